From an optimization exercise on the open Yosys and OpenROAD flow, aimed at small area, a short achievable clock period and few clock cycles per item; shortcuts taken in it are not production practice.
RTL that was checked went through simulation tests only; none was proved equivalent to the original.
Order is by start time. A run may have started before the one above it ended, and the first run may already hold edits.
Not every run is shown, and edits may drop behaviour that the tests do not exercise.
No functional check of the RTL was part of runs 9, 11 to 14 and 23.

==> flow/weights_pe_0.hex <==
ff58
0015
0084
ffd6
fedd
fff4
004c
ffe0
ff70
003a
008d
ffe7
ff32
012e
ff9f
ffcc
fe5c
ffc0
007a
ffe1
fef7
ffae
00a1
fff8
fe8b
ff44
0073
ffdb
ff6a
000f
0058
ffe7
ffcc
003d
0063
ffce
fe97
ff77
0087
ffc3
0168
ffbe
ff94
ffe1
fedf
ffdd
00af
ffde
00b1
002b
ffe1
ffd1
ff17
fff5
00d4
ffd7
00fb
00aa
fff2
ffd1
ff09
fff8
0111
ffee
0400
==> flow/constraint.sdc <==
create_clock -name core_clock -period 10.0 [get_ports {clk}]
set_input_delay 2.0000 -clock core_clock [delete_from_list [all_inputs] [get_ports {clk}]]
set_output_delay 2.0000 -clock core_clock [all_outputs]
set_load 0.01 [all_outputs]
==> flow/design.v <==
`timescale 1ns / 1ps
module pe_quad #(
    parameter integer WIDTH = 16,
    parameter integer FRAC_BITS = 10,
    parameter integer DEGREE = 3          
)(
    input  logic             clk,
    input  logic             rst_n,
    input  logic             start, 
    input  logic signed [WIDTH-1:0] x_A, x_B, x_C, x_D,
    input  logic signed [WIDTH-1:0] coeff_in, 
    output logic [1:0]       curr_thread,
    output logic [7:0]       curr_k,
    output logic             done, 
    output logic signed [WIDTH-1:0] y_A, y_B, y_C, y_D
);
    logic [1:0] thread_idx;
    logic [7:0] k; 
    logic active;
    assign curr_thread = thread_idx;
    assign curr_k = k;
    logic [1:0] thread_idx_d1, thread_idx_d2, thread_idx_d3;
    logic [7:0] k_d1, k_d2, k_d3;
    logic active_d1, active_d2, active_d3;
    logic signed [WIDTH-1:0] b_next [0:3];
    logic signed [WIDTH-1:0] b_prev [0:3];
    logic signed [WIDTH-1:0] current_x, current_b;
    logic signed [WIDTH-1:0] reg_x, reg_b;
    always_comb begin
        case (thread_idx)
            0: begin current_x = x_A; current_b = b_next[0]; end
            1: begin current_x = x_B; current_b = b_next[1]; end
            2: begin current_x = x_C; current_b = b_next[2]; end
            3: begin current_x = x_D; current_b = b_next[3]; end
        endcase
    end
    always_ff @(posedge clk or negedge rst_n) begin
        if (!rst_n) begin
            reg_x <= 0; reg_b <= 0;
            thread_idx_d1 <= 0; k_d1 <= 0; active_d1 <= 0;
        end else begin
            reg_x <= current_x; reg_b <= current_b;
            thread_idx_d1 <= thread_idx;
            k_d1 <= k;
            active_d1 <= active;
        end
    end
    logic signed [2*WIDTH-1:0] mult_reg;
    always_ff @(posedge clk or negedge rst_n) begin
        if (!rst_n) begin
            mult_reg <= 0;
            thread_idx_d2 <= 0; k_d2 <= 0; active_d2 <= 0;
        end else begin
            mult_reg <= reg_x * reg_b;
            thread_idx_d2 <= thread_idx_d1;
            k_d2 <= k_d1;
            active_d2 <= active_d1;
        end
    end
    logic signed [2*WIDTH-1:0] scaled_product;
    logic signed [WIDTH-1:0] term;
    logic signed [WIDTH-1:0] add_reg;
    always_comb begin
        scaled_product = (k_d2 == 0) ? mult_reg : (mult_reg <<< 1);
        term = WIDTH'((scaled_product + (1 <<< (FRAC_BITS - 1))) >>> FRAC_BITS);
    end
    always_ff @(posedge clk or negedge rst_n) begin
        if (!rst_n) begin
            add_reg <= 0;
            thread_idx_d3 <= 0; k_d3 <= 0; active_d3 <= 0;
        end else begin
            add_reg <= coeff_in + term;
            thread_idx_d3 <= thread_idx_d2;
            k_d3 <= k_d2;
            active_d3 <= active_d2;
        end
    end
    always_ff @(posedge clk or negedge rst_n) begin
        if (!rst_n) begin
            active <= 0; thread_idx <= 0; k <= DEGREE; done <= 0;
            for(int i=0; i<4; i++) begin b_next[i]<=0; b_prev[i]<=0; end
            y_A <= 0; y_B <= 0; y_C <= 0; y_D <= 0;
        end else begin
            done <= 0;
            if (start) begin
                active <= 1; thread_idx <= 0; k <= DEGREE;
                for(int i=0; i<4; i++) begin b_next[i]<=0; b_prev[i]<=0; end
            end else if (active) begin
                if (thread_idx == 3) begin
                    if (k == 0) begin active <= 0; end
                    else begin k <= k - 1; thread_idx <= 0; end
                end else begin
                    thread_idx <= thread_idx + 1;
                end
            end
            if (active_d3) begin
                b_prev[thread_idx_d3] <= b_next[thread_idx_d3];
                b_next[thread_idx_d3] <= add_reg - b_prev[thread_idx_d3];
                if (k_d3 == 0) begin 
                    case (thread_idx_d3)
                        0: y_A <= add_reg - b_prev[0];
                        1: y_B <= add_reg - b_prev[1];
                        2: y_C <= add_reg - b_prev[2];
                        3: y_D <= add_reg - b_prev[3];
                    endcase
                    if (thread_idx_d3 == 3) done <= 1;
                end
            end
        end
    end
endmodule
`timescale 1ns / 1ps
module layer #(
    parameter integer NUM_INPUTS  = 16,
    parameter integer NUM_OUTPUTS = 1,
    parameter integer WIDTH       = 16,
    parameter integer DEGREE      = 3,
    parameter integer ACC_WIDTH   = 22,
    parameter integer REQUANT_SHIFT = 5,    
    parameter MIF_PREFIX = "mem_init/weights_pe_"
)(
    input  logic              clk,
    input  logic              rst_n,
    input  logic              start,
    input  logic signed [WIDTH-1:0] x_in,
    output logic              ready,
    output logic              debug_bit,
    output logic signed [WIDTH-1:0]     y_out,
    output logic signed [ACC_WIDTH-1:0] acc_out
);
    localparam integer NUM_GROUPS     = (NUM_INPUTS + 3) / 4;
    localparam integer MEM_SIZE       = NUM_GROUPS * 4;
    localparam integer COEFFS_PER_IN  = DEGREE + 1;
    localparam integer NUM_COEFF_ROWS = MEM_SIZE * COEFFS_PER_IN;
    localparam integer MEM_DEPTH      = NUM_COEFF_ROWS + 1;
    localparam integer ADDR_BITS      = $clog2(MEM_DEPTH);
    localparam integer GRP_BITS       = $clog2(NUM_GROUPS + 1);
    localparam [ADDR_BITS-1:0] SCALE_ROW_ADDR = NUM_COEFF_ROWS;
    localparam integer PROD_WIDTH = ACC_WIDTH + WIDTH;
    localparam signed [PROD_WIDTH-1:0] SAT_MAX =  32767;
    localparam signed [PROD_WIDTH-1:0] SAT_MIN = -32767;
    typedef enum logic [2:0] {
        IDLE,
        WAIT_FIRST_QUAD,
        FETCH,
        COMPUTE,
        ACCUM_1,
        ACCUM_2,
        REQUANT,
        FINISH
    } state_t;
    state_t state;
    logic signed [WIDTH-1:0] input_buffer [0:MEM_SIZE-1];
    logic [15:0] load_idx;
    logic loading;
    logic [GRP_BITS-1:0] group_idx;
    logic pe_start;
    logic [NUM_OUTPUTS-1:0] pe_dones;
    logic signed [WIDTH-1:0] curr_x_A, curr_x_B, curr_x_C, curr_x_D;
    wire [GRP_BITS+1:0] base_addr = {group_idx, 2'b00};
    assign curr_x_A = input_buffer[base_addr];
    assign curr_x_B = input_buffer[base_addr + 1];
    assign curr_x_C = input_buffer[base_addr + 2];
    assign curr_x_D = input_buffer[base_addr + 3];
    logic signed [WIDTH-1:0] pe_coeff_in [0:NUM_OUTPUTS-1];
    logic [1:0] curr_thread [0:NUM_OUTPUTS-1];
    logic [7:0] curr_k      [0:NUM_OUTPUTS-1];
    logic [ADDR_BITS-1:0] mem_addr;
    logic                  requant_reading;
    always_comb begin
        if (requant_reading)
            mem_addr = SCALE_ROW_ADDR;
        else
            mem_addr = (group_idx * 4 * COEFFS_PER_IN
                        + curr_thread[0] * COEFFS_PER_IN
                        + (DEGREE - curr_k[0]));
    end
    logic signed [ACC_WIDTH-1:0] accumulator [0:NUM_OUTPUTS-1];
    logic signed [WIDTH-1:0] res_A [0:NUM_OUTPUTS-1], res_B [0:NUM_OUTPUTS-1],
                             res_C [0:NUM_OUTPUTS-1], res_D [0:NUM_OUTPUTS-1];
    logic signed [ACC_WIDTH-1:0] sum_AB [0:NUM_OUTPUTS-1];
    logic signed [ACC_WIDTH-1:0] sum_CD [0:NUM_OUTPUTS-1];
    localparam integer LAST_GROUP_VALID = (NUM_INPUTS % 4 == 0) ? 4 : (NUM_INPUTS % 4);
    logic [3:0] thread_mask;
    assign thread_mask = (group_idx == NUM_GROUPS - 1)
                         ? ((1 << LAST_GROUP_VALID) - 1)
                         : 4'b1111;
    logic signed [WIDTH-1:0]       requant_scale [0:NUM_OUTPUTS-1];
    (* keep *) logic signed [WIDTH-1:0] requant_out [0:NUM_OUTPUTS-1];
    localparam integer PE_IDX_BITS = $clog2(NUM_OUTPUTS + 1);
    logic [PE_IDX_BITS-1:0] rq_idx;
    logic [1:0]             rq_phase;
    logic signed [ACC_WIDTH-1:0]   rq_acc_reg;
    logic signed [WIDTH-1:0]       rq_scale_reg;
    logic [PE_IDX_BITS-1:0]        rq_wr_idx;
    logic                          rq_pipe_valid;
    logic signed [PROD_WIDTH-1:0]  rq_product;
    logic [PE_IDX_BITS-1:0]        rq_wr_idx_d1;
    logic                          rq_pipe_valid_d1;
    function automatic logic signed [WIDTH-1:0] saturate_s16(
        input logic signed [PROD_WIDTH-1:0] val
    );
        if (val > SAT_MAX)
            saturate_s16 = 16'sd32767;
        else if (val < SAT_MIN)
            saturate_s16 = -16'sd32767;
        else
            saturate_s16 = val[WIDTH-1:0];
    endfunction
    genvar gi;
    generate
        for (gi = 0; gi < NUM_OUTPUTS; gi++) begin : pes
            localparam [7:0] D0 = 8'd48 + (gi % 10);
            localparam [7:0] D1 = 8'd48 + ((gi / 10) % 10);
            localparam [7:0] D2 = 8'd48 + ((gi / 100) % 10);
            weight_rom #(
                .WIDTH(16),
                .ADDR_BITS(ADDR_BITS),
                .DEPTH(MEM_DEPTH)
            ) weight_ram (
                .clk(clk),
                .address(mem_addr),
                .q(pe_coeff_in[gi])
            );
            pe_quad #(.WIDTH(WIDTH), .DEGREE(DEGREE)) core (
                .clk(clk), .rst_n(rst_n), .start(pe_start),
                .x_A(curr_x_A), .x_B(curr_x_B), .x_C(curr_x_C), .x_D(curr_x_D),
                .coeff_in(pe_coeff_in[gi]),
                .curr_thread(curr_thread[gi]),
                .curr_k(curr_k[gi]),
                .done(pe_dones[gi]),
                .y_A(res_A[gi]), .y_B(res_B[gi]), .y_C(res_C[gi]), .y_D(res_D[gi])
            );
        end
    endgenerate
    always_ff @(posedge clk or negedge rst_n) begin
        if (!rst_n) begin
            loading  <= 0;
            load_idx <= 0;
        end else begin
            if (start) begin
                loading  <= 1;
                load_idx <= 1;
                input_buffer[0] <= x_in;
                for (int p = NUM_INPUTS; p < MEM_SIZE; p++)
                    input_buffer[p] <= '0;
            end else if (loading) begin
                input_buffer[load_idx] <= x_in;
                if (load_idx == NUM_INPUTS - 1) loading <= 0;
                else load_idx <= load_idx + 1;
            end
        end
    end
    always_ff @(posedge clk or negedge rst_n) begin
        if (!rst_n) begin
            rq_product       <= '0;
            rq_wr_idx_d1     <= '0;
            rq_pipe_valid_d1 <= 1'b0;
        end else begin
            rq_product       <= rq_acc_reg * rq_scale_reg;
            rq_wr_idx_d1     <= rq_wr_idx;
            rq_pipe_valid_d1 <= rq_pipe_valid;
        end
    end
    always_ff @(posedge clk or negedge rst_n) begin
        if (!rst_n) begin
            for (int p = 0; p < NUM_OUTPUTS; p++)
                requant_out[p] <= '0;
        end else if (rq_pipe_valid_d1) begin
            requant_out[rq_wr_idx_d1] <= saturate_s16(rq_product >>> REQUANT_SHIFT);
        end
    end
    always_ff @(posedge clk or negedge rst_n) begin
        if (!rst_n) begin
            state     <= IDLE;
            group_idx <= 0;
            ready     <= 0;
            pe_start  <= 0;
            requant_reading <= 0;
            rq_phase  <= 0;
            rq_idx    <= 0;
            rq_acc_reg    <= '0;
            rq_scale_reg  <= '0;
            rq_wr_idx     <= '0;
            rq_pipe_valid <= 1'b0;
            for (int p = 0; p < NUM_OUTPUTS; p++) begin
                accumulator[p]   <= 0;
                sum_AB[p]        <= 0;
                sum_CD[p]        <= 0;
                requant_scale[p] <= 0;
            end
        end else begin
            rq_pipe_valid <= 1'b0;
            case (state)
                IDLE: begin
                    ready <= 0;
                    if (start) begin
                        state     <= WAIT_FIRST_QUAD;
                        group_idx <= 0;
                        for (int p = 0; p < NUM_OUTPUTS; p++) begin
                            accumulator[p] <= 0;
                            sum_AB[p]      <= 0;
                            sum_CD[p]      <= 0;
                        end
                    end
                end
                WAIT_FIRST_QUAD: begin
                    if (load_idx >= 4 || !loading) begin
                        state <= FETCH;
                    end
                end
                FETCH: begin
                    pe_start <= 1;
                    state    <= COMPUTE;
                end
                COMPUTE: begin
                    pe_start <= 0;
                    if (pe_dones[0]) begin
                        state <= ACCUM_1;
                    end
                end
                ACCUM_1: begin
                    for (int p = 0; p < NUM_OUTPUTS; p++) begin
                        sum_AB[p] <= (thread_mask[0] ? res_A[p] : 16'sd0)
                                   + (thread_mask[1] ? res_B[p] : 16'sd0);
                        sum_CD[p] <= (thread_mask[2] ? res_C[p] : 16'sd0)
                                   + (thread_mask[3] ? res_D[p] : 16'sd0);
                    end
                    state <= ACCUM_2;
                end
                ACCUM_2: begin
                    for (int p = 0; p < NUM_OUTPUTS; p++) begin
                        accumulator[p] <= accumulator[p] + sum_AB[p] + sum_CD[p];
                    end
                    if (group_idx >= NUM_GROUPS - 1) begin
                        state           <= REQUANT;
                        requant_reading <= 1;
                        rq_phase        <= 2'd0;
                        rq_idx          <= 0;
                    end else begin
                        group_idx <= group_idx + 1;
                        state     <= FETCH;
                    end
                end
                REQUANT: begin
                    case (rq_phase)
                        2'd0: begin
                            rq_phase <= 2'd1;
                        end
                        2'd1: begin
                            rq_phase <= 2'd2;
                            rq_idx   <= 0;
                        end
                        2'd2: begin
                            rq_acc_reg    <= accumulator[rq_idx];
                            rq_scale_reg  <= pe_coeff_in[rq_idx]; 
                            rq_wr_idx     <= rq_idx;
                            rq_pipe_valid <= 1'b1;
                            if (rq_idx == NUM_OUTPUTS - 1) begin
                                rq_phase <= 2'd3;
                            end else begin
                                rq_idx <= rq_idx + 1;
                            end
                        end
                        2'd3: begin
                            requant_reading <= 0;
                            state           <= FINISH;
                        end
                    endcase
                end
                FINISH: begin
                    ready <= 1;
                    state <= IDLE;
                end
            endcase
        end
    end
    (* keep *) logic [NUM_OUTPUTS*ACC_WIDTH-1:0] pe_accum_results;
    (* keep *) logic [NUM_OUTPUTS*WIDTH-1:0]     pe_requant_results;
    genvar j;
    generate
        for (j = 0; j < NUM_OUTPUTS; j++) begin : pack_results
            assign pe_accum_results[j*ACC_WIDTH +: ACC_WIDTH]  = accumulator[j];
            assign pe_requant_results[j*WIDTH +: WIDTH]        = requant_out[j];
        end
    endgenerate
    assign debug_bit = ^pe_accum_results ^ ^pe_requant_results;
    assign y_out   = requant_out[0];
    assign acc_out = accumulator[0];
endmodule
module weight_rom #(
    parameter integer WIDTH     = 16,
    parameter integer ADDR_BITS = 7,
    parameter integer DEPTH     = 65
)(
    input  logic                 clk,
    input  logic [ADDR_BITS-1:0] address,
    output logic [WIDTH-1:0]     q
);
    logic [WIDTH-1:0] mem [0:DEPTH-1];
    logic [ADDR_BITS-1:0] addr_reg;
    initial $readmemh("weights_pe_0.hex", mem);
    always_ff @(posedge clk) begin
        addr_reg <= address;
        q        <= mem[addr_reg];
    end
endmodule
==> flow/config.mk <==
export PLATFORM = sky130hd
export DESIGN_NAME = layer
export DESIGN_NICKNAME = layer
export VERILOG_FILES = /design/flow/design.v
export SDC_FILE = /design/flow/constraint.sdc
export NUM_CORES = 4
export LEC_CHECK = 0
export CAP_MARGIN = 20
export CORE_MARGIN = 2
export CORE_UTILIZATION = 40
export SLEW_MARGIN = 20
==> flow/run.sh <==
#!/bin/bash
# synth_recipe.tcl (not shown) runs the flow's synth.tcl, then flattens the netlist and writes it again
# the make line also repeats each setting of config.mk as NAME=value (left out here)
make -C /OpenROAD-flow-scripts/flow DESIGN_CONFIG=/design/flow/config.mk WORK_HOME=/design/flow/orfs CLKGATE_MAP_FILE= SYNTH_SCRIPT=/design/flow/synth_recipe.tcl finish
==> flow_summary.json, run 1 <==
{
  "clk_pin_slew_worst_paths_ns": 0.06,
  "core_area_um2": 140000,
  "cts_tree": "yes",
  "area_growth_pct": 9.34,
  "htree_levels": 3,
  "place_ws_ns": 3.03,
  "multiInputGateArea_um2": 32400,
  "met3_usage_pct": 2.18,
  "relSlewSlack_pct": 28.6,
  "viasPerCell": 5.22,
  "grt_max_degree": 157,
  "finalHoldViolCount": 0,
  "reg_top3": "input_buffer x256, pes.core.b_next x64, pes.core.b_prev x64",
  "cts-resized-gates": 0,
  "busiest_layer": "met2",
  "placed_cells": 7211,
  "avgSynthCellArea_um2": 10.3,
  "fmax_mhz": 145,
  "syn-cell-area_um2": 56400,
  "cts-root-buf": "clkbuf_16",
  "grt.met1_usage_pct": 27.9,
  "port_buffers": 58,
  "clock_sinks": 745,
  "finalCritPeriodShare_pct": 69.2,
  "firstDrtPassIters": 6,
  "critical_path_required_ns": 10.59,
  "met2_usage_pct": 32.7,
  "die_y_um": 380,
  "numCtsBuffers": 87,
  "fin_skew_ns": 0.0575,
  "io_pins": 59,
  "regMostFlops": "input_buffer",
  "crit_type": "register to register",
  "slew_viol_final": 0,
  "layout_common_cells": "inv_1 (810), nand2_1 (654), fa_1 (576), dfrtp_1 (468), ha_1 (340)",
  "worst_setup_path_start_kind": "register",
  "cts_buffer_depth": 3,
  "status": "complete, no violations",
  "end_kind": "register",
  "drt-total-wl_um": 143000,
  "chipWidth_um": 380,
  "largest_reg_flops": 256,
  "die_area_um2": 144000,
  "drt_iter0_drc": 2719,
  "via_count": 38500,
  "grt_use_total_pct": 19.9,
  "arrival_ns": 7.51,
  "fin_cells": 7373,
  "critPathMaxFanout": 23,
  "overflow": 0,
  "n_fill_cell": 13200,
  "rows": 137,
  "final_nets": 6364,
  "setup_tns_ns": 0,
  "finalWeightedCongestion": 0.869,
  "syn-num-nets": 6430,
  "grt_pass1_wl_um": 227000,
  "grt_pass1_vias": 39500,
  "synthCells": 5490,
  "antenna_found_initial": 3,
  "final_common_cell": "inv_1",
  "rsz0062_at_grt": "no",
  "cap_viol_max_count": 0,
  "start_util_pct": 40.4,
  "avgRoutedWirePerCell_um": 19.3,
  "seq_area_um2": 19800,
  "dpl.hpwl_um": 104000,
  "drc": 0,
  "cts_setup_buffers": 0,
  "worst_pin_slew_ns": 1.07,
  "synth_warnings": 24,
  "hold_buffers": 0,
  "drive_gt1_share_pct": 5.35,
  "setup_viol": 0,
  "fin_ws_ns": 3.08,
  "detail-route-antenna-nets": 0,
  "fin_crit_ns": 6.92,
  "clk_latency_ns": 0.70,
  "hold_class": "register to register"
}
==> metal layers <==
metal | vias to the layer above | share of wire, %
met5 | - | 0
met4 | 0 | 2.7
met3 | 201 | 4.3
met2 | 844 | 47
met1 | 19500 | 46
li1 | 18000 | -
==> path summary, 6_finish.rpt <==
check	startpoint	slack [ns]	endpoint	cells after the start
worst max register to register	rq_scale_reg[4]	3.08	rq_product[31]	21
max in group asynchronous	rst_n	6.83	pe_start	3
worst min register to register	pes[0].core.k_d1[5]	0.35	pes[0].core.k_d2[5]	0
min in group asynchronous	rst_n	1.22	rq_product[5]	1
worst max-delay path	rq_scale_reg[4]	3.08	rq_product[31]	21
worst min-delay path	pes[0].core.k_d1[5]	0.35	pes[0].core.k_d2[5]	0
==> layout make-up <==
class / count / area share (%)
multi-input combinational: 3657 / 52.6
sequential: 745 / 32.2
inverter: 812 / 4.94
clock buffer: 114 / 3.84
tap: 1876 / 3.80
timing repair buffer: 121 / 1.74
clock inverter: 47 / 0.959
antenna: 1 / 0.00406
==> per-stage QoR <==
| stage | hold slack [ns] | util [%] | area (um2) |
|---|---|---|---|
| 2_1_floorplan | 0.331 | - | 56400 |
| 3_3_place_gp | 0.331 | 42.0 | 58700 |
| 3_5_place_dp | 0.335 | 42.0 | 58700 |
| 4_1_cts | 0.348 | 44.2 | 61700 |
| 5_1_grt | 0.353 | 44.2 | 61700 |
| 6_report | 0.348 | 44.2 | 61700 |
==> critical path, stage by stage, from the launching register on <==
cell      delay [ns]
dfrtp_1         0.86
nand2_1         0.18
fa_1            0.58
inv_1           0.05
fa_1            0.47
fa_1            0.50
fa_1            0.50
fa_1            0.49
inv_1           0.05
fa_1            0.48
inv_1           0.04
ha_1            0.31
a211oi_1        0.25
nor2_1          0.07
a211oi_1        0.41
o21a_1          0.25
nand3_1         0.12
a221o_1         0.40
a21oi_2         0.21
o21bai_2        0.12
nor4b_1         0.34
a211o_1         0.14
Testbench counts, summed over its fixed seeds: cycles 40,712, items 384.
Power of run 1 is not shown: default switching activity piles up to over one toggle a cycle in this logic, so the estimate is an artifact.
==> inputs of run 2 (changes only) <==
==> flow/design.v (replaced) <==
`timescale 1ns / 1ps
module cheb_mac2 (
  input  logic [3:0]  idx,
  input  logic [15:0] x,
  output logic [15:0] b
);
  logic [4:0] m2_one;
  always_comb begin
    case (idx)
      4'd0: m2_one = 5'h18;
      4'd1: m2_one = 5'h1b;
      4'd2: m2_one = 5'h14;
      4'd3: m2_one = 5'h1e;
      4'd4: m2_one = 5'ha;
      4'd5: m2_one = 5'h15;
      4'd6: m2_one = 5'h17;
      4'd7: m2_one = 5'h16;
      4'd8: m2_one = 5'he;
      4'd9: m2_one = 5'h15;
      4'd10: m2_one = 5'h14;
      4'd11: m2_one = 5'h19;
      4'd12: m2_one = 5'h1d;
      4'd13: m2_one = 5'h15;
      4'd14: m2_one = 5'h13;
      4'd15: m2_one = 5'h15;
      default: m2_one = '0;
    endcase
  end
  logic [4:0] m2_two;
  always_comb begin
    case (idx)
      4'd0: m2_two = 5'h6;
      4'd1: m2_two = 5'h4;
      4'd2: m2_two = 5'h8;
      4'd3: m2_two = 5'h1;
      4'd4: m2_two = 5'h14;
      4'd5: m2_two = 5'h2;
      4'd6: m2_two = 5'h8;
      4'd7: m2_two = 5'h9;
      4'd8: m2_two = 5'h0;
      4'd9: m2_two = 5'ha;
      4'd10: m2_two = 5'ha;
      4'd11: m2_two = 5'h4;
      4'd12: m2_two = 5'h0;
      4'd13: m2_two = 5'h2;
      4'd14: m2_two = 5'h0;
      4'd15: m2_two = 5'h2;
      default: m2_two = '0;
    endcase
  end
  logic [4:0] m2_neg;
  always_comb begin
    case (idx)
      4'd0: m2_neg = 5'h12;
      4'd1: m2_neg = 5'h1a;
      4'd2: m2_neg = 5'h14;
      4'd3: m2_neg = 5'h15;
      4'd4: m2_neg = 5'h12;
      4'd5: m2_neg = 5'h15;
      4'd6: m2_neg = 5'h1b;
      4'd7: m2_neg = 5'h17;
      4'd8: m2_neg = 5'ha;
      4'd9: m2_neg = 5'h19;
      4'd10: m2_neg = 5'h6;
      4'd11: m2_neg = 5'h19;
      4'd12: m2_neg = 5'hc;
      4'd13: m2_neg = 5'h11;
      4'd14: m2_neg = 5'h3;
      4'd15: m2_neg = 5'h12;
      default: m2_neg = '0;
    endcase
  end
  logic [24:0] m2_k;
  always_comb begin
    case (idx)
      4'd0: m2_k = 25'hab2c04;
      4'd1: m2_k = 25'haaea44;
      4'd2: m2_k = 25'hab7610;
      4'd3: m2_k = 25'had5e11;
      4'd4: m2_k = 25'haa8204;
      4'd5: m2_k = 25'haa5e11;
      4'd6: m2_k = 25'ha98a45;
      4'd7: m2_k = 25'hab2015;
      4'd8: m2_k = 25'hab7b44;
      4'd9: m2_k = 25'ha9f041;
      4'd10: m2_k = 25'haa7d14;
      4'd11: m2_k = 25'haabc41;
      4'd12: m2_k = 25'hab5750;
      4'd13: m2_k = 25'haaec01;
      4'd14: m2_k = 25'hac5505;
      4'd15: m2_k = 25'haaf204;
      default: m2_k = '0;
    endcase
  end
  wire [16:0] m2_m0 = ({17{m2_one[0]}} & {x[15], x}) | ({17{m2_two[0]}} & {x, 1'b0});
  wire [16:0] m2_p0 = m2_m0 ^ {17{m2_neg[0]}};
  wire [16:0] m2_m1 = ({17{m2_one[1]}} & {x[15], x}) | ({17{m2_two[1]}} & {x, 1'b0});
  wire [16:0] m2_p1 = m2_m1 ^ {17{m2_neg[1]}};
  wire [16:0] m2_m2 = ({17{m2_one[2]}} & {x[15], x}) | ({17{m2_two[2]}} & {x, 1'b0});
  wire [16:0] m2_p2 = m2_m2 ^ {17{m2_neg[2]}};
  wire [16:0] m2_m3 = ({17{m2_one[3]}} & {x[15], x}) | ({17{m2_two[3]}} & {x, 1'b0});
  wire [16:0] m2_p3 = m2_m3 ^ {17{m2_neg[3]}};
  wire [16:0] m2_m4 = ({17{m2_one[4]}} & {x[15], x}) | ({17{m2_two[4]}} & {x, 1'b0});
  wire [16:0] m2_p4 = m2_m4 ^ {17{m2_neg[4]}};
  wire m2_w1, m2_w2;
  assign m2_w1 = m2_k[6] ^ m2_p0[6];
  assign m2_w2 = m2_k[6] & m2_p0[6];
  wire m2_w3, m2_w4;
  assign m2_w3 = m2_k[7] ^ m2_p0[7] ^ m2_p1[5];
  assign m2_w4 = (m2_k[7] & m2_p0[7]) | (m2_k[7] & m2_p1[5]) | (m2_p0[7] & m2_p1[5]);
  wire m2_w5, m2_w6;
  assign m2_w5 = m2_k[8] ^ m2_p0[8] ^ m2_p1[6];
  assign m2_w6 = (m2_k[8] & m2_p0[8]) | (m2_k[8] & m2_p1[6]) | (m2_p0[8] & m2_p1[6]);
  wire m2_w7, m2_w8;
  assign m2_w7 = m2_p2[4] ^ m2_p3[2];
  assign m2_w8 = m2_p2[4] & m2_p3[2];
  wire m2_w9, m2_w10;
  assign m2_w9 = m2_k[9] ^ m2_p0[9] ^ m2_p1[7];
  assign m2_w10 = (m2_k[9] & m2_p0[9]) | (m2_k[9] & m2_p1[7]) | (m2_p0[9] & m2_p1[7]);
  wire m2_w11, m2_w12;
  assign m2_w11 = m2_p2[5] ^ m2_p3[3] ^ m2_p4[1];
  assign m2_w12 = (m2_p2[5] & m2_p3[3]) | (m2_p2[5] & m2_p4[1]) | (m2_p3[3] & m2_p4[1]);
  wire m2_w13, m2_w14;
  assign m2_w13 = m2_k[10] ^ m2_p0[10] ^ m2_p1[8];
  assign m2_w14 = (m2_k[10] & m2_p0[10]) | (m2_k[10] & m2_p1[8]) | (m2_p0[10] & m2_p1[8]);
  wire m2_w15, m2_w16;
  assign m2_w15 = m2_p2[6] ^ m2_p3[4] ^ m2_p4[2];
  assign m2_w16 = (m2_p2[6] & m2_p3[4]) | (m2_p2[6] & m2_p4[2]) | (m2_p3[4] & m2_p4[2]);
  wire m2_w17, m2_w18;
  assign m2_w17 = m2_k[11] ^ m2_p0[11] ^ m2_p1[9];
  assign m2_w18 = (m2_k[11] & m2_p0[11]) | (m2_k[11] & m2_p1[9]) | (m2_p0[11] & m2_p1[9]);
  wire m2_w19, m2_w20;
  assign m2_w19 = m2_p2[7] ^ m2_p3[5] ^ m2_p4[3];
  assign m2_w20 = (m2_p2[7] & m2_p3[5]) | (m2_p2[7] & m2_p4[3]) | (m2_p3[5] & m2_p4[3]);
  wire m2_w21, m2_w22;
  assign m2_w21 = m2_k[12] ^ m2_p0[12] ^ m2_p1[10];
  assign m2_w22 = (m2_k[12] & m2_p0[12]) | (m2_k[12] & m2_p1[10]) | (m2_p0[12] & m2_p1[10]);
  wire m2_w23, m2_w24;
  assign m2_w23 = m2_p2[8] ^ m2_p3[6] ^ m2_p4[4];
  assign m2_w24 = (m2_p2[8] & m2_p3[6]) | (m2_p2[8] & m2_p4[4]) | (m2_p3[6] & m2_p4[4]);
  wire m2_w25, m2_w26;
  assign m2_w25 = m2_k[13] ^ m2_p0[13] ^ m2_p1[11];
  assign m2_w26 = (m2_k[13] & m2_p0[13]) | (m2_k[13] & m2_p1[11]) | (m2_p0[13] & m2_p1[11]);
  wire m2_w27, m2_w28;
  assign m2_w27 = m2_p2[9] ^ m2_p3[7] ^ m2_p4[5];
  assign m2_w28 = (m2_p2[9] & m2_p3[7]) | (m2_p2[9] & m2_p4[5]) | (m2_p3[7] & m2_p4[5]);
  wire m2_w29, m2_w30;
  assign m2_w29 = m2_k[14] ^ m2_p0[14] ^ m2_p1[12];
  assign m2_w30 = (m2_k[14] & m2_p0[14]) | (m2_k[14] & m2_p1[12]) | (m2_p0[14] & m2_p1[12]);
  wire m2_w31, m2_w32;
  assign m2_w31 = m2_p2[10] ^ m2_p3[8] ^ m2_p4[6];
  assign m2_w32 = (m2_p2[10] & m2_p3[8]) | (m2_p2[10] & m2_p4[6]) | (m2_p3[8] & m2_p4[6]);
  wire m2_w33, m2_w34;
  assign m2_w33 = m2_k[15] ^ m2_p0[15] ^ m2_p1[13];
  assign m2_w34 = (m2_k[15] & m2_p0[15]) | (m2_k[15] & m2_p1[13]) | (m2_p0[15] & m2_p1[13]);
  wire m2_w35, m2_w36;
  assign m2_w35 = m2_p2[11] ^ m2_p3[9] ^ m2_p4[7];
  assign m2_w36 = (m2_p2[11] & m2_p3[9]) | (m2_p2[11] & m2_p4[7]) | (m2_p3[9] & m2_p4[7]);
  wire m2_w37, m2_w38;
  assign m2_w37 = m2_k[16] ^ ~m2_p0[16] ^ m2_p1[14];
  assign m2_w38 = (m2_k[16] & ~m2_p0[16]) | (m2_k[16] & m2_p1[14]) | (~m2_p0[16] & m2_p1[14]);
  wire m2_w39, m2_w40;
  assign m2_w39 = m2_p2[12] ^ m2_p3[10] ^ m2_p4[8];
  assign m2_w40 = (m2_p2[12] & m2_p3[10]) | (m2_p2[12] & m2_p4[8]) | (m2_p3[10] & m2_p4[8]);
  wire m2_w41, m2_w42;
  assign m2_w41 = m2_k[17] ^ m2_p1[15] ^ m2_p2[13];
  assign m2_w42 = (m2_k[17] & m2_p1[15]) | (m2_k[17] & m2_p2[13]) | (m2_p1[15] & m2_p2[13]);
  wire m2_w43, m2_w44;
  assign m2_w43 = m2_p3[11] ^ m2_p4[9];
  assign m2_w44 = m2_p3[11] & m2_p4[9];
  wire m2_w45, m2_w46;
  assign m2_w45 = m2_k[18] ^ ~m2_p1[16] ^ m2_p2[14];
  assign m2_w46 = (m2_k[18] & ~m2_p1[16]) | (m2_k[18] & m2_p2[14]) | (~m2_p1[16] & m2_p2[14]);
  wire m2_w47, m2_w48;
  assign m2_w47 = m2_p3[12] ^ m2_p4[10];
  assign m2_w48 = m2_p3[12] & m2_p4[10];
  wire m2_w49, m2_w50;
  assign m2_w49 = m2_k[19] ^ m2_p2[15] ^ m2_p3[13];
  assign m2_w50 = (m2_k[19] & m2_p2[15]) | (m2_k[19] & m2_p3[13]) | (m2_p2[15] & m2_p3[13]);
  wire m2_w51, m2_w52;
  assign m2_w51 = m2_k[20] ^ ~m2_p2[16];
  assign m2_w52 = m2_k[20] & ~m2_p2[16];
  wire m2_w53, m2_w54;
  assign m2_w53 = m2_k[4] ^ m2_p0[4];
  assign m2_w54 = m2_k[4] & m2_p0[4];
  wire m2_w55, m2_w56;
  assign m2_w55 = m2_k[5] ^ m2_p0[5] ^ m2_p1[3];
  assign m2_w56 = (m2_k[5] & m2_p0[5]) | (m2_k[5] & m2_p1[3]) | (m2_p0[5] & m2_p1[3]);
  wire m2_w57, m2_w58;
  assign m2_w57 = m2_p1[4] ^ m2_p2[2] ^ m2_p3[0];
  assign m2_w58 = (m2_p1[4] & m2_p2[2]) | (m2_p1[4] & m2_p3[0]) | (m2_p2[2] & m2_p3[0]);
  wire m2_w59, m2_w60;
  assign m2_w59 = m2_p2[3] ^ m2_p3[1] ^ m2_w2;
  assign m2_w60 = (m2_p2[3] & m2_p3[1]) | (m2_p2[3] & m2_w2) | (m2_p3[1] & m2_w2);
  wire m2_w61, m2_w62;
  assign m2_w61 = m2_p4[0] ^ m2_w7 ^ m2_w4;
  assign m2_w62 = (m2_p4[0] & m2_w7) | (m2_p4[0] & m2_w4) | (m2_w7 & m2_w4);
  wire m2_w63, m2_w64;
  assign m2_w63 = m2_w8 ^ m2_w6 ^ m2_w9;
  assign m2_w64 = (m2_w8 & m2_w6) | (m2_w8 & m2_w9) | (m2_w6 & m2_w9);
  wire m2_w65, m2_w66;
  assign m2_w65 = m2_w10 ^ m2_w12 ^ m2_w13;
  assign m2_w66 = (m2_w10 & m2_w12) | (m2_w10 & m2_w13) | (m2_w12 & m2_w13);
  wire m2_w67, m2_w68;
  assign m2_w67 = m2_w14 ^ m2_w16 ^ m2_w17;
  assign m2_w68 = (m2_w14 & m2_w16) | (m2_w14 & m2_w17) | (m2_w16 & m2_w17);
  wire m2_w69, m2_w70;
  assign m2_w69 = m2_w18 ^ m2_w20 ^ m2_w21;
  assign m2_w70 = (m2_w18 & m2_w20) | (m2_w18 & m2_w21) | (m2_w20 & m2_w21);
  wire m2_w71, m2_w72;
  assign m2_w71 = m2_w22 ^ m2_w24 ^ m2_w25;
  assign m2_w72 = (m2_w22 & m2_w24) | (m2_w22 & m2_w25) | (m2_w24 & m2_w25);
  wire m2_w73, m2_w74;
  assign m2_w73 = m2_w26 ^ m2_w28 ^ m2_w29;
  assign m2_w74 = (m2_w26 & m2_w28) | (m2_w26 & m2_w29) | (m2_w28 & m2_w29);
  wire m2_w75, m2_w76;
  assign m2_w75 = m2_w30 ^ m2_w32 ^ m2_w33;
  assign m2_w76 = (m2_w30 & m2_w32) | (m2_w30 & m2_w33) | (m2_w32 & m2_w33);
  wire m2_w77, m2_w78;
  assign m2_w77 = m2_w34 ^ m2_w36 ^ m2_w37;
  assign m2_w78 = (m2_w34 & m2_w36) | (m2_w34 & m2_w37) | (m2_w36 & m2_w37);
  wire m2_w79, m2_w80;
  assign m2_w79 = m2_w43 ^ m2_w38 ^ m2_w40;
  assign m2_w80 = (m2_w43 & m2_w38) | (m2_w43 & m2_w40) | (m2_w38 & m2_w40);
  wire m2_w81, m2_w82;
  assign m2_w81 = m2_w44 ^ m2_w47 ^ m2_w42;
  assign m2_w82 = (m2_w44 & m2_w47) | (m2_w44 & m2_w42) | (m2_w47 & m2_w42);
  wire m2_w83, m2_w84;
  assign m2_w83 = m2_p4[11] ^ m2_w48 ^ m2_w46;
  assign m2_w84 = (m2_p4[11] & m2_w48) | (m2_p4[11] & m2_w46) | (m2_w48 & m2_w46);
  wire m2_w85, m2_w86;
  assign m2_w85 = m2_p3[14] ^ m2_p4[12] ^ m2_w51;
  assign m2_w86 = (m2_p3[14] & m2_p4[12]) | (m2_p3[14] & m2_w51) | (m2_p4[12] & m2_w51);
  wire m2_w87, m2_w88;
  assign m2_w87 = m2_k[21] ^ m2_p3[15] ^ m2_p4[13];
  assign m2_w88 = (m2_k[21] & m2_p3[15]) | (m2_k[21] & m2_p4[13]) | (m2_p3[15] & m2_p4[13]);
  wire m2_w89, m2_w90;
  assign m2_w89 = m2_k[22] ^ ~m2_p3[16];
  assign m2_w90 = m2_k[22] & ~m2_p3[16];
  wire m2_w91, m2_w92;
  assign m2_w91 = m2_k[2] ^ m2_p0[2];
  assign m2_w92 = m2_k[2] & m2_p0[2];
  wire m2_w93, m2_w94;
  assign m2_w93 = m2_k[3] ^ m2_p0[3] ^ m2_p1[1];
  assign m2_w94 = (m2_k[3] & m2_p0[3]) | (m2_k[3] & m2_p1[1]) | (m2_p0[3] & m2_p1[1]);
  wire m2_w95, m2_w96;
  assign m2_w95 = m2_p1[2] ^ m2_p2[0] ^ m2_w53;
  assign m2_w96 = (m2_p1[2] & m2_p2[0]) | (m2_p1[2] & m2_w53) | (m2_p2[0] & m2_w53);
  wire m2_w97, m2_w98;
  assign m2_w97 = m2_p2[1] ^ m2_w54 ^ m2_w55;
  assign m2_w98 = (m2_p2[1] & m2_w54) | (m2_p2[1] & m2_w55) | (m2_w54 & m2_w55);
  wire m2_w99, m2_w100;
  assign m2_w99 = m2_w1 ^ m2_w56 ^ m2_w57;
  assign m2_w100 = (m2_w1 & m2_w56) | (m2_w1 & m2_w57) | (m2_w56 & m2_w57);
  wire m2_w101, m2_w102;
  assign m2_w101 = m2_w58 ^ m2_w3 ^ m2_w59;
  assign m2_w102 = (m2_w58 & m2_w3) | (m2_w58 & m2_w59) | (m2_w3 & m2_w59);
  wire m2_w103, m2_w104;
  assign m2_w103 = m2_w5 ^ m2_w60 ^ m2_w61;
  assign m2_w104 = (m2_w5 & m2_w60) | (m2_w5 & m2_w61) | (m2_w60 & m2_w61);
  wire m2_w105, m2_w106;
  assign m2_w105 = m2_w11 ^ m2_w62 ^ m2_w63;
  assign m2_w106 = (m2_w11 & m2_w62) | (m2_w11 & m2_w63) | (m2_w62 & m2_w63);
  wire m2_w107, m2_w108;
  assign m2_w107 = m2_w15 ^ m2_w64 ^ m2_w65;
  assign m2_w108 = (m2_w15 & m2_w64) | (m2_w15 & m2_w65) | (m2_w64 & m2_w65);
  wire m2_w109, m2_w110;
  assign m2_w109 = m2_w19 ^ m2_w66 ^ m2_w67;
  assign m2_w110 = (m2_w19 & m2_w66) | (m2_w19 & m2_w67) | (m2_w66 & m2_w67);
  wire m2_w111, m2_w112;
  assign m2_w111 = m2_w23 ^ m2_w68 ^ m2_w69;
  assign m2_w112 = (m2_w23 & m2_w68) | (m2_w23 & m2_w69) | (m2_w68 & m2_w69);
  wire m2_w113, m2_w114;
  assign m2_w113 = m2_w27 ^ m2_w70 ^ m2_w71;
  assign m2_w114 = (m2_w27 & m2_w70) | (m2_w27 & m2_w71) | (m2_w70 & m2_w71);
  wire m2_w115, m2_w116;
  assign m2_w115 = m2_w31 ^ m2_w72 ^ m2_w73;
  assign m2_w116 = (m2_w31 & m2_w72) | (m2_w31 & m2_w73) | (m2_w72 & m2_w73);
  wire m2_w117, m2_w118;
  assign m2_w117 = m2_w35 ^ m2_w74 ^ m2_w75;
  assign m2_w118 = (m2_w35 & m2_w74) | (m2_w35 & m2_w75) | (m2_w74 & m2_w75);
  wire m2_w119, m2_w120;
  assign m2_w119 = m2_w39 ^ m2_w76 ^ m2_w77;
  assign m2_w120 = (m2_w39 & m2_w76) | (m2_w39 & m2_w77) | (m2_w76 & m2_w77);
  wire m2_w121, m2_w122;
  assign m2_w121 = m2_w41 ^ m2_w78 ^ m2_w79;
  assign m2_w122 = (m2_w41 & m2_w78) | (m2_w41 & m2_w79) | (m2_w78 & m2_w79);
  wire m2_w123, m2_w124;
  assign m2_w123 = m2_w45 ^ m2_w80 ^ m2_w81;
  assign m2_w124 = (m2_w45 & m2_w80) | (m2_w45 & m2_w81) | (m2_w80 & m2_w81);
  wire m2_w125, m2_w126;
  assign m2_w125 = m2_w49 ^ m2_w82 ^ m2_w83;
  assign m2_w126 = (m2_w49 & m2_w82) | (m2_w49 & m2_w83) | (m2_w82 & m2_w83);
  wire m2_w127, m2_w128;
  assign m2_w127 = m2_w50 ^ m2_w85 ^ m2_w84;
  assign m2_w128 = (m2_w50 & m2_w85) | (m2_w50 & m2_w84) | (m2_w85 & m2_w84);
  wire m2_w129, m2_w130;
  assign m2_w129 = m2_w52 ^ m2_w87 ^ m2_w86;
  assign m2_w130 = (m2_w52 & m2_w87) | (m2_w52 & m2_w86) | (m2_w87 & m2_w86);
  wire m2_w131, m2_w132;
  assign m2_w131 = m2_p4[14] ^ m2_w89 ^ m2_w88;
  assign m2_w132 = (m2_p4[14] & m2_w89) | (m2_p4[14] & m2_w88) | (m2_w89 & m2_w88);
  wire m2_w133, m2_w134;
  assign m2_w133 = m2_k[23] ^ m2_p4[15] ^ m2_w90;
  assign m2_w134 = (m2_k[23] & m2_p4[15]) | (m2_k[23] & m2_w90) | (m2_p4[15] & m2_w90);
  wire m2_w135, m2_w136;
  assign m2_w135 = m2_k[24] ^ ~m2_p4[16];
  assign m2_w136 = m2_k[24] & ~m2_p4[16];
  wire [24:0] m2_ra = {m2_w134, m2_w132, m2_w130, m2_w128, m2_w126, m2_w124, m2_w122, m2_w120, m2_w118, m2_w116, m2_w114, m2_w112, m2_w110, m2_w108, m2_w106, m2_w104, m2_w102, m2_w100, m2_w98, m2_w96, m2_w94, m2_w92, m2_w91, m2_k[1], m2_k[0]};
  wire [24:0] m2_rb = {m2_w135, m2_w133, m2_w131, m2_w129, m2_w127, m2_w125, m2_w123, m2_w121, m2_w119, m2_w117, m2_w115, m2_w113, m2_w111, m2_w109, m2_w107, m2_w105, m2_w103, m2_w101, m2_w99, m2_w97, m2_w95, m2_w93, m2_p1[0], m2_p0[1], m2_p0[0]};
  wire [24:0] m2_sum = m2_ra + m2_rb;
  assign b = m2_sum[24:9];
endmodule
module cheb_mac1 (
  input  logic [3:0]  idx,
  input  logic [15:0] x,
  input  logic [15:0] bin,
  output logic [15:0] b
);
  wire m1_one0 = x[0] ^ 1'b0;
  wire m1_two0 = (x[1] & ~x[0] & ~1'b0) | (~x[1] & x[0] & 1'b0);
  wire m1_neg0 = x[1];
  wire [16:0] m1_m0 = ({17{m1_one0}} & {bin[15], bin}) | ({17{m1_two0}} & {bin, 1'b0});
  wire [16:0] m1_p0 = m1_m0 ^ {17{m1_neg0}};
  wire m1_one1 = x[2] ^ x[1];
  wire m1_two1 = (x[3] & ~x[2] & ~x[1]) | (~x[3] & x[2] & x[1]);
  wire m1_neg1 = x[3];
  wire [16:0] m1_m1 = ({17{m1_one1}} & {bin[15], bin}) | ({17{m1_two1}} & {bin, 1'b0});
  wire [16:0] m1_p1 = m1_m1 ^ {17{m1_neg1}};
  wire m1_one2 = x[4] ^ x[3];
  wire m1_two2 = (x[5] & ~x[4] & ~x[3]) | (~x[5] & x[4] & x[3]);
  wire m1_neg2 = x[5];
  wire [16:0] m1_m2 = ({17{m1_one2}} & {bin[15], bin}) | ({17{m1_two2}} & {bin, 1'b0});
  wire [16:0] m1_p2 = m1_m2 ^ {17{m1_neg2}};
  wire m1_one3 = x[6] ^ x[5];
  wire m1_two3 = (x[7] & ~x[6] & ~x[5]) | (~x[7] & x[6] & x[5]);
  wire m1_neg3 = x[7];
  wire [16:0] m1_m3 = ({17{m1_one3}} & {bin[15], bin}) | ({17{m1_two3}} & {bin, 1'b0});
  wire [16:0] m1_p3 = m1_m3 ^ {17{m1_neg3}};
  wire m1_one4 = x[8] ^ x[7];
  wire m1_two4 = (x[9] & ~x[8] & ~x[7]) | (~x[9] & x[8] & x[7]);
  wire m1_neg4 = x[9];
  wire [16:0] m1_m4 = ({17{m1_one4}} & {bin[15], bin}) | ({17{m1_two4}} & {bin, 1'b0});
  wire [16:0] m1_p4 = m1_m4 ^ {17{m1_neg4}};
  wire m1_one5 = x[10] ^ x[9];
  wire m1_two5 = (x[11] & ~x[10] & ~x[9]) | (~x[11] & x[10] & x[9]);
  wire m1_neg5 = x[11];
  wire [16:0] m1_m5 = ({17{m1_one5}} & {bin[15], bin}) | ({17{m1_two5}} & {bin, 1'b0});
  wire [16:0] m1_p5 = m1_m5 ^ {17{m1_neg5}};
  wire m1_one6 = x[12] ^ x[11];
  wire m1_two6 = (x[13] & ~x[12] & ~x[11]) | (~x[13] & x[12] & x[11]);
  wire m1_neg6 = x[13];
  wire [16:0] m1_m6 = ({17{m1_one6}} & {bin[15], bin}) | ({17{m1_two6}} & {bin, 1'b0});
  wire [16:0] m1_p6 = m1_m6 ^ {17{m1_neg6}};
  wire m1_one7 = x[14] ^ x[13];
  wire m1_two7 = (x[15] & ~x[14] & ~x[13]) | (~x[15] & x[14] & x[13]);
  wire m1_neg7 = x[15];
  wire [16:0] m1_m7 = ({17{m1_one7}} & {bin[15], bin}) | ({17{m1_two7}} & {bin, 1'b0});
  wire [16:0] m1_p7 = m1_m7 ^ {17{m1_neg7}};
  logic [24:0] m1_k;
  always_comb begin
    case (idx)
      4'd0: m1_k = 25'had5900;
      4'd1: m1_k = 25'haddf00;
      4'd2: m1_k = 25'had3b00;
      4'd3: m1_k = 25'habdb00;
      4'd4: m1_k = 25'haf3d00;
      4'd5: m1_k = 25'hae5500;
      4'd6: m1_k = 25'haed100;
      4'd7: m1_k = 25'hacdd00;
      4'd8: m1_k = 25'hac2f00;
      4'd9: m1_k = 25'haee100;
      4'd10: m1_k = 25'ha75900;
      4'd11: m1_k = 25'haea100;
      4'd12: m1_k = 25'ha96100;
      4'd13: m1_k = 25'hae7b00;
      4'd14: m1_k = 25'ha8ef00;
      4'd15: m1_k = 25'haf1100;
      default: m1_k = '0;
    endcase
  end
  wire m1_w1, m1_w2;
  assign m1_w1 = m1_neg7 ^ m1_k[14];
  assign m1_w2 = m1_neg7 & m1_k[14];
  wire m1_w3, m1_w4;
  assign m1_w3 = m1_k[15] ^ m1_p0[15];
  assign m1_w4 = m1_k[15] & m1_p0[15];
  wire m1_w5, m1_w6;
  assign m1_w5 = m1_k[16] ^ ~m1_p0[16];
  assign m1_w6 = m1_k[16] & ~m1_p0[16];
  wire m1_w7, m1_w8;
  assign m1_w7 = m1_neg4 ^ m1_k[8];
  assign m1_w8 = m1_neg4 & m1_k[8];
  wire m1_w9, m1_w10;
  assign m1_w9 = m1_k[9] ^ m1_p0[9];
  assign m1_w10 = m1_k[9] & m1_p0[9];
  wire m1_w11, m1_w12;
  assign m1_w11 = m1_neg5 ^ m1_k[10] ^ m1_p0[10];
  assign m1_w12 = (m1_neg5 & m1_k[10]) | (m1_neg5 & m1_p0[10]) | (m1_k[10] & m1_p0[10]);
  wire m1_w13, m1_w14;
  assign m1_w13 = m1_p1[8] ^ m1_p2[6];
  assign m1_w14 = m1_p1[8] & m1_p2[6];
  wire m1_w15, m1_w16;
  assign m1_w15 = m1_k[11] ^ m1_p0[11] ^ m1_p1[9];
  assign m1_w16 = (m1_k[11] & m1_p0[11]) | (m1_k[11] & m1_p1[9]) | (m1_p0[11] & m1_p1[9]);
  wire m1_w17, m1_w18;
  assign m1_w17 = m1_p2[7] ^ m1_p3[5];
  assign m1_w18 = m1_p2[7] & m1_p3[5];
  wire m1_w19, m1_w20;
  assign m1_w19 = m1_neg6 ^ m1_k[12] ^ m1_p0[12];
  assign m1_w20 = (m1_neg6 & m1_k[12]) | (m1_neg6 & m1_p0[12]) | (m1_k[12] & m1_p0[12]);
  wire m1_w21, m1_w22;
  assign m1_w21 = m1_p1[10] ^ m1_p2[8] ^ m1_p3[6];
  assign m1_w22 = (m1_p1[10] & m1_p2[8]) | (m1_p1[10] & m1_p3[6]) | (m1_p2[8] & m1_p3[6]);
  wire m1_w23, m1_w24;
  assign m1_w23 = m1_p4[4] ^ m1_p5[2];
  assign m1_w24 = m1_p4[4] & m1_p5[2];
  wire m1_w25, m1_w26;
  assign m1_w25 = m1_k[13] ^ m1_p0[13] ^ m1_p1[11];
  assign m1_w26 = (m1_k[13] & m1_p0[13]) | (m1_k[13] & m1_p1[11]) | (m1_p0[13] & m1_p1[11]);
  wire m1_w27, m1_w28;
  assign m1_w27 = m1_p2[9] ^ m1_p3[7] ^ m1_p4[5];
  assign m1_w28 = (m1_p2[9] & m1_p3[7]) | (m1_p2[9] & m1_p4[5]) | (m1_p3[7] & m1_p4[5]);
  wire m1_w29, m1_w30;
  assign m1_w29 = m1_p5[3] ^ m1_p6[1];
  assign m1_w30 = m1_p5[3] & m1_p6[1];
  wire m1_w31, m1_w32;
  assign m1_w31 = m1_p0[14] ^ m1_p1[12] ^ m1_p2[10];
  assign m1_w32 = (m1_p0[14] & m1_p1[12]) | (m1_p0[14] & m1_p2[10]) | (m1_p1[12] & m1_p2[10]);
  wire m1_w33, m1_w34;
  assign m1_w33 = m1_p3[8] ^ m1_p4[6] ^ m1_p5[4];
  assign m1_w34 = (m1_p3[8] & m1_p4[6]) | (m1_p3[8] & m1_p5[4]) | (m1_p4[6] & m1_p5[4]);
  wire m1_w35, m1_w36;
  assign m1_w35 = m1_p6[2] ^ m1_p7[0] ^ m1_w1;
  assign m1_w36 = (m1_p6[2] & m1_p7[0]) | (m1_p6[2] & m1_w1) | (m1_p7[0] & m1_w1);
  wire m1_w37, m1_w38;
  assign m1_w37 = m1_p1[13] ^ m1_p2[11] ^ m1_p3[9];
  assign m1_w38 = (m1_p1[13] & m1_p2[11]) | (m1_p1[13] & m1_p3[9]) | (m1_p2[11] & m1_p3[9]);
  wire m1_w39, m1_w40;
  assign m1_w39 = m1_p4[7] ^ m1_p5[5] ^ m1_p6[3];
  assign m1_w40 = (m1_p4[7] & m1_p5[5]) | (m1_p4[7] & m1_p6[3]) | (m1_p5[5] & m1_p6[3]);
  wire m1_w41, m1_w42;
  assign m1_w41 = m1_p7[1] ^ m1_w2 ^ m1_w3;
  assign m1_w42 = (m1_p7[1] & m1_w2) | (m1_p7[1] & m1_w3) | (m1_w2 & m1_w3);
  wire m1_w43, m1_w44;
  assign m1_w43 = m1_p1[14] ^ m1_p2[12] ^ m1_p3[10];
  assign m1_w44 = (m1_p1[14] & m1_p2[12]) | (m1_p1[14] & m1_p3[10]) | (m1_p2[12] & m1_p3[10]);
  wire m1_w45, m1_w46;
  assign m1_w45 = m1_p4[8] ^ m1_p5[6] ^ m1_p6[4];
  assign m1_w46 = (m1_p4[8] & m1_p5[6]) | (m1_p4[8] & m1_p6[4]) | (m1_p5[6] & m1_p6[4]);
  wire m1_w47, m1_w48;
  assign m1_w47 = m1_p7[2] ^ m1_w4 ^ m1_w5;
  assign m1_w48 = (m1_p7[2] & m1_w4) | (m1_p7[2] & m1_w5) | (m1_w4 & m1_w5);
  wire m1_w49, m1_w50;
  assign m1_w49 = m1_k[17] ^ m1_p1[15] ^ m1_p2[13];
  assign m1_w50 = (m1_k[17] & m1_p1[15]) | (m1_k[17] & m1_p2[13]) | (m1_p1[15] & m1_p2[13]);
  wire m1_w51, m1_w52;
  assign m1_w51 = m1_p3[11] ^ m1_p4[9] ^ m1_p5[7];
  assign m1_w52 = (m1_p3[11] & m1_p4[9]) | (m1_p3[11] & m1_p5[7]) | (m1_p4[9] & m1_p5[7]);
  wire m1_w53, m1_w54;
  assign m1_w53 = m1_p6[5] ^ m1_p7[3] ^ m1_w6;
  assign m1_w54 = (m1_p6[5] & m1_p7[3]) | (m1_p6[5] & m1_w6) | (m1_p7[3] & m1_w6);
  wire m1_w55, m1_w56;
  assign m1_w55 = m1_k[18] ^ ~m1_p1[16] ^ m1_p2[14];
  assign m1_w56 = (m1_k[18] & ~m1_p1[16]) | (m1_k[18] & m1_p2[14]) | (~m1_p1[16] & m1_p2[14]);
  wire m1_w57, m1_w58;
  assign m1_w57 = m1_p3[12] ^ m1_p4[10] ^ m1_p5[8];
  assign m1_w58 = (m1_p3[12] & m1_p4[10]) | (m1_p3[12] & m1_p5[8]) | (m1_p4[10] & m1_p5[8]);
  wire m1_w59, m1_w60;
  assign m1_w59 = m1_p6[6] ^ m1_p7[4];
  assign m1_w60 = m1_p6[6] & m1_p7[4];
  wire m1_w61, m1_w62;
  assign m1_w61 = m1_k[19] ^ m1_p2[15] ^ m1_p3[13];
  assign m1_w62 = (m1_k[19] & m1_p2[15]) | (m1_k[19] & m1_p3[13]) | (m1_p2[15] & m1_p3[13]);
  wire m1_w63, m1_w64;
  assign m1_w63 = m1_p4[11] ^ m1_p5[9] ^ m1_p6[7];
  assign m1_w64 = (m1_p4[11] & m1_p5[9]) | (m1_p4[11] & m1_p6[7]) | (m1_p5[9] & m1_p6[7]);
  wire m1_w65, m1_w66;
  assign m1_w65 = m1_k[20] ^ ~m1_p2[16] ^ m1_p3[14];
  assign m1_w66 = (m1_k[20] & ~m1_p2[16]) | (m1_k[20] & m1_p3[14]) | (~m1_p2[16] & m1_p3[14]);
  wire m1_w67, m1_w68;
  assign m1_w67 = m1_p4[12] ^ m1_p5[10];
  assign m1_w68 = m1_p4[12] & m1_p5[10];
  wire m1_w69, m1_w70;
  assign m1_w69 = m1_k[21] ^ m1_p3[15] ^ m1_p4[13];
  assign m1_w70 = (m1_k[21] & m1_p3[15]) | (m1_k[21] & m1_p4[13]) | (m1_p3[15] & m1_p4[13]);
  wire m1_w71, m1_w72;
  assign m1_w71 = m1_k[22] ^ ~m1_p3[16];
  assign m1_w72 = m1_k[22] & ~m1_p3[16];
  wire m1_w73, m1_w74;
  assign m1_w73 = m1_neg2 ^ m1_k[4];
  assign m1_w74 = m1_neg2 & m1_k[4];
  wire m1_w75, m1_w76;
  assign m1_w75 = m1_k[5] ^ m1_p0[5];
  assign m1_w76 = m1_k[5] & m1_p0[5];
  wire m1_w77, m1_w78;
  assign m1_w77 = m1_neg3 ^ m1_k[6] ^ m1_p0[6];
  assign m1_w78 = (m1_neg3 & m1_k[6]) | (m1_neg3 & m1_p0[6]) | (m1_k[6] & m1_p0[6]);
  wire m1_w79, m1_w80;
  assign m1_w79 = m1_p1[4] ^ m1_p2[2];
  assign m1_w80 = m1_p1[4] & m1_p2[2];
  wire m1_w81, m1_w82;
  assign m1_w81 = m1_k[7] ^ m1_p0[7] ^ m1_p1[5];
  assign m1_w82 = (m1_k[7] & m1_p0[7]) | (m1_k[7] & m1_p1[5]) | (m1_p0[7] & m1_p1[5]);
  wire m1_w83, m1_w84;
  assign m1_w83 = m1_p2[3] ^ m1_p3[1];
  assign m1_w84 = m1_p2[3] & m1_p3[1];
  wire m1_w85, m1_w86;
  assign m1_w85 = m1_p0[8] ^ m1_p1[6] ^ m1_p2[4];
  assign m1_w86 = (m1_p0[8] & m1_p1[6]) | (m1_p0[8] & m1_p2[4]) | (m1_p1[6] & m1_p2[4]);
  wire m1_w87, m1_w88;
  assign m1_w87 = m1_p3[2] ^ m1_p4[0] ^ m1_w7;
  assign m1_w88 = (m1_p3[2] & m1_p4[0]) | (m1_p3[2] & m1_w7) | (m1_p4[0] & m1_w7);
  wire m1_w89, m1_w90;
  assign m1_w89 = m1_p1[7] ^ m1_p2[5] ^ m1_p3[3];
  assign m1_w90 = (m1_p1[7] & m1_p2[5]) | (m1_p1[7] & m1_p3[3]) | (m1_p2[5] & m1_p3[3]);
  wire m1_w91, m1_w92;
  assign m1_w91 = m1_p4[1] ^ m1_w8 ^ m1_w9;
  assign m1_w92 = (m1_p4[1] & m1_w8) | (m1_p4[1] & m1_w9) | (m1_w8 & m1_w9);
  wire m1_w93, m1_w94;
  assign m1_w93 = m1_p3[4] ^ m1_p4[2] ^ m1_p5[0];
  assign m1_w94 = (m1_p3[4] & m1_p4[2]) | (m1_p3[4] & m1_p5[0]) | (m1_p4[2] & m1_p5[0]);
  wire m1_w95, m1_w96;
  assign m1_w95 = m1_w10 ^ m1_w13 ^ m1_w11;
  assign m1_w96 = (m1_w10 & m1_w13) | (m1_w10 & m1_w11) | (m1_w13 & m1_w11);
  wire m1_w97, m1_w98;
  assign m1_w97 = m1_p4[3] ^ m1_p5[1] ^ m1_w14;
  assign m1_w98 = (m1_p4[3] & m1_p5[1]) | (m1_p4[3] & m1_w14) | (m1_p5[1] & m1_w14);
  wire m1_w99, m1_w100;
  assign m1_w99 = m1_w17 ^ m1_w12 ^ m1_w15;
  assign m1_w100 = (m1_w17 & m1_w12) | (m1_w17 & m1_w15) | (m1_w12 & m1_w15);
  wire m1_w101, m1_w102;
  assign m1_w101 = m1_p6[0] ^ m1_w18 ^ m1_w23;
  assign m1_w102 = (m1_p6[0] & m1_w18) | (m1_p6[0] & m1_w23) | (m1_w18 & m1_w23);
  wire m1_w103, m1_w104;
  assign m1_w103 = m1_w16 ^ m1_w19 ^ m1_w21;
  assign m1_w104 = (m1_w16 & m1_w19) | (m1_w16 & m1_w21) | (m1_w19 & m1_w21);
  wire m1_w105, m1_w106;
  assign m1_w105 = m1_w24 ^ m1_w29 ^ m1_w20;
  assign m1_w106 = (m1_w24 & m1_w29) | (m1_w24 & m1_w20) | (m1_w29 & m1_w20);
  wire m1_w107, m1_w108;
  assign m1_w107 = m1_w22 ^ m1_w25 ^ m1_w27;
  assign m1_w108 = (m1_w22 & m1_w25) | (m1_w22 & m1_w27) | (m1_w25 & m1_w27);
  wire m1_w109, m1_w110;
  assign m1_w109 = m1_w30 ^ m1_w26 ^ m1_w28;
  assign m1_w110 = (m1_w30 & m1_w26) | (m1_w30 & m1_w28) | (m1_w26 & m1_w28);
  wire m1_w111, m1_w112;
  assign m1_w111 = m1_w31 ^ m1_w33 ^ m1_w35;
  assign m1_w112 = (m1_w31 & m1_w33) | (m1_w31 & m1_w35) | (m1_w33 & m1_w35);
  wire m1_w113, m1_w114;
  assign m1_w113 = m1_w32 ^ m1_w34 ^ m1_w37;
  assign m1_w114 = (m1_w32 & m1_w34) | (m1_w32 & m1_w37) | (m1_w34 & m1_w37);
  wire m1_w115, m1_w116;
  assign m1_w115 = m1_w39 ^ m1_w36 ^ m1_w41;
  assign m1_w116 = (m1_w39 & m1_w36) | (m1_w39 & m1_w41) | (m1_w36 & m1_w41);
  wire m1_w117, m1_w118;
  assign m1_w117 = m1_w38 ^ m1_w40 ^ m1_w43;
  assign m1_w118 = (m1_w38 & m1_w40) | (m1_w38 & m1_w43) | (m1_w40 & m1_w43);
  wire m1_w119, m1_w120;
  assign m1_w119 = m1_w45 ^ m1_w42 ^ m1_w47;
  assign m1_w120 = (m1_w45 & m1_w42) | (m1_w45 & m1_w47) | (m1_w42 & m1_w47);
  wire m1_w121, m1_w122;
  assign m1_w121 = m1_w44 ^ m1_w46 ^ m1_w49;
  assign m1_w122 = (m1_w44 & m1_w46) | (m1_w44 & m1_w49) | (m1_w46 & m1_w49);
  wire m1_w123, m1_w124;
  assign m1_w123 = m1_w51 ^ m1_w48 ^ m1_w53;
  assign m1_w124 = (m1_w51 & m1_w48) | (m1_w51 & m1_w53) | (m1_w48 & m1_w53);
  wire m1_w125, m1_w126;
  assign m1_w125 = m1_w59 ^ m1_w50 ^ m1_w52;
  assign m1_w126 = (m1_w59 & m1_w50) | (m1_w59 & m1_w52) | (m1_w50 & m1_w52);
  wire m1_w127, m1_w128;
  assign m1_w127 = m1_w55 ^ m1_w57 ^ m1_w54;
  assign m1_w128 = (m1_w55 & m1_w57) | (m1_w55 & m1_w54) | (m1_w57 & m1_w54);
  wire m1_w129, m1_w130;
  assign m1_w129 = m1_p7[5] ^ m1_w60 ^ m1_w56;
  assign m1_w130 = (m1_p7[5] & m1_w60) | (m1_p7[5] & m1_w56) | (m1_w60 & m1_w56);
  wire m1_w131, m1_w132;
  assign m1_w131 = m1_w58 ^ m1_w61 ^ m1_w63;
  assign m1_w132 = (m1_w58 & m1_w61) | (m1_w58 & m1_w63) | (m1_w61 & m1_w63);
  wire m1_w133, m1_w134;
  assign m1_w133 = m1_p6[8] ^ m1_p7[6] ^ m1_w67;
  assign m1_w134 = (m1_p6[8] & m1_p7[6]) | (m1_p6[8] & m1_w67) | (m1_p7[6] & m1_w67);
  wire m1_w135, m1_w136;
  assign m1_w135 = m1_w62 ^ m1_w64 ^ m1_w65;
  assign m1_w136 = (m1_w62 & m1_w64) | (m1_w62 & m1_w65) | (m1_w64 & m1_w65);
  wire m1_w137, m1_w138;
  assign m1_w137 = m1_p5[11] ^ m1_p6[9] ^ m1_p7[7];
  assign m1_w138 = (m1_p5[11] & m1_p6[9]) | (m1_p5[11] & m1_p7[7]) | (m1_p6[9] & m1_p7[7]);
  wire m1_w139, m1_w140;
  assign m1_w139 = m1_w68 ^ m1_w66 ^ m1_w69;
  assign m1_w140 = (m1_w68 & m1_w66) | (m1_w68 & m1_w69) | (m1_w66 & m1_w69);
  wire m1_w141, m1_w142;
  assign m1_w141 = m1_p4[14] ^ m1_p5[12] ^ m1_p6[10];
  assign m1_w142 = (m1_p4[14] & m1_p5[12]) | (m1_p4[14] & m1_p6[10]) | (m1_p5[12] & m1_p6[10]);
  wire m1_w143, m1_w144;
  assign m1_w143 = m1_p7[8] ^ m1_w71 ^ m1_w70;
  assign m1_w144 = (m1_p7[8] & m1_w71) | (m1_p7[8] & m1_w70) | (m1_w71 & m1_w70);
  wire m1_w145, m1_w146;
  assign m1_w145 = m1_k[23] ^ m1_p4[15] ^ m1_p5[13];
  assign m1_w146 = (m1_k[23] & m1_p4[15]) | (m1_k[23] & m1_p5[13]) | (m1_p4[15] & m1_p5[13]);
  wire m1_w147, m1_w148;
  assign m1_w147 = m1_p6[11] ^ m1_p7[9] ^ m1_w72;
  assign m1_w148 = (m1_p6[11] & m1_p7[9]) | (m1_p6[11] & m1_w72) | (m1_p7[9] & m1_w72);
  wire m1_w149, m1_w150;
  assign m1_w149 = m1_k[24] ^ ~m1_p4[16] ^ m1_p5[14];
  assign m1_w150 = (m1_k[24] & ~m1_p4[16]) | (m1_k[24] & m1_p5[14]) | (~m1_p4[16] & m1_p5[14]);
  wire m1_w151, m1_w152;
  assign m1_w151 = m1_p6[12] ^ m1_p7[10];
  assign m1_w152 = m1_p6[12] & m1_p7[10];
  wire m1_w153, m1_w154;
  assign m1_w153 = m1_neg1 ^ m1_k[2];
  assign m1_w154 = m1_neg1 & m1_k[2];
  wire m1_w155, m1_w156;
  assign m1_w155 = m1_k[3] ^ m1_p0[3];
  assign m1_w156 = m1_k[3] & m1_p0[3];
  wire m1_w157, m1_w158;
  assign m1_w157 = m1_p0[4] ^ m1_p1[2] ^ m1_p2[0];
  assign m1_w158 = (m1_p0[4] & m1_p1[2]) | (m1_p0[4] & m1_p2[0]) | (m1_p1[2] & m1_p2[0]);
  wire m1_w159, m1_w160;
  assign m1_w159 = m1_p1[3] ^ m1_p2[1] ^ m1_w74;
  assign m1_w160 = (m1_p1[3] & m1_p2[1]) | (m1_p1[3] & m1_w74) | (m1_p2[1] & m1_w74);
  wire m1_w161, m1_w162;
  assign m1_w161 = m1_p3[0] ^ m1_w76 ^ m1_w79;
  assign m1_w162 = (m1_p3[0] & m1_w76) | (m1_p3[0] & m1_w79) | (m1_w76 & m1_w79);
  wire m1_w163, m1_w164;
  assign m1_w163 = m1_w80 ^ m1_w83 ^ m1_w78;
  assign m1_w164 = (m1_w80 & m1_w83) | (m1_w80 & m1_w78) | (m1_w83 & m1_w78);
  wire m1_w165, m1_w166;
  assign m1_w165 = m1_w84 ^ m1_w82 ^ m1_w85;
  assign m1_w166 = (m1_w84 & m1_w82) | (m1_w84 & m1_w85) | (m1_w82 & m1_w85);
  wire m1_w167, m1_w168;
  assign m1_w167 = m1_w86 ^ m1_w89 ^ m1_w88;
  assign m1_w168 = (m1_w86 & m1_w89) | (m1_w86 & m1_w88) | (m1_w89 & m1_w88);
  wire m1_w169, m1_w170;
  assign m1_w169 = m1_w90 ^ m1_w93 ^ m1_w92;
  assign m1_w170 = (m1_w90 & m1_w93) | (m1_w90 & m1_w92) | (m1_w93 & m1_w92);
  wire m1_w171, m1_w172;
  assign m1_w171 = m1_w94 ^ m1_w97 ^ m1_w96;
  assign m1_w172 = (m1_w94 & m1_w97) | (m1_w94 & m1_w96) | (m1_w97 & m1_w96);
  wire m1_w173, m1_w174;
  assign m1_w173 = m1_w98 ^ m1_w101 ^ m1_w100;
  assign m1_w174 = (m1_w98 & m1_w101) | (m1_w98 & m1_w100) | (m1_w101 & m1_w100);
  wire m1_w175, m1_w176;
  assign m1_w175 = m1_w102 ^ m1_w104 ^ m1_w105;
  assign m1_w176 = (m1_w102 & m1_w104) | (m1_w102 & m1_w105) | (m1_w104 & m1_w105);
  wire m1_w177, m1_w178;
  assign m1_w177 = m1_w106 ^ m1_w108 ^ m1_w109;
  assign m1_w178 = (m1_w106 & m1_w108) | (m1_w106 & m1_w109) | (m1_w108 & m1_w109);
  wire m1_w179, m1_w180;
  assign m1_w179 = m1_w110 ^ m1_w113 ^ m1_w112;
  assign m1_w180 = (m1_w110 & m1_w113) | (m1_w110 & m1_w112) | (m1_w113 & m1_w112);
  wire m1_w181, m1_w182;
  assign m1_w181 = m1_w114 ^ m1_w117 ^ m1_w116;
  assign m1_w182 = (m1_w114 & m1_w117) | (m1_w114 & m1_w116) | (m1_w117 & m1_w116);
  wire m1_w183, m1_w184;
  assign m1_w183 = m1_w118 ^ m1_w121 ^ m1_w120;
  assign m1_w184 = (m1_w118 & m1_w121) | (m1_w118 & m1_w120) | (m1_w121 & m1_w120);
  wire m1_w185, m1_w186;
  assign m1_w185 = m1_w122 ^ m1_w125 ^ m1_w124;
  assign m1_w186 = (m1_w122 & m1_w125) | (m1_w122 & m1_w124) | (m1_w125 & m1_w124);
  wire m1_w187, m1_w188;
  assign m1_w187 = m1_w126 ^ m1_w129 ^ m1_w131;
  assign m1_w188 = (m1_w126 & m1_w129) | (m1_w126 & m1_w131) | (m1_w129 & m1_w131);
  wire m1_w189, m1_w190;
  assign m1_w189 = m1_w133 ^ m1_w130 ^ m1_w132;
  assign m1_w190 = (m1_w133 & m1_w130) | (m1_w133 & m1_w132) | (m1_w130 & m1_w132);
  wire m1_w191, m1_w192;
  assign m1_w191 = m1_w137 ^ m1_w134 ^ m1_w136;
  assign m1_w192 = (m1_w137 & m1_w134) | (m1_w137 & m1_w136) | (m1_w134 & m1_w136);
  wire m1_w193, m1_w194;
  assign m1_w193 = m1_w138 ^ m1_w141 ^ m1_w140;
  assign m1_w194 = (m1_w138 & m1_w141) | (m1_w138 & m1_w140) | (m1_w141 & m1_w140);
  wire m1_w195, m1_w196;
  assign m1_w195 = m1_w142 ^ m1_w145 ^ m1_w147;
  assign m1_w196 = (m1_w142 & m1_w145) | (m1_w142 & m1_w147) | (m1_w145 & m1_w147);
  wire m1_w197, m1_w198;
  assign m1_w197 = m1_w151 ^ m1_w146 ^ m1_w149;
  assign m1_w198 = (m1_w151 & m1_w146) | (m1_w151 & m1_w149) | (m1_w146 & m1_w149);
  wire m1_w199, m1_w200;
  assign m1_w199 = m1_neg0 ^ m1_k[0];
  assign m1_w200 = m1_neg0 & m1_k[0];
  wire m1_w201, m1_w202;
  assign m1_w201 = m1_k[1] ^ m1_p0[1];
  assign m1_w202 = m1_k[1] & m1_p0[1];
  wire m1_w203, m1_w204;
  assign m1_w203 = m1_p0[2] ^ m1_p1[0] ^ m1_w153;
  assign m1_w204 = (m1_p0[2] & m1_p1[0]) | (m1_p0[2] & m1_w153) | (m1_p1[0] & m1_w153);
  wire m1_w205, m1_w206;
  assign m1_w205 = m1_p1[1] ^ m1_w154 ^ m1_w155;
  assign m1_w206 = (m1_p1[1] & m1_w154) | (m1_p1[1] & m1_w155) | (m1_w154 & m1_w155);
  wire m1_w207, m1_w208;
  assign m1_w207 = m1_w73 ^ m1_w156 ^ m1_w157;
  assign m1_w208 = (m1_w73 & m1_w156) | (m1_w73 & m1_w157) | (m1_w156 & m1_w157);
  wire m1_w209, m1_w210;
  assign m1_w209 = m1_w75 ^ m1_w158 ^ m1_w159;
  assign m1_w210 = (m1_w75 & m1_w158) | (m1_w75 & m1_w159) | (m1_w158 & m1_w159);
  wire m1_w211, m1_w212;
  assign m1_w211 = m1_w77 ^ m1_w160 ^ m1_w161;
  assign m1_w212 = (m1_w77 & m1_w160) | (m1_w77 & m1_w161) | (m1_w160 & m1_w161);
  wire m1_w213, m1_w214;
  assign m1_w213 = m1_w81 ^ m1_w162 ^ m1_w163;
  assign m1_w214 = (m1_w81 & m1_w162) | (m1_w81 & m1_w163) | (m1_w162 & m1_w163);
  wire m1_w215, m1_w216;
  assign m1_w215 = m1_w87 ^ m1_w164 ^ m1_w165;
  assign m1_w216 = (m1_w87 & m1_w164) | (m1_w87 & m1_w165) | (m1_w164 & m1_w165);
  wire m1_w217, m1_w218;
  assign m1_w217 = m1_w91 ^ m1_w166 ^ m1_w167;
  assign m1_w218 = (m1_w91 & m1_w166) | (m1_w91 & m1_w167) | (m1_w166 & m1_w167);
  wire m1_w219, m1_w220;
  assign m1_w219 = m1_w168 ^ m1_w95 ^ m1_w169;
  assign m1_w220 = (m1_w168 & m1_w95) | (m1_w168 & m1_w169) | (m1_w95 & m1_w169);
  wire m1_w221, m1_w222;
  assign m1_w221 = m1_w99 ^ m1_w170 ^ m1_w171;
  assign m1_w222 = (m1_w99 & m1_w170) | (m1_w99 & m1_w171) | (m1_w170 & m1_w171);
  wire m1_w223, m1_w224;
  assign m1_w223 = m1_w103 ^ m1_w172 ^ m1_w173;
  assign m1_w224 = (m1_w103 & m1_w172) | (m1_w103 & m1_w173) | (m1_w172 & m1_w173);
  wire m1_w225, m1_w226;
  assign m1_w225 = m1_w107 ^ m1_w174 ^ m1_w175;
  assign m1_w226 = (m1_w107 & m1_w174) | (m1_w107 & m1_w175) | (m1_w174 & m1_w175);
  wire m1_w227, m1_w228;
  assign m1_w227 = m1_w111 ^ m1_w176 ^ m1_w177;
  assign m1_w228 = (m1_w111 & m1_w176) | (m1_w111 & m1_w177) | (m1_w176 & m1_w177);
  wire m1_w229, m1_w230;
  assign m1_w229 = m1_w115 ^ m1_w178 ^ m1_w179;
  assign m1_w230 = (m1_w115 & m1_w178) | (m1_w115 & m1_w179) | (m1_w178 & m1_w179);
  wire m1_w231, m1_w232;
  assign m1_w231 = m1_w119 ^ m1_w180 ^ m1_w181;
  assign m1_w232 = (m1_w119 & m1_w180) | (m1_w119 & m1_w181) | (m1_w180 & m1_w181);
  wire m1_w233, m1_w234;
  assign m1_w233 = m1_w123 ^ m1_w182 ^ m1_w183;
  assign m1_w234 = (m1_w123 & m1_w182) | (m1_w123 & m1_w183) | (m1_w182 & m1_w183);
  wire m1_w235, m1_w236;
  assign m1_w235 = m1_w127 ^ m1_w184 ^ m1_w185;
  assign m1_w236 = (m1_w127 & m1_w184) | (m1_w127 & m1_w185) | (m1_w184 & m1_w185);
  wire m1_w237, m1_w238;
  assign m1_w237 = m1_w128 ^ m1_w187 ^ m1_w186;
  assign m1_w238 = (m1_w128 & m1_w187) | (m1_w128 & m1_w186) | (m1_w187 & m1_w186);
  wire m1_w239, m1_w240;
  assign m1_w239 = m1_w135 ^ m1_w188 ^ m1_w189;
  assign m1_w240 = (m1_w135 & m1_w188) | (m1_w135 & m1_w189) | (m1_w188 & m1_w189);
  wire m1_w241, m1_w242;
  assign m1_w241 = m1_w139 ^ m1_w190 ^ m1_w191;
  assign m1_w242 = (m1_w139 & m1_w190) | (m1_w139 & m1_w191) | (m1_w190 & m1_w191);
  wire m1_w243, m1_w244;
  assign m1_w243 = m1_w143 ^ m1_w192 ^ m1_w193;
  assign m1_w244 = (m1_w143 & m1_w192) | (m1_w143 & m1_w193) | (m1_w192 & m1_w193);
  wire m1_w245, m1_w246;
  assign m1_w245 = m1_w144 ^ m1_w195 ^ m1_w194;
  assign m1_w246 = (m1_w144 & m1_w195) | (m1_w144 & m1_w194) | (m1_w195 & m1_w194);
  wire m1_w247, m1_w248;
  assign m1_w247 = m1_w148 ^ m1_w197 ^ m1_w196;
  assign m1_w248 = (m1_w148 & m1_w197) | (m1_w148 & m1_w196) | (m1_w197 & m1_w196);
  wire [24:0] m1_ra = {m1_w246, m1_w244, m1_w242, m1_w240, m1_w238, m1_w236, m1_w234, m1_w232, m1_w230, m1_w228, m1_w226, m1_w224, m1_w222, m1_w220, m1_w218, m1_w216, m1_w214, m1_w212, m1_w210, m1_w208, m1_w206, m1_w204, m1_w202, m1_w200, m1_w199};
  wire [24:0] m1_rb = {m1_w247, m1_w245, m1_w243, m1_w241, m1_w239, m1_w237, m1_w235, m1_w233, m1_w231, m1_w229, m1_w227, m1_w225, m1_w223, m1_w221, m1_w219, m1_w217, m1_w215, m1_w213, m1_w211, m1_w209, m1_w207, m1_w205, m1_w203, m1_w201, m1_p0[0]};
  wire [24:0] m1_sum = m1_ra + m1_rb;
  assign b = m1_sum[24:9];
endmodule
module cheb_mac0 (
  input  logic [3:0]  idx,
  input  logic [15:0] x,
  input  logic [15:0] bin,
  input  logic [15:0] b2,
  output logic [15:0] y
);
  wire m0_one0 = x[0] ^ 1'b0;
  wire m0_two0 = (x[1] & ~x[0] & ~1'b0) | (~x[1] & x[0] & 1'b0);
  wire m0_neg0 = x[1];
  wire [16:0] m0_m0 = ({17{m0_one0}} & {bin[15], bin}) | ({17{m0_two0}} & {bin, 1'b0});
  wire [16:0] m0_p0 = m0_m0 ^ {17{m0_neg0}};
  wire m0_one1 = x[2] ^ x[1];
  wire m0_two1 = (x[3] & ~x[2] & ~x[1]) | (~x[3] & x[2] & x[1]);
  wire m0_neg1 = x[3];
  wire [16:0] m0_m1 = ({17{m0_one1}} & {bin[15], bin}) | ({17{m0_two1}} & {bin, 1'b0});
  wire [16:0] m0_p1 = m0_m1 ^ {17{m0_neg1}};
  wire m0_one2 = x[4] ^ x[3];
  wire m0_two2 = (x[5] & ~x[4] & ~x[3]) | (~x[5] & x[4] & x[3]);
  wire m0_neg2 = x[5];
  wire [16:0] m0_m2 = ({17{m0_one2}} & {bin[15], bin}) | ({17{m0_two2}} & {bin, 1'b0});
  wire [16:0] m0_p2 = m0_m2 ^ {17{m0_neg2}};
  wire m0_one3 = x[6] ^ x[5];
  wire m0_two3 = (x[7] & ~x[6] & ~x[5]) | (~x[7] & x[6] & x[5]);
  wire m0_neg3 = x[7];
  wire [16:0] m0_m3 = ({17{m0_one3}} & {bin[15], bin}) | ({17{m0_two3}} & {bin, 1'b0});
  wire [16:0] m0_p3 = m0_m3 ^ {17{m0_neg3}};
  wire m0_one4 = x[8] ^ x[7];
  wire m0_two4 = (x[9] & ~x[8] & ~x[7]) | (~x[9] & x[8] & x[7]);
  wire m0_neg4 = x[9];
  wire [16:0] m0_m4 = ({17{m0_one4}} & {bin[15], bin}) | ({17{m0_two4}} & {bin, 1'b0});
  wire [16:0] m0_p4 = m0_m4 ^ {17{m0_neg4}};
  wire m0_one5 = x[10] ^ x[9];
  wire m0_two5 = (x[11] & ~x[10] & ~x[9]) | (~x[11] & x[10] & x[9]);
  wire m0_neg5 = x[11];
  wire [16:0] m0_m5 = ({17{m0_one5}} & {bin[15], bin}) | ({17{m0_two5}} & {bin, 1'b0});
  wire [16:0] m0_p5 = m0_m5 ^ {17{m0_neg5}};
  wire m0_one6 = x[12] ^ x[11];
  wire m0_two6 = (x[13] & ~x[12] & ~x[11]) | (~x[13] & x[12] & x[11]);
  wire m0_neg6 = x[13];
  wire [16:0] m0_m6 = ({17{m0_one6}} & {bin[15], bin}) | ({17{m0_two6}} & {bin, 1'b0});
  wire [16:0] m0_p6 = m0_m6 ^ {17{m0_neg6}};
  wire m0_one7 = x[14] ^ x[13];
  wire m0_two7 = (x[15] & ~x[14] & ~x[13]) | (~x[15] & x[14] & x[13]);
  wire m0_neg7 = x[15];
  wire [16:0] m0_m7 = ({17{m0_one7}} & {bin[15], bin}) | ({17{m0_two7}} & {bin, 1'b0});
  wire [16:0] m0_p7 = m0_m7 ^ {17{m0_neg7}};
  logic [25:0] m0_k;
  always_comb begin
    case (idx)
      4'd0: m0_k = 26'h2aa5e00;
      4'd1: m0_k = 26'h2aa8600;
      4'd2: m0_k = 26'h2aaa200;
      4'd3: m0_k = 26'h2aa3600;
      4'd4: m0_k = 26'h2aa8a00;
      4'd5: m0_k = 26'h2aae600;
      4'd6: m0_k = 26'h2aa7200;
      4'd7: m0_k = 26'h2aaa200;
      4'd8: m0_k = 26'h2aa3e00;
      4'd9: m0_k = 26'h2aa1200;
      4'd10: m0_k = 26'h2aa8a00;
      4'd11: m0_k = 26'h2aa7e00;
      4'd12: m0_k = 26'h2aa4a00;
      4'd13: m0_k = 26'h2aa6200;
      4'd14: m0_k = 26'h2aa4a00;
      4'd15: m0_k = 26'h2aabe00;
      default: m0_k = '0;
    endcase
  end
  wire [15:0] m0_nb2 = ~b2;
  wire m0_w1, m0_w2;
  assign m0_w1 = m0_nb2[2] ^ m0_neg6;
  assign m0_w2 = m0_nb2[2] & m0_neg6;
  wire m0_w3, m0_w4;
  assign m0_w3 = m0_nb2[3] ^ m0_k[13];
  assign m0_w4 = m0_nb2[3] & m0_k[13];
  wire m0_w5, m0_w6;
  assign m0_w5 = m0_nb2[4] ^ m0_neg7 ^ m0_k[14];
  assign m0_w6 = (m0_nb2[4] & m0_neg7) | (m0_nb2[4] & m0_k[14]) | (m0_neg7 & m0_k[14]);
  wire m0_w7, m0_w8;
  assign m0_w7 = m0_p0[14] ^ m0_p1[12];
  assign m0_w8 = m0_p0[14] & m0_p1[12];
  wire m0_w9, m0_w10;
  assign m0_w9 = m0_nb2[5] ^ m0_k[15] ^ m0_p0[15];
  assign m0_w10 = (m0_nb2[5] & m0_k[15]) | (m0_nb2[5] & m0_p0[15]) | (m0_k[15] & m0_p0[15]);
  wire m0_w11, m0_w12;
  assign m0_w11 = m0_p1[13] ^ m0_p2[11];
  assign m0_w12 = m0_p1[13] & m0_p2[11];
  wire m0_w13, m0_w14;
  assign m0_w13 = m0_nb2[6] ^ m0_k[16] ^ ~m0_p0[16];
  assign m0_w14 = (m0_nb2[6] & m0_k[16]) | (m0_nb2[6] & ~m0_p0[16]) | (m0_k[16] & ~m0_p0[16]);
  wire m0_w15, m0_w16;
  assign m0_w15 = m0_p1[14] ^ m0_p2[12];
  assign m0_w16 = m0_p1[14] & m0_p2[12];
  wire m0_w17, m0_w18;
  assign m0_w17 = m0_nb2[7] ^ m0_k[17] ^ m0_p1[15];
  assign m0_w18 = (m0_nb2[7] & m0_k[17]) | (m0_nb2[7] & m0_p1[15]) | (m0_k[17] & m0_p1[15]);
  wire m0_w19, m0_w20;
  assign m0_w19 = m0_nb2[8] ^ m0_k[18];
  assign m0_w20 = m0_nb2[8] & m0_k[18];
  wire m0_w21, m0_w22;
  assign m0_w21 = m0_neg4 ^ m0_k[8];
  assign m0_w22 = m0_neg4 & m0_k[8];
  wire m0_w23, m0_w24;
  assign m0_w23 = m0_k[9] ^ m0_p0[9];
  assign m0_w24 = m0_k[9] & m0_p0[9];
  wire m0_w25, m0_w26;
  assign m0_w25 = m0_nb2[0] ^ m0_neg5 ^ m0_k[10];
  assign m0_w26 = (m0_nb2[0] & m0_neg5) | (m0_nb2[0] & m0_k[10]) | (m0_neg5 & m0_k[10]);
  wire m0_w27, m0_w28;
  assign m0_w27 = m0_p0[10] ^ m0_p1[8] ^ m0_p2[6];
  assign m0_w28 = (m0_p0[10] & m0_p1[8]) | (m0_p0[10] & m0_p2[6]) | (m0_p1[8] & m0_p2[6]);
  wire m0_w29, m0_w30;
  assign m0_w29 = m0_nb2[1] ^ m0_k[11] ^ m0_p0[11];
  assign m0_w30 = (m0_nb2[1] & m0_k[11]) | (m0_nb2[1] & m0_p0[11]) | (m0_k[11] & m0_p0[11]);
  wire m0_w31, m0_w32;
  assign m0_w31 = m0_p1[9] ^ m0_p2[7] ^ m0_p3[5];
  assign m0_w32 = (m0_p1[9] & m0_p2[7]) | (m0_p1[9] & m0_p3[5]) | (m0_p2[7] & m0_p3[5]);
  wire m0_w33, m0_w34;
  assign m0_w33 = m0_k[12] ^ m0_p0[12] ^ m0_p1[10];
  assign m0_w34 = (m0_k[12] & m0_p0[12]) | (m0_k[12] & m0_p1[10]) | (m0_p0[12] & m0_p1[10]);
  wire m0_w35, m0_w36;
  assign m0_w35 = m0_p2[8] ^ m0_p3[6] ^ m0_p4[4];
  assign m0_w36 = (m0_p2[8] & m0_p3[6]) | (m0_p2[8] & m0_p4[4]) | (m0_p3[6] & m0_p4[4]);
  wire m0_w37, m0_w38;
  assign m0_w37 = m0_p5[2] ^ m0_p6[0];
  assign m0_w38 = m0_p5[2] & m0_p6[0];
  wire m0_w39, m0_w40;
  assign m0_w39 = m0_w2 ^ m0_p0[13] ^ m0_p1[11];
  assign m0_w40 = (m0_w2 & m0_p0[13]) | (m0_w2 & m0_p1[11]) | (m0_p0[13] & m0_p1[11]);
  wire m0_w41, m0_w42;
  assign m0_w41 = m0_p2[9] ^ m0_p3[7] ^ m0_p4[5];
  assign m0_w42 = (m0_p2[9] & m0_p3[7]) | (m0_p2[9] & m0_p4[5]) | (m0_p3[7] & m0_p4[5]);
  wire m0_w43, m0_w44;
  assign m0_w43 = m0_p5[3] ^ m0_p6[1] ^ m0_w3;
  assign m0_w44 = (m0_p5[3] & m0_p6[1]) | (m0_p5[3] & m0_w3) | (m0_p6[1] & m0_w3);
  wire m0_w45, m0_w46;
  assign m0_w45 = m0_p2[10] ^ m0_p3[8] ^ m0_p4[6];
  assign m0_w46 = (m0_p2[10] & m0_p3[8]) | (m0_p2[10] & m0_p4[6]) | (m0_p3[8] & m0_p4[6]);
  wire m0_w47, m0_w48;
  assign m0_w47 = m0_p5[4] ^ m0_p6[2] ^ m0_p7[0];
  assign m0_w48 = (m0_p5[4] & m0_p6[2]) | (m0_p5[4] & m0_p7[0]) | (m0_p6[2] & m0_p7[0]);
  wire m0_w49, m0_w50;
  assign m0_w49 = m0_w4 ^ m0_w7 ^ m0_w5;
  assign m0_w50 = (m0_w4 & m0_w7) | (m0_w4 & m0_w5) | (m0_w7 & m0_w5);
  wire m0_w51, m0_w52;
  assign m0_w51 = m0_p3[9] ^ m0_p4[7] ^ m0_p5[5];
  assign m0_w52 = (m0_p3[9] & m0_p4[7]) | (m0_p3[9] & m0_p5[5]) | (m0_p4[7] & m0_p5[5]);
  wire m0_w53, m0_w54;
  assign m0_w53 = m0_p6[3] ^ m0_p7[1] ^ m0_w8;
  assign m0_w54 = (m0_p6[3] & m0_p7[1]) | (m0_p6[3] & m0_w8) | (m0_p7[1] & m0_w8);
  wire m0_w55, m0_w56;
  assign m0_w55 = m0_w6 ^ m0_w11 ^ m0_w9;
  assign m0_w56 = (m0_w6 & m0_w11) | (m0_w6 & m0_w9) | (m0_w11 & m0_w9);
  wire m0_w57, m0_w58;
  assign m0_w57 = m0_p3[10] ^ m0_p4[8] ^ m0_p5[6];
  assign m0_w58 = (m0_p3[10] & m0_p4[8]) | (m0_p3[10] & m0_p5[6]) | (m0_p4[8] & m0_p5[6]);
  wire m0_w59, m0_w60;
  assign m0_w59 = m0_p6[4] ^ m0_p7[2] ^ m0_w12;
  assign m0_w60 = (m0_p6[4] & m0_p7[2]) | (m0_p6[4] & m0_w12) | (m0_p7[2] & m0_w12);
  wire m0_w61, m0_w62;
  assign m0_w61 = m0_w15 ^ m0_w10 ^ m0_w13;
  assign m0_w62 = (m0_w15 & m0_w10) | (m0_w15 & m0_w13) | (m0_w10 & m0_w13);
  wire m0_w63, m0_w64;
  assign m0_w63 = m0_p2[13] ^ m0_p3[11] ^ m0_p4[9];
  assign m0_w64 = (m0_p2[13] & m0_p3[11]) | (m0_p2[13] & m0_p4[9]) | (m0_p3[11] & m0_p4[9]);
  wire m0_w65, m0_w66;
  assign m0_w65 = m0_p5[7] ^ m0_p6[5] ^ m0_p7[3];
  assign m0_w66 = (m0_p5[7] & m0_p6[5]) | (m0_p5[7] & m0_p7[3]) | (m0_p6[5] & m0_p7[3]);
  wire m0_w67, m0_w68;
  assign m0_w67 = m0_w16 ^ m0_w14 ^ m0_w17;
  assign m0_w68 = (m0_w16 & m0_w14) | (m0_w16 & m0_w17) | (m0_w14 & m0_w17);
  wire m0_w69, m0_w70;
  assign m0_w69 = ~m0_p1[16] ^ m0_p2[14] ^ m0_p3[12];
  assign m0_w70 = (~m0_p1[16] & m0_p2[14]) | (~m0_p1[16] & m0_p3[12]) | (m0_p2[14] & m0_p3[12]);
  wire m0_w71, m0_w72;
  assign m0_w71 = m0_p4[10] ^ m0_p5[8] ^ m0_p6[6];
  assign m0_w72 = (m0_p4[10] & m0_p5[8]) | (m0_p4[10] & m0_p6[6]) | (m0_p5[8] & m0_p6[6]);
  wire m0_w73, m0_w74;
  assign m0_w73 = m0_p7[4] ^ m0_w19 ^ m0_w18;
  assign m0_w74 = (m0_p7[4] & m0_w19) | (m0_p7[4] & m0_w18) | (m0_w19 & m0_w18);
  wire m0_w75, m0_w76;
  assign m0_w75 = m0_nb2[9] ^ m0_k[19] ^ m0_p2[15];
  assign m0_w76 = (m0_nb2[9] & m0_k[19]) | (m0_nb2[9] & m0_p2[15]) | (m0_k[19] & m0_p2[15]);
  wire m0_w77, m0_w78;
  assign m0_w77 = m0_p3[13] ^ m0_p4[11] ^ m0_p5[9];
  assign m0_w78 = (m0_p3[13] & m0_p4[11]) | (m0_p3[13] & m0_p5[9]) | (m0_p4[11] & m0_p5[9]);
  wire m0_w79, m0_w80;
  assign m0_w79 = m0_p6[7] ^ m0_p7[5] ^ m0_w20;
  assign m0_w80 = (m0_p6[7] & m0_p7[5]) | (m0_p6[7] & m0_w20) | (m0_p7[5] & m0_w20);
  wire m0_w81, m0_w82;
  assign m0_w81 = m0_nb2[10] ^ m0_k[20] ^ ~m0_p2[16];
  assign m0_w82 = (m0_nb2[10] & m0_k[20]) | (m0_nb2[10] & ~m0_p2[16]) | (m0_k[20] & ~m0_p2[16]);
  wire m0_w83, m0_w84;
  assign m0_w83 = m0_p3[14] ^ m0_p4[12] ^ m0_p5[10];
  assign m0_w84 = (m0_p3[14] & m0_p4[12]) | (m0_p3[14] & m0_p5[10]) | (m0_p4[12] & m0_p5[10]);
  wire m0_w85, m0_w86;
  assign m0_w85 = m0_p6[8] ^ m0_p7[6];
  assign m0_w86 = m0_p6[8] & m0_p7[6];
  wire m0_w87, m0_w88;
  assign m0_w87 = m0_nb2[11] ^ m0_k[21] ^ m0_p3[15];
  assign m0_w88 = (m0_nb2[11] & m0_k[21]) | (m0_nb2[11] & m0_p3[15]) | (m0_k[21] & m0_p3[15]);
  wire m0_w89, m0_w90;
  assign m0_w89 = m0_p4[13] ^ m0_p5[11] ^ m0_p6[9];
  assign m0_w90 = (m0_p4[13] & m0_p5[11]) | (m0_p4[13] & m0_p6[9]) | (m0_p5[11] & m0_p6[9]);
  wire m0_w91, m0_w92;
  assign m0_w91 = m0_nb2[12] ^ m0_k[22] ^ ~m0_p3[16];
  assign m0_w92 = (m0_nb2[12] & m0_k[22]) | (m0_nb2[12] & ~m0_p3[16]) | (m0_k[22] & ~m0_p3[16]);
  wire m0_w93, m0_w94;
  assign m0_w93 = m0_p4[14] ^ m0_p5[12];
  assign m0_w94 = m0_p4[14] & m0_p5[12];
  wire m0_w95, m0_w96;
  assign m0_w95 = m0_nb2[13] ^ m0_k[23] ^ m0_p4[15];
  assign m0_w96 = (m0_nb2[13] & m0_k[23]) | (m0_nb2[13] & m0_p4[15]) | (m0_k[23] & m0_p4[15]);
  wire m0_w97, m0_w98;
  assign m0_w97 = m0_nb2[14] ^ m0_k[24];
  assign m0_w98 = m0_nb2[14] & m0_k[24];
  wire m0_w99, m0_w100;
  assign m0_w99 = m0_neg2 ^ m0_k[4];
  assign m0_w100 = m0_neg2 & m0_k[4];
  wire m0_w101, m0_w102;
  assign m0_w101 = m0_k[5] ^ m0_p0[5];
  assign m0_w102 = m0_k[5] & m0_p0[5];
  wire m0_w103, m0_w104;
  assign m0_w103 = m0_neg3 ^ m0_k[6] ^ m0_p0[6];
  assign m0_w104 = (m0_neg3 & m0_k[6]) | (m0_neg3 & m0_p0[6]) | (m0_k[6] & m0_p0[6]);
  wire m0_w105, m0_w106;
  assign m0_w105 = m0_p1[4] ^ m0_p2[2];
  assign m0_w106 = m0_p1[4] & m0_p2[2];
  wire m0_w107, m0_w108;
  assign m0_w107 = m0_k[7] ^ m0_p0[7] ^ m0_p1[5];
  assign m0_w108 = (m0_k[7] & m0_p0[7]) | (m0_k[7] & m0_p1[5]) | (m0_p0[7] & m0_p1[5]);
  wire m0_w109, m0_w110;
  assign m0_w109 = m0_p2[3] ^ m0_p3[1];
  assign m0_w110 = m0_p2[3] & m0_p3[1];
  wire m0_w111, m0_w112;
  assign m0_w111 = m0_p0[8] ^ m0_p1[6] ^ m0_p2[4];
  assign m0_w112 = (m0_p0[8] & m0_p1[6]) | (m0_p0[8] & m0_p2[4]) | (m0_p1[6] & m0_p2[4]);
  wire m0_w113, m0_w114;
  assign m0_w113 = m0_p3[2] ^ m0_p4[0] ^ m0_w21;
  assign m0_w114 = (m0_p3[2] & m0_p4[0]) | (m0_p3[2] & m0_w21) | (m0_p4[0] & m0_w21);
  wire m0_w115, m0_w116;
  assign m0_w115 = m0_p1[7] ^ m0_p2[5] ^ m0_p3[3];
  assign m0_w116 = (m0_p1[7] & m0_p2[5]) | (m0_p1[7] & m0_p3[3]) | (m0_p2[5] & m0_p3[3]);
  wire m0_w117, m0_w118;
  assign m0_w117 = m0_p4[1] ^ m0_w22 ^ m0_w23;
  assign m0_w118 = (m0_p4[1] & m0_w22) | (m0_p4[1] & m0_w23) | (m0_w22 & m0_w23);
  wire m0_w119, m0_w120;
  assign m0_w119 = m0_p3[4] ^ m0_p4[2] ^ m0_p5[0];
  assign m0_w120 = (m0_p3[4] & m0_p4[2]) | (m0_p3[4] & m0_p5[0]) | (m0_p4[2] & m0_p5[0]);
  wire m0_w121, m0_w122;
  assign m0_w121 = m0_w24 ^ m0_w25 ^ m0_w27;
  assign m0_w122 = (m0_w24 & m0_w25) | (m0_w24 & m0_w27) | (m0_w25 & m0_w27);
  wire m0_w123, m0_w124;
  assign m0_w123 = m0_p4[3] ^ m0_p5[1] ^ m0_w26;
  assign m0_w124 = (m0_p4[3] & m0_p5[1]) | (m0_p4[3] & m0_w26) | (m0_p5[1] & m0_w26);
  wire m0_w125, m0_w126;
  assign m0_w125 = m0_w28 ^ m0_w29 ^ m0_w31;
  assign m0_w126 = (m0_w28 & m0_w29) | (m0_w28 & m0_w31) | (m0_w29 & m0_w31);
  wire m0_w127, m0_w128;
  assign m0_w127 = m0_w1 ^ m0_w37 ^ m0_w30;
  assign m0_w128 = (m0_w1 & m0_w37) | (m0_w1 & m0_w30) | (m0_w37 & m0_w30);
  wire m0_w129, m0_w130;
  assign m0_w129 = m0_w32 ^ m0_w33 ^ m0_w35;
  assign m0_w130 = (m0_w32 & m0_w33) | (m0_w32 & m0_w35) | (m0_w33 & m0_w35);
  wire m0_w131, m0_w132;
  assign m0_w131 = m0_w38 ^ m0_w34 ^ m0_w36;
  assign m0_w132 = (m0_w38 & m0_w34) | (m0_w38 & m0_w36) | (m0_w34 & m0_w36);
  wire m0_w133, m0_w134;
  assign m0_w133 = m0_w39 ^ m0_w41 ^ m0_w43;
  assign m0_w134 = (m0_w39 & m0_w41) | (m0_w39 & m0_w43) | (m0_w41 & m0_w43);
  wire m0_w135, m0_w136;
  assign m0_w135 = m0_w40 ^ m0_w42 ^ m0_w45;
  assign m0_w136 = (m0_w40 & m0_w42) | (m0_w40 & m0_w45) | (m0_w42 & m0_w45);
  wire m0_w137, m0_w138;
  assign m0_w137 = m0_w47 ^ m0_w44 ^ m0_w49;
  assign m0_w138 = (m0_w47 & m0_w44) | (m0_w47 & m0_w49) | (m0_w44 & m0_w49);
  wire m0_w139, m0_w140;
  assign m0_w139 = m0_w46 ^ m0_w48 ^ m0_w51;
  assign m0_w140 = (m0_w46 & m0_w48) | (m0_w46 & m0_w51) | (m0_w48 & m0_w51);
  wire m0_w141, m0_w142;
  assign m0_w141 = m0_w53 ^ m0_w50 ^ m0_w55;
  assign m0_w142 = (m0_w53 & m0_w50) | (m0_w53 & m0_w55) | (m0_w50 & m0_w55);
  wire m0_w143, m0_w144;
  assign m0_w143 = m0_w52 ^ m0_w57 ^ m0_w54;
  assign m0_w144 = (m0_w52 & m0_w57) | (m0_w52 & m0_w54) | (m0_w57 & m0_w54);
  wire m0_w145, m0_w146;
  assign m0_w145 = m0_w59 ^ m0_w56 ^ m0_w61;
  assign m0_w146 = (m0_w59 & m0_w56) | (m0_w59 & m0_w61) | (m0_w56 & m0_w61);
  wire m0_w147, m0_w148;
  assign m0_w147 = m0_w58 ^ m0_w63 ^ m0_w65;
  assign m0_w148 = (m0_w58 & m0_w63) | (m0_w58 & m0_w65) | (m0_w63 & m0_w65);
  wire m0_w149, m0_w150;
  assign m0_w149 = m0_w60 ^ m0_w62 ^ m0_w67;
  assign m0_w150 = (m0_w60 & m0_w62) | (m0_w60 & m0_w67) | (m0_w62 & m0_w67);
  wire m0_w151, m0_w152;
  assign m0_w151 = m0_w64 ^ m0_w66 ^ m0_w69;
  assign m0_w152 = (m0_w64 & m0_w66) | (m0_w64 & m0_w69) | (m0_w66 & m0_w69);
  wire m0_w153, m0_w154;
  assign m0_w153 = m0_w71 ^ m0_w68 ^ m0_w73;
  assign m0_w154 = (m0_w71 & m0_w68) | (m0_w71 & m0_w73) | (m0_w68 & m0_w73);
  wire m0_w155, m0_w156;
  assign m0_w155 = m0_w70 ^ m0_w72 ^ m0_w75;
  assign m0_w156 = (m0_w70 & m0_w72) | (m0_w70 & m0_w75) | (m0_w72 & m0_w75);
  wire m0_w157, m0_w158;
  assign m0_w157 = m0_w77 ^ m0_w79 ^ m0_w74;
  assign m0_w158 = (m0_w77 & m0_w79) | (m0_w77 & m0_w74) | (m0_w79 & m0_w74);
  wire m0_w159, m0_w160;
  assign m0_w159 = m0_w85 ^ m0_w76 ^ m0_w78;
  assign m0_w160 = (m0_w85 & m0_w76) | (m0_w85 & m0_w78) | (m0_w76 & m0_w78);
  wire m0_w161, m0_w162;
  assign m0_w161 = m0_w81 ^ m0_w83 ^ m0_w80;
  assign m0_w162 = (m0_w81 & m0_w83) | (m0_w81 & m0_w80) | (m0_w83 & m0_w80);
  wire m0_w163, m0_w164;
  assign m0_w163 = m0_p7[7] ^ m0_w86 ^ m0_w82;
  assign m0_w164 = (m0_p7[7] & m0_w86) | (m0_p7[7] & m0_w82) | (m0_w86 & m0_w82);
  wire m0_w165, m0_w166;
  assign m0_w165 = m0_w84 ^ m0_w87 ^ m0_w89;
  assign m0_w166 = (m0_w84 & m0_w87) | (m0_w84 & m0_w89) | (m0_w87 & m0_w89);
  wire m0_w167, m0_w168;
  assign m0_w167 = m0_p6[10] ^ m0_p7[8] ^ m0_w93;
  assign m0_w168 = (m0_p6[10] & m0_p7[8]) | (m0_p6[10] & m0_w93) | (m0_p7[8] & m0_w93);
  wire m0_w169, m0_w170;
  assign m0_w169 = m0_w88 ^ m0_w90 ^ m0_w91;
  assign m0_w170 = (m0_w88 & m0_w90) | (m0_w88 & m0_w91) | (m0_w90 & m0_w91);
  wire m0_w171, m0_w172;
  assign m0_w171 = m0_p5[13] ^ m0_p6[11] ^ m0_p7[9];
  assign m0_w172 = (m0_p5[13] & m0_p6[11]) | (m0_p5[13] & m0_p7[9]) | (m0_p6[11] & m0_p7[9]);
  wire m0_w173, m0_w174;
  assign m0_w173 = m0_w94 ^ m0_w92 ^ m0_w95;
  assign m0_w174 = (m0_w94 & m0_w92) | (m0_w94 & m0_w95) | (m0_w92 & m0_w95);
  wire m0_w175, m0_w176;
  assign m0_w175 = ~m0_p4[16] ^ m0_p5[14] ^ m0_p6[12];
  assign m0_w176 = (~m0_p4[16] & m0_p5[14]) | (~m0_p4[16] & m0_p6[12]) | (m0_p5[14] & m0_p6[12]);
  wire m0_w177, m0_w178;
  assign m0_w177 = m0_p7[10] ^ m0_w97 ^ m0_w96;
  assign m0_w178 = (m0_p7[10] & m0_w97) | (m0_p7[10] & m0_w96) | (m0_w97 & m0_w96);
  wire m0_w179, m0_w180;
  assign m0_w179 = m0_nb2[15] ^ m0_k[25] ^ m0_p5[15];
  assign m0_w180 = (m0_nb2[15] & m0_k[25]) | (m0_nb2[15] & m0_p5[15]) | (m0_k[25] & m0_p5[15]);
  wire m0_w181, m0_w182;
  assign m0_w181 = m0_p6[13] ^ m0_p7[11] ^ m0_w98;
  assign m0_w182 = (m0_p6[13] & m0_p7[11]) | (m0_p6[13] & m0_w98) | (m0_p7[11] & m0_w98);
  wire m0_w183, m0_w184;
  assign m0_w183 = m0_neg1 ^ m0_k[2];
  assign m0_w184 = m0_neg1 & m0_k[2];
  wire m0_w185, m0_w186;
  assign m0_w185 = m0_k[3] ^ m0_p0[3];
  assign m0_w186 = m0_k[3] & m0_p0[3];
  wire m0_w187, m0_w188;
  assign m0_w187 = m0_p0[4] ^ m0_p1[2] ^ m0_p2[0];
  assign m0_w188 = (m0_p0[4] & m0_p1[2]) | (m0_p0[4] & m0_p2[0]) | (m0_p1[2] & m0_p2[0]);
  wire m0_w189, m0_w190;
  assign m0_w189 = m0_p1[3] ^ m0_p2[1] ^ m0_w100;
  assign m0_w190 = (m0_p1[3] & m0_p2[1]) | (m0_p1[3] & m0_w100) | (m0_p2[1] & m0_w100);
  wire m0_w191, m0_w192;
  assign m0_w191 = m0_p3[0] ^ m0_w102 ^ m0_w105;
  assign m0_w192 = (m0_p3[0] & m0_w102) | (m0_p3[0] & m0_w105) | (m0_w102 & m0_w105);
  wire m0_w193, m0_w194;
  assign m0_w193 = m0_w106 ^ m0_w109 ^ m0_w104;
  assign m0_w194 = (m0_w106 & m0_w109) | (m0_w106 & m0_w104) | (m0_w109 & m0_w104);
  wire m0_w195, m0_w196;
  assign m0_w195 = m0_w110 ^ m0_w108 ^ m0_w111;
  assign m0_w196 = (m0_w110 & m0_w108) | (m0_w110 & m0_w111) | (m0_w108 & m0_w111);
  wire m0_w197, m0_w198;
  assign m0_w197 = m0_w112 ^ m0_w115 ^ m0_w114;
  assign m0_w198 = (m0_w112 & m0_w115) | (m0_w112 & m0_w114) | (m0_w115 & m0_w114);
  wire m0_w199, m0_w200;
  assign m0_w199 = m0_w116 ^ m0_w119 ^ m0_w118;
  assign m0_w200 = (m0_w116 & m0_w119) | (m0_w116 & m0_w118) | (m0_w119 & m0_w118);
  wire m0_w201, m0_w202;
  assign m0_w201 = m0_w120 ^ m0_w123 ^ m0_w122;
  assign m0_w202 = (m0_w120 & m0_w123) | (m0_w120 & m0_w122) | (m0_w123 & m0_w122);
  wire m0_w203, m0_w204;
  assign m0_w203 = m0_w124 ^ m0_w126 ^ m0_w127;
  assign m0_w204 = (m0_w124 & m0_w126) | (m0_w124 & m0_w127) | (m0_w126 & m0_w127);
  wire m0_w205, m0_w206;
  assign m0_w205 = m0_w128 ^ m0_w130 ^ m0_w131;
  assign m0_w206 = (m0_w128 & m0_w130) | (m0_w128 & m0_w131) | (m0_w130 & m0_w131);
  wire m0_w207, m0_w208;
  assign m0_w207 = m0_w132 ^ m0_w135 ^ m0_w134;
  assign m0_w208 = (m0_w132 & m0_w135) | (m0_w132 & m0_w134) | (m0_w135 & m0_w134);
  wire m0_w209, m0_w210;
  assign m0_w209 = m0_w136 ^ m0_w139 ^ m0_w138;
  assign m0_w210 = (m0_w136 & m0_w139) | (m0_w136 & m0_w138) | (m0_w139 & m0_w138);
  wire m0_w211, m0_w212;
  assign m0_w211 = m0_w140 ^ m0_w143 ^ m0_w142;
  assign m0_w212 = (m0_w140 & m0_w143) | (m0_w140 & m0_w142) | (m0_w143 & m0_w142);
  wire m0_w213, m0_w214;
  assign m0_w213 = m0_w147 ^ m0_w144 ^ m0_w146;
  assign m0_w214 = (m0_w147 & m0_w144) | (m0_w147 & m0_w146) | (m0_w144 & m0_w146);
  wire m0_w215, m0_w216;
  assign m0_w215 = m0_w148 ^ m0_w151 ^ m0_w150;
  assign m0_w216 = (m0_w148 & m0_w151) | (m0_w148 & m0_w150) | (m0_w151 & m0_w150);
  wire m0_w217, m0_w218;
  assign m0_w217 = m0_w152 ^ m0_w155 ^ m0_w154;
  assign m0_w218 = (m0_w152 & m0_w155) | (m0_w152 & m0_w154) | (m0_w155 & m0_w154);
  wire m0_w219, m0_w220;
  assign m0_w219 = m0_w156 ^ m0_w159 ^ m0_w161;
  assign m0_w220 = (m0_w156 & m0_w159) | (m0_w156 & m0_w161) | (m0_w159 & m0_w161);
  wire m0_w221, m0_w222;
  assign m0_w221 = m0_w160 ^ m0_w163 ^ m0_w162;
  assign m0_w222 = (m0_w160 & m0_w163) | (m0_w160 & m0_w162) | (m0_w163 & m0_w162);
  wire m0_w223, m0_w224;
  assign m0_w223 = m0_w167 ^ m0_w164 ^ m0_w166;
  assign m0_w224 = (m0_w167 & m0_w164) | (m0_w167 & m0_w166) | (m0_w164 & m0_w166);
  wire m0_w225, m0_w226;
  assign m0_w225 = m0_w171 ^ m0_w168 ^ m0_w170;
  assign m0_w226 = (m0_w171 & m0_w168) | (m0_w171 & m0_w170) | (m0_w168 & m0_w170);
  wire m0_w227, m0_w228;
  assign m0_w227 = m0_w172 ^ m0_w175 ^ m0_w174;
  assign m0_w228 = (m0_w172 & m0_w175) | (m0_w172 & m0_w174) | (m0_w175 & m0_w174);
  wire m0_w229, m0_w230;
  assign m0_w229 = m0_w176 ^ m0_w179 ^ m0_w181;
  assign m0_w230 = (m0_w176 & m0_w179) | (m0_w176 & m0_w181) | (m0_w179 & m0_w181);
  wire m0_w231, m0_w232;
  assign m0_w231 = m0_neg0 ^ m0_k[0];
  assign m0_w232 = m0_neg0 & m0_k[0];
  wire m0_w233, m0_w234;
  assign m0_w233 = m0_k[1] ^ m0_p0[1];
  assign m0_w234 = m0_k[1] & m0_p0[1];
  wire m0_w235, m0_w236;
  assign m0_w235 = m0_p0[2] ^ m0_p1[0] ^ m0_w183;
  assign m0_w236 = (m0_p0[2] & m0_p1[0]) | (m0_p0[2] & m0_w183) | (m0_p1[0] & m0_w183);
  wire m0_w237, m0_w238;
  assign m0_w237 = m0_p1[1] ^ m0_w184 ^ m0_w185;
  assign m0_w238 = (m0_p1[1] & m0_w184) | (m0_p1[1] & m0_w185) | (m0_w184 & m0_w185);
  wire m0_w239, m0_w240;
  assign m0_w239 = m0_w99 ^ m0_w186 ^ m0_w187;
  assign m0_w240 = (m0_w99 & m0_w186) | (m0_w99 & m0_w187) | (m0_w186 & m0_w187);
  wire m0_w241, m0_w242;
  assign m0_w241 = m0_w101 ^ m0_w188 ^ m0_w189;
  assign m0_w242 = (m0_w101 & m0_w188) | (m0_w101 & m0_w189) | (m0_w188 & m0_w189);
  wire m0_w243, m0_w244;
  assign m0_w243 = m0_w103 ^ m0_w190 ^ m0_w191;
  assign m0_w244 = (m0_w103 & m0_w190) | (m0_w103 & m0_w191) | (m0_w190 & m0_w191);
  wire m0_w245, m0_w246;
  assign m0_w245 = m0_w107 ^ m0_w192 ^ m0_w193;
  assign m0_w246 = (m0_w107 & m0_w192) | (m0_w107 & m0_w193) | (m0_w192 & m0_w193);
  wire m0_w247, m0_w248;
  assign m0_w247 = m0_w113 ^ m0_w194 ^ m0_w195;
  assign m0_w248 = (m0_w113 & m0_w194) | (m0_w113 & m0_w195) | (m0_w194 & m0_w195);
  wire m0_w249, m0_w250;
  assign m0_w249 = m0_w117 ^ m0_w196 ^ m0_w197;
  assign m0_w250 = (m0_w117 & m0_w196) | (m0_w117 & m0_w197) | (m0_w196 & m0_w197);
  wire m0_w251, m0_w252;
  assign m0_w251 = m0_w198 ^ m0_w121 ^ m0_w199;
  assign m0_w252 = (m0_w198 & m0_w121) | (m0_w198 & m0_w199) | (m0_w121 & m0_w199);
  wire m0_w253, m0_w254;
  assign m0_w253 = m0_w125 ^ m0_w200 ^ m0_w201;
  assign m0_w254 = (m0_w125 & m0_w200) | (m0_w125 & m0_w201) | (m0_w200 & m0_w201);
  wire m0_w255, m0_w256;
  assign m0_w255 = m0_w129 ^ m0_w202 ^ m0_w203;
  assign m0_w256 = (m0_w129 & m0_w202) | (m0_w129 & m0_w203) | (m0_w202 & m0_w203);
  wire m0_w257, m0_w258;
  assign m0_w257 = m0_w133 ^ m0_w204 ^ m0_w205;
  assign m0_w258 = (m0_w133 & m0_w204) | (m0_w133 & m0_w205) | (m0_w204 & m0_w205);
  wire m0_w259, m0_w260;
  assign m0_w259 = m0_w206 ^ m0_w137 ^ m0_w207;
  assign m0_w260 = (m0_w206 & m0_w137) | (m0_w206 & m0_w207) | (m0_w137 & m0_w207);
  wire m0_w261, m0_w262;
  assign m0_w261 = m0_w208 ^ m0_w141 ^ m0_w209;
  assign m0_w262 = (m0_w208 & m0_w141) | (m0_w208 & m0_w209) | (m0_w141 & m0_w209);
  wire m0_w263, m0_w264;
  assign m0_w263 = m0_w145 ^ m0_w210 ^ m0_w211;
  assign m0_w264 = (m0_w145 & m0_w210) | (m0_w145 & m0_w211) | (m0_w210 & m0_w211);
  wire m0_w265, m0_w266;
  assign m0_w265 = m0_w149 ^ m0_w212 ^ m0_w213;
  assign m0_w266 = (m0_w149 & m0_w212) | (m0_w149 & m0_w213) | (m0_w212 & m0_w213);
  wire m0_w267, m0_w268;
  assign m0_w267 = m0_w153 ^ m0_w214 ^ m0_w215;
  assign m0_w268 = (m0_w153 & m0_w214) | (m0_w153 & m0_w215) | (m0_w214 & m0_w215);
  wire m0_w269, m0_w270;
  assign m0_w269 = m0_w157 ^ m0_w216 ^ m0_w217;
  assign m0_w270 = (m0_w157 & m0_w216) | (m0_w157 & m0_w217) | (m0_w216 & m0_w217);
  wire m0_w271, m0_w272;
  assign m0_w271 = m0_w158 ^ m0_w219 ^ m0_w218;
  assign m0_w272 = (m0_w158 & m0_w219) | (m0_w158 & m0_w218) | (m0_w219 & m0_w218);
  wire m0_w273, m0_w274;
  assign m0_w273 = m0_w165 ^ m0_w220 ^ m0_w221;
  assign m0_w274 = (m0_w165 & m0_w220) | (m0_w165 & m0_w221) | (m0_w220 & m0_w221);
  wire m0_w275, m0_w276;
  assign m0_w275 = m0_w169 ^ m0_w222 ^ m0_w223;
  assign m0_w276 = (m0_w169 & m0_w222) | (m0_w169 & m0_w223) | (m0_w222 & m0_w223);
  wire m0_w277, m0_w278;
  assign m0_w277 = m0_w173 ^ m0_w224 ^ m0_w225;
  assign m0_w278 = (m0_w173 & m0_w224) | (m0_w173 & m0_w225) | (m0_w224 & m0_w225);
  wire m0_w279, m0_w280;
  assign m0_w279 = m0_w177 ^ m0_w226 ^ m0_w227;
  assign m0_w280 = (m0_w177 & m0_w226) | (m0_w177 & m0_w227) | (m0_w226 & m0_w227);
  wire m0_w281, m0_w282;
  assign m0_w281 = m0_w178 ^ m0_w229 ^ m0_w228;
  assign m0_w282 = (m0_w178 & m0_w229) | (m0_w178 & m0_w228) | (m0_w229 & m0_w228);
  wire [25:0] m0_ra = {m0_w280, m0_w278, m0_w276, m0_w274, m0_w272, m0_w270, m0_w268, m0_w266, m0_w264, m0_w262, m0_w260, m0_w258, m0_w256, m0_w254, m0_w252, m0_w250, m0_w248, m0_w246, m0_w244, m0_w242, m0_w240, m0_w238, m0_w236, m0_w234, m0_w232, m0_w231};
  wire [25:0] m0_rb = {m0_w281, m0_w279, m0_w277, m0_w275, m0_w273, m0_w271, m0_w269, m0_w267, m0_w265, m0_w263, m0_w261, m0_w259, m0_w257, m0_w255, m0_w253, m0_w251, m0_w249, m0_w247, m0_w245, m0_w243, m0_w241, m0_w239, m0_w237, m0_w235, m0_w233, m0_p0[0]};
  wire [25:0] m0_sum = m0_ra + m0_rb;
  assign y = m0_sum[25:10];
endmodule
`timescale 1ns / 1ps
module layer #(
    parameter integer WIDTH     = 16,
    parameter integer ACC_WIDTH = 22
)(
    input  logic              clk,
    input  logic              rst_n,
    input  logic              start,
    input  logic signed [WIDTH-1:0] x_in,
    output logic              ready,
    output logic              debug_bit,
    output logic signed [WIDTH-1:0]     y_out,
    output logic signed [ACC_WIDTH-1:0] acc_out
);
    logic        active;
    logic [3:0]  cnt;
    always_ff @(posedge clk or negedge rst_n) begin
        if (!rst_n) begin
            active <= 1'b0;
            cnt    <= 4'd0;
        end else if (start) begin
            active <= 1'b1;
            cnt    <= 4'd1;
        end else if (active) begin
            cnt <= cnt + 4'd1;
            if (cnt == 4'd15) active <= 1'b0;
        end
    end
    logic        v0, va, vb, vc;
    logic [3:0]  i0, ia, ib;
    logic        first_c, last_c;
    logic [15:0] x0, xa, xb;
    logic [15:0] b2a, b2b, b1b, yc;
    logic [15:0] b2_n, b1_n, y_n;
    always_ff @(posedge clk or negedge rst_n) begin
        if (!rst_n) begin
            v0 <= 1'b0; va <= 1'b0; vb <= 1'b0; vc <= 1'b0;
        end else begin
            v0 <= start | active;
            va <= v0;
            vb <= va;
            vc <= vb;
        end
    end
    always_ff @(posedge clk) begin
        x0  <= x_in;
        i0  <= start ? 4'd0 : cnt;
        xa  <= x0;
        ia  <= i0;
        b2a <= b2_n;
        xb  <= xa;
        ib  <= ia;
        b2b <= b2a;
        b1b <= b1_n;
        yc      <= y_n;
        first_c <= (ib == 4'd0);
        last_c  <= (ib == 4'd15);
    end
    cheb_mac2 u_m2 (.idx(i0), .x(x0), .b(b2_n));
    cheb_mac1 u_m1 (.idx(ia), .x(xa), .bin(b2a), .b(b1_n));
    cheb_mac0 u_m0 (.idx(ib), .x(xb), .bin(b1b), .b2(b2b), .y(y_n));
    logic signed [ACC_WIDTH-1:0] acc, acc_n;
    logic signed [WIDTH-1:0]     yq_n, yq;
    logic                        dbg;
    assign acc_n = (first_c ? '0 : acc) + {{(ACC_WIDTH-WIDTH){yc[15]}}, yc};
    always_comb begin
        if (!acc_n[21] && acc_n[20:10] != '0)
            yq_n = 16'sd32767;
        else if (acc_n[21] && (acc_n[20:10] != '1 || acc_n[9:0] == '0))
            yq_n = -16'sd32767;
        else
            yq_n = {acc_n[10:0], 5'b0};
    end
    always_ff @(posedge clk) begin
        if (vc) begin
            acc <= acc_n;
            yq  <= yq_n;
            dbg <= ^acc_n ^ ^yq_n;
        end
    end
    always_ff @(posedge clk or negedge rst_n) begin
        if (!rst_n) ready <= 1'b0;
        else        ready <= vc & last_c;
    end
    assign acc_out   = acc;
    assign y_out     = yq;
    assign debug_bit = dbg;
endmodule
removed: flow/weights_pe_0.hex
==> run 2 against run 1 <==
  * Clock skew shrank 0.041 ns
  * Sequential share of layout area shrank 16 points
  * Critical path type unchanged
  * Global-route usage grew 1.3 points
  * Count of clock-buffer cells in the layout shrank 78
  * Still clean
  * First-iteration DRC count shrank 14%
  * Via count shrank 41%
  * Non-clock buffer count shrank 5
  * Core utilization shrank 1.4 points
  * Critical path depth shrank 1
==> flow_summary.json, run 2 <==
{
  "status": "complete, no violations",
  "fin_skew_ns": 0.0162,
  "htree_levels": 1,
  "fin_ws_ns": 3.56,
  "synth_mux_area_share_pct": 1.55,
  "arrival_ns": 6.92,
  "synth_area_leaders": "fa_1 (18%), dfxtp_1 (13%), ha_1 (8.5%), inv_1 (5.2%), nand2_1 (4.9%)",
  "critical_path_required_ns": 10.48,
  "slew_viol_final": 0,
  "end_kind": "register",
  "rsz0062_at_grt": "no",
  "die_y_um": 263,
  "synth-async-reset-ratio_pct": 4.65,
  "min_from": "vb",
  "synth_simple_gate_area_share_pct": 12.5,
  "overflow": 0,
  "worst_pin_slew_ns": 1.09,
  "avgRoutedWirePerCell_um": 18.2,
  "final_common_cell": "inv_1",
  "synth_top_family_by_area": "adder cells",
  "cts_setup_buffers": 0,
  "area_growth_pct": 6.33,
  "min_path_cells": 0,
  "synth.largest_area_cell": "fa_1",
  "detail-route-antenna-nets": 0,
  "setup_tns_ns": 0,
  "cts-root-buf": "clkbuf_16",
  "synth-main-ff-cell": "dfxtp_1",
  "synth_adder_area_share_pct": 28.7,
  "layout_common_cells": "inv_1 (374), nand2_1 (348), a21oi_1 (255), fa_1 (240), nor2_1 (229)",
  "cts-resized-gates": 0,
  "clock_sinks": 215,
  "antenna_found_initial": 2,
  "n_fill_cell": 6763,
  "setup_viol": 0,
  "fin_crit_ns": 6.44,
  "r2r_cells": 20,
  "cts_tree": "yes",
  "clk_pin_slew_worst_paths_ns": 0.06,
  "finalCritPeriodShare_pct": 64.4,
  "drt-total-wl_um": 74600,
  "largest_reg_flops": 22,
  "finalHoldViolCount": 0,
  "synthCells": 3394,
  "core_area_um2": 66900,
  "critPathMaxFanout": 22,
  "syn-cell-area_um2": 26900,
  "relSlewSlack_pct": 26.9,
  "rows": 95,
  "holdPathEnd": "vc",
  "final_nets": 3654,
  "synth_most_common_cell": "inv_1",
  "start_util_pct": 40.2,
  "worst_setup_path_start_kind": "register",
  "multiInputGateArea_um2": 19600,
  "netlist-cell-type-count": 79,
  "syn-num-nets": 3835,
  "synth_xor_area_share_pct": 7.47,
  "viasPerCell": 5.55,
  "yosysSeqAreaShare_pct": 17.5,
  "avgSynthCellArea_um2": 7.93,
  "seq_area_um2": 4720,
  "place_ws_ns": 3.62,
  "synth_commonest_cells": "inv_1 (374), nand2_1 (348), clkbuf_1 (279), a21oi_1 (255), fa_1 (240)",
  "grt_use_total_pct": 21.2,
  "drc": 0,
  "die_area_um2": 69400,
  "numCtsBuffers": 25,
  "dpl.hpwl_um": 53300,
  "cts_buffer_depth": 3,
  "port_buffers": 58,
  "ys_ff_latch": 215,
  "synth_top_area_share_pct": 17.8,
  "via_count": 22800,
  "hold_class": "register to register",
  "chipWidth_um": 263,
  "drt_iter0_drc": 2343,
  "reg2reg_from": "b1b[6]",
  "cap_viol_max_count": 0,
  "grt_pass1_wl_um": 120000,
  "grt_max_degree": 89,
  "timing.rr.end": "yc[12]",
  "synth_compound_area_share_pct": 22.4,
  "synth_warnings": 4,
  "crit_type": "register to register",
  "fmax_mhz": 155,
  "drive_gt1_share_pct": 4.12,
  "regMostFlops": "acc",
  "synth_edf_count": 36,
  "hold_buffers": 0,
  "finalWeightedCongestion": 0.876,
  "clk_latency_ns": 0.56,
  "io_pins": 59,
  "rrSetupSlack_ns": 3.56,
  "grt_pass1_vias": 21300,
  "firstDrtPassIters": 6
}
-- run 2: cell types whose count changed in the layout (fill, tap and decap cells not counted), sizes merged, moves of 82 or more --
cell	delta
dfrtp	-459
edfxtp	-220
and2	-201
ha	-163
dfxtp	+151
o31ai	-82
fa	-336
a21oi	+85
nand2	-307
inv	-439
-- run 2: worst max path at each step --
stage | start | slack, ns | endpoint
2_1_floorplan | xb[1] | 4.29 | yc[12]
3_3_place_gp | b1b[6] | 3.68 | yc[12]
3_5_place_dp | b1b[6] | 3.62 | yc[12]
4_1_cts | b1b[6] | 3.54 | yc[12]
5_1_grt | xb[7] | 3.19 | yc[12]
6_report | b1b[6] | 3.56 | yc[12]
-- run 2: metal layers --
| layer | up-vias | global-route usage [%] | routed length (um) | share of wire [%] |
|---|---|---|---|---|
| met2 | 718 | 34.0 | 34400 | 46 |
| met4 | 0 | 5.85 | 1990 | 2.7 |
| met5 | - | 0 | 0 | 0 |
| li1 | 11100 | - | - | - |
| met1 | 10900 | 30.4 | 34100 | 46 |
| met3 | 108 | 2.21 | 4120 | 5.5 |
-- run 2: critical path, stage by stage (launching register included) --
cell and delay (ns):
dfxtp_1 0.89, inv_1 0.48, nor2_1 0.26, nand2_1 0.09, o311a_1 0.16, o22ai_1 0.21
fa_1 0.48, fa_1 0.55, inv_1 0.06, fa_1 0.47, ha_1 0.21, or3_1 0.38
a211oi_2 0.17, o21bai_2 0.16, a2111oi_4 0.41, nor3_2 0.10, o31a_2 0.38, o21a_4 0.22
a311o_2 0.41, a21oi_2 0.15, xnor2_1 0.13
-- run 2: logic make-up after synthesis --
logic type | Yosys count
flip-flops | 215
AO/OA/AOI/OAI | 950
multiplexers | 35
AND/OR/NAND/NOR | 777
XOR/XNOR | 228
buffers and inverters | 702
adder cells (fa/ha/maj) | 487
-- run 2: area by class of cell --
| class | count | area share [%] |
|---|---|---|
| inverters | 378 | 4.95 |
| repair buffers | 116 | 3.55 |
| flip-flops and latches | 215 | 16.5 |
| multi-input cells | 2477 | 68.3 |
| clock buffers | 36 | 2.55 |
| clock inverters | 9 | 0.323 |
| diodes | 1 | 0.00874 |
| well taps | 873 | 3.81 |
-- run 2: stage by stage --
step	hold WS [ns]	utilization, %	area (um2)	cells
after global routing	0.362	42.8	28600	4104
after floorplan	0.329	-	26900	3394
after CTS	0.349	42.8	28600	4104
after detailed placement	0.335	41.6	27800	4059
after global placement	0.334	41.6	27800	4059
final	0.347	42.8	28600	4105
Testbench counts for the RTL of run 2, summed over its fixed seeds: cycles 7,688, items 384.
Power of run 2 is left out for the same reason.
==> inputs of run 3 (changes only) <==
--- a/flow/config.mk
+++ b/flow/config.mk
@@ -8,4 +8,5 @@
 export CAP_MARGIN = 20
 export CORE_MARGIN = 2
 export CORE_UTILIZATION = 40
+export SETUP_SLACK_MARGIN = 5
 export SLEW_MARGIN = 20
==> run 3 against run 2 <==
  * Still clean
  * Worst setup slack improved by 1.2 ns
  * Synthesized cell count unchanged
  * Critical path depth increased by 1
  * Via count rose by 6.0%
  * Highest routed layer unchanged
==> flow_summary.json, run 3 <==
{
  "status": "complete, no violations",
  "wl_met3_um": 5220,
  "netlist-cell-type-count": 79,
  "path_cells": "clkbuf_4, nand2_2, nand2_1, a21oi_1, nor2_1, a221oi_4, ha_1, inv_1, fa_1, inv_1, fa_1, fa_1, fa_1, ha_4, nand4_1, nor3_2, o31a_2, o21a_4, a311o_2, a21oi_2, xnor2_1",
  "syn-num-nets": 3835,
  "place_ws_ns": 3.77,
  "drive_gt1_share_pct": 14.3,
  "rows": 95,
  "setup_tns_ns": 0,
  "area_growth_pct": 17.8,
  "die_area_um2": 69400,
  "grt_max_degree": 77,
  "fmax_mhz": 190,
  "grt_use_total_pct": 22.4,
  "placed_area_um2": 27900,
  "min_from": "vb",
  "via_count": 24200,
  "slew_viol_final": 0,
  "synth.largest_area_cell": "fa_1",
  "crit_type": "register to register",
  "largest_reg_flops": 22,
  "relSlewSlack_pct": 33.0,
  "critical_path_required_ns": 10.49,
  "routed.top_layer": "met4",
  "antenna_found_initial": 3,
  "regMostFlops": "acc",
  "synth-async-reset-ratio_pct": 4.65,
  "core_area_um2": 66900,
  "finalCritPeriodShare_pct": 52.5,
  "clk_latency_ns": 0.58,
  "utilization_pct": 47.4,
  "overflow": 0,
  "grt_pass1_wl_um": 126000,
  "min_path_cells": 0,
  "final_common_cell": "inv_1",
  "synth_area_leaders": "fa_1 (18%), dfxtp_1 (13%), ha_1 (8.5%), inv_1 (5.2%), nand2_1 (4.9%)",
  "clock_sinks": 215,
  "cap_viol_max_count": 0,
  "crit_cells": 21,
  "dpl.hpwl_um": 55000,
  "critPathBufInv": 3,
  "syn-cell-area_um2": 26900,
  "yosysSeqAreaShare_pct": 17.5,
  "drt-total-wl_um": 83700,
  "numCtsBuffers": 27,
  "synth_warnings": 4,
  "drt_iter0_drc": 2068,
  "rrSetupSlack_ns": 4.75,
  "synth_commonest_cells": "inv_1 (374), nand2_1 (348), clkbuf_1 (279), a21oi_1 (255), fa_1 (240)",
  "crit_top_cell": "fa_1",
  "cts-root-buf": "clkbuf_16",
  "clk_pin_slew_worst_paths_ns": 0.06,
  "final_area_um2": 31700,
  "viasPerCell": 5.69,
  "fin_crit_ns": 5.25,
  "synthCells": 3394,
  "avgSynthCellArea_um2": 7.93,
  "synth_top_area_share_pct": 17.8,
  "met2_length_um": 39800,
  "finalWeightedCongestion": 0.919,
  "ys_ff_latch": 215,
  "drc": 0,
  "port_buffers": 58,
  "layout_common_cells": "inv_1 (358), nand2_1 (336), a21oi_1 (246), fa_1 (228), nor2_1 (214)",
  "holdPathEnd": "vc",
  "worst_pin_slew_ns": 1.00,
  "synth_most_common_cell": "inv_1",
  "timing.rr.end": "yc[12]",
  "reg2reg_from": "xb[2]",
  "slowest_delay_ns": 0.56,
  "fin_skew_ns": 0.0180,
  "avgRoutedWirePerCell_um": 19.7,
  "arrival_ns": 5.74,
  "synth-main-ff-cell": "dfxtp_1",
  "critPathMaxFanout": 6,
  "end_kind": "register",
  "chipWidth_um": 263,
  "n_fill_cell": 6427,
  "firstDrtPassIters": 6,
  "worst_setup_path_start_kind": "register",
  "hold_class": "register to register",
  "finalHoldViolCount": 0,
  "r2r_cells": 21,
  "detail-route-antenna-nets": 0,
  "htree_levels": 1,
  "wl_met1_um": 34400,
  "worst_path_dominant_cell_family": "adder cells",
  "die_y_um": 263,
  "synth_edf_count": 36,
  "final_nets": 3796,
  "grt_pass1_vias": 22400,
  "cts_tree": "yes",
  "hold_buffers": 0,
  "rsz0062_at_grt": "yes",
  "setup_viol": 0,
  "cts_buffer_depth": 3,
  "fin_ws_ns": 4.75,
  "io_pins": 59,
  "start_util_pct": 40.2,
  "crit_slowest_cell": "fa_1"
}
-- run 3: cell types whose count changed in the layout (fill, tap and decap cells not counted), moves of 16 or more --
cell / previous run / this run
and2_1: 25 / 9
dfxtp_1: 161 / 119
buf_4: 58 / 129
dfxtp_4: 0 / 28
o21ai_1: 0 / 23
o21ai_0: 225 / 194
inv_1: 374 / 358
ha_1: 182 / 163
buf_12: 0 / 21
and2_4: 0 / 16
-- run 3: cell families (layout without fill, tap and decap cells) --
kind of cell	count (synthesis)	after routing	share of synthesized area, %
flip-flops	215	215	17.5
other	0	1	0
AND/OR/NAND/NOR	777	777	12.5
buffers and inverters	702	683	9.87
adder cells (fa/ha/maj)	487	487	28.7
multiplexers	35	35	1.55
XOR/XNOR	228	228	7.47
AO/OA/AOI/OAI	950	950	22.4
-- run 3: per-layer routing --
metal,vias to the layer above,GRT usage (%)
met2,1011,38.2
met1,11500,28.9
met4,0,9.31
met5,-,0
met3,247,2.45
li1,11400,-
-- run 3: final cells by class --
type / instances / area, um2 / area share [%]
sequential: 215 / 4850 / 15.3
clock inverter: 12 / 153 / 0.481
inverter: 378 / 1470 / 4.62
antenna: 1 / 2.50 / 0.00789
timing repair buffer: 256 / 2960 / 9.33
multi-input combinational: 2477 / 20400 / 64.4
tap: 873 / 1090 / 3.44
clock buffer: 37 / 757 / 2.39
-- run 3: repair_timing --
item,in CTS,in global routing
pin swaps,31,63
endpoints found under the setup margin,26,21
buffers inserted,61,56
gates resized for setup,200,194
cloned,12,13
-- run 3: worst max path at each step --
stage | startpoint | endpoint | slack [ns]
final | xb[2] | yc[12] | 4.75
after global routing | b1b[2] | yc[12] | 4.57
after CTS | xb[3] | yc[12] | 4.73
after detailed placement | xb[2] | yc[12] | 3.77
after global placement | xb[2] | yc[12] | 3.86
after floorplan | xb[7] | yc[12] | 4.99
-- run 3: per-stage QoR --
step           hold slack, ns  cells
6_report                0.347   4249
5_1_grt                 0.350   4248
4_1_cts                 0.348   4179
3_5_place_dp            0.335   4057
3_3_place_gp            0.332   4057
2_1_floorplan           0.329   3394
Power of run 3 is left out for the same reason.
## Run 4: large edit since run 3, in outline
flow/design.v: 1344 -> 1935 lines; modules unchanged: 0
  cheb_fa: new, 4 lines
  cheb_ha: new, 4 lines
  cheb_bpp: new, 3 lines
  cheb_bppn: new, 3 lines
  cheb_mac2: edited, 312 -> 519 lines, not shown
  cheb_mac1: edited, 445 -> 647 lines, not shown
  cheb_mac0: edited, 498 -> 673 lines, shown in part
  layer: edited, 87 -> 80 lines, not shown
==> module cheb_fa as of run 4 <==
module cheb_fa (input logic a, b, c, output logic s, co);
  assign s  = a ^ b ^ c;
  assign co = (a & b) | (a & c) | (b & c);
endmodule
==> module cheb_ha as of run 4 <==
module cheb_ha (input logic a, b, output logic s, co);
  assign s  = a ^ b;
  assign co = a & b;
endmodule
==> module cheb_bpp as of run 4 <==
module cheb_bpp (input logic one, two, neg, bi, bim1, output logic p);
  assign p = ((one & bi) | (two & bim1)) ^ neg;
endmodule
==> module cheb_bppn as of run 4 <==
module cheb_bppn (input logic one, two, neg, bi, bim1, output logic p);
  assign p = ~(((one & bi) | (two & bim1)) ^ neg);
endmodule
==> module cheb_mac0, changes in run 4, first 30 of 1007 lines <==
@@ -8,491 +8,666 @@
   wire m0_one0 = x[0] ^ 1'b0;
   wire m0_two0 = (x[1] & ~x[0] & ~1'b0) | (~x[1] & x[0] & 1'b0);
   wire m0_neg0 = x[1];
-  wire [16:0] m0_m0 = ({17{m0_one0}} & {bin[15], bin}) | ({17{m0_two0}} & {bin, 1'b0});
-  wire [16:0] m0_p0 = m0_m0 ^ {17{m0_neg0}};
+  wire m0_pp0_0 = (m0_one0 & bin[0]) ^ m0_neg0;
+  wire m0_pp0_1;
+  cheb_bpp u_m0_pp0_1 (.one(m0_one0), .two(m0_two0), .neg(m0_neg0), .bi(bin[1]), .bim1(bin[0]), .p(m0_pp0_1));
+  wire m0_pp0_2;
+  cheb_bpp u_m0_pp0_2 (.one(m0_one0), .two(m0_two0), .neg(m0_neg0), .bi(bin[2]), .bim1(bin[1]), .p(m0_pp0_2));
+  wire m0_pp0_3;
+  cheb_bpp u_m0_pp0_3 (.one(m0_one0), .two(m0_two0), .neg(m0_neg0), .bi(bin[3]), .bim1(bin[2]), .p(m0_pp0_3));
+  wire m0_pp0_4;
+  cheb_bpp u_m0_pp0_4 (.one(m0_one0), .two(m0_two0), .neg(m0_neg0), .bi(bin[4]), .bim1(bin[3]), .p(m0_pp0_4));
+  wire m0_pp0_5;
+  cheb_bpp u_m0_pp0_5 (.one(m0_one0), .two(m0_two0), .neg(m0_neg0), .bi(bin[5]), .bim1(bin[4]), .p(m0_pp0_5));
+  wire m0_pp0_6;
+  cheb_bpp u_m0_pp0_6 (.one(m0_one0), .two(m0_two0), .neg(m0_neg0), .bi(bin[6]), .bim1(bin[5]), .p(m0_pp0_6));
+  wire m0_pp0_7;
+  cheb_bpp u_m0_pp0_7 (.one(m0_one0), .two(m0_two0), .neg(m0_neg0), .bi(bin[7]), .bim1(bin[6]), .p(m0_pp0_7));
+  wire m0_pp0_8;
+  cheb_bpp u_m0_pp0_8 (.one(m0_one0), .two(m0_two0), .neg(m0_neg0), .bi(bin[8]), .bim1(bin[7]), .p(m0_pp0_8));
+  wire m0_pp0_9;
+  cheb_bpp u_m0_pp0_9 (.one(m0_one0), .two(m0_two0), .neg(m0_neg0), .bi(bin[9]), .bim1(bin[8]), .p(m0_pp0_9));
+  wire m0_pp0_10;
+  cheb_bpp u_m0_pp0_10 (.one(m0_one0), .two(m0_two0), .neg(m0_neg0), .bi(bin[10]), .bim1(bin[9]), .p(m0_pp0_10));
+  wire m0_pp0_11;
+  cheb_bpp u_m0_pp0_11 (.one(m0_one0), .two(m0_two0), .neg(m0_neg0), .bi(bin[11]), .bim1(bin[10]), .p(m0_pp0_11));
+  wire m0_pp0_12;
--- a/flow/config.mk
+++ b/flow/config.mk
@@ -8,5 +8,6 @@
 export CAP_MARGIN = 20
 export CORE_MARGIN = 2
 export CORE_UTILIZATION = 40
-export SETUP_SLACK_MARGIN = 5
 export SLEW_MARGIN = 20
+export SYNTH_HIERARCHICAL = 1
+export SYNTH_MINIMUM_KEEP_SIZE = 0
==> run 4 against run 3 <==
  * Still clean
  * First-iteration DRC count is 60% lower
  * Maximum frequency is 17% lower
  * Register-to-register slack worse by 1.1 ns
  * Largest cell class unchanged
==> flow_summary.json, run 4 <==
{
  "reg2reg_from": "xb[1]",
  "synth-main-ff-cell": "dfxtp_1",
  "clk_latency_ns": 0.49,
  "largest_reg_flops": 22,
  "setup_tns_ns": 0,
  "status": "complete, no violations",
  "worst_pin_slew_ns": 1.13,
  "fin_crit_ns": 6.33,
  "synth_area_leaders": "fa_1 (24%), a22oi_2 (18%), xnor2_1 (15%), dfxtp_1 (13%), ha_1 (9.7%)",
  "synth_warnings": 10,
  "grt_use_total_pct": 21.0,
  "finalWeightedCongestion": 0.880,
  "fmax_mhz": 158,
  "port_buffers": 58,
  "grt_pass1_wl_um": 93500,
  "start_util_pct": 40.3,
  "netlist-cell-type-count": 82,
  "via_count": 16000,
  "htree_levels": 4,
  "final_nets": 2573,
  "area_growth_pct": 11.6,
  "yosysSeqAreaShare_pct": 14.5,
  "syn-num-nets": 2460,
  "drive_gt1_share_pct": 21.9,
  "drt-total-wl_um": 57800,
  "overflow": 0,
  "finalCritPeriodShare_pct": 63.3,
  "end_kind": "register",
  "arrival_ns": 6.75,
  "synth_commonest_cells": "xnor2_1 (375), a22oi_2 (316), fa_1 (266), ha_1 (172), dfxtp_1 (148)",
  "clock_sinks": 158,
  "rrSetupSlack_ns": 3.67,
  "worst_setup_path_start_kind": "register",
  "min_from": "v0",
  "rows": 86,
  "chipWidth_um": 239,
  "critPathMaxFanout": 21,
  "drc": 0,
  "grt_max_degree": 38,
  "slew_viol_final": 0,
  "drt_iter0_drc": 830,
  "timing.rr.end": "yc[11]",
  "synth-async-reset-ratio_pct": 6.33,
  "relSlewSlack_pct": 24.7,
  "setup_viol": 0,
  "crit_type": "register to register",
  "hold_class": "register to register",
  "io_pins": 59,
  "hold_buffers": 0,
  "synth_most_common_cell": "xnor2_1",
  "holdPathEnd": "va",
  "die_y_um": 239,
  "synth_top_area_share_pct": 24.1,
  "regMostFlops": "acc",
  "cts_tree": "yes",
  "min_path_cells": 0,
  "die_area_um2": 57200,
  "grt_pass1_vias": 17100,
  "layout_common_cells": "xnor2_1 (375), a22oi_2 (316), fa_1 (266), ha_1 (172), dfxtp_1 (147)",
  "ys_ff_latch": 158,
  "synthCells": 2003,
  "diodes": 0,
  "final_common_cell": "xnor2_1",
  "viasPerCell": 5.64,
  "cts-resized-gates": 0,
  "avgRoutedWirePerCell_um": 20.4,
  "finalHoldViolCount": 0,
  "cts-root-buf": "clkbuf_16",
  "cts_buffer_depth": 2,
  "avgSynthCellArea_um2": 11.0,
  "syn-cell-area_um2": 22100,
  "critical_path_required_ns": 10.42,
  "numCtsBuffers": 17,
  "core_area_um2": 54900,
  "dpl.hpwl_um": 43600,
  "synth_edf_count": 0,
  "antenna_found_initial": 0,
  "cap_viol_max_count": 0,
  "clk_pin_slew_worst_paths_ns": 0.08,
  "detail-route-antenna-nets": 0,
  "cts_setup_buffers": 0,
  "r2r_cells": 15,
  "rsz0062_at_grt": "no",
  "firstDrtPassIters": 5,
  "synth.largest_area_cell": "fa_1",
  "fin_skew_ns": 0.0153
}
[run 4: how the worst max path moves through the flow]
| stage | to | from | slack [ns] |
|---|---|---|---|
| final | yc[11] | xb[1] | 3.67 |
| after global routing | yc[14] | xb[1] | 3.36 |
| after CTS | b2a[15] | i0[0] | 3.61 |
| after detailed placement | b2a[15] | i0[0] | 3.64 |
| after global placement | b2a[7] | i0[0] | 3.89 |
| after floorplan | b1b[15] | xa[3] | 3.26 |
[run 4: logic make-up (layout without fill, tap and decap cells)]
group | count (synthesis) | after routing | share of synthesized area, %
compound gates | 559 | 559 | 25.3
xor+xnor | 433 | 433 | 17.2
fa+ha+maj | 438 | 438 | 33.8
buf+inv | 134 | 260 | 2.36
flops | 158 | 158 | 14.5
mux | 16 | 16 | 1.13
simple gates | 265 | 265 | 5.68
[run 4: metal layers]
| metal | global-route usage [%] | routed length, um | vias up |
|---|---|---|---|
| met5 | 0 | 0 | - |
| met4 | 8.05 | 1780 | 0 |
| met3 | 3.05 | 2430 | 98 |
| met2 | 36.6 | 28900 | 412 |
| met1 | 26.3 | 24700 | 8113 |
| li1 | - | - | 7358 |
[run 4: per-module statistics from Yosys (local to each module, per instance)]
| module | copies in the design | cells | flip-flops and latches | area (um2) |
|---|---|---|---|---|
| cheb_bpp | 300 | 2 | 0 | 21.3 |
| cheb_bppn | 15 | 2 | 0 | 21.3 |
| cheb_fa | 262 | 1 | 0 | 20.0 |
| cheb_ha | 40 | 1 | 0 | 12.5 |
| cheb_mac0 | 1 | 223 | 0 | 1520 |
| cheb_mac1 | 1 | 221 | 0 | 1570 |
| cheb_mac2 | 1 | 209 | 0 | 1510 |
| layer | 1 | 418 | 158 | 5080 |
[run 4: critical path: stages, from the launching register on]
cell      delay (ns)
dfxtp_1         1.07
xor2_2          0.90
a22oi_2         0.19
xnor2_1         0.24
fa_1            0.47
fa_1            0.43
fa_1            0.53
fa_1            0.41
ha_1            0.37
a21o_1          0.21
a21oi_1         0.18
o221a_2         0.24
a21boi_2        0.20
o221ai_1        0.22
or4_1           0.46
nand4_1         0.10
[run 4: layout make-up]
cell class	count	area (um2)
clock buffer	18	439
clock inverter	14	148
fill	5096	30200
inverter	109	409
multi-input combinational	1711	18600
sequential	158	3210
tap	704	881
timing repair buffer	119	1040
[run 4: metrics by stage]
step	cell area (um2)	setup slack, ns	hold slack [ns]	std cells	util [%]
floorplan	22100	3.26	0.329	2003	-
global placement	24000	3.89	0.334	2801	43.8
detailed placement	24100	3.64	0.340	2801	43.9
CTS	24700	3.61	0.356	2833	44.9
global route	24700	3.36	0.369	2833	45.0
finish	24700	3.67	0.352	2833	45.0
Testbench counts for the RTL of run 4, summed over its fixed seeds: cycles 7,688, items 384.
Power of run 4 is left out for the same reason.
==> run 5: too many edits to list; what changed since run 4 <==
flow/design.v: 1935 -> 2087 lines; modules unchanged: 5
  cheb_mac1: edited, 647 -> 660 lines, shown in part
  cheb_mac0: edited, 673 -> 617 lines, not shown
  cheb_dsub: new, 103 lines, not shown
  cheb_accadd: new, 85 lines, not shown
  layer: edited, 80 -> 87 lines
==> module cheb_mac1, changes in run 5, first 56 of 436 lines <==
@@ -268,270 +268,283 @@
   cheb_bpp u_m1_pp7_9 (.one(m1_one7), .two(m1_two7), .neg(m1_neg7), .bi(bin[9]), .bim1(bin[8]), .p(m1_pp7_9));
   wire m1_pp7_10;
   cheb_bpp u_m1_pp7_10 (.one(m1_one7), .two(m1_two7), .neg(m1_neg7), .bi(bin[10]), .bim1(bin[9]), .p(m1_pp7_10));
+  wire [4:0] m1_sel = {x[15], idx};
   logic [15:0] m1_k;
   always_comb begin
-    case (idx)
-      4'd0: m1_k = 16'h12c;
-      4'd1: m1_k = 16'h16f;
-      4'd2: m1_k = 16'h11d;
-      4'd3: m1_k = 16'h6d;
-      4'd4: m1_k = 16'h21e;
-      4'd5: m1_k = 16'h1aa;
-      4'd6: m1_k = 16'h1e8;
-      4'd7: m1_k = 16'hee;
-      4'd8: m1_k = 16'h97;
-      4'd9: m1_k = 16'h1f0;
-      4'd10: m1_k = 16'hfe2c;
-      4'd11: m1_k = 16'h1d0;
-      4'd12: m1_k = 16'hff30;
-      4'd13: m1_k = 16'h1bd;
-      4'd14: m1_k = 16'hfef7;
-      4'd15: m1_k = 16'h208;
+    case (m1_sel)
+      5'd0: m1_k = 16'h12c;
+      5'd1: m1_k = 16'h16f;
+      5'd2: m1_k = 16'h11d;
+      5'd3: m1_k = 16'h6d;
+      5'd4: m1_k = 16'h21e;
+      5'd5: m1_k = 16'h1aa;
+      5'd6: m1_k = 16'h1e8;
+      5'd7: m1_k = 16'hee;
+      5'd8: m1_k = 16'h97;
+      5'd9: m1_k = 16'h1f0;
+      5'd10: m1_k = 16'hfe2c;
+      5'd11: m1_k = 16'h1d0;
+      5'd12: m1_k = 16'hff30;
+      5'd13: m1_k = 16'h1bd;
+      5'd14: m1_k = 16'hfef7;
+      5'd15: m1_k = 16'h208;
+      5'd16: m1_k = 16'h14c;
+      5'd17: m1_k = 16'h18f;
+      5'd18: m1_k = 16'h13d;
+      5'd19: m1_k = 16'h8d;
+      5'd20: m1_k = 16'h23e;
+      5'd21: m1_k = 16'h1ca;
+      5'd22: m1_k = 16'h208;
+      5'd23: m1_k = 16'h10e;
+      5'd24: m1_k = 16'hb7;
+      5'd25: m1_k = 16'h210;
+      5'd26: m1_k = 16'hfe4c;
+      5'd27: m1_k = 16'h1f0;
+      5'd28: m1_k = 16'hff50;
+      5'd29: m1_k = 16'h1dd;
+      5'd30: m1_k = 16'hff17;
==> module layer as of run 5 <==
module layer #(
    parameter integer WIDTH     = 16,
    parameter integer ACC_WIDTH = 22
)(
    input  logic              clk,
    input  logic              rst_n,
    input  logic              start,
    input  logic signed [WIDTH-1:0] x_in,
    output logic              ready,
    output logic              debug_bit,
    output logic signed [WIDTH-1:0]     y_out,
    output logic signed [ACC_WIDTH-1:0] acc_out
);
    logic        active;
    logic [3:0]  cnt;
    always_ff @(posedge clk or negedge rst_n) begin
        if (!rst_n) begin
            active <= 1'b0;
            cnt    <= 4'd0;
        end else if (start) begin
            active <= 1'b1;
            cnt    <= 4'd1;
        end else if (active) begin
            cnt <= cnt + 4'd1;
            if (cnt == 4'd15) active <= 1'b0;
        end
    end
    logic v0, va, vb, vc;
    always_ff @(posedge clk or negedge rst_n) begin
        if (!rst_n) begin
            v0 <= 1'b0; va <= 1'b0; vb <= 1'b0; vc <= 1'b0;
        end else begin
            v0 <= start | active;
            va <= v0;
            vb <= va;
            vc <= vb;
        end
    end
    logic [3:0]  i0, ia, ib;
    logic        first_c, last_c;
    logic [15:0] x0, xa, xb;
    logic [15:0] b2a, db, b1b, yc;
    logic [15:0] b2_n, b1_n, d_n, y_n;
    always_ff @(posedge clk) begin
        x0  <= x_in;
        i0  <= start ? 4'd0 : cnt;
        xa  <= x0;
        ia  <= i0;
        b2a <= b2_n;
        xb  <= xa;
        ib  <= ia;
        db  <= d_n;
        b1b <= b1_n;
        yc      <= y_n;
        first_c <= (ib == 4'd0);
        last_c  <= (ib == 4'd15);
    end
    cheb_mac2 u_m2 (.idx(i0), .x(x0), .b(b2_n));
    cheb_mac1 u_m1 (.idx(ia), .x(xa), .bin(b2a), .b(b1_n));
    cheb_dsub u_ds (.idx(ia), .x15(xa[15]), .b2(b2a), .d(d_n));
    cheb_mac0 u_m0 (.x(xb), .bin(b1b), .d(db), .y(y_n));
    logic signed [ACC_WIDTH-1:0] acc, acc_n;
    logic                        dbg;
    cheb_accadd u_acc (.first(first_c), .acc(acc), .y(yc), .s(acc_n));
    always_ff @(posedge clk) begin
        acc <= acc_n;
        dbg <= sat_parity(acc_n);
    end
    always_ff @(posedge clk or negedge rst_n) begin
        if (!rst_n) ready <= 1'b0;
        else        ready <= vc & last_c;
    end
    function automatic logic [WIDTH-1:0] requant(input logic [ACC_WIDTH-1:0] a);
        if (!a[21] && a[20:10] != '0)
            requant = 16'h7fff;
        else if (a[21] && (a[20:10] != '1 || a[9:0] == '0))
            requant = 16'h8001;
        else
            requant = {a[10:0], 5'b0};
    endfunction
    function automatic logic sat_parity(input logic [ACC_WIDTH-1:0] a);
        sat_parity = ^a ^ ^requant(a);
    endfunction
    assign acc_out   = acc;
    assign y_out     = requant(acc);
    assign debug_bit = dbg;
endmodule
--- a/flow/config.mk
+++ b/flow/config.mk
@@ -8,6 +8,7 @@
 export CAP_MARGIN = 20
 export CORE_MARGIN = 2
 export CORE_UTILIZATION = 40
+export SETUP_SLACK_MARGIN = 5
 export SLEW_MARGIN = 20
 export SYNTH_HIERARCHICAL = 1
 export SYNTH_MINIMUM_KEEP_SIZE = 0
==> run 5 against run 4 <==
  * Synthesized cell count is 2.5% higher
  * Via count is 8.9% higher
  * Routed wire length is 13% higher
  * Critical path depth is 1 lower
  * Design area is 14% higher
  * Count of clock-buffer cells in the layout stayed put
  * Still clean on timing, DRC and antenna
  * Die area is 1.9% higher
  * Highest routed layer unchanged
  * Final cell count is 11% higher
==> flow_summary.json, run 5 <==
{
  "grt_use_total_pct": 22.9,
  "die_y_um": 241,
  "cap_viol_max_count": 0,
  "core_area_um2": 56100,
  "syn-num-nets": 2516,
  "crit_slowest_cell": "mux4_2",
  "io_pins": 59,
  "antenna_found_initial": 0,
  "min_from": "v0",
  "final_nets": 2831,
  "detail-route-antenna-nets": 0,
  "cts-root-buf": "clkbuf_16",
  "firstDrtPassIters": 5,
  "yosysSeqAreaShare_pct": 14.3,
  "critical_path_required_ns": 10.37,
  "worst_setup_path_start_kind": "register",
  "synth_most_common_cell": "xnor2_1",
  "arrival_ns": 5.39,
  "largest_reg_flops": 22,
  "grt_pass1_vias": 18800,
  "synth-main-ff-cell": "dfxtp_1",
  "synth_edf_count": 0,
  "timing.rr.end": "b2a[7]",
  "grt_pass1_wl_um": 103000,
  "r2r_cells": 14,
  "slowest_delay_ns": 0.66,
  "crit_top_cell": "fa_1",
  "rsz0062_at_grt": "yes",
  "area_growth_pct": 25.4,
  "dpl.hpwl_um": 44700,
  "die_area_um2": 58300,
  "rows": 87,
  "synth_commonest_cells": "xnor2_1 (374), a22oi_2 (315), fa_1 (272), ha_1 (171), dfxtp_1 (149)",
  "critPathMaxFanout": 8,
  "fin_skew_ns": 0.0212,
  "drive_gt1_share_pct": 36.0,
  "hold_buffers": 0,
  "rrSetupSlack_ns": 4.98,
  "diodes": 0,
  "clk_pin_slew_worst_paths_ns": 0.08,
  "viasPerCell": 5.55,
  "slew_viol_final": 0,
  "reg2reg_from": "i0[0]",
  "synth.largest_area_cell": "fa_1",
  "netlist-cell-type-count": 88,
  "relSlewSlack_pct": 26.9,
  "synth_top_area_share_pct": 24.2,
  "clk_latency_ns": 0.49,
  "final_common_cell": "xnor2_1",
  "cts_tree": "yes",
  "finalCritPeriodShare_pct": 50.2,
  "synthCells": 2054,
  "regMostFlops": "acc",
  "end_kind": "register",
  "port_buffers": 58,
  "via_count": 17400,
  "setup_tns_ns": 0,
  "avgSynthCellArea_um2": 11.0,
  "worst_pin_slew_ns": 1.09,
  "drt-total-wl_um": 65300,
  "holdPathEnd": "va",
  "htree_levels": 4,
  "min_path_cells": 0,
  "cts_buffer_depth": 2,
  "crit_type": "register to register",
  "hold_class": "register to register",
  "utilization_pct": 50.4,
  "finalHoldViolCount": 0,
  "start_util_pct": 40.2,
  "ys_ff_latch": 159,
  "chipWidth_um": 241,
  "path_cells": "inv_6, ha_4, mux4_2, xnor2_2, fa_1, fa_1, fa_1, ha_4, nand2_4, o21ai_4, a311oi_4, o41a_4, fa_2, inv_2",
  "drc": 0,
  "synth_area_leaders": "fa_1 (24%), a22oi_2 (17%), xnor2_1 (15%), dfxtp_1 (13%), ha_1 (9.5%)",
  "synth_warnings": 10,
  "drt_iter0_drc": 847,
  "finalWeightedCongestion": 0.868,
  "status": "complete, no violations",
  "avgRoutedWirePerCell_um": 20.8,
  "fin_crit_ns": 5.02,
  "syn-cell-area_um2": 22500,
  "fmax_mhz": 199,
  "layout_common_cells": "xnor2_1 (360), a22oi_2 (315), fa_1 (252), buf_4 (227), ha_1 (151)",
  "synth-async-reset-ratio_pct": 6.29,
  "overflow": 0,
  "numCtsBuffers": 17,
  "setup_viol": 0,
  "grt_max_degree": 49,
  "clock_sinks": 159
}
==> run 5: cell types whose count changed in the layout (fill, tap and decap cells not counted), moves of 13 or more <==
cell | previous run | this run
ha_4 | 0 | 15
buf_4 | 61 | 227
ha_1 | 172 | 151
xnor2_1 | 375 | 360
dfxtp_2 | 1 | 24
fa_1 | 266 | 252
xnor2_2 | 1 | 14
dfxtp_1 | 147 | 102
buf_12 | 0 | 20
dfxtp_4 | 0 | 23
inv_1 | 109 | 94
nor2b_1 | 14 | 33
fa_2 | 0 | 20
o21ai_4 | 4 | 19
==> run 5: layout make-up <==
cell class                      instances  area, um2
Fill cell                            4968      27800
Multi-Input combinational cell       1760      20000
Sequential cell                       159       3350
Timing Repair Buffer                  327       2990
Tap cell                              756        946
Clock buffer                           18        429
Inverter                              104        410
Clock inverter                         14        191
==> run 5: per-module statistics from Yosys (local to each module, per instance), a selection <==
module	cell area, um2	flops+latches	copies in the design
cheb_accadd	1000	0	1
cheb_bpp	21.3	0	300
cheb_bppn	21.3	0	15
cheb_dsub	830	0	1
cheb_fa	20.0	0	254
cheb_ha	12.5	0	35
cheb_mac1	1670	0	1
==> run 5: how the worst max path moves through the flow <==
stage | start | end | slack [ns] | cells past startpoint
2_1_floorplan | xa[9] | b1b[15] | 5.00 | 16
3_3_place_gp | i0[2] | b2a[7] | 4.42 | 14
3_5_place_dp | i0[2] | b2a[7] | 4.29 | 14
4_1_cts | i0[3] | b2a[7] | 4.99 | 17
5_1_grt | xb[6] | yc[15] | 4.86 | 15
6_report | i0[0] | b2a[7] | 4.98 | 14
==> run 5: metal layers <==
layer	part of all wire (%)	vias up	GRT usage, %
li1	-	7946	-
met1	41	8804	27.5
met2	51	525	40.8
met3	4.5	132	3.00
met4	3.7	0	10.2
met5	0	-	0
==> run 5: worst max-delay path: cells and delay by family, from the launching register on <==
kind / cells / cell delay [ns]
DFF: 1 / 0.45
adders and majority gates: 6 / 2.64
buffers and inverters: 2 / 0.10
AOI/OAI and AO/OA: 3 / 0.76
xor gates and xnor gates: 1 / 0.22
muxes: 1 / 0.66
and+or+nand+nor: 1 / 0.06
==> run 5: cell families (layout without fill, tap and decap cells) <==
logic type | Yosys count | count (layout) | synth area share (%)
xor+xnor | 437 | 437 | 17.0
mux | 13 | 14 | 0.777
buf+inv | 136 | 463 | 2.52
flops | 159 | 159 | 14.3
fa+ha+maj | 443 | 443 | 33.6
simple gates | 313 | 313 | 6.80
compound gates | 553 | 553 | 24.9
==> run 5: timing repair <==
item	CTS	global route
setup buffers	172	70
gates resized for setup	77	98
setup endpoints to repair	33	24
cloned	1	2
pin swaps	44	44
==> run 5: through the flow <==
step,instance area (um2),cells,setup slack (ns),hold WS (ns)
floorplan,23200,2054,5.00,0.331
CTS,27200,3066,4.99,0.361
global placement,24700,2861,4.42,0.335
finish,28300,3138,4.98,0.356
detailed placement,24700,2861,4.29,0.342
global route,28300,3138,4.86,0.369
Testbench counts for the RTL of run 5, summed over its fixed seeds: cycles 7,688, items 384.
Power of run 5 is left out for the same reason.
==> inputs of run 6 (changes only) <==
--- a/flow/config.mk
+++ b/flow/config.mk
@@ -5,6 +5,7 @@
 export SDC_FILE = /design/flow/constraint.sdc
 export NUM_CORES = 4
 export LEC_CHECK = 0
+export ABC_CLOCK_PERIOD_IN_PS = 4000
 export CAP_MARGIN = 20
 export CORE_MARGIN = 2
 export CORE_UTILIZATION = 40
==> run 6 against run 5 <==
  * Global-route usage is the same
  * Routed wire length is the same
  * First-iteration DRC count is the same
  * Sequential cell count unchanged
  * Worst setup slack is the same
  * Synthesized cell count did not move
  * Die area unchanged
  * Area after synthesis unchanged
  * Critical path type unchanged
==> flow_summary.json, run 6 <==
{
  "synth_simple_gate_area_share_pct": 6.80,
  "final_nets": 2831,
  "drive_gt1_share_pct": 36.0,
  "die_y_um": 241,
  "overflow": 0,
  "chipWidth_um": 241,
  "min_path_cells": 0,
  "grt_max_degree": 49,
  "avgSynthCellArea_um2": 11.0,
  "htree_levels": 4,
  "cts_tree": "yes",
  "cts-root-buf": "clkbuf_16",
  "critical_path_required_ns": 10.37,
  "reg2reg_from": "i0[0]",
  "synth.largest_area_cell": "fa_1",
  "port_buffers": 58,
  "setup_viol": 0,
  "drt_iter0_drc": 847,
  "worst_setup_path_start_kind": "register",
  "syn-cell-area_um2": 22500,
  "detail-route-antenna-nets": 0,
  "synth_most_common_cell": "xnor2_1",
  "area_growth_pct": 25.4,
  "largest_reg_flops": 22,
  "io_pins": 59,
  "yosysSeqAreaShare_pct": 14.3,
  "synth_adder_area_share_pct": 33.6,
  "critPathMaxFanout": 8,
  "core_area_um2": 56100,
  "final_common_cell": "xnor2_1",
  "timing.rr.end": "b2a[7]",
  "grt_pass1_wl_um": 103000,
  "min_from": "v0",
  "syn-num-nets": 2516,
  "synth_commonest_cells": "xnor2_1 (374), a22oi_2 (315), fa_1 (272), ha_1 (171), dfxtp_1 (149)",
  "fin_crit_ns": 5.02,
  "status": "complete, no violations",
  "end_kind": "register",
  "fmax_mhz": 199,
  "worst_path_dominant_cell_family": "adder cells",
  "rows": 87,
  "synth-main-ff-cell": "dfxtp_1",
  "synth_xor_area_share_pct": 17.0,
  "layout_common_cells": "xnor2_1 (360), a22oi_2 (315), fa_1 (252), buf_4 (227), ha_1 (151)",
  "synth_edf_count": 0,
  "grt_use_total_pct": 22.9,
  "rsz0062_at_grt": "yes",
  "grt_pass1_vias": 18800,
  "numCtsBuffers": 17,
  "clock_sinks": 159,
  "setup_tns_ns": 0,
  "holdPathEnd": "va",
  "synth_mux_area_share_pct": 0.777,
  "relSlewSlack_pct": 26.9,
  "netlist-cell-type-count": 88,
  "via_count": 17400,
  "die_area_um2": 58300,
  "finalHoldViolCount": 0,
  "slowest_delay_ns": 0.66,
  "synth-async-reset-ratio_pct": 6.29,
  "r2r_cells": 14,
  "crit_slowest_cell": "mux4_2",
  "drt-total-wl_um": 65300,
  "cap_viol_max_count": 0,
  "crit_type": "register to register",
  "cts_buffer_depth": 2,
  "finalCritPeriodShare_pct": 50.2,
  "worst_pin_slew_ns": 1.09,
  "synth_compound_area_share_pct": 24.9,
  "synth_top_family_by_area": "adder cells",
  "finalWeightedCongestion": 0.868,
  "dpl.hpwl_um": 44700,
  "synth_area_leaders": "fa_1 (24%), a22oi_2 (17%), xnor2_1 (15%), dfxtp_1 (13%), ha_1 (9.5%)",
  "start_util_pct": 40.2,
  "arrival_ns": 5.39,
  "regMostFlops": "acc",
  "ys_ff_latch": 159,
  "synth_warnings": 10,
  "clk_latency_ns": 0.49,
  "slew_viol_final": 0,
  "crit_top_cell": "fa_1",
  "clk_pin_slew_worst_paths_ns": 0.08,
  "viasPerCell": 5.55,
  "antenna_found_initial": 0,
  "path_cells": "inv_6, ha_4, mux4_2, xnor2_2, fa_1, fa_1, fa_1, ha_4, nand2_4, o21ai_4, a311oi_4, o41a_4, fa_2, inv_2",
  "synth_top_area_share_pct": 24.2,
  "avgRoutedWirePerCell_um": 20.8,
  "firstDrtPassIters": 5,
  "rrSetupSlack_ns": 4.98,
  "drc": 0,
  "diodes": 0,
  "hold_class": "register to register",
  "fin_skew_ns": 0.0212,
  "synthCells": 2054,
  "critPathBufInv": 2
}
## run 6: cell counts in the layout (fill, tap and decap cells not counted)
No cell type changed its count.
## run 6: final cells by class
type                       count  area, um2
clock buffer                  18        429
clock inverter                14        191
fill                        4968      27800
inverter                     104        410
multi-input combinational   1760      20000
sequential                   159       3350
tap                          756        946
timing repair buffer         327       2990
## run 6: through the flow
| step | hold slack [ns] | std cells | setup slack, ns | utilization (%) | area, um2 |
|---|---|---|---|---|---|
| final | 0.356 | 3138 | 4.98 | 50.4 | 28300 |
| after global routing | 0.369 | 3138 | 4.86 | 50.4 | 28300 |
| after CTS | 0.361 | 3066 | 4.99 | 48.6 | 27200 |
| after detailed placement | 0.342 | 2861 | 4.29 | 44.1 | 24700 |
| after global placement | 0.335 | 2861 | 4.42 | 44.1 | 24700 |
| after floorplan | 0.331 | 2054 | 5.00 | - | 23200 |
## run 6: how the worst max path moves through the flow
stage	start	endpoint	slack (ns)	cells past startpoint
6_report	i0[0]	b2a[7]	4.98	14
3_5_place_dp	i0[2]	b2a[7]	4.29	14
3_3_place_gp	i0[2]	b2a[7]	4.42	14
4_1_cts	i0[3]	b2a[7]	4.99	17
5_1_grt	xb[6]	yc[15]	4.86	15
2_1_floorplan	xa[9]	b1b[15]	5.00	16
## run 6: routing by layer
layer	wire, um	track usage (%)	vias to the layer above
met5	0	0	-
met4	2440	10.2	0
met3	2940	3.00	132
met2	33100	40.8	525
met1	26800	27.5	8804
li1	-	-	7946
## run 6: cell families (layout without fill, tap and decap cells)
group                    after synthesis  count (layout)
flip-flops                           159             159
adder cells (fa/ha/maj)              443             443
XOR/XNOR                             437             437
buffers and inverters                136             463
multiplexers                          13              14
AND/OR/NAND/NOR                      313             313
AO/OA/AOI/OAI                        553             553
## run 6: repair_timing
item | in CTS | in global routing
setup endpoints to repair | 33 | 24
hold buffers | 0 | 0
setup buffers | 172 | 70
gates resized for setup | 77 | 98
pin swaps | 44 | 44
cloned | 1 | 2
## run 6: per-module statistics from Yosys, one instance, submodules excluded, excerpt
module / cells inside / area [um2] / times used
layer: 286 / 4080 / 1
cheb_dsub: 111 / 830 / 1
cheb_bppn: 2 / 21.3 / 15
cheb_mac2: 218 / 1580 / 1
cheb_accadd: 119 / 1000 / 1
cheb_mac1: 244 / 1670 / 1
cheb_bpp: 2 / 21.3 / 300
Power of run 6 is left out for the same reason.
--- run 7: outline of the changes from run 6 ---
flow/design.v: 2087 -> 1866 lines; modules unchanged: 5
  cheb_mac2: edited, 519 -> 368 lines, shown in part
  cheb_mac1: edited, 660 -> 571 lines, not shown
  cheb_mac0: edited, 617 -> 524 lines, not shown
  cheb_accadd: edited, 85 -> 86 lines
  cheb_cpa16: new, 75 lines, not shown
  layer: edited, 87 -> 123 lines, not shown
==> module cheb_mac2, changes in run 7, first 69 of 218 lines <==
@@ -1,74 +1,14 @@
 module cheb_mac2 (
   input  logic [3:0]  idx,
+  input  logic [14:0] dig,
   input  logic [15:0] x,
-  output logic [15:0] b
+  output logic [15:0] ca,
+  output logic [15:0] cb,
+  output logic cc
 );
-  logic [4:0] m2_one;
-  always_comb begin
-    case (idx)
-      4'd0: m2_one = 5'h18;
-      4'd1: m2_one = 5'h1b;
-      4'd2: m2_one = 5'h14;
-      4'd3: m2_one = 5'h1e;
-      4'd4: m2_one = 5'ha;
-      4'd5: m2_one = 5'h15;
-      4'd6: m2_one = 5'h17;
-      4'd7: m2_one = 5'h16;
-      4'd8: m2_one = 5'he;
-      4'd9: m2_one = 5'h15;
-      4'd10: m2_one = 5'h14;
-      4'd11: m2_one = 5'h19;
-      4'd12: m2_one = 5'h1d;
-      4'd13: m2_one = 5'h15;
-      4'd14: m2_one = 5'h13;
-      4'd15: m2_one = 5'h15;
-      default: m2_one = '0;
-    endcase
-  end
-  logic [4:0] m2_two;
-  always_comb begin
-    case (idx)
-      4'd0: m2_two = 5'h6;
-      4'd1: m2_two = 5'h4;
-      4'd2: m2_two = 5'h8;
-      4'd3: m2_two = 5'h1;
-      4'd4: m2_two = 5'h14;
-      4'd5: m2_two = 5'h2;
-      4'd6: m2_two = 5'h8;
-      4'd7: m2_two = 5'h9;
-      4'd8: m2_two = 5'h0;
-      4'd9: m2_two = 5'ha;
-      4'd10: m2_two = 5'ha;
-      4'd11: m2_two = 5'h4;
-      4'd12: m2_two = 5'h0;
-      4'd13: m2_two = 5'h2;
-      4'd14: m2_two = 5'h0;
-      4'd15: m2_two = 5'h2;
-      default: m2_two = '0;
-    endcase
-  end
-  logic [4:0] m2_neg;
-  always_comb begin
-    case (idx)
-      4'd0: m2_neg = 5'h12;
-      4'd1: m2_neg = 5'h1a;
-      4'd2: m2_neg = 5'h14;
-      4'd3: m2_neg = 5'h15;
-      4'd4: m2_neg = 5'h12;
-      4'd5: m2_neg = 5'h15;
-      4'd6: m2_neg = 5'h1b;
-      4'd7: m2_neg = 5'h17;
-      4'd8: m2_neg = 5'ha;
-      4'd9: m2_neg = 5'h19;
-      4'd10: m2_neg = 5'h6;
-      4'd11: m2_neg = 5'h19;
==> module cheb_accadd, changes in run 7 <==
@@ -1,11 +1,12 @@
 module cheb_accadd (
   input  logic        first,
+  input  logic        valid,
   input  logic [21:0] acc,
   input  logic [15:0] y,
   output logic [21:0] s
 );
   wire [21:0] a = first ? 22'd0 : acc;
-  wire [21:0] b = {{6{y[15]}}, y};
+  wire [21:0] b = valid ? {{6{y[15]}}, y} : 22'd0;
   wire [21:0] aa_g0 = a & b;
   wire [21:0] aa_p0 = a ^ b;
   wire aa_G1 = aa_g0[1] | (aa_p0[1] & aa_g0[0]);
--- a/flow/config.mk
+++ b/flow/config.mk
@@ -5,7 +5,6 @@
 export SDC_FILE = /design/flow/constraint.sdc
 export NUM_CORES = 4
 export LEC_CHECK = 0
-export ABC_CLOCK_PERIOD_IN_PS = 4000
 export CAP_MARGIN = 20
 export CORE_MARGIN = 2
 export CORE_UTILIZATION = 40
==> run 7 against run 6 <==
  * Clock skew up 0.0015 ns
  * Die area up 19%
  * Still clean
  * Design area up 4.8%
  * Critical path depth up 4
  * Final cell count up 4.3%
  * Synthesized cell count up 14%
  * Hold slack worse by 0.035 ns
  * Routed wire length down 0.17%
  * Worst setup slack better by 0.36 ns
==> flow_summary.json, run 7 <==
{
  "io_pins": 59,
  "crit_type": "register to register",
  "syn-num-nets": 2821,
  "synth.largest_area_cell": "dfxtp_1",
  "status": "complete, no violations",
  "cts_buffer_depth": 3,
  "min_from": "x3[13]",
  "final_nets": 2846,
  "ys_ff_latch": 329,
  "worst_setup_path_start_kind": "register",
  "final_area_um2": 29600,
  "n_fill_cell": 6165,
  "critPathBufInv": 3,
  "synth-async-reset-ratio_pct": 4.56,
  "slew_viol_final": 0,
  "cts_tree": "yes",
  "numCtsBuffers": 40,
  "worstSetupStartpoint": "a0[0]",
  "syn-cell-area_um2": 26900,
  "netlist-cell-type-count": 79,
  "hold_class": "register to register",
  "drt-total-wl_um": 65200,
  "grt_pass1_wl_um": 105000,
  "area_growth_pct": 10.0,
  "rows": 95,
  "relSlewSlack_pct": 20.7,
  "path_cells": "inv_1, fa_1, fa_1, nor2b_1, o2111ai_1, a21oi_2, o21ai_0, a2111oi_1, a211oi_1, nand2_1, inv_1, ha_1, nand4_1, inv_1, a221oi_2, a31oi_1, fa_1, xor2_1",
  "core_area_um2": 66900,
  "grt_max_degree": 31,
  "firstDrtPassIters": 5,
  "slowest_delay_ns": 0.46,
  "final_common_cell": "xnor2_1",
  "start_util_pct": 40.2,
  "synth_area_leaders": "dfxtp_1 (23%), fa_1 (21%), a22oi_2 (15%), xnor2_1 (12%), ha_1 (8.0%)",
  "dpl.hpwl_um": 47500,
  "die_area_um2": 69400,
  "drt_iter0_drc": 1092,
  "synth_commonest_cells": "xnor2_1 (372), a22oi_2 (315), dfxtp_1 (314), fa_1 (284), ha_1 (173)",
  "worst_path_dominant_cell_family": "adder cells",
  "avgSynthCellArea_um2": 11.5,
  "yosysSeqAreaShare_pct": 24.7,
  "grt_pass1_vias": 18500,
  "finalHoldViolCount": 0,
  "die_y_um": 263,
  "clk_pin_slew_worst_paths_ns": 0.06,
  "critical_path_required_ns": 10.45,
  "largest_reg_flops": 22,
  "rsz0062_at_grt": "no",
  "finalWeightedCongestion": 0.875,
  "detail-route-antenna-nets": 0,
  "setup_viol": 0,
  "finalCritPeriodShare_pct": 46.6,
  "critPathMaxFanout": 7,
  "synth-main-ff-cell": "dfxtp_1",
  "worst_pin_slew_ns": 1.19,
  "synth_most_common_cell": "xnor2_1",
  "viasPerCell": 5.33,
  "cts-root-buf": "clkbuf_16",
  "fin_cells": 3272,
  "cap_viol_max_count": 0,
  "synth_edf_count": 0,
  "regMostFlops": "acc",
  "layout_common_cells": "xnor2_1 (372), a22oi_2 (315), dfxtp_1 (304), fa_1 (284), ha_1 (173)",
  "avgRoutedWirePerCell_um": 19.9,
  "drive_gt1_share_pct": 20.8,
  "synthCells": 2345,
  "placed_area_um2": 28200,
  "grt_use_total_pct": 19.0,
  "placed_cells": 3200,
  "setup_tns_ns": 0,
  "htree_levels": 2,
  "end_kind": "register",
  "cts_setup_buffers": 0,
  "synth_warnings": 10,
  "port_buffers": 58,
  "drc": 0,
  "diodes": 0,
  "clk_latency_ns": 0.57,
  "hold_buffers": 0,
  "fin_crit_ns": 4.66,
  "clock_sinks": 329,
  "reg2reg_from": "a0[0]",
  "fin_skew_ns": 0.0227,
  "crit_slowest_cell": "fa_1",
  "place_ws_ns": 5.27,
  "arrival_ns": 5.11,
  "rrSetupSlack_ns": 5.34,
  "via_count": 17400,
  "antenna_found_initial": 0,
  "fin_ws_ns": 5.34,
  "chipWidth_um": 263,
  "fmax_mhz": 214,
  "synth_top_area_share_pct": 23.3,
  "overflow": 0
}
run 7: cell count changes after synthesis, sizes merged, moves of 8 or more:
cell	change
buf	+99
nand2	+8
nor2	-18
and2	+17
inv	+31
dfxtp	+165
a211oi	+10
xor2	-14
o21bai	-8
o21ai	-13
fa	+12
run 7: layout make-up:
class	instances	area (um2)	area share, %
Clock buffer	52	1160	3.90
Clock inverter	19	253	0.853
Inverter	135	507	1.71
Multi-Input combinational cell	1753	19000	64.0
Sequential cell	329	6670	22.5
Tap cell	873	1090	3.69
Timing Repair Buffer	111	986	3.33
run 7: Yosys stat by module, one instance, submodules excluded, a selection:
| module | copies in the design | cells inside | cell area (um2) |
|---|---|---|---|
| cheb_accadd | 1 | 137 | 1130 |
| cheb_bpp | 300 | 2 | 21.3 |
| cheb_bppn | 15 | 2 | 21.3 |
| cheb_cpa16 | 3 | 87 | 672 |
| cheb_fa | 254 | 1 | 20.0 |
| cheb_ha | 35 | 1 | 12.5 |
| cheb_mac0 | 1 | 100 | 708 |
| cheb_mac1 | 1 | 182 | 1200 |
| cheb_mac2 | 1 | 132 | 948 |
| layer | 1 | 502 | 7880 |
run 7: through the flow:
step,hold slack (ns),utilization [%]
detailed placement,0.312,42.1
global route,0.330,44.3
floorplan,0.310,-
finish,0.320,44.3
global placement,0.310,42.1
CTS,0.324,44.2
run 7: kinds of logic after synthesis:
logic type | Yosys count | synth area share (%)
xor gates and xnor gates | 421 | 13.7
and+or+nand+nor | 299 | 5.47
AOI/OAI and AO/OA | 558 | 20.8
buffers and inverters | 263 | 5.25
adders and majority gates | 457 | 29.1
muxes | 18 | 0.841
DFF | 329 | 24.7
run 7: what timing repair did:
item	in CTS	in global routing
resized for setup	0	1
endpoints found under the hold margin	0	0
endpoints found under the setup margin	0	2
run 7: path summary, 6_finish.rpt:
path	end	depth (start not counted)
max	acc[19]	18
max reg2reg	acc[19]	18
min in group asynchronous	cnt[3]	1
min	x4[13]	0
min reg2reg	x4[13]	0
max in group asynchronous	ready	1
run 7: worst reg2reg max path: cells and delay by family (launching register included):
family,cells,cell delay (ns)
AOI/OAI and AO/OA,7,1.59
xor gates and xnor gates,1,0.15
adders and majority gates,4,1.69
buffers and inverters,3,0.32
DFF,1,0.30
and+or+nand+nor,3,0.52
run 7: per-layer routing:
layer,share of wire [%],track usage (%)
met1,45,24.8
met2,48,31.4
met4,3.6,7.40
met5,0,0
met3,4.3,3.04
Testbench counts for the RTL of run 7, summed over its fixed seeds: cycles 8,840, items 384.
Power of run 7 is not shown: the default activity estimate is doubtful for this run.
==> inputs of run 8 (changes only) <==
==> flow/flow/run.sh (new file) <==
#!/bin/bash
# The standard layout (standard.sh: ORFS synthesis to final layout),
# with timing repair aimed at a setup slack margin of 6.6 ns, i.e. paths of
# at most 3.4 ns; the SDC, clock period and I/O constraints are unchanged.
set -euo pipefail
bash standard.sh SETUP_SLACK_MARGIN=6.6 finish > standard.log 2>&1
==> flow/standard.sh (new file) <==
#!/bin/bash
# synth_recipe.tcl (not shown) runs the flow's synth.tcl, then flattens the netlist and writes it again
# the make line also repeats each setting of config.mk as NAME=value (left out here)
make -C /OpenROAD-flow-scripts/flow DESIGN_CONFIG=/design/flow/config.mk WORK_HOME=/design/flow/orfs CLKGATE_MAP_FILE= SYNTH_SCRIPT=/design/flow/synth_recipe.tcl "${@:-finish}"
--- a/flow/config.mk
+++ b/flow/config.mk
@@ -8,7 +8,6 @@
 export CAP_MARGIN = 20
 export CORE_MARGIN = 2
 export CORE_UTILIZATION = 40
-export SETUP_SLACK_MARGIN = 5
 export SLEW_MARGIN = 20
 export SYNTH_HIERARCHICAL = 1
 export SYNTH_MINIMUM_KEEP_SIZE = 0
removed: flow/run.sh
==> run 8 against run 7 <==
  * Design area increased by 11%
  * Count of clock-buffer cells in the layout is 3 higher
  * Sequential share of layout area decreased by 1.6 points
  * Via count is 5.9% higher
  * Sequential cell count stayed put
  * First-iteration DRC count down 13%
  * Core utilization is 4.7 points higher
  * Hold slack got worse by 0.00090 ns
  * Die area unchanged
==> flow_summary.json, run 8 <==
{
  "htree_levels": 2,
  "drc": 0,
  "critPathBufInv": 4,
  "antenna_found_initial": 1,
  "finalCritPeriodShare_pct": 39.4,
  "netlist-cell-type-count": 79,
  "synth_warnings": 10,
  "grt_use_total_pct": 20.5,
  "viasPerCell": 5.37,
  "synth_area_leaders": "dfxtp_1 (23%), fa_1 (21%), a22oi_2 (15%), xnor2_1 (12%), ha_1 (8.0%)",
  "relSlewSlack_pct": 25.1,
  "ys_ff_latch": 329,
  "clock_sinks": 329,
  "dpl.hpwl_um": 48300,
  "critical_path_required_ns": 10.44,
  "reg2reg_from": "c0",
  "rsz0062_at_grt": "yes",
  "synth_compound_area_share_pct": 20.8,
  "synth_top_family_by_area": "adder cells",
  "synth_most_common_cell": "xnor2_1",
  "via_count": 18500,
  "worst_path_dominant_cell_family": "adder cells",
  "final_nets": 3012,
  "rows": 95,
  "cts_buffer_depth": 3,
  "final_common_cell": "xnor2_1",
  "worst_pin_slew_ns": 1.12,
  "drt_iter0_drc": 955,
  "end_kind": "register",
  "io_pins": 59,
  "firstDrtPassIters": 5,
  "clk_latency_ns": 0.57,
  "synth-main-ff-cell": "dfxtp_1",
  "synth-async-reset-ratio_pct": 4.56,
  "clk_pin_slew_worst_paths_ns": 0.06,
  "synth.largest_area_cell": "dfxtp_1",
  "crit_top_cell": "fa_2",
  "hold_class": "register to register",
  "cts-root-buf": "clkbuf_16",
  "n_fill_cell": 5832,
  "die_y_um": 263,
  "synth_commonest_cells": "xnor2_1 (372), a22oi_2 (315), dfxtp_1 (314), fa_1 (284), ha_1 (173)",
  "seq_area_um2": 6840,
  "fmax_mhz": 253,
  "area_growth_pct": 21.6,
  "core_area_um2": 66900,
  "crit_slowest_cell": "fa_2",
  "finalWeightedCongestion": 0.863,
  "drt-total-wl_um": 71400,
  "hold_buffers": 0,
  "die_area_um2": 69400,
  "synth_xor_area_share_pct": 13.7,
  "overflow": 0,
  "detail-route-antenna-nets": 0,
  "setup_tns_ns": 0,
  "synth_adder_area_share_pct": 29.1,
  "avgRoutedWirePerCell_um": 20.8,
  "finalHoldViolCount": 0,
  "regMostFlops": "acc",
  "layout_common_cells": "xnor2_1 (355), a22oi_2 (316), dfxtp_1 (230), fa_1 (206), buf_4 (167)",
  "synth_top_area_share_pct": 23.3,
  "cap_viol_max_count": 0,
  "worst_setup_path_start_kind": "register",
  "synthCells": 2345,
  "yosysSeqAreaShare_pct": 24.7,
  "chipWidth_um": 263,
  "grt_pass1_vias": 19700,
  "setup_viol": 0,
  "syn-cell-area_um2": 26900,
  "grt_pass1_wl_um": 113000,
  "crit_type": "register to register",
  "avgSynthCellArea_um2": 11.5,
  "path_cells": "inv_2, fa_2, fa_2, nor2b_4, buf_4, o21a_1, nor2_1, fa_2, inv_2, and2_4, ha_4, o211ai_4, o211ai_4, buf_4, a41oi_4, o21ai_2, fa_2",
  "min_from": "x1[11]",
  "numCtsBuffers": 39,
  "arrival_ns": 4.39,
  "fin_crit_ns": 3.94,
  "cts_tree": "yes",
  "fin_skew_ns": 0.0397,
  "largest_reg_flops": 22,
  "start_util_pct": 40.2,
  "diodes": 0,
  "drive_gt1_share_pct": 36.4,
  "grt_max_degree": 31,
  "synth_mux_area_share_pct": 0.841,
  "multiInputGateArea_um2": 20200,
  "syn-num-nets": 2821,
  "worstSetupStartpoint": "c0",
  "status": "complete, no violations",
  "critPathMaxFanout": 3,
  "synth_simple_gate_area_share_pct": 5.47,
  "synth_edf_count": 0,
  "slowest_delay_ns": 0.60,
  "port_buffers": 58,
  "slew_viol_final": 0
}
## run 8: cell counts after synthesis
No cell type changed its count.
## run 8: area by class of cell
cell class                 instances  share of cell area [%]
clock buffer                      55                    3.44
clock inverter                    16                   0.649
multi-input combinational       1753                    61.7
tap                              873                    3.33
sequential                       329                    20.9
inverter                         135                    1.57
timing repair buffer             278                    8.43
## run 8: per-module statistics from Yosys, one instance, submodules excluded
module | cells inside | times used | cell area (um2)
layer | 502 | 1 | 7880
cheb_mac1 | 182 | 1 | 1200
cheb_accadd | 137 | 1 | 1130
cheb_mac2 | 132 | 1 | 948
cheb_dsub | 112 | 1 | 832
cheb_mac0 | 100 | 1 | 708
cheb_cpa16 | 87 | 3 | 672
cheb_bpp | 2 | 300 | 21.3
cheb_bppn | 2 | 15 | 21.3
cheb_fa | 1 | 254 | 20.0
cheb_ha | 1 | 35 | 12.5
## run 8: stage by stage
step | area, um2 | std cells | hold WS [ns] | util [%] | worst slack [ns]
detailed placement | 28700 | 3167 | 0.312 | 42.8 | 5.73
global placement | 28700 | 3167 | 0.310 | 42.8 | 5.88
CTS | 31800 | 3381 | 0.322 | 47.6 | 6.03
floorplan | 27800 | 2345 | 0.309 | - | 6.26
finish | 32800 | 3439 | 0.320 | 48.9 | 6.06
global route | 32800 | 3439 | 0.325 | 48.9 | 5.91
## run 8: metal layers
layer / part of all wire, % / vias to the layer above / GRT usage [%] / routed length (um)
met1: 44 / 9470 / 26.5 / 31100
met4: 2.7 / 0 / 5.87 / 1930
met2: 50 / 419 / 35.9 / 35500
li1: - / 8446 / - / -
met5: 0 / - / 0 / 0
met3: 4.0 / 121 / 2.78 / 2820
## run 8: cell families (layout without fill, tap and decap cells)
family / count (synthesis) / in the layout
buffers and inverters: 263 / 484
AND/OR/NAND/NOR: 299 / 299
AO/OA/AOI/OAI: 558 / 558
adder cells (fa/ha/maj): 457 / 457
multiplexers: 18 / 18
flip-flops: 329 / 329
XOR/XNOR: 421 / 421
## run 8: repair_timing
| action | 4_1_cts | 5_1_grt |
|---|---|---|
| pin swaps | 52 | 54 |
| cloned | 0 | 1 |
| buffers inserted | 143 | 57 |
| endpoints found under the setup margin | 135 | 65 |
| resized for setup | 144 | 95 |
## run 8: worst paths after layout
check / cells past startpoint / slack, ns / to
min in group asynchronous: 1 / 1.85 / lst6
setup reg to reg: 17 / 6.06 / acc[14]
setup / recovery: 17 / 6.06 / acc[14]
hold / removal: 0 / 0.32 / x2[11]
hold reg to reg: 0 / 0.32 / x2[11]
max in group asynchronous: 1 / 7.71 / v1
Power of run 8 is not shown: the default activity estimate is doubtful for this run.
==> inputs of run 9 (changes only) <==
--- a/flow/design.v
+++ b/flow/design.v
@@ -15,15 +15,77 @@
 endmodule
 module cheb_mac2 (
   input  logic [3:0]  idx,
-  input  logic [14:0] dig,
   input  logic [15:0] x,
   output logic [15:0] ca,
   output logic [15:0] cb,
   output logic cc
 );
-  wire [4:0] m2_one = dig[4:0];
-  wire [4:0] m2_two = dig[9:5];
-  wire [4:0] m2_neg = dig[14:10];
+  logic [4:0] m2_one;
+  always_comb begin
+    case (idx)
+      4'd0: m2_one = 5'h18;
+      4'd1: m2_one = 5'h1b;
+      4'd2: m2_one = 5'h14;
+      4'd3: m2_one = 5'h1e;
+      4'd4: m2_one = 5'ha;
+      4'd5: m2_one = 5'h15;
+      4'd6: m2_one = 5'h17;
+      4'd7: m2_one = 5'h16;
+      4'd8: m2_one = 5'he;
+      4'd9: m2_one = 5'h15;
+      4'd10: m2_one = 5'h14;
+      4'd11: m2_one = 5'h19;
+      4'd12: m2_one = 5'h1d;
+      4'd13: m2_one = 5'h15;
+      4'd14: m2_one = 5'h13;
+      4'd15: m2_one = 5'h15;
+      default: m2_one = '0;
+    endcase
+  end
+  logic [4:0] m2_two;
+  always_comb begin
+    case (idx)
+      4'd0: m2_two = 5'h6;
+      4'd1: m2_two = 5'h4;
+      4'd2: m2_two = 5'h8;
+      4'd3: m2_two = 5'h1;
+      4'd4: m2_two = 5'h14;
+      4'd5: m2_two = 5'h2;
+      4'd6: m2_two = 5'h8;
+      4'd7: m2_two = 5'h9;
+      4'd8: m2_two = 5'h0;
+      4'd9: m2_two = 5'ha;
+      4'd10: m2_two = 5'ha;
+      4'd11: m2_two = 5'h4;
+      4'd12: m2_two = 5'h0;
+      4'd13: m2_two = 5'h2;
+      4'd14: m2_two = 5'h0;
+      4'd15: m2_two = 5'h2;
+      default: m2_two = '0;
+    endcase
+  end
+  logic [4:0] m2_neg;
+  always_comb begin
+    case (idx)
+      4'd0: m2_neg = 5'h12;
+      4'd1: m2_neg = 5'h1a;
+      4'd2: m2_neg = 5'h14;
+      4'd3: m2_neg = 5'h15;
+      4'd4: m2_neg = 5'h12;
+      4'd5: m2_neg = 5'h15;
+      4'd6: m2_neg = 5'h1b;
+      4'd7: m2_neg = 5'h17;
+      4'd8: m2_neg = 5'ha;
+      4'd9: m2_neg = 5'h19;
+      4'd10: m2_neg = 5'h6;
+      4'd11: m2_neg = 5'h19;
+      4'd12: m2_neg = 5'hc;
+      4'd13: m2_neg = 5'h11;
+      4'd14: m2_neg = 5'h3;
+      4'd15: m2_neg = 5'h12;
+      default: m2_neg = '0;
+    endcase
+  end
   wire m2_pp0_0 = (m2_one[0] & x[0]) ^ m2_neg[0];
   wire m2_pp0_1;
   cheb_bpp u_m2_pp0_1 (.one(m2_one[0]), .two(m2_two[0]), .neg(m2_neg[0]), .bi(x[1]), .bim1(x[0]), .p(m2_pp0_1));
@@ -1581,89 +1643,141 @@
 endmodule
 module cheb_accadd (
   input  logic        first,
-  input  logic        valid,
   input  logic [21:0] acc,
-  input  logic [15:0] y,
+  input  logic [15:0] a,
+  input  logic [15:0] b,
+  input  logic        c,
   output logic [21:0] s
 );
-  wire [21:0] a = first ? 22'd0 : acc;
-  wire [21:0] b = valid ? {{6{y[15]}}, y} : 22'd0;
-  wire [21:0] aa_g0 = a & b;
-  wire [21:0] aa_p0 = a ^ b;
-  wire aa_G1 = aa_g0[1] | (aa_p0[1] & aa_g0[0]);
-  wire aa_P1 = aa_p0[1] & aa_p0[0];
-  wire aa_G2 = aa_g0[3] | (aa_p0[3] & aa_g0[2]);
-  wire aa_P2 = aa_p0[3] & aa_p0[2];
-  wire aa_G3 = aa_g0[5] | (aa_p0[5] & aa_g0[4]);
-  wire aa_P3 = aa_p0[5] & aa_p0[4];
-  wire aa_G4 = aa_g0[7] | (aa_p0[7] & aa_g0[6]);
-  wire aa_P4 = aa_p0[7] & aa_p0[6];
-  wire aa_G5 = aa_g0[9] | (aa_p0[9] & aa_g0[8]);
-  wire aa_P5 = aa_p0[9] & aa_p0[8];
-  wire aa_G6 = aa_g0[11] | (aa_p0[11] & aa_g0[10]);
-  wire aa_P6 = aa_p0[11] & aa_p0[10];
-  wire aa_G7 = aa_g0[13] | (aa_p0[13] & aa_g0[12]);
-  wire aa_P7 = aa_p0[13] & aa_p0[12];
-  wire aa_G8 = aa_g0[15] | (aa_p0[15] & aa_g0[14]);
-  wire aa_P8 = aa_p0[15] & aa_p0[14];
-  wire aa_G9 = aa_g0[17] | (aa_p0[17] & aa_g0[16]);
-  wire aa_P9 = aa_p0[17] & aa_p0[16];
-  wire aa_G10 = aa_g0[19] | (aa_p0[19] & aa_g0[18]);
-  wire aa_P10 = aa_p0[19] & aa_p0[18];
-  wire aa_G11 = aa_g0[21] | (aa_p0[21] & aa_g0[20]);
-  wire aa_P11 = aa_p0[21] & aa_p0[20];
-  wire aa_G12 = aa_G2 | (aa_P2 & aa_G1);
-  wire aa_P12 = aa_P2 & aa_P1;
-  wire aa_G13 = aa_G4 | (aa_P4 & aa_G3);
-  wire aa_P13 = aa_P4 & aa_P3;
-  wire aa_G14 = aa_G6 | (aa_P6 & aa_G5);
-  wire aa_P14 = aa_P6 & aa_P5;
-  wire aa_G15 = aa_G8 | (aa_P8 & aa_G7);
-  wire aa_P15 = aa_P8 & aa_P7;
-  wire aa_G16 = aa_G10 | (aa_P10 & aa_G9);
-  wire aa_P16 = aa_P10 & aa_P9;
-  wire aa_G17 = aa_G13 | (aa_P13 & aa_G12);
-  wire aa_P17 = aa_P13 & aa_P12;
-  wire aa_G18 = aa_G15 | (aa_P15 & aa_G14);
-  wire aa_P18 = aa_P15 & aa_P14;
-  wire aa_G19 = aa_G18 | (aa_P18 & aa_G17);
-  wire aa_P19 = aa_P18 & aa_P17;
-  wire aa_G20 = aa_G14 | (aa_P14 & aa_G17);
-  wire aa_P20 = aa_P14 & aa_P17;
-  wire aa_G21 = aa_G16 | (aa_P16 & aa_G19);
-  wire aa_P21 = aa_P16 & aa_P19;
-  wire aa_G22 = aa_G3 | (aa_P3 & aa_G12);
-  wire aa_P22 = aa_P3 & aa_P12;
-  wire aa_G23 = aa_G5 | (aa_P5 & aa_G17);
-  wire aa_P23 = aa_P5 & aa_P17;
-  wire aa_G24 = aa_G7 | (aa_P7 & aa_G20);
-  wire aa_P24 = aa_P7 & aa_P20;
-  wire aa_G25 = aa_G9 | (aa_P9 & aa_G19);
-  wire aa_P25 = aa_P9 & aa_P19;
-  wire aa_G26 = aa_G11 | (aa_P11 & aa_G21);
-  wire aa_P26 = aa_P11 & aa_P21;
-  wire aa_G27 = aa_g0[2] | (aa_p0[2] & aa_G1);
-  wire aa_P27 = aa_p0[2] & aa_P1;
-  wire aa_G28 = aa_g0[4] | (aa_p0[4] & aa_G12);
-  wire aa_P28 = aa_p0[4] & aa_P12;
-  wire aa_G29 = aa_g0[6] | (aa_p0[6] & aa_G22);
-  wire aa_P29 = aa_p0[6] & aa_P22;
-  wire aa_G30 = aa_g0[8] | (aa_p0[8] & aa_G17);
-  wire aa_P30 = aa_p0[8] & aa_P17;
-  wire aa_G31 = aa_g0[10] | (aa_p0[10] & aa_G23);
-  wire aa_P31 = aa_p0[10] & aa_P23;
-  wire aa_G32 = aa_g0[12] | (aa_p0[12] & aa_G20);
-  wire aa_P32 = aa_p0[12] & aa_P20;
-  wire aa_G33 = aa_g0[14] | (aa_p0[14] & aa_G24);
-  wire aa_P33 = aa_p0[14] & aa_P24;
-  wire aa_G34 = aa_g0[16] | (aa_p0[16] & aa_G19);
-  wire aa_P34 = aa_p0[16] & aa_P19;
-  wire aa_G35 = aa_g0[18] | (aa_p0[18] & aa_G25);
-  wire aa_P35 = aa_p0[18] & aa_P25;
-  wire aa_G36 = aa_g0[20] | (aa_p0[20] & aa_G21);
-  wire aa_P36 = aa_p0[20] & aa_P21;
-  wire [21:0] aa_s = {aa_p0[21] ^ aa_G36, aa_p0[20] ^ aa_G21, aa_p0[19] ^ aa_G35, aa_p0[18] ^ aa_G25, aa_p0[17] ^ aa_G34, aa_p0[16] ^ aa_G19, aa_p0[15] ^ aa_G33, aa_p0[14] ^ aa_G24, aa_p0[13] ^ aa_G32, aa_p0[12] ^ aa_G20, aa_p0[11] ^ aa_G31, aa_p0[10] ^ aa_G23, aa_p0[9] ^ aa_G30, aa_p0[8] ^ aa_G17, aa_p0[7] ^ aa_G29, aa_p0[6] ^ aa_G22, aa_p0[5] ^ aa_G28, aa_p0[4] ^ aa_G12, aa_p0[3] ^ aa_G27, aa_p0[2] ^ aa_G1, aa_p0[1] ^ aa_g0[0], aa_p0[0] ^ 1'b0};
-  assign s = aa_s;
+  wire [21:0] ax = first ? 22'd0 : acc;
+  wire [15:0] ap = a ^ 16'h8000;
+  wire [16:0] cr;
+  wire [15:0] sm;
+  assign cr[0] = c;
+  cheb_fa u_f0 (.a(ax[0]), .b(ap[0]), .c(b[0]), .s(sm[0]), .co(cr[1]));
+  cheb_fa u_f1 (.a(ax[1]), .b(ap[1]), .c(b[1]), .s(sm[1]), .co(cr[2]));
+  cheb_fa u_f2 (.a(ax[2]), .b(ap[2]), .c(b[2]), .s(sm[2]), .co(cr[3]));
+  cheb_fa u_f3 (.a(ax[3]), .b(ap[3]), .c(b[3]), .s(sm[3]), .co(cr[4]));
+  cheb_fa u_f4 (.a(ax[4]), .b(ap[4]), .c(b[4]), .s(sm[4]), .co(cr[5]));
+  cheb_fa u_f5 (.a(ax[5]), .b(ap[5]), .c(b[5]), .s(sm[5]), .co(cr[6]));
+  cheb_fa u_f6 (.a(ax[6]), .b(ap[6]), .c(b[6]), .s(sm[6]), .co(cr[7]));
+  cheb_fa u_f7 (.a(ax[7]), .b(ap[7]), .c(b[7]), .s(sm[7]), .co(cr[8]));
+  cheb_fa u_f8 (.a(ax[8]), .b(ap[8]), .c(b[8]), .s(sm[8]), .co(cr[9]));
+  cheb_fa u_f9 (.a(ax[9]), .b(ap[9]), .c(b[9]), .s(sm[9]), .co(cr[10]));
+  cheb_fa u_f10 (.a(ax[10]), .b(ap[10]), .c(b[10]), .s(sm[10]), .co(cr[11]));
+  cheb_fa u_f11 (.a(ax[11]), .b(ap[11]), .c(b[11]), .s(sm[11]), .co(cr[12]));
+  cheb_fa u_f12 (.a(ax[12]), .b(ap[12]), .c(b[12]), .s(sm[12]), .co(cr[13]));
+  cheb_fa u_f13 (.a(ax[13]), .b(ap[13]), .c(b[13]), .s(sm[13]), .co(cr[14]));
+  cheb_fa u_f14 (.a(ax[14]), .b(ap[14]), .c(b[14]), .s(sm[14]), .co(cr[15]));
+  cheb_fa u_f15 (.a(ax[15]), .b(ap[15]), .c(b[15]), .s(sm[15]), .co(cr[16]));
+  wire [16:0] ra = {1'b0, sm};
+  wire [16:0] rb = cr;
+  wire [16:0] g = ra & rb;
+  wire [16:0] p = ra ^ rb;
+  wire G0_1 = g[1] | (p[1] & g[0]);
+  wire P0_1 = p[1] & p[0];
+  wire G0_3 = g[3] | (p[3] & g[2]);
+  wire P0_3 = p[3] & p[2];
+  wire G0_5 = g[5] | (p[5] & g[4]);
+  wire P0_5 = p[5] & p[4];
+  wire G0_7 = g[7] | (p[7] & g[6]);
+  wire P0_7 = p[7] & p[6];
+  wire G0_9 = g[9] | (p[9] & g[8]);
+  wire P0_9 = p[9] & p[8];
+  wire G0_11 = g[11] | (p[11] & g[10]);
+  wire P0_11 = p[11] & p[10];
+  wire G0_13 = g[13] | (p[13] & g[12]);
+  wire P0_13 = p[13] & p[12];
+  wire G0_15 = g[15] | (p[15] & g[14]);
+  wire P0_15 = p[15] & p[14];
+  wire G1_2 = g[2] | (p[2] & G0_1);
+  wire P1_2 = p[2] & P0_1;
+  wire G1_3 = G0_3 | (P0_3 & G0_1);
+  wire P1_3 = P0_3 & P0_1;
+  wire G1_6 = g[6] | (p[6] & G0_5);
+  wire P1_6 = p[6] & P0_5;
+  wire G1_7 = G0_7 | (P0_7 & G0_5);
+  wire P1_7 = P0_7 & P0_5;
+  wire G1_10 = g[10] | (p[10] & G0_9);
+  wire P1_10 = p[10] & P0_9;
+  wire G1_11 = G0_11 | (P0_11 & G0_9);
+  wire P1_11 = P0_11 & P0_9;
+  wire G1_14 = g[14] | (p[14] & G0_13);
+  wire P1_14 = p[14] & P0_13;
+  wire G1_15 = G0_15 | (P0_15 & G0_13);
+  wire P1_15 = P0_15 & P0_13;
+  wire G2_4 = g[4] | (p[4] & G1_3);
+  wire P2_4 = p[4] & P1_3;
+  wire G2_5 = G0_5 | (P0_5 & G1_3);
+  wire P2_5 = P0_5 & P1_3;
+  wire G2_6 = G1_6 | (P1_6 & G1_3);
+  wire P2_6 = P1_6 & P1_3;
+  wire G2_7 = G1_7 | (P1_7 & G1_3);
+  wire P2_7 = P1_7 & P1_3;
+  wire G2_12 = g[12] | (p[12] & G1_11);
+  wire P2_12 = p[12] & P1_11;
+  wire G2_13 = G0_13 | (P0_13 & G1_11);
+  wire P2_13 = P0_13 & P1_11;
+  wire G2_14 = G1_14 | (P1_14 & G1_11);
+  wire P2_14 = P1_14 & P1_11;
+  wire G2_15 = G1_15 | (P1_15 & G1_11);
+  wire P2_15 = P1_15 & P1_11;
+  wire G3_8 = g[8] | (p[8] & G2_7);
+  wire P3_8 = p[8] & P2_7;
+  wire G3_9 = G0_9 | (P0_9 & G2_7);
+  wire P3_9 = P0_9 & P2_7;
+  wire G3_10 = G1_10 | (P1_10 & G2_7);
+  wire P3_10 = P1_10 & P2_7;
+  wire G3_11 = G1_11 | (P1_11 & G2_7);
+  wire P3_11 = P1_11 & P2_7;
+  wire G3_12 = G2_12 | (P2_12 & G2_7);
+  wire P3_12 = P2_12 & P2_7;
+  wire G3_13 = G2_13 | (P2_13 & G2_7);
+  wire P3_13 = P2_13 & P2_7;
+  wire G3_14 = G2_14 | (P2_14 & G2_7);
+  wire P3_14 = P2_14 & P2_7;
+  wire G3_15 = G2_15 | (P2_15 & G2_7);
+  wire P3_15 = P2_15 & P2_7;
+  wire G4_16 = g[16] | (p[16] & G3_15);
+  wire P4_16 = p[16] & P3_15;
+  wire [16:0] lo = {p[16] ^ G3_15, p[15] ^ G3_14, p[14] ^ G3_13, p[13] ^ G3_12, p[12] ^ G3_11, p[11] ^ G3_10, p[10] ^ G3_9, p[9] ^ G3_8, p[8] ^ G2_7, p[7] ^ G2_6, p[6] ^ G2_5, p[5] ^ G2_4, p[4] ^ G1_3, p[3] ^ G1_2, p[2] ^ G0_1, p[1] ^ g[0], p[0]};
+  wire lo17 = G4_16;
+  wire [15:0] tg = ap & b;
+  wire [15:0] tp = ap ^ b;
+  wire tg0c = tg[0] | (tp[0] & c);
+  wire TG0_1 = tg[1] | (tp[1] & tg0c);
+  wire TP0_1 = tp[1] & tp[0];
+  wire TG2_3 = tg[3] | (tp[3] & tg[2]);
+  wire TP2_3 = tp[3] & tp[2];
+  wire TG0_3 = TG2_3 | (TP2_3 & TG0_1);
+  wire TP0_3 = TP2_3 & TP0_1;
+  wire TG4_5 = tg[5] | (tp[5] & tg[4]);
+  wire TP4_5 = tp[5] & tp[4];
+  wire TG6_7 = tg[7] | (tp[7] & tg[6]);
+  wire TP6_7 = tp[7] & tp[6];
+  wire TG4_7 = TG6_7 | (TP6_7 & TG4_5);
+  wire TP4_7 = TP6_7 & TP4_5;
+  wire TG0_7 = TG4_7 | (TP4_7 & TG0_3);
+  wire TP0_7 = TP4_7 & TP0_3;
+  wire TG8_9 = tg[9] | (tp[9] & tg[8]);
+  wire TP8_9 = tp[9] & tp[8];
+  wire TG10_11 = tg[11] | (tp[11] & tg[10]);
+  wire TP10_11 = tp[11] & tp[10];
+  wire TG8_11 = TG10_11 | (TP10_11 & TG8_9);
+  wire TP8_11 = TP10_11 & TP8_9;
+  wire TG12_13 = tg[13] | (tp[13] & tg[12]);
+  wire TP12_13 = tp[13] & tp[12];
+  wire TG14_15 = tg[15] | (tp[15] & tg[14]);
+  wire TP14_15 = tp[15] & tp[14];
+  wire TG12_15 = TG14_15 | (TP14_15 & TG12_13);
+  wire TP12_15 = TP14_15 & TP12_13;
+  wire TG8_15 = TG12_15 | (TP12_15 & TG8_11);
+  wire TP8_15 = TP12_15 & TP8_11;
+  wire TG0_15 = TG8_15 | (TP8_15 & TG0_7);
+  wire TP0_15 = TP8_15 & TP0_7;
+  wire t16 = TG0_15;
+  wire [5:0] hi = ax[21:16] + {4'b0, lo17, lo[16]} + {5'b0, lo[15]} - 6'd1 - {5'b0, t16};
+  assign s = {hi, lo[15:0] ^ 16'h8000};
 endmodule
 module cheb_cpa16 (
   input  logic [15:0] a,
@@ -1787,42 +1901,17 @@
             ready <= lst7;
         end
     end
-    wire [3:0] idx_n = start ? 4'd0 : cnt;
-  logic [14:0] dig_n;
-  always_comb begin
-    case (idx_n)
-      4'd0: dig_n = 15'h48d8;
-      4'd1: dig_n = 15'h689b;
-      4'd2: dig_n = 15'h5114;
-      4'd3: dig_n = 15'h543e;
-      4'd4: dig_n = 15'h4a8a;
-      4'd5: dig_n = 15'h5455;
-      4'd6: dig_n = 15'h6d17;
-      4'd7: dig_n = 15'h5d36;
-      4'd8: dig_n = 15'h280e;
-      4'd9: dig_n = 15'h6555;
-      4'd10: dig_n = 15'h1954;
-      4'd11: dig_n = 15'h6499;
-      4'd12: dig_n = 15'h301d;
-      4'd13: dig_n = 15'h4455;
-      4'd14: dig_n = 15'hc13;
-      4'd15: dig_n = 15'h4855;
-      default: dig_n = '0;
-    endcase
-  end
     logic [3:0]  i0, i1, i2, i3, i4;
-    logic [14:0] dig0;
     logic [15:0] x0, x1, x2, x3, x4;
     logic [15:0] a2, b2s, a1, b1s, a0, b0s;      
     logic        c2, c1, c0;
     logic [15:0] b2, b2d, b1, d;
     logic [15:0] a2_n, b2s_n, a1_n, b1s_n, a0_n, b0s_n;
     logic        c2_n, c1_n, c0_n;
-    logic [15:0] b2_n, b1_n, d_n, y_n;
+    logic [15:0] b2_n, b1_n, d_n;
     always_ff @(posedge clk) begin
         x0   <= x_in;
-        i0   <= idx_n;
-        dig0 <= dig_n;
+        i0   <= start ? 4'd0 : cnt;
         x1 <= x0;  i1 <= i0;
         a2 <= a2_n; b2s <= b2s_n; c2 <= c2_n;
         x2 <= x1;  i2 <= i1;
@@ -1835,17 +1924,16 @@
         d  <= d_n;
         a0 <= a0_n; b0s <= b0s_n; c0 <= c0_n;
     end
-    cheb_mac2  u_m2  (.idx(i0), .dig(dig0), .x(x0), .ca(a2_n), .cb(b2s_n), .cc(c2_n));
+    cheb_mac2  u_m2  (.idx(i0), .x(x0), .ca(a2_n), .cb(b2s_n), .cc(c2_n));
     cheb_cpa16 u_p2  (.a(a2), .b(b2s), .c(c2), .s(b2_n));
     cheb_mac1  u_m1  (.idx(i2), .x(x2), .bin(b2), .ca(a1_n), .cb(b1s_n), .cc(c1_n));
     cheb_cpa16 u_p1  (.a(a1), .b(b1s), .c(c1), .s(b1_n));
     cheb_dsub  u_ds  (.idx(i3), .x15(x3[15]), .b2(b2d), .d(d_n));
     cheb_mac0  u_m0  (.x(x4), .bin(b1), .d(d), .ca(a0_n), .cb(b0s_n), .cc(c0_n));
-    cheb_cpa16 u_p0  (.a(a0), .b(b0s), .c(c0), .s(y_n));
     logic signed [ACC_WIDTH-1:0] acc, acc_n;
-    cheb_accadd u_acc (.first(fst6), .valid(v5), .acc(acc), .y(y_n), .s(acc_n));
+    cheb_accadd u_acc (.first(fst6), .acc(acc), .a(a0), .b(b0s), .c(c0), .s(acc_n));
     always_ff @(posedge clk)
-        acc <= acc_n;
+        if (v5) acc <= acc_n;
     function automatic logic [WIDTH-1:0] requant(input logic [ACC_WIDTH-1:0] a);
         if (!a[21] && a[20:10] != '0)
             requant = 16'h7fff;
==> flow/flow/run.sh (replaced) <==
#!/bin/bash
# The standard layout (standard.sh), in two parts:
#  1. the standard synthesis;
#  3. the rest of the standard flow, with timing repair aimed at a setup
#     slack margin of 6.6 ns. The SDC, clock period and I/O constraints are
#     unchanged.
set -euo pipefail
bash standard.sh synth > synth.log 2>&1
R=orfs/results/sky130hd/layer/base
openroad -no_init -exit flow/downsize.tcl > downsize.log 2>&1
bash standard.sh SETUP_SLACK_MARGIN=6.6 finish > standard.log 2>&1
==> flow/flow/downsize.tcl (new file) <==
set odb orfs/results/sky130hd/layer/base/1_synth.odb
read_db $odb
set db [ord::get_db]
set block [ord::get_db_block]
set to [$db findMaster sky130_fd_sc_hd__a22oi_1]
set n 0
foreach inst [$block getInsts] {
  if {[[$inst getMaster] getName] eq "sky130_fd_sc_hd__a22oi_2"} {
    $inst swapMaster $to
    incr n
  }
}
puts "downsized $n a22oi_2 to a22oi_1"
write_db $odb
--- a/flow/config.mk
+++ b/flow/config.mk
@@ -8,6 +8,7 @@
 export CAP_MARGIN = 20
 export CORE_MARGIN = 2
 export CORE_UTILIZATION = 40
+export CTS_BUF_LIST = sky130_fd_sc_hd__clkbuf_4 sky130_fd_sc_hd__clkbuf_8
 export SLEW_MARGIN = 20
 export SYNTH_HIERARCHICAL = 1
 export SYNTH_MINIMUM_KEEP_SIZE = 0
==> run 9 against run 8 <==
  * Still clean on timing, DRC and antenna
  * Count of clock-buffer cells in the layout grew 28
  * Area after synthesis shrank 7.1%
  * Register-to-register slack got worse by 0.72 ns
  * First-iteration DRC count rose by 19%
  * Sequential share of layout area grew 0.56 points
  * Non-clock buffer count rose by 49
  * Critical path depth up 2
  * Sequential cell count fell by 15
  * Critical path type unchanged
  * Largest cell class unchanged
  * Highest routed layer unchanged
==> flow_summary.json, run 9 <==
{
  "end_kind": "register",
  "fmax_mhz": 214,
  "syn-cell-area_um2": 25000,
  "reg2reg_from": "fst6",
  "rrSetupSlack_ns": 5.34,
  "chipWidth_um": 254,
  "synth_warnings": 10,
  "hold_buffers": 0,
  "setup_viol": 0,
  "htree_levels": 2,
  "n_fill_cell": 5470,
  "arrival_ns": 5.05,
  "grt_use_total_pct": 20.8,
  "worst_pin_slew_ns": 0.979,
  "cts_tree": "yes",
  "largest_reg_flops": 22,
  "hold_class": "register to register",
  "layout_common_cells": "xnor2_1 (345), a22oi_1 (259), dfxtp_1 (231), fa_1 (224), buf_4 (199)",
  "antenna_found_initial": 2,
  "firstDrtPassIters": 6,
  "syn-num-nets": 2714,
  "timing.rr.end": "acc[20]",
  "crit_type": "register to register",
  "cts-root-buf": "clkbuf_8",
  "core_area_um2": 61800,
  "finalWeightedCongestion": 0.859,
  "setup_tns_ns": 0,
  "cap_viol_max_count": 0,
  "numCtsBuffers": 59,
  "grt_max_degree": 35,
  "port_buffers": 58,
  "avgSynthCellArea_um2": 11.2,
  "clk_latency_ns": 0.68,
  "avgRoutedWirePerCell_um": 19.6,
  "drt-total-wl_um": 66400,
  "clk_pin_slew_worst_paths_ns": 0.06,
  "area_growth_pct": 24.9,
  "holdPathEnd": "x4[1]",
  "rsz0062_at_grt": "yes",
  "fin_crit_ns": 4.66,
  "worst_setup_path_start_kind": "register",
  "io_pins": 59,
  "min_path_cells": 0,
  "dpl.hpwl_um": 44100,
  "status": "complete, no violations",
  "start_util_pct": 40.5,
  "critPathMaxFanout": 7,
  "overflow": 0,
  "drt_iter0_drc": 1137,
  "r2r_cells": 19,
  "relSlewSlack_pct": 34.7,
  "synthCells": 2234,
  "min_from": "x3[1]",
  "final_common_cell": "xnor2_1",
  "viasPerCell": 5.35,
  "via_count": 18100,
  "die_area_um2": 64600,
  "finalCritPeriodShare_pct": 46.6,
  "slew_viol_final": 0,
  "critical_path_required_ns": 10.38,
  "die_y_um": 254,
  "clock_sinks": 314,
  "rows": 91,
  "regMostFlops": "acc",
  "drc": 0,
  "final_nets": 2978,
  "multiInputGateArea_um2": 18500,
  "finalHoldViolCount": 0,
  "detail-route-antenna-nets": 0,
  "cts_buffer_depth": 3,
  "grt_pass1_vias": 19700,
  "fin_skew_ns": 0.0422,
  "drive_gt1_share_pct": 28.2,
  "seq_area_um2": 6700,
  "grt_pass1_wl_um": 106000
}
-- run 9: area by class of cell --
| cell class | instances | area share, % |
|---|---|---|
| flip-flops and latches | 314 | 21.4 |
| repair buffers | 327 | 9.93 |
| clock buffers | 83 | 3.40 |
| multi-input cells | 1677 | 59.3 |
| diodes | 1 | 0.00801 |
| inverters | 119 | 1.53 |
| clock inverters | 28 | 1.09 |
| well taps | 837 | 3.35 |
-- run 9: how the worst max path moves through the flow --
stage	startpoint	to	slack [ns]	cells after the start
global route	fst6	acc[20]	5.11	19
CTS	fst6	acc[20]	5.32	19
finish	fst6	acc[20]	5.34	19
detailed placement	fst6	acc[20]	4.83	19
floorplan	acc[0]	acc[20]	5.44	19
global placement	fst6	acc[20]	4.93	19
-- run 9: layer usage --
layer / track usage, % / vias up / routed length, um
met1: 23.9 / 9103 / 25900
li1: - / 8273 / -
met3: 3.10 / 136 / 3430
met2: 38.3 / 615 / 34900
met5: 0 / - / 0
met4: 8.61 / 0 / 2170
-- run 9: per-stage QoR --
stage	hold WS (ns)	std cells	instance area (um2)	util (%)	setup slack, ns
after floorplan	0.309	2234	26000	-	5.44
final	0.308	3386	31200	50.5	5.34
after global placement	0.310	3012	26800	43.3	4.93
after detailed placement	0.312	3012	26800	43.3	4.83
after global routing	0.314	3386	31200	50.5	5.11
after CTS	0.290	3326	30400	49.2	5.32
-- run 9: what timing repair did --
item	in CTS	in global routing
setup buffers	203	58
pin swaps	51	78
cloned	0	1
setup endpoints to repair	136	94
resized for setup	212	89
-- run 9: worst max-delay path, cell delays in order (launching register included) --
cell and delay [ns]:
dfrtp_4 0.52, nor2b_4 0.13, fa_1 0.40, ha_2 0.19
fa_2 0.35, a211oi_2 0.22, o21ai_2 0.12, a41oi_4 0.20
o21ai_4 0.09, a221oi_4 0.24, o21bai_1 0.09, ha_1 0.27
inv_1 0.05, fa_1 0.49, inv_2 0.04, ha_4 0.15
fa_2 0.34, a21o_1 0.16, a21oi_1 0.19, xnor2_1 0.09
Power of run 9 is not shown: the default activity estimate is doubtful for this run.
==> inputs of run 10 (changes only) <==
==> flow/design.v: back to that of run 5 <==
==> flow/flow/run.sh (replaced) <==
#!/bin/bash
# The standard layout (standard.sh), in two parts:
#  1. the standard synthesis;
#  3. the rest of the standard flow, with timing repair aimed at a setup
#     slack margin of 5.7 ns. The SDC, clock period and I/O constraints are
#     unchanged.
set -euo pipefail
bash standard.sh synth > synth.log 2>&1
R=orfs/results/sky130hd/layer/base
openroad -no_init -exit flow/downsize.tcl > downsize.log 2>&1
bash standard.sh SETUP_SLACK_MARGIN=5.7 finish > standard.log 2>&1
==> run 10 against run 9 <==
  * Area after synthesis decreased by 16%
  * Highest routed layer unchanged
  * Critical endpoint is now b1b[15]
  * Maximum frequency decreased by 6.3%
  * Still clean on timing, DRC and antenna
  * Critical path type unchanged
  * Core utilization increased by 2.5 points
==> flow_summary.json, run 10 <==
{
  "status": "complete, no violations",
  "numCtsBuffers": 17,
  "largest_reg_flops": 22,
  "cts_tree": "yes",
  "via_count": 17400,
  "finalWeightedCongestion": 0.898,
  "synthCells": 2054,
  "clk_latency_ns": 0.52,
  "htree_levels": 4,
  "cap_viol_max_count": 0,
  "fin_ws_ns": 5.02,
  "worstSetupStartpoint": "ia[1]",
  "timing.rr.end": "b1b[15]",
  "grt_pass1_wl_um": 98100,
  "overflow": 0,
  "critical_path_required_ns": 10.41,
  "synth_warnings": 10,
  "critPathBufInv": 1,
  "place_ws_ns": 4.55,
  "slowest_delay_ns": 0.57,
  "port_buffers": 58,
  "drc": 0,
  "rsz0062_at_grt": "yes",
  "multiInputGateArea_um2": 19300,
  "end_kind": "register",
  "clock_sinks": 159,
  "rows": 83,
  "hold_buffers": 0,
  "drt-total-wl_um": 63700,
  "path_cells": "buf_4, ha_2, mux4_2, xnor2_2, fa_2, fa_1, fa_1, fa_1, ha_4, and4_4, a221oi_4, a2bb2oi_2, nand2_4, o21a_4, o211a_1",
  "hold_class": "register to register",
  "die_area_um2": 54300,
  "syn-cell-area_um2": 21000,
  "finalHoldViolCount": 0,
  "endpoint": "b1b[15]",
  "crit_top_cell": "fa_1",
  "final_common_cell": "xnor2_1",
  "detail-route-antenna-nets": 0,
  "layout_common_cells": "xnor2_1 (349), a22oi_1 (283), fa_1 (237), buf_4 (177), ha_1 (131)",
  "dpl.hpwl_um": 42800,
  "r2r_cells": 15,
  "worst_setup_path_start_kind": "register",
  "die_y_um": 233,
  "antenna_found_initial": 2,
  "worst_pin_slew_ns": 0.918,
  "rrSetupSlack_ns": 5.02,
  "drive_gt1_share_pct": 28.5,
  "slew_viol_final": 0,
  "syn-num-nets": 2516,
  "crit_slowest_cell": "fa_1",
  "cts-root-buf": "clkbuf_8",
  "crit_cells": 15,
  "fin_crit_ns": 4.98,
  "reg2reg_from": "ia[1]",
  "area_growth_pct": 30.6,
  "finalCritPeriodShare_pct": 49.8,
  "clk_pin_slew_worst_paths_ns": 0.11,
  "avgRoutedWirePerCell_um": 20.9,
  "regMostFlops": "acc",
  "grt_pass1_vias": 17700,
  "grt_use_total_pct": 23.3,
  "whs_ns": 0.359,
  "final_nets": 2812,
  "seq_area_um2": 3380,
  "firstDrtPassIters": 6,
  "start_util_pct": 40.6,
  "viasPerCell": 5.73,
  "setup_viol": 0,
  "relSlewSlack_pct": 38.7,
  "utilization_pct": 53.1,
  "chipWidth_um": 233,
  "io_pins": 59,
  "drt_iter0_drc": 1536,
  "cts_buffer_depth": 2,
  "fin_skew_ns": 0.0249,
  "critPathMaxFanout": 5,
  "setup_tns_ns": 0,
  "grt_max_degree": 49,
  "core_area_um2": 51600,
  "avgSynthCellArea_um2": 10.2,
  "crit_type": "register to register",
  "n_fill_cell": 4429,
  "worst_path_dominant_cell_family": "adder cells",
  "arrival_ns": 5.39,
  "fmax_mhz": 201
}
-- run 10: worst register-to-register path, delay by kind of cell, from the launching register on --
family          cells  cell delay [ns]
fa+ha+maj           6             2.39
compound gates      4             0.99
mux                 1             0.51
flops               1             0.38
simple gates        2             0.30
xor+xnor            1             0.17
buf+inv             1             0.16
-- run 10: cell type report --
type / count / area share (%)
multi-input combinational: 1761 / 70.3
sequential: 159 / 12.4
timing repair buffer: 307 / 11.2
tap: 680 / 3.11
inverter: 104 / 1.50
clock buffer: 18 / 0.882
clock inverter: 14 / 0.626
antenna: 1 / 0.00914
-- run 10: worst min path at each step --
stage          endpoint  slack (ns)  cells past startpoint  startpoint
2_1_floorplan        va        0.33                      0          v0
5_1_grt              va        0.37                      0          v0
3_5_place_dp         va        0.33                      0          v0
4_1_cts              va        0.36                      0          v0
3_3_place_gp         va        0.34                      0          v0
6_report             va        0.36                      0          v0
-- run 10: layer usage --
layer / wire length, um / GRT usage [%] / vias up
li1: - / - / 7922
met1: 27000 / 30.4 / 8772
met2: 31300 / 38.8 / 614
met3: 3520 / 3.63 / 131
met4: 1910 / 8.46 / 0
met5: 0 / 0 / -
-- run 10: what timing repair did --
action | 4_1_cts | 5_1_grt
buffers inserted | 187 | 49
setup endpoints to repair | 60 | 56
pin swaps | 103 | 138
resized for setup | 172 | 175
gates cloned | 6 | 0
-- run 10: metrics by stage --
| stage | cells | area [um2] |
|---|---|---|
| after floorplan | 2054 | 21800 |
| after global placement | 2769 | 23100 |
| after detailed placement | 2769 | 23100 |
| after CTS | 2994 | 26200 |
| after global routing | 3044 | 27400 |
| final | 3044 | 27400 |
Testbench counts for the RTL of run 10, summed over its fixed seeds: cycles 7,688, items 384.
Power of run 10 is left out: the tool's default activity adds up to more than one toggle a clock period on the data nets, which glitch-free logic cannot reach.
==> run 11: too many edits to list; what changed since run 10 <==
flow/design.v: 2087 -> 1964 lines; modules unchanged: 5
  cheb_mac2: edited, 519 -> 430 lines, not shown
  cheb_mac1: edited, 660 -> 571 lines, not shown
  cheb_mac0: edited, 617 -> 524 lines, shown in part
  cheb_accadd: edited, 85 -> 148 lines, not shown
  cheb_cpa16: new, 75 lines, not shown
  layer: edited, 87 -> 97 lines, not shown
==> module cheb_mac0, changes in run 11, first 35 of 155 lines <==
@@ -2,7 +2,9 @@
   input  logic [15:0] x,
   input  logic [15:0] bin,
   input  logic [15:0] d,
-  output logic [15:0] y
+  output logic [15:0] ca,
+  output logic [15:0] cb,
+  output logic cc
 );
   wire m0_one0 = x[0] ^ 1'b0;
   wire m0_two0 = (x[1] & ~x[0] & ~1'b0) | (~x[1] & x[0] & 1'b0);
@@ -496,122 +498,27 @@
   cheb_fa u_m0_w219 (.a(m0_w127), .b(m0_w170), .c(m0_w171), .s(m0_w219), .co(m0_w220));
   wire [25:0] m0_a = {m0_w218, m0_w216, m0_w214, m0_w212, m0_w210, m0_w208, m0_w206, m0_w204, m0_w202, m0_w200, m0_w198, m0_w196, m0_w194, m0_w192, m0_w190, m0_w188, m0_w186, m0_w184, m0_w182, m0_w180, m0_w178, m0_w176, m0_w174, m0_w173, m0_pp0_1, m0_neg0};
   wire [25:0] m0_b = {m0_w219, m0_w217, m0_w215, m0_w213, m0_w211, m0_w209, m0_w207, m0_w205, m0_w203, m0_w201, m0_w199, m0_w197, m0_w195, m0_w193, m0_w191, m0_w189, m0_w187, m0_w185, m0_w183, m0_w181, m0_w179, m0_w177, m0_w175, m0_pp1_0, 1'b0, m0_pp0_0};
-  wire [25:0] m0_g = m0_a & m0_b;
-  wire [25:0] m0_p = m0_a ^ m0_b;
+  wire [9:0] m0_g = m0_a[9:0] & m0_b[9:0];
+  wire [9:0] m0_p = m0_a[9:0] ^ m0_b[9:0];
   wire m0_G0_1 = m0_g[1] | (m0_p[1] & m0_g[0]);
   wire m0_P0_1 = m0_p[1] & m0_p[0];
-  wire m0_G0_3 = m0_g[3] | (m0_p[3] & m0_g[2]);
-  wire m0_P0_3 = m0_p[3] & m0_p[2];
-  wire m0_G0_5 = m0_g[5] | (m0_p[5] & m0_g[4]);
-  wire m0_P0_5 = m0_p[5] & m0_p[4];
-  wire m0_G0_7 = m0_g[7] | (m0_p[7] & m0_g[6]);
-  wire m0_P0_7 = m0_p[7] & m0_p[6];
-  wire m0_G0_9 = m0_g[9] | (m0_p[9] & m0_g[8]);
-  wire m0_P0_9 = m0_p[9] & m0_p[8];
-  wire m0_G0_11 = m0_g[11] | (m0_p[11] & m0_g[10]);
-  wire m0_P0_11 = m0_p[11] & m0_p[10];
-  wire m0_G0_13 = m0_g[13] | (m0_p[13] & m0_g[12]);
-  wire m0_P0_13 = m0_p[13] & m0_p[12];
-  wire m0_G0_15 = m0_g[15] | (m0_p[15] & m0_g[14]);
-  wire m0_P0_15 = m0_p[15] & m0_p[14];
==> flow/flow/run.sh (replaced) <==
#!/bin/bash
# The standard layout (standard.sh: ORFS synthesis to final layout),
# with timing repair aimed at a setup slack margin of 6.6 ns, i.e. paths of
# at most 3.4 ns; the SDC, clock period and I/O constraints are unchanged.
set -euo pipefail
bash standard.sh SETUP_SLACK_MARGIN=6.6 finish > standard.log 2>&1
==> run 11 against run 10 <==
  * Register-to-register slack better by 0.37 ns
  * Sequential cell count is 155 higher
  * First-iteration DRC count is 40% lower
  * Design area is 21% higher
  * Global-route usage is 1.8 points lower
  * Sequential share of layout area is 7.3 points higher
  * Core utilization is 2.8 points lower
  * Critical path type unchanged
  * Still clean
  * Final cell count is 14% higher
  * Area after synthesis is 28% higher
==> flow_summary.json, run 11 <==
{
  "end_kind": "register",
  "synth_warnings": 10,
  "cts-root-buf": "clkbuf_8",
  "chipWidth_um": 263,
  "cts_buffer_depth": 3,
  "ys_ff_latch": 314,
  "clock_sinks": 314,
  "clk_pin_slew_worst_paths_ns": 0.08,
  "slowest_delay_ns": 0.58,
  "final_common_cell": "xnor2_1",
  "placed_area_um2": 28500,
  "drive_gt1_share_pct": 39.9,
  "grt_pass1_vias": 20500,
  "htree_levels": 2,
  "fin_skew_ns": 0.0571,
  "start_util_pct": 40.6,
  "fmax_mhz": 217,
  "fin_crit_ns": 4.60,
  "setup_viol": 0,
  "status": "complete, no violations",
  "overflow": 0,
  "grt_pass1_wl_um": 116000,
  "regMostFlops": "acc",
  "finalCritPeriodShare_pct": 46.0,
  "critPathBufInv": 1,
  "die_area_um2": 69000,
  "viasPerCell": 5.38,
  "finalHoldViolCount": 0,
  "finalWeightedCongestion": 0.815,
  "slew_viol_final": 0,
  "hold_buffers": 0,
  "path_cells": "and2_4, fa_1, ha_2, fa_2, a211oi_2, o211a_1, o22a_2, a21oi_2, a21o_1, ha_4, inv_2, fa_2, and4bb_2, o21a_1, or2_4, a22oi_2, o21ai_1",
  "cts_tree": "yes",
  "worst_path_dominant_cell_family": "adder cells",
  "hold_class": "register to register",
  "synth_edf_count": 0,
  "largest_reg_flops": 22,
  "via_count": 18700,
  "utilization_pct": 50.3,
  "die_y_um": 263,
  "drc": 0,
  "synth-async-reset-ratio_pct": 4.78,
  "crit_type": "register to register",
  "netlist-cell-type-count": 89,
  "syn-num-nets": 2796,
  "area_growth_pct": 23.9,
  "final_nets": 3051,
  "synth_most_common_cell": "xnor2_1",
  "setup_tns_ns": 0,
  "cap_viol_max_count": 0,
  "whs_ns": 0.312,
  "numCtsBuffers": 57,
  "firstDrtPassIters": 5,
  "crit_slowest_cell": "fa_2",
  "relSlewSlack_pct": 39.4,
  "critical_path_required_ns": 10.55,
  "dpl.hpwl_um": 47900,
  "rows": 94,
  "avgRoutedWirePerCell_um": 21.3,
  "worst_pin_slew_ns": 0.907,
  "synth.largest_area_cell": "dfxtp_1",
  "yosysSeqAreaShare_pct": 23.8,
  "worst_setup_path_start_kind": "register",
  "core_area_um2": 66000,
  "synth_area_leaders": "dfxtp_1 (22%), fa_1 (22%), a22oi_2 (15%), xnor2_1 (12%), ha_1 (8.0%)",
  "port_buffers": 58,
  "rsz0062_at_grt": "yes",
  "synth-main-ff-cell": "dfxtp_1",
  "synth_commonest_cells": "xnor2_1 (362), a22oi_2 (315), dfxtp_1 (299), fa_1 (289), ha_1 (171)",
  "crit_top_cell": "fa_2",
  "avgSynthCellArea_um2": 11.6,
  "arrival_ns": 5.16,
  "synth_top_area_share_pct": 22.4,
  "clk_latency_ns": 0.67,
  "drt-total-wl_um": 74400,
  "grt_use_total_pct": 21.4,
  "syn-cell-area_um2": 26800,
  "final_area_um2": 33200,
  "io_pins": 59,
  "antenna_found_initial": 3,
  "drt_iter0_drc": 921,
  "detail-route-antenna-nets": 0,
  "critPathMaxFanout": 7,
  "layout_common_cells": "xnor2_1 (332), a22oi_2 (316), dfxtp_1 (229), fa_1 (202), buf_4 (193)",
  "synthCells": 2317,
  "grt_max_degree": 35
}
## run 11: logic make-up (layout without fill, tap and decap cells)
| family | Yosys count | count (layout) | synth area share [%] |
|---|---|---|---|
| AOI/OAI and AO/OA | 540 | 540 | 20.4 |
| adders and majority gates | 460 | 460 | 29.6 |
| xor gates and xnor gates | 412 | 412 | 13.6 |
| and+or+nand+nor | 316 | 316 | 6.16 |
| DFF | 314 | 314 | 23.8 |
| buffers and inverters | 253 | 555 | 5.19 |
| muxes | 22 | 22 | 1.32 |
| other | 0 | 1 | 0 |
## run 11: final cells by class
cell class	instances	area, um2
Timing Repair Buffer	330	3280
Multi-Input combinational cell	1750	20500
Fill cell	5700	32800
Clock inverter	22	313
Clock buffer	84	1040
Antenna cell	1	2.50
Sequential cell	314	6520
Inverter	119	483
Tap cell	864	1080
## run 11: repair_timing
action / in CTS / in global routing
endpoints found under the setup margin: 136 / 71
buffers inserted: 219 / 33
gates resized for setup: 185 / 94
pin swaps: 87 / 73
cloned: 0 / 2
## run 11: path summary, 6_finish.rpt
kind | startpoint | endpoint | slack, ns | cells past startpoint
setup / recovery | v5 | acc[21] | 5.40 | 17
hold / removal | x3[0] | x4[0] | 0.31 | 0
setup reg to reg | v5 | acc[21] | 5.40 | 17
hold reg to reg | x3[0] | x4[0] | 0.31 | 0
max in group asynchronous | rst_n | fst6 | 7.70 | 1
min in group asynchronous | rst_n | lst6 | 1.76 | 1
## run 11: routing by layer
metal | track usage (%) | up-vias | wire length (um)
li1 | - | 8521 | -
met2 | 37.4 | 510 | 37300
met4 | 9.93 | 2 | 2990
met3 | 3.15 | 172 | 3460
met1 | 26.0 | 9532 | 30600
met5 | 0 | - | 13
## run 11: through the flow
step / setup WS, ns / std cells
finish: 5.40 / 3484
global route: 5.23 / 3484
CTS: 5.41 / 3448
detailed placement: 4.88 / 3123
global placement: 4.99 / 3123
floorplan: 5.65 / 2317
## run 11: per-module statistics from Yosys (local to each module, per instance)
| module | flops+latches | copies in the design | area [um2] |
|---|---|---|---|
| cheb_ha | 0 | 35 | 12.5 |
| cheb_fa | 0 | 270 | 20.0 |
| cheb_mac0 | 0 | 1 | 714 |
| layer | 314 | 1 | 7130 |
| cheb_bppn | 0 | 15 | 21.3 |
| cheb_mac2 | 0 | 1 | 1180 |
| cheb_bpp | 0 | 300 | 21.3 |
| cheb_accadd | 0 | 1 | 1780 |
| cheb_dsub | 0 | 1 | 832 |
| cheb_cpa16 | 0 | 2 | 672 |
| cheb_mac1 | 0 | 1 | 1260 |
Power of run 11 is not shown: the default activity estimate is doubtful for this run.
==> inputs of run 12 (changes only) <==
==> flow/flow/run.sh (replaced) <==
#!/bin/bash
# The standard layout (standard.sh), in three parts:
#  1. the standard synthesis;
#  3. the rest of the standard flow, with timing repair aimed at a setup
#     slack margin of 6.6 ns and free to resize cells across footprints, so
#     that it sizes up again the cells on critical paths. The SDC, clock
#     period and I/O constraints are unchanged.
set -euo pipefail
bash standard.sh synth > synth.log 2>&1
openroad -no_init -exit flow/downsize.tcl > downsize.log 2>&1
bash standard.sh SETUP_SLACK_MARGIN=6.6 MATCH_CELL_FOOTPRINT=0 finish > standard.log 2>&1
==> run 12 against run 11 <==
  * Via count up 0.96%
  * Sequential share of layout area up 0.65 points
  * Area after synthesis down 5.9%
  * Count of clock-buffer cells in the layout down 9
  * Register-to-register slack better by 0.05 ns
  * Maximum frequency up 1.2%
  * Critical path depth up 2
  * Die area down 5.8%
  * Sequential cell count unchanged
  * Critical path type unchanged
  * Critical endpoint unchanged
==> flow_summary.json, run 12 <==
{
  "fin_cells": 3466,
  "drt_iter0_drc": 1355,
  "cts_tree": "yes",
  "end_kind": "register",
  "min_path_cells": 0,
  "critPathMaxFanout": 7,
  "grt_max_degree": 33,
  "status": "complete, no violations",
  "die_y_um": 255,
  "layout_common_cells": "xnor2_1 (338), a22oi_1 (244), dfxtp_1 (237), fa_1 (211), buf_4 (175)",
  "cts_buffer_depth": 3,
  "via_count": 18900,
  "rrSetupSlack_ns": 5.45,
  "critical_path_required_ns": 10.53,
  "whs_ns": 0.319,
  "fmax_mhz": 220,
  "finalWeightedCongestion": 0.890,
  "cts-root-buf": "clkbuf_8",
  "io_pins": 59,
  "chipWidth_um": 255,
  "htree_levels": 2,
  "crit_slowest_cell": "fa_1",
  "final_common_cell": "xnor2_1",
  "rows": 92,
  "dpl.hpwl_um": 45900,
  "holdPathEnd": "x4[4]",
  "grt_pass1_wl_um": 112000,
  "finalCritPeriodShare_pct": 45.5,
  "antenna_found_initial": 3,
  "fin_crit_ns": 4.55,
  "overflow": 0,
  "worst_setup_path_start_kind": "register",
  "arrival_ns": 5.08,
  "grt_use_total_pct": 22.1,
  "drive_gt1_share_pct": 30.1,
  "area_growth_pct": 27.3,
  "multiInputGateArea_um2": 19300,
  "slew_viol_final": 0,
  "placed_cells": 3095,
  "fin_skew_ns": 0.0473,
  "die_area_um2": 65000,
  "reg2reg_from": "v5",
  "firstDrtPassIters": 6,
  "drc": 0,
  "worst_pin_slew_ns": 0.873,
  "r2r_cells": 19,
  "clk_latency_ns": 0.66,
  "syn-num-nets": 2796,
  "hold_class": "register to register",
  "crit_type": "register to register",
  "relSlewSlack_pct": 41.7,
  "numCtsBuffers": 54,
  "grt_pass1_vias": 20000,
  "final_nets": 3051,
  "avgRoutedWirePerCell_um": 20.6,
  "seq_area_um2": 6510,
  "timing.rr.end": "acc[21]",
  "clk_pin_slew_worst_paths_ns": 0.08,
  "drt-total-wl_um": 71500,
  "n_fill_cell": 5448,
  "path_cells": "buf_6, and2_4, fa_1, ha_4, and3_4, a221oi_4, o22a_2, a21oi_2, a21o_1, ha_1, inv_2, fa_2, inv_2, ha_4, and4bb_2, o21a_1, or2_4, o211ai_1, o21ai_1",
  "core_area_um2": 62600,
  "slowest_delay_ns": 0.57,
  "cap_viol_max_count": 0,
  "synth_warnings": 10,
  "setup_tns_ns": 0,
  "min_from": "x3[4]",
  "port_buffers": 58,
  "finalHoldViolCount": 0,
  "largest_reg_flops": 22,
  "rsz0062_at_grt": "yes",
  "viasPerCell": 5.46,
  "worst_path_dominant_cell_family": "adder cells",
  "synthCells": 2317,
  "clock_sinks": 314,
  "setup_viol": 0,
  "start_util_pct": 40.2,
  "detail-route-antenna-nets": 0,
  "critPathBufInv": 3,
  "avgSynthCellArea_um2": 10.9,
  "regMostFlops": "acc",
  "syn-cell-area_um2": 25200
}
==> run 12: layout make-up <==
class                           instances  area share, %
Tap cell                              846           3.30
Timing Repair inverter                  1         0.0156
Clock buffer                           75           3.02
Multi-Input combinational cell       1750           60.1
Clock inverter                         27           1.04
Timing Repair Buffer                  332           10.8
Antenna cell                            2         0.0156
Sequential cell                       314           20.3
Inverter                              119           1.46
==> run 12: metrics by stage <==
step | worst slack, ns | area, um2 | utilization [%]
4_1_cts | 5.46 | 31000 | 49.5
3_3_place_gp | 4.96 | 26900 | 43.0
5_1_grt | 5.27 | 32100 | 51.2
2_1_floorplan | 5.66 | 26200 | -
3_5_place_dp | 4.85 | 26900 | 43.0
6_report | 5.45 | 32100 | 51.2
==> run 12: worst max path at each step <==
stage,slack [ns],endpoint,startpoint,cells past startpoint
floorplan,5.66,acc[21],v5,20
global placement,4.96,acc[21],fst6,17
detailed placement,4.85,acc[21],v5,17
CTS,5.46,acc[21],v5,19
global route,5.27,acc[21],v5,20
finish,5.45,acc[21],v5,19
==> run 12: worst register-to-register path: stages, from the launching register on <==
cell,delay (ns)
dfrtp_4,0.54
buf_6,0.16
and2_4,0.16
fa_1,0.57
ha_4,0.24
and3_4,0.20
a221oi_4,0.28
o22a_2,0.20
a21oi_2,0.06
a21o_1,0.17
ha_1,0.28
inv_2,0.04
fa_2,0.37
inv_2,0.08
ha_4,0.21
and4bb_2,0.23
o21a_1,0.18
or2_4,0.26
o211ai_1,0.11
o21ai_1,0.09
==> run 12: metal layers <==
metal | vias up | global-route usage [%] | part of all wire (%)
li1 | 8509 | - | -
met1 | 9531 | 27.3 | 40
met2 | 678 | 38.5 | 50
met3 | 194 | 3.34 | 5.7
met4 | 4 | 9.11 | 4.0
met5 | - | 0 | 0.038
==> run 12: repair_timing <==
| action | CTS | global route |
|---|---|---|
| buffers inserted | 210 | 53 |
| gates resized for setup | 227 | 131 |
| pin swaps | 112 | 119 |
| endpoints found under the setup margin | 135 | 78 |
| gates cloned | 2 | 2 |
| hold buffers | 0 | 0 |
Power of run 12 is not shown: the default activity estimate is doubtful for this run.
==> inputs of run 13 (changes only) <==
--- a/flow/design.v
+++ b/flow/design.v
@@ -1654,30 +1654,28 @@
   wire [15:0] ag = valid ? a : 16'd0;
   wire [15:0] bg = valid ? b : 16'd0;
   wire cg = valid & c;
-  wire [15:0] ap = ag ^ 16'h8000;
   wire [16:0] cr;
   wire [15:0] sm;
   assign cr[0] = cg;
-  cheb_fa u_f0 (.a(ax[0]), .b(ap[0]), .c(bg[0]), .s(sm[0]), .co(cr[1]));
-  cheb_fa u_f1 (.a(ax[1]), .b(ap[1]), .c(bg[1]), .s(sm[1]), .co(cr[2]));
-  cheb_fa u_f2 (.a(ax[2]), .b(ap[2]), .c(bg[2]), .s(sm[2]), .co(cr[3]));
-  cheb_fa u_f3 (.a(ax[3]), .b(ap[3]), .c(bg[3]), .s(sm[3]), .co(cr[4]));
-  cheb_fa u_f4 (.a(ax[4]), .b(ap[4]), .c(bg[4]), .s(sm[4]), .co(cr[5]));
-  cheb_fa u_f5 (.a(ax[5]), .b(ap[5]), .c(bg[5]), .s(sm[5]), .co(cr[6]));
-  cheb_fa u_f6 (.a(ax[6]), .b(ap[6]), .c(bg[6]), .s(sm[6]), .co(cr[7]));
-  cheb_fa u_f7 (.a(ax[7]), .b(ap[7]), .c(bg[7]), .s(sm[7]), .co(cr[8]));
-  cheb_fa u_f8 (.a(ax[8]), .b(ap[8]), .c(bg[8]), .s(sm[8]), .co(cr[9]));
-  cheb_fa u_f9 (.a(ax[9]), .b(ap[9]), .c(bg[9]), .s(sm[9]), .co(cr[10]));
-  cheb_fa u_f10 (.a(ax[10]), .b(ap[10]), .c(bg[10]), .s(sm[10]), .co(cr[11]));
-  cheb_fa u_f11 (.a(ax[11]), .b(ap[11]), .c(bg[11]), .s(sm[11]), .co(cr[12]));
-  cheb_fa u_f12 (.a(ax[12]), .b(ap[12]), .c(bg[12]), .s(sm[12]), .co(cr[13]));
-  cheb_fa u_f13 (.a(ax[13]), .b(ap[13]), .c(bg[13]), .s(sm[13]), .co(cr[14]));
-  cheb_fa u_f14 (.a(ax[14]), .b(ap[14]), .c(bg[14]), .s(sm[14]), .co(cr[15]));
-  cheb_fa u_f15 (.a(ax[15]), .b(ap[15]), .c(bg[15]), .s(sm[15]), .co(cr[16]));
+  cheb_fa u_f0 (.a(ax[0]), .b(ag[0]), .c(bg[0]), .s(sm[0]), .co(cr[1]));
+  cheb_fa u_f1 (.a(ax[1]), .b(ag[1]), .c(bg[1]), .s(sm[1]), .co(cr[2]));
+  cheb_fa u_f2 (.a(ax[2]), .b(ag[2]), .c(bg[2]), .s(sm[2]), .co(cr[3]));
+  cheb_fa u_f3 (.a(ax[3]), .b(ag[3]), .c(bg[3]), .s(sm[3]), .co(cr[4]));
+  cheb_fa u_f4 (.a(ax[4]), .b(ag[4]), .c(bg[4]), .s(sm[4]), .co(cr[5]));
+  cheb_fa u_f5 (.a(ax[5]), .b(ag[5]), .c(bg[5]), .s(sm[5]), .co(cr[6]));
+  cheb_fa u_f6 (.a(ax[6]), .b(ag[6]), .c(bg[6]), .s(sm[6]), .co(cr[7]));
+  cheb_fa u_f7 (.a(ax[7]), .b(ag[7]), .c(bg[7]), .s(sm[7]), .co(cr[8]));
+  cheb_fa u_f8 (.a(ax[8]), .b(ag[8]), .c(bg[8]), .s(sm[8]), .co(cr[9]));
+  cheb_fa u_f9 (.a(ax[9]), .b(ag[9]), .c(bg[9]), .s(sm[9]), .co(cr[10]));
+  cheb_fa u_f10 (.a(ax[10]), .b(ag[10]), .c(bg[10]), .s(sm[10]), .co(cr[11]));
+  cheb_fa u_f11 (.a(ax[11]), .b(ag[11]), .c(bg[11]), .s(sm[11]), .co(cr[12]));
+  cheb_fa u_f12 (.a(ax[12]), .b(ag[12]), .c(bg[12]), .s(sm[12]), .co(cr[13]));
+  cheb_fa u_f13 (.a(ax[13]), .b(ag[13]), .c(bg[13]), .s(sm[13]), .co(cr[14]));
+  cheb_fa u_f14 (.a(ax[14]), .b(ag[14]), .c(bg[14]), .s(sm[14]), .co(cr[15]));
+  cheb_fa u_f15 (.a(ax[15]), .b(ag[15]), .c(bg[15]), .s(sm[15]), .co(cr[16]));
   wire [16:0] ra = {1'b0, sm};
-  wire [16:0] rb = cr;
-  wire [16:0] g = ra & rb;
-  wire [16:0] p = ra ^ rb;
+  wire [16:0] g = ra & cr;
+  wire [16:0] p = ra ^ cr;
   wire G0_1 = g[1] | (p[1] & g[0]);
   wire P0_1 = p[1] & p[0];
   wire G0_3 = g[3] | (p[3] & g[2]);
@@ -1745,49 +1743,44 @@
   wire G4_16 = g[16] | (p[16] & G3_15);
   wire P4_16 = p[16] & P3_15;
   wire [16:0] lo = {p[16] ^ G3_15, p[15] ^ G3_14, p[14] ^ G3_13, p[13] ^ G3_12, p[12] ^ G3_11, p[11] ^ G3_10, p[10] ^ G3_9, p[9] ^ G3_8, p[8] ^ G2_7, p[7] ^ G2_6, p[6] ^ G2_5, p[5] ^ G2_4, p[4] ^ G1_3, p[3] ^ G1_2, p[2] ^ G0_1, p[1] ^ g[0], p[0]};
-  wire lo17 = G4_16;
-  wire [15:0] tg = ap & bg;
-  wire [15:0] tp = ap ^ bg;
+  wire [15:0] tg = ag & bg;
+  wire [15:0] tp = ag ^ bg;
   wire tg0c = tg[0] | (tp[0] & cg);
-  wire TG0_1 = tg[1] | (tp[1] & tg0c);
-  wire TP0_1 = tp[1] & tp[0];
-  wire TG2_3 = tg[3] | (tp[3] & tg[2]);
-  wire TP2_3 = tp[3] & tp[2];
-  wire TG0_3 = TG2_3 | (TP2_3 & TG0_1);
-  wire TP0_3 = TP2_3 & TP0_1;
-  wire TG4_5 = tg[5] | (tp[5] & tg[4]);
-  wire TP4_5 = tp[5] & tp[4];
-  wire TG6_7 = tg[7] | (tp[7] & tg[6]);
-  wire TP6_7 = tp[7] & tp[6];
-  wire TG4_7 = TG6_7 | (TP6_7 & TG4_5);
-  wire TP4_7 = TP6_7 & TP4_5;
-  wire TG0_7 = TG4_7 | (TP4_7 & TG0_3);
-  wire TP0_7 = TP4_7 & TP0_3;
-  wire TG8_9 = tg[9] | (tp[9] & tg[8]);
-  wire TP8_9 = tp[9] & tp[8];
-  wire TG10_11 = tg[11] | (tp[11] & tg[10]);
-  wire TP10_11 = tp[11] & tp[10];
-  wire TG8_11 = TG10_11 | (TP10_11 & TG8_9);
-  wire TP8_11 = TP10_11 & TP8_9;
-  wire TG12_13 = tg[13] | (tp[13] & tg[12]);
-  wire TP12_13 = tp[13] & tp[12];
-  wire TG14_15 = tg[15] | (tp[15] & tg[14]);
-  wire TP14_15 = tp[15] & tp[14];
-  wire TG12_15 = TG14_15 | (TP14_15 & TG12_13);
-  wire TP12_15 = TP14_15 & TP12_13;
-  wire TG8_15 = TG12_15 | (TP12_15 & TG8_11);
-  wire TP8_15 = TP12_15 & TP8_11;
-  wire TG0_15 = TG8_15 | (TP8_15 & TG0_7);
-  wire TP0_15 = TP8_15 & TP0_7;
-  wire t16 = TG0_15;
-  wire [5:0] h0 = ax[21:16] - 6'd2;
-  wire [5:0] h1 = ax[21:16] - 6'd1;
-  wire [5:0] h2 = ax[21:16];
-  wire [5:0] h3 = ax[21:16] + 6'd1;
-  wire [5:0] h4 = ax[21:16] + 6'd2;
-  wire [2:0] e = {1'b0, lo17, lo[16]} + {2'b0, lo[15]} + {2'b0, ~t16};
-  wire [5:0] hi = e == 3'd0 ? h0 : e == 3'd1 ? h1 : e == 3'd2 ? h2 : e == 3'd3 ? h3 : h4;
-  assign s = {hi, lo[15:0] ^ 16'h8000};
+  wire TG1_2 = tg[2] | (tp[2] & tg[1]);
+  wire TP1_2 = tp[2] & tp[1];
+  wire TG0_2 = TG1_2 | (TP1_2 & tg0c);
+  wire TP0_2 = TP1_2 & tp[0];
+  wire TG3_4 = tg[4] | (tp[4] & tg[3]);
+  wire TP3_4 = tp[4] & tp[3];
+  wire TG5_6 = tg[6] | (tp[6] & tg[5]);
+  wire TP5_6 = tp[6] & tp[5];
+  wire TG3_6 = TG5_6 | (TP5_6 & TG3_4);
+  wire TP3_6 = TP5_6 & TP3_4;
+  wire TG0_6 = TG3_6 | (TP3_6 & TG0_2);
+  wire TP0_6 = TP3_6 & TP0_2;
+  wire TG7_8 = tg[8] | (tp[8] & tg[7]);
+  wire TP7_8 = tp[8] & tp[7];
+  wire TG9_10 = tg[10] | (tp[10] & tg[9]);
+  wire TP9_10 = tp[10] & tp[9];
+  wire TG7_10 = TG9_10 | (TP9_10 & TG7_8);
+  wire TP7_10 = TP9_10 & TP7_8;
+  wire TG11_12 = tg[12] | (tp[12] & tg[11]);
+  wire TP11_12 = tp[12] & tp[11];
+  wire TG13_14 = tg[14] | (tp[14] & tg[13]);
+  wire TP13_14 = tp[14] & tp[13];
+  wire TG11_14 = TG13_14 | (TP13_14 & TG11_12);
+  wire TP11_14 = TP13_14 & TP11_12;
+  wire TG7_14 = TG11_14 | (TP11_14 & TG7_10);
+  wire TP7_14 = TP11_14 & TP7_10;
+  wire TG0_14 = TG7_14 | (TP7_14 & TG0_6);
+  wire TP0_14 = TP7_14 & TP0_6;
+  wire t16 = tg[15] | (tp[15] & TG0_14);
+  wire y15 = tp[15] ^ TG0_14;
+  wire co = lo[16] ^ t16;
+  wire [5:0] hp = ax[21:16] + 6'd1;
+  wire [5:0] hm = ax[21:16] - 6'd1;
+  wire [5:0] hi = (co & ~y15) ? hp : (~co & y15) ? hm : ax[21:16];
+  assign s = {hi, lo[15:0]};
 endmodule
 module cheb_cpa16 (
   input  logic [15:0] a,
==> run 13 against run 12 <==
  * Design area shrank 2.1%
  * Hold slack worse by 0.014 ns
  * Synthesized cell count stayed put
  * Clock skew up 0.011 ns
  * Non-clock buffer count decreased by 37
  * Global-route usage down 0.48 points
  * Maximum frequency up 22%
  * First-iteration DRC count decreased by 11%
  * Via count down 1.1%
  * Critical path type unchanged
  * Core utilization fell by 0.32 points
  * Final cell count shrank 1.0%
==> flow_summary.json, run 13 <==
{
  "syn-num-nets": 2790,
  "critPathMaxFanout": 34,
  "cts_buffer_depth": 3,
  "core_area_um2": 61700,
  "clk_latency_ns": 0.69,
  "clock_sinks": 314,
  "dpl.hpwl_um": 45300,
  "crit_slowest_cell": "fa_1",
  "grt_pass1_wl_um": 109000,
  "path_cells": "buf_12, mux2_2, o22a_4, a22oi_2, xnor2_1, ha_1, fa_1, fa_1, ha_1, a211o_1, o31a_1, a31o_1",
  "crit_type": "register to register",
  "wl_met1_um": 27500,
  "synth_warnings": 10,
  "synthCells": 2317,
  "slowest_delay_ns": 0.53,
  "fin_crit_ns": 3.73,
  "die_y_um": 254,
  "detail-route-antenna-nets": 0,
  "die_area_um2": 64500,
  "finalHoldViolCount": 0,
  "clk_pin_slew_worst_paths_ns": 0.07,
  "antenna_found_initial": 2,
  "area_growth_pct": 25.7,
  "status": "complete, no violations",
  "cap_viol_max_count": 0,
  "numCtsBuffers": 59,
  "final_nets": 3015,
  "routed.top_layer": "met4",
  "wl_met3_um": 4410,
  "critical_path_required_ns": 10.55,
  "fmax_mhz": 268,
  "fin_skew_ns": 0.0585,
  "syn-cell-area_um2": 25000,
  "rows": 91,
  "hold_buffers": 0,
  "arrival_ns": 4.28,
  "viasPerCell": 5.45,
  "place_ws_ns": 5.55,
  "met2_length_um": 35000,
  "worst_setup_path_start_kind": "register",
  "critPathBufInv": 1,
  "largest_reg_flops": 22,
  "final_common_cell": "xnor2_1",
  "slew_viol_final": 0,
  "hold_class": "register to register",
  "overflow": 0,
  "drc": 0,
  "avgSynthCellArea_um2": 10.8,
  "relSlewSlack_pct": 42.2,
  "avgRoutedWirePerCell_um": 20.4,
  "setup_viol": 0,
  "cts-root-buf": "clkbuf_8",
  "port_buffers": 58,
  "finalWeightedCongestion": 0.865,
  "grt_use_total_pct": 21.6,
  "end_kind": "register",
  "finalCritPeriodShare_pct": 37.3,
  "cts_tree": "yes",
  "drive_gt1_share_pct": 28.3,
  "chipWidth_um": 254,
  "firstDrtPassIters": 5,
  "grt_pass1_vias": 19700,
  "regMostFlops": "acc",
  "setup_tns_ns": 0,
  "layout_common_cells": "xnor2_1 (330), a22oi_1 (258), dfxtp_1 (224), fa_1 (214), buf_4 (155)",
  "drt-total-wl_um": 69900,
  "start_util_pct": 40.5,
  "htree_levels": 2,
  "fin_ws_ns": 6.27,
  "via_count": 18700,
  "worst_pin_slew_ns": 0.866,
  "io_pins": 59,
  "drt_iter0_drc": 1209,
  "rsz0062_at_grt": "yes",
  "worst_path_dominant_cell_family": "adder cells",
  "grt_max_degree": 35,
  "n_fill_cell": 5392
}
run 13: final timing paths:
kind	from	end	slack, ns	cells past startpoint
worst max-delay path	i0[3]	c2	6.27	12
worst min-delay path	x3[2]	x4[2]	0.31	0
worst max register to register	i0[3]	c2	6.27	12
worst min register to register	x3[2]	x4[2]	0.31	0
max in group asynchronous	rst_n	fst6	7.60	1
min in group asynchronous	rst_n	v5	1.81	1
run 13: timing repair:
action	4_1_cts	5_1_grt
endpoints found under the setup margin	134	79
cloned	2	1
gates resized for setup	184	141
pin swaps	84	129
buffers inserted	181	46
run 13: final cells by class:
cell class / instances / area (um2) / area share (%)
antenna: 1 / 2.50 / 0.00796
clock buffer: 82 / 1050 / 3.35
clock inverter: 30 / 309 / 0.984
inverter: 117 / 458 / 1.46
multi-input combinational: 1754 / 18900 / 60.1
sequential: 314 / 6530 / 20.8
tap: 837 / 1050 / 3.33
timing repair buffer: 295 / 3130 / 9.96
timing repair inverter: 1 / 5.00 / 0.0159
run 13: per-layer routing:
| layer | up-vias | global-route usage [%] |
|---|---|---|
| met1 | 9347 | 25.7 |
| li1 | 8454 | - |
| met2 | 715 | 38.1 |
| met4 | 0 | 9.46 |
| met3 | 196 | 3.77 |
| met5 | - | 0 |
run 13: worst register-to-register path, stage by stage, from the launching register on:
cell and delay [ns]:
dfxtp_1 0.35, buf_12 0.20, mux2_2 0.39, o22a_4 0.25, a22oi_2 0.19, xnor2_1 0.09
ha_1 0.21, fa_1 0.53, fa_1 0.42, ha_1 0.30, a211o_1 0.29, o31a_1 0.23
a31o_1 0.19
run 13: per-stage QoR:
stage,hold slack [ns],std cells,cell area (um2),utilization (%)
3_5_place_dp,0.312,3088,26600,43.0
6_report,0.305,3431,31400,50.9
5_1_grt,0.323,3431,31400,50.9
3_3_place_gp,0.309,3088,26600,43.0
4_1_cts,0.292,3383,30400,49.3
2_1_floorplan,0.309,2317,25900,-
Power of run 13 is not shown: the default activity estimate is doubtful for this run.
==> inputs of run 14 (changes only) <==
--- a/flow/config.mk
+++ b/flow/config.mk
@@ -7,7 +7,7 @@
 export LEC_CHECK = 0
 export CAP_MARGIN = 20
 export CORE_MARGIN = 2
-export CORE_UTILIZATION = 40
+export CORE_UTILIZATION = 60
 export CTS_BUF_LIST = sky130_fd_sc_hd__clkbuf_4 sky130_fd_sc_hd__clkbuf_8
 export SLEW_MARGIN = 20
 export SYNTH_HIERARCHICAL = 1
==> run 14 against run 13 <==
  * Largest cell class unchanged
  * Routed wire length up 1.6%
  * Synthesized cell count stayed put
  * Count of clock-buffer cells in the layout down 9
  * Critical path type unchanged
  * Worst setup slack got worse by 0.040 ns
  * Clock skew is 0.025 ns lower
  * Area after synthesis did not move
  * Via count increased by 2.6%
  * Core utilization up 24 points
  * Non-clock buffer count rose by 1
==> flow_summary.json, run 14 <==
{
  "status": "complete, no violations",
  "io_pins": 59,
  "port_buffers": 58,
  "arrival_ns": 4.30,
  "critPathMaxFanout": 5,
  "rows": 74,
  "rsz0062_at_grt": "yes",
  "worstSetupStartpoint": "i0[1]",
  "syn-num-nets": 2790,
  "hold_class": "register to register",
  "finalCritPeriodShare_pct": 37.7,
  "min_from": "x3[10]",
  "cts_buffer_depth": 3,
  "drc": 0,
  "area_growth_pct": 23.3,
  "clock_sinks": 314,
  "fin_ws_ns": 6.23,
  "final_nets": 3009,
  "clk_latency_ns": 0.65,
  "finalWeightedCongestion": 0.891,
  "cts_tree": "yes",
  "antenna_found_initial": 4,
  "synth_warnings": 10,
  "grt_pass1_vias": 19800,
  "numCtsBuffers": 52,
  "final_common_cell": "xnor2_1",
  "crit_slowest_cell": "fa_1",
  "hold_buffers": 0,
  "drive_gt1_share_pct": 27.6,
  "drt-total-wl_um": 71000,
  "final_area_um2": 30800,
  "start_util_pct": 60.9,
  "slowest_delay_ns": 0.44,
  "avgSynthCellArea_um2": 10.8,
  "synthCells": 2317,
  "htree_levels": 2,
  "fin_skew_ns": 0.0337,
  "critical_path_required_ns": 10.53,
  "fmax_mhz": 265,
  "path_cells": "inv_6, ha_4, mux2_2, o22a_4, a22oi_2, xnor2_1, ha_2, fa_1, fa_1, ha_1, a211o_1, o31a_1, a31o_1",
  "detail-route-antenna-nets": 0,
  "finalHoldViolCount": 0,
  "die_area_um2": 43300,
  "setup_tns_ns": 0,
  "slew_viol_final": 0,
  "clk_pin_slew_worst_paths_ns": 0.07,
  "grt_use_total_pct": 32.2,
  "place_ws_ns": 5.65,
  "worst_pin_slew_ns": 0.906,
  "core_area_um2": 41000,
  "syn-cell-area_um2": 25000,
  "cts-root-buf": "clkbuf_8",
  "via_count": 19200,
  "regMostFlops": "acc",
  "dpl.hpwl_um": 45400,
  "die_y_um": 208,
  "viasPerCell": 6.16,
  "n_fill_cell": 2725,
  "reg2reg_from": "i0[1]",
  "drt_iter0_drc": 1796,
  "chipWidth_um": 208,
  "setup_viol": 0,
  "layout_common_cells": "xnor2_1 (329), a22oi_1 (261), dfxtp_1 (226), fa_1 (210), buf_4 (159)",
  "firstDrtPassIters": 8,
  "worst_path_dominant_cell_family": "adder cells",
  "largest_reg_flops": 22,
  "end_kind": "register",
  "grt_pass1_wl_um": 109000,
  "cap_viol_max_count": 0,
  "placed_area_um2": 26200,
  "grt_max_degree": 27,
  "overflow": 0,
  "avgRoutedWirePerCell_um": 22.8,
  "crit_top_cell": "fa_1",
  "critPathBufInv": 1,
  "worst_setup_path_start_kind": "register",
  "fin_crit_ns": 3.77,
  "crit_type": "register to register",
  "relSlewSlack_pct": 39.5
}
[run 14: cell count changes in the layout (fill, tap and decap cells not counted), moves of 5 or more]
cell and change:
clkbuf_8 -11, ha_4 -7, clkinv_2 -6, dfxtp_2 -6, ha_2 +6, buf_12 -5, clkinvlp_4 -5
[run 14: through the flow]
step                      hold WS, ns  instances  utilization [%]
final                           0.317       3113             75.1
after global routing            0.322       3112             75.1
after CTS                       0.324       3038             71.7
after detailed placement        0.312       2780             63.8
after global placement          0.310       2780             63.8
after floorplan                 0.309       2317                -
[run 14: repair_timing]
action,in CTS,in global routing
endpoints found under the setup margin,136,87
buffers inserted,159,72
resized for setup,153,168
pin swaps,67,123
gates cloned,2,1
[run 14: layout make-up]
| class | instances | area, um2 | share of cell area [%] |
|---|---|---|---|
| multi-input combinational | 1754 | 18800 | 61.1 |
| sequential | 314 | 6540 | 21.2 |
| timing repair buffer | 296 | 3100 | 10.1 |
| clock buffer | 73 | 923 | 3.00 |
| tap | 532 | 666 | 2.16 |
| inverter | 117 | 454 | 1.47 |
| clock inverter | 24 | 290 | 0.942 |
| timing repair inverter | 1 | 5.00 | 0.0162 |
| antenna | 2 | 5.00 | 0.0162 |
[run 14: layer usage]
metal  vias to the layer above  share of wire [%]  GRT usage, %
met2                       917                 49          53.6
met4                         0                4.1          14.5
li1                       8435                  -             -
met5                         -                  0             0
met1                      9622                 40          41.3
met3                       216                7.3          5.42
[run 14: final timing paths]
kind	slack, ns	endpoint	cells past startpoint
setup reg to reg	6.23	c2	13
hold / removal	0.32	x4[10]	0
setup / recovery	6.23	c2	13
hold reg to reg	0.32	x4[10]	0
min in group asynchronous	1.75	v1	1
max in group asynchronous	7.77	v5	1
Power of run 14 is not shown: the default activity estimate is doubtful for this run.
==> inputs of run 15 (changes only) <==
==> flow/design.v: back to that of run 5 <==
==> flow/flow/run.sh (replaced) <==
#!/bin/bash
# The standard layout (standard.sh), in three parts:
#  1. the standard synthesis;
#  3. the rest of the standard flow, with timing repair aimed at a setup
#     slack margin of 5.8 ns and free to resize cells across footprints, so
#     that it sizes up again the cells on critical paths. The SDC, clock
#     period and I/O constraints are unchanged.
set -euo pipefail
bash standard.sh synth > synth.log 2>&1
openroad -no_init -exit flow/downsize.tcl > downsize.log 2>&1
bash standard.sh SETUP_SLACK_MARGIN=5.8 MATCH_CELL_FOOTPRINT=0 finish > standard.log 2>&1
--- a/flow/config.mk
+++ b/flow/config.mk
@@ -7,7 +7,7 @@
 export LEC_CHECK = 0
 export CAP_MARGIN = 20
 export CORE_MARGIN = 2
-export CORE_UTILIZATION = 60
+export CORE_UTILIZATION = 40
 export CTS_BUF_LIST = sky130_fd_sc_hd__clkbuf_4 sky130_fd_sc_hd__clkbuf_8
 export SLEW_MARGIN = 20
 export SYNTH_HIERARCHICAL = 1
==> run 15 against run 14 <==
  * Still clean on timing, DRC and antenna
  * First-iteration DRC count down 23%
  * Count of clock-buffer cells in the layout down 55
  * Core utilization down 23 points
  * Area after synthesis down 16%
  * Critical path type unchanged
==> flow_summary.json, run 15 <==
{
  "slowest_delay_ns": 0.57,
  "path_cells": "inv_2, ha_4, inv_2, mux4_2, xnor2_4, fa_2, fa_1, fa_1, fa_1, ha_4, and4_4, a221oi_4, a2bb2oi_2, nand2_2, o21a_4, o211a_1",
  "chipWidth_um": 233,
  "crit_top_cell": "fa_1",
  "grt_pass1_vias": 17800,
  "worst_path_dominant_cell_family": "adder cells",
  "via_count": 17400,
  "avgRoutedWirePerCell_um": 20.8,
  "hold_class": "register to register",
  "finalWeightedCongestion": 0.881,
  "synthCells": 2054,
  "die_area_um2": 54300,
  "numCtsBuffers": 17,
  "slew_viol_final": 0,
  "arrival_ns": 5.43,
  "grt_use_total_pct": 23.3,
  "setup_viol": 0,
  "grt_pass1_wl_um": 98100,
  "end_kind": "register",
  "n_fill_cell": 4551,
  "area_growth_pct": 28.3,
  "dpl.hpwl_um": 42400,
  "overflow": 0,
  "final_common_cell": "xnor2_1",
  "crit_slowest_cell": "fa_1",
  "firstDrtPassIters": 6,
  "drc": 0,
  "worst_pin_slew_ns": 1.04,
  "finalCritPeriodShare_pct": 50.0,
  "cap_viol_max_count": 0,
  "drt_iter0_drc": 1382,
  "final_nets": 2804,
  "drive_gt1_share_pct": 26.2,
  "timing.rr.end": "b1b[15]",
  "utilization_pct": 52.1,
  "crit_cells": 16,
  "critPathBufInv": 2,
  "whs_ns": 0.359,
  "grt_max_degree": 49,
  "clk_latency_ns": 0.55,
  "critPathMaxFanout": 4,
  "antenna_found_initial": 2,
  "core_area_um2": 51600,
  "rows": 83,
  "start_util_pct": 40.6,
  "finalHoldViolCount": 0,
  "die_y_um": 233,
  "fin_crit_ns": 5.00,
  "fin_skew_ns": 0.0265,
  "relSlewSlack_pct": 30.8,
  "hold_buffers": 0,
  "syn-num-nets": 2516,
  "htree_levels": 4,
  "clock_sinks": 159,
  "rsz0062_at_grt": "yes",
  "min_from": "va",
  "rrSetupSlack_ns": 5.00,
  "syn-cell-area_um2": 21000,
  "status": "complete, no violations",
  "cts_buffer_depth": 2,
  "critical_path_required_ns": 10.43,
  "cts-root-buf": "clkbuf_8",
  "viasPerCell": 5.74,
  "worst_setup_path_start_kind": "register",
  "avgSynthCellArea_um2": 10.2,
  "port_buffers": 58,
  "regMostFlops": "acc",
  "detail-route-antenna-nets": 0,
  "crit_type": "register to register",
  "fin_cells": 3037,
  "r2r_cells": 16,
  "drt-total-wl_um": 63300,
  "min_path_cells": 0,
  "setup_tns_ns": 0,
  "clk_pin_slew_worst_paths_ns": 0.10,
  "io_pins": 59,
  "cts_tree": "yes",
  "layout_common_cells": "xnor2_1 (357), a22oi_1 (287), fa_1 (244), buf_4 (178), ha_1 (137)",
  "largest_reg_flops": 22,
  "placed_cells": 2770,
  "holdPathEnd": "vb",
  "reg2reg_from": "ia[0]",
  "synth_warnings": 10,
  "fmax_mhz": 200
}
[run 15: cell types whose count changed in the layout (fill, tap and decap cells not counted), sizes merged, moves of 7 or more]
| cell | previous run | this run |
|---|---|---|
| dfxtp | 299 | 149 |
| clkbuf | 76 | 22 |
| and2 | 39 | 6 |
| clkdlybuf4s50 | 18 | 47 |
| dlymetal6s2s | 40 | 11 |
| nor2 | 62 | 81 |
| fa | 289 | 272 |
| xor2 | 47 | 62 |
| xnor2 | 365 | 374 |
| clkinv | 14 | 6 |
| inv | 119 | 111 |
| o21bai | 1 | 9 |
| o21ai | 56 | 63 |
[run 15: metrics by stage]
step,setup slack (ns),instance area (um2)
floorplan,5.10,21800
global placement,4.43,23100
detailed placement,4.25,23100
CTS,5.04,26000
global route,4.90,26900
finish,5.00,26900
[run 15: how the worst max path moves through the flow]
stage | start | endpoint | slack [ns]
after floorplan | i0[0] | b2a[8] | 5.10
after global placement | i0[2] | b2a[7] | 4.43
after detailed placement | i0[2] | b2a[8] | 4.25
after CTS | ia[1] | b1b[15] | 5.04
after global routing | ia[1] | b1b[15] | 4.90
final | ia[0] | b1b[15] | 5.00
[run 15: layer usage]
layer	wire length (um)	track usage, %
met5	0	0
met3	3920	4.39
met2	30800	39.2
met1	26400	29.5
met4	2190	9.26
[run 15: cell type report]
class	count	area (um2)	share of cell area, %
antenna	2	5.00	0.0186
clock buffer	18	248	0.921
inverter	104	410	1.53
multi-input combinational	1759	19000	70.5
sequential	159	3380	12.6
clock inverter	14	145	0.539
tap	680	851	3.16
timing repair buffer	301	2900	10.8
[run 15: what timing repair did]
item | 4_1_cts | 5_1_grt
setup endpoints to repair | 63 | 48
gates resized for setup | 191 | 99
pin swaps | 123 | 73
buffers inserted | 191 | 41
gates cloned | 1 | 0
Testbench counts for the RTL of run 15, summed over its fixed seeds: cycles 7,688, items 384.
Power of run 15 is left out: the tool's default activity adds up to more than one toggle a clock period on the data nets, which glitch-free logic cannot reach.
## Run 16: large edit since run 15, in outline
flow/design.v: 2087 -> 1921 lines; modules unchanged: 5
  cheb_mac2: edited, 519 -> 368 lines, shown in part
  cheb_mac1: edited, 660 -> 571 lines, not shown
  cheb_mac0: edited, 617 -> 524 lines, not shown
  cheb_accadd: edited, 85 -> 140 lines, not shown
  cheb_cpa16: new, 75 lines, not shown
  layer: edited, 87 -> 124 lines, not shown
==> module cheb_mac2, changes in run 16, first 69 of 218 lines <==
@@ -1,74 +1,14 @@
 module cheb_mac2 (
   input  logic [3:0]  idx,
+  input  logic [14:0] dig,
   input  logic [15:0] x,
-  output logic [15:0] b
+  output logic [15:0] ca,
+  output logic [15:0] cb,
+  output logic cc
 );
-  logic [4:0] m2_one;
-  always_comb begin
-    case (idx)
-      4'd0: m2_one = 5'h18;
-      4'd1: m2_one = 5'h1b;
-      4'd2: m2_one = 5'h14;
-      4'd3: m2_one = 5'h1e;
-      4'd4: m2_one = 5'ha;
-      4'd5: m2_one = 5'h15;
-      4'd6: m2_one = 5'h17;
-      4'd7: m2_one = 5'h16;
-      4'd8: m2_one = 5'he;
-      4'd9: m2_one = 5'h15;
-      4'd10: m2_one = 5'h14;
-      4'd11: m2_one = 5'h19;
-      4'd12: m2_one = 5'h1d;
-      4'd13: m2_one = 5'h15;
-      4'd14: m2_one = 5'h13;
-      4'd15: m2_one = 5'h15;
-      default: m2_one = '0;
-    endcase
-  end
-  logic [4:0] m2_two;
-  always_comb begin
-    case (idx)
-      4'd0: m2_two = 5'h6;
-      4'd1: m2_two = 5'h4;
-      4'd2: m2_two = 5'h8;
-      4'd3: m2_two = 5'h1;
-      4'd4: m2_two = 5'h14;
-      4'd5: m2_two = 5'h2;
-      4'd6: m2_two = 5'h8;
-      4'd7: m2_two = 5'h9;
-      4'd8: m2_two = 5'h0;
-      4'd9: m2_two = 5'ha;
-      4'd10: m2_two = 5'ha;
-      4'd11: m2_two = 5'h4;
-      4'd12: m2_two = 5'h0;
-      4'd13: m2_two = 5'h2;
-      4'd14: m2_two = 5'h0;
-      4'd15: m2_two = 5'h2;
-      default: m2_two = '0;
-    endcase
-  end
-  logic [4:0] m2_neg;
-  always_comb begin
-    case (idx)
-      4'd0: m2_neg = 5'h12;
-      4'd1: m2_neg = 5'h1a;
-      4'd2: m2_neg = 5'h14;
-      4'd3: m2_neg = 5'h15;
-      4'd4: m2_neg = 5'h12;
-      4'd5: m2_neg = 5'h15;
-      4'd6: m2_neg = 5'h1b;
-      4'd7: m2_neg = 5'h17;
-      4'd8: m2_neg = 5'ha;
-      4'd9: m2_neg = 5'h19;
-      4'd10: m2_neg = 5'h6;
-      4'd11: m2_neg = 5'h19;
==> flow/flow/run.sh (replaced) <==
#!/bin/bash
# The standard layout (standard.sh), in three parts:
#  1. the standard synthesis;
#  3. the rest of the standard flow, with timing repair aimed at a setup
#     slack margin of 6.6 ns and free to resize cells across footprints, so
#     that it sizes up again the cells on critical paths. The SDC, clock
#     period and I/O constraints are unchanged.
set -euo pipefail
bash standard.sh synth > synth.log 2>&1
openroad -no_init -exit flow/downsize.tcl > downsize.log 2>&1
bash standard.sh SETUP_SLACK_MARGIN=6.6 MATCH_CELL_FOOTPRINT=0 finish > standard.log 2>&1
==> run 16 against run 15 <==
  * Critical path depth decreased by 6
  * Global-route usage decreased by 4.0 points
  * Routed wire length increased by 3.5%
  * Non-clock buffer count decreased by 56
  * Highest routed layer unchanged
  * Sequential cell count increased by 191
  * Largest cell class unchanged
  * Area after synthesis increased by 23%
  * Synthesized cell count increased by 14%
  * Clock skew increased by 0.017 ns
  * Sequential share of layout area increased by 11 points
  * Design area increased by 16%
  * Final cell count increased by 13%
==> flow_summary.json, run 16 <==
{
  "port_buffers": 58,
  "grt_pass1_wl_um": 104000,
  "drt_iter0_drc": 1161,
  "drc": 0,
  "clock_sinks": 350,
  "cts_tree": "yes",
  "clk_pin_slew_worst_paths_ns": 0.06,
  "worst_setup_path_start_kind": "register",
  "cts-root-buf": "clkbuf_8",
  "fin_skew_ns": 0.0431,
  "die_area_um2": 66400,
  "final_nets": 3003,
  "viasPerCell": 5.40,
  "worst_pin_slew_ns": 0.798,
  "synthCells": 2341,
  "avgRoutedWirePerCell_um": 19.1,
  "critical_path_required_ns": 10.53,
  "grt_use_total_pct": 19.4,
  "critPathMaxFanout": 5,
  "min_path_cells": 0,
  "syn-num-nets": 2822,
  "crit_slowest_cell": "fa_1",
  "grt_pass1_vias": 19600,
  "via_count": 18500,
  "end_kind": "register",
  "rows": 93,
  "relSlewSlack_pct": 46.7,
  "drt-total-wl_um": 65600,
  "numCtsBuffers": 61,
  "setup_tns_ns": 0,
  "crit_cells": 10,
  "layout_common_cells": "xnor2_1 (363), a22oi_1 (298), dfxtp_1 (265), fa_1 (247), ha_1 (162)",
  "clk_latency_ns": 0.68,
  "fin_crit_ns": 3.41,
  "core_area_um2": 64000,
  "worst_path_dominant_cell_family": "adder cells",
  "arrival_ns": 3.94,
  "n_fill_cell": 5764,
  "io_pins": 59,
  "overflow": 0,
  "slowest_delay_ns": 0.54,
  "status": "complete, no violations",
  "critPathBufInv": 2,
  "cap_viol_max_count": 0,
  "placed_area_um2": 26900,
  "fmax_mhz": 293,
  "r2r_cells": 10,
  "area_growth_pct": 21.0,
  "path_cells": "or2b_1, o22ai_4, buf_12, clkbuf_16, a22oi_1, xnor2_1, fa_1, fa_2, fa_1, fa_1",
  "start_util_pct": 40.2,
  "drive_gt1_share_pct": 22.1,
  "antenna_found_initial": 1,
  "synth_warnings": 10,
  "crit_type": "register to register",
  "finalHoldViolCount": 0,
  "firstDrtPassIters": 5,
  "hold_class": "register to register",
  "final_area_um2": 31200,
  "syn-cell-area_um2": 25800,
  "htree_levels": 2,
  "reg_top3": "acc x22, acc_q x22",
  "dpl.hpwl_um": 44000,
  "final_common_cell": "xnor2_1",
  "chipWidth_um": 258,
  "avgSynthCellArea_um2": 11.0,
  "finalCritPeriodShare_pct": 34.1,
  "detail-route-antenna-nets": 0,
  "setup_viol": 0,
  "hold_buffers": 0,
  "rsz0062_at_grt": "yes",
  "grt_max_degree": 31,
  "crit_top_cell": "fa_1",
  "die_y_um": 258,
  "finalWeightedCongestion": 0.839,
  "cts_buffer_depth": 3,
  "slew_viol_final": 0
}
## run 16: final timing paths
kind                       slack [ns]      to  startpoint
min in group asynchronous        1.73  cnt[3]       rst_n
max                              6.59  b0s[3]       x4[3]
min                              0.32  x2[11]      x1[11]
max in group asynchronous        7.79    fst6       rst_n
min reg2reg                      0.32  x2[11]      x1[11]
max reg2reg                      6.59  b0s[3]       x4[3]
## run 16: through the flow
step                      setup slack [ns]  hold slack, ns  instances  util [%]
after floorplan                       6.52           0.309       2341         -
after global placement                5.80           0.311       3128      42.0
after detailed placement              5.74           0.312       3128      42.0
after CTS                             6.51           0.318       3352      46.9
after global routing                  6.50           0.326       3430      48.7
final                                 6.59           0.321       3430      48.7
## run 16: worst reg2reg max path: stages, from the launching register on
cell and delay (ns):
dfxtp_4 0.38, or2b_1 0.27, o22ai_4 0.13, buf_12 0.15, clkbuf_16 0.14, a22oi_1 0.09, xnor2_1 0.33, fa_1 0.46
fa_2 0.38, fa_1 0.54, fa_1 0.40
## run 16: layout make-up
type	count	area, um2	share of cell area, %
clock buffers	95	1180	3.79
inverters	114	440	1.41
well taps	855	1070	3.43
clock inverters	20	244	0.783
diodes	1	2.50	0.00803
multi-input cells	1750	18400	59.0
repair buffers	245	2600	8.34
flip-flops and latches	350	7220	23.2
## run 16: what timing repair did
action | 4_1_cts | 5_1_grt
cloned | 1 | 2
resized for setup | 116 | 134
setup endpoints to repair | 124 | 62
buffers inserted | 108 | 75
pin swaps | 39 | 97
## run 16: routing by layer
layer | part of all wire [%] | vias up | wire (um) | track usage, %
met2 | 51 | 645 | 33300 | 34.5
met5 | 0 | - | 0 | 0
met3 | 5.7 | 162 | 3710 | 3.13
met1 | 40 | 9255 | 26200 | 22.9
li1 | - | 8472 | - | -
met4 | 3.5 | 0 | 2300 | 8.65
Testbench counts for the RTL of run 16, summed over its fixed seeds: cycles 8,840, items 384.
Power of run 16 is not shown: the default activity estimate is doubtful for this run.
==> inputs of run 17 (changes only) <==
==> flow/flow/run.sh (replaced) <==
#!/bin/bash
# The standard layout (standard.sh), in three parts:
#  1. the standard synthesis;
#  3. the rest of the standard flow, with timing repair aimed at a setup
#     slack margin of 6.9 ns and free to resize cells across footprints, so
#     that it sizes up again the cells on critical paths. The SDC, clock
#     period and I/O constraints are unchanged.
set -euo pipefail
bash standard.sh synth > synth.log 2>&1
openroad -no_init -exit flow/downsize.tcl > downsize.log 2>&1
bash standard.sh SETUP_SLACK_MARGIN=6.9 MATCH_CELL_FOOTPRINT=0 finish > standard.log 2>&1
==> run 17 against run 16 <==
  * Still clean
  * Critical path depth unchanged
  * Design area increased by 2.9%
  * Register-to-register slack about the same
  * Via count increased by 1.2%
  * Sequential share of layout area decreased by 0.40 points
  * First-iteration DRC count increased by 20%
  * Maximum frequency decreased by 0.16%
  * Global-route usage increased by 0.83 points
  * Hold slack got worse by 0.0058 ns
  * Worst setup slack got worse by 0.0056 ns
  * Core utilization increased by 1.4 points
  * Final cell count increased by 0.55%
  * Largest cell class unchanged
==> flow_summary.json, run 17 <==
{
  "status": "complete, no violations",
  "reg_top3": "acc x22, acc_q x22",
  "port_buffers": 58,
  "overflow": 0,
  "fin_crit_ns": 3.41,
  "grt_pass1_wl_um": 108000,
  "clock_sinks": 350,
  "io_pins": 59,
  "seq_area_um2": 7310,
  "cts-root-buf": "clkbuf_8",
  "synthCells": 2341,
  "detail-route-antenna-nets": 0,
  "syn-num-nets": 2822,
  "grt_max_degree": 31,
  "firstDrtPassIters": 5,
  "htree_levels": 2,
  "finalCritPeriodShare_pct": 34.1,
  "rsz0062_at_grt": "yes",
  "setup_tns_ns": 0,
  "clk_pin_slew_worst_paths_ns": 0.08,
  "core_area_um2": 64000,
  "worst_pin_slew_ns": 0.842,
  "dpl.hpwl_um": 43700,
  "avgSynthCellArea_um2": 11.0,
  "critical_path_required_ns": 10.62,
  "synth_warnings": 10,
  "finalHoldViolCount": 0,
  "slew_viol_final": 0,
  "slowest_delay_ns": 0.56,
  "path_cells": "or2b_1, o22ai_4, buf_6, buf_12, a22oi_2, xor2_2, fa_2, fa_2, fa_2, fa_2",
  "drive_gt1_share_pct": 32.0,
  "setup_viol": 0,
  "critPathBufInv": 2,
  "rows": 93,
  "final_area_um2": 32100,
  "finalWeightedCongestion": 0.860,
  "worst_setup_path_start_kind": "register",
  "multiInputGateArea_um2": 19200,
  "final_nets": 3023,
  "avgRoutedWirePerCell_um": 19.7,
  "via_count": 18800,
  "worstSetupStartpoint": "x4[3]",
  "crit_type": "register to register",
  "drt-total-wl_um": 67900,
  "die_y_um": 258,
  "reg2reg_from": "x4[3]",
  "grt_pass1_vias": 20000,
  "die_area_um2": 66400,
  "numCtsBuffers": 61,
  "viasPerCell": 5.44,
  "chipWidth_um": 258,
  "n_fill_cell": 5634,
  "crit_top_cell": "fa_2",
  "drt_iter0_drc": 1390,
  "min_from": "x3[3]",
  "cap_viol_max_count": 0,
  "cts_tree": "yes",
  "clk_latency_ns": 0.69,
  "start_util_pct": 40.2,
  "fin_skew_ns": 0.0418,
  "grt_use_total_pct": 20.2,
  "placed_area_um2": 27000,
  "relSlewSlack_pct": 43.8,
  "cts_buffer_depth": 3,
  "whs_ns": 0.315,
  "area_growth_pct": 24.5,
  "critPathMaxFanout": 5,
  "worst_path_dominant_cell_family": "adder cells",
  "fmax_mhz": 293,
  "drc": 0,
  "antenna_found_initial": 1,
  "crit_slowest_cell": "fa_2",
  "hold_class": "register to register",
  "layout_common_cells": "xnor2_1 (338), a22oi_1 (259), dfxtp_1 (240), fa_1 (182), ha_1 (146)",
  "final_common_cell": "xnor2_1",
  "arrival_ns": 4.03,
  "syn-cell-area_um2": 25800,
  "end_kind": "register"
}
==> run 17: routing by layer <==
layer  GRT usage, %  vias up  wire [um]  part of all wire (%)
li1               -     8515          -                     -
met1           23.7     9318      26900                    40
met2           36.2      758      34700                    51
met3           3.35      173       4090                   6.0
met4           8.88        0       2160                   3.2
met5              0        -          0                     0
==> run 17: path summary, 6_finish.rpt <==
| check | depth (start not counted) | slack [ns] | to |
|---|---|---|---|
| min in group asynchronous | 1 | 1.71 | active |
| worst min-delay path | 0 | 0.31 | x4[3] |
| worst max-delay path | 10 | 6.59 | b0s[9] |
| worst max register to register | 10 | 6.59 | b0s[9] |
| worst min register to register | 0 | 0.31 | x4[3] |
| max in group asynchronous | 1 | 7.81 | fst6 |
==> run 17: final cells by class <==
type | count | share of cell area (%)
multi-input cells | 1750 | 60.0
flip-flops and latches | 350 | 22.8
inverters | 114 | 1.38
repair buffers | 265 | 8.22
clock inverters | 20 | 0.605
clock buffers | 94 | 3.70
diodes | 1 | 0.00780
well taps | 855 | 3.34
==> run 17: what timing repair did <==
| item | 4_1_cts | 5_1_grt |
|---|---|---|
| pin swaps | 174 | 155 |
| gates resized for setup | 425 | 177 |
| cloned | 4 | 1 |
| endpoints found under the setup margin | 163 | 123 |
| setup buffers | 169 | 31 |
| hold buffers | 0 | 0 |
==> run 17: worst reg2reg max path: cells and delay by family (launching register included) <==
family,cells,cell delay (ns)
flip-flops,1,0.36
buffers and inverters,2,0.28
XOR/XNOR,1,0.21
AND/OR/NAND/NOR,1,0.25
adder cells (fa/ha/maj),4,1.97
AO/OA/AOI/OAI,2,0.26
==> run 17: metrics by stage <==
step | cells | worst slack [ns] | util (%)
floorplan | 2341 | 6.52 | -
global placement | 3129 | 5.97 | 42.2
detailed placement | 3129 | 5.94 | 42.2
CTS | 3416 | 6.57 | 48.4
global route | 3449 | 6.46 | 50.1
finish | 3449 | 6.59 | 50.1
Power of run 17 is not shown: the default activity estimate is doubtful for this run.
==> inputs of run 18 (changes only) <==
==> flow/flow/run.sh (replaced) <==
#!/bin/bash
# The standard layout (standard.sh), in three parts:
#  1. the standard synthesis;
#  3. the rest of the standard flow, with timing repair aimed at a setup
#     slack margin of 6.6 ns and free to resize cells across footprints, so
#     that it buffers and sizes up what the critical paths need. The SDC,
#     clock period and I/O constraints are unchanged.
set -euo pipefail
bash standard.sh synth > synth.log 2>&1
openroad -no_init -exit flow/downsize.tcl > downsize.log 2>&1
bash standard.sh SETUP_SLACK_MARGIN=6.6 MATCH_CELL_FOOTPRINT=0 finish > standard.log 2>&1
--- a/flow/flow/downsize.tcl
+++ b/flow/flow/downsize.tcl
@@ -1,5 +1,7 @@
 set odb orfs/results/sky130hd/layer/base/1_synth.odb
 read_db $odb
+read_liberty $::env(FLOW_HOME)/platforms/sky130hd/lib/sky130_fd_sc_hd__tt_025C_1v80.lib
+remove_buffers
 set db [ord::get_db]
 set block [ord::get_db_block]
 set to [$db findMaster sky130_fd_sc_hd__a22oi_1]
==> run 18 against run 17 <==
  * Still clean
  * Design area decreased by 4.8%
  * Register-to-register slack got worse by 0.07 ns
  * Final cell count decreased by 2.0%
  * Synthesized cell count fell by 5.4%
  * Die area decreased by 3.5%
  * Area after synthesis decreased by 3.5%
  * Critical path depth increased by 2
  * Global-route usage about the same
  * Non-clock buffer count down 46
==> flow_summary.json, run 18 <==
{
  "syn-cell-area_um2": 24900,
  "drive_gt1_share_pct": 19.3,
  "area_growth_pct": 22.8,
  "crit_top_cell": "fa_1",
  "arrival_ns": 4.03,
  "crit_cells": 12,
  "critPathMaxFanout": 5,
  "synthCells": 2214,
  "end_kind": "register",
  "timing.rr.end": "c0",
  "cap_viol_max_count": 0,
  "finalCritPeriodShare_pct": 34.8,
  "critPathBufInv": 1,
  "grt_use_total_pct": 20.1,
  "grt_pass1_wl_um": 103000,
  "cts-root-buf": "clkbuf_8",
  "path_cells": "or2b_1, o22ai_4, buf_6, a22oi_2, xnor2_2, fa_2, fa_1, fa_1, ha_1, nand3_1, a21oi_1, a211o_1",
  "placed_area_um2": 26800,
  "numCtsBuffers": 61,
  "rsz0062_at_grt": "yes",
  "fin_skew_ns": 0.0446,
  "avgSynthCellArea_um2": 11.2,
  "reg2reg_from": "x4[3]",
  "setup_viol": 0,
  "hold_class": "register to register",
  "htree_levels": 2,
  "finalHoldViolCount": 0,
  "syn-num-nets": 2695,
  "core_area_um2": 61600,
  "firstDrtPassIters": 7,
  "drt-total-wl_um": 64100,
  "rows": 91,
  "fin_crit_ns": 3.48,
  "synth_warnings": 10,
  "port_buffers": 58,
  "slowest_delay_ns": 0.51,
  "drc": 0,
  "r2r_cells": 12,
  "io_pins": 59,
  "worstSetupStartpoint": "x4[3]",
  "n_fill_cell": 5476,
  "clock_sinks": 350,
  "start_util_pct": 40.3,
  "final_area_um2": 30500,
  "relSlewSlack_pct": 47.4,
  "viasPerCell": 5.42,
  "final_nets": 2977,
  "crit_type": "register to register",
  "rrSetupSlack_ns": 6.52,
  "die_area_um2": 64100,
  "slew_viol_final": 0,
  "cts_buffer_depth": 3,
  "grt_max_degree": 31,
  "layout_common_cells": "xnor2_1 (367), a22oi_1 (304), dfxtp_1 (275), fa_1 (250), ha_1 (166)",
  "seq_area_um2": 7210,
  "avgRoutedWirePerCell_um": 19.0,
  "critical_path_required_ns": 10.55,
  "chipWidth_um": 253,
  "worst_setup_path_start_kind": "register",
  "drt_iter0_drc": 1088,
  "clk_latency_ns": 0.67,
  "overflow": 0,
  "worst_pin_slew_ns": 0.789,
  "die_y_um": 253,
  "clk_pin_slew_worst_paths_ns": 0.06,
  "multiInputGateArea_um2": 18200,
  "grt_pass1_vias": 19400,
  "finalWeightedCongestion": 0.835,
  "detail-route-antenna-nets": 0,
  "worst_path_dominant_cell_family": "adder cells",
  "via_count": 18300,
  "final_common_cell": "xnor2_1",
  "antenna_found_initial": 1,
  "status": "complete, no violations",
  "reg_top3": "acc x22, acc_q x22",
  "setup_tns_ns": 0,
  "cts_tree": "yes",
  "crit_slowest_cell": "fa_1",
  "fmax_mhz": 287,
  "endpoint": "c0",
  "dpl.hpwl_um": 43500
}
==> run 18: final cells by class <==
cell class | instances | share of cell area, %
flip-flops and latches | 350 | 23.6
multi-input cells | 1750 | 59.6
clock buffers | 85 | 3.52
well taps | 837 | 3.43
diodes | 1 | 0.00820
inverters | 114 | 1.41
clock inverters | 24 | 0.820
repair buffers | 219 | 7.56
==> run 18: through the flow <==
stage	setup slack (ns)	utilization, %	hold slack [ns]	instances
after floorplan	6.59	-	0.309	2214
after global placement	5.82	43.5	0.311	3113
after detailed placement	5.79	43.5	0.312	3113
after CTS	6.52	48.5	0.284	3335
after global routing	6.40	49.6	0.310	3380
final	6.52	49.6	0.291	3380
==> run 18: layer usage <==
metal / vias up / global-route usage [%] / part of all wire [%]
li1: 8407 / - / -
met4: 0 / 7.95 / 2.9
met2: 630 / 35.8 / 51
met3: 130 / 2.95 / 5.6
met5: - / 0 / 0
met1: 9141 / 24.5 / 41
==> run 18: repair_timing <==
| action | CTS | global route |
|---|---|---|
| cloned | 2 | 0 |
| endpoints found under the setup margin | 122 | 66 |
| hold buffers | 0 | 0 |
| setup buffers | 111 | 44 |
| pin swaps | 64 | 66 |
| resized for setup | 134 | 100 |
==> run 18: worst min-delay path by stage <==
stage | from | to | cells past startpoint
floorplan | x1[1] | x2[1] | 0
global placement | x3[13] | x4[13] | 0
detailed placement | x3[11] | x4[11] | 0
CTS | x3[10] | x4[10] | 0
global route | x3[10] | x4[10] | 0
finish | x3[10] | x4[10] | 0
Power of run 18 is not shown: the default activity estimate is doubtful for this run.
==> inputs of run 19 (changes only) <==
--- a/flow/config.mk
+++ b/flow/config.mk
@@ -8,7 +8,9 @@
 export CAP_MARGIN = 20
 export CORE_MARGIN = 2
 export CORE_UTILIZATION = 40
-export CTS_BUF_LIST = sky130_fd_sc_hd__clkbuf_4 sky130_fd_sc_hd__clkbuf_8
+export CTS_BUF_LIST = sky130_fd_sc_hd__clkbuf_8 sky130_fd_sc_hd__clkbuf_16
+export CTS_CLUSTER_DIAMETER = 60
+export CTS_CLUSTER_SIZE = 24
 export SLEW_MARGIN = 20
 export SYNTH_HIERARCHICAL = 1
 export SYNTH_MINIMUM_KEEP_SIZE = 0
==> run 19 against run 18 <==
  * Hold slack gained 0.027 ns
  * Worst setup slack got worse by 0.0080 ns
  * Final cell count shrank 0.95%
  * Global-route usage is 0.093 points lower
  * Via count fell by 0.76%
  * Design area increased by 0.76%
  * Critical path type unchanged
==> flow_summary.json, run 19 <==
{
  "core_area_um2": 61600,
  "clock_sinks": 350,
  "arrival_ns": 3.93,
  "worst_setup_path_start_kind": "register",
  "start_util_pct": 40.3,
  "area_growth_pct": 23.8,
  "avgRoutedWirePerCell_um": 19.2,
  "final_nets": 2963,
  "syn-cell-area_um2": 24900,
  "grt.met1_usage_pct": 24.1,
  "busiest_layer": "met2",
  "finalCritPeriodShare_pct": 34.9,
  "drive_gt1_share_pct": 19.0,
  "end_kind": "register",
  "fin_ws_ns": 6.51,
  "viasPerCell": 5.43,
  "met2_usage_pct": 35.9,
  "hold_class": "register to register",
  "hold_buffers": 0,
  "via_count": 18200,
  "overflow": 0,
  "n_fill_cell": 5440,
  "clk_pin_slew_worst_paths_ns": 0.09,
  "worst_pin_slew_ns": 0.812,
  "fmax_mhz": 286,
  "antenna_found_initial": 0,
  "r2r_cells": 14,
  "drc": 0,
  "grt_max_degree": 31,
  "min_path_cells": 0,
  "placed_area_um2": 26800,
  "slew_viol_final": 0,
  "diodes": 0,
  "htree_levels": 2,
  "fin_skew_ns": 0.0370,
  "critical_path_required_ns": 10.44,
  "crit_type": "register to register",
  "clk_latency_ns": 0.59,
  "drt-total-wl_um": 64200,
  "dpl.hpwl_um": 43500,
  "avgSynthCellArea_um2": 11.2,
  "reg_top3": "acc x22, acc_q x22",
  "die_area_um2": 64100,
  "synth_warnings": 10,
  "io_pins": 59,
  "utilization_pct": 49.9,
  "met3_usage_pct": 3.55,
  "finalWeightedCongestion": 0.835,
  "synthCells": 2214,
  "status": "complete, no violations",
  "firstDrtPassIters": 5,
  "grt_use_total_pct": 20.1,
  "layout_common_cells": "xnor2_1 (363), a22oi_1 (300), dfxtp_1 (267), fa_1 (250), ha_1 (168)",
  "rows": 91,
  "cts_tree": "yes",
  "cap_viol_max_count": 0,
  "drt_iter0_drc": 1177,
  "critPathMaxFanout": 5,
  "chipWidth_um": 253,
  "port_buffers": 58,
  "finalHoldViolCount": 0,
  "numCtsBuffers": 37,
  "grt_pass1_vias": 19100,
  "detail-route-antenna-nets": 0,
  "syn-num-nets": 2695,
  "setup_tns_ns": 0,
  "cts_buffer_depth": 3,
  "relSlewSlack_pct": 45.8,
  "rsz0062_at_grt": "yes",
  "final_common_cell": "xnor2_1",
  "final_area_um2": 30800,
  "cts-root-buf": "clkbuf_16",
  "die_y_um": 253,
  "grt_pass1_wl_um": 102000,
  "fin_crit_ns": 3.49,
  "setup_viol": 0,
  "place_ws_ns": 5.79
}
run 19: worst paths after layout:
| kind | from | to | slack, ns |
|---|---|---|---|
| hold / removal | i1[1] | i2[1] | 0.32 |
| min in group asynchronous | rst_n | cnt[2] | 1.80 |
| hold reg to reg | i1[1] | i2[1] | 0.32 |
| setup reg to reg | x4[3] | c0 | 6.51 |
| max in group asynchronous | rst_n | fst6 | 7.71 |
| setup / recovery | x4[3] | c0 | 6.51 |
run 19: critical path, cell delays in order (launching register included):
cell and delay, ns:
dfxtp_4 0.39, or2b_1 0.27, o22ai_4 0.13, buf_4 0.19, a22oi_2 0.08, xnor2_1 0.18, inv_1 0.07, ha_1 0.27
inv_1 0.05, fa_1 0.48, fa_1 0.52, ha_1 0.30, nand3_1 0.09, a21oi_1 0.04, a211o_1 0.29
run 19: cell type report:
class | count | area [um2] | share of cell area, %
multi-input cells | 1750 | 18200 | 59.3
clock buffers | 38 | 940 | 3.05
repair buffers | 229 | 2460 | 8.01
flip-flops and latches | 350 | 7230 | 23.5
well taps | 837 | 1050 | 3.40
inverters | 114 | 434 | 1.41
clock inverters | 30 | 402 | 1.31
run 19: repair_timing:
| item | 4_1_cts | 5_1_grt |
|---|---|---|
| setup buffers | 100 | 64 |
| hold endpoints to repair | 0 | 0 |
| gates cloned | 2 | 1 |
| setup endpoints to repair | 123 | 65 |
| pin swaps | 48 | 91 |
| resized for setup | 125 | 132 |
run 19: routing by layer:
layer / up-vias / share of wire (%)
li1: 8376 / -
met1: 9040 / 41
met2: 622 / 51
met3: 130 / 5.7
met4: 0 / 2.9
met5: - / 0
run 19: stage by stage:
step / cells / hold WS [ns]
after global routing: 3348 / 0.324
after CTS: 3283 / 0.320
after floorplan: 2214 / 0.309
final: 3348 / 0.318
after detailed placement: 3113 / 0.312
after global placement: 3113 / 0.311
Power of run 19 is not shown: the default activity estimate is doubtful for this run.
==> inputs of run 20 (changes only) <==
--- a/flow/flow/run.sh
+++ b/flow/flow/run.sh
@@ -7,5 +7,5 @@
 #     clock period and I/O constraints are unchanged.
 set -euo pipefail
 bash standard.sh synth > synth.log 2>&1
-openroad -no_init -exit flow/downsize.tcl > downsize.log 2>&1
+openroad -no_init -exit flow/presize.tcl > presize.log 2>&1
 bash standard.sh SETUP_SLACK_MARGIN=6.6 MATCH_CELL_FOOTPRINT=0 finish > standard.log 2>&1
==> flow/flow/presize.tcl (new file) <==
# After the standard synthesis, before the standard floorplan:
#  - take out the buffers ABC put in (the layout's repair buffers what it needs);
#  - give flip-flops that drive many loads a stronger drive (same cell type,
#    dfxtp_1 -> dfxtp_2 or dfxtp_4).
set odb orfs/results/sky130hd/layer/base/1_synth.odb
read_db $odb
read_liberty $::env(FLOW_HOME)/platforms/sky130hd/lib/sky130_fd_sc_hd__tt_025C_1v80.lib
remove_buffers
set db [ord::get_db]
set block [ord::get_db_block]
set aoi1 [$db findMaster sky130_fd_sc_hd__a22oi_1]
set ff2 [$db findMaster sky130_fd_sc_hd__dfxtp_2]
set ff4 [$db findMaster sky130_fd_sc_hd__dfxtp_4]
set n 0
set f2 0
set f4 0
foreach inst [$block getInsts] {
  set m [[$inst getMaster] getName]
  if {$m eq "sky130_fd_sc_hd__a22oi_2"} {
    $inst swapMaster $aoi1
    incr n
  } elseif {$m eq "sky130_fd_sc_hd__dfxtp_1"} {
    set q [$inst findITerm Q]
    set net [$q getNet]
    if {$net eq "NULL"} { continue }
    set loads [expr {[llength [$net getITerms]] - 1 + [llength [$net getBTerms]]}]
    if {$loads >= 12} {
      $inst swapMaster $ff4
      incr f4
    } elseif {$loads >= 6} {
      $inst swapMaster $ff2
      incr f2
    }
  }
}
puts "a22oi_2 -> a22oi_1: $n; dfxtp_1 -> dfxtp_2: $f2, -> dfxtp_4: $f4"
write_db $odb
--- a/flow/config.mk
+++ b/flow/config.mk
@@ -8,9 +8,7 @@
 export CAP_MARGIN = 20
 export CORE_MARGIN = 2
 export CORE_UTILIZATION = 40
-export CTS_BUF_LIST = sky130_fd_sc_hd__clkbuf_8 sky130_fd_sc_hd__clkbuf_16
-export CTS_CLUSTER_DIAMETER = 60
-export CTS_CLUSTER_SIZE = 24
+export CTS_BUF_LIST = sky130_fd_sc_hd__clkbuf_4 sky130_fd_sc_hd__clkbuf_8
 export SLEW_MARGIN = 20
 export SYNTH_HIERARCHICAL = 1
 export SYNTH_MINIMUM_KEEP_SIZE = 0
removed: flow/flow/downsize.tcl
==> run 20 against run 19 <==
  * Maximum frequency is 1.4% higher
  * Global-route usage is 0.078 points lower
  * Non-clock buffer count is 12 lower
  * Clock skew is 0.0066 ns lower
  * Critical endpoint is now b0s[3]
==> flow_summary.json, run 20 <==
{
  "viasPerCell": 5.46,
  "min_from": "x1[11]",
  "clk_pin_slew_worst_paths_ns": 0.07,
  "slew_viol_final": 0,
  "syn-cell-area_um2": 25200,
  "hold_buffers": 0,
  "firstDrtPassIters": 6,
  "port_buffers": 58,
  "grt_pass1_wl_um": 103000,
  "core_area_um2": 61900,
  "critPathMaxFanout": 7,
  "finalWeightedCongestion": 0.843,
  "clk_latency_ns": 0.69,
  "io_pins": 59,
  "finalCritPeriodShare_pct": 34.4,
  "end_kind": "register",
  "fin_crit_ns": 3.44,
  "rrSetupSlack_ns": 6.56,
  "layout_common_cells": "xnor2_1 (364), a22oi_1 (304), fa_1 (250), dfxtp_1 (226), ha_1 (162)",
  "n_fill_cell": 5546,
  "fin_skew_ns": 0.0304,
  "avgRoutedWirePerCell_um": 19.3,
  "reg2reg_from": "x4[3]",
  "r2r_cells": 10,
  "syn-num-nets": 2695,
  "crit_type": "register to register",
  "arrival_ns": 4.00,
  "drt-total-wl_um": 65300,
  "timing.rr.end": "b0s[3]",
  "antenna_found_initial": 2,
  "start_util_pct": 40.6,
  "cts_tree": "yes",
  "synth_warnings": 10,
  "rsz0062_at_grt": "yes",
  "drc": 0,
  "drt_iter0_drc": 1326,
  "holdPathEnd": "x2[11]",
  "avgSynthCellArea_um2": 11.4,
  "min_path_cells": 0,
  "detail-route-antenna-nets": 0,
  "dpl.hpwl_um": 43600,
  "reg_top3": "acc x22, acc_q x22",
  "clock_sinks": 350,
  "synthCells": 2214,
  "grt_max_degree": 31,
  "setup_viol": 0,
  "final_area_um2": 30900,
  "grt_pass1_vias": 19300,
  "final_common_cell": "xnor2_1",
  "worst_setup_path_start_kind": "register",
  "rows": 91,
  "die_y_um": 255,
  "via_count": 18500,
  "cts-root-buf": "clkbuf_8",
  "cts_buffer_depth": 3,
  "finalHoldViolCount": 0,
  "final_nets": 2975,
  "critical_path_required_ns": 10.56,
  "fmax_mhz": 290,
  "worst_pin_slew_ns": 0.799,
  "cap_viol_max_count": 0,
  "placed_area_um2": 27000,
  "relSlewSlack_pct": 46.6,
  "chipWidth_um": 255,
  "status": "complete, no violations",
  "hold_class": "register to register",
  "drive_gt1_share_pct": 22.1,
  "setup_tns_ns": 0,
  "die_area_um2": 64900,
  "grt_use_total_pct": 20.0,
  "overflow": 0,
  "numCtsBuffers": 61,
  "htree_levels": 2,
  "area_growth_pct": 22.8
}
## run 20: critical path: stages (launching register included)
cell	delay, ns
dfxtp_4	0.38
or2b_1	0.26
o22ai_4	0.22
buf_6	0.18
buf_4	0.10
a22oi_1	0.07
xnor2_1	0.27
fa_2	0.49
fa_2	0.38
fa_2	0.55
fa_1	0.39
## run 20: repair_timing
action / 4_1_cts / 5_1_grt
cloned: 0 / 2
gates resized for setup: 102 / 108
pin swaps: 31 / 72
setup buffers: 93 / 61
setup endpoints to repair: 121 / 55
## run 20: stage by stage
step | cells | worst slack, ns | hold slack (ns) | utilization (%)
detailed placement | 3112 | 5.74 | 0.312 | 43.6
finish | 3386 | 6.56 | 0.315 | 49.9
floorplan | 2214 | 6.54 | 0.309 | -
global route | 3386 | 6.46 | 0.317 | 49.9
global placement | 3112 | 5.79 | 0.310 | 43.6
CTS | 3321 | 6.45 | 0.314 | 48.3
## run 20: layout make-up
cell class / instances / area, um2 / share of cell area, %
Multi-Input combinational cell: 1750 / 18300 / 59.1
Sequential cell: 350 / 7410 / 24.0
Timing Repair Buffer: 217 / 2320 / 7.52
Clock buffer: 93 / 1190 / 3.86
Tap cell: 837 / 1050 / 3.39
Inverter: 114 / 434 / 1.40
Clock inverter: 23 / 230 / 0.745
Antenna cell: 2 / 5.00 / 0.0162
## run 20: worst max path at each step
stage / from / end / cells after the start
floorplan: x4[3] / c0 / 11
global placement: start / dig0[6] / 7
detailed placement: start / dig0[6] / 7
CTS: i0[0] / b2s[9] / 8
global route: x4[3] / b0s[3] / 10
finish: x4[3] / b0s[3] / 10
## run 20: metal layers
layer,share of wire [%],track usage (%),vias to the layer above
met1,40,24.4,9307
met4,2.9,6.97,0
met3,5.6,2.86,147
met5,0,0,-
met2,51,35.9,626
li1,-,-,8411
Power of run 20 is not shown: the default activity estimate is doubtful for this run.
==> inputs of run 21 (changes only) <==
--- a/flow/design.v
+++ b/flow/design.v
@@ -17,9 +17,8 @@
   input  logic [3:0]  idx,
   input  logic [14:0] dig,
   input  logic [15:0] x,
-  output logic [15:0] ca,
-  output logic [15:0] cb,
-  output logic cc
+  output logic [24:0] ca,
+  output logic [24:0] cb
 );
   wire [4:0] m2_one = dig[4:0];
   wire [4:0] m2_two = dig[9:5];
@@ -357,41 +356,20 @@
   cheb_fa u_m2_w143 (.a(m2_pp4_15), .b(m2_w99), .c(m2_w98), .s(m2_w143), .co(m2_w144));
   wire m2_w145, m2_w146;
   cheb_fa u_m2_w145 (.a(m2_k[20]), .b(m2_w100), .c(m2_pp4_16), .s(m2_w145), .co(m2_w146));
-  wire [24:0] m2_a = {m2_w144, m2_w142, m2_w140, m2_w138, m2_w136, m2_w134, m2_w132, m2_w130, m2_w128, m2_w126, m2_w124, m2_w122, m2_w120, m2_w118, m2_w116, m2_w114, m2_w112, m2_w110, m2_w108, m2_w106, m2_w104, m2_w102, m2_w101, m2_pp0_1, m2_k[0]};
-  wire [24:0] m2_b = {m2_w145, m2_w143, m2_w141, m2_w139, m2_w137, m2_w135, m2_w133, m2_w131, m2_w129, m2_w127, m2_w125, m2_w123, m2_w121, m2_w119, m2_w117, m2_w115, m2_w113, m2_w111, m2_w109, m2_w107, m2_w105, m2_w103, m2_pp1_0, 1'b0, m2_pp0_0};
-  wire [8:0] m2_g = m2_a[8:0] & m2_b[8:0];
-  wire [8:0] m2_p = m2_a[8:0] ^ m2_b[8:0];
-  wire m2_G0_1 = m2_g[1] | (m2_p[1] & m2_g[0]);
-  wire m2_P0_1 = m2_p[1] & m2_p[0];
-  wire m2_G2_3 = m2_g[3] | (m2_p[3] & m2_g[2]);
-  wire m2_P2_3 = m2_p[3] & m2_p[2];
-  wire m2_G0_3 = m2_G2_3 | (m2_P2_3 & m2_G0_1);
-  wire m2_P0_3 = m2_P2_3 & m2_P0_1;
-  wire m2_G4_5 = m2_g[5] | (m2_p[5] & m2_g[4]);
-  wire m2_P4_5 = m2_p[5] & m2_p[4];
-  wire m2_G7_8 = m2_g[8] | (m2_p[8] & m2_g[7]);
-  wire m2_P7_8 = m2_p[8] & m2_p[7];
-  wire m2_G6_8 = m2_G7_8 | (m2_P7_8 & m2_g[6]);
-  wire m2_P6_8 = m2_P7_8 & m2_p[6];
-  wire m2_G4_8 = m2_G6_8 | (m2_P6_8 & m2_G4_5);
-  wire m2_P4_8 = m2_P6_8 & m2_P4_5;
-  wire m2_G0_8 = m2_G4_8 | (m2_P4_8 & m2_G0_3);
-  wire m2_P0_8 = m2_P4_8 & m2_P0_3;
-  assign ca = m2_a[24:9];
-  assign cb = m2_b[24:9];
-  assign cc = m2_G0_8;
+  assign ca = {m2_w144, m2_w142, m2_w140, m2_w138, m2_w136, m2_w134, m2_w132, m2_w130, m2_w128, m2_w126, m2_w124, m2_w122, m2_w120, m2_w118, m2_w116, m2_w114, m2_w112, m2_w110, m2_w108, m2_w106, m2_w104, m2_w102, m2_w101, m2_pp0_1, m2_k[0]};
+  assign cb = {m2_w145, m2_w143, m2_w141, m2_w139, m2_w137, m2_w135, m2_w133, m2_w131, m2_w129, m2_w127, m2_w125, m2_w123, m2_w121, m2_w119, m2_w117, m2_w115, m2_w113, m2_w111, m2_w109, m2_w107, m2_w105, m2_w103, m2_pp1_0, 1'b0, m2_pp0_0};
 endmodule
 module cheb_mac1 (
   input  logic [3:0]  idx,
-  input  logic [15:0] x,
+  input  logic [23:0] xe,
   input  logic [15:0] bin,
   output logic [15:0] ca,
   output logic [15:0] cb,
   output logic cc
 );
-  wire m1_one0 = x[0] ^ 1'b0;
-  wire m1_two0 = (x[1] & ~x[0] & ~1'b0) | (~x[1] & x[0] & 1'b0);
-  wire m1_neg0 = x[1];
+  wire m1_one0 = xe[0];
+  wire m1_two0 = xe[8];
+  wire m1_neg0 = xe[16];
   wire m1_pp0_0 = (m1_one0 & bin[0]) ^ m1_neg0;
   wire m1_pp0_1;
   cheb_bpp u_m1_pp0_1 (.one(m1_one0), .two(m1_two0), .neg(m1_neg0), .bi(bin[1]), .bim1(bin[0]), .p(m1_pp0_1));
@@ -425,9 +403,9 @@
   cheb_bpp u_m1_pp0_15 (.one(m1_one0), .two(m1_two0), .neg(m1_neg0), .bi(bin[15]), .bim1(bin[14]), .p(m1_pp0_15));
   wire m1_pp0_16;
   cheb_bppn u_m1_pp0_16 (.one(m1_one0), .two(m1_two0), .neg(m1_neg0), .bi(bin[15]), .bim1(bin[15]), .p(m1_pp0_16));
-  wire m1_one1 = x[2] ^ x[1];
-  wire m1_two1 = (x[3] & ~x[2] & ~x[1]) | (~x[3] & x[2] & x[1]);
-  wire m1_neg1 = x[3];
+  wire m1_one1 = xe[1];
+  wire m1_two1 = xe[9];
+  wire m1_neg1 = xe[17];
   wire m1_pp1_0 = (m1_one1 & bin[0]) ^ m1_neg1;
   wire m1_pp1_1;
   cheb_bpp u_m1_pp1_1 (.one(m1_one1), .two(m1_two1), .neg(m1_neg1), .bi(bin[1]), .bim1(bin[0]), .p(m1_pp1_1));
@@ -461,9 +439,9 @@
   cheb_bpp u_m1_pp1_15 (.one(m1_one1), .two(m1_two1), .neg(m1_neg1), .bi(bin[15]), .bim1(bin[14]), .p(m1_pp1_15));
   wire m1_pp1_16;
   cheb_bppn u_m1_pp1_16 (.one(m1_one1), .two(m1_two1), .neg(m1_neg1), .bi(bin[15]), .bim1(bin[15]), .p(m1_pp1_16));
-  wire m1_one2 = x[4] ^ x[3];
-  wire m1_two2 = (x[5] & ~x[4] & ~x[3]) | (~x[5] & x[4] & x[3]);
-  wire m1_neg2 = x[5];
+  wire m1_one2 = xe[2];
+  wire m1_two2 = xe[10];
+  wire m1_neg2 = xe[18];
   wire m1_pp2_0 = (m1_one2 & bin[0]) ^ m1_neg2;
   wire m1_pp2_1;
   cheb_bpp u_m1_pp2_1 (.one(m1_one2), .two(m1_two2), .neg(m1_neg2), .bi(bin[1]), .bim1(bin[0]), .p(m1_pp2_1));
@@ -497,9 +475,9 @@
   cheb_bpp u_m1_pp2_15 (.one(m1_one2), .two(m1_two2), .neg(m1_neg2), .bi(bin[15]), .bim1(bin[14]), .p(m1_pp2_15));
   wire m1_pp2_16;
   cheb_bppn u_m1_pp2_16 (.one(m1_one2), .two(m1_two2), .neg(m1_neg2), .bi(bin[15]), .bim1(bin[15]), .p(m1_pp2_16));
-  wire m1_one3 = x[6] ^ x[5];
-  wire m1_two3 = (x[7] & ~x[6] & ~x[5]) | (~x[7] & x[6] & x[5]);
-  wire m1_neg3 = x[7];
+  wire m1_one3 = xe[3];
+  wire m1_two3 = xe[11];
+  wire m1_neg3 = xe[19];
   wire m1_pp3_0 = (m1_one3 & bin[0]) ^ m1_neg3;
   wire m1_pp3_1;
   cheb_bpp u_m1_pp3_1 (.one(m1_one3), .two(m1_two3), .neg(m1_neg3), .bi(bin[1]), .bim1(bin[0]), .p(m1_pp3_1));
@@ -533,9 +511,9 @@
   cheb_bpp u_m1_pp3_15 (.one(m1_one3), .two(m1_two3), .neg(m1_neg3), .bi(bin[15]), .bim1(bin[14]), .p(m1_pp3_15));
   wire m1_pp3_16;
   cheb_bppn u_m1_pp3_16 (.one(m1_one3), .two(m1_two3), .neg(m1_neg3), .bi(bin[15]), .bim1(bin[15]), .p(m1_pp3_16));
-  wire m1_one4 = x[8] ^ x[7];
-  wire m1_two4 = (x[9] & ~x[8] & ~x[7]) | (~x[9] & x[8] & x[7]);
-  wire m1_neg4 = x[9];
+  wire m1_one4 = xe[4];
+  wire m1_two4 = xe[12];
+  wire m1_neg4 = xe[20];
   wire m1_pp4_0 = (m1_one4 & bin[0]) ^ m1_neg4;
   wire m1_pp4_1;
   cheb_bpp u_m1_pp4_1 (.one(m1_one4), .two(m1_two4), .neg(m1_neg4), .bi(bin[1]), .bim1(bin[0]), .p(m1_pp4_1));
@@ -569,9 +547,9 @@
   cheb_bpp u_m1_pp4_15 (.one(m1_one4), .two(m1_two4), .neg(m1_neg4), .bi(bin[15]), .bim1(bin[14]), .p(m1_pp4_15));
   wire m1_pp4_16;
   cheb_bppn u_m1_pp4_16 (.one(m1_one4), .two(m1_two4), .neg(m1_neg4), .bi(bin[15]), .bim1(bin[15]), .p(m1_pp4_16));
-  wire m1_one5 = x[10] ^ x[9];
-  wire m1_two5 = (x[11] & ~x[10] & ~x[9]) | (~x[11] & x[10] & x[9]);
-  wire m1_neg5 = x[11];
+  wire m1_one5 = xe[5];
+  wire m1_two5 = xe[13];
+  wire m1_neg5 = xe[21];
   wire m1_pp5_0 = (m1_one5 & bin[0]) ^ m1_neg5;
   wire m1_pp5_1;
   cheb_bpp u_m1_pp5_1 (.one(m1_one5), .two(m1_two5), .neg(m1_neg5), .bi(bin[1]), .bim1(bin[0]), .p(m1_pp5_1));
@@ -601,9 +579,9 @@
   cheb_bpp u_m1_pp5_13 (.one(m1_one5), .two(m1_two5), .neg(m1_neg5), .bi(bin[13]), .bim1(bin[12]), .p(m1_pp5_13));
   wire m1_pp5_14;
   cheb_bpp u_m1_pp5_14 (.one(m1_one5), .two(m1_two5), .neg(m1_neg5), .bi(bin[14]), .bim1(bin[13]), .p(m1_pp5_14));
-  wire m1_one6 = x[12] ^ x[11];
-  wire m1_two6 = (x[13] & ~x[12] & ~x[11]) | (~x[13] & x[12] & x[11]);
-  wire m1_neg6 = x[13];
+  wire m1_one6 = xe[6];
+  wire m1_two6 = xe[14];
+  wire m1_neg6 = xe[22];
   wire m1_pp6_0 = (m1_one6 & bin[0]) ^ m1_neg6;
   wire m1_pp6_1;
   cheb_bpp u_m1_pp6_1 (.one(m1_one6), .two(m1_two6), .neg(m1_neg6), .bi(bin[1]), .bim1(bin[0]), .p(m1_pp6_1));
@@ -629,9 +607,9 @@
   cheb_bpp u_m1_pp6_11 (.one(m1_one6), .two(m1_two6), .neg(m1_neg6), .bi(bin[11]), .bim1(bin[10]), .p(m1_pp6_11));
   wire m1_pp6_12;
   cheb_bpp u_m1_pp6_12 (.one(m1_one6), .two(m1_two6), .neg(m1_neg6), .bi(bin[12]), .bim1(bin[11]), .p(m1_pp6_12));
-  wire m1_one7 = x[14] ^ x[13];
-  wire m1_two7 = (x[15] & ~x[14] & ~x[13]) | (~x[15] & x[14] & x[13]);
-  wire m1_neg7 = x[15];
+  wire m1_one7 = xe[7];
+  wire m1_two7 = xe[15];
+  wire m1_neg7 = xe[23];
   wire m1_pp7_0 = (m1_one7 & bin[0]) ^ m1_neg7;
   wire m1_pp7_1;
   cheb_bpp u_m1_pp7_1 (.one(m1_one7), .two(m1_two7), .neg(m1_neg7), .bi(bin[1]), .bim1(bin[0]), .p(m1_pp7_1));
@@ -653,7 +631,7 @@
   cheb_bpp u_m1_pp7_9 (.one(m1_one7), .two(m1_two7), .neg(m1_neg7), .bi(bin[9]), .bim1(bin[8]), .p(m1_pp7_9));
   wire m1_pp7_10;
   cheb_bpp u_m1_pp7_10 (.one(m1_one7), .two(m1_two7), .neg(m1_neg7), .bi(bin[10]), .bim1(bin[9]), .p(m1_pp7_10));
-  wire [4:0] m1_sel = {x[15], idx};
+  wire [4:0] m1_sel = {xe[23], idx};
   logic [15:0] m1_k;
   always_comb begin
     case (m1_sel)
@@ -953,16 +931,16 @@
   assign cc = m1_G0_8;
 endmodule
 module cheb_mac0 (
-  input  logic [15:0] x,
+  input  logic [23:0] xe,
   input  logic [15:0] bin,
   input  logic [15:0] d,
   output logic [15:0] ca,
   output logic [15:0] cb,
   output logic cc
 );
-  wire m0_one0 = x[0] ^ 1'b0;
-  wire m0_two0 = (x[1] & ~x[0] & ~1'b0) | (~x[1] & x[0] & 1'b0);
-  wire m0_neg0 = x[1];
+  wire m0_one0 = xe[0];
+  wire m0_two0 = xe[8];
+  wire m0_neg0 = xe[16];
   wire m0_pp0_0 = (m0_one0 & bin[0]) ^ m0_neg0;
   wire m0_pp0_1;
   cheb_bpp u_m0_pp0_1 (.one(m0_one0), .two(m0_two0), .neg(m0_neg0), .bi(bin[1]), .bim1(bin[0]), .p(m0_pp0_1));
@@ -996,9 +974,9 @@
   cheb_bpp u_m0_pp0_15 (.one(m0_one0), .two(m0_two0), .neg(m0_neg0), .bi(bin[15]), .bim1(bin[14]), .p(m0_pp0_15));
   wire m0_pp0_16;
   cheb_bppn u_m0_pp0_16 (.one(m0_one0), .two(m0_two0), .neg(m0_neg0), .bi(bin[15]), .bim1(bin[15]), .p(m0_pp0_16));
-  wire m0_one1 = x[2] ^ x[1];
-  wire m0_two1 = (x[3] & ~x[2] & ~x[1]) | (~x[3] & x[2] & x[1]);
-  wire m0_neg1 = x[3];
+  wire m0_one1 = xe[1];
+  wire m0_two1 = xe[9];
+  wire m0_neg1 = xe[17];
   wire m0_pp1_0 = (m0_one1 & bin[0]) ^ m0_neg1;
   wire m0_pp1_1;
   cheb_bpp u_m0_pp1_1 (.one(m0_one1), .two(m0_two1), .neg(m0_neg1), .bi(bin[1]), .bim1(bin[0]), .p(m0_pp1_1));
@@ -1032,9 +1010,9 @@
   cheb_bpp u_m0_pp1_15 (.one(m0_one1), .two(m0_two1), .neg(m0_neg1), .bi(bin[15]), .bim1(bin[14]), .p(m0_pp1_15));
   wire m0_pp1_16;
   cheb_bppn u_m0_pp1_16 (.one(m0_one1), .two(m0_two1), .neg(m0_neg1), .bi(bin[15]), .bim1(bin[15]), .p(m0_pp1_16));
-  wire m0_one2 = x[4] ^ x[3];
-  wire m0_two2 = (x[5] & ~x[4] & ~x[3]) | (~x[5] & x[4] & x[3]);
-  wire m0_neg2 = x[5];
+  wire m0_one2 = xe[2];
+  wire m0_two2 = xe[10];
+  wire m0_neg2 = xe[18];
   wire m0_pp2_0 = (m0_one2 & bin[0]) ^ m0_neg2;
   wire m0_pp2_1;
   cheb_bpp u_m0_pp2_1 (.one(m0_one2), .two(m0_two2), .neg(m0_neg2), .bi(bin[1]), .bim1(bin[0]), .p(m0_pp2_1));
@@ -1068,9 +1046,9 @@
   cheb_bpp u_m0_pp2_15 (.one(m0_one2), .two(m0_two2), .neg(m0_neg2), .bi(bin[15]), .bim1(bin[14]), .p(m0_pp2_15));
   wire m0_pp2_16;
   cheb_bppn u_m0_pp2_16 (.one(m0_one2), .two(m0_two2), .neg(m0_neg2), .bi(bin[15]), .bim1(bin[15]), .p(m0_pp2_16));
-  wire m0_one3 = x[6] ^ x[5];
-  wire m0_two3 = (x[7] & ~x[6] & ~x[5]) | (~x[7] & x[6] & x[5]);
-  wire m0_neg3 = x[7];
+  wire m0_one3 = xe[3];
+  wire m0_two3 = xe[11];
+  wire m0_neg3 = xe[19];
   wire m0_pp3_0 = (m0_one3 & bin[0]) ^ m0_neg3;
   wire m0_pp3_1;
   cheb_bpp u_m0_pp3_1 (.one(m0_one3), .two(m0_two3), .neg(m0_neg3), .bi(bin[1]), .bim1(bin[0]), .p(m0_pp3_1));
@@ -1104,9 +1082,9 @@
   cheb_bpp u_m0_pp3_15 (.one(m0_one3), .two(m0_two3), .neg(m0_neg3), .bi(bin[15]), .bim1(bin[14]), .p(m0_pp3_15));
   wire m0_pp3_16;
   cheb_bppn u_m0_pp3_16 (.one(m0_one3), .two(m0_two3), .neg(m0_neg3), .bi(bin[15]), .bim1(bin[15]), .p(m0_pp3_16));
-  wire m0_one4 = x[8] ^ x[7];
-  wire m0_two4 = (x[9] & ~x[8] & ~x[7]) | (~x[9] & x[8] & x[7]);
-  wire m0_neg4 = x[9];
+  wire m0_one4 = xe[4];
+  wire m0_two4 = xe[12];
+  wire m0_neg4 = xe[20];
   wire m0_pp4_0 = (m0_one4 & bin[0]) ^ m0_neg4;
   wire m0_pp4_1;
   cheb_bpp u_m0_pp4_1 (.one(m0_one4), .two(m0_two4), .neg(m0_neg4), .bi(bin[1]), .bim1(bin[0]), .p(m0_pp4_1));
@@ -1140,9 +1118,9 @@
   cheb_bpp u_m0_pp4_15 (.one(m0_one4), .two(m0_two4), .neg(m0_neg4), .bi(bin[15]), .bim1(bin[14]), .p(m0_pp4_15));
   wire m0_pp4_16;
   cheb_bppn u_m0_pp4_16 (.one(m0_one4), .two(m0_two4), .neg(m0_neg4), .bi(bin[15]), .bim1(bin[15]), .p(m0_pp4_16));
-  wire m0_one5 = x[10] ^ x[9];
-  wire m0_two5 = (x[11] & ~x[10] & ~x[9]) | (~x[11] & x[10] & x[9]);
-  wire m0_neg5 = x[11];
+  wire m0_one5 = xe[5];
+  wire m0_two5 = xe[13];
+  wire m0_neg5 = xe[21];
   wire m0_pp5_0 = (m0_one5 & bin[0]) ^ m0_neg5;
   wire m0_pp5_1;
   cheb_bpp u_m0_pp5_1 (.one(m0_one5), .two(m0_two5), .neg(m0_neg5), .bi(bin[1]), .bim1(bin[0]), .p(m0_pp5_1));
@@ -1174,9 +1152,9 @@
   cheb_bpp u_m0_pp5_14 (.one(m0_one5), .two(m0_two5), .neg(m0_neg5), .bi(bin[14]), .bim1(bin[13]), .p(m0_pp5_14));
   wire m0_pp5_15;
   cheb_bpp u_m0_pp5_15 (.one(m0_one5), .two(m0_two5), .neg(m0_neg5), .bi(bin[15]), .bim1(bin[14]), .p(m0_pp5_15));
-  wire m0_one6 = x[12] ^ x[11];
-  wire m0_two6 = (x[13] & ~x[12] & ~x[11]) | (~x[13] & x[12] & x[11]);
-  wire m0_neg6 = x[13];
+  wire m0_one6 = xe[6];
+  wire m0_two6 = xe[14];
+  wire m0_neg6 = xe[22];
   wire m0_pp6_0 = (m0_one6 & bin[0]) ^ m0_neg6;
   wire m0_pp6_1;
   cheb_bpp u_m0_pp6_1 (.one(m0_one6), .two(m0_two6), .neg(m0_neg6), .bi(bin[1]), .bim1(bin[0]), .p(m0_pp6_1));
@@ -1204,9 +1182,9 @@
   cheb_bpp u_m0_pp6_12 (.one(m0_one6), .two(m0_two6), .neg(m0_neg6), .bi(bin[12]), .bim1(bin[11]), .p(m0_pp6_12));
   wire m0_pp6_13;
   cheb_bpp u_m0_pp6_13 (.one(m0_one6), .two(m0_two6), .neg(m0_neg6), .bi(bin[13]), .bim1(bin[12]), .p(m0_pp6_13));
-  wire m0_one7 = x[14] ^ x[13];
-  wire m0_two7 = (x[15] & ~x[14] & ~x[13]) | (~x[15] & x[14] & x[13]);
-  wire m0_neg7 = x[15];
+  wire m0_one7 = xe[7];
+  wire m0_two7 = xe[15];
+  wire m0_neg7 = xe[23];
   wire m0_pp7_0 = (m0_one7 & bin[0]) ^ m0_neg7;
   wire m0_pp7_1;
   cheb_bpp u_m0_pp7_1 (.one(m0_one7), .two(m0_two7), .neg(m0_neg7), .bi(bin[1]), .bim1(bin[0]), .p(m0_pp7_1));
@@ -1580,14 +1558,13 @@
   assign d = ad_s;
 endmodule
 module cheb_accadd (
-  input  logic        first,
   input  logic [21:0] acc,
   input  logic [15:0] a,
   input  logic [15:0] b,
   input  logic        c,
   output logic [21:0] s
 );
-  wire [21:0] ax = first ? 22'd0 : acc;
+  wire [21:0] ax = acc;
   wire [15:0] ag = a;
   wire [15:0] bg = b;
   wire cg = c;
@@ -1794,6 +1771,123 @@
   wire P3_15 = P2_15 & P2_7;
   assign s = {p[15] ^ G3_14, p[14] ^ G3_13, p[13] ^ G3_12, p[12] ^ G3_11, p[11] ^ G3_10, p[10] ^ G3_9, p[9] ^ G3_8, p[8] ^ G2_7, p[7] ^ G2_6, p[6] ^ G2_5, p[5] ^ G2_4, p[4] ^ G1_3, p[3] ^ G1_2, p[2] ^ G0_1, p[1] ^ g0c, p[0] ^ c};
 endmodule
+module cheb_cpa25 (
+  input  logic [24:0] a,
+  input  logic [24:0] b,
+  output logic [15:0] s
+);
+  wire [24:0] g = a & b;
+  wire [24:0] p = a ^ b;
+  wire G0_1 = g[1] | (p[1] & g[0]);
+  wire P0_1 = p[1] & p[0];
+  wire G0_3 = g[3] | (p[3] & g[2]);
+  wire P0_3 = p[3] & p[2];
+  wire G0_5 = g[5] | (p[5] & g[4]);
+  wire P0_5 = p[5] & p[4];
+  wire G0_7 = g[7] | (p[7] & g[6]);
+  wire P0_7 = p[7] & p[6];
+  wire G0_9 = g[9] | (p[9] & g[8]);
+  wire P0_9 = p[9] & p[8];
+  wire G0_11 = g[11] | (p[11] & g[10]);
+  wire P0_11 = p[11] & p[10];
+  wire G0_13 = g[13] | (p[13] & g[12]);
+  wire P0_13 = p[13] & p[12];
+  wire G0_15 = g[15] | (p[15] & g[14]);
+  wire P0_15 = p[15] & p[14];
+  wire G0_17 = g[17] | (p[17] & g[16]);
+  wire P0_17 = p[17] & p[16];
+  wire G0_19 = g[19] | (p[19] & g[18]);
+  wire P0_19 = p[19] & p[18];
+  wire G0_21 = g[21] | (p[21] & g[20]);
+  wire P0_21 = p[21] & p[20];
+  wire G0_23 = g[23] | (p[23] & g[22]);
+  wire P0_23 = p[23] & p[22];
+  wire G1_2 = g[2] | (p[2] & G0_1);
+  wire P1_2 = p[2] & P0_1;
+  wire G1_3 = G0_3 | (P0_3 & G0_1);
+  wire P1_3 = P0_3 & P0_1;
+  wire G1_6 = g[6] | (p[6] & G0_5);
+  wire P1_6 = p[6] & P0_5;
+  wire G1_7 = G0_7 | (P0_7 & G0_5);
+  wire P1_7 = P0_7 & P0_5;
+  wire G1_10 = g[10] | (p[10] & G0_9);
+  wire P1_10 = p[10] & P0_9;
+  wire G1_11 = G0_11 | (P0_11 & G0_9);
+  wire P1_11 = P0_11 & P0_9;
+  wire G1_14 = g[14] | (p[14] & G0_13);
+  wire P1_14 = p[14] & P0_13;
+  wire G1_15 = G0_15 | (P0_15 & G0_13);
+  wire P1_15 = P0_15 & P0_13;
+  wire G1_18 = g[18] | (p[18] & G0_17);
+  wire P1_18 = p[18] & P0_17;
+  wire G1_19 = G0_19 | (P0_19 & G0_17);
+  wire P1_19 = P0_19 & P0_17;
+  wire G1_22 = g[22] | (p[22] & G0_21);
+  wire P1_22 = p[22] & P0_21;
+  wire G1_23 = G0_23 | (P0_23 & G0_21);
+  wire P1_23 = P0_23 & P0_21;
+  wire G2_4 = g[4] | (p[4] & G1_3);
+  wire P2_4 = p[4] & P1_3;
+  wire G2_5 = G0_5 | (P0_5 & G1_3);
+  wire P2_5 = P0_5 & P1_3;
+  wire G2_6 = G1_6 | (P1_6 & G1_3);
+  wire P2_6 = P1_6 & P1_3;
+  wire G2_7 = G1_7 | (P1_7 & G1_3);
+  wire P2_7 = P1_7 & P1_3;
+  wire G2_12 = g[12] | (p[12] & G1_11);
+  wire P2_12 = p[12] & P1_11;
+  wire G2_13 = G0_13 | (P0_13 & G1_11);
+  wire P2_13 = P0_13 & P1_11;
+  wire G2_14 = G1_14 | (P1_14 & G1_11);
+  wire P2_14 = P1_14 & P1_11;
+  wire G2_15 = G1_15 | (P1_15 & G1_11);
+  wire P2_15 = P1_15 & P1_11;
+  wire G2_20 = g[20] | (p[20] & G1_19);
+  wire P2_20 = p[20] & P1_19;
+  wire G2_21 = G0_21 | (P0_21 & G1_19);
+  wire P2_21 = P0_21 & P1_19;
+  wire G2_22 = G1_22 | (P1_22 & G1_19);
+  wire P2_22 = P1_22 & P1_19;
+  wire G2_23 = G1_23 | (P1_23 & G1_19);
+  wire P2_23 = P1_23 & P1_19;
+  wire G3_8 = g[8] | (p[8] & G2_7);
+  wire P3_8 = p[8] & P2_7;
+  wire G3_9 = G0_9 | (P0_9 & G2_7);
+  wire P3_9 = P0_9 & P2_7;
+  wire G3_10 = G1_10 | (P1_10 & G2_7);
+  wire P3_10 = P1_10 & P2_7;
+  wire G3_11 = G1_11 | (P1_11 & G2_7);
+  wire P3_11 = P1_11 & P2_7;
+  wire G3_12 = G2_12 | (P2_12 & G2_7);
+  wire P3_12 = P2_12 & P2_7;
+  wire G3_13 = G2_13 | (P2_13 & G2_7);
+  wire P3_13 = P2_13 & P2_7;
+  wire G3_14 = G2_14 | (P2_14 & G2_7);
+  wire P3_14 = P2_14 & P2_7;
+  wire G3_15 = G2_15 | (P2_15 & G2_7);
+  wire P3_15 = P2_15 & P2_7;
+  wire G3_24 = g[24] | (p[24] & G2_23);
+  wire P3_24 = p[24] & P2_23;
+  wire G4_16 = g[16] | (p[16] & G3_15);
+  wire P4_16 = p[16] & P3_15;
+  wire G4_17 = G0_17 | (P0_17 & G3_15);
+  wire P4_17 = P0_17 & P3_15;
+  wire G4_18 = G1_18 | (P1_18 & G3_15);
+  wire P4_18 = P1_18 & P3_15;
+  wire G4_19 = G1_19 | (P1_19 & G3_15);
+  wire P4_19 = P1_19 & P3_15;
+  wire G4_20 = G2_20 | (P2_20 & G3_15);
+  wire P4_20 = P2_20 & P3_15;
+  wire G4_21 = G2_21 | (P2_21 & G3_15);
+  wire P4_21 = P2_21 & P3_15;
+  wire G4_22 = G2_22 | (P2_22 & G3_15);
+  wire P4_22 = P2_22 & P3_15;
+  wire G4_23 = G2_23 | (P2_23 & G3_15);
+  wire P4_23 = P2_23 & P3_15;
+  wire G4_24 = G3_24 | (P3_24 & G3_15);
+  wire P4_24 = P3_24 & P3_15;
+  assign s = {p[24] ^ G4_23, p[23] ^ G4_22, p[22] ^ G4_21, p[21] ^ G4_20, p[20] ^ G4_19, p[19] ^ G4_18, p[18] ^ G4_17, p[17] ^ G4_16, p[16] ^ G3_15, p[15] ^ G3_14, p[14] ^ G3_13, p[13] ^ G3_12, p[12] ^ G3_11, p[11] ^ G3_10, p[10] ^ G3_9, p[9] ^ G3_8};
+endmodule
 `timescale 1ns / 1ps
 module layer #(
     parameter integer WIDTH     = 16,
@@ -1822,12 +1916,13 @@
             if (cnt == 4'd15) active <= 1'b0;
         end
     end
-    logic v0, v1, v2, v3, v4, v5, fst6, lst6, lst7;
+    logic v0, v1, v2, v3, v4, v5, lst6, lst7;
+    logic [3:0] i0, i1, i2, i3, i4;
     always_ff @(posedge clk or negedge rst_n) begin
         if (!rst_n) begin
             v0 <= 1'b0; v1 <= 1'b0; v2 <= 1'b0; v3 <= 1'b0;
             v4 <= 1'b0; v5 <= 1'b0;
-            fst6 <= 1'b0; lst6 <= 1'b0; lst7 <= 1'b0; ready <= 1'b0;
+            lst6 <= 1'b0; lst7 <= 1'b0; ready <= 1'b0;
         end else begin
             v0 <= start | active;
             v1 <= v0;
@@ -1835,70 +1930,81 @@
             v3 <= v2;
             v4 <= v3;
             v5 <= v4;
-            fst6 <= v4 && i4 == 4'd0;
-            lst6 <= v4 && i4 == 4'd15;
+            lst6  <= v4 && i4 == 4'd15;
             lst7  <= lst6;
             ready <= lst7;
         end
     end
-    wire [3:0] idx_n = start ? 4'd0 : cnt;
-  logic [14:0] dig_n;
+  logic [14:0] dig_c;
   always_comb begin
-    case (idx_n)
-      4'd0: dig_n = 15'h48d8;
-      4'd1: dig_n = 15'h689b;
-      4'd2: dig_n = 15'h5114;
-      4'd3: dig_n = 15'h543e;
-      4'd4: dig_n = 15'h4a8a;
-      4'd5: dig_n = 15'h5455;
-      4'd6: dig_n = 15'h6d17;
-      4'd7: dig_n = 15'h5d36;
-      4'd8: dig_n = 15'h280e;
-      4'd9: dig_n = 15'h6555;
-      4'd10: dig_n = 15'h1954;
-      4'd11: dig_n = 15'h6499;
-      4'd12: dig_n = 15'h301d;
-      4'd13: dig_n = 15'h4455;
-      4'd14: dig_n = 15'hc13;
-      4'd15: dig_n = 15'h4855;
-      default: dig_n = '0;
+    case (cnt)
+      4'd0: dig_c = 15'h48d8;
+      4'd1: dig_c = 15'h689b;
+      4'd2: dig_c = 15'h5114;
+      4'd3: dig_c = 15'h543e;
+      4'd4: dig_c = 15'h4a8a;
+      4'd5: dig_c = 15'h5455;
+      4'd6: dig_c = 15'h6d17;
+      4'd7: dig_c = 15'h5d36;
+      4'd8: dig_c = 15'h280e;
+      4'd9: dig_c = 15'h6555;
+      4'd10: dig_c = 15'h1954;
+      4'd11: dig_c = 15'h6499;
+      4'd12: dig_c = 15'h301d;
+      4'd13: dig_c = 15'h4455;
+      4'd14: dig_c = 15'hc13;
+      4'd15: dig_c = 15'h4855;
+      default: dig_c = '0;
     endcase
   end
+    wire [14:0] dig_n = start ? 15'h48d8 : dig_c;
+    function automatic logic [23:0] booth_enc(input logic [15:0] x);
+        logic [16:0] xx;
+        xx = {x, 1'b0};
+        for (int j = 0; j < 8; j++) begin
+            booth_enc[j]      = xx[2*j+1] ^ xx[2*j];
+            booth_enc[8 + j]  = (xx[2*j+2] & ~xx[2*j+1] & ~xx[2*j]) |
+                                (~xx[2*j+2] & xx[2*j+1] & xx[2*j]);
+            booth_enc[16 + j] = xx[2*j+2];
+        end
+    endfunction
     logic [14:0] dig0;
-    logic [3:0]  i0, i1, i2, i3, i4;
-    logic [15:0] x0, x1, x2, x3, x4;
-    logic [15:0] a2, b2s, a1, b1s, a0, b0s;      
-    logic        c2, c1, c0;
+    logic [15:0] x0, x1;
+    logic [23:0] e2, e3, e4;                      
+    logic [24:0] a2, b2s;                         
+    logic [15:0] a1, b1s, a0, b0s;
+    logic        c1, c0;
     logic [15:0] b2, b2d, b1, d;
-    logic [15:0] a2_n, b2s_n, a1_n, b1s_n, a0_n, b0s_n;
-    logic        c2_n, c1_n, c0_n;
+    logic [24:0] a2_n, b2s_n;
+    logic [15:0] a1_n, b1s_n, a0_n, b0s_n;
+    logic        c1_n, c0_n;
     logic [15:0] b2_n, b1_n, d_n;
     always_ff @(posedge clk) begin
         x0   <= x_in;
-        i0   <= idx_n;
+        i0   <= start ? 4'd0 : cnt;
         dig0 <= dig_n;
         x1 <= x0;  i1 <= i0;
-        a2 <= a2_n; b2s <= b2s_n; c2 <= c2_n;
-        x2 <= x1;  i2 <= i1;
+        a2 <= a2_n; b2s <= b2s_n;
+        e2 <= booth_enc(x1);  i2 <= i1;
         b2 <= b2_n;
-        x3 <= x2;  i3 <= i2;
+        e3 <= e2;  i3 <= i2;
         a1 <= a1_n; b1s <= b1s_n; c1 <= c1_n;
         b2d <= b2;
-        x4 <= x3;  i4 <= i3;
+        e4 <= e3;  i4 <= i3;
         b1 <= b1_n;
         d  <= d_n;
         a0 <= a0_n; b0s <= b0s_n; c0 <= c0_n;
     end
-    cheb_mac2  u_m2  (.idx(i0), .dig(dig0), .x(x0), .ca(a2_n), .cb(b2s_n), .cc(c2_n));
-    cheb_cpa16 u_p2  (.a(a2), .b(b2s), .c(c2), .s(b2_n));
-    cheb_mac1  u_m1  (.idx(i2), .x(x2), .bin(b2), .ca(a1_n), .cb(b1s_n), .cc(c1_n));
+    cheb_mac2  u_m2  (.idx(i0), .dig(dig0), .x(x0), .ca(a2_n), .cb(b2s_n));
+    cheb_cpa25 u_p2  (.a(a2), .b(b2s), .s(b2_n));
+    cheb_mac1  u_m1  (.idx(i2), .xe(e2), .bin(b2), .ca(a1_n), .cb(b1s_n), .cc(c1_n));
     cheb_cpa16 u_p1  (.a(a1), .b(b1s), .c(c1), .s(b1_n));
-    cheb_dsub  u_ds  (.idx(i3), .x15(x3[15]), .b2(b2d), .d(d_n));
-    cheb_mac0  u_m0  (.x(x4), .bin(b1), .d(d), .ca(a0_n), .cb(b0s_n), .cc(c0_n));
+    cheb_dsub  u_ds  (.idx(i3), .x15(e3[23]), .b2(b2d), .d(d_n));
+    cheb_mac0  u_m0  (.xe(e4), .bin(b1), .d(d), .ca(a0_n), .cb(b0s_n), .cc(c0_n));
     logic signed [ACC_WIDTH-1:0] acc, acc_n;
-    cheb_accadd u_acc (.first(fst6), .acc(acc), .a(a0), .b(b0s), .c(c0), .s(acc_n));
+    cheb_accadd u_acc (.acc(acc), .a(a0), .b(b0s), .c(c0), .s(acc_n));
     always_ff @(posedge clk)
-        acc <= acc_n;
+        acc <= v5 ? acc_n : '0;
     function automatic logic [WIDTH-1:0] requant(input logic [ACC_WIDTH-1:0] a);
         if (!a[21] && a[20:10] != '0)
             requant = 16'h7fff;
==> flow/flow/run.sh (replaced) <==
#!/bin/bash
# The standard layout (standard.sh), in three parts:
#  1. the standard synthesis;
#  3. the rest of the standard flow, with timing repair aimed at a setup
#     slack margin of 6.85 ns and free to resize cells across footprints, so
#     that it buffers and sizes up what the critical paths need. The SDC,
#     clock period and I/O constraints are unchanged.
set -euo pipefail
bash standard.sh synth > synth.log 2>&1
openroad -no_init -exit flow/presize.tcl > presize.log 2>&1
bash standard.sh SETUP_SLACK_MARGIN=6.85 MATCH_CELL_FOOTPRINT=0 finish > standard.log 2>&1
==> run 21 against run 20 <==
  * Highest routed layer unchanged
  * Routed wire length is 2.8% lower
  * Hold slack better by 0.0022 ns
  * First-iteration DRC count is 13% lower
  * Final cell count is 3.0% lower
  * Area after synthesis is 2.7% higher
==> flow_summary.json, run 21 <==
{
  "grt_pass1_wl_um": 102000,
  "n_fill_cell": 5898,
  "layout_common_cells": "xnor2_1 (365), a22oi_1 (313), fa_1 (252), dfxtp_1 (238), ha_1 (166)",
  "fin_skew_ns": 0.0339,
  "grt_pass1_vias": 19200,
  "finalWeightedCongestion": 0.855,
  "firstDrtPassIters": 8,
  "cts_tree": "yes",
  "setup_tns_ns": 0,
  "detail-route-antenna-nets": 0,
  "worst_setup_path_start_kind": "register",
  "cap_viol_max_count": 0,
  "slew_viol_final": 0,
  "syn-num-nets": 2678,
  "grt_use_total_pct": 19.1,
  "worst_path_dominant_cell_family": "adder cells",
  "rsz0062_at_grt": "yes",
  "core_area_um2": 64100,
  "area_growth_pct": 14.7,
  "critical_path_required_ns": 10.50,
  "cts_buffer_depth": 3,
  "status": "complete, no violations",
  "critPathBufInv": 2,
  "fmax_mhz": 294,
  "viasPerCell": 5.44,
  "avgRoutedWirePerCell_um": 19.3,
  "clk_latency_ns": 0.65,
  "end_kind": "register",
  "synthCells": 2199,
  "via_count": 17900,
  "path_cells": "inv_6, ha_4, inv_4, mux4_2, mux2i_4, fa_1, fa_2, fa_2, fa_2",
  "reg_top3": "a2 x25, b2s x25",
  "rows": 93,
  "numCtsBuffers": 68,
  "avgSynthCellArea_um2": 11.8,
  "syn-cell-area_um2": 25800,
  "chipWidth_um": 258,
  "start_util_pct": 40.3,
  "grt_max_degree": 30,
  "cts-root-buf": "clkbuf_8",
  "drive_gt1_share_pct": 18.4,
  "final_common_cell": "xnor2_1",
  "relSlewSlack_pct": 50.3,
  "clk_pin_slew_worst_paths_ns": 0.06,
  "crit_type": "register to register",
  "dpl.hpwl_um": 45200,
  "finalCritPeriodShare_pct": 34.0,
  "crit_top_cell": "fa_2",
  "drc": 0,
  "antenna_found_initial": 1,
  "critPathMaxFanout": 7,
  "crit_slowest_cell": "fa_2",
  "drt-total-wl_um": 63400,
  "finalHoldViolCount": 0,
  "clock_sinks": 391,
  "drt_iter0_drc": 1151,
  "synth_warnings": 10,
  "overflow": 0,
  "slowest_delay_ns": 0.53,
  "fin_crit_ns": 3.40,
  "die_area_um2": 66700,
  "arrival_ns": 3.90,
  "htree_levels": 3,
  "die_y_um": 258,
  "port_buffers": 58,
  "final_nets": 2853,
  "setup_viol": 0,
  "hold_class": "register to register",
  "io_pins": 59,
  "worst_pin_slew_ns": 0.746
}
-- run 21: what timing repair did --
action	in CTS	in global routing
setup buffers	22	25
pin swaps	36	35
gates cloned	0	0
gates resized for setup	115	57
setup endpoints to repair	78	67
hold buffers	0	0
-- run 21: path summary, 6_finish.rpt --
| kind | endpoint | from | slack [ns] | cells past startpoint |
|---|---|---|---|---|
| worst max-delay path | b1s[6] | i2[0] | 6.60 | 9 |
| worst min-delay path | e4[2] | e3[2] | 0.32 | 0 |
| worst max register to register | b1s[6] | i2[0] | 6.60 | 9 |
| worst min register to register | e4[2] | e3[2] | 0.32 | 0 |
| max in group asynchronous | lst6 | rst_n | 7.83 | 1 |
| min in group asynchronous | cnt[0] | rst_n | 1.75 | 1 |
-- run 21: layout make-up --
class	count	area, um2	share of cell area, %
multi-input cells	1713	17500	59.1
flip-flops and latches	391	8340	28.1
clock buffers	98	1220	4.11
well taps	855	1070	3.61
repair buffers	105	883	2.98
inverters	95	367	1.24
clock inverters	25	250	0.844
diodes	1	2.50	0.00844
-- run 21: metal layers --
layer | routed length [um] | vias up | GRT usage [%]
li1 | - | 8156 | -
met1 | 25100 | 8892 | 22.6
met2 | 32700 | 654 | 34.3
met3 | 3470 | 155 | 3.51
met4 | 2170 | 0 | 7.43
met5 | 0 | - | 0
-- run 21: stage by stage --
stage | setup slack (ns) | util, % | hold slack (ns) | instances | instance area, um2
6_report | 6.60 | 46.2 | 0.317 | 3283 | 29600
5_1_grt | 6.51 | 46.2 | 0.324 | 3283 | 29600
4_1_cts | 6.60 | 45.8 | 0.319 | 3257 | 29400
3_5_place_dp | 6.31 | 43.0 | 0.312 | 3112 | 27500
3_3_place_gp | 6.32 | 43.0 | 0.312 | 3112 | 27500
2_1_floorplan | 6.82 | - | 0.309 | 2199 | 25900
Testbench counts for the RTL of run 21, summed over its fixed seeds: cycles 8,840, items 384.
Power of run 21 is not shown: the default activity estimate is doubtful for this run.
==> inputs of run 22 (changes only) <==
==> flow/flow/run.sh (replaced) <==
#!/bin/bash
# The standard layout (standard.sh), in three parts:
#  1. the standard synthesis;
#  3. the rest of the standard flow, with timing repair aimed at a setup
#     slack margin of 6.6 ns and free to resize cells across footprints, so
#     that it buffers and sizes up what the critical paths need. The SDC,
#     clock period and I/O constraints are unchanged.
set -euo pipefail
bash standard.sh synth > synth.log 2>&1
openroad -no_init -exit flow/presize.tcl > presize.log 2>&1
bash standard.sh SETUP_SLACK_MARGIN=6.6 MATCH_CELL_FOOTPRINT=0 finish > standard.log 2>&1
==> run 22 against run 21 <==
  * Design area is 0.41% lower
  * Critical path type unchanged
  * Area after synthesis stayed put
  * Sequential share of layout area is 0.083 points higher
  * Core utilization is 0.19 points lower
==> flow_summary.json, run 22 <==
{
  "detail-route-antenna-nets": 0,
  "final_nets": 2816,
  "worstSetupStartpoint": "i2[1]",
  "utilization_pct": 46.0,
  "numCtsBuffers": 72,
  "via_count": 17600,
  "fmax_mhz": 297,
  "final_common_cell": "xnor2_1",
  "cap_viol_max_count": 0,
  "dpl.hpwl_um": 44600,
  "arrival_ns": 3.87,
  "finalHoldViolCount": 0,
  "reg2reg_from": "i2[1]",
  "slowest_delay_ns": 0.59,
  "start_util_pct": 40.3,
  "drt_iter0_drc": 1096,
  "drive_gt1_share_pct": 14.2,
  "antenna_found_initial": 1,
  "overflow": 0,
  "rsz0062_at_grt": "yes",
  "critical_path_required_ns": 10.51,
  "cts-root-buf": "clkbuf_8",
  "grt_max_degree": 34,
  "clk_pin_slew_worst_paths_ns": 0.06,
  "core_area_um2": 64100,
  "syn-num-nets": 2678,
  "finalCritPeriodShare_pct": 33.6,
  "worst_setup_path_start_kind": "register",
  "firstDrtPassIters": 5,
  "port_buffers": 58,
  "cts_tree": "yes",
  "rows": 93,
  "hold_buffers": 0,
  "setup_viol": 0,
  "drt-total-wl_um": 61500,
  "crit_type": "register to register",
  "syn-cell-area_um2": 25800,
  "min_from": "e3[9]",
  "finalWeightedCongestion": 0.868,
  "slew_viol_final": 0,
  "die_area_um2": 66700,
  "die_y_um": 258,
  "clk_latency_ns": 0.66,
  "worst_path_dominant_cell_family": "adder cells",
  "chipWidth_um": 258,
  "crit_top_cell": "fa_1",
  "layout_common_cells": "xnor2_1 (366), a22oi_1 (315), fa_1 (274), dfxtp_1 (240), ha_1 (170)",
  "avgRoutedWirePerCell_um": 18.9,
  "path_cells": "inv_4, ha_1, nor2_1, a21oi_1, mux4_2, fa_1, fa_2, fa_1, fa_1",
  "synthCells": 2199,
  "setup_tns_ns": 0,
  "cts_buffer_depth": 3,
  "critPathBufInv": 1,
  "grt_pass1_vias": 18600,
  "critPathMaxFanout": 5,
  "hold_class": "register to register",
  "io_pins": 59,
  "grt_pass1_wl_um": 100000,
  "grt_use_total_pct": 18.7,
  "viasPerCell": 5.41,
  "drc": 0,
  "status": "complete, no violations",
  "avgSynthCellArea_um2": 11.8,
  "htree_levels": 3,
  "end_kind": "register",
  "area_growth_pct": 14.2,
  "worst_pin_slew_ns": 0.804,
  "fin_skew_ns": 0.0388,
  "clock_sinks": 391,
  "relSlewSlack_pct": 46.4,
  "fin_crit_ns": 3.36,
  "synth_warnings": 10,
  "reg_top3": "a2 x25, b2s x25",
  "crit_slowest_cell": "fa_2",
  "n_fill_cell": 5760
}
==> run 22: cell types whose count changed in the layout (fill, tap and decap cells not counted), sizes merged <==
| cell | previous run | this run |
|---|---|---|
| buf | 54 | 6 |
| dlymetal6s2s | 10 | 40 |
| clkbuf | 121 | 94 |
| clkinv | 16 | 25 |
| bufinv | 4 | 11 |
| clkinvlp | 4 | 2 |
| diode | 1 | 3 |
| inv | 96 | 95 |
==> run 22: final timing paths <==
kind / endpoint / slack [ns] / depth (start not counted)
min in group asynchronous: cnt[3] / 1.80 / 1
max in group asynchronous: ready / 7.72 / 1
worst min register to register: e4[9] / 0.32 / 0
worst min-delay path: e4[9] / 0.32 / 0
worst max-delay path: b1s[7] / 6.64 / 9
worst max register to register: b1s[7] / 6.64 / 9
==> run 22: routing by layer <==
metal / share of wire [%] / vias to the layer above / GRT usage, %
met5: 0 / - / 0
met4: 2.6 / 0 / 6.90
met3: 4.9 / 113 / 3.53
met2: 51 / 552 / 32.9
met1: 42 / 8831 / 22.8
li1: - / 8094 / -
==> run 22: area by class of cell <==
| cell class | instances | area (um2) | area share [%] |
|---|---|---|---|
| timing repair buffer | 64 | 729 | 2.47 |
| clock inverter | 38 | 489 | 1.66 |
| sequential | 391 | 8330 | 28.2 |
| clock buffer | 94 | 1220 | 4.13 |
| inverter | 95 | 367 | 1.24 |
| antenna | 3 | 7.51 | 0.0254 |
| multi-input combinational | 1713 | 17300 | 58.6 |
| tap | 855 | 1070 | 3.62 |
==> run 22: repair_timing <==
item | in CTS | in global routing
gates resized for setup | 54 | 31
pin swaps | 10 | 15
setup buffers | 4 | 2
cloned | 0 | 0
endpoints found under the setup margin | 56 | 14
==> run 22: metrics by stage <==
stage / cell area [um2] / setup slack [ns] / cells / hold WS [ns]
2_1_floorplan: 25900 / 6.61 / 2199 / 0.309
3_3_place_gp: 27500 / 6.38 / 3112 / 0.310
6_report: 29500 / 6.64 / 3253 / 0.319
5_1_grt: 29500 / 6.56 / 3253 / 0.313
3_5_place_dp: 27500 / 6.36 / 3112 / 0.312
4_1_cts: 29400 / 6.52 / 3248 / 0.319
Power of run 22 is not shown: the default activity estimate is doubtful for this run.
--- run 23: outline of the changes from run 22 ---
flow/design.v: 2027 -> 2077 lines; modules unchanged: 7
  cheb_mac2: edited, 346 -> 346 lines, not shown
  cheb_mac1: edited, 571 -> 571 lines, shown in part
  cheb_dsub: edited, 103 -> 115 lines, not shown
  cheb_accadd: edited, 139 -> 173 lines, not shown
  layer: edited, 136 -> 140 lines
==> module cheb_mac1, changes in run 23, first 37 of 286 lines <==
@@ -309,82 +309,82 @@
       default: m1_k = '0;
     endcase
   end
-  wire m1_w1 = ~m1_k[7];
-  wire m1_w2 = m1_k[7];
-  wire m1_w3 = ~m1_k[8];
-  wire m1_w4 = m1_k[8];
+  wire m1_w1 = ~m1_pp0_16;
+  wire m1_w2 = m1_pp0_16;
+  wire m1_w3 = ~m1_pp1_15;
+  wire m1_w4 = m1_pp1_15;
   wire m1_w5 = ~m1_neg4;
   wire m1_w6 = m1_neg4;
   wire m1_w7, m1_w8;
-  cheb_ha u_m1_w7 (.a(m1_k[0]), .b(m1_pp0_9), .s(m1_w7), .co(m1_w8));
+  cheb_ha u_m1_w7 (.a(m1_pp0_9), .b(m1_pp1_7), .s(m1_w7), .co(m1_w8));
   wire m1_w9, m1_w10;
-  cheb_fa u_m1_w9 (.a(m1_k[1]), .b(m1_neg5), .c(m1_pp0_10), .s(m1_w9), .co(m1_w10));
+  cheb_fa u_m1_w9 (.a(m1_neg5), .b(m1_pp0_10), .c(m1_pp1_8), .s(m1_w9), .co(m1_w10));
   wire m1_w11, m1_w12;
-  cheb_ha u_m1_w11 (.a(m1_pp1_8), .b(m1_pp2_6), .s(m1_w11), .co(m1_w12));
+  cheb_ha u_m1_w11 (.a(m1_pp2_6), .b(m1_pp3_4), .s(m1_w11), .co(m1_w12));
   wire m1_w13, m1_w14;
-  cheb_fa u_m1_w13 (.a(m1_k[2]), .b(m1_pp0_11), .c(m1_pp1_9), .s(m1_w13), .co(m1_w14));
+  cheb_fa u_m1_w13 (.a(m1_pp0_11), .b(m1_pp1_9), .c(m1_pp2_7), .s(m1_w13), .co(m1_w14));
   wire m1_w15, m1_w16;
-  cheb_ha u_m1_w15 (.a(m1_pp2_7), .b(m1_pp3_5), .s(m1_w15), .co(m1_w16));
+  cheb_ha u_m1_w15 (.a(m1_pp3_5), .b(m1_pp4_3), .s(m1_w15), .co(m1_w16));
   wire m1_w17, m1_w18;
-  cheb_fa u_m1_w17 (.a(m1_k[3]), .b(m1_neg6), .c(m1_pp0_12), .s(m1_w17), .co(m1_w18));
+  cheb_fa u_m1_w17 (.a(m1_neg6), .b(m1_pp0_12), .c(m1_pp1_10), .s(m1_w17), .co(m1_w18));
   wire m1_w19, m1_w20;
-  cheb_fa u_m1_w19 (.a(m1_pp1_10), .b(m1_pp2_8), .c(m1_pp3_6), .s(m1_w19), .co(m1_w20));
+  cheb_fa u_m1_w19 (.a(m1_pp2_8), .b(m1_pp3_6), .c(m1_pp4_4), .s(m1_w19), .co(m1_w20));
   wire m1_w21, m1_w22;
-  cheb_ha u_m1_w21 (.a(m1_pp4_4), .b(m1_pp5_2), .s(m1_w21), .co(m1_w22));
==> module layer, changes in run 23 <==
@@ -110,10 +110,14 @@
     cheb_cpa16 u_p1  (.a(a1), .b(b1s), .c(c1), .s(b1_n));
     cheb_dsub  u_ds  (.idx(i3), .x15(e3[23]), .b2(b2d), .d(d_n));
     cheb_mac0  u_m0  (.xe(e4), .bin(b1), .d(d), .ca(a0_n), .cb(b0s_n), .cc(c0_n));
-    logic signed [ACC_WIDTH-1:0] acc, acc_n;
-    cheb_accadd u_acc (.acc(acc), .a(a0), .b(b0s), .c(c0), .s(acc_n));
-    always_ff @(posedge clk)
-        acc <= v5 ? acc_n : '0;
+    logic [ACC_WIDTH-1:0] u, u_n;
+    logic [1:0]           cr, cr_n;
+    cheb_accadd u_acc (.u(u), .cr(cr), .a(a0), .b(b0s), .c(c0), .s(u_n), .crn(cr_n));
+    always_ff @(posedge clk) begin
+        u  <= v5 ? u_n : '0;
+        cr <= v5 ? cr_n : 2'd0;
+    end
+    wire [ACC_WIDTH-1:0] acc = {u[21:16] - {4'b0, cr}, u[15:0]};
     function automatic logic [WIDTH-1:0] requant(input logic [ACC_WIDTH-1:0] a);
         if (!a[21] && a[20:10] != '0)
             requant = 16'h7fff;
==> flow/flow/run.sh (replaced) <==
#!/bin/bash
# The standard layout (standard.sh), in three parts:
#  1. the standard synthesis;
#  3. the rest of the standard flow, with timing repair aimed at a setup
#     slack margin of 6.75 ns and free to resize cells across footprints, so
#     that it buffers and sizes up what the critical paths need. The SDC,
#     clock period and I/O constraints are unchanged.
set -euo pipefail
bash standard.sh synth > synth.log 2>&1
openroad -no_init -exit flow/presize.tcl > presize.log 2>&1
bash standard.sh SETUP_SLACK_MARGIN=6.75 MATCH_CELL_FOOTPRINT=0 finish > standard.log 2>&1
==> run 23 against run 22 <==
  * Design area grew 0.46%
  * Highest routed layer unchanged
  * Maximum frequency down 2.1%
  * Area after synthesis up 0.95%
  * Core utilization is essentially flat
  * Global-route usage about the same
==> flow_summary.json, run 23 <==
{
  "drt_iter0_drc": 1259,
  "via_count": 17800,
  "critPathMaxFanout": 3,
  "arrival_ns": 3.96,
  "detail-route-antenna-nets": 0,
  "rsz0062_at_grt": "yes",
  "die_area_um2": 67300,
  "syn-cell-area_um2": 26100,
  "critical_path_required_ns": 10.53,
  "avgSynthCellArea_um2": 11.7,
  "overflow": 0,
  "firstDrtPassIters": 6,
  "htree_levels": 3,
  "avgRoutedWirePerCell_um": 18.8,
  "path_cells": "fa_1, ha_2, fa_2, a21o_1, nand4_1, nand3_2, a41oi_4, o21bai_1, ha_1, nor2b_4, o21ai_2, mux2i_1, a31oi_1, xnor2_1, and2_1",
  "worst_setup_path_start_kind": "register",
  "hold_class": "register to register",
  "die_y_um": 259,
  "grt_use_total_pct": 18.7,
  "port_buffers": 58,
  "crit_type": "register to register",
  "clk_pin_slew_worst_paths_ns": 0.06,
  "placed_cells": 3146,
  "reg2reg_from": "u[0]",
  "chipWidth_um": 259,
  "cts_tree": "yes",
  "n_fill_cell": 5910,
  "grt_pass1_wl_um": 101000,
  "numCtsBuffers": 69,
  "setup_viol": 0,
  "drt-total-wl_um": 61800,
  "cap_viol_max_count": 0,
  "cts_buffer_depth": 3,
  "finalWeightedCongestion": 0.854,
  "cts-root-buf": "clkbuf_8",
  "rrSetupSlack_ns": 6.57,
  "hold_buffers": 0,
  "clock_sinks": 393,
  "clk_latency_ns": 0.65,
  "core_area_um2": 64500,
  "grt_pass1_vias": 19100,
  "status": "complete, no violations",
  "slowest_delay_ns": 0.48,
  "worstSetupStartpoint": "u[0]",
  "rows": 93,
  "end_kind": "register",
  "crit_slowest_cell": "fa_1",
  "fmax_mhz": 291,
  "antenna_found_initial": 1,
  "final_nets": 2867,
  "reg_top3": "a2 x25, b2s x25",
  "relSlewSlack_pct": 44.9,
  "area_growth_pct": 13.7,
  "endpoint": "u[21]",
  "synth_warnings": 10,
  "dpl.hpwl_um": 44200,
  "fin_ws_ns": 6.57,
  "fin_cells": 3293,
  "finalHoldViolCount": 0,
  "fin_crit_ns": 3.43,
  "start_util_pct": 40.5,
  "slew_viol_final": 0,
  "setup_tns_ns": 0,
  "final_common_cell": "xnor2_1",
  "grt_max_degree": 29,
  "timing.rr.end": "u[21]",
  "syn-num-nets": 2717,
  "worst_pin_slew_ns": 0.826,
  "layout_common_cells": "xnor2_1 (373), a22oi_1 (317), fa_1 (271), dfxtp_1 (244), ha_1 (175)",
  "drc": 0,
  "fin_skew_ns": 0.0347,
  "viasPerCell": 5.40,
  "drive_gt1_share_pct": 14.4,
  "place_ws_ns": 6.28,
  "synthCells": 2232,
  "seq_area_um2": 8370,
  "finalCritPeriodShare_pct": 34.3,
  "io_pins": 59,
  "multiInputGateArea_um2": 17500,
  "r2r_cells": 15
}
## run 23: timing repair
item                       4_1_cts  5_1_grt
hold endpoints to repair         0        0
pin swaps                        8       16
resized for setup               65       24
setup endpoints to repair       58       21
setup buffers                   10       10
## run 23: through the flow
step                utilization (%)  hold slack [ns]  area, um2
floorplan                         -            0.309      26100
global placement               43.1            0.310      27800
detailed placement             43.1            0.312      27800
CTS                            45.7            0.323      29500
global route                   46.0            0.323      29700
finish                         46.0            0.317      29700
## run 23: worst min path at each step
stage	to	cells after the start	from	slack, ns
after global placement	e4[17]	0	e3[17]	0.31
after detailed placement	e4[13]	0	e3[13]	0.31
after floorplan	e4[0]	0	e3[0]	0.31
after global routing	e4[22]	0	e3[22]	0.32
final	i2[1]	0	i1[1]	0.32
after CTS	e4[4]	0	e3[4]	0.32
## run 23: final cells by class
type                    instances  share of cell area, %
inverters                     108                   1.38
flip-flops and latches        393                   28.2
clock inverters                21                  0.456
clock buffers                 105                   4.41
diodes                          1                0.00844
well taps                     855                   3.61
multi-input cells            1731                   59.0
repair buffers                 79                   2.92
## run 23: per-layer routing
layer	wire length (um)	part of all wire [%]	vias up	global-route usage [%]
met5	0	0	-	0
met4	2020	3.3	0	7.85
met3	3500	5.7	170	3.33
met2	30700	50	599	32.8
met1	25600	41	8814	22.5
li1	-	-	8197	-
## run 23: critical path, delay by kind of cell (launching register included)
kind	cells	cell delay (ns)
adder cells (fa/ha/maj)	4	1.32
AO/OA/AOI/OAI	5	0.75
AND/OR/NAND/NOR	4	0.57
flip-flops	1	0.34
multiplexers	1	0.22
XOR/XNOR	1	0.14
Power of run 23 is not shown: the default activity estimate is doubtful for this run.
## Run 24: large edit since run 23, in outline
flow/design.v: 2077 -> 2086 lines; modules unchanged: 8
  cheb_sel3: new, 3 lines
  cheb_mac2: edited, 346 -> 324 lines, shown in part
  cheb_mac1: edited, 571 -> 532 lines, not shown
  cheb_accadd: edited, 173 -> 175 lines
  layer: edited, 140 -> 205 lines, not shown
==> module cheb_sel3 as of run 24 <==
module cheb_sel3 (input logic [1:0] k, input logic [5:0] a, b, c, output logic [5:0] y);
  assign y = k[1] ? c : k[0] ? b : a;
endmodule
==> module cheb_mac2, changes in run 24, first 50 of 231 lines <==
@@ -1,5 +1,5 @@
 module cheb_mac2 (
-  input  logic [3:0]  idx,
+  input  logic [20:0] kin,
   input  logic [14:0] dig,
   input  logic [15:0] x,
   output logic [24:0] ca,
@@ -173,144 +173,122 @@
   cheb_bpp u_m2_pp4_15 (.one(m2_one[4]), .two(m2_two[4]), .neg(m2_neg[4]), .bi(x[15]), .bim1(x[14]), .p(m2_pp4_15));
   wire m2_pp4_16;
   cheb_bppn u_m2_pp4_16 (.one(m2_one[4]), .two(m2_two[4]), .neg(m2_neg[4]), .bi(x[15]), .bim1(x[15]), .p(m2_pp4_16));
-  logic [20:0] m2_k;
-  always_comb begin
-    case (idx)
-      4'd0: m2_k = 21'h2c2;
-      4'd1: m2_k = 21'h1ffeaa;
-      4'd2: m2_k = 21'h764;
-      4'd3: m2_k = 21'h25e5;
-      4'd4: m2_k = 21'h1ff822;
-      4'd5: m2_k = 21'h1ff5e5;
-      4'd6: m2_k = 21'h1fe8ab;
-      4'd7: m2_k = 21'h207;
-      4'd8: m2_k = 21'h7ba;
-      4'd9: m2_k = 21'h1fef09;
-      4'd10: m2_k = 21'h1ff7d6;
-      4'd11: m2_k = 21'h1ffbc9;
-      4'd12: m2_k = 21'h57c;
-      4'd13: m2_k = 21'h1ffec1;
-      4'd14: m2_k = 21'h1553;
-      4'd15: m2_k = 21'h1fff22;
-      default: m2_k = '0;
-    endcase
-  end
-  wire m2_w1 = ~m2_pp0_16;
-  wire m2_w2 = m2_pp0_16;
-  wire m2_w3 = ~m2_pp1_15;
-  wire m2_w4 = m2_pp1_15;
+  wire m2_w1 = ~kin[12];
+  wire m2_w2 = kin[12];
+  wire m2_w3 = ~kin[13];
+  wire m2_w4 = kin[13];
   wire m2_w5, m2_w6;
-  cheb_ha u_m2_w5 (.a(m2_pp0_6), .b(m2_pp1_4), .s(m2_w5), .co(m2_w6));
+  cheb_ha u_m2_w5 (.a(kin[3]), .b(m2_pp0_6), .s(m2_w5), .co(m2_w6));
   wire m2_w7, m2_w8;
   cheb_ha u_m2_w7 (.a(m2_pp0_7), .b(m2_pp1_5), .s(m2_w7), .co(m2_w8));
   wire m2_w9, m2_w10;
-  cheb_fa u_m2_w9 (.a(m2_pp0_8), .b(m2_pp1_6), .c(m2_pp2_4), .s(m2_w9), .co(m2_w10));
+  cheb_fa u_m2_w9 (.a(kin[4]), .b(m2_pp0_8), .c(m2_pp1_6), .s(m2_w9), .co(m2_w10));
   wire m2_w11, m2_w12;
==> module cheb_accadd, changes in run 24 <==
@@ -100,7 +100,9 @@
   wire [5:0] base = u[21:16] - {4'b0, cr};
   wire [5:0] bp1 = base + 6'd1;
   wire [5:0] bp2 = base + 6'd2;
-  assign s = {k[1] ? bp2 : k[0] ? bp1 : base, lo_s[15:0]};
+  wire [5:0] hi;
+  cheb_sel3 u_sel (.k(k), .a(base), .b(bp1), .c(bp2), .y(hi));
+  assign s = {hi, lo_s[15:0]};
   wire [15:0] t_g0 = a & b;
   wire [15:0] t_p0 = a ^ b;
   wire t_gc = t_g0[0] | (t_p0[0] & c);
==> flow/flow/run.sh (replaced) <==
#!/bin/bash
# The standard layout (standard.sh), in three parts:
#  1. the standard synthesis;
#  3. the rest of the standard flow, with timing repair aimed at a setup
#     slack margin of 6.6 ns and free to resize cells across footprints, so
#     that it buffers and sizes up what the critical paths need. The SDC,
#     clock period and I/O constraints are unchanged.
set -euo pipefail
bash standard.sh synth > synth.log 2>&1
openroad -no_init -exit flow/presize.tcl > presize.log 2>&1
bash standard.sh SETUP_SLACK_MARGIN=6.6 MATCH_CELL_FOOTPRINT=0 finish > standard.log 2>&1
==> run 24 against run 23 <==
  * Clock skew is 0.0061 ns higher
  * Critical path depth is 3 lower
  * Hold slack better by 0.0060 ns
  * Critical path type unchanged
  * Maximum frequency is 5.6% higher
  * Count of clock-buffer cells in the layout is 5 higher
  * First-iteration DRC count is 17% lower
  * Non-clock buffer count is 17 lower
  * Design area is 0.56% higher
  * Synthesized cell count is 1.2% higher
  * Final cell count is 0.82% higher
  * Global-route usage is 0.42 points lower
  * Core utilization is 0.48 points lower
==> flow_summary.json, run 24 <==
{
  "drc": 0,
  "cap_viol_max_count": 0,
  "drive_gt1_share_pct": 12.4,
  "arrival_ns": 3.77,
  "firstDrtPassIters": 6,
  "dpl.hpwl_um": 43800,
  "syn-num-nets": 2736,
  "timing.rr.end": "u[19]",
  "met2_usage_pct": 32.0,
  "grt_use_total_pct": 18.3,
  "worstSetupStartpoint": "b0s[0]",
  "finalWeightedCongestion": 0.865,
  "rrSetupSlack_ns": 6.75,
  "drt-total-wl_um": 60800,
  "core_area_um2": 65500,
  "reg_top3": "a2 x25, b2s x25",
  "r2r_cells": 12,
  "fin_skew_ns": 0.0408,
  "cts_tree": "yes",
  "cts-root-buf": "clkbuf_8",
  "final_nets": 2873,
  "crit_slowest_cell": "fa_1",
  "setup_tns_ns": 0,
  "multiInputGateArea_um2": 17200,
  "reg2reg_from": "b0s[0]",
  "endpoint": "u[19]",
  "critPathMaxFanout": 6,
  "relSlewSlack_pct": 30.4,
  "layout_common_cells": "xnor2_1 (372), a22oi_1 (316), fa_1 (284), dfxtp_1 (267), ha_1 (172)",
  "slew_viol_final": 0,
  "fin_crit_ns": 3.25,
  "die_y_um": 261,
  "via_count": 17700,
  "antenna_found_initial": 1,
  "setup_viol": 0,
  "io_pins": 59,
  "rsz0062_at_grt": "no",
  "finalCritPeriodShare_pct": 32.5,
  "final_common_cell": "xnor2_1",
  "avgSynthCellArea_um2": 11.7,
  "clock_sinks": 415,
  "drt_iter0_drc": 1043,
  "port_buffers": 58,
  "chipWidth_um": 261,
  "grt_max_degree": 38,
  "busiest_layer": "met2",
  "hold_class": "register to register",
  "grt_pass1_wl_um": 99300,
  "critical_path_required_ns": 10.52,
  "fmax_mhz": 307,
  "numCtsBuffers": 73,
  "fin_ws_ns": 6.75,
  "syn-cell-area_um2": 26400,
  "detail-route-antenna-nets": 0,
  "clk_pin_slew_worst_paths_ns": 0.05,
  "grt_pass1_vias": 19200,
  "area_growth_pct": 13.0,
  "met3_usage_pct": 3.85,
  "clk_latency_ns": 0.68,
  "seq_area_um2": 8790,
  "crit_type": "register to register",
  "status": "complete, no violations",
  "synthCells": 2258,
  "end_kind": "register",
  "finalHoldViolCount": 0,
  "cts_buffer_depth": 3,
  "worst_setup_path_start_kind": "register",
  "grt.met1_usage_pct": 21.7,
  "avgRoutedWirePerCell_um": 18.3,
  "slowest_delay_ns": 0.48,
  "overflow": 0,
  "start_util_pct": 40.3,
  "synth_warnings": 8,
  "viasPerCell": 5.34,
  "rows": 94,
  "htree_levels": 3,
  "n_fill_cell": 5978,
  "worst_pin_slew_ns": 1.04,
  "die_area_um2": 68000,
  "path_cells": "fa_1, ha_2, fa_2, a211oi_4, o211ai_2, a31oi_4, o21ai_2, a21o_1, ha_4, mux2i_1, o21ai_1, and2_1",
  "place_ws_ns": 6.24
}
## run 24: critical path: cells and delay by family, from the launching register on
kind                       cells  cell delay, ns
adders and majority gates      4            1.43
AOI/OAI and AO/OA              6            1.01
DFF                            1            0.33
muxes                          1            0.21
and+or+nand+nor                1            0.15
## run 24: final cells by class
cell class	instances	share of cell area, %
Antenna cell	1	0.00839
Inverter	111	1.40
Sequential cell	415	29.5
Clock inverter	25	0.738
Clock buffer	110	4.66
Tap cell	864	3.62
Timing Repair Buffer	62	2.38
Multi-Input combinational cell	1732	57.7
## run 24: repair_timing
action / CTS / global route
resized for setup: 45 / 5
cloned: 0 / 0
hold buffers: 0 / 0
endpoints found under the hold margin: 0 / 0
buffers inserted: 1 / 1
pin swaps: 3 / 8
setup endpoints to repair: 46 / 6
## run 24: through the flow
step                      std cells  cell area, um2  hold slack [ns]  utilization (%)
after floorplan                2258           26400            0.309                -
after global placement         3182           28100            0.312             42.8
after detailed placement       3182           28100            0.312             42.8
after CTS                      3318           29800            0.321             45.5
after global routing           3320           29800            0.324             45.5
final                          3320           29800            0.323             45.5
## run 24: worst min-delay path by stage
| stage | from | endpoint | slack (ns) | depth (start not counted) |
|---|---|---|---|---|
| 2_1_floorplan | e3[0] | e4[0] | 0.31 | 0 |
| 3_3_place_gp | i2[2] | i3[2] | 0.31 | 0 |
| 3_5_place_dp | i0[3] | i1[3] | 0.31 | 0 |
| 4_1_cts | e3[4] | e4[4] | 0.32 | 0 |
| 5_1_grt | i2[3] | i3[3] | 0.32 | 0 |
| 6_report | i2[3] | i3[3] | 0.32 | 0 |
## run 24: metal layers
layer  vias to the layer above  share of wire (%)
li1                       8208                  -
met4                         0                2.9
met1                      8802                 41
met5                         -                  0
met3                       136                6.4
met2                       591                 50
Testbench counts for the RTL of run 24, summed over its fixed seeds: cycles 8,840, items 384.
Power of run 24 is not shown: the default activity estimate is doubtful for this run.
==> inputs of run 25 (changes only) <==
==> flow/flow/run.sh (replaced) <==
#!/bin/bash
# The standard layout (standard.sh), in three parts:
#  1. the standard synthesis;
#  3. the rest of the standard flow, with timing repair aimed at a setup
#     slack margin of 6.8 ns and free to resize cells across footprints, so
#     that it buffers and sizes up what the critical paths need. The SDC,
#     clock period and I/O constraints are unchanged.
set -euo pipefail
bash standard.sh synth > synth.log 2>&1
openroad -no_init -exit flow/presize.tcl > presize.log 2>&1
bash standard.sh SETUP_SLACK_MARGIN=6.8 MATCH_CELL_FOOTPRINT=0 finish > standard.log 2>&1
==> run 25 against run 24 <==
  * Still clean
  * Count of clock-buffer cells in the layout decreased by 3
  * Die area unchanged
  * Critical path depth shrank 11
  * Highest routed layer unchanged
==> flow_summary.json, run 25 <==
{
  "clk_pin_slew_worst_paths_ns": 0.07,
  "r2r_cells": 12,
  "avgRoutedWirePerCell_um": 18.5,
  "via_count": 17700,
  "htree_levels": 3,
  "setup_tns_ns": 0,
  "hold_buffers": 0,
  "busiest_layer": "met2",
  "arrival_ns": 1.13,
  "clock_sinks": 415,
  "rsz0062_at_grt": "yes",
  "core_area_um2": 65500,
  "met3_usage_pct": 3.29,
  "cap_viol_max_count": 0,
  "antenna_found_initial": 1,
  "avgSynthCellArea_um2": 11.7,
  "hold_class": "register to register",
  "end_kind": "primary output",
  "slew_viol_final": 0,
  "worst_path_dominant_cell_family": "flip-flops",
  "grt_pass1_wl_um": 100000,
  "final_common_cell": "xnor2_1",
  "fmax_mhz": 319,
  "grt_pass1_vias": 19200,
  "numCtsBuffers": 72,
  "drive_gt1_share_pct": 12.8,
  "crit_cells": 1,
  "io_pins": 59,
  "reg_top3": "a2 x25, b2s x25",
  "critPathMaxFanout": 1,
  "reg2reg_from": "u[0]",
  "slowest_delay_ns": 0.36,
  "firstDrtPassIters": 6,
  "layout_common_cells": "xnor2_1 (372), a22oi_1 (316), fa_1 (284), dfxtp_1 (266), ha_1 (171)",
  "rrSetupSlack_ns": 6.89,
  "path_cells": "clkbuf_2",
  "grt_use_total_pct": 18.5,
  "fin_skew_ns": 0.0442,
  "holdPathEnd": "e4[20]",
  "area_growth_pct": 13.0,
  "fin_crit_ns": 3.13,
  "syn-num-nets": 2736,
  "cts_tree": "yes",
  "synth_warnings": 8,
  "critical_path_required_ns": 8.00,
  "dpl.hpwl_um": 43800,
  "chipWidth_um": 261,
  "clk_latency_ns": 0.67,
  "port_buffers": 58,
  "drc": 0,
  "cts_buffer_depth": 3,
  "status": "complete, no violations",
  "die_y_um": 261,
  "overflow": 0,
  "final_nets": 2872,
  "viasPerCell": 5.34,
  "finalWeightedCongestion": 0.879,
  "relSlewSlack_pct": 23.8,
  "grt.met1_usage_pct": 22.4,
  "die_area_um2": 68000,
  "drt-total-wl_um": 61400,
  "setup_viol": 0,
  "rows": 94,
  "cts-root-buf": "clkbuf_8",
  "syn-cell-area_um2": 26400,
  "worst_setup_path_start_kind": "register",
  "drt_iter0_drc": 1015,
  "crit_slowest_cell": "dfrtp_1",
  "grt_max_degree": 38,
  "worst_pin_slew_ns": 1.14,
  "critPathBufInv": 1,
  "timing.rr.end": "u[18]",
  "synthCells": 2258,
  "detail-route-antenna-nets": 0,
  "crit_type": "register to primary output",
  "start_util_pct": 40.3,
  "min_from": "e3[20]",
  "finalCritPeriodShare_pct": 31.3,
  "met2_usage_pct": 31.9,
  "finalHoldViolCount": 0,
  "min_path_cells": 0
}
[run 25: area by class of cell]
class	instances	area [um2]
inverter	111	417
antenna	1	2.50
fill	6027	35700
sequential	415	8790
timing repair buffer	62	673
clock inverter	26	253
tap	864	1080
clock buffer	107	1350
multi-input combinational	1732	17200
[run 25: per-stage QoR]
stage          setup slack, ns  area [um2]  hold slack (ns)  util, %  instances
6_report                  6.87       29800            0.311     45.5       3318
4_1_cts                   6.74       29800            0.308     45.4       3316
3_3_place_gp              6.43       28100            0.310     42.8       3182
2_1_floorplan             6.84       26400            0.309        -       2258
3_5_place_dp              6.41       28100            0.312     42.8       3182
5_1_grt                   6.71       29800            0.309     45.5       3318
[run 25: layer usage]
| layer | share of wire, % | routed length (um) |
|---|---|---|
| met1 | 42 | 25500 |
| met2 | 50 | 30600 |
| met3 | 5.4 | 3300 |
| met4 | 3.1 | 1900 |
| met5 | 0 | 0 |
[run 25: what timing repair did]
item | 4_1_cts | 5_1_grt
gates resized for setup | 50 | 7
buffers inserted | 1 | 1
setup endpoints to repair | 46 | 16
pin swaps | 8 | 5
[run 25: worst max path at each step]
stage / start / endpoint
5_1_grt: b0s[0] / u[19]
3_5_place_dp: start / dig0[2]
6_report: ready / ready
2_1_floorplan: u[0] / u[18]
3_3_place_gp: start / dig0[2]
4_1_cts: b0s[0] / u[18]
Power of run 25 is not shown: the default activity estimate is doubtful for this run.
==> inputs of run 26 (changes only) <==
--- a/flow/design.v
+++ b/flow/design.v
@@ -20,8 +20,9 @@
   input  logic [20:0] kin,
   input  logic [14:0] dig,
   input  logic [15:0] x,
-  output logic [24:0] ca,
-  output logic [24:0] cb
+  output logic [15:0] ca,
+  output logic [15:0] cb,
+  output logic cc
 );
   wire [4:0] m2_one = dig[4:0];
   wire [4:0] m2_two = dig[9:5];
@@ -337,8 +338,29 @@
   cheb_fa u_m2_w143 (.a(m2_w99), .b(m2_pp4_15), .c(m2_w98), .s(m2_w143), .co(m2_w144));
   wire m2_w145, m2_w146;
   cheb_fa u_m2_w145 (.a(kin[20]), .b(m2_w100), .c(m2_pp4_16), .s(m2_w145), .co(m2_w146));
-  assign ca = {m2_w144, m2_w142, m2_w140, m2_w138, m2_w136, m2_w134, m2_w132, m2_w130, m2_w128, m2_w126, m2_w124, m2_w122, m2_w120, m2_w118, m2_w116, m2_w114, m2_w112, m2_w110, m2_w108, m2_w106, m2_w104, m2_w102, m2_w101, m2_pp0_1, kin[0]};
-  assign cb = {m2_w145, m2_w143, m2_w141, m2_w139, m2_w137, m2_w135, m2_w133, m2_w131, m2_w129, m2_w127, m2_w125, m2_w123, m2_w121, m2_w119, m2_w117, m2_w115, m2_w113, m2_w111, m2_w109, m2_w107, m2_w105, m2_w103, m2_pp1_0, 1'b0, m2_pp0_0};
+  wire [24:0] m2_a = {m2_w144, m2_w142, m2_w140, m2_w138, m2_w136, m2_w134, m2_w132, m2_w130, m2_w128, m2_w126, m2_w124, m2_w122, m2_w120, m2_w118, m2_w116, m2_w114, m2_w112, m2_w110, m2_w108, m2_w106, m2_w104, m2_w102, m2_w101, m2_pp0_1, kin[0]};
+  wire [24:0] m2_b = {m2_w145, m2_w143, m2_w141, m2_w139, m2_w137, m2_w135, m2_w133, m2_w131, m2_w129, m2_w127, m2_w125, m2_w123, m2_w121, m2_w119, m2_w117, m2_w115, m2_w113, m2_w111, m2_w109, m2_w107, m2_w105, m2_w103, m2_pp1_0, 1'b0, m2_pp0_0};
+  wire [8:0] m2_g = m2_a[8:0] & m2_b[8:0];
+  wire [8:0] m2_p = m2_a[8:0] ^ m2_b[8:0];
+  wire m2_G0_1 = m2_g[1] | (m2_p[1] & m2_g[0]);
+  wire m2_P0_1 = m2_p[1] & m2_p[0];
+  wire m2_G2_3 = m2_g[3] | (m2_p[3] & m2_g[2]);
+  wire m2_P2_3 = m2_p[3] & m2_p[2];
+  wire m2_G0_3 = m2_G2_3 | (m2_P2_3 & m2_G0_1);
+  wire m2_P0_3 = m2_P2_3 & m2_P0_1;
+  wire m2_G4_5 = m2_g[5] | (m2_p[5] & m2_g[4]);
+  wire m2_P4_5 = m2_p[5] & m2_p[4];
+  wire m2_G7_8 = m2_g[8] | (m2_p[8] & m2_g[7]);
+  wire m2_P7_8 = m2_p[8] & m2_p[7];
+  wire m2_G6_8 = m2_G7_8 | (m2_P7_8 & m2_g[6]);
+  wire m2_P6_8 = m2_P7_8 & m2_p[6];
+  wire m2_G4_8 = m2_G6_8 | (m2_P6_8 & m2_G4_5);
+  wire m2_P4_8 = m2_P6_8 & m2_P4_5;
+  wire m2_G0_8 = m2_G4_8 | (m2_P4_8 & m2_G0_3);
+  wire m2_P0_8 = m2_P4_8 & m2_P0_3;
+  assign ca = m2_a[24:9];
+  assign cb = m2_b[24:9];
+  assign cc = m2_G0_8;
 endmodule
 module cheb_mac1 (
   input  logic [15:0] kin1,
@@ -1761,123 +1783,6 @@
   wire P3_15 = P2_15 & P2_7;
   assign s = {p[15] ^ G3_14, p[14] ^ G3_13, p[13] ^ G3_12, p[12] ^ G3_11, p[11] ^ G3_10, p[10] ^ G3_9, p[9] ^ G3_8, p[8] ^ G2_7, p[7] ^ G2_6, p[6] ^ G2_5, p[5] ^ G2_4, p[4] ^ G1_3, p[3] ^ G1_2, p[2] ^ G0_1, p[1] ^ g0c, p[0] ^ c};
 endmodule
-module cheb_cpa25 (
-  input  logic [24:0] a,
-  input  logic [24:0] b,
-  output logic [15:0] s
-);
-  wire [24:0] g = a & b;
-  wire [24:0] p = a ^ b;
-  wire G0_1 = g[1] | (p[1] & g[0]);
-  wire P0_1 = p[1] & p[0];
-  wire G0_3 = g[3] | (p[3] & g[2]);
-  wire P0_3 = p[3] & p[2];
-  wire G0_5 = g[5] | (p[5] & g[4]);
-  wire P0_5 = p[5] & p[4];
-  wire G0_7 = g[7] | (p[7] & g[6]);
-  wire P0_7 = p[7] & p[6];
-  wire G0_9 = g[9] | (p[9] & g[8]);
-  wire P0_9 = p[9] & p[8];
-  wire G0_11 = g[11] | (p[11] & g[10]);
-  wire P0_11 = p[11] & p[10];
-  wire G0_13 = g[13] | (p[13] & g[12]);
-  wire P0_13 = p[13] & p[12];
-  wire G0_15 = g[15] | (p[15] & g[14]);
-  wire P0_15 = p[15] & p[14];
-  wire G0_17 = g[17] | (p[17] & g[16]);
-  wire P0_17 = p[17] & p[16];
-  wire G0_19 = g[19] | (p[19] & g[18]);
-  wire P0_19 = p[19] & p[18];
-  wire G0_21 = g[21] | (p[21] & g[20]);
-  wire P0_21 = p[21] & p[20];
-  wire G0_23 = g[23] | (p[23] & g[22]);
-  wire P0_23 = p[23] & p[22];
-  wire G1_2 = g[2] | (p[2] & G0_1);
-  wire P1_2 = p[2] & P0_1;
-  wire G1_3 = G0_3 | (P0_3 & G0_1);
-  wire P1_3 = P0_3 & P0_1;
-  wire G1_6 = g[6] | (p[6] & G0_5);
-  wire P1_6 = p[6] & P0_5;
-  wire G1_7 = G0_7 | (P0_7 & G0_5);
-  wire P1_7 = P0_7 & P0_5;
-  wire G1_10 = g[10] | (p[10] & G0_9);
-  wire P1_10 = p[10] & P0_9;
-  wire G1_11 = G0_11 | (P0_11 & G0_9);
-  wire P1_11 = P0_11 & P0_9;
-  wire G1_14 = g[14] | (p[14] & G0_13);
-  wire P1_14 = p[14] & P0_13;
-  wire G1_15 = G0_15 | (P0_15 & G0_13);
-  wire P1_15 = P0_15 & P0_13;
-  wire G1_18 = g[18] | (p[18] & G0_17);
-  wire P1_18 = p[18] & P0_17;
-  wire G1_19 = G0_19 | (P0_19 & G0_17);
-  wire P1_19 = P0_19 & P0_17;
-  wire G1_22 = g[22] | (p[22] & G0_21);
-  wire P1_22 = p[22] & P0_21;
-  wire G1_23 = G0_23 | (P0_23 & G0_21);
-  wire P1_23 = P0_23 & P0_21;
-  wire G2_4 = g[4] | (p[4] & G1_3);
-  wire P2_4 = p[4] & P1_3;
-  wire G2_5 = G0_5 | (P0_5 & G1_3);
-  wire P2_5 = P0_5 & P1_3;
-  wire G2_6 = G1_6 | (P1_6 & G1_3);
-  wire P2_6 = P1_6 & P1_3;
-  wire G2_7 = G1_7 | (P1_7 & G1_3);
-  wire P2_7 = P1_7 & P1_3;
-  wire G2_12 = g[12] | (p[12] & G1_11);
-  wire P2_12 = p[12] & P1_11;
-  wire G2_13 = G0_13 | (P0_13 & G1_11);
-  wire P2_13 = P0_13 & P1_11;
-  wire G2_14 = G1_14 | (P1_14 & G1_11);
-  wire P2_14 = P1_14 & P1_11;
-  wire G2_15 = G1_15 | (P1_15 & G1_11);
-  wire P2_15 = P1_15 & P1_11;
-  wire G2_20 = g[20] | (p[20] & G1_19);
-  wire P2_20 = p[20] & P1_19;
-  wire G2_21 = G0_21 | (P0_21 & G1_19);
-  wire P2_21 = P0_21 & P1_19;
-  wire G2_22 = G1_22 | (P1_22 & G1_19);
-  wire P2_22 = P1_22 & P1_19;
-  wire G2_23 = G1_23 | (P1_23 & G1_19);
-  wire P2_23 = P1_23 & P1_19;
-  wire G3_8 = g[8] | (p[8] & G2_7);
-  wire P3_8 = p[8] & P2_7;
-  wire G3_9 = G0_9 | (P0_9 & G2_7);
-  wire P3_9 = P0_9 & P2_7;
-  wire G3_10 = G1_10 | (P1_10 & G2_7);
-  wire P3_10 = P1_10 & P2_7;
-  wire G3_11 = G1_11 | (P1_11 & G2_7);
-  wire P3_11 = P1_11 & P2_7;
-  wire G3_12 = G2_12 | (P2_12 & G2_7);
-  wire P3_12 = P2_12 & P2_7;
-  wire G3_13 = G2_13 | (P2_13 & G2_7);
-  wire P3_13 = P2_13 & P2_7;
-  wire G3_14 = G2_14 | (P2_14 & G2_7);
-  wire P3_14 = P2_14 & P2_7;
-  wire G3_15 = G2_15 | (P2_15 & G2_7);
-  wire P3_15 = P2_15 & P2_7;
-  wire G3_24 = g[24] | (p[24] & G2_23);
-  wire P3_24 = p[24] & P2_23;
-  wire G4_16 = g[16] | (p[16] & G3_15);
-  wire P4_16 = p[16] & P3_15;
-  wire G4_17 = G0_17 | (P0_17 & G3_15);
-  wire P4_17 = P0_17 & P3_15;
-  wire G4_18 = G1_18 | (P1_18 & G3_15);
-  wire P4_18 = P1_18 & P3_15;
-  wire G4_19 = G1_19 | (P1_19 & G3_15);
-  wire P4_19 = P1_19 & P3_15;
-  wire G4_20 = G2_20 | (P2_20 & G3_15);
-  wire P4_20 = P2_20 & P3_15;
-  wire G4_21 = G2_21 | (P2_21 & G3_15);
-  wire P4_21 = P2_21 & P3_15;
-  wire G4_22 = G2_22 | (P2_22 & G3_15);
-  wire P4_22 = P2_22 & P3_15;
-  wire G4_23 = G2_23 | (P2_23 & G3_15);
-  wire P4_23 = P2_23 & P3_15;
-  wire G4_24 = G3_24 | (P3_24 & G3_15);
-  wire P4_24 = P3_24 & P3_15;
-  assign s = {p[24] ^ G4_23, p[23] ^ G4_22, p[22] ^ G4_21, p[21] ^ G4_20, p[20] ^ G4_19, p[19] ^ G4_18, p[18] ^ G4_17, p[17] ^ G4_16, p[16] ^ G3_15, p[15] ^ G3_14, p[14] ^ G3_13, p[13] ^ G3_12, p[12] ^ G3_11, p[11] ^ G3_10, p[10] ^ G3_9, p[9] ^ G3_8};
-endmodule
 `timescale 1ns / 1ps
 module layer #(
     parameter integer WIDTH     = 16,
@@ -1961,13 +1866,11 @@
     logic [15:0] x0, x1;
     logic [14:0] dig0;
     logic [23:0] e2, e3, e4;                      
-    logic [24:0] a2, b2s;                         
-    logic [15:0] a1, b1s, a0, b0s;
-    logic        c1, c0;
+    logic [15:0] a2, b2s, a1, b1s, a0, b0s;      
+    logic        c2, c1, c0;
     logic [15:0] b2, b2d, b1, d;
-    logic [24:0] a2_n, b2s_n;
-    logic [15:0] a1_n, b1s_n, a0_n, b0s_n;
-    logic        c1_n, c0_n;
+    logic [15:0] a2_n, b2s_n, a1_n, b1s_n, a0_n, b0s_n;
+    logic        c2_n, c1_n, c0_n;
     logic [15:0] b2_n, b1_n, d_n;
   logic [20:0] k2_c;
   always_comb begin
@@ -2038,7 +1941,7 @@
         dig0 <= dig_n;
         k2r  <= k2_n;
         x1 <= x0;  i1 <= i0;
-        a2 <= a2_n; b2s <= b2s_n;
+        a2 <= a2_n; b2s <= b2s_n; c2 <= c2_n;
         e2 <= booth_enc(x1);  i2 <= i1;
         k1r <= k1_n;
         b2 <= b2_n;
@@ -2050,8 +1953,8 @@
         d  <= d_n;
         a0 <= a0_n; b0s <= b0s_n; c0 <= c0_n;
     end
-    cheb_mac2  u_m2  (.kin(k2r), .dig(dig0), .x(x0), .ca(a2_n), .cb(b2s_n));
-    cheb_cpa25 u_p2  (.a(a2), .b(b2s), .s(b2_n));
+    cheb_mac2  u_m2  (.kin(k2r), .dig(dig0), .x(x0), .ca(a2_n), .cb(b2s_n), .cc(c2_n));
+    cheb_cpa16 u_p2  (.a(a2), .b(b2s), .c(c2), .s(b2_n));
     cheb_mac1  u_m1  (.kin1(k1r), .xe(e2), .bin(b2), .ca(a1_n), .cb(b1s_n), .cc(c1_n));
     cheb_cpa16 u_p1  (.a(a1), .b(b1s), .c(c1), .s(b1_n));
     cheb_dsub  u_ds  (.idx(i3), .x15(e3[23]), .b2(b2d), .d(d_n));
==> flow/flow/run.sh (replaced) <==
#!/bin/bash
# The standard layout (standard.sh), in three parts:
#  1. the standard synthesis;
#  3. the rest of the standard flow, with timing repair aimed at a setup
#     slack margin of 6.9 ns and free to resize cells across footprints, so
#     that it buffers and sizes up what the critical paths need, and with
#     every input and output port buffered by a plain buf_2 (the standard
#     flow's port buffers here are delay cells). The SDC, clock period and
#     I/O constraints are unchanged.
set -euo pipefail
bash standard.sh synth > synth.log 2>&1
openroad -no_init -exit flow/presize.tcl > presize.log 2>&1
bash standard.sh SETUP_SLACK_MARGIN=6.9 MATCH_CELL_FOOTPRINT=0 \
  "BUFFER_PORTS_ARGS=-buffer_cell sky130_fd_sc_hd__buf_2" finish > standard.log 2>&1
==> run 26 against run 25 <==
  * Hold slack better by 0.014 ns
  * Via count up 0.60%
  * Sequential cell count down 17
  * Design area down 0.47%
  * Worst setup slack worse by 0.011 ns
  * Die area down 0.97%
  * Routed wire length up 1.4%
  * Sequential share of layout area down 0.93 points
  * Synthesized cell count unchanged
  * First-iteration DRC count up 26%
  * Clock skew down 0.023 ns
==> flow_summary.json, run 26 <==
{
  "status": "complete, no violations",
  "final_common_cell": "xnor2_1",
  "fmax_mhz": 318,
  "worst_path_dominant_cell_family": "flip-flops",
  "avgRoutedWirePerCell_um": 18.7,
  "drt-total-wl_um": 62200,
  "cts-root-buf": "clkbuf_8",
  "drive_gt1_share_pct": 16.5,
  "setup_tns_ns": 0,
  "rsz0062_at_grt": "yes",
  "r2r_cells": 12,
  "slew_viol_final": 0,
  "die_area_um2": 67400,
  "setup_viol": 0,
  "chipWidth_um": 260,
  "worst_pin_slew_ns": 0.857,
  "slowest_delay_ns": 0.36,
  "fin_crit_ns": 3.14,
  "cts_tree": "yes",
  "port_buffers": 58,
  "htree_levels": 3,
  "reg2reg_from": "b0s[0]",
  "hold_class": "register to register",
  "reg_top3": "e2 x24, e3 x24, e4 x24",
  "area_growth_pct": 13.5,
  "synth_warnings": 8,
  "cts_buffer_depth": 3,
  "hold_buffers": 0,
  "antenna_found_initial": 0,
  "relSlewSlack_pct": 42.6,
  "min_path_cells": 0,
  "place_ws_ns": 6.61,
  "worst_setup_path_start_kind": "register",
  "finalCritPeriodShare_pct": 31.4,
  "io_pins": 59,
  "crit_type": "register to primary output",
  "drc": 0,
  "critical_path_required_ns": 8.00,
  "finalHoldViolCount": 0,
  "core_area_um2": 64500,
  "crit_slowest_cell": "dfrtp_1",
  "clk_pin_slew_worst_paths_ns": 0.06,
  "syn-num-nets": 2736,
  "min_from": "i2[1]",
  "grt_use_total_pct": 18.7,
  "diodes": 0,
  "critPathMaxFanout": 1,
  "fin_skew_ns": 0.0213,
  "arrival_ns": 1.14,
  "numCtsBuffers": 73,
  "viasPerCell": 5.35,
  "start_util_pct": 40.5,
  "finalWeightedCongestion": 0.852,
  "end_kind": "primary output",
  "clock_sinks": 398,
  "syn-cell-area_um2": 26100,
  "synthCells": 2258,
  "n_fill_cell": 5960,
  "clk_latency_ns": 0.65,
  "grt_pass1_wl_um": 101000,
  "cap_viol_max_count": 0,
  "layout_common_cells": "xnor2_1 (369), a22oi_1 (319), fa_1 (288), dfxtp_1 (240), ha_1 (167)",
  "dpl.hpwl_um": 44000,
  "firstDrtPassIters": 6,
  "critPathBufInv": 1,
  "detail-route-antenna-nets": 0,
  "path_cells": "buf_2",
  "die_y_um": 260,
  "grt_pass1_vias": 18900,
  "final_nets": 2894,
  "worstSetupStartpoint": "ready",
  "via_count": 17800,
  "rows": 93,
  "drt_iter0_drc": 1274,
  "grt_max_degree": 42,
  "crit_cells": 1,
  "fin_ws_ns": 6.86,
  "avgSynthCellArea_um2": 11.6,
  "overflow": 0
}
run 26: cell types whose count changed in the layout (fill, tap and decap cells not counted), moves of 10 or more:
cell             previous run  this run
buf_6                       0        17
dfxtp_1                   266       240
clkdlybuf4s50_1            18         0
buf_2                       0        45
nor2b_1                    13        24
dlymetal6s2s_1             35         0
buf_4                       4        18
inv_1                     108       118
run 26: worst register-to-register path, stage by stage, from the launching register on:
cell	delay (ns)
dfxtp_2	0.32
fa_1	0.48
ha_2	0.19
fa_2	0.36
a211oi_4	0.24
o211ai_2	0.16
a31oi_4	0.20
o21ai_2	0.08
a21o_1	0.19
ha_4	0.33
mux2i_1	0.21
o21ai_1	0.07
and2_1	0.14
run 26: worst paths after layout:
check	to	slack, ns
setup / recovery	ready	6.86
hold / removal	i3[1]	0.32
min in group asynchronous	cnt[2]	1.22
hold reg to reg	i3[1]	0.32
max in group asynchronous	cnt[2]	8.52
setup reg to reg	u[18]	6.92
run 26: metal layers:
metal  GRT usage (%)  up-vias  wire, um
met5               0        -         0
met4            7.95        0      2170
met3            3.44      136      3560
met2            32.4      642     30800
met1            22.8     8793     25600
li1                -     8258         -
run 26: layout make-up:
| class | count | area (um2) | area share, % |
|---|---|---|---|
| clock inverters | 30 | 448 | 1.51 |
| well taps | 855 | 1070 | 3.61 |
| flip-flops and latches | 398 | 8480 | 28.6 |
| inverters | 122 | 458 | 1.54 |
| repair buffers | 83 | 612 | 2.06 |
| clock buffers | 105 | 1330 | 4.47 |
| multi-input cells | 1738 | 17300 | 58.2 |
run 26: what timing repair did:
item | 4_1_cts | 5_1_grt
setup buffers | 9 | 15
hold endpoints to repair | 0 | 0
cloned | 0 | 0
pin swaps | 8 | 9
resized for setup | 15 | 26
endpoints found under the setup margin | 46 | 55
run 26: stage by stage:
stage	area [um2]	hold slack (ns)	std cells	utilization, %
global route	29700	0.328	3331	46.0
global placement	27500	0.311	3172	42.7
CTS	29400	0.325	3316	45.6
detailed placement	27500	0.312	3172	42.7
finish	29700	0.324	3331	46.0
floorplan	26100	0.309	2258	-
Testbench counts for the RTL of run 26, summed over its fixed seeds: cycles 8,840, items 384.
Power of run 26 is not shown: the default activity estimate is doubtful for this run.
==> inputs of run 27 (changes only) <==
--- a/flow/config.mk
+++ b/flow/config.mk
@@ -8,7 +8,9 @@
 export CAP_MARGIN = 20
 export CORE_MARGIN = 2
 export CORE_UTILIZATION = 40
-export CTS_BUF_LIST = sky130_fd_sc_hd__clkbuf_4 sky130_fd_sc_hd__clkbuf_8
+export CTS_BUF_LIST = sky130_fd_sc_hd__clkbuf_16
+export CTS_CLUSTER_DIAMETER = 150
+export CTS_CLUSTER_SIZE = 30
 export SLEW_MARGIN = 20
 export SYNTH_HIERARCHICAL = 1
 export SYNTH_MINIMUM_KEEP_SIZE = 0
==> run 27 against run 26 <==
  * Critical path depth increased by 11
  * First-iteration DRC count is 2.9% higher
  * Hold slack got worse by 0.0068 ns
  * Final cell count fell by 2.8%
  * Synthesized cell count stayed put
  * Routed wire length is 1.9% lower
  * Clock skew grew 0.0049 ns
  * Critical endpoint is now u[16]
  * Die area did not move
  * Still clean on timing, DRC and antenna
  * Non-clock buffer count up 12
  * Register-to-register slack lost 0.02 ns
  * Design area down 4.1%
==> flow_summary.json, run 27 <==
{
  "status": "complete, no violations",
  "critical_path_required_ns": 10.44,
  "port_buffers": 58,
  "placed_cells": 3172,
  "reg2reg_from": "b0s[0]",
  "hold_class": "register to register",
  "detail-route-antenna-nets": 0,
  "fin_crit_ns": 3.10,
  "grt_max_degree": 42,
  "layout_common_cells": "xnor2_1 (369), a22oi_1 (319), fa_1 (288), dfxtp_1 (249), ha_1 (167)",
  "reg_top3": "e2 x24, e3 x24, e4 x24",
  "cts_buffer_depth": 3,
  "rsz0062_at_grt": "yes",
  "min_from": "e3[9]",
  "clk_pin_slew_worst_paths_ns": 0.12,
  "finalHoldViolCount": 0,
  "syn-cell-area_um2": 26100,
  "crit_type": "register to register",
  "overflow": 0,
  "grt_pass1_vias": 18300,
  "setup_tns_ns": 0,
  "antenna_found_initial": 0,
  "die_area_um2": 67400,
  "drive_gt1_share_pct": 12.6,
  "area_growth_pct": 8.85,
  "grt_pass1_wl_um": 98300,
  "n_fill_cell": 6054,
  "finalWeightedCongestion": 0.852,
  "grt_use_total_pct": 18.1,
  "drt-total-wl_um": 61100,
  "clock_sinks": 398,
  "diodes": 0,
  "slew_viol_final": 0,
  "worst_setup_path_start_kind": "register",
  "drt_iter0_drc": 1311,
  "setup_viol": 0,
  "arrival_ns": 3.54,
  "fin_cells": 3237,
  "synthCells": 2258,
  "cts_tree": "yes",
  "rows": 93,
  "avgSynthCellArea_um2": 11.6,
  "die_y_um": 260,
  "worst_pin_slew_ns": 0.844,
  "cts-root-buf": "clkbuf_16",
  "fmax_mhz": 323,
  "cap_viol_max_count": 0,
  "worstSetupStartpoint": "b0s[0]",
  "io_pins": 59,
  "htree_levels": 1,
  "avgRoutedWirePerCell_um": 18.9,
  "numCtsBuffers": 17,
  "start_util_pct": 40.5,
  "via_count": 17500,
  "finalCritPeriodShare_pct": 31.0,
  "end_kind": "register",
  "fin_skew_ns": 0.0262,
  "core_area_um2": 64500,
  "critPathMaxFanout": 6,
  "viasPerCell": 5.40,
  "hold_buffers": 0,
  "final_common_cell": "xnor2_1",
  "syn-num-nets": 2736,
  "final_nets": 2850,
  "clk_latency_ns": 0.55,
  "firstDrtPassIters": 6,
  "drc": 0,
  "synth_warnings": 8,
  "dpl.hpwl_um": 44000,
  "chipWidth_um": 260,
  "relSlewSlack_pct": 43.5
}
## run 27: per-stage QoR
step | setup WS [ns] | cell area, um2 | hold slack [ns] | utilization, %
2_1_floorplan | 6.92 | 26100 | 0.309 | -
3_3_place_gp | 6.65 | 27500 | 0.311 | 42.7
3_5_place_dp | 6.61 | 27500 | 0.312 | 42.7
4_1_cts | 6.76 | 28100 | 0.321 | 43.6
5_1_grt | 6.72 | 28400 | 0.324 | 44.1
6_report | 6.90 | 28400 | 0.317 | 44.1
## run 27: worst max-delay path, cell delays in order (launching register included)
cell      delay [ns]
dfxtp_2         0.35
fa_1            0.47
ha_2            0.19
fa_2            0.36
a211oi_4        0.24
o211ai_2        0.16
a31oi_4         0.20
o21ai_2         0.08
a21o_1          0.19
ha_4            0.33
mux2i_1         0.19
o21ai_1         0.07
and2_1          0.15
## run 27: what timing repair did
item | CTS | global route
endpoints found under the hold margin | 0 | 0
pin swaps | 8 | 9
gates resized for setup | 5 | 15
setup endpoints to repair | 6 | 20
setup buffers | 9 | 27
## run 27: per-layer routing
| layer | global-route usage, % | routed length, um | up-vias |
|---|---|---|---|
| li1 | - | - | 8122 |
| met1 | 23.1 | 25800 | 8632 |
| met2 | 32.1 | 30400 | 618 |
| met3 | 1.56 | 2960 | 108 |
| met4 | 6.11 | 1870 | 0 |
| met5 | 0 | 0 | - |
## run 27: final cells by class
cell class              instances  area (um2)  area share, %
multi-input cells            1738       17300           60.8
clock buffers                  17         425           1.50
clock inverters                12        62.6          0.220
repair buffers                 95         674           2.37
well taps                     855        1070           3.76
flip-flops and latches        398        8470           29.8
inverters                     122         458           1.61
## run 27: path summary, 6_finish.rpt
path                       slack (ns)  depth (start not counted)  endpoint
min in group asynchronous        1.34                          1    cnt[2]
hold / removal                   0.32                          0     e4[9]
hold reg to reg                  0.32                          0     e4[9]
setup reg to reg                 6.90                         12     u[16]
max in group asynchronous        8.41                          1    cnt[2]
setup / recovery                 6.90                         12     u[16]
Power of run 27 is not shown: the default activity estimate is doubtful for this run.
==> inputs of run 28 (changes only) <==
--- a/flow/config.mk
+++ b/flow/config.mk
@@ -9,8 +9,8 @@
 export CORE_MARGIN = 2
 export CORE_UTILIZATION = 40
 export CTS_BUF_LIST = sky130_fd_sc_hd__clkbuf_16
-export CTS_CLUSTER_DIAMETER = 150
-export CTS_CLUSTER_SIZE = 30
+export CTS_CLUSTER_DIAMETER = 80
+export CTS_CLUSTER_SIZE = 24
 export SLEW_MARGIN = 20
 export SYNTH_HIERARCHICAL = 1
 export SYNTH_MINIMUM_KEEP_SIZE = 0
==> run 28 against run 27 <==
  * Still clean
  * Register-to-register slack about the same
  * Synthesized cell count unchanged
  * Design area up 1.5%
  * Hold slack better by 0.0061 ns
  * Worst setup slack better by 0.0017 ns
  * Critical path depth down 11
  * Area after synthesis unchanged
  * First-iteration DRC count down 12%
  * Routed wire length down 0.23%
  * Global-route usage about the same
  * Critical path type is now register to primary output
  * Critical endpoint is now ready
  * Highest routed layer unchanged
==> flow_summary.json, run 28 <==
{
  "finalCritPeriodShare_pct": 31.0,
  "slowest_delay_ns": 0.37,
  "cap_viol_max_count": 0,
  "drt_iter0_drc": 1155,
  "synth_warnings": 8,
  "final_nets": 2853,
  "start_util_pct": 40.5,
  "slew_viol_final": 0,
  "layout_common_cells": "xnor2_1 (369), a22oi_1 (317), fa_1 (288), dfxtp_1 (249), ha_1 (167)",
  "reg2reg_from": "b0s[0]",
  "port_buffers": 58,
  "drt-total-wl_um": 60900,
  "worst_path_dominant_cell_family": "flip-flops",
  "viasPerCell": 5.37,
  "avgRoutedWirePerCell_um": 18.7,
  "arrival_ns": 1.10,
  "area_growth_pct": 10.5,
  "setup_tns_ns": 0,
  "chipWidth_um": 260,
  "min_path_cells": 0,
  "cts-root-buf": "clkbuf_16",
  "hold_class": "register to register",
  "r2r_cells": 12,
  "clk_latency_ns": 0.60,
  "grt_use_total_pct": 18.1,
  "end_kind": "primary output",
  "firstDrtPassIters": 6,
  "critPathBufInv": 1,
  "holdPathEnd": "i1[2]",
  "status": "complete, no violations",
  "min_from": "i0[2]",
  "finalHoldViolCount": 0,
  "detail-route-antenna-nets": 0,
  "grt_max_degree": 42,
  "rows": 93,
  "core_area_um2": 64500,
  "drc": 0,
  "numCtsBuffers": 27,
  "crit_cells": 1,
  "clock_sinks": 398,
  "timing.rr.end": "u[17]",
  "worst_setup_path_start_kind": "register",
  "grt_pass1_vias": 18400,
  "setup_viol": 0,
  "reg_top3": "e2 x24, e3 x24, e4 x24",
  "syn-num-nets": 2736,
  "fmax_mhz": 323,
  "fin_skew_ns": 0.0404,
  "relSlewSlack_pct": 43.6,
  "die_area_um2": 67400,
  "rrSetupSlack_ns": 6.91,
  "critical_path_required_ns": 8.00,
  "cts_buffer_depth": 3,
  "rsz0062_at_grt": "yes",
  "cts_tree": "yes",
  "drive_gt1_share_pct": 13.4,
  "syn-cell-area_um2": 26100,
  "avgSynthCellArea_um2": 11.6,
  "die_y_um": 260,
  "io_pins": 59,
  "via_count": 17500,
  "worst_pin_slew_ns": 0.843,
  "diodes": 0,
  "htree_levels": 1,
  "grt_pass1_wl_um": 98500,
  "critPathMaxFanout": 1,
  "overflow": 0,
  "final_common_cell": "xnor2_1",
  "fin_crit_ns": 3.10,
  "antenna_found_initial": 0,
  "clk_pin_slew_worst_paths_ns": 0.09,
  "finalWeightedCongestion": 0.852,
  "dpl.hpwl_um": 44000,
  "path_cells": "buf_2",
  "synthCells": 2258,
  "crit_slowest_cell": "dfrtp_1",
  "crit_type": "register to primary output"
}
[run 28: cell types whose count changed in the layout (fill, tap and decap cells not counted), sizes merged]
cell | before | now
clkinv | 2 | 7
inv | 132 | 135
clkbuf | 17 | 29
clkinvlp | 0 | 1
buf | 95 | 88
[run 28: worst max-delay path by stage]
| stage | startpoint | to |
|---|---|---|
| 6_report | ready | ready |
| 3_5_place_dp | u[0] | u[16] |
| 5_1_grt | b0s[0] | u[19] |
| 2_1_floorplan | u[0] | u[18] |
| 3_3_place_gp | u[0] | u[16] |
| 4_1_cts | b0s[0] | u[18] |
[run 28: layout make-up]
class | instances | area, um2
multi-input cells | 1738 | 17300
fillers | 6014 | 35600
clock inverters | 21 | 230
clock buffers | 29 | 726
repair buffers | 88 | 618
inverters | 122 | 458
flip-flops and latches | 398 | 8470
well taps | 855 | 1070
[run 28: layer usage]
metal	global-route usage (%)	wire, um	vias up
met5	0	0	-
met4	6.23	1900	0
met3	1.90	3270	109
met2	32.2	30400	621
met1	22.9	25400	8587
li1	-	-	8157
[run 28: what timing repair did]
item	4_1_cts	5_1_grt
buffers inserted	9	20
hold buffers	0	0
endpoints found under the setup margin	11	19
resized for setup	6	17
pin swaps	8	9
[run 28: stage by stage]
step | std cells | setup WS [ns] | util [%] | instance area [um2] | hold slack [ns]
floorplan | 2258 | 6.92 | - | 26100 | 0.309
global placement | 3172 | 6.65 | 42.7 | 27500 | 0.311
detailed placement | 3172 | 6.61 | 42.7 | 27500 | 0.312
CTS | 3231 | 6.78 | 44.3 | 28500 | 0.326
global route | 3251 | 6.74 | 44.8 | 28900 | 0.333
finish | 3251 | 6.90 | 44.8 | 28900 | 0.324
Power of run 28 is not shown: the default activity estimate is doubtful for this run.
==> inputs of run 29 (changes only) <==
--- a/flow/config.mk
+++ b/flow/config.mk
@@ -9,8 +9,8 @@
 export CORE_MARGIN = 2
 export CORE_UTILIZATION = 40
 export CTS_BUF_LIST = sky130_fd_sc_hd__clkbuf_16
-export CTS_CLUSTER_DIAMETER = 80
-export CTS_CLUSTER_SIZE = 24
+export CTS_CLUSTER_DIAMETER = 120
+export CTS_CLUSTER_SIZE = 20
 export SLEW_MARGIN = 20
 export SYNTH_HIERARCHICAL = 1
 export SYNTH_MINIMUM_KEEP_SIZE = 0
==> run 29 against run 28 <==
  * Via count is 0.50% lower
  * Final cell count is 0.15% lower
  * Sequential share of layout area is 0.22 points higher
  * Register-to-register slack hardly changed
  * Clock skew is 0.0099 ns higher
  * Critical endpoint is now u[16]
==> flow_summary.json, run 29 <==
{
  "cts-root-buf": "clkbuf_16",
  "reg2reg_from": "b0s[0]",
  "layout_common_cells": "xnor2_1 (369), a22oi_1 (318), fa_1 (288), dfxtp_1 (249), ha_1 (167)",
  "avgSynthCellArea_um2": 11.6,
  "start_util_pct": 40.5,
  "chipWidth_um": 260,
  "fin_crit_ns": 3.10,
  "port_buffers": 58,
  "htree_levels": 1,
  "drive_gt1_share_pct": 12.8,
  "area_growth_pct": 9.62,
  "end_kind": "register",
  "synthCells": 2258,
  "die_y_um": 260,
  "arrival_ns": 3.55,
  "r2r_cells": 12,
  "avgRoutedWirePerCell_um": 18.9,
  "syn-num-nets": 2736,
  "n_fill_cell": 6028,
  "multiInputGateArea_um2": 17300,
  "io_pins": 59,
  "critPathMaxFanout": 6,
  "drc": 0,
  "cts_tree": "yes",
  "dpl.hpwl_um": 44000,
  "grt_max_degree": 42,
  "hold_buffers": 0,
  "final_common_cell": "xnor2_1",
  "grt_pass1_wl_um": 98600,
  "antenna_found_initial": 0,
  "hold_class": "register to register",
  "reg_top3": "e2 x24, e3 x24, e4 x24",
  "drt-total-wl_um": 61400,
  "finalWeightedCongestion": 0.852,
  "die_area_um2": 67400,
  "cap_viol_max_count": 0,
  "overflow": 0,
  "setup_viol": 0,
  "min_path_cells": 0,
  "timing.rr.end": "u[16]",
  "numCtsBuffers": 24,
  "clock_sinks": 398,
  "setup_tns_ns": 0,
  "cts_buffer_depth": 3,
  "worst_setup_path_start_kind": "register",
  "via_count": 17400,
  "clk_pin_slew_worst_paths_ns": 0.09,
  "finalHoldViolCount": 0,
  "firstDrtPassIters": 5,
  "clk_latency_ns": 0.59,
  "final_nets": 2853,
  "holdPathEnd": "e4[5]",
  "slew_viol_final": 0,
  "rsz0062_at_grt": "yes",
  "relSlewSlack_pct": 43.4,
  "synth_warnings": 8,
  "detail-route-antenna-nets": 0,
  "finalCritPeriodShare_pct": 31.0,
  "rows": 93,
  "syn-cell-area_um2": 26100,
  "core_area_um2": 64500,
  "viasPerCell": 5.36,
  "grt_pass1_vias": 18400,
  "seq_area_um2": 8470,
  "worst_pin_slew_ns": 0.846,
  "status": "complete, no violations",
  "grt_use_total_pct": 18.2,
  "critical_path_required_ns": 10.45,
  "rrSetupSlack_ns": 6.90,
  "drt_iter0_drc": 1383,
  "fin_skew_ns": 0.0502,
  "fmax_mhz": 322,
  "diodes": 0,
  "min_from": "e3[5]",
  "crit_type": "register to register"
}
-- run 29: cell count changes in the layout (fill, tap and decap cells not counted), moves of 2 or more --
cell       before  now
inv_4           3    1
buf_6           6    4
inv_8           4    0
buf_2          56   58
buf_12          6    9
clkbuf_16      29   24
inv_1         122  133
inv_16          3    0
clkinv_8        3    1
-- run 29: layer usage --
metal | track usage, % | up-vias | share of wire [%]
met5 | 0 | - | 0
met4 | 6.40 | 0 | 3.1
met3 | 1.85 | 105 | 5.1
met2 | 32.2 | 601 | 50
met1 | 23.0 | 8555 | 42
li1 | - | 8126 | -
-- run 29: metrics by stage --
stage,cell area (um2),hold WS (ns),setup WS [ns],util [%],cells
finish,28600,0.322,6.90,44.4,3246
global route,28600,0.324,6.73,44.4,3246
CTS,28300,0.318,6.77,43.9,3223
detailed placement,27500,0.312,6.61,42.7,3172
global placement,27500,0.311,6.65,42.7,3172
floorplan,26100,0.309,6.92,-,2258
-- run 29: worst max path at each step --
| stage | startpoint | endpoint | slack, ns | cells past startpoint |
|---|---|---|---|---|
| 2_1_floorplan | u[0] | u[18] | 6.92 | 12 |
| 6_report | b0s[0] | u[16] | 6.90 | 12 |
| 5_1_grt | b0s[0] | u[19] | 6.73 | 12 |
| 4_1_cts | b0s[0] | u[16] | 6.77 | 12 |
| 3_5_place_dp | u[0] | u[16] | 6.61 | 12 |
| 3_3_place_gp | u[0] | u[16] | 6.65 | 12 |
-- run 29: repair_timing --
action / in CTS / in global routing
pin swaps: 8 / 9
buffers inserted: 9 / 23
resized for setup: 5 / 15
setup endpoints to repair: 7 / 20
hold endpoints to repair: 0 / 0
-- run 29: critical path, cell delays in order (launching register included) --
cell and delay (ns):
dfxtp_2 0.34, fa_1 0.48, ha_2 0.19, fa_2 0.36, a211oi_4 0.24, o211ai_2 0.16, a31oi_4 0.20, o21ai_2 0.08
a21o_1 0.19, ha_4 0.33, mux2i_1 0.19, o21ai_1 0.07, and2_1 0.15
-- run 29: area by class of cell --
cell class,instances,share of cell area (%)
repair buffers,91,2.32
flip-flops and latches,398,29.6
inverters,122,1.60
clock buffers,24,2.10
clock inverters,18,0.336
well taps,855,3.74
multi-input cells,1738,60.3
Power of run 29 is not shown: the default activity estimate is doubtful for this run.
==> inputs of run 30 (changes only) <==
--- a/flow/flow/presize.tcl
+++ b/flow/flow/presize.tcl
@@ -24,10 +24,10 @@
     set net [$q getNet]
     if {$net eq "NULL"} { continue }
     set loads [expr {[llength [$net getITerms]] - 1 + [llength [$net getBTerms]]}]
-    if {$loads >= 12} {
+    if {$loads >= 1000} {
       $inst swapMaster $ff4
       incr f4
-    } elseif {$loads >= 6} {
+    } elseif {$loads >= 1000} {
       $inst swapMaster $ff2
       incr f2
     }
==> run 30 against run 29 <==
  * Die area down 1.6%
  * Critical path depth stayed put
  * Critical endpoint is now u[18]
  * Still clean
  * Global-route usage fell by 0.12 points
==> flow_summary.json, run 30 <==
{
  "cts_tree": "yes",
  "grt_pass1_wl_um": 97500,
  "drive_gt1_share_pct": 10.6,
  "syn-cell-area_um2": 25700,
  "finalCritPeriodShare_pct": 31.9,
  "numCtsBuffers": 23,
  "grt_use_total_pct": 18.1,
  "hold_class": "register to register",
  "viasPerCell": 5.48,
  "cts_buffer_depth": 3,
  "setup_viol": 0,
  "rows": 92,
  "final_common_cell": "xnor2_1",
  "finalWeightedCongestion": 0.889,
  "fmax_mhz": 314,
  "min_from": "e3[10]",
  "clk_pin_slew_worst_paths_ns": 0.09,
  "drc": 0,
  "worst_pin_slew_ns": 1.11,
  "cts-root-buf": "clkbuf_16",
  "setup_tns_ns": 0,
  "worstSetupStartpoint": "u[0]",
  "rsz0062_at_grt": "yes",
  "detail-route-antenna-nets": 0,
  "die_y_um": 258,
  "hold_buffers": 0,
  "final_area_um2": 28100,
  "die_area_um2": 66300,
  "syn-num-nets": 2736,
  "synth_warnings": 8,
  "clock_sinks": 398,
  "port_buffers": 58,
  "final_nets": 2833,
  "layout_common_cells": "xnor2_1 (369), a22oi_1 (319), fa_1 (288), dfxtp_1 (282), ha_1 (167)",
  "slew_viol_final": 0,
  "start_util_pct": 40.6,
  "critical_path_required_ns": 10.45,
  "status": "complete, no violations",
  "cap_viol_max_count": 0,
  "end_kind": "register",
  "chipWidth_um": 258,
  "fin_crit_ns": 3.19,
  "io_pins": 59,
  "clk_latency_ns": 0.57,
  "dpl.hpwl_um": 44200,
  "overflow": 0,
  "core_area_um2": 63300,
  "reg_top3": "e2 x24, e3 x24, e4 x24",
  "placed_area_um2": 27100,
  "fin_skew_ns": 0.0306,
  "antenna_found_initial": 0,
  "reg2reg_from": "u[0]",
  "via_count": 17600,
  "crit_type": "register to register",
  "relSlewSlack_pct": 26.2,
  "grt_pass1_vias": 18100,
  "worst_setup_path_start_kind": "register",
  "avgRoutedWirePerCell_um": 18.9,
  "drt_iter0_drc": 1395,
  "avgSynthCellArea_um2": 11.4,
  "htree_levels": 1,
  "area_growth_pct": 9.31,
  "firstDrtPassIters": 5,
  "drt-total-wl_um": 60500,
  "arrival_ns": 3.64,
  "synthCells": 2258,
  "finalHoldViolCount": 0,
  "grt_max_degree": 42,
  "critPathMaxFanout": 6,
  "diodes": 0
}
run 30: layout make-up:
class,count,area [um2]
Tap cell,846,1060
Clock buffer,23,576
Fill cell,5987,35200
Multi-Input combinational cell,1738,17300
Clock inverter,5,23.8
Sequential cell,398,8310
Inverter,122,458
Timing Repair Buffer,72,395
run 30: timing repair:
item | CTS | global route
pin swaps | 8 | 6
resized for setup | 97 | 70
hold endpoints to repair | 0 | 0
endpoints found under the setup margin | 65 | 48
buffers inserted | 4 | 4
run 30: path summary, 6_finish.rpt:
path                          end  slack (ns)  cells past startpoint
max                         u[18]        6.81                     12
min                        e4[10]        0.33                      0
max reg2reg                 u[18]        6.81                     12
min reg2reg                e4[10]        0.33                      0
max in group asynchronous      v5        8.46                      1
min in group asynchronous  active        1.31                      1
run 30: routing by layer:
metal | vias to the layer above | track usage [%] | wire, um
li1 | 8090 | - | -
met1 | 8746 | 22.9 | 25600
met2 | 607 | 32.0 | 30100
met3 | 107 | 2.23 | 3010
met4 | 0 | 5.68 | 1770
met5 | - | 0 | 0
run 30: per-stage QoR:
stage / hold slack, ns / util (%) / instances / setup slack (ns)
after global placement: 0.310 / 42.8 / 3168 / 6.56
after CTS: 0.326 / 44.1 / 3200 / 6.71
after global routing: 0.331 / 44.4 / 3204 / 6.67
after floorplan: 0.310 / - / 2258 / 6.91
after detailed placement: 0.312 / 42.8 / 3168 / 6.50
final: 0.327 / 44.4 / 3204 / 6.81
run 30: critical path: stages (launching register included):
cell and delay [ns]:
dfxtp_4 0.35, fa_1 0.47, ha_2 0.19, fa_2 0.37, a211oi_4 0.26, o211ai_2 0.18
a31oi_4 0.21, o21ai_2 0.09, a21o_1 0.19, ha_4 0.35, mux2i_1 0.21, o21ai_1 0.07
and2_1 0.15
Power of run 30 is not shown: the default activity estimate is doubtful for this run.
==> inputs of run 31 (changes only) <==
--- a/flow/flow/presize.tcl
+++ b/flow/flow/presize.tcl
@@ -24,7 +24,7 @@
     set net [$q getNet]
     if {$net eq "NULL"} { continue }
     set loads [expr {[llength [$net getITerms]] - 1 + [llength [$net getBTerms]]}]
-    if {$loads >= 1000} {
+    if {$loads >= 16} {
       $inst swapMaster $ff4
       incr f4
     } elseif {$loads >= 1000} {
==> run 31 against run 30 <==
  * Critical path depth did not move
  * Still clean
  * Non-clock buffer count rose by 19
  * Core utilization is 0.22 points lower
  * Hold slack got worse by 0.0032 ns
  * Synthesized cell count unchanged
  * Die area grew 1.1%
  * Global-route usage is 0.17 points higher
  * Worst setup slack improved by 0.035 ns
  * Sequential share of layout area decreased by 0.080 points
==> flow_summary.json, run 31 <==
{
  "status": "complete, no violations",
  "finalHoldViolCount": 0,
  "cts_buffer_depth": 3,
  "utilization_pct": 44.2,
  "grt_max_degree": 42,
  "rows": 93,
  "cts_tree": "yes",
  "critPathMaxFanout": 6,
  "avgRoutedWirePerCell_um": 19.0,
  "via_count": 17600,
  "die_area_um2": 67100,
  "drt_iter0_drc": 1254,
  "numCtsBuffers": 23,
  "relSlewSlack_pct": 42.8,
  "fin_cells": 3244,
  "detail-route-antenna-nets": 0,
  "avgSynthCellArea_um2": 11.5,
  "synth_warnings": 8,
  "drive_gt1_share_pct": 11.7,
  "reg_top3": "e2 x24, e3 x24, e4 x24",
  "worst_setup_path_start_kind": "register",
  "path_cells": "fa_1, ha_2, fa_2, a211oi_4, o211ai_2, a31oi_4, o21ai_2, a21o_1, ha_4, mux2i_2, o21ai_1, and2_1",
  "rsz0062_at_grt": "yes",
  "setup_tns_ns": 0,
  "finalCritPeriodShare_pct": 31.5,
  "cap_viol_max_count": 0,
  "end_kind": "register",
  "final_nets": 2852,
  "grt_pass1_vias": 18600,
  "arrival_ns": 3.60,
  "setup_viol": 0,
  "critical_path_required_ns": 10.45,
  "core_area_um2": 64300,
  "start_util_pct": 40.4,
  "fin_crit_ns": 3.15,
  "drt-total-wl_um": 61500,
  "fin_skew_ns": 0.0203,
  "n_fill_cell": 6003,
  "drc": 0,
  "fmax_mhz": 317,
  "port_buffers": 58,
  "syn-cell-area_um2": 26000,
  "placed_area_um2": 27400,
  "finalWeightedCongestion": 0.883,
  "reg2reg_from": "u[0]",
  "synthCells": 2258,
  "slew_viol_final": 0,
  "firstDrtPassIters": 5,
  "htree_levels": 1,
  "grt_pass1_wl_um": 99000,
  "min_from": "e3[3]",
  "layout_common_cells": "xnor2_1 (369), a22oi_1 (316), fa_1 (287), dfxtp_1 (276), ha_1 (166)",
  "crit_type": "register to register",
  "chipWidth_um": 259,
  "antenna_found_initial": 0,
  "worstSetupStartpoint": "u[0]",
  "diodes": 0,
  "io_pins": 59,
  "final_area_um2": 28400,
  "clk_pin_slew_worst_paths_ns": 0.09,
  "clk_latency_ns": 0.56,
  "cts-root-buf": "clkbuf_16",
  "hold_class": "register to register",
  "area_growth_pct": 9.32,
  "crit_slowest_cell": "fa_1",
  "viasPerCell": 5.44,
  "syn-num-nets": 2736,
  "slowest_delay_ns": 0.46,
  "clock_sinks": 398,
  "grt_use_total_pct": 18.2,
  "die_y_um": 259,
  "final_common_cell": "xnor2_1",
  "dpl.hpwl_um": 43700,
  "placed_cells": 3172,
  "worst_pin_slew_ns": 0.855,
  "overflow": 0
}
-- run 31: changes by cell type in the layout (fill, tap and decap cells not counted), sizes merged --
cell	previous run	this run
clkinv	2	3
inv	125	136
buf	72	90
clkbuf	23	24
-- run 31: final cells by class --
type | count | area [um2] | share of cell area [%]
clock buffer | 23 | 576 | 2.03
clock inverter | 17 | 68.8 | 0.242
inverter | 122 | 458 | 1.61
multi-input combinational | 1738 | 17300 | 60.9
sequential | 398 | 8380 | 29.5
tap | 855 | 1070 | 3.76
timing repair buffer | 91 | 561 | 1.97
-- run 31: what timing repair did --
| item | CTS | global route |
|---|---|---|
| hold buffers | 0 | 0 |
| endpoints found under the setup margin | 55 | 34 |
| pin swaps | 9 | 13 |
| resized for setup | 28 | 24 |
| buffers inserted | 7 | 25 |
-- run 31: metrics by stage --
step | setup slack [ns] | hold WS, ns
finish | 6.85 | 0.324
global route | 6.75 | 0.332
CTS | 6.72 | 0.324
detailed placement | 6.58 | 0.312
global placement | 6.66 | 0.313
floorplan | 6.92 | 0.309
-- run 31: worst max-delay path: cells and delay by family (launching register included) --
family                   cells  cell delay, ns
AO/OA/AOI/OAI                6            0.97
adder cells (fa/ha/maj)      4            1.37
flip-flops                   1            0.36
multiplexers                 1            0.22
AND/OR/NAND/NOR              1            0.14
-- run 31: worst paths after layout --
kind                       endpoint  slack [ns]  depth (start not counted)
setup / recovery              u[21]        6.85                         12
max in group asynchronous    cnt[2]        8.44                          1
min in group asynchronous    cnt[3]        1.31                          1
setup reg to reg              u[21]        6.85                         12
hold reg to reg               e4[3]        0.32                          0
hold / removal                e4[3]        0.32                          0
-- run 31: routing by layer --
layer	part of all wire [%]	GRT usage, %
met1	42	22.5
met2	51	33.2
met3	5.1	2.11
met4	2.5	5.60
met5	0	0
Power of run 31 is not shown: the default activity estimate is doubtful for this run.

-- separate check: timing with driven ports --
The flow's constraints put no driver on any port. The routed layouts listed below were extracted and timed again, unchanged, in two steps. Step 1: set_driving_cell puts a clkbuf_16 on clk and a buf_2 on each other input, an assumption about the parent block. Step 2 moves the port delays by t, midway between the first and last clock arrival at a register: inputs arrive t later, outputs are due t later. That takes back most of the time a late clock gives input paths. Slacks: ideal ports / drivers / drivers and shift; pairs: ideal ports / drivers.
run | t (ns) | setup WS [ns] | worst hold slack (ns) | latest minus earliest clock arrival (ns)
run 1 | 0.761 | 3.085 / 3.085 / 3.085 | 0.348 / 0.348 / 0.348 | 0.086 / 0.086
run 2 | 0.611 | 3.563 / 3.563 / 3.563 | 0.347 / 0.347 / 0.347 | 0.019 / 0.019
run 3 | 0.634 | 4.749 / 4.749 / 4.749 | 0.347 / 0.347 / 0.347 | 0.018 / 0.018
run 4 | 0.532 | 3.672 / 3.672 / 3.672 | 0.352 / 0.352 / 0.352 | 0.015 / 0.016
run 5 | 0.535 | 4.978 / 4.978 / 4.978 | 0.356 / 0.356 / 0.356 | 0.024 / 0.024
run 6 | 0.535 | 4.978 / 4.978 / 4.978 | 0.356 / 0.356 / 0.356 | 0.024 / 0.024
run 7 | 0.617 | 5.337 / 5.337 / 5.337 | 0.320 / 0.320 / 0.320 | 0.024 / 0.024
run 8 | 0.607 | 6.055 / 6.055 / 6.055 | 0.320 / 0.320 / 0.320 | 0.040 / 0.040
run 9 | 0.710 | 5.335 / 5.335 / 5.335 | 0.308 / 0.308 / 0.308 | 0.047 / 0.047
run 10 | 0.563 | 5.022 / 5.022 / 5.022 | 0.359 / 0.359 / 0.359 | 0.026 / 0.026
run 11 | 0.711 | 5.397 / 5.397 / 5.397 | 0.312 / 0.312 / 0.312 | 0.058 / 0.057
run 12 | 0.697 | 5.452 / 5.452 / 5.452 | 0.319 / 0.319 / 0.319 | 0.048 / 0.047
run 13 | 0.712 | 6.272 / 6.272 / 6.272 | 0.305 / 0.305 / 0.305 | 0.060 / 0.060
run 14 | 0.688 | 6.231 / 6.231 / 6.231 | 0.317 / 0.317 / 0.317 | 0.039 / 0.039
run 15 | 0.591 | 4.999 / 4.999 / 4.999 | 0.359 / 0.359 / 0.359 | 0.027 / 0.026
run 16 | 0.715 | 6.592 / 6.592 / 6.145 | 0.321 / 0.321 / 0.321 | 0.043 / 0.044
run 17 | 0.728 | 6.587 / 6.587 / 6.308 | 0.315 / 0.315 / 0.315 | 0.042 / 0.042
run 18 | 0.710 | 6.516 / 6.516 / 6.165 | 0.291 / 0.291 / 0.291 | 0.046 / 0.047
run 19 | 0.629 | 6.508 / 6.508 / 6.186 | 0.318 / 0.318 / 0.318 | 0.039 / 0.039
run 20 | 0.741 | 6.555 / 6.555 / 6.106 | 0.315 / 0.315 / 0.315 | 0.032 / 0.032
run 21 | 0.692 | 6.598 / 6.598 / 6.598 | 0.317 / 0.317 / 0.317 | 0.043 / 0.043
run 22 | 0.695 | 6.638 / 6.638 / 6.555 | 0.319 / 0.319 / 0.319 | 0.044 / 0.044
run 23 | 0.683 | 6.565 / 6.565 / 6.307 | 0.317 / 0.317 / 0.317 | 0.045 / 0.046
run 24 | 0.705 | 6.746 / 6.746 / 6.306 | 0.323 / 0.323 / 0.323 | 0.050 / 0.050
run 25 | 0.705 | 6.869 / 6.816 / 6.366 | 0.311 / 0.311 / 0.311 | 0.046 / 0.046
run 26 | 0.700 | 6.858 / 6.804 / 6.816 | 0.324 / 0.324 / 0.324 | 0.026 / 0.025
run 27 | 0.589 | 6.901 / 6.901 / 6.798 | 0.317 / 0.317 / 0.317 | 0.029 / 0.029
run 28 | 0.639 | 6.903 / 6.846 / 6.846 | 0.324 / 0.324 / 0.324 | 0.043 / 0.043
run 29 | 0.628 | 6.899 / 6.861 / 6.832 | 0.322 / 0.322 / 0.322 | 0.051 / 0.052
run 30 | 0.613 | 6.812 / 6.812 / 6.812 | 0.327 / 0.327 / 0.327 | 0.032 / 0.032
run 31 | 0.615 | 6.847 / 6.847 / 6.788 | 0.324 / 0.324 / 0.324 | 0.027 / 0.027
After both steps every run listed still meets setup and hold. The setup slack of run 25, which loses most, moves by -0.053 ns with the drivers and by -0.503 ns with both steps.
